What follows belongs to an exercise in optimizing a design on an open flow for small area; a production flow would make more cautious choices.
Where RTL was checked, it was by simulation tests only, not by an equivalence proof against the original.
The runs stand in the order in which they began. Some may have run side by side, so a run need not build on the results above it, and the first need not be the original design.
Some runs may be left out. An edit can pass the tests and still lose a function that they never use.
For runs 2, 3, 7, 8, 11, 15 and 19, only the layout was checked, not whether the RTL still works.
Power figures rest on the tool's default switching activity, not on a simulated workload.

==> flow/design.v <==
module design_5 #(parameter width = 8, parameter cwidth =4)(
  input [width-1:0] OPA, OPB,
  input CLK, RST, CE, MODE, CIN,
  input [1:0] INP_VALID,
  input [cwidth-1:0] CMD,
  output reg [2*width:0] RES,
  output reg OFLOW,
  output reg COUT,
  output reg G,
  output reg L,
  output reg E,
  output reg ERR
);
reg [2*width:0] temp;
reg [2*width:0] next_RES;
reg next_COUT, next_OFLOW, next_G, next_L, next_E, next_ERR;
localparam CMD_ADD = 4'b0000;
localparam CMD_SUB = 4'b0001;
localparam CMD_ADD_CIN = 4'b0010;
localparam CMD_SUB_CIN = 4'b0011;
localparam CMD_EGL = 4'b1000;
localparam CMD_INC_MUL = 4'b1001;
localparam CMD_SHIFT_MUL = 4'b1010;
localparam CMD_SI_UNSI_ADD = 4'b1011;
localparam CMD_SI_UNSI_SUB = 4'b1100;
localparam CMD_INC_A = 4'b0100;
localparam CMD_DEC_A = 4'b0101;
localparam CMD_INC_B = 4'b0110;
localparam CMD_DEC_B = 4'b0111;
localparam CMD_AND = 4'b0000;
localparam CMD_NAND = 4'b0001;
localparam CMD_OR = 4'b0010;
localparam CMD_NOR = 4'b0011;
localparam CMD_XOR = 4'b0100;
localparam CMD_XNOR = 4'b0101;
localparam CMD_ROL_A_B = 4'b1100;
localparam CMD_ROR_A_B = 4'b1101;
localparam CMD_NOT_A = 4'b0110;
localparam CMD_SHR1_A = 4'b1000;
localparam CMD_SHLI_A = 4'b1001;
localparam CMD_NOT_B = 4'b0111;
localparam CMD_SHR1_B = 4'b1010;
localparam CMD_SHL1_B = 4'b1011;
wire [2:0] amount;
assign amount = OPB[2:0];
always@(posedge CLK or posedge RST)
begin
    if(RST)begin
        next_RES <= 'b0;
        next_COUT <= 1'b0;
        next_OFLOW <= 1'b0;
        next_G <= 1'b0;
        next_E <= 1'b0;
        next_L <= 1'b0;
        next_ERR <= 1'b0;
    end
    else if(CE)
    begin
        if(INP_VALID == 2'b00)
        begin
            next_RES <= 'b0;
            next_COUT <= 1'b0;
            next_OFLOW <= 1'b0;
            next_G <= 1'b0;
            next_E <= 1'b0;
            next_L <= 1'b0;
            next_ERR <= 1'b0;
        end
        else if(INP_VALID ==2'b11)
        begin
            next_RES <= 'b0;
            next_COUT <= 1'b0;
            next_OFLOW <= 1'b0;
            next_G <= 1'b0;
            next_E <= 1'b0;
            next_L <= 1'b0;
            next_ERR <= 1'b0;
            if(MODE)begin
                case(CMD)
                    CMD_ADD:
                    begin
                        temp = OPA + OPB;
                        next_RES <= temp;
                        next_COUT <= temp[width];
                    end
                    CMD_SUB:
                    begin
                        next_OFLOW <= (OPA<OPB)?1'b1:1'b0;
                        next_RES <= OPA-OPB;
                    end
                    CMD_ADD_CIN:
                    begin
                        temp = OPA + OPB + CIN;
                        next_RES <= temp;
                        next_COUT <= temp[width];
                    end
                    CMD_SUB_CIN:
                    begin
                        next_OFLOW <= (OPA<OPB)?1'b1:1'b0;
                        next_RES <= OPA-OPB-CIN;
                    end
                    CMD_EGL:
                    begin
                        next_RES <= 'b0;
                        if(OPA==OPB)
                        begin
                            next_E <= 1'b1;
                            next_G <= 1'b0;
                            next_L <= 1'b0;
                        end
                        else if(OPA>OPB)
                        begin
                            next_E <= 1'b0;
                            next_G <= 1'b1;
                            next_L <= 1'b0;
                        end
                        else
                        begin
                            next_E <= 1'b0;
                            next_G <= 1'b0;
                            next_L <= 1'b1;
                        end
                    end
                    CMD_INC_MUL:
                    begin
                        temp = (OPA+1) * (OPB+1);
                        next_RES <= temp;
                        next_COUT <= temp[2*width];
                    end
                    CMD_SHIFT_MUL:
                    begin
                        temp =(OPA<<1)*OPB;
                        next_RES <= temp;
                        next_COUT <= temp[2*width];
                    end
                    CMD_SI_UNSI_ADD:
                    begin
                        temp = $signed(OPA) + $signed(OPB);
                        next_RES <= temp;
                        next_COUT <= temp[width];
                        next_OFLOW <= ((OPA[width-1] == OPB[width-1]) && (temp[width-1] != OPA[width-1])) ? 1'b1 : 1'b0;
                        if($signed(OPA)==$signed(OPB))
                        begin
                            next_E <= 1'b1;
                            next_G <= 1'b0;
                            next_L <= 1'b0;
                        end
                        else if($signed(OPA)>$signed(OPB))
                        begin
                            next_E <= 1'b0;
                            next_G <= 1'b1;
                            next_L <= 1'b0;
                        end
                        else
                        begin
                            next_E <= 1'b0;
                            next_G <= 1'b0;
                            next_L <= 1'b1;
                        end
                    end
                    CMD_SI_UNSI_SUB:
                    begin
                        temp = $signed(OPA) - $signed(OPB);
                        next_RES<= temp;
                        next_COUT <= temp[width];
                       next_OFLOW <= ((OPA[width-1] != OPB[width-1]) && (temp[width-1] != OPA[width-1])) ? 1'b1 : 1'b0;
                        if($signed(OPA) == $signed(OPB))
                        begin
                            next_E <= 1'b1;
                            next_G <= 1'b0;
                            next_L <= 1'b0;
                        end
                        else if($signed(OPA) > $signed(OPB))
                        begin
                            next_E <= 1'b0;
                            next_G <= 1'b1;
                            next_L <= 1'b0;
                        end
                        else
                        begin
                            next_E <= 1'b0;
                            next_G <= 1'b0;
                            next_L <= 1'b1;
                        end
                    end
                    default:
                    begin
                        next_RES <= 'b0;
                        next_COUT <= 1'b0;
                        next_OFLOW <= 1'b0;
                        next_G <= 1'b0;
                        next_E <= 1'b0;
                        next_L <= 1'b0;
                        next_ERR <= 1'b0;
                    end
                endcase
            end
            else begin
                case(CMD)
                    CMD_AND:next_RES <= {{width*2-(width-1){1'b0}},OPA&OPB};
                    CMD_NAND:next_RES <= {{width*2-(width-1){1'b0}},~(OPA&OPB)};
                    CMD_OR:next_RES <= {{width*2-(width-1){1'b0}},OPA|OPB};
                    CMD_NOR:next_RES <= {{width*2-(width-1){1'b0}},~(OPA|OPB)};
                    CMD_XOR:next_RES <= {{width*2-(width-1){1'b0}},OPA^OPB};
                    CMD_XNOR:next_RES <= {{width*2-(width-1){1'b0}},~(OPA^OPB)};
                    CMD_ROL_A_B:
                    begin
                        if (amount == 0)
                            next_RES <= {{width*2-(width-1){1'b0}}, OPA};
                        else
                            next_RES <= {{width*2-(width){1'b0}}, (OPA << amount) | (OPA >> (width - amount))};
                        next_ERR <= (width > 3 && |OPB[width-1:3]) ? 1'b1 : 1'b0;
                    end
                    CMD_ROR_A_B:
                    begin
                        if (amount == 0)
                            next_RES <= {{width*2-(width-1){1'b0}}, OPA};
                        else
                            next_RES <= {{width*2-(width-1){1'b0}}, (OPA >> amount) | (OPA << (width - amount))};
                        next_ERR <= (width > 3 && |OPB[width-1:3]) ? 1'b1 : 1'b0;
                    end
                    default:
                    begin
                        next_RES <='b0;
                        next_COUT <= 1'b0;
                        next_OFLOW <= 1'b0;
                        next_G <= 1'b0;
                        next_E <= 1'b0;
                        next_L <= 1'b0;
                        next_ERR <= 1'b0;
                    end
                endcase
            end
        end
        else if(INP_VALID == 2'b01)
        begin
            next_RES <=  'b0;
            next_COUT <= 1'b0;
            next_OFLOW <= 1'b0;
            next_G <= 1'b0;
            next_E <= 1'b0;
            next_L <= 1'b0;
            next_ERR <= 1'b0;
            if(MODE)begin
                case(CMD)
                    CMD_INC_A:next_RES <= OPA+1;
                    CMD_DEC_A:next_RES <= OPA-1;
                    default:
                    begin
                        next_RES <= 'b0;
                        next_COUT <= 1'b0;
                        next_OFLOW <= 1'b0;
                        next_G <= 1'b0;
                        next_E <= 1'b0;
                        next_L <= 1'b0;
                        next_ERR <= 1'b0;
                    end
                endcase
            end
            else begin
                case(CMD)
                    CMD_NOT_A:next_RES <= {{width*2-(width-1){1'b0}},~OPA};
                    CMD_SHR1_A:next_RES <= {{width*2-(width-1){1'b0}},OPA>>1};
                    CMD_SHLI_A:next_RES <= {{width*2-(width-1){1'b0}},OPA<<1};
                    default:
                    begin
                        next_RES <= 'b0;
                        next_COUT <= 1'b0;
                        next_OFLOW <= 1'b0;
                        next_G <= 1'b0;
                        next_E <= 1'b0;
                        next_L <= 1'b0;
                        next_ERR <= 1'b0;
                    end
                endcase
            end
        end
        else if(INP_VALID == 2'b10)
            begin
                next_RES <= 'b0;
                next_COUT <= 1'b0;
                next_OFLOW <= 1'b0;
                next_G <= 1'b0;
                next_E <= 1'b0;
                next_L <= 1'b0;
                next_ERR <= 1'b0;
                if(MODE) begin
                    case(CMD)
                        CMD_INC_B: next_RES <= OPB + 1;
                        CMD_DEC_B: next_RES <= OPB - 1;
                        default:
                        begin
                            next_RES <= 'b0;
                            next_COUT <= 1'b0;
                            next_OFLOW <= 1'b0;
                            next_G <= 1'b0;
                            next_E <= 1'b0;
                            next_L <= 1'b0;
                            next_ERR <= 1'b0;
                        end
                    endcase
                end
                else begin
                    case(CMD)
                        CMD_NOT_B:next_RES <= {{width*2-(width-1){1'b0}},~OPB};
                        CMD_SHR1_B:next_RES <= {{width*2-(width-1){1'b0}},OPB>>1};
                        CMD_SHL1_B:next_RES <= {{width*2-(width-1){1'b0}},OPB<<1};
                        default:
                        begin
                            next_RES <= 'b0;
                            next_COUT <= 1'b0;
                            next_OFLOW <= 1'b0;
                            next_G <= 1'b0;
                            next_E <= 1'b0;
                            next_L <= 1'b0;
                            next_ERR <= 1'b0;
                        end
                    endcase
                end
        end
    end
end
always @(posedge CLK or posedge RST) begin
    if(RST) begin
        RES <= 'b0;
        COUT <= 1'b0;
        OFLOW <= 1'b0;
        G <= 1'b0;
        E <= 1'b0;
        L <= 1'b0;
        ERR <= 1'b0;
    end else if (CE) begin
        RES <= next_RES;
        COUT <= next_COUT;
        OFLOW <= next_OFLOW;
        G <= next_G;
        L <= next_L;
        E <= next_E;
        ERR <= next_ERR;
    end
end
endmodule
==> flow/run.sh <==
#!/bin/bash
# synth_recipe.tcl (not shown) runs the flow's synth.tcl, then flattens the netlist and writes it again
# the make line also repeats each setting of config.mk as NAME=value (left out here)
make -C /OpenROAD-flow-scripts/flow DESIGN_CONFIG=/design/flow/config.mk WORK_HOME=/design/flow/orfs CLKGATE_MAP_FILE= SYNTH_SCRIPT=/design/flow/synth_recipe.tcl finish
==> flow/config.mk <==
export PLATFORM = sky130hd
export DESIGN_NAME = design_5
export DESIGN_NICKNAME = design_5
export VERILOG_FILES = /design/flow/design.v
export SDC_FILE = /design/flow/constraint.sdc
export NUM_CORES = 4
export LEC_CHECK = 0
export CAP_MARGIN = 20
export CORE_MARGIN = 2
export CORE_UTILIZATION = 40
export SLEW_MARGIN = 20
==> flow/constraint.sdc <==
create_clock -name core_clock -period 8.0 [get_ports {CLK}]
set_input_delay 1.6000 -clock core_clock [delete_from_list [all_inputs] [get_ports {CLK}]]
set_output_delay 1.6000 -clock core_clock [all_outputs]
set_load 0.01 [all_outputs]
==> flow_summary_export.csv, run 1 <==
group,metric,value,unit
cells_and_area,drive_gt1_share,10.5,%
synth,yosysTopAreaCellShare,15.4,%
clocking,cts_buffers,5,
clocking,cts_tree,"yes",
cells_and_area,areaGrowthSynthToFinish,9.84,%
global_routing,grt-ovfl-total,0,
global_routing,use_met2,43.5,%
critical_path,timing.rr.end,"next_RES[0]$_DFFE_PP0P_",
clocking,cts_sinks,46,
global_routing,grt_pass1_vias,10400,
place,routabilityCongestion,0.984,
timing,hold_ws,487,ps
power,irDropWorstVdd,0.000117,V
worst_hold_path,hp-start,"next_OFLOW$_DFFE_PP0P_",
die,rows,61,
timing,hold_viol_final,0,
place,hpwl,32.5,mm
detailed_routing,post_drt_wl_per_cell,22.7,um
die,start_util,40.6,%
cells_and_area,fillers,2845,
global_routing,grt_first_pass_wirelength,62.8,mm
status,status,"finished clean",
timing,worst_slew_pin_slew,929,ps
clocking,clock_latency,280,ps
clocking,cts_hold_buf,0,
clocking,cts.htree.levels,2,
cells_and_area,nets,1658,
critical_path,max_stage_delay,730,ps
power,p_leak,5.66,nW
place,portBuffers,49,
critical_path,ff2ff_path_depth,4,
timing,rsz0062_at_grt,"false",
detailed_routing,drc_errors,0,
run,cap_violations,0,
synth,ys_seq_area_share,10.2,%
synth,netlist.top_cell.by_area,"fa_1",
detailed_routing,routed_via_density,6.05,
timing,skew,2.34,ps
die,pin_count,50,
clocking,cts-root-buf,"clkbuf_16",
critical_path,r2r_start,"next_RES[0]$_DFFE_PP0P_",
clocking,clockBufferDepth,2,
synth,synthArstFlopShare,100,%
critical_path,startpoint_type,"primary input",
critical_path,r2r_slack,6860,ps
detailed_routing,drt-initial-drc-count,1325,
critical_path,crit_required,8170,ps
die,die_x,172,um
synth,yosys-top-cells-area,"fa_1 15%, ha_1 12%, dfrtp_1 10%, inv_1 5.3%, nor2_1 4.9%",
detailed_routing,vias,11000,
critical_path,crit_chain,"clkdlybuf4s50_1 > ha_1 > nand4_1 > nor2_1 > xnor2_1 > nand2_1 > fa_1 > inv_1 > fa_1 > fa_1 > inv_1 > fa_1 > inv_1 > ha_1 > or2_2 > a21oi_1 > nor3_1 > nor3_1 > nor3_1 > xor2_1 > a221oi_2 > o21ai_2",
detailed_routing,postRouteAntennaNets,0,
global_routing,grt_max_degree,47,
synth,synth_cell_types,104,
worst_hold_path,hold_class,"register to register",
timing,setup_viol,0,
synth,postSynthAreaPerCell,8.06,um^2
synth,syn_inst,1401,
critical_path,crit_top_cell,"fa_1",
synth,yosys_register_bits,46,
critical_path,crit_arrival,7650,ps
synth,synth_edf_count,0,
clocking,cts_resized,0,
timing,fmax,134,MHz
synth,synth_fp_nets,1626,
synth,synth_ff_type,"dfrtp_1",
synth,synth_area,11300,um^2
critical_path,path_class,"primary input to register",
global_routing,grtUsageMet1,39.9,%
critical_path,cp-end-kind,"register",
timing,maxSlewViolCount,0,
clocking,path_clk_slew,60,ps
synth,synth_warnings,1,
critical_path,crit_fanout,7,
timing,tns,0,ps
die,core,27800,um^2
worst_hold_path,whs_endpoint,"next_OFLOW$_DFFE_PP0P_",
global_routing,grt_usage,27.9,%
power,power_density,168,nW/um^2
timing,slew_headroom,38.0,%
detailed_routing,firstDrtPassIters,8,
global_routing,use_met3,4.01,%
worst_hold_path,min_path_cells,1,
cells_and_area,diodes,0,
die,die-area,29600,um^2
critical_path,slowest_stage,"clkdlybuf4s50_1",
clocking,cts_setup_buffers,0,
global_routing,globalRoute.busiestLayer,"met2",
detailed_routing,routed_wl,41.2,mm
global_routing,antenna_found_initial,0,
die,die_height,172,um
timing,period_needed,7480,ps
timing,finalCritPeriodShare,93.5,%
==> final cells by class <==
class	count	area [um^2]	area share (%)
Timing Repair Buffer	105	906	7.31
Inverter	166	623	5.02
Clock inverter	1	30.0	0.242
Tap cell	378	473	3.81
Multi-Input combinational cell	1109	9080	73.3
Sequential cell	46	1150	9.28
Clock buffer	7	133	1.07
==> per-layer routing <==
metal / up-vias / routed length, um
met3: 96 / 3950
met2: 626 / 17600
met4: 0 / 1530
met5: - / 0
met1: 5279 / 18100
li1: 4955 / -
==> metrics by stage <==
step	setup slack (ps)	instance area (um^2)	power [W]	cells	utilization, %
2_1_floorplan	1010	11300	0.00136	1401	-
3_3_place_gp	455	12200	0.00182	1804	44.1
3_5_place_dp	323	12200	0.00183	1804	44.1
4_1_cts	626	12400	0.00207	1812	44.6
5_1_grt	267	12400	0.00226	1812	44.6
6_report	520	12400	0.00208	1812	44.6
==> sequential cells by signal (all words and copies together), names as in the netlist <==
name	cells
E	1
next_ERR	1
OFLOW	1
RES	17
next_RES	17
G	1
next_COUT	1
next_E	1
next_L	1
L	1
ERR	1
next_G	1
next_OFLOW	1
COUT	1
==> worst max-delay path, delay by kind of cell <==
kind                       cells  cell delay, ps
AOI/OAI and AO/OA              3             560
and+or+nand+nor                7            1490
xor gates and xnor gates       2             450
buffers and inverters          4             870
adders and majority gates      6            2670
==> cell usage after synthesis, drive strengths merged, types with 14 or more instances <==
library cell  count
ha              111
nor2b            14
xnor2            53
or2              22
a221oi           24
nand2b           19
mux2             26
mux2i            16
dfrtp            46
a21oi            69
buf              46
o21ai            73
o211ai           20
nor2            149
nand3            34
nand2           108
clkbuf           34
xor2             28
fa               87
a22oi            17
inv             161
nor3             29
==> logic make-up after synthesis <==
group                    after synthesis  share of synthesized area [%]
flip-flops                            46                           10.2
AO/OA/AOI/OAI                        334                           21.3
buffers and inverters                246                           9.33
adder cells (fa/ha/maj)              198                           27.7
XOR/XNOR                              81                           6.35
AND/OR/NAND/NOR                      447                           19.6
multiplexers                          49                           5.41
==> power by group <==
part / switching [W] / internal [W] / total [W]
Combinational: 0.000964 / 0.000629 / 0.00159
Sequential: 0.0000119 / 0.000254 / 0.000266
Clock: 0.0000780 / 0.000147 / 0.000225
Total: 0.00105 / 0.00103 / 0.00208
==> worst max path at each step <==
stage | from | end | slack (ps) | cells past startpoint
2_1_floorplan | OPB[0] | next_RES[15]$_DFFE_PP0P_ | 1010 | 24
3_3_place_gp | OPB[2] | next_RES[16]$_DFFE_PP0P_ | 460 | 21
3_5_place_dp | OPB[0] | next_RES[16]$_DFFE_PP0P_ | 320 | 21
4_1_cts | OPB[0] | next_RES[16]$_DFFE_PP0P_ | 630 | 21
5_1_grt | OPA[1] | next_RES[16]$_DFFE_PP0P_ | 270 | 21
6_report | OPA[1] | next_RES[15]$_DFFE_PP0P_ | 520 | 22
==> cells in the final DEF, fill, tap and decap left out, types with 19 or more instances in the layout <==
cell type	n
o21ai_0	56
xor2_1	28
nor3_1	25
nand2_1	108
a221oi_1	20
fa_1	87
clkdlybuf4s50_1	48
mux2_2	26
ha_1	111
inv_1	157
o211ai_1	19
buf_4	56
nor2_1	148
xnor2_1	52
dfrtp_1	46
a21oi_1	68
nand3_1	34
==> run 2: changes to the inputs <==
==> flow/design.v (replaced) <==
module design_5 #(parameter width = 8, parameter cwidth = 4)(
  input [width-1:0] OPA, OPB,
  input CLK, RST, CE, MODE, CIN,
  input [1:0] INP_VALID,
  input [cwidth-1:0] CMD,
  output [2*width:0] RES,
  output OFLOW,
  output COUT,
  output G,
  output L,
  output E,
  output ERR
);
  wire [7:0] A = OPA;
  wire [7:0] B = OPB;
  wire v11 = INP_VALID == 2'b11;
  wire v01 = INP_VALID == 2'b01;
  wire v10 = INP_VALID == 2'b10;
  wire op_add  =  MODE & v11 & (CMD == 4'b0000);
  wire op_sub  =  MODE & v11 & (CMD == 4'b0001);
  wire op_addc =  MODE & v11 & (CMD == 4'b0010);
  wire op_subc =  MODE & v11 & (CMD == 4'b0011);
  wire op_cmp  =  MODE & v11 & (CMD == 4'b1000);
  wire op_imul =  MODE & v11 & (CMD == 4'b1001);
  wire op_smul =  MODE & v11 & (CMD == 4'b1010);
  wire op_sadd =  MODE & v11 & (CMD == 4'b1011);
  wire op_ssub =  MODE & v11 & (CMD == 4'b1100);
  wire op_inca =  MODE & v01 & (CMD == 4'b0100);
  wire op_deca =  MODE & v01 & (CMD == 4'b0101);
  wire op_incb =  MODE & v10 & (CMD == 4'b0110);
  wire op_decb =  MODE & v10 & (CMD == 4'b0111);
  wire op_and  = ~MODE & v11 & (CMD == 4'b0000);
  wire op_nand = ~MODE & v11 & (CMD == 4'b0001);
  wire op_or   = ~MODE & v11 & (CMD == 4'b0010);
  wire op_nor  = ~MODE & v11 & (CMD == 4'b0011);
  wire op_xor  = ~MODE & v11 & (CMD == 4'b0100);
  wire op_xnor = ~MODE & v11 & (CMD == 4'b0101);
  wire op_rol  = ~MODE & v11 & (CMD == 4'b1100);
  wire op_ror  = ~MODE & v11 & (CMD == 4'b1101);
  wire op_nota = ~MODE & v01 & (CMD == 4'b0110);
  wire op_shra = ~MODE & v01 & (CMD == 4'b1000);
  wire op_shla = ~MODE & v01 & (CMD == 4'b1001);
  wire op_notb = ~MODE & v10 & (CMD == 4'b0111);
  wire op_shrb = ~MODE & v10 & (CMD == 4'b1010);
  wire op_shlb = ~MODE & v10 & (CMD == 4'b1011);
  wire sgn   = op_sadd | op_ssub;
  wire use_a = op_add | op_sub | op_addc | op_subc | op_sadd | op_ssub | op_inca | op_deca | op_imul;
  wire use_b = op_add | op_sub | op_addc | op_subc | op_sadd | op_ssub | op_incb | op_decb | op_imul;
  wire inv_b = op_sub | op_subc | op_ssub | op_deca;
  wire mul   = op_imul | op_smul;
  wire cin   = (op_addc & CIN) | op_sub | (op_subc & ~CIN) | op_ssub | op_inca | op_incb | op_imul;
  wire [8:0] U = ({sgn & A[7], A} & {9{use_a}}) | {9{op_decb}};
  wire [8:0] V = ({sgn & B[7], B} & {9{use_b}}) ^ {9{inv_b}};
  wire [7:0] X = A & {8{mul}};
  wire [16:0] R;
  wire pp0_0 = X[0] & B[0];
  wire pp0_1 = X[0] & B[1];
  wire pp0_2 = X[0] & B[2];
  wire pp0_3 = X[0] & B[3];
  wire pp0_4 = X[0] & B[4];
  wire pp0_5 = X[0] & B[5];
  wire pp0_6 = X[0] & B[6];
  wire pp0_7 = X[0] & B[7];
  wire pp1_0 = X[1] & B[0];
  wire pp1_1 = X[1] & B[1];
  wire pp1_2 = X[1] & B[2];
  wire pp1_3 = X[1] & B[3];
  wire pp1_4 = X[1] & B[4];
  wire pp1_5 = X[1] & B[5];
  wire pp1_6 = X[1] & B[6];
  wire pp1_7 = X[1] & B[7];
  wire pp2_0 = X[2] & B[0];
  wire pp2_1 = X[2] & B[1];
  wire pp2_2 = X[2] & B[2];
  wire pp2_3 = X[2] & B[3];
  wire pp2_4 = X[2] & B[4];
  wire pp2_5 = X[2] & B[5];
  wire pp2_6 = X[2] & B[6];
  wire pp2_7 = X[2] & B[7];
  wire pp3_0 = X[3] & B[0];
  wire pp3_1 = X[3] & B[1];
  wire pp3_2 = X[3] & B[2];
  wire pp3_3 = X[3] & B[3];
  wire pp3_4 = X[3] & B[4];
  wire pp3_5 = X[3] & B[5];
  wire pp3_6 = X[3] & B[6];
  wire pp3_7 = X[3] & B[7];
  wire pp4_0 = X[4] & B[0];
  wire pp4_1 = X[4] & B[1];
  wire pp4_2 = X[4] & B[2];
  wire pp4_3 = X[4] & B[3];
  wire pp4_4 = X[4] & B[4];
  wire pp4_5 = X[4] & B[5];
  wire pp4_6 = X[4] & B[6];
  wire pp4_7 = X[4] & B[7];
  wire pp5_0 = X[5] & B[0];
  wire pp5_1 = X[5] & B[1];
  wire pp5_2 = X[5] & B[2];
  wire pp5_3 = X[5] & B[3];
  wire pp5_4 = X[5] & B[4];
  wire pp5_5 = X[5] & B[5];
  wire pp5_6 = X[5] & B[6];
  wire pp5_7 = X[5] & B[7];
  wire pp6_0 = X[6] & B[0];
  wire pp6_1 = X[6] & B[1];
  wire pp6_2 = X[6] & B[2];
  wire pp6_3 = X[6] & B[3];
  wire pp6_4 = X[6] & B[4];
  wire pp6_5 = X[6] & B[5];
  wire pp6_6 = X[6] & B[6];
  wire pp6_7 = X[6] & B[7];
  wire pp7_0 = X[7] & B[0];
  wire pp7_1 = X[7] & B[1];
  wire pp7_2 = X[7] & B[2];
  wire pp7_3 = X[7] & B[3];
  wire pp7_4 = X[7] & B[4];
  wire pp7_5 = X[7] & B[5];
  wire pp7_6 = X[7] & B[6];
  wire pp7_7 = X[7] & B[7];
  wire hs0, hc0;
  assign hs0 = pp0_7 ^ pp1_6;
  assign hc0 = pp0_7 & pp1_6;
  wire hs1, hc1;
  assign hs1 = pp1_7 ^ pp2_6;
  assign hc1 = pp1_7 & pp2_6;
  wire hs2, hc2;
  assign hs2 = pp0_4 ^ pp1_3;
  assign hc2 = pp0_4 & pp1_3;
  wire fs3, fc3;
  assign fs3 = pp0_5 ^ pp1_4 ^ pp2_3;
  assign fc3 = (pp0_5 & pp1_4) | (pp2_3 & (pp0_5 ^ pp1_4));
  wire hs4, hc4;
  assign hs4 = pp3_2 ^ pp4_1;
  assign hc4 = pp3_2 & pp4_1;
  wire fs5, fc5;
  assign fs5 = pp0_6 ^ pp1_5 ^ pp2_4;
  assign fc5 = (pp0_6 & pp1_5) | (pp2_4 & (pp0_6 ^ pp1_5));
  wire fs6, fc6;
  assign fs6 = pp3_3 ^ pp4_2 ^ pp5_1;
  assign fc6 = (pp3_3 & pp4_2) | (pp5_1 & (pp3_3 ^ pp4_2));
  wire hs7, hc7;
  assign hs7 = pp6_0 ^ U[6];
  assign hc7 = pp6_0 & U[6];
  wire fs8, fc8;
  assign fs8 = hs0 ^ pp2_5 ^ pp3_4;
  assign fc8 = (hs0 & pp2_5) | (pp3_4 & (hs0 ^ pp2_5));
  wire fs9, fc9;
  assign fs9 = pp4_3 ^ pp5_2 ^ pp6_1;
  assign fc9 = (pp4_3 & pp5_2) | (pp6_1 & (pp4_3 ^ pp5_2));
  wire fs10, fc10;
  assign fs10 = pp7_0 ^ U[7] ^ V[7];
  assign fc10 = (pp7_0 & U[7]) | (V[7] & (pp7_0 ^ U[7]));
  wire fs11, fc11;
  assign fs11 = hs1 ^ pp3_5 ^ pp4_4;
  assign fc11 = (hs1 & pp3_5) | (pp4_4 & (hs1 ^ pp3_5));
  wire fs12, fc12;
  assign fs12 = pp5_3 ^ pp6_2 ^ pp7_1;
  assign fc12 = (pp5_3 & pp6_2) | (pp7_1 & (pp5_3 ^ pp6_2));
  wire fs13, fc13;
  assign fs13 = U[8] ^ V[8] ^ hc0;
  assign fc13 = (U[8] & V[8]) | (hc0 & (U[8] ^ V[8]));
  wire fs14, fc14;
  assign fs14 = pp2_7 ^ pp3_6 ^ pp4_5;
  assign fc14 = (pp2_7 & pp3_6) | (pp4_5 & (pp2_7 ^ pp3_6));
  wire fs15, fc15;
  assign fs15 = pp5_4 ^ pp6_3 ^ pp7_2;
  assign fc15 = (pp5_4 & pp6_3) | (pp7_2 & (pp5_4 ^ pp6_3));
  wire hs16, hc16;
  assign hs16 = pp3_7 ^ pp4_6;
  assign hc16 = pp3_7 & pp4_6;
  wire hs17, hc17;
  assign hs17 = pp0_2 ^ pp1_1;
  assign hc17 = pp0_2 & pp1_1;
  wire fs18, fc18;
  assign fs18 = pp0_3 ^ pp1_2 ^ pp2_1;
  assign fc18 = (pp0_3 & pp1_2) | (pp2_1 & (pp0_3 ^ pp1_2));
  wire hs19, hc19;
  assign hs19 = pp3_0 ^ U[3];
  assign hc19 = pp3_0 & U[3];
  wire fs20, fc20;
  assign fs20 = hs2 ^ pp2_2 ^ pp3_1;
  assign fc20 = (hs2 & pp2_2) | (pp3_1 & (hs2 ^ pp2_2));
  wire fs21, fc21;
  assign fs21 = pp4_0 ^ U[4] ^ V[4];
  assign fc21 = (pp4_0 & U[4]) | (V[4] & (pp4_0 ^ U[4]));
  wire fs22, fc22;
  assign fs22 = fs3 ^ hs4 ^ pp5_0;
  assign fc22 = (fs3 & hs4) | (pp5_0 & (fs3 ^ hs4));
  wire fs23, fc23;
  assign fs23 = U[5] ^ V[5] ^ hc2;
  assign fc23 = (U[5] & V[5]) | (hc2 & (U[5] ^ V[5]));
  wire fs24, fc24;
  assign fs24 = fs5 ^ fs6 ^ hs7;
  assign fc24 = (fs5 & fs6) | (hs7 & (fs5 ^ fs6));
  wire fs25, fc25;
  assign fs25 = V[6] ^ fc3 ^ hc4;
  assign fc25 = (V[6] & fc3) | (hc4 & (V[6] ^ fc3));
  wire fs26, fc26;
  assign fs26 = fs8 ^ fs9 ^ fs10;
  assign fc26 = (fs8 & fs9) | (fs10 & (fs8 ^ fs9));
  wire fs27, fc27;
  assign fs27 = fc5 ^ fc6 ^ hc7;
  assign fc27 = (fc5 & fc6) | (hc7 & (fc5 ^ fc6));
  wire fs28, fc28;
  assign fs28 = fs11 ^ fs12 ^ fs13;
  assign fc28 = (fs11 & fs12) | (fs13 & (fs11 ^ fs12));
  wire fs29, fc29;
  assign fs29 = fc8 ^ fc9 ^ fc10;
  assign fc29 = (fc8 & fc9) | (fc10 & (fc8 ^ fc9));
  wire fs30, fc30;
  assign fs30 = fs14 ^ fs15 ^ hc1;
  assign fc30 = (fs14 & fs15) | (hc1 & (fs14 ^ fs15));
  wire fs31, fc31;
  assign fs31 = fc11 ^ fc12 ^ fc13;
  assign fc31 = (fc11 & fc12) | (fc13 & (fc11 ^ fc12));
  wire fs32, fc32;
  assign fs32 = hs16 ^ pp5_5 ^ pp6_4;
  assign fc32 = (hs16 & pp5_5) | (pp6_4 & (hs16 ^ pp5_5));
  wire fs33, fc33;
  assign fs33 = pp7_3 ^ fc14 ^ fc15;
  assign fc33 = (pp7_3 & fc14) | (fc15 & (pp7_3 ^ fc14));
  wire fs34, fc34;
  assign fs34 = pp4_7 ^ pp5_6 ^ pp6_5;
  assign fc34 = (pp4_7 & pp5_6) | (pp6_5 & (pp4_7 ^ pp5_6));
  wire hs35, hc35;
  assign hs35 = pp7_4 ^ hc16;
  assign hc35 = pp7_4 & hc16;
  wire hs36, hc36;
  assign hs36 = pp5_7 ^ pp6_6;
  assign hc36 = pp5_7 & pp6_6;
  wire hs37, hc37;
  assign hs37 = pp0_0 ^ U[0];
  assign hc37 = pp0_0 & U[0];
  wire fs38, fc38;
  assign fs38 = pp0_1 ^ pp1_0 ^ U[1];
  assign fc38 = (pp0_1 & pp1_0) | (U[1] & (pp0_1 ^ pp1_0));
  wire fs39, fc39;
  assign fs39 = hs17 ^ pp2_0 ^ U[2];
  assign fc39 = (hs17 & pp2_0) | (U[2] & (hs17 ^ pp2_0));
  wire fs40, fc40;
  assign fs40 = fs18 ^ hs19 ^ V[3];
  assign fc40 = (fs18 & hs19) | (V[3] & (fs18 ^ hs19));
  wire fs41, fc41;
  assign fs41 = fs20 ^ fs21 ^ fc18;
  assign fc41 = (fs20 & fs21) | (fc18 & (fs20 ^ fs21));
  wire fs42, fc42;
  assign fs42 = fs22 ^ fs23 ^ fc20;
  assign fc42 = (fs22 & fs23) | (fc20 & (fs22 ^ fs23));
  wire fs43, fc43;
  assign fs43 = fs24 ^ fs25 ^ fc22;
  assign fc43 = (fs24 & fs25) | (fc22 & (fs24 ^ fs25));
  wire fs44, fc44;
  assign fs44 = fs26 ^ fs27 ^ fc24;
  assign fc44 = (fs26 & fs27) | (fc24 & (fs26 ^ fs27));
  wire fs45, fc45;
  assign fs45 = fs28 ^ fs29 ^ fc26;
  assign fc45 = (fs28 & fs29) | (fc26 & (fs28 ^ fs29));
  wire fs46, fc46;
  assign fs46 = fs30 ^ fs31 ^ fc28;
  assign fc46 = (fs30 & fs31) | (fc28 & (fs30 ^ fs31));
  wire fs47, fc47;
  assign fs47 = fs32 ^ fs33 ^ fc30;
  assign fc47 = (fs32 & fs33) | (fc30 & (fs32 ^ fs33));
  wire fs48, fc48;
  assign fs48 = fs34 ^ hs35 ^ fc32;
  assign fc48 = (fs34 & hs35) | (fc32 & (fs34 ^ hs35));
  wire fs49, fc49;
  assign fs49 = hs36 ^ pp7_5 ^ fc34;
  assign fc49 = (hs36 & pp7_5) | (fc34 & (hs36 ^ pp7_5));
  wire hs50, hc50;
  assign hs50 = pp6_7 ^ pp7_6;
  assign hc50 = pp6_7 & pp7_6;
  wire hs51, hc51;
  assign hs51 = hs37 ^ V[0];
  assign hc51 = hs37 & V[0];
  wire fs52, fc52;
  assign fs52 = fs38 ^ V[1] ^ hc37;
  assign fc52 = (fs38 & V[1]) | (hc37 & (fs38 ^ V[1]));
  wire fs53, fc53;
  assign fs53 = fs39 ^ V[2] ^ fc38;
  assign fc53 = (fs39 & V[2]) | (fc38 & (fs39 ^ V[2]));
  wire fs54, fc54;
  assign fs54 = fs40 ^ hc17 ^ fc39;
  assign fc54 = (fs40 & hc17) | (fc39 & (fs40 ^ hc17));
  wire fs55, fc55;
  assign fs55 = fs41 ^ hc19 ^ fc40;
  assign fc55 = (fs41 & hc19) | (fc40 & (fs41 ^ hc19));
  wire fs56, fc56;
  assign fs56 = fs42 ^ fc21 ^ fc41;
  assign fc56 = (fs42 & fc21) | (fc41 & (fs42 ^ fc21));
  wire fs57, fc57;
  assign fs57 = fs43 ^ fc23 ^ fc42;
  assign fc57 = (fs43 & fc23) | (fc42 & (fs43 ^ fc23));
  wire fs58, fc58;
  assign fs58 = fs44 ^ fc25 ^ fc43;
  assign fc58 = (fs44 & fc25) | (fc43 & (fs44 ^ fc25));
  wire fs59, fc59;
  assign fs59 = fs45 ^ fc27 ^ fc44;
  assign fc59 = (fs45 & fc27) | (fc44 & (fs45 ^ fc27));
  wire fs60, fc60;
  assign fs60 = fs46 ^ fc29 ^ fc45;
  assign fc60 = (fs46 & fc29) | (fc45 & (fs46 ^ fc29));
  wire fs61, fc61;
  assign fs61 = fs47 ^ fc31 ^ fc46;
  assign fc61 = (fs47 & fc31) | (fc46 & (fs47 ^ fc31));
  wire fs62, fc62;
  assign fs62 = fs48 ^ fc33 ^ fc47;
  assign fc62 = (fs48 & fc33) | (fc47 & (fs48 ^ fc33));
  wire fs63, fc63;
  assign fs63 = fs49 ^ hc35 ^ fc48;
  assign fc63 = (fs49 & hc35) | (fc48 & (fs49 ^ hc35));
  wire fs64, fc64;
  assign fs64 = hs50 ^ hc36 ^ fc49;
  assign fc64 = (hs50 & hc36) | (fc49 & (hs50 ^ hc36));
  wire hs65, hc65;
  assign hs65 = pp7_7 ^ hc50;
  assign hc65 = pp7_7 & hc50;
  wire hs66, hc66;
  assign hs66 = hs51 ^ cin;
  assign hc66 = hs51 & cin;
  assign R[0] = hs66;
  wire fs67, fc67;
  assign fs67 = fs52 ^ hc51 ^ hc66;
  assign fc67 = (fs52 & hc51) | (hc66 & (fs52 ^ hc51));
  assign R[1] = fs67;
  wire fs68, fc68;
  assign fs68 = fs53 ^ fc52 ^ fc67;
  assign fc68 = (fs53 & fc52) | (fc67 & (fs53 ^ fc52));
  assign R[2] = fs68;
  wire fs69, fc69;
  assign fs69 = fs54 ^ fc53 ^ fc68;
  assign fc69 = (fs54 & fc53) | (fc68 & (fs54 ^ fc53));
  assign R[3] = fs69;
  wire fs70, fc70;
  assign fs70 = fs55 ^ fc54 ^ fc69;
  assign fc70 = (fs55 & fc54) | (fc69 & (fs55 ^ fc54));
  assign R[4] = fs70;
  wire fs71, fc71;
  assign fs71 = fs56 ^ fc55 ^ fc70;
  assign fc71 = (fs56 & fc55) | (fc70 & (fs56 ^ fc55));
  assign R[5] = fs71;
  wire fs72, fc72;
  assign fs72 = fs57 ^ fc56 ^ fc71;
  assign fc72 = (fs57 & fc56) | (fc71 & (fs57 ^ fc56));
  assign R[6] = fs72;
  wire fs73, fc73;
  assign fs73 = fs58 ^ fc57 ^ fc72;
  assign fc73 = (fs58 & fc57) | (fc72 & (fs58 ^ fc57));
  assign R[7] = fs73;
  wire fs74, fc74;
  assign fs74 = fs59 ^ fc58 ^ fc73;
  assign fc74 = (fs59 & fc58) | (fc73 & (fs59 ^ fc58));
  assign R[8] = fs74;
  wire fs75, fc75;
  assign fs75 = fs60 ^ fc59 ^ fc74;
  assign fc75 = (fs60 & fc59) | (fc74 & (fs60 ^ fc59));
  assign R[9] = fs75;
  wire fs76, fc76;
  assign fs76 = fs61 ^ fc60 ^ fc75;
  assign fc76 = (fs61 & fc60) | (fc75 & (fs61 ^ fc60));
  assign R[10] = fs76;
  wire fs77, fc77;
  assign fs77 = fs62 ^ fc61 ^ fc76;
  assign fc77 = (fs62 & fc61) | (fc76 & (fs62 ^ fc61));
  assign R[11] = fs77;
  wire fs78, fc78;
  assign fs78 = fs63 ^ fc62 ^ fc77;
  assign fc78 = (fs63 & fc62) | (fc77 & (fs63 ^ fc62));
  assign R[12] = fs78;
  wire fs79, fc79;
  assign fs79 = fs64 ^ fc63 ^ fc78;
  assign fc79 = (fs64 & fc63) | (fc78 & (fs64 ^ fc63));
  assign R[13] = fs79;
  wire fs80, fc80;
  assign fs80 = hs65 ^ fc64 ^ fc79;
  assign fc80 = (hs65 & fc64) | (fc79 & (hs65 ^ fc64));
  assign R[14] = fs80;
  wire hs81, hc81;
  assign hs81 = hc65 ^ fc80;
  assign hc81 = hc65 & fc80;
  assign R[15] = hs81;
  assign R[16] = hc81;
  wire [7:0] ca = {A[7] ^ sgn, A[6:0]};
  wire [7:0] cb = {B[7] ^ sgn, B[6:0]};
  wire lt = ca < cb;
  wire eq = A == B;
  reg [3:0] tt;
  always @* begin
    tt = 4'b0000;
    if (op_and)  tt = 4'b1000;
    if (op_nand) tt = 4'b0111;
    if (op_or)   tt = 4'b1110;
    if (op_nor)  tt = 4'b0001;
    if (op_xor)  tt = 4'b0110;
    if (op_xnor) tt = 4'b1001;
    if (op_nota) tt = 4'b0011;
    if (op_notb) tt = 4'b0101;
  end
  reg [7:0] f2;
  integer i;
  always @* for (i = 0; i < 8; i = i + 1) f2[i] = tt[{A[i], B[i]}];
  wire [15:0] rl = {A, A} << B[2:0];
  wire [15:0] rr = {A, A} >> B[2:0];
  wire [7:0] lres = f2
    | ({8{op_shra}} & {1'b0, A[7:1]}) | ({8{op_shla}} & {A[6:0], 1'b0})
    | ({8{op_shrb}} & {1'b0, B[7:1]}) | ({8{op_shlb}} & {B[6:0], 1'b0})
    | ({8{op_rol}} & rl[15:8]) | ({8{op_ror}} & rr[7:0]);
  wire arith9 = op_add | op_sub | op_addc | op_subc | op_sadd | op_ssub | op_inca | op_deca | op_incb | op_decb;
  wire sx     = op_sub | op_subc | op_sadd | op_ssub | op_deca | op_decb;
  wire cf     = op_add | op_addc | op_sadd | op_ssub;
  wire [8:0] val = arith9 ? R[8:0] : {1'b0, lres};
  wire f_of = ((op_sub | op_subc) & lt)
            | (op_sadd & (A[7] == B[7]) & (R[7] != A[7]))
            | (op_ssub & (A[7] != B[7]) & (R[7] != A[7]));
  wire cmpop = op_cmp | sgn;
  wire f_e = cmpop & eq;
  wire f_l = cmpop & lt;
  wire f_g = cmpop & ~lt & ~eq;
  wire f_err = (op_rol | op_ror) & (|B[7:3]);
  wire [17:0] enc = mul ? {1'b1, op_imul ? R[16:0] : {R[15:0], 1'b0}}
                        : {1'b0, cf, 1'b0, f_err, f_e, f_l, f_g, f_of, sx, val};
  reg [17:0] s1, s2;
  always @(posedge CLK or posedge RST) begin
    if (RST) begin
      s1 <= 18'b0;
      s2 <= 18'b0;
    end else if (CE) begin
      s1 <= enc;
      s2 <= s1;
    end
  end
  wire m = s2[17];
  wire sext = s2[8] & s2[9];
  assign RES   = {m ? s2[16:9] : {8{sext}}, s2[8:0]};
  assign COUT  = s2[16] & (m | s2[8]);
  assign OFLOW = ~m & s2[10];
  assign G     = ~m & s2[11];
  assign L     = ~m & s2[12];
  assign E     = ~m & s2[13];
  assign ERR   = ~m & s2[14];
endmodule
--- a/flow/config.mk
+++ b/flow/config.mk
@@ -5,6 +5,7 @@
 export SDC_FILE = /design/flow/constraint.sdc
 export NUM_CORES = 4
 export LEC_CHECK = 0
+export ABC_AREA = 1
 export CAP_MARGIN = 20
 export CORE_MARGIN = 2
 export CORE_UTILIZATION = 40
==> flow_summary_export.csv, run 2 <==
group,metric,value,unit
detailed_routing,drt-initial-drc-count,475,
global_routing,grt_max_degree,48,
die,pin_count,50,
global_routing,grt_pass1_vias,6565,
timing,worst_slew_pin_slew,774,ps
power,power_density,82.1,nW/um^2
synth,synth_ff_type,"dfrtp_1",
timing,worst_slack,-422,ps
cells_and_area,diodes,0,
place,dpl_cell_area,7570,um^2
timing,fmax,119,MHz
detailed_routing,firstDrtPassIters,5,
power,comb_power_share,40.0,%
synth,synth_warnings,1,
clocking,cts_buffers,5,
critical_path,max_stage_delay,370,ps
synth,netlist.top_cell.by_area,"fa_1",
synth,synth_edf_count,0,
detailed_routing,vias,6413,
die,rows,44,
cells_and_area,nets,1177,
critical_path,r2r_slack,7110,ps
clocking,cts-root-buf,"clkbuf_16",
synth,synth_cell_types,40,
clocking,path_clk_slew,60,ps
detailed_routing,postRouteAntennaNets,0,
timing,skew,2.23,ps
timing,period_needed,8420,ps
power,pwr-share-clk,28.4,%
clocking,cts_sinks,36,
timing,maxSlewViolCount,0,
place,portBuffers,49,
detailed_routing,post_drt_wl_per_cell,16.4,um
synth,synth_fp_nets,1013,
power,p_seq_share,31.6,%
synth,syn_inst,895,
die,die_height,126,um
cells_and_area,final_common_cell,"nand2_1",
synth,synth.most_common_cell,"nand2_1",
synth,synthArstFlopShare,100,%
cells_and_area,fin_area,8050,um^2
global_routing,antenna_found_initial,0,
cells_and_area,layout_common_cells,"233 x nand2_1, 140 x buf_4, 110 x inv_1",
synth,yosys-top-cells-area,"fa_1 22%, nand2_1 15%, dfrtp_1 15%, inv_1 8.0%, nor2_1 7.2%",
critical_path,slowest_stage,"fa_2",
cells_and_area,seq_area,901,um^2
cells_and_area,fillers,1432,
timing,hold_ws,469,ps
clocking,clock_latency,270,ps
detailed_routing,routed_wl,20.5,mm
status,check-failures,"setup timing",
timing,hold_viol_final,0,
synth,yosysTopAreaCellShare,22.1,%
cells_and_area,multi_input_area,4600,um^2
power,irDropWorstVdd,0.0000727,V
critical_path,crit_arrival,8610,ps
clocking,cts_tree,"yes",
cells_and_area,top_regs,"s1: 18 flops, s2: 18 flops",
cells_and_area,drive_gt1_share,24.5,%
detailed_routing,drc_errors,0,
critical_path,startpoint_type,"primary input",
synth,postSynthAreaPerCell,6.67,um^2
synth,synth_commonest_cells,"241 x nand2_1, 128 x inv_1, 115 x nor2_1",
clocking,cts.htree.levels,2,
timing,finalCritPeriodShare,105,%
status,status,"complete, but fails checks",
power,p_leak,4.01,nW
run,cap_violations,0,
timing,setup_viol,4,
critical_path,crit_top_cell,"fa_2",
timing,slew_headroom,48.1,%
clocking,clockBufferDepth,2,
clocking,cts_hold_buf,0,
critical_path,crit_fanout,6,
power,internal_power,0.000429,W
critical_path,crit_required,8190,ps
die,core,14500,um^2
place,routabilityCongestion,0.929,
place,hpwl,16.7,mm
synth,yosys_register_bits,36,
power,p_sw_share,35.1,%
synth,ys_seq_area_share,15.1,%
critical_path,cp-end-kind,"register",
die,start_util,41.1,%
critical_path,path_class,"primary input to register",
die,die_x,126,um
die,die-area,15900,um^2
synth,synth_area,5970,um^2
worst_hold_path,hold_class,"register to register",
timing,tns,-1010,ps
global_routing,grt-ovfl-total,0,
global_routing,grt_first_pass_wirelength,33.6,mm
cells_and_area,areaGrowthSynthToFinish,34.8,%
timing,rsz0062_at_grt,"true",
detailed_routing,routed_via_density,5.16,
global_routing,grt_usage,26.5,%
power,switchingPower,0.000232,W
[run 2: timing repair]
item,CTS,global route
setup endpoints to repair,6,5
pin swaps,41,18
cloned,0,0
gates resized for setup,75,33
buffers inserted,10,7
[run 2: power by group through the flow]
| stage | sequential, W | combinational [W] | clock, W |
|---|---|---|---|
| finish | 0.000209 | 0.000264 | 0.000187 |
| floorplan | 0.000210 | 0.000140 | 0 |
| CTS | 0.000209 | 0.000255 | 0.000191 |
| detailed placement | 0.000212 | 0.000249 | 0 |
| global placement | 0.000212 | 0.000248 | 0 |
| global route | 0.000211 | 0.000292 | 0.000200 |
[run 2: worst paths after layout]
| check | from | to | cells after the start |
|---|---|---|---|
| max | INP_VALID[1] | s1[16]$_DFFE_PP0P_ | 41 |
| max in group asynchronous | RST | s2[8]$_DFFE_PP0P_ | 3 |
| min | s2[5]$_DFFE_PP0P_ | s2[5]$_DFFE_PP0P_ | 2 |
| min reg2reg | s2[5]$_DFFE_PP0P_ | s2[5]$_DFFE_PP0P_ | 2 |
| min in group asynchronous | RST | s2[12]$_DFFE_PP0P_ | 3 |
| max reg2reg | s2[17]$_DFFE_PP0P_ | s2[17]$_DFFE_PP0P_ | 2 |
[run 2: worst max-delay path: cells and delay by family]
family	cells	cell delay (ps)
adders and majority gates	18	4910
AOI/OAI and AO/OA	4	420
buffers and inverters	15	1010
and+or+nand+nor	4	660
[run 2: kinds of logic (layout without fill, tap and decap cells)]
kind of cell	count (synthesis)	in the layout	share of synthesized area [%]
and+or+nand+nor	482	482	34.7
AOI/OAI and AO/OA	97	97	9.09
DFF	36	36	15.1
xor gates and xnor gates	10	10	1.47
adders and majority gates	91	91	27.4
buffers and inverters	179	344	12.3
[run 2: per-layer routing]
| layer | vias up | routed length (um) | global-route usage (%) |
|---|---|---|---|
| met5 | - | 0 | 0 |
| met4 | 0 | 571 | 7.89 |
| met3 | 46 | 1480 | 4.55 |
| met2 | 283 | 9640 | 44.7 |
| met1 | 2967 | 8770 | 35.1 |
| li1 | 3117 | - | - |
[run 2: final cells by class]
class                           instances  area share (%)
Multi-Input combinational cell        680            57.2
Timing Repair Buffer                  195            20.1
Sequential cell                        36            11.2
Inverter                              141            6.89
Tap cell                              184            2.86
Clock buffer                            5            1.55
Clock inverter                          3           0.233
[run 2: metrics by stage]
step                      cells  setup WS, ps  utilization, %  total power, W
final                      1244          -422            55.4        0.000660
after global routing       1244          -694            55.4        0.000703
after global placement     1222         -1150            52.1        0.000460
after CTS                  1240          -515            54.4        0.000655
after detailed placement   1222         -1290            52.1        0.000461
after floorplan             895          -569               -        0.000350
==> run 3: changes to the inputs <==
==> flow/design.v (replaced) <==
module design_5 #(parameter width = 8, parameter cwidth = 4)(
  input [width-1:0] OPA, OPB,
  input CLK, RST, CE, MODE, CIN,
  input [1:0] INP_VALID,
  input [cwidth-1:0] CMD,
  output [2*width:0] RES,
  output OFLOW,
  output COUT,
  output G,
  output L,
  output E,
  output ERR
);
  localparam [4:0] C_ZERO = 5'b00000;
  localparam [4:0] C_AND  = 5'b01000, C_NAND = 5'b00111, C_OR   = 5'b01110, C_NOR = 5'b00001;
  localparam [4:0] C_XOR  = 5'b00110, C_XNOR = 5'b01001, C_NOTA = 5'b00011, C_NOTB = 5'b00101;
  localparam [4:0] C_ADD  = 5'b10000, C_ADD1 = 5'b10001, C_SUB1 = 5'b10010, C_SUB  = 5'b10011;
  localparam [4:0] C_SADD = 5'b10100, C_SSUB = 5'b10111, C_IDA  = 5'b10110, C_IDB  = 5'b10101;
  localparam [4:0] C_IMUL = 5'b11000, C_SMUL = 5'b11001, C_SHB  = 5'b11010, C_CMP  = 5'b11011;
  localparam [4:0] C_ROL  = 5'b11100, C_ROR  = 5'b11101, C_SHA  = 5'b11110;
  reg [4:0] code;
  always @* begin
    code = C_ZERO;
    case ({INP_VALID, MODE, CMD})
      7'b11_1_0000: code = C_ADD;
      7'b11_1_0001: code = C_SUB;
      7'b11_1_0010: code = CIN ? C_ADD1 : C_ADD;
      7'b11_1_0011: code = CIN ? C_SUB1 : C_SUB;
      7'b11_1_1000: code = C_CMP;
      7'b11_1_1001: code = C_IMUL;
      7'b11_1_1010: code = C_SMUL;
      7'b11_1_1011: code = C_SADD;
      7'b11_1_1100: code = C_SSUB;
      7'b01_1_0100: code = C_IDA;
      7'b01_1_0101: code = C_IDA;
      7'b10_1_0110: code = C_IDB;
      7'b10_1_0111: code = C_IDB;
      7'b11_0_0000: code = C_AND;
      7'b11_0_0001: code = C_NAND;
      7'b11_0_0010: code = C_OR;
      7'b11_0_0011: code = C_NOR;
      7'b11_0_0100: code = C_XOR;
      7'b11_0_0101: code = C_XNOR;
      7'b11_0_1100: code = C_ROL;
      7'b11_0_1101: code = C_ROR;
      7'b01_0_0110: code = C_NOTA;
      7'b01_0_1000: code = C_SHA;
      7'b01_0_1001: code = C_SHA;
      7'b10_0_0111: code = C_NOTB;
      7'b10_0_1010: code = C_SHB;
      7'b10_0_1011: code = C_SHB;
      default:      code = C_ZERO;
    endcase
  end
  wire [7:0] a_in = {OPA[7:1], INP_VALID == 2'b10 ? CMD[0] : OPA[0]};
  wire [7:0] b_in = {OPB[7:1], INP_VALID == 2'b01 ? CMD[0] : OPB[0]};
  reg [7:0] A, B;
  reg [4:0] op;
  reg [17:0] s2;
  wire [17:0] enc;
  always @(posedge CLK or posedge RST) begin
    if (RST) begin
      A  <= 8'b0;
      B  <= 8'b0;
      op <= 5'b0;
      s2 <= 18'b0;
    end else if (CE) begin
      A  <= a_in;
      B  <= b_in;
      op <= code;
      s2 <= enc;
    end
  end
  wire o_add  = op == C_ADD,  o_add1 = op == C_ADD1, o_sub  = op == C_SUB,  o_sub1 = op == C_SUB1;
  wire o_sadd = op == C_SADD, o_ssub = op == C_SSUB, o_ida  = op == C_IDA,  o_idb  = op == C_IDB;
  wire o_imul = op == C_IMUL, o_smul = op == C_SMUL, o_shb  = op == C_SHB,  o_cmp  = op == C_CMP;
  wire o_rol  = op == C_ROL,  o_ror  = op == C_ROR,  o_sha  = op == C_SHA;
  wire fgrp   = ~op[4];
  wire sgn   = o_sadd | o_ssub;
  wire use_a = o_add | o_add1 | o_sub | o_sub1 | sgn | o_ida | o_imul;
  wire use_b = o_add | o_add1 | o_sub | o_sub1 | sgn | o_idb | o_imul;
  wire inv_b = o_sub | o_sub1 | o_ssub | (o_ida & B[0]);
  wire ones_a = o_idb & A[0];
  wire mul   = o_imul | o_smul;
  wire cin   = o_add1 | o_sub | o_ssub | (o_ida & ~B[0]) | (o_idb & ~A[0]) | o_imul;
  wire rot   = o_rol | o_ror;
  wire sa    = o_sha | rot;             
  wire shl   = (o_sha & B[0]) | (o_shb & A[0]);
  wire shr   = (o_sha & ~B[0]) | (o_shb & ~A[0]);
  wire [2:0] k = o_ror ? 3'd0 - B[2:0] : B[2:0];
  wire [7:0] oh;
  genvar gj;
  generate for (gj = 0; gj < 8; gj = gj + 1) begin : g_oh
    if (gj == 1)      assign oh[gj] = (rot & (k == gj)) | shl;
    else if (gj == 7) assign oh[gj] = (rot & (k == gj)) | shr;
    else              assign oh[gj] = rot & (k == gj);
  end endgenerate
  wire [8:0] U = ({sgn & A[7], A} & {9{use_a}}) | {9{ones_a}};
  wire [8:0] V = ({sgn & B[7], B} & {9{use_b}}) ^ {9{inv_b}};
  wire [7:0] X = (A & {8{mul | sa}}) | (oh & {8{o_shb}});
  wire [7:0] Y = (B & {8{mul | o_shb}}) | (oh & {8{sa}});
  wire [16:0] R;
  wire pp0_0 = X[0] & Y[0];
  wire pp0_1 = X[0] & Y[1];
  wire pp0_2 = X[0] & Y[2];
  wire pp0_3 = X[0] & Y[3];
  wire pp0_4 = X[0] & Y[4];
  wire pp0_5 = X[0] & Y[5];
  wire pp0_6 = X[0] & Y[6];
  wire pp0_7 = X[0] & Y[7];
  wire pp1_0 = X[1] & Y[0];
  wire pp1_1 = X[1] & Y[1];
  wire pp1_2 = X[1] & Y[2];
  wire pp1_3 = X[1] & Y[3];
  wire pp1_4 = X[1] & Y[4];
  wire pp1_5 = X[1] & Y[5];
  wire pp1_6 = X[1] & Y[6];
  wire pp1_7 = X[1] & Y[7];
  wire pp2_0 = X[2] & Y[0];
  wire pp2_1 = X[2] & Y[1];
  wire pp2_2 = X[2] & Y[2];
  wire pp2_3 = X[2] & Y[3];
  wire pp2_4 = X[2] & Y[4];
  wire pp2_5 = X[2] & Y[5];
  wire pp2_6 = X[2] & Y[6];
  wire pp2_7 = X[2] & Y[7];
  wire pp3_0 = X[3] & Y[0];
  wire pp3_1 = X[3] & Y[1];
  wire pp3_2 = X[3] & Y[2];
  wire pp3_3 = X[3] & Y[3];
  wire pp3_4 = X[3] & Y[4];
  wire pp3_5 = X[3] & Y[5];
  wire pp3_6 = X[3] & Y[6];
  wire pp3_7 = X[3] & Y[7];
  wire pp4_0 = X[4] & Y[0];
  wire pp4_1 = X[4] & Y[1];
  wire pp4_2 = X[4] & Y[2];
  wire pp4_3 = X[4] & Y[3];
  wire pp4_4 = X[4] & Y[4];
  wire pp4_5 = X[4] & Y[5];
  wire pp4_6 = X[4] & Y[6];
  wire pp4_7 = X[4] & Y[7];
  wire pp5_0 = X[5] & Y[0];
  wire pp5_1 = X[5] & Y[1];
  wire pp5_2 = X[5] & Y[2];
  wire pp5_3 = X[5] & Y[3];
  wire pp5_4 = X[5] & Y[4];
  wire pp5_5 = X[5] & Y[5];
  wire pp5_6 = X[5] & Y[6];
  wire pp5_7 = X[5] & Y[7];
  wire pp6_0 = X[6] & Y[0];
  wire pp6_1 = X[6] & Y[1];
  wire pp6_2 = X[6] & Y[2];
  wire pp6_3 = X[6] & Y[3];
  wire pp6_4 = X[6] & Y[4];
  wire pp6_5 = X[6] & Y[5];
  wire pp6_6 = X[6] & Y[6];
  wire pp6_7 = X[6] & Y[7];
  wire pp7_0 = X[7] & Y[0];
  wire pp7_1 = X[7] & Y[1];
  wire pp7_2 = X[7] & Y[2];
  wire pp7_3 = X[7] & Y[3];
  wire pp7_4 = X[7] & Y[4];
  wire pp7_5 = X[7] & Y[5];
  wire pp7_6 = X[7] & Y[6];
  wire pp7_7 = X[7] & Y[7];
  wire hs0, hc0;
  ha_cell u_h0 (.a(pp0_7), .b(pp1_6), .s(hs0), .co(hc0));
  wire hs1, hc1;
  ha_cell u_h1 (.a(pp1_7), .b(pp2_6), .s(hs1), .co(hc1));
  wire hs2, hc2;
  ha_cell u_h2 (.a(pp0_4), .b(pp1_3), .s(hs2), .co(hc2));
  wire fs3, fc3;
  fa_cell u_f3 (.a(pp0_5), .b(pp1_4), .c(pp2_3), .s(fs3), .co(fc3));
  wire hs4, hc4;
  ha_cell u_h4 (.a(pp3_2), .b(pp4_1), .s(hs4), .co(hc4));
  wire fs5, fc5;
  fa_cell u_f5 (.a(pp0_6), .b(pp1_5), .c(pp2_4), .s(fs5), .co(fc5));
  wire fs6, fc6;
  fa_cell u_f6 (.a(pp3_3), .b(pp4_2), .c(pp5_1), .s(fs6), .co(fc6));
  wire hs7, hc7;
  ha_cell u_h7 (.a(pp6_0), .b(U[6]), .s(hs7), .co(hc7));
  wire fs8, fc8;
  fa_cell u_f8 (.a(hs0), .b(pp2_5), .c(pp3_4), .s(fs8), .co(fc8));
  wire fs9, fc9;
  fa_cell u_f9 (.a(pp4_3), .b(pp5_2), .c(pp6_1), .s(fs9), .co(fc9));
  wire fs10, fc10;
  fa_cell u_f10 (.a(pp7_0), .b(U[7]), .c(V[7]), .s(fs10), .co(fc10));
  wire fs11, fc11;
  fa_cell u_f11 (.a(hs1), .b(pp3_5), .c(pp4_4), .s(fs11), .co(fc11));
  wire fs12, fc12;
  fa_cell u_f12 (.a(pp5_3), .b(pp6_2), .c(pp7_1), .s(fs12), .co(fc12));
  wire fs13, fc13;
  fa_cell u_f13 (.a(U[8]), .b(V[8]), .c(hc0), .s(fs13), .co(fc13));
  wire fs14, fc14;
  fa_cell u_f14 (.a(pp2_7), .b(pp3_6), .c(pp4_5), .s(fs14), .co(fc14));
  wire fs15, fc15;
  fa_cell u_f15 (.a(pp5_4), .b(pp6_3), .c(pp7_2), .s(fs15), .co(fc15));
  wire hs16, hc16;
  ha_cell u_h16 (.a(pp3_7), .b(pp4_6), .s(hs16), .co(hc16));
  wire hs17, hc17;
  ha_cell u_h17 (.a(pp0_2), .b(pp1_1), .s(hs17), .co(hc17));
  wire fs18, fc18;
  fa_cell u_f18 (.a(pp0_3), .b(pp1_2), .c(pp2_1), .s(fs18), .co(fc18));
  wire hs19, hc19;
  ha_cell u_h19 (.a(pp3_0), .b(U[3]), .s(hs19), .co(hc19));
  wire fs20, fc20;
  fa_cell u_f20 (.a(hs2), .b(pp2_2), .c(pp3_1), .s(fs20), .co(fc20));
  wire fs21, fc21;
  fa_cell u_f21 (.a(pp4_0), .b(U[4]), .c(V[4]), .s(fs21), .co(fc21));
  wire fs22, fc22;
  fa_cell u_f22 (.a(fs3), .b(hs4), .c(pp5_0), .s(fs22), .co(fc22));
  wire fs23, fc23;
  fa_cell u_f23 (.a(U[5]), .b(V[5]), .c(hc2), .s(fs23), .co(fc23));
  wire fs24, fc24;
  fa_cell u_f24 (.a(fs5), .b(fs6), .c(hs7), .s(fs24), .co(fc24));
  wire fs25, fc25;
  fa_cell u_f25 (.a(V[6]), .b(fc3), .c(hc4), .s(fs25), .co(fc25));
  wire fs26, fc26;
  fa_cell u_f26 (.a(fs8), .b(fs9), .c(fs10), .s(fs26), .co(fc26));
  wire fs27, fc27;
  fa_cell u_f27 (.a(fc5), .b(fc6), .c(hc7), .s(fs27), .co(fc27));
  wire fs28, fc28;
  fa_cell u_f28 (.a(fs11), .b(fs12), .c(fs13), .s(fs28), .co(fc28));
  wire fs29, fc29;
  fa_cell u_f29 (.a(fc8), .b(fc9), .c(fc10), .s(fs29), .co(fc29));
  wire fs30, fc30;
  fa_cell u_f30 (.a(fs14), .b(fs15), .c(hc1), .s(fs30), .co(fc30));
  wire fs31, fc31;
  fa_cell u_f31 (.a(fc11), .b(fc12), .c(fc13), .s(fs31), .co(fc31));
  wire fs32, fc32;
  fa_cell u_f32 (.a(hs16), .b(pp5_5), .c(pp6_4), .s(fs32), .co(fc32));
  wire fs33, fc33;
  fa_cell u_f33 (.a(pp7_3), .b(fc14), .c(fc15), .s(fs33), .co(fc33));
  wire fs34, fc34;
  fa_cell u_f34 (.a(pp4_7), .b(pp5_6), .c(pp6_5), .s(fs34), .co(fc34));
  wire hs35, hc35;
  ha_cell u_h35 (.a(pp7_4), .b(hc16), .s(hs35), .co(hc35));
  wire hs36, hc36;
  ha_cell u_h36 (.a(pp5_7), .b(pp6_6), .s(hs36), .co(hc36));
  wire hs37, hc37;
  ha_cell u_h37 (.a(pp0_0), .b(U[0]), .s(hs37), .co(hc37));
  wire fs38, fc38;
  fa_cell u_f38 (.a(pp0_1), .b(pp1_0), .c(U[1]), .s(fs38), .co(fc38));
  wire fs39, fc39;
  fa_cell u_f39 (.a(hs17), .b(pp2_0), .c(U[2]), .s(fs39), .co(fc39));
  wire fs40, fc40;
  fa_cell u_f40 (.a(fs18), .b(hs19), .c(V[3]), .s(fs40), .co(fc40));
  wire fs41, fc41;
  fa_cell u_f41 (.a(fs20), .b(fs21), .c(fc18), .s(fs41), .co(fc41));
  wire fs42, fc42;
  fa_cell u_f42 (.a(fs22), .b(fs23), .c(fc20), .s(fs42), .co(fc42));
  wire fs43, fc43;
  fa_cell u_f43 (.a(fs24), .b(fs25), .c(fc22), .s(fs43), .co(fc43));
  wire fs44, fc44;
  fa_cell u_f44 (.a(fs26), .b(fs27), .c(fc24), .s(fs44), .co(fc44));
  wire fs45, fc45;
  fa_cell u_f45 (.a(fs28), .b(fs29), .c(fc26), .s(fs45), .co(fc45));
  wire fs46, fc46;
  fa_cell u_f46 (.a(fs30), .b(fs31), .c(fc28), .s(fs46), .co(fc46));
  wire fs47, fc47;
  fa_cell u_f47 (.a(fs32), .b(fs33), .c(fc30), .s(fs47), .co(fc47));
  wire fs48, fc48;
  fa_cell u_f48 (.a(fs34), .b(hs35), .c(fc32), .s(fs48), .co(fc48));
  wire fs49, fc49;
  fa_cell u_f49 (.a(hs36), .b(pp7_5), .c(fc34), .s(fs49), .co(fc49));
  wire hs50, hc50;
  ha_cell u_h50 (.a(pp6_7), .b(pp7_6), .s(hs50), .co(hc50));
  wire hs51, hc51;
  ha_cell u_h51 (.a(hs37), .b(V[0]), .s(hs51), .co(hc51));
  wire fs52, fc52;
  fa_cell u_f52 (.a(fs38), .b(V[1]), .c(hc37), .s(fs52), .co(fc52));
  wire fs53, fc53;
  fa_cell u_f53 (.a(fs39), .b(V[2]), .c(fc38), .s(fs53), .co(fc53));
  wire fs54, fc54;
  fa_cell u_f54 (.a(fs40), .b(hc17), .c(fc39), .s(fs54), .co(fc54));
  wire fs55, fc55;
  fa_cell u_f55 (.a(fs41), .b(hc19), .c(fc40), .s(fs55), .co(fc55));
  wire fs56, fc56;
  fa_cell u_f56 (.a(fs42), .b(fc21), .c(fc41), .s(fs56), .co(fc56));
  wire fs57, fc57;
  fa_cell u_f57 (.a(fs43), .b(fc23), .c(fc42), .s(fs57), .co(fc57));
  wire fs58, fc58;
  fa_cell u_f58 (.a(fs44), .b(fc25), .c(fc43), .s(fs58), .co(fc58));
  wire fs59, fc59;
  fa_cell u_f59 (.a(fs45), .b(fc27), .c(fc44), .s(fs59), .co(fc59));
  wire fs60, fc60;
  fa_cell u_f60 (.a(fs46), .b(fc29), .c(fc45), .s(fs60), .co(fc60));
  wire fs61, fc61;
  fa_cell u_f61 (.a(fs47), .b(fc31), .c(fc46), .s(fs61), .co(fc61));
  wire fs62, fc62;
  fa_cell u_f62 (.a(fs48), .b(fc33), .c(fc47), .s(fs62), .co(fc62));
  wire fs63, fc63;
  fa_cell u_f63 (.a(fs49), .b(hc35), .c(fc48), .s(fs63), .co(fc63));
  wire fs64, fc64;
  fa_cell u_f64 (.a(hs50), .b(hc36), .c(fc49), .s(fs64), .co(fc64));
  wire hs65, hc65;
  ha_cell u_h65 (.a(pp7_7), .b(hc50), .s(hs65), .co(hc65));
  wire hs66, hc66;
  ha_cell u_h66 (.a(hs51), .b(cin), .s(hs66), .co(hc66));
  assign R[0] = hs66;
  wire fs67, fc67;
  fa_cell u_f67 (.a(fs52), .b(hc51), .c(hc66), .s(fs67), .co(fc67));
  assign R[1] = fs67;
  wire fs68, fc68;
  fa_cell u_f68 (.a(fs53), .b(fc52), .c(fc67), .s(fs68), .co(fc68));
  assign R[2] = fs68;
  wire fs69, fc69;
  fa_cell u_f69 (.a(fs54), .b(fc53), .c(fc68), .s(fs69), .co(fc69));
  assign R[3] = fs69;
  wire fs70, fc70;
  fa_cell u_f70 (.a(fs55), .b(fc54), .c(fc69), .s(fs70), .co(fc70));
  assign R[4] = fs70;
  wire fs71, fc71;
  fa_cell u_f71 (.a(fs56), .b(fc55), .c(fc70), .s(fs71), .co(fc71));
  assign R[5] = fs71;
  wire fs72, fc72;
  fa_cell u_f72 (.a(fs57), .b(fc56), .c(fc71), .s(fs72), .co(fc72));
  assign R[6] = fs72;
  wire fs73, fc73;
  fa_cell u_f73 (.a(fs58), .b(fc57), .c(fc72), .s(fs73), .co(fc73));
  assign R[7] = fs73;
  wire fs74, fc74;
  fa_cell u_f74 (.a(fs59), .b(fc58), .c(fc73), .s(fs74), .co(fc74));
  assign R[8] = fs74;
  wire fs75, fc75;
  fa_cell u_f75 (.a(fs60), .b(fc59), .c(fc74), .s(fs75), .co(fc75));
  assign R[9] = fs75;
  wire fs76, fc76;
  fa_cell u_f76 (.a(fs61), .b(fc60), .c(fc75), .s(fs76), .co(fc76));
  assign R[10] = fs76;
  wire fs77, fc77;
  fa_cell u_f77 (.a(fs62), .b(fc61), .c(fc76), .s(fs77), .co(fc77));
  assign R[11] = fs77;
  wire fs78, fc78;
  fa_cell u_f78 (.a(fs63), .b(fc62), .c(fc77), .s(fs78), .co(fc78));
  assign R[12] = fs78;
  wire fs79, fc79;
  fa_cell u_f79 (.a(fs64), .b(fc63), .c(fc78), .s(fs79), .co(fc79));
  assign R[13] = fs79;
  wire fs80, fc80;
  fa_cell u_f80 (.a(hs65), .b(fc64), .c(fc79), .s(fs80), .co(fc80));
  assign R[14] = fs80;
  wire hs81, hc81;
  ha_cell u_h81 (.a(hc65), .b(fc80), .s(hs81), .co(hc81));
  assign R[15] = hs81;
  assign R[16] = hc81;
  wire [7:0] ca = {A[7] ^ sgn, A[6:0]};
  wire [7:0] cb = {B[7] ^ sgn, B[6:0]};
  reg gt;
  integer ci;
  always @* begin
    gt = 1'b0;
    for (ci = 0; ci < 8; ci = ci + 1)
      gt = (ca[ci] ^ cb[ci]) ? ca[ci] : gt;
  end
  wire eq = A == B;
  wire lt = ~gt & ~eq;
  reg [7:0] f2;
  integer i;
  always @* for (i = 0; i < 8; i = i + 1) f2[i] = fgrp & op[{A[i], B[i]}];
  wire arith9 = o_add | o_add1 | o_sub | o_sub1 | sgn | o_ida | o_idb;
  wire lo_en  = arith9 | rot | shl;
  wire hi_en  = rot | shr;
  wire sx     = o_sub | o_sub1 | sgn | (o_ida & B[0]) | (o_idb & A[0]);
  wire cf     = o_add | o_add1 | sgn;
  wire [8:0] val = ({R[8] & arith9, R[7:0] & {8{lo_en}}}) | {1'b0, R[15:8] & {8{hi_en}}} | {1'b0, f2};
  wire f_of = ((o_sub | o_sub1) & lt)
            | (o_sadd & (A[7] == B[7]) & (R[7] != A[7]))
            | (o_ssub & (A[7] != B[7]) & (R[7] != A[7]));
  wire cmpop = o_cmp | sgn;
  wire f_e = cmpop & eq;
  wire f_l = cmpop & lt;
  wire f_g = cmpop & gt;
  wire f_err = rot & (|B[7:3]);
  assign enc = mul ? {1'b1, o_imul ? R[16:0] : {R[15:0], 1'b0}}
                   : {1'b0, cf, 1'b0, f_err, f_e, f_l, f_g, f_of, sx, val};
  wire m = s2[17];
  wire sext = s2[8] & s2[9];
  assign RES   = {m ? s2[16:9] : {8{sext}}, s2[8:0]};
  assign COUT  = s2[16] & (m | s2[8]);
  assign OFLOW = ~m & s2[10];
  assign G     = ~m & s2[11];
  assign L     = ~m & s2[12];
  assign E     = ~m & s2[13];
  assign ERR   = ~m & s2[14];
endmodule
module fa_cell(input a, input b, input c, output s, output co);
  assign s = a ^ b ^ c;
  assign co = (a & b) | (c & (a ^ b));
endmodule
module ha_cell(input a, input b, output s, output co);
  assign s = a ^ b;
  assign co = a & b;
endmodule
--- a/flow/config.mk
+++ b/flow/config.mk
@@ -10,3 +10,5 @@
 export CORE_MARGIN = 2
 export CORE_UTILIZATION = 40
 export SLEW_MARGIN = 20
+export SYNTH_HIERARCHICAL = 1
+export SYNTH_MINIMUM_KEEP_SIZE = 0
==> flow_summary_export.csv, run 3 <==
group,metric,value,unit
timing,worst_slew_pin_slew,889,ps
power,pwr-share-clk,30.8,%
cells_and_area,multi_input_area,4020,um^2
die,rows,41,
synth,ys_seq_area_share,18.7,%
synth,synth_commonest_cells,"146 x nand2_1, 107 x nor2_1, 66 x fa_1",
clocking,cts_buffers,5,
die,start_util,41.2,%
synth,synth_area,5220,um^2
cells_and_area,final_cells,986,
die,pin_count,50,
status,check-failures,"setup timing",
cells_and_area,nets,927,
clocking,cts_tree,"yes",
cells_and_area,top_regs,"s2: 18 flops, A: 8 flops, B: 8 flops",
power,internal_power,0.000495,W
clocking,clock_latency,290,ps
clocking,cts-root-buf,"clkbuf_16",
timing,fmax,124,MHz
clocking,cts_sinks,39,
place,post-place-ws,-288,ps
synth,yosysTopAreaCellShare,25.3,%
run,cap_violations,0,
clocking,clockBufferDepth,2,
critical_path,max_stage_delay,470,ps
timing,maxSlewViolCount,0,
critical_path,path_class,"register to register",
synth,netlist.top_cell.by_area,"fa_1",
detailed_routing,firstDrtPassIters,5,
power,comb_power_share,37.6,%
detailed_routing,vias,5242,
critical_path,ff2ff_path_depth,28,
synth,postSynthAreaPerCell,7.46,um^2
worst_hold_path,min_path_cells,2,
place,dp.cells,972,
synth,yosys_register_bits,39,
synth,yosys-top-cells-area,"fa_1 25%, dfrtp_1 19%, nand2_1 11%, nor2_1 7.7%, o21ai_0 5.8%",
cells_and_area,diodes,0,
detailed_routing,post_drt_wl_per_cell,17.1,um
cells_and_area,regMostFlops,"s2",
die,die_height,118,um
die,core,12700,um^2
power,p_leak,3.29,nW
critical_path,crit_arrival,8240,ps
critical_path,crit_fanout,4,
synth,synth_warnings,7,
clocking,path_clk_slew,60,ps
power,p_seq_share,31.6,%
place,routabilityCongestion,0.933,
synth,synthArstFlopShare,100,%
cells_and_area,seq_area,976,um^2
cells_and_area,fillers,1231,
die,die_x,118,um
status,status,"complete, but fails checks",
timing,slew_headroom,40.7,%
worst_hold_path,whs_endpoint,"s2[4]$_DFFE_PP0P_",
critical_path,timing.rr.end,"s2[16]$_DFFE_PP0P_",
critical_path,r2r_start,"B[0]$_DFFE_PP0P_",
timing,skew,1.58,ps
critical_path,crit_top_cell,"fa_2",
timing,worst_slack,-68.4,ps
detailed_routing,routed_wl,16.9,mm
global_routing,grt_max_degree,58,
cells_and_area,drive_gt1_share,19.8,%
synth,synth.most_common_cell,"nand2_1",
detailed_routing,drt-initial-drc-count,409,
cells_and_area,largest_reg_flops,18,
timing,finalCritPeriodShare,101,%
timing,setup_viol,2,
critical_path,slowest_stage,"fa_1",
global_routing,grt_first_pass_wirelength,27.1,mm
detailed_routing,postRouteAntennaNets,0,
power,switchingPower,0.000261,W
cells_and_area,areaGrowthSynthToFinish,29.7,%
critical_path,crit_required,8170,ps
global_routing,grt_pass1_vias,5257,
power,power_density,112,nW/um^2
synth,synth_cell_types,41,
synth,synth_edf_count,0,
detailed_routing,drc_errors,0,
place,portBuffers,49,
global_routing,grt-ovfl-total,0,
cells_and_area,final_common_cell,"nand2_1",
worst_hold_path,hold_class,"register to register",
synth,synth_fp_nets,814,
synth,synth_ff_type,"dfrtp_1",
critical_path,r2r_slack,-70,ps
clocking,cts.htree.levels,2,
power,irDropWorstVdd,0.000104,V
global_routing,antenna_found_initial,0,
synth,syn_inst,700,
timing,rsz0062_at_grt,"true",
power,p_sw_share,34.5,%
worst_hold_path,hp-start,"s2[4]$_DFFE_PP0P_",
detailed_routing,routed_via_density,5.32,
timing,period_needed,8070,ps
critical_path,cp-end-kind,"register",
critical_path,startpoint_type,"register",
global_routing,grt_usage,24.3,%
place,hpwl,14.0,mm
die,die-area,14000,um^2
cells_and_area,layout_common_cells,"140 x nand2_1, 100 x nor2_1, 85 x buf_4",
timing,hold_viol_final,0,
-- run 3: cell count changes after synthesis, moves of 7 or more --
cell	change
nand3_1	-58
xor2_1	-7
o21ai_0	+10
nor2_1	-8
inv_1	-67
nand2_1	-95
a21oi_1	+37
xnor2_1	+8
-- run 3: cells by family (layout without fill, tap and decap cells) --
| kind of cell | Yosys count | after routing | synth area share (%) |
|---|---|---|---|
| AND/OR/NAND/NOR | 302 | 302 | 23.4 |
| AO/OA/AOI/OAI | 161 | 161 | 17.3 |
| buffers and inverters | 97 | 211 | 7.79 |
| adder cells (fa/ha/maj) | 87 | 87 | 30.4 |
| flip-flops | 39 | 39 | 18.7 |
| XOR/XNOR | 11 | 11 | 1.85 |
| multiplexers | 3 | 3 | 0.599 |
-- run 3: cell type report --
| class | instances | area share [%] |
|---|---|---|
| Clock buffer | 6 | 2.05 |
| Multi-Input combinational cell | 564 | 59.3 |
| Timing Repair Buffer | 134 | 16.6 |
| Tap cell | 172 | 3.18 |
| Clock inverter | 2 | 0.517 |
| Sequential cell | 39 | 14.4 |
| Inverter | 69 | 3.90 |
-- run 3: repair_timing --
item / CTS / global route
setup buffers: 4 / 2
hold buffers: 0 / 0
resized for setup: 10 / 18
setup endpoints to repair: 3 / 5
pin swaps: 5 / 8
-- run 3: worst max-delay path by stage --
stage                           start                 end  cells past startpoint
detailed placement  op[1]$_DFFE_PP0P_  s2[16]$_DFFE_PP0P_                     30
global placement    op[1]$_DFFE_PP0P_  s2[16]$_DFFE_PP0P_                     30
floorplan            B[0]$_DFFE_PP0P_  s2[16]$_DFFE_PP0P_                     31
CTS                  B[0]$_DFFE_PP0P_  s2[16]$_DFFE_PP0P_                     28
global route         B[0]$_DFFE_PP0P_  s2[16]$_DFFE_PP0P_                     28
finish               B[0]$_DFFE_PP0P_  s2[16]$_DFFE_PP0P_                     28
-- run 3: critical path: cells and delay by family, from the launching register on --
family	cells	cell delay, ps
AO/OA/AOI/OAI	5	800
adder cells (fa/ha/maj)	18	6410
buffers and inverters	2	110
flip-flops	1	410
AND/OR/NAND/NOR	3	240
-- run 3: metrics by stage --
step	cell area, um^2	power, W	TNS [ps]	util, %	hold slack (ps)
6_report	6770	0.000756	-118	53.4	476
5_1_grt	6770	0.000800	-983	53.4	495
4_1_cts	6690	0.000756	-107	52.8	481
3_5_place_dp	6430	0.000515	-636	50.8	465
3_3_place_gp	6430	0.000511	-427	50.8	461
2_1_floorplan	5300	0.000402	-129	-	450
-- run 3: power by group through the flow --
stage / Combinational, W / Clock (W) / Sequential, W
floorplan: 0.000165 / 0 / 0.000236
global placement: 0.000270 / 0 / 0.000242
detailed placement: 0.000273 / 0 / 0.000242
CTS: 0.000278 / 0.000240 / 0.000239
global route: 0.000311 / 0.000247 / 0.000242
finish: 0.000284 / 0.000233 / 0.000239
-- run 3: routing by layer --
metal	routed length (um)	global-route usage [%]	up-vias	share of wire, %
met5	0	0	-	0
met1	7630	33.7	2528	45
li1	-	-	2514	-
met2	7920	39.5	171	47
met3	998	4.05	29	5.9
met4	355	6.17	0	2.1
-- run 3: Yosys stat by module (local to each module, per instance) --
module    flip-flops and latches  cell area, um^2
design_5                      39             3700
fa_cell                        0             20.0
ha_cell                        0             12.5
==> run 4: changes to the inputs <==
--- a/flow/design.v
+++ b/flow/design.v
@@ -17,7 +17,7 @@
   localparam [4:0] C_ADD  = 5'b10000, C_ADD1 = 5'b10001, C_SUB1 = 5'b10010, C_SUB  = 5'b10011;
   localparam [4:0] C_SADD = 5'b10100, C_SSUB = 5'b10111, C_IDA  = 5'b10110, C_IDB  = 5'b10101;
   localparam [4:0] C_IMUL = 5'b11000, C_SMUL = 5'b11001, C_SHB  = 5'b11010, C_CMP  = 5'b11011;
-  localparam [4:0] C_ROL  = 5'b11100, C_ROR  = 5'b11101, C_SHA  = 5'b11110;
+  localparam [4:0] C_ROT  = 5'b11100, C_SHA  = 5'b11110;
   reg [4:0] code;
   always @* begin
     code = C_ZERO;
@@ -41,8 +41,8 @@
       7'b11_0_0011: code = C_NOR;
       7'b11_0_0100: code = C_XOR;
       7'b11_0_0101: code = C_XNOR;
-      7'b11_0_1100: code = C_ROL;
-      7'b11_0_1101: code = C_ROR;
+      7'b11_0_1100: code = C_ROT;
+      7'b11_0_1101: code = C_ROT;
       7'b01_0_0110: code = C_NOTA;
       7'b01_0_1000: code = C_SHA;
       7'b01_0_1001: code = C_SHA;
@@ -53,17 +53,19 @@
     endcase
   end
   wire [7:0] a_in = {OPA[7:1], INP_VALID == 2'b10 ? CMD[0] : OPA[0]};
-  wire [7:0] b_in = {OPB[7:1], INP_VALID == 2'b01 ? CMD[0] : OPB[0]};
+  wire ror_in = {INP_VALID, MODE, CMD} == 7'b11_0_1101;
+  wire [7:0] b_in = {OPB[7:3], OPB[2] ^ (ror_in & (OPB[1] | OPB[0])), OPB[1] ^ (ror_in & OPB[0]),
+                     INP_VALID == 2'b01 ? CMD[0] : OPB[0]};
   reg [7:0] A, B;
   reg [4:0] op;
-  reg [17:0] s2;
-  wire [17:0] enc;
+  reg [18:0] s2;
+  wire [18:0] enc;
   always @(posedge CLK or posedge RST) begin
     if (RST) begin
       A  <= 8'b0;
       B  <= 8'b0;
       op <= 5'b0;
-      s2 <= 18'b0;
+      s2 <= 19'b0;
     end else if (CE) begin
       A  <= a_in;
       B  <= b_in;
@@ -74,7 +76,7 @@
   wire o_add  = op == C_ADD,  o_add1 = op == C_ADD1, o_sub  = op == C_SUB,  o_sub1 = op == C_SUB1;
   wire o_sadd = op == C_SADD, o_ssub = op == C_SSUB, o_ida  = op == C_IDA,  o_idb  = op == C_IDB;
   wire o_imul = op == C_IMUL, o_smul = op == C_SMUL, o_shb  = op == C_SHB,  o_cmp  = op == C_CMP;
-  wire o_rol  = op == C_ROL,  o_ror  = op == C_ROR,  o_sha  = op == C_SHA;
+  wire o_rot  = op == C_ROT,  o_sha  = op == C_SHA;
   wire fgrp   = ~op[4];
   wire sgn   = o_sadd | o_ssub;
   wire use_a = o_add | o_add1 | o_sub | o_sub1 | sgn | o_ida | o_imul;
@@ -83,11 +85,11 @@
   wire ones_a = o_idb & A[0];
   wire mul   = o_imul | o_smul;
   wire cin   = o_add1 | o_sub | o_ssub | (o_ida & ~B[0]) | (o_idb & ~A[0]) | o_imul;
-  wire rot   = o_rol | o_ror;
+  wire rot   = o_rot;
   wire sa    = o_sha | rot;             
   wire shl   = (o_sha & B[0]) | (o_shb & A[0]);
   wire shr   = (o_sha & ~B[0]) | (o_shb & ~A[0]);
-  wire [2:0] k = o_ror ? 3'd0 - B[2:0] : B[2:0];
+  wire [2:0] k = B[2:0];
   wire [7:0] oh;
   genvar gj;
   generate for (gj = 0; gj < 8; gj = gj + 1) begin : g_oh
@@ -99,7 +101,9 @@
   wire [8:0] V = ({sgn & B[7], B} & {9{use_b}}) ^ {9{inv_b}};
   wire [7:0] X = (A & {8{mul | sa}}) | (oh & {8{o_shb}});
   wire [7:0] Y = (B & {8{mul | o_shb}}) | (oh & {8{sa}});
-  wire [16:0] R;
+  wire [16:0] R;      
+  wire c_split;
+  wire r8 = R[8] ^ c_split;
   wire pp0_0 = X[0] & Y[0];
   wire pp0_1 = X[0] & Y[1];
   wire pp0_2 = X[0] & Y[2];
@@ -320,11 +324,12 @@
   wire fs73, fc73;
   fa_cell u_f73 (.a(fs58), .b(fc57), .c(fc72), .s(fs73), .co(fc73));
   assign R[7] = fs73;
-  wire fs74, fc74;
-  fa_cell u_f74 (.a(fs59), .b(fc58), .c(fc73), .s(fs74), .co(fc74));
-  assign R[8] = fs74;
+  assign c_split = fc73;
+  wire hs74, hc74;
+  ha_cell u_h74 (.a(fs59), .b(fc58), .s(hs74), .co(hc74));
+  assign R[8] = hs74;
   wire fs75, fc75;
-  fa_cell u_f75 (.a(fs60), .b(fc59), .c(fc74), .s(fs75), .co(fc75));
+  fa_cell u_f75 (.a(fs60), .b(fc59), .c(hc74), .s(fs75), .co(fc75));
   assign R[9] = fs75;
   wire fs76, fc76;
   fa_cell u_f76 (.a(fs61), .b(fc60), .c(fc75), .s(fs76), .co(fc76));
@@ -364,7 +369,7 @@
   wire hi_en  = rot | shr;
   wire sx     = o_sub | o_sub1 | sgn | (o_ida & B[0]) | (o_idb & A[0]);
   wire cf     = o_add | o_add1 | sgn;
-  wire [8:0] val = ({R[8] & arith9, R[7:0] & {8{lo_en}}}) | {1'b0, R[15:8] & {8{hi_en}}} | {1'b0, f2};
+  wire [8:0] val = ({r8 & arith9, R[7:0] & {8{lo_en}}}) | {1'b0, R[15:8] & {8{hi_en}}} | {1'b0, f2};
   wire f_of = ((o_sub | o_sub1) & lt)
             | (o_sadd & (A[7] == B[7]) & (R[7] != A[7]))
             | (o_ssub & (A[7] != B[7]) & (R[7] != A[7]));
@@ -373,12 +378,14 @@
   wire f_l = cmpop & lt;
   wire f_g = cmpop & gt;
   wire f_err = rot & (|B[7:3]);
-  assign enc = mul ? {1'b1, o_imul ? R[16:0] : {R[15:0], 1'b0}}
-                   : {1'b0, cf, 1'b0, f_err, f_e, f_l, f_g, f_of, sx, val};
-  wire m = s2[17];
+  assign enc = mul ? (o_imul ? {1'b1, R[8] & c_split, R[16:9], r8, R[7:0]}
+                             : {1'b1, c_split, R[15:8], R[7:0], 1'b0})
+                   : {2'b00, cf, 1'b0, f_err, f_e, f_l, f_g, f_of, sx, val};
+  wire m = s2[18];
   wire sext = s2[8] & s2[9];
-  assign RES   = {m ? s2[16:9] : {8{sext}}, s2[8:0]};
-  assign COUT  = s2[16] & (m | s2[8]);
+  wire [7:0] hi = s2[16:9] + s2[17];
+  assign RES   = {m ? hi : {8{sext}}, s2[8:0]};
+  assign COUT  = m ? hi[7] : s2[16] & s2[8];
   assign OFLOW = ~m & s2[10];
   assign G     = ~m & s2[11];
   assign L     = ~m & s2[12];
==> flow_summary_export.csv, run 4 <==
group,metric,value,unit
status,status,"finished clean",
synth,synth_ff_type,"dfrtp_1",
detailed_routing,vias,5392,
run,cap_violations,0,
die,die-area,14800,um^2
detailed_routing,drt-initial-drc-count,401,
timing,skew,6.41,ps
cells_and_area,final_cells,981,
cells_and_area,utilization,47.3,%
synth,synth_cell_types,40,
clocking,cts-root-buf,"clkbuf_16",
die,die_x,121,um
critical_path,crit_arrival,7810,ps
cells_and_area,layout_common_cells,"184 x nand2_1, 115 x nor2_1, 72 x o21ai_0",
timing,tns,0,ps
synth,synthArstFlopShare,100,%
synth,netlist.top_cell.by_area,"fa_1",
timing,rsz0062_at_grt,"false",
synth,synth_edf_count,0,
die,core,13300,um^2
critical_path,crit_fanout,14,
cells_and_area,diodes,0,
cells_and_area,nets,918,
cells_and_area,areaGrowthSynthToFinish,14.4,%
power,power_density,111,nW/um^2
synth,syn_inst,770,
synth,postSynthAreaPerCell,7.17,um^2
die,die_height,121,um
clocking,cts.htree.levels,2,
cells_and_area,top_regs,"s2: 19 flops, A: 8 flops, B: 8 flops",
detailed_routing,firstDrtPassIters,5,
timing,worst_slew_pin_slew,874,ps
place,dp.cells,973,
power,p_sw_share,35.3,%
detailed_routing,route.met3.wl,976,um
timing,setup_viol,0,
synth,synth_area,5520,um^2
global_routing,antenna_found_initial,0,
global_routing,grt_pass1_vias,5258,
synth,ys_seq_area_share,18.1,%
clocking,clockBufferDepth,2,
die,rows,42,
cells_and_area,largest_reg_flops,19,
synth,yosysTopAreaCellShare,23.6,%
global_routing,grt_max_degree,46,
critical_path,path_class,"register to register",
detailed_routing,drt-met1-wl,7.67,mm
detailed_routing,postRouteAntennaNets,0,
clocking,cts_sinks,40,
global_routing,grt_first_pass_wirelength,27.6,mm
critical_path,startpoint_type,"register",
place,hpwl,14.0,mm
power,comb_power_share,31.1,%
clocking,cts_buffers,5,
worst_hold_path,hold_class,"register to register",
detailed_routing,drc_errors,0,
clocking,clock_latency,290,ps
cells_and_area,drive_gt1_share,5.22,%
synth,synth_commonest_cells,"184 x nand2_1, 116 x nor2_1, 72 x o21ai_0",
power,switchingPower,0.000246,W
power,p_leak,3.08,nW
place,post-place-ws,353,ps
critical_path,crit_required,8180,ps
synth,synth_fp_nets,884,
timing,fmax,131,MHz
power,pwr-share-clk,33.0,%
cells_and_area,regMostFlops,"s2",
detailed_routing,post_drt_wl_per_cell,17.2,um
clocking,cts_tree,"yes",
timing,maxSlewViolCount,0,
timing,slew_headroom,41.5,%
synth,synth.most_common_cell,"nand2_1",
global_routing,grt_usage,24.0,%
power,internal_power,0.000452,W
die,start_util,41.3,%
synth,yosys-top-cells-area,"fa_1 24%, dfrtp_1 18%, nand2_1 13%, nor2_1 7.9%, o21ai_0 6.5%",
timing,period_needed,7640,ps
place,routabilityCongestion,1.04,
cells_and_area,final_common_cell,"nand2_1",
power,irDropWorstVdd,0.0000837,V
power,p_seq_share,35.9,%
global_routing,grt-ovfl-total,0,
detailed_routing,routed_wl,16.9,mm
die,pin_count,50,
place,portBuffers,49,
synth,synth_warnings,7,
clocking,path_clk_slew,60,ps
timing,hold_viol_final,0,
detailed_routing,routed_via_density,5.50,
detailed_routing,routed.top_layer,"met4",
timing,worst_slack,365,ps
timing,finalCritPeriodShare,95.4,%
critical_path,cp-end-kind,"register",
synth,yosys_register_bits,40,
detailed_routing,wl_met2,7.84,mm
[run 4: area by class of cell]
class | instances | area, um^2
Tap cell | 176 | 220
Clock buffer | 5 | 125
Inverter | 73 | 274
Fill cell | 1380 | 7040
Clock inverter | 3 | 42.5
Timing Repair Buffer | 60 | 573
Sequential cell | 40 | 1000
Multi-Input combinational cell | 624 | 4080
[run 4: worst max-delay path: stages (launching register included)]
cell and delay (ps):
dfrtp_1 680, nor2_2 130, nand2_2 100, nor2_4 50, nor2_1 120, nand2_1 220
a21boi_2 450, a21oi_1 90, ha_1 350, fa_1 510, fa_1 520, fa_1 530
fa_1 500, ha_1 220, fa_1 370, fa_1 380, fa_1 390, fa_1 390
fa_1 450, fa_1 400, ha_1 320, a21oi_1 170, nand2_1 70, nand2_1 60
nand2_1 50
[run 4: kinds of logic (layout without fill, tap and decap cells)]
kind of cell / after synthesis / count (layout) / share of synthesized area (%)
and+or+nand+nor: 370 / 370 / 27.9
DFF: 40 / 40 / 18.1
xor gates and xnor gates: 11 / 11 / 1.75
AOI/OAI and AO/OA: 156 / 156 / 15.5
adders and majority gates: 87 / 87 / 28.6
buffers and inverters: 106 / 141 / 8.23
[run 4: layer usage]
| metal | up-vias | GRT usage (%) |
|---|---|---|
| met5 | - | 0 |
| met4 | 0 | 6.03 |
| met3 | 24 | 2.82 |
| met2 | 208 | 38.1 |
| met1 | 2590 | 35.1 |
| li1 | 2570 | - |
[run 4: worst paths after layout]
check | start | end | slack, ps | cells past startpoint
worst max-delay path | op[1]$_DFFE_PP0P_ | s2[7]$_DFFE_PP0P_ | 360 | 24
worst min register to register | s2[0]$_DFFE_PP0P_ | s2[0]$_DFFE_PP0P_ | 480 | 2
min in group asynchronous | RST | op[0]$_DFFE_PP0P_ | 1750 | 3
worst min-delay path | s2[0]$_DFFE_PP0P_ | s2[0]$_DFFE_PP0P_ | 480 | 2
worst max register to register | op[1]$_DFFE_PP0P_ | s2[7]$_DFFE_PP0P_ | 360 | 24
max in group asynchronous | RST | s2[8]$_DFFE_PP0P_ | 5900 | 3
[run 4: repair_timing]
| action | CTS | global route |
|---|---|---|
| gates resized for setup | 0 | 3 |
| setup buffers | 0 | 0 |
| endpoints found under the hold margin | 0 | 0 |
| hold buffers | 0 | 0 |
| setup endpoints to repair | 0 | 2 |
[run 4: through the flow]
stage | hold WS [ps] | total power (W) | area [um^2]
after CTS | 488 | 0.000701 | 6300
after floorplan | 450 | 0.000388 | 5520
final | 483 | 0.000699 | 6310
after detailed placement | 471 | 0.000468 | 6130
after global routing | 514 | 0.000741 | 6310
after global placement | 470 | 0.000466 | 6130
[run 4: power groups by stage]
stage	Combinational, W	Clock (W)	Sequential (W)
2_1_floorplan	0.000150	0	0.000238
3_3_place_gp	0.000213	0	0.000253
6_report	0.000217	0.000231	0.000251
4_1_cts	0.000216	0.000235	0.000250
3_5_place_dp	0.000215	0	0.000253
5_1_grt	0.000242	0.000245	0.000254
[run 4: modules after synthesis, one instance, submodules excluded]
module	times used	cell area, um^2	cells	flops+latches
design_5	1	4010	688	40
fa_cell	65	20.0	1	0
ha_cell	17	12.5	1	0
==> run 5: changes to the inputs <==
==> flow/design.v (replaced) <==
module design_5 #(parameter width = 8, parameter cwidth = 4)(
  input [width-1:0] OPA, OPB,
  input CLK, RST, CE, MODE, CIN,
  input [1:0] INP_VALID,
  input [cwidth-1:0] CMD,
  output [2*width:0] RES,
  output OFLOW,
  output COUT,
  output G,
  output L,
  output E,
  output ERR
);
  localparam [4:0] C_ZERO = 5'b00000;
  localparam [4:0] C_AND  = 5'b01000, C_NAND = 5'b00111, C_OR   = 5'b01110, C_NOR = 5'b00001;
  localparam [4:0] C_XOR  = 5'b00110, C_XNOR = 5'b01001, C_NOTA = 5'b00011, C_NOTB = 5'b00101;
  localparam [4:0] C_ADD  = 5'b10000, C_ADD1 = 5'b10001, C_SUB1 = 5'b10010, C_SUB  = 5'b10011;
  localparam [4:0] C_SADD = 5'b10100, C_SSUB = 5'b10111, C_IDA  = 5'b10110, C_IDB  = 5'b10101;
  localparam [4:0] C_IMUL = 5'b11000, C_SMUL = 5'b11001, C_SHB  = 5'b11010, C_CMP  = 5'b11011;
  localparam [4:0] C_ROT  = 5'b11100, C_SHA  = 5'b11110;
  reg [4:0] code;
  always @* begin
    code = C_ZERO;
    case ({INP_VALID, MODE, CMD})
      7'b11_1_0000: code = C_ADD;
      7'b11_1_0001: code = C_SUB;
      7'b11_1_0010: code = CIN ? C_ADD1 : C_ADD;
      7'b11_1_0011: code = CIN ? C_SUB1 : C_SUB;
      7'b11_1_1000: code = C_CMP;
      7'b11_1_1001: code = C_IMUL;
      7'b11_1_1010: code = C_SMUL;
      7'b11_1_1011: code = C_SADD;
      7'b11_1_1100: code = C_SSUB;
      7'b01_1_0100: code = C_IDA;
      7'b01_1_0101: code = C_IDA;
      7'b10_1_0110: code = C_IDB;
      7'b10_1_0111: code = C_IDB;
      7'b11_0_0000: code = C_AND;
      7'b11_0_0001: code = C_NAND;
      7'b11_0_0010: code = C_OR;
      7'b11_0_0011: code = C_NOR;
      7'b11_0_0100: code = C_XOR;
      7'b11_0_0101: code = C_XNOR;
      7'b11_0_1100: code = C_ROT;
      7'b11_0_1101: code = C_ROT;
      7'b01_0_0110: code = C_NOTA;
      7'b01_0_1000: code = C_SHA;
      7'b01_0_1001: code = C_SHA;
      7'b10_0_0111: code = C_NOTB;
      7'b10_0_1010: code = C_SHB;
      7'b10_0_1011: code = C_SHB;
      default:      code = C_ZERO;
    endcase
  end
  wire [7:0] a_in = {OPA[7:1], INP_VALID == 2'b10 ? CMD[0] : OPA[0]};
  wire ror_in = {INP_VALID, MODE, CMD} == 7'b11_0_1101;
  wire [7:0] b_in = {OPB[7:3], OPB[2] ^ (ror_in & (OPB[1] | OPB[0])), OPB[1] ^ (ror_in & OPB[0]),
                     INP_VALID == 2'b01 ? CMD[0] : OPB[0]};
  reg [7:0] A, B;
  reg [4:0] op;
  reg [18:0] s2;
  wire [18:0] enc;
  always @(posedge CLK) begin
    if (CE) begin
      A  <= a_in;
      B  <= b_in;
    end
  end
  always @(posedge CLK or posedge RST) begin
    if (RST) begin
      op <= 5'b0;
      s2 <= 19'b0;
    end else if (CE) begin
      op <= code;
      s2 <= enc;
    end
  end
  wire o_add  = op == C_ADD,  o_add1 = op == C_ADD1, o_sub  = op == C_SUB,  o_sub1 = op == C_SUB1;
  wire o_sadd = op == C_SADD, o_ssub = op == C_SSUB, o_ida  = op == C_IDA,  o_idb  = op == C_IDB;
  wire o_imul = op == C_IMUL, o_smul = op == C_SMUL, o_shb  = op == C_SHB,  o_cmp  = op == C_CMP;
  wire o_rot  = op == C_ROT,  o_sha  = op == C_SHA;
  wire fgrp   = ~op[4];
  wire sgn   = o_sadd | o_ssub;
  wire use_a = o_add | o_add1 | o_sub | o_sub1 | sgn | o_ida | o_imul;
  wire use_b = o_add | o_add1 | o_sub | o_sub1 | sgn | o_idb | o_imul;
  wire inv_b = o_sub | o_sub1 | o_ssub | (o_ida & B[0]);
  wire ones_a = o_idb & A[0];
  wire mul   = o_imul | o_smul;
  wire cin   = o_add1 | o_sub | o_ssub | (o_ida & ~B[0]) | (o_idb & ~A[0]) | o_imul;
  wire rot   = o_rot;
  wire sa    = o_sha | rot;             
  wire shl   = (o_sha & B[0]) | (o_shb & A[0]);
  wire shr   = (o_sha & ~B[0]) | (o_shb & ~A[0]);
  wire [2:0] k = B[2:0];
  wire [7:0] oh;
  genvar gj;
  generate for (gj = 0; gj < 8; gj = gj + 1) begin : g_oh
    if (gj == 1)      assign oh[gj] = (rot & (k == gj)) | shl;
    else if (gj == 7) assign oh[gj] = (rot & (k == gj)) | shr;
    else              assign oh[gj] = rot & (k == gj);
  end endgenerate
  wire [8:0] U = ({sgn & A[7], A} & {9{use_a}}) | {9{ones_a}};
  wire [8:0] V = ({sgn & B[7], B} & {9{use_b}}) ^ {9{inv_b}};
  wire [7:0] X = (A & {8{mul | sa}}) | (oh & {8{o_shb}});
  wire [7:0] Y = (B & {8{mul | o_shb}}) | (oh & {8{sa}});
  wire [16:0] R;      
  wire c_split;
  wire r8 = R[8] ^ c_split;
  wire pp0_0 = X[0] & Y[0];
  wire pp0_1 = X[0] & Y[1];
  wire pp0_2 = X[0] & Y[2];
  wire pp0_3 = X[0] & Y[3];
  wire pp0_4 = X[0] & Y[4];
  wire pp0_5 = X[0] & Y[5];
  wire pp0_6 = X[0] & Y[6];
  wire pp0_7 = X[0] & Y[7];
  wire pp1_0 = X[1] & Y[0];
  wire pp1_1 = X[1] & Y[1];
  wire pp1_2 = X[1] & Y[2];
  wire pp1_3 = X[1] & Y[3];
  wire pp1_4 = X[1] & Y[4];
  wire pp1_5 = X[1] & Y[5];
  wire pp1_6 = X[1] & Y[6];
  wire pp1_7 = X[1] & Y[7];
  wire pp2_0 = X[2] & Y[0];
  wire pp2_1 = X[2] & Y[1];
  wire pp2_2 = X[2] & Y[2];
  wire pp2_3 = X[2] & Y[3];
  wire pp2_4 = X[2] & Y[4];
  wire pp2_5 = X[2] & Y[5];
  wire pp2_6 = X[2] & Y[6];
  wire pp2_7 = X[2] & Y[7];
  wire pp3_0 = X[3] & Y[0];
  wire pp3_1 = X[3] & Y[1];
  wire pp3_2 = X[3] & Y[2];
  wire pp3_3 = X[3] & Y[3];
  wire pp3_4 = X[3] & Y[4];
  wire pp3_5 = X[3] & Y[5];
  wire pp3_6 = X[3] & Y[6];
  wire pp3_7 = X[3] & Y[7];
  wire pp4_0 = X[4] & Y[0];
  wire pp4_1 = X[4] & Y[1];
  wire pp4_2 = X[4] & Y[2];
  wire pp4_3 = X[4] & Y[3];
  wire pp4_4 = X[4] & Y[4];
  wire pp4_5 = X[4] & Y[5];
  wire pp4_6 = X[4] & Y[6];
  wire pp4_7 = X[4] & Y[7];
  wire pp5_0 = X[5] & Y[0];
  wire pp5_1 = X[5] & Y[1];
  wire pp5_2 = X[5] & Y[2];
  wire pp5_3 = X[5] & Y[3];
  wire pp5_4 = X[5] & Y[4];
  wire pp5_5 = X[5] & Y[5];
  wire pp5_6 = X[5] & Y[6];
  wire pp5_7 = X[5] & Y[7];
  wire pp6_0 = X[6] & Y[0];
  wire pp6_1 = X[6] & Y[1];
  wire pp6_2 = X[6] & Y[2];
  wire pp6_3 = X[6] & Y[3];
  wire pp6_4 = X[6] & Y[4];
  wire pp6_5 = X[6] & Y[5];
  wire pp6_6 = X[6] & Y[6];
  wire pp6_7 = X[6] & Y[7];
  wire pp7_0 = X[7] & Y[0];
  wire pp7_1 = X[7] & Y[1];
  wire pp7_2 = X[7] & Y[2];
  wire pp7_3 = X[7] & Y[3];
  wire pp7_4 = X[7] & Y[4];
  wire pp7_5 = X[7] & Y[5];
  wire pp7_6 = X[7] & Y[6];
  wire pp7_7 = X[7] & Y[7];
  wire fs0, fc0;
  fa_cell u_f0 (.a(U[0]), .b(cin), .c(V[0]), .s(fs0), .co(fc0));
  wire hs0, hc0;
  ha_cell u_h0 (.a(pp0_0), .b(fs0), .s(hs0), .co(hc0));
  assign R[0] = hs0;
  wire fs1, fc1;
  fa_cell u_f1 (.a(U[1]), .b(V[1]), .c(pp0_1), .s(fs1), .co(fc1));
  wire fs2, fc2;
  fa_cell u_f2 (.a(pp1_0), .b(fc0), .c(fs1), .s(fs2), .co(fc2));
  wire hs1, hc1;
  ha_cell u_h1 (.a(hc0), .b(fs2), .s(hs1), .co(hc1));
  assign R[1] = hs1;
  wire fs3, fc3;
  fa_cell u_f3 (.a(U[2]), .b(V[2]), .c(pp0_2), .s(fs3), .co(fc3));
  wire fs4, fc4;
  fa_cell u_f4 (.a(pp1_1), .b(pp2_0), .c(fc1), .s(fs4), .co(fc4));
  wire fs5, fc5;
  fa_cell u_f5 (.a(fs3), .b(fs4), .c(fc2), .s(fs5), .co(fc5));
  wire hs2, hc2;
  ha_cell u_h2 (.a(hc1), .b(fs5), .s(hs2), .co(hc2));
  assign R[2] = hs2;
  wire fs6, fc6;
  fa_cell u_f6 (.a(U[3]), .b(V[3]), .c(pp0_3), .s(fs6), .co(fc6));
  wire fs7, fc7;
  fa_cell u_f7 (.a(pp1_2), .b(pp2_1), .c(pp3_0), .s(fs7), .co(fc7));
  wire fs8, fc8;
  fa_cell u_f8 (.a(fc3), .b(fs6), .c(fs7), .s(fs8), .co(fc8));
  wire fs9, fc9;
  fa_cell u_f9 (.a(fc4), .b(fs8), .c(fc5), .s(fs9), .co(fc9));
  wire hs3, hc3;
  ha_cell u_h3 (.a(hc2), .b(fs9), .s(hs3), .co(hc3));
  assign R[3] = hs3;
  wire fs10, fc10;
  fa_cell u_f10 (.a(U[4]), .b(V[4]), .c(pp0_4), .s(fs10), .co(fc10));
  wire fs11, fc11;
  fa_cell u_f11 (.a(pp1_3), .b(pp2_2), .c(pp3_1), .s(fs11), .co(fc11));
  wire fs12, fc12;
  fa_cell u_f12 (.a(pp4_0), .b(fc6), .c(fc7), .s(fs12), .co(fc12));
  wire fs13, fc13;
  fa_cell u_f13 (.a(fs10), .b(fs11), .c(fs12), .s(fs13), .co(fc13));
  wire fs14, fc14;
  fa_cell u_f14 (.a(fc8), .b(fs13), .c(fc9), .s(fs14), .co(fc14));
  wire hs4, hc4;
  ha_cell u_h4 (.a(hc3), .b(fs14), .s(hs4), .co(hc4));
  assign R[4] = hs4;
  wire fs15, fc15;
  fa_cell u_f15 (.a(U[5]), .b(V[5]), .c(pp0_5), .s(fs15), .co(fc15));
  wire fs16, fc16;
  fa_cell u_f16 (.a(pp1_4), .b(pp2_3), .c(pp3_2), .s(fs16), .co(fc16));
  wire fs17, fc17;
  fa_cell u_f17 (.a(pp4_1), .b(pp5_0), .c(fc10), .s(fs17), .co(fc17));
  wire fs18, fc18;
  fa_cell u_f18 (.a(fc11), .b(fs15), .c(fs16), .s(fs18), .co(fc18));
  wire fs19, fc19;
  fa_cell u_f19 (.a(fc12), .b(fs17), .c(fs18), .s(fs19), .co(fc19));
  wire fs20, fc20;
  fa_cell u_f20 (.a(fc13), .b(fs19), .c(fc14), .s(fs20), .co(fc20));
  wire hs5, hc5;
  ha_cell u_h5 (.a(hc4), .b(fs20), .s(hs5), .co(hc5));
  assign R[5] = hs5;
  wire fs21, fc21;
  fa_cell u_f21 (.a(U[6]), .b(V[6]), .c(pp0_6), .s(fs21), .co(fc21));
  wire fs22, fc22;
  fa_cell u_f22 (.a(pp1_5), .b(pp2_4), .c(pp3_3), .s(fs22), .co(fc22));
  wire fs23, fc23;
  fa_cell u_f23 (.a(pp4_2), .b(pp5_1), .c(pp6_0), .s(fs23), .co(fc23));
  wire fs24, fc24;
  fa_cell u_f24 (.a(fc15), .b(fc16), .c(fs21), .s(fs24), .co(fc24));
  wire fs25, fc25;
  fa_cell u_f25 (.a(fs22), .b(fs23), .c(fc17), .s(fs25), .co(fc25));
  wire fs26, fc26;
  fa_cell u_f26 (.a(fc18), .b(fs24), .c(fs25), .s(fs26), .co(fc26));
  wire fs27, fc27;
  fa_cell u_f27 (.a(fc19), .b(fs26), .c(fc20), .s(fs27), .co(fc27));
  wire hs6, hc6;
  ha_cell u_h6 (.a(hc5), .b(fs27), .s(hs6), .co(hc6));
  assign R[6] = hs6;
  wire fs28, fc28;
  fa_cell u_f28 (.a(U[7]), .b(V[7]), .c(pp0_7), .s(fs28), .co(fc28));
  wire fs29, fc29;
  fa_cell u_f29 (.a(pp1_6), .b(pp2_5), .c(pp3_4), .s(fs29), .co(fc29));
  wire fs30, fc30;
  fa_cell u_f30 (.a(pp4_3), .b(pp5_2), .c(pp6_1), .s(fs30), .co(fc30));
  wire fs31, fc31;
  fa_cell u_f31 (.a(pp7_0), .b(fc21), .c(fc22), .s(fs31), .co(fc31));
  wire fs32, fc32;
  fa_cell u_f32 (.a(fc23), .b(fs28), .c(fs29), .s(fs32), .co(fc32));
  wire fs33, fc33;
  fa_cell u_f33 (.a(fs30), .b(fs31), .c(fc24), .s(fs33), .co(fc33));
  wire fs34, fc34;
  fa_cell u_f34 (.a(fs32), .b(fc25), .c(fs33), .s(fs34), .co(fc34));
  wire fs35, fc35;
  fa_cell u_f35 (.a(fc26), .b(fs34), .c(fc27), .s(fs35), .co(fc35));
  wire hs7, hc7;
  ha_cell u_h7 (.a(hc6), .b(fs35), .s(hs7), .co(hc7));
  assign R[7] = hs7;
  assign c_split = hc7;
  wire fs36, fc36;
  fa_cell u_f36 (.a(U[8]), .b(V[8]), .c(pp1_7), .s(fs36), .co(fc36));
  wire fs37, fc37;
  fa_cell u_f37 (.a(pp2_6), .b(pp3_5), .c(pp4_4), .s(fs37), .co(fc37));
  wire fs38, fc38;
  fa_cell u_f38 (.a(pp5_3), .b(pp6_2), .c(pp7_1), .s(fs38), .co(fc38));
  wire fs39, fc39;
  fa_cell u_f39 (.a(fc28), .b(fc29), .c(fc30), .s(fs39), .co(fc39));
  wire fs40, fc40;
  fa_cell u_f40 (.a(fs36), .b(fs37), .c(fs38), .s(fs40), .co(fc40));
  wire fs41, fc41;
  fa_cell u_f41 (.a(fc31), .b(fs39), .c(fc32), .s(fs41), .co(fc41));
  wire fs42, fc42;
  fa_cell u_f42 (.a(fs40), .b(fc33), .c(fs41), .s(fs42), .co(fc42));
  wire fs43, fc43;
  fa_cell u_f43 (.a(fc34), .b(fs42), .c(fc35), .s(fs43), .co(fc43));
  assign R[8] = fs43;
  wire fs44, fc44;
  fa_cell u_f44 (.a(pp2_7), .b(pp3_6), .c(pp4_5), .s(fs44), .co(fc44));
  wire fs45, fc45;
  fa_cell u_f45 (.a(pp5_4), .b(pp6_3), .c(pp7_2), .s(fs45), .co(fc45));
  wire fs46, fc46;
  fa_cell u_f46 (.a(fc36), .b(fc37), .c(fc38), .s(fs46), .co(fc46));
  wire fs47, fc47;
  fa_cell u_f47 (.a(fs44), .b(fs45), .c(fc39), .s(fs47), .co(fc47));
  wire fs48, fc48;
  fa_cell u_f48 (.a(fs46), .b(fc40), .c(fc41), .s(fs48), .co(fc48));
  wire fs49, fc49;
  fa_cell u_f49 (.a(fs47), .b(fc42), .c(fs48), .s(fs49), .co(fc49));
  wire hs8, hc8;
  ha_cell u_h8 (.a(fs49), .b(fc43), .s(hs8), .co(hc8));
  assign R[9] = hs8;
  wire fs50, fc50;
  fa_cell u_f50 (.a(pp3_7), .b(pp4_6), .c(pp5_5), .s(fs50), .co(fc50));
  wire fs51, fc51;
  fa_cell u_f51 (.a(pp6_4), .b(pp7_3), .c(fc44), .s(fs51), .co(fc51));
  wire fs52, fc52;
  fa_cell u_f52 (.a(fc45), .b(fs50), .c(fc46), .s(fs52), .co(fc52));
  wire fs53, fc53;
  fa_cell u_f53 (.a(fs51), .b(fc47), .c(fs52), .s(fs53), .co(fc53));
  wire fs54, fc54;
  fa_cell u_f54 (.a(fc48), .b(fs53), .c(fc49), .s(fs54), .co(fc54));
  wire hs9, hc9;
  ha_cell u_h9 (.a(fs54), .b(hc8), .s(hs9), .co(hc9));
  assign R[10] = hs9;
  wire fs55, fc55;
  fa_cell u_f55 (.a(pp4_7), .b(pp5_6), .c(pp6_5), .s(fs55), .co(fc55));
  wire fs56, fc56;
  fa_cell u_f56 (.a(pp7_4), .b(fc50), .c(fs55), .s(fs56), .co(fc56));
  wire fs57, fc57;
  fa_cell u_f57 (.a(fc51), .b(fs56), .c(fc52), .s(fs57), .co(fc57));
  wire fs58, fc58;
  fa_cell u_f58 (.a(fc53), .b(fs57), .c(fc54), .s(fs58), .co(fc58));
  wire hs10, hc10;
  ha_cell u_h10 (.a(fs58), .b(hc9), .s(hs10), .co(hc10));
  assign R[11] = hs10;
  wire fs59, fc59;
  fa_cell u_f59 (.a(pp5_7), .b(pp6_6), .c(pp7_5), .s(fs59), .co(fc59));
  wire fs60, fc60;
  fa_cell u_f60 (.a(fc55), .b(fs59), .c(fc56), .s(fs60), .co(fc60));
  wire fs61, fc61;
  fa_cell u_f61 (.a(fs60), .b(fc57), .c(fc58), .s(fs61), .co(fc61));
  wire hs11, hc11;
  ha_cell u_h11 (.a(fs61), .b(hc10), .s(hs11), .co(hc11));
  assign R[12] = hs11;
  wire fs62, fc62;
  fa_cell u_f62 (.a(pp6_7), .b(pp7_6), .c(fc59), .s(fs62), .co(fc62));
  wire fs63, fc63;
  fa_cell u_f63 (.a(fs62), .b(fc60), .c(fc61), .s(fs63), .co(fc63));
  wire hs12, hc12;
  ha_cell u_h12 (.a(fs63), .b(hc11), .s(hs12), .co(hc12));
  assign R[13] = hs12;
  wire fs64, fc64;
  fa_cell u_f64 (.a(pp7_7), .b(fc62), .c(fc63), .s(fs64), .co(fc64));
  wire hs13, hc13;
  ha_cell u_h13 (.a(fs64), .b(hc12), .s(hs13), .co(hc13));
  assign R[14] = hs13;
  wire hs14, hc14;
  ha_cell u_h14 (.a(fc64), .b(hc13), .s(hs14), .co(hc14));
  assign R[15] = hs14;
  assign R[16] = hc14;
  wire [7:0] ca = {A[7] ^ sgn, A[6:0]};
  wire [7:0] cb = {B[7] ^ sgn, B[6:0]};
  reg gt;
  integer ci;
  always @* begin
    gt = 1'b0;
    for (ci = 0; ci < 8; ci = ci + 1)
      gt = (ca[ci] ^ cb[ci]) ? ca[ci] : gt;
  end
  wire eq = A == B;
  wire lt = ~gt & ~eq;
  reg [7:0] f2;
  integer i;
  always @* for (i = 0; i < 8; i = i + 1)
    f2[i] = fgrp & ((op[3] & A[i] & B[i]) | (op[2] & A[i] & ~B[i]) | (op[1] & ~A[i] & B[i]) | (op[0] & ~A[i] & ~B[i]));
  wire arith9 = o_add | o_add1 | o_sub | o_sub1 | sgn | o_ida | o_idb;
  wire lo_en  = arith9 | rot | shl;
  wire hi_en  = rot | shr;
  wire sx     = o_sub | o_sub1 | sgn | (o_ida & B[0]) | (o_idb & A[0]);
  wire cf     = o_add | o_add1 | sgn;
  wire [8:0] val = ({r8 & arith9, R[7:0] & {8{lo_en}}}) | {1'b0, R[15:8] & {8{hi_en}}} | {1'b0, f2};
  wire f_of = ((o_sub | o_sub1) & lt)
            | (o_sadd & (A[7] == B[7]) & (R[7] != A[7]))
            | (o_ssub & (A[7] != B[7]) & (R[7] != A[7]));
  wire cmpop = o_cmp | sgn;
  wire f_e = cmpop & eq;
  wire f_l = cmpop & lt;
  wire f_g = cmpop & gt;
  wire f_err = rot & (|B[7:3]);
  assign enc = mul ? (o_imul ? {1'b1, R[8] & c_split, R[16:9], r8, R[7:0]}
                             : {1'b1, c_split, R[15:8], R[7:0], 1'b0})
                   : {2'b00, cf, 1'b0, f_err, f_e, f_l, f_g, f_of, sx, val};
  wire m = s2[18];
  wire sext = s2[8] & s2[9];
  wire [7:0] hi = s2[16:9] + s2[17];
  assign RES   = {m ? hi : {8{sext}}, s2[8:0]};
  assign COUT  = m ? hi[7] : s2[16] & s2[8];
  assign OFLOW = ~m & s2[10];
  assign G     = ~m & s2[11];
  assign L     = ~m & s2[12];
  assign E     = ~m & s2[13];
  assign ERR   = ~m & s2[14];
endmodule
module fa_cell(input a, input b, input c, output s, output co);
  assign s = a ^ b ^ c;
  assign co = (a & b) | (c & (a ^ b));
endmodule
module ha_cell(input a, input b, output s, output co);
  assign s = a ^ b;
  assign co = a & b;
endmodule
==> flow_summary_export.csv, run 5 <==
group,metric,value,unit
cells_and_area,final_common_cell,"nand2_1",
clocking,cts_resized,0,
place,hpwl,13.1,mm
global_routing,grt_pass1_vias,5071,
clocking,cts.htree.levels,2,
clocking,cts_tree,"yes",
place,portBuffers,49,
clocking,cts_setup_buffers,0,
synth,syn_inst,720,
synth,muxShareOfSynthArea,0,%
die,die-area,14400,um^2
die,die_height,120,um
critical_path,crit_arrival,7700,ps
critical_path,cp-end-kind,"register",
detailed_routing,drt-initial-drc-count,466,
global_routing,grt_first_pass_wirelength,26.6,mm
synth,synth_cell_types,44,
place,dpl_cell_area,6040,um^2
place,post-place-ws,490,ps
die,pin_count,50,
clocking,cts_sinks,40,
timing,skew,7.46,ps
timing,worst_slack,454,ps
die,start_util,40.9,%
run,cap_violations,0,
synth,synthArstFlopShare,60.0,%
cells_and_area,fillers,1320,
cells_and_area,diodes,0,
power,irDropWorstVdd,0.0000717,V
timing,maxSlewViolCount,0,
die,die_x,120,um
critical_path,path_class,"register to register",
synth,synth-xor-area-share,1.95,%
synth,synthSimpleGateAreaFrac,28.3,%
timing,hold_viol_final,0,
synth,synth_top_family_by_area,"adder cells",
synth,netlist.top_cell.by_area,"fa_1",
power,finalPower,0.000687,W
detailed_routing,vias,4916,
cells_and_area,areaGrowthSynthToFinish,15.4,%
synth,ys_seq_area_share,20.1,%
detailed_routing,drc_errors,0,
timing,period_needed,7550,ps
global_routing,grt_max_degree,36,
cells_and_area,drive_gt1_share,6.41,%
clocking,cts_hold_buf,0,
synth,synth_commonest_cells,"179 x nand2_1, 114 x nor2_1, 73 x inv_1",
synth,synth-compound-area-share,12.5,%
critical_path,crit_top_cell,"fa_1",
clocking,path_clk_slew,60,ps
timing,slew_headroom,68.3,%
timing,finalCritPeriodShare,94.3,%
critical_path,crit_buf_inv,1,
worst_hold_path,hold_class,"register to register",
global_routing,grt-ovfl-total,0,
place,routabilityCongestion,1.00,
detailed_routing,post_drt_wl_per_cell,17.0,um
critical_path,crit_required,8150,ps
die,rows,42,
synth,synth_edf_count,16,
detailed_routing,postRouteAntennaNets,0,
timing,rsz0062_at_grt,"false",
power,power_density,111,nW/um^2
cells_and_area,largest_reg_flops,19,
status,status,"finished clean",
timing,fmax,133,MHz
cells_and_area,layout_common_cells,"179 x nand2_1, 114 x nor2_1, 73 x inv_1",
synth,synth_fp_nets,832,
timing,setup_viol,0,
clocking,cts-root-buf,"clkbuf_16",
cells_and_area,top_regs,"s2: 19 flops, A: 8 flops, B: 8 flops",
synth,synth_warnings,7,
clocking,cts_buffers,5,
critical_path,crit_fanout,12,
detailed_routing,routed_wl,15.9,mm
power,p_leak,3.05,nW
synth,postSynthAreaPerCell,7.48,um^2
critical_path,startpoint_type,"register",
global_routing,antenna_found_initial,0,
clocking,clockBufferDepth,2,
critical_path,cp_top_family,"adder cells",
cells_and_area,multi_input_area,3850,um^2
global_routing,grt_usage,23.7,%
die,core,13200,um^2
synth,yosys_register_bits,40,
timing,tns,0,ps
clocking,clock_latency,290,ps
cells_and_area,seq_area,1080,um^2
cells_and_area,regMostFlops,"s2",
synth,yosys-top-cells-area,"fa_1 24%, nand2_1 12%, dfrtp_1 11%, edfxtp_1 8.9%, nor2_1 7.9%",
synth,synth.most_common_cell,"nand2_1",
synth,synth_fa_ha_area_share,28.8,%
timing,worst_slew_pin_slew,474,ps
synth,yosysTopAreaCellShare,24.1,%
synth,synth_ff_type,"dfrtp_1",
cells_and_area,nets,875,
critical_path,max_stage_delay,560,ps
synth,synth_area,5390,um^2
detailed_routing,routed_via_density,5.23,
cells_and_area,fin_area,6220,um^2
detailed_routing,firstDrtPassIters,7,
critical_path,slowest_stage,"dfrtp_1",
-- run 5: path summary, 6_finish.rpt --
| kind | startpoint | to | slack (ps) | cells after the start |
|---|---|---|---|---|
| max | op[3]$_DFFE_PP0P_ | s2[16]$_DFFE_PP0P_ | 450 | 27 |
| min | s2[7]$_DFFE_PP0P_ | s2[7]$_DFFE_PP0P_ | 480 | 2 |
| max reg2reg | op[3]$_DFFE_PP0P_ | s2[16]$_DFFE_PP0P_ | 450 | 27 |
| min reg2reg | s2[7]$_DFFE_PP0P_ | s2[7]$_DFFE_PP0P_ | 480 | 2 |
| max in group asynchronous | RST | op[2]$_DFFE_PP0P_ | 5950 | 3 |
| min in group asynchronous | RST | s2[0]$_DFFE_PP0P_ | 1600 | 2 |
-- run 5: cell type report --
cell class                 count  area share, %
tap                          176           3.54
timing repair buffer          63           9.70
multi-input combinational    575           62.0
inverter                      78           4.71
clock buffer                   5           2.01
sequential                    40           17.4
clock inverter                 3          0.684
-- run 5: worst register-to-register path: cells and delay by family, from the launching register on --
family | cells | cell delay [ps]
and+or+nand+nor | 8 | 1340
buffers and inverters | 1 | 150
DFF | 1 | 560
AOI/OAI and AO/OA | 2 | 280
adders and majority gates | 16 | 5060
-- run 5: kinds of logic after synthesis --
kind of cell	count (synthesis)
compound gates	115
flops	40
fa+ha+maj	85
buf+inv	105
simple gates	363
xor+xnor	12
-- run 5: through the flow --
step           hold WS [ps]  instances  utilization, %
6_report                476        940            47.2
5_1_grt                 491        940            47.2
4_1_cts                 482        939            47.0
3_5_place_dp            466        931            45.8
3_3_place_gp            462        931            45.8
2_1_floorplan           450        720               -
-- run 5: layer usage --
layer  wire, um  global-route usage [%]
met4        127                    3.97
met5          0                       0
met3        845                    3.85
met1       7330                    33.5
met2       7630                    38.8
-- run 5: report_power, final --
group	switching (W)	leakage (nW)	internal, W
registers	0.0000227	0.477	0.000233
logic	0.000122	2.50	0.0000788
clock network	0.0000839	0.0798	0.000147
total	0.000229	3.05	0.000459
-- run 5: modules after synthesis (local to each module, per instance) --
module    cells  copies in the design
fa_cell       1                    65
ha_cell       1                    15
design_5    640                     1
==> run 6: changes to the inputs <==
==> flow/flow/run.sh (new file) <==
#!/bin/bash
# Layout flow: the standard flow (standard.sh) with two changes:
#  - synthesis is the standard synthesis script (synth_recipe.tcl) with only
#    the ABC mapping script replaced by flow/area.abc (area-oriented mapping);
#  - the port buffers that placement inserts use sky130_fd_sc_hd__buf_1.
# Each tool's full output goes to a log file in this folder.
set -euo pipefail
W=$(pwd)
export MY_ABC_SCRIPT="$W/flow/area.abc"
{
  cat <<'TCL'
proc abc {args} {
  set i [lsearch -exact $args -script]
  if { $i >= 0 } { lset args [expr {$i + 1}] $::env(MY_ABC_SCRIPT) }
  yosys abc {*}$args
}
TCL
  cat "$W/synth_recipe.tcl"
} > "$W/own_synth.tcl"
bash "$W/standard.sh" finish "SYNTH_SCRIPT=$W/own_synth.tcl" \
  "BUFFER_PORTS_ARGS=-buffer_cell sky130_fd_sc_hd__buf_1" > "$W/flow_make.log" 2>&1
==> flow/flow/area.abc (new file) <==
&get -n
&st
&dc2
&dch -f
&nf -a
&put
topo
==> flow/standard.sh (new file) <==
#!/bin/bash
# synth_recipe.tcl (not shown) runs the flow's synth.tcl, then flattens the netlist and writes it again
# the make line also repeats each setting of config.mk as NAME=value (left out here)
make -C /OpenROAD-flow-scripts/flow DESIGN_CONFIG=/design/flow/config.mk WORK_HOME=/design/flow/orfs CLKGATE_MAP_FILE= SYNTH_SCRIPT=/design/flow/synth_recipe.tcl "${@:-finish}"
removed: flow/run.sh
==> flow_summary_export.csv, run 6 <==
group,metric,value,unit
critical_path,crit_buf_inv,0,
synth,synth_area,4960,um^2
place,post-place-ws,403,ps
global_routing,grt_usage,21.8,%
synth,synth_cell_types,53,
timing,rsz0062_at_grt,"false",
synth,yosys-top-cells-area,"fa_1 26%, dfrtp_1 12%, edfxtp_1 9.7%, nor2_1 7.0%, ha_1 5.0%",
timing,fmax,130,MHz
critical_path,crit_fanout,15,
synth,ys_seq_area_share,21.8,%
clocking,cts_tree,"yes",
global_routing,grt_first_pass_wirelength,22.4,mm
synth,synth-xor-area-share,2.30,%
clocking,clockBufferDepth,2,
synth,synth_top_family_by_area,"adder cells",
clocking,clock_latency,280,ps
timing,maxSlewViolCount,0,
cells_and_area,fin_area,5500,um^2
cells_and_area,areaGrowthSynthToFinish,10.9,%
cells_and_area,drive_gt1_share,4.76,%
power,irDropWorstVdd,0.0000758,V
die,start_util,41.1,%
clocking,cts_sinks,40,
timing,tns,0,ps
critical_path,slowest_stage,"dfrtp_1",
clocking,cts_buffers,5,
die,rows,40,
power,power_density,94.7,nW/um^2
clocking,cts.htree.levels,2,
synth,yosysTopAreaCellShare,26.2,%
place,portBuffers,49,
critical_path,crit_top_cell,"fa_1",
synth,synth_commonest_cells,"93 x nor2_1, 65 x fa_1, 49 x nand2_1",
detailed_routing,post_drt_wl_per_cell,19.0,um
synth,synth-compound-area-share,17.4,%
detailed_routing,vias,4545,
place,routabilityCongestion,0.943,
critical_path,startpoint_type,"register",
worst_hold_path,min_path_cells,2,
power,p_leak,2.37,nW
die,die-area,13300,um^2
synth,synth_warnings,7,
cells_and_area,diodes,0,
critical_path,cp_top_family,"adder cells",
die,die_height,115,um
critical_path,max_stage_delay,530,ps
timing,period_needed,7680,ps
detailed_routing,routed_wl,14.0,mm
critical_path,path_class,"register to register",
timing,hold_ws,504,ps
synth,netlist.top_cell.by_area,"fa_1",
clocking,path_clk_slew,60,ps
synth,synth_ff_type,"dfrtp_1",
synth,syn_inst,511,
global_routing,antenna_found_initial,0,
critical_path,crit_required,8150,ps
cells_and_area,nets,678,
die,core,12100,um^2
critical_path,crit_arrival,7830,ps
place,hpwl,10.9,mm
timing,setup_viol,0,
run,cap_violations,0,
global_routing,grt_pass1_vias,4315,
synth,synthArstFlopShare,60.0,%
timing,hold_viol_final,0,
detailed_routing,routed_via_density,6.18,
timing,skew,5.17,ps
synth,synth_fa_ha_area_share,31.3,%
global_routing,grt_max_degree,33,
clocking,cts-root-buf,"clkbuf_16",
timing,worst_slack,320,ps
place,dpl_cell_area,5350,um^2
detailed_routing,drt-initial-drc-count,674,
synth,synth_edf_count,16,
critical_path,cp-end-kind,"register",
timing,finalCritPeriodShare,96.0,%
detailed_routing,postRouteAntennaNets,0,
cells_and_area,regMostFlops,"s2",
cells_and_area,largest_reg_flops,19,
synth,synthSimpleGateAreaFrac,19.7,%
status,status,"finished clean",
critical_path,ff2ff_path_depth,25,
synth,synth.most_common_cell,"nor2_1",
timing,slew_headroom,31.7,%
synth,muxShareOfSynthArea,4.72,%
cells_and_area,final_common_cell,"nor2_1",
worst_hold_path,hold_class,"register to register",
cells_and_area,top_regs,"s2: 19 flops, A: 8 flops, B: 8 flops",
synth,postSynthAreaPerCell,9.71,um^2
synth,yosys_register_bits,40,
detailed_routing,firstDrtPassIters,9,
critical_path,critical_path_depth,25,
die,die_x,115,um
timing,worst_slew_pin_slew,1020,ps
die,pin_count,50,
synth,synth_fp_nets,623,
detailed_routing,drc_errors,0,
cells_and_area,layout_common_cells,"93 x nor2_1, 65 x fa_1, 49 x buf_1",
global_routing,grt-ovfl-total,0,
## run 6: changes by cell type after synthesis, moves of 9 or more
cell      change
o21ai_0      -36
xnor2_1      +11
nor2b_1      +16
clkinv_1     +19
nand3_1      -21
xor2_1       -10
a21oi_1       -9
nand2_1     -130
nor2_1       -21
inv_1        -73
## run 6: power by group
part | switching (W) | leakage, nW | internal, W
logic | 0.0000492 | 1.83 | 0.0000326
registers | 0.0000252 | 0.481 | 0.000227
clock network | 0.0000726 | 0.0655 | 0.000115
total | 0.000147 | 2.37 | 0.000374
## run 6: layout make-up
type                       count  area [um^2]
clock inverter                 1         3.75
multi-input combinational    443         3760
inverter                      19         71.3
sequential                    40         1080
fill                        1153         6560
tap                          168          210
clock buffer                   7          133
timing repair buffer          57          244
## run 6: metal layers
layer	GRT usage [%]	share of wire [%]	vias up
met4	4.58	1.7	0
met2	34.2	47	275
met1	32.0	43	2243
met3	3.53	8.4	32
li1	-	-	1995
met5	0	0	-
## run 6: path summary, 6_finish.rpt
kind	startpoint	endpoint	slack, ps
min reg2reg	s2[4]$_DFFE_PP0P_	s2[4]$_DFFE_PP0P_	500
min	s2[4]$_DFFE_PP0P_	s2[4]$_DFFE_PP0P_	500
max in group asynchronous	RST	op[2]$_DFFE_PP0P_	6190
min in group asynchronous	RST	s2[2]$_DFFE_PP0P_	1360
max reg2reg	op[3]$_DFFE_PP0P_	s2[7]$_DFFE_PP0P_	320
max	op[3]$_DFFE_PP0P_	s2[7]$_DFFE_PP0P_	320
## run 6: what timing repair did
item | 4_1_cts | 5_1_grt
endpoints found under the setup margin | 0 | 1
hold buffers | 0 | 0
buffers inserted | 0 | 0
gates resized for setup | 0 | 6
endpoints found under the hold margin | 0 | 0
## run 6: modules after synthesis, one instance, submodules excluded
module    copies in the design  area (um^2)
design_5                     1         3470
fa_cell                     65         20.0
ha_cell                     15         12.5
## run 6: worst reg2reg max path, stage by stage (launching register included)
cell and delay [ps]:
dfrtp_1 530, nor2b_1 340, nand4_1 230, nand2_1 260
nor2_1 100, nand3_1 230, nand2_1 120, xnor2_1 240
fa_1 480, fa_1 400, fa_1 390, fa_1 400
fa_1 390, fa_1 390, fa_1 380, fa_1 380
fa_1 370, ha_1 190, ha_1 180, ha_1 180
ha_1 190, ha_1 190, ha_1 190, ha_1 310
a222oi_1 360, o21ai_0 120
## run 6: cell families (layout without fill, tap and decap cells)
family / count (synthesis) / after routing
AOI/OAI and AO/OA: 118 / 118
xor gates and xnor gates: 13 / 13
adders and majority gates: 85 / 85
buffers and inverters: 28 / 84
DFF: 40 / 40
muxes: 13 / 13
and+or+nand+nor: 214 / 214
## run 6: through the flow
step / std cells / utilization (%) / power [W]
after CTS: 735 / 45.5 / 0.000524
after global routing: 735 / 45.6 / 0.000544
after detailed placement: 727 / 44.3 / 0.000336
final: 735 / 45.6 / 0.000521
after global placement: 727 / 44.3 / 0.000334
after floorplan: 511 / - / 0.000300
==> run 7: changes to the inputs <==
--- a/flow/design.v
+++ b/flow/design.v
@@ -3,7 +3,7 @@
   input CLK, RST, CE, MODE, CIN,
   input [1:0] INP_VALID,
   input [cwidth-1:0] CMD,
-  output [2*width:0] RES,
+  output reg [2*width:0] RES,
   output OFLOW,
   output COUT,
   output G,
@@ -58,7 +58,7 @@
                      INP_VALID == 2'b01 ? CMD[0] : OPB[0]};
   reg [7:0] A, B;
   reg [4:0] op;
-  reg [18:0] s2;
+  reg [18:9] s2;
   wire [18:0] enc;
   always @(posedge CLK) begin
     if (CE) begin
@@ -69,10 +69,12 @@
   always @(posedge CLK or posedge RST) begin
     if (RST) begin
       op <= 5'b0;
-      s2 <= 19'b0;
+      s2 <= 10'b0;
+      RES[8:0] <= 9'b0;
     end else if (CE) begin
       op <= code;
-      s2 <= enc;
+      s2 <= enc[18:9];
+      RES[8:0] <= enc[8:0];
     end
   end
   wire o_add  = op == C_ADD,  o_add1 = op == C_ADD1, o_sub  = op == C_SUB,  o_sub1 = op == C_SUB1;
@@ -379,12 +381,12 @@
   wire f_err = rot & (|B[7:3]);
   assign enc = mul ? (o_imul ? {1'b1, R[8] & c_split, R[16:9], r8, R[7:0]}
                              : {1'b1, c_split, R[15:8], R[7:0], 1'b0})
-                   : {2'b00, cf, 1'b0, f_err, f_e, f_l, f_g, f_of, sx, val};
+                   : {2'b00, cf & r8, 1'b0, f_err, f_e, f_l, f_g, f_of, sx & r8, val};
   wire m = s2[18];
-  wire sext = s2[8] & s2[9];
+  wire sext = s2[9];
   wire [7:0] hi = s2[16:9] + s2[17];
-  assign RES   = {m ? hi : {8{sext}}, s2[8:0]};
-  assign COUT  = m ? hi[7] : s2[16] & s2[8];
+  always @* RES[16:9] = m ? hi : {8{sext}};
+  assign COUT  = m ? hi[7] : s2[16];
   assign OFLOW = ~m & s2[10];
   assign G     = ~m & s2[11];
   assign L     = ~m & s2[12];
==> flow/flow/area.abc (replaced) <==
&get -n
&st
&dc2
&put
dch -f
amap
topo
==> flow_summary_export.csv, run 7 <==
group,metric,value,unit
critical_path,startpoint_type,"register",
cells_and_area,top_regs,"s2: 10 flops, RES: 9 flops",
critical_path,r2r_slack,520,ps
detailed_routing,postRouteAntennaNets,0,
critical_path,crit_required,8160,ps
detailed_routing,routed_via_density,5.82,
synth,synth_edf_count,16,
clocking,cts_buffers,5,
place,dp.cells,829,
die,die_height,115,um
timing,setup_viol,0,
critical_path,ff2ff_path_depth,25,
die,pin_count,50,
synth,synth_fp_nets,700,
die,rows,40,
timing,rsz0062_at_grt,"false",
critical_path,cp_top_family,"adder cells",
clocking,cts_resized,0,
critical_path,critical_path_depth,25,
power,power_density,101,nW/um^2
cells_and_area,nets,780,
detailed_routing,routed_wl,15.0,mm
place,routabilityCongestion,1.01,
detailed_routing,drc_errors,0,
critical_path,max_stage_delay,490,ps
clocking,clock_latency,290,ps
detailed_routing,vias,4869,
timing,period_needed,7480,ps
synth,synth_cell_types,40,
timing,fmax,134,MHz
die,start_util,41.0,%
critical_path,crit_top_cell,"fa_1",
cells_and_area,fillers,1214,
synth,synth.most_common_cell,"nor2_1",
cells_and_area,areaGrowthSynthToFinish,15.3,%
clocking,cts_hold_buf,0,
detailed_routing,firstDrtPassIters,5,
place,hpwl,12.0,mm
critical_path,crit_fanout,18,
place,portBuffers,49,
critical_path,crit_end,"RES[7]$_DFFE_PP0P_",
clocking,cts_sinks,40,
global_routing,antenna_found_initial,0,
critical_path,r2r_start,"op[0]$_DFFE_PP0P_",
critical_path,cp-end-kind,"register",
timing,maxSlewViolCount,0,
power,irDropWorstVdd,0.0000739,V
cells_and_area,multi_input_area,3640,um^2
cells_and_area,final_common_cell,"nor2_1",
worst_hold_path,hold_class,"register to register",
global_routing,grt_first_pass_wirelength,25.1,mm
timing,tns,0,ps
global_routing,grt_pass1_vias,4688,
synth,yosysTopAreaCellShare,26.3,%
timing,hold_viol_final,0,
synth,synth_warnings,7,
cells_and_area,layout_common_cells,"134 x nor2_1, 67 x o21ai_0, 65 x fa_1",
critical_path,path_class,"register to register",
cells_and_area,seq_area,1080,um^2
synth,synth_ff_type,"dfrtp_1",
synth,netlist.top_cell.by_area,"fa_1",
global_routing,grt-ovfl-total,0,
run,cap_violations,0,
timing,worst_slew_pin_slew,855,ps
synth,synth_commonest_cells,"135 x nor2_1, 67 x o21ai_0, 65 x clkinv_1, 65 x fa_1, 45 x nand2_1",
global_routing,grt_max_degree,46,
die,die_x,115,um
status,status,"finished clean",
critical_path,crit_buf_inv,2,
synth,synthArstFlopShare,60.0,%
synth,postSynthAreaPerCell,8.41,um^2
cells_and_area,final_cells,837,
critical_path,slowest_stage,"fa_1",
cells_and_area,largest_reg_flops,10,
timing,slew_headroom,42.6,%
global_routing,grt_usage,24.1,%
synth,synth_area,4940,um^2
clocking,clockBufferDepth,2,
detailed_routing,post_drt_wl_per_cell,18.0,um
clocking,cts_setup_buffers,0,
timing,skew,7.76,ps
cells_and_area,drive_gt1_share,6.13,%
critical_path,crit_arrival,7640,ps
clocking,cts.htree.levels,2,
synth,yosys-top-cells-area,"fa_1 26%, dfrtp_1 12%, nor2_1 10%, edfxtp_1 9.7%, o21ai_0 6.8%",
synth,ys_seq_area_share,21.9,%
synth,yosys_register_bits,40,
power,p_leak,2.35,nW
critical_path,critPathLaunch,"op[0]$_DFFE_PP0P_",
die,die-area,13300,um^2
clocking,cts_tree,"yes",
clocking,path_clk_slew,60,ps
timing,finalCritPeriodShare,93.5,%
detailed_routing,drt-initial-drc-count,562,
cells_and_area,diodes,0,
die,core,12100,um^2
cells_and_area,regMostFlops,"s2",
clocking,cts-root-buf,"clkbuf_16",
synth,syn_inst,588,
critical_path,timing.rr.end,"RES[7]$_DFFE_PP0P_",
## run 7: changes by cell type after synthesis, sizes merged, moves of 10 or more
| cell | before | now |
|---|---|---|
| o21ai | 21 | 67 |
| a221oi | 0 | 11 |
| xnor2 | 13 | 1 |
| clkinv | 19 | 65 |
| o22a | 1 | 11 |
| o22ai | 5 | 19 |
| a31oi | 3 | 15 |
| nor2b | 16 | 1 |
| nor2 | 93 | 135 |
## run 7: power by group
part | leakage (nW) | internal (W) | total [W] | switching [W]
registers | 0.470 | 0.000231 | 0.000249 | 0.0000183
logic | 1.81 | 0.0000412 | 0.000118 | 0.0000765
clock network | 0.0691 | 0.000124 | 0.000207 | 0.0000834
## run 7: cell type report
cell class	instances	area share, %
clock buffers	6	2.44
multi-input cells	483	63.9
well taps	168	3.69
repair buffers	73	6.41
clock inverters	2	0.263
flip-flops and latches	40	19.0
inverters	65	4.30
## run 7: kinds of logic after synthesis
family	Yosys count	share of synthesized area, %
AO/OA/AOI/OAI	174	23.0
XOR/XNOR	1	0.177
adder cells (fa/ha/maj)	85	31.4
buffers and inverters	65	4.93
flip-flops	40	21.9
AND/OR/NAND/NOR	223	18.6
## run 7: how the worst min path moves through the flow
stage	from	cells past startpoint	to	slack [ps]
detailed placement	RES[8]$_DFFE_PP0P_	1	RES[8]$_DFFE_PP0P_	510
global placement	RES[8]$_DFFE_PP0P_	1	RES[8]$_DFFE_PP0P_	490
floorplan	s2[9]$_DFFE_PP0P_	1	s2[9]$_DFFE_PP0P_	500
CTS	RES[8]$_DFFE_PP0P_	1	RES[8]$_DFFE_PP0P_	520
global route	RES[4]$_DFFE_PP0P_	2	RES[4]$_DFFE_PP0P_	550
finish	RES[8]$_DFFE_PP0P_	1	RES[8]$_DFFE_PP0P_	520
## run 7: Yosys stat by module, one instance, submodules excluded
module,cell area (um^2),times used,flops+latches,cells inside
design_5,3460,1,40,508
fa_cell,20.0,65,0,1
ha_cell,12.5,15,0,1
## run 7: metal layers
metal / GRT usage (%) / vias up / wire (um)
met3: 2.53 / 16 / 993
met5: 0 / - / 0
met2: 37.7 / 213 / 6910
met1: 36.5 / 2374 / 6970
li1: - / 2266 / -
met4: 4.42 / 0 / 174
## run 7: through the flow
| step | power [W] | utilization [%] | cell area, um^2 | hold WS, ps | worst slack, ps |
|---|---|---|---|---|---|
| 2_1_floorplan | 0.000320 | - | 4950 | 497 | 176 |
| 3_3_place_gp | 0.000366 | 45.8 | 5530 | 488 | 499 |
| 3_5_place_dp | 0.000368 | 45.8 | 5530 | 505 | 379 |
| 4_1_cts | 0.000575 | 47.1 | 5680 | 521 | 395 |
| 5_1_grt | 0.000604 | 47.3 | 5700 | 547 | 28.5 |
| 6_report | 0.000574 | 47.3 | 5700 | 517 | 521 |
==> run 8: changes to the inputs <==
--- a/flow/config.mk
+++ b/flow/config.mk
@@ -9,6 +9,7 @@
 export CAP_MARGIN = 20
 export CORE_MARGIN = 2
 export CORE_UTILIZATION = 40
+export GPL_TIMING_DRIVEN = 0
 export SLEW_MARGIN = 20
 export SYNTH_HIERARCHICAL = 1
 export SYNTH_MINIMUM_KEEP_SIZE = 0
==> flow_summary_export.csv, run 8 <==
group,metric,value,unit
status,status,"finished clean",
synth,yosys-top-cells-area,"fa_1 26%, dfrtp_1 12%, nor2_1 10%, edfxtp_1 9.7%, o21ai_0 6.8%",
timing,period_needed,7720,ps
power,power_density,97.3,nW/um^2
detailed_routing,postRouteAntennaNets,0,
detailed_routing,vias,4843,
global_routing,use_met3,3.16,%
die,pin_count,50,
cells_and_area,fin_area,5760,um^2
cells_and_area,nets,771,
power,irDropWorstVdd,0.0000777,V
place,portBuffers,49,
power,comb_power_share,21.3,%
synth,postSynthAreaPerCell,8.41,um^2
critical_path,crit_required,8160,ps
synth,yosys_register_bits,40,
power,internal_power,0.000389,W
die,die_x,115,um
synth,yosysTopAreaCellShare,26.3,%
power,pwr-share-clk,34.2,%
synth,synth.most_common_cell,"nor2_1",
detailed_routing,routed_wl,14.8,mm
global_routing,grt_pass1_vias,4696,
die,rows,40,
place,dpl_cell_area,5380,um^2
clocking,path_clk_slew,50,ps
critical_path,cp-end-kind,"register",
detailed_routing,drt-initial-drc-count,511,
detailed_routing,drc_errors,0,
cells_and_area,largest_reg_flops,10,
detailed_routing,routed_via_density,5.85,
timing,skew,5.04,ps
die,start_util,41.0,%
cells_and_area,fillers,1198,
power,p_sw_share,30.5,%
run,cap_violations,0,
cells_and_area,areaGrowthSynthToFinish,16.5,%
critical_path,path_class,"register to register",
cells_and_area,regMostFlops,"s2",
place,routabilityCongestion,0.962,
synth,synth_warnings,7,
global_routing,grt_first_pass_wirelength,24.1,mm
timing,hold_viol_final,0,
synth,syn_inst,588,
global_routing,antenna_found_initial,0,
die,die_height,115,um
cells_and_area,drive_gt1_share,6.97,%
critical_path,crit_top_cell,"fa_1",
critical_path,crit_arrival,7880,ps
timing,finalCritPeriodShare,96.5,%
clocking,cts_tree,"yes",
power,finalPower,0.000560,W
synth,ys_seq_area_share,21.9,%
power,p_seq_share,44.5,%
timing,worst_slew_pin_slew,995,ps
clocking,cts.htree.levels,2,
synth,synthArstFlopShare,60.0,%
place,post-place-ws,-1020,ps
power,switchingPower,0.000171,W
timing,setup_viol,0,
clocking,clock_latency,290,ps
detailed_routing,post_drt_wl_per_cell,17.9,um
clocking,cts-root-buf,"clkbuf_16",
global_routing,globalRoute.busiestLayer,"met2",
clocking,cts_buffers,5,
timing,maxSlewViolCount,0,
global_routing,grt-ovfl-total,0,
synth,synth_edf_count,16,
critical_path,max_stage_delay,550,ps
cells_and_area,final_common_cell,"nor2_1",
synth,synth_cell_types,40,
cells_and_area,diodes,0,
detailed_routing,firstDrtPassIters,7,
power,p_leak,2.37,nW
critical_path,startpoint_type,"register",
clocking,clockBufferDepth,2,
global_routing,grt_max_degree,31,
timing,slew_headroom,33.0,%
synth,synth_ff_type,"dfrtp_1",
synth,synth_fp_nets,700,
synth,synth_commonest_cells,"135 x nor2_1, 67 x o21ai_0, 65 x clkinv_1, 65 x fa_1, 45 x nand2_1",
critical_path,slowest_stage,"dfrtp_1",
global_routing,use_met2,39.0,%
synth,synth_area,4940,um^2
die,die-area,13300,um^2
global_routing,grt_usage,23.2,%
timing,tns,0,ps
worst_hold_path,hold_class,"register to register",
global_routing,grtUsageMet1,32.2,%
synth,netlist.top_cell.by_area,"fa_1",
place,hpwl,11.5,mm
critical_path,crit_fanout,21,
cells_and_area,top_regs,"s2: 10 flops, RES: 9 flops",
cells_and_area,layout_common_cells,"129 x nor2_1, 65 x fa_1, 62 x o21ai_0",
timing,worst_slack,280,ps
timing,fmax,130,MHz
clocking,cts_sinks,40,
die,core,12100,um^2
run 8: cell counts after synthesis:
No cell type changed its count.
run 8: final cells by class:
| cell class | count | area (um^2) | area share [%] |
|---|---|---|---|
| Multi-Input combinational cell | 483 | 3730 | 64.7 |
| Sequential cell | 40 | 1090 | 18.9 |
| Timing Repair Buffer | 64 | 318 | 5.51 |
| Inverter | 65 | 277 | 4.80 |
| Tap cell | 168 | 210 | 3.65 |
| Clock buffer | 7 | 133 | 2.30 |
| Clock inverter | 1 | 5.00 | 0.0868 |
run 8: layer usage:
layer | vias to the layer above | share of wire (%)
met3 | 28 | 6.6
met2 | 224 | 47
met4 | 0 | 1.8
met1 | 2343 | 45
met5 | - | 0
li1 | 2248 | -
run 8: power by group through the flow:
stage / Sequential, W / Clock [W] / Combinational (W)
floorplan: 0.000250 / 0 / 0.0000694
global placement: 0.000252 / 0 / 0.000109
detailed placement: 0.000252 / 0 / 0.000112
CTS: 0.000249 / 0.000195 / 0.000113
global route: 0.000251 / 0.000206 / 0.000134
finish: 0.000249 / 0.000192 / 0.000119
run 8: path summary, 6_finish.rpt:
check	startpoint	endpoint	slack, ps	cells past startpoint
min in group asynchronous	RST	s2[10]$_DFFE_PP0P_	1350	2
worst max-delay path	op[2]$_DFFE_PP0P_	RES[7]$_DFFE_PP0P_	280	26
worst min register to register	RES[1]$_DFFE_PP0P_	RES[1]$_DFFE_PP0P_	520	2
worst max register to register	op[2]$_DFFE_PP0P_	RES[7]$_DFFE_PP0P_	280	26
max in group asynchronous	RST	op[1]$_DFFE_PP0P_	6200	2
worst min-delay path	RES[1]$_DFFE_PP0P_	RES[1]$_DFFE_PP0P_	520	2
run 8: per-module statistics from Yosys (local to each module, per instance):
module / copies in the design / area, um^2
design_5: 1 / 3460
fa_cell: 65 / 20.0
ha_cell: 15 / 12.5
run 8: timing repair:
action,4_1_cts,5_1_grt
resized for setup,16,21
pin swaps,1,3
setup endpoints to repair,15,7
endpoints found under the hold margin,0,0
hold buffers,0,0
buffers inserted,1,13
run 8: through the flow:
step	std cells	hold slack [ps]	util, %
final	828	516	47.8
after global routing	828	532	47.8
after CTS	815	520	46.3
after detailed placement	806	510	44.6
after global placement	805	488	44.3
after floorplan	588	497	-
run 8: cells by family (layout without fill, tap and decap cells):
group / after synthesis / in the layout / share of synthesized area, %
and+or+nand+nor: 223 / 223 / 18.6
AOI/OAI and AO/OA: 174 / 174 / 23.0
adders and majority gates: 85 / 85 / 31.4
buffers and inverters: 65 / 137 / 4.93
DFF: 40 / 40 / 21.9
xor gates and xnor gates: 1 / 1 / 0.177
run 8: worst max-delay path: cells and delay by family, from the launching register on:
family / cells / cell delay (ps)
AO/OA/AOI/OAI: 2 / 470
adder cells (fa/ha/maj): 16 / 5200
buffers and inverters: 3 / 540
flip-flops: 1 / 550
AND/OR/NAND/NOR: 5 / 820
==> run 9: changes to the inputs <==
--- a/flow/design.v
+++ b/flow/design.v
@@ -91,20 +91,21 @@
   wire cin   = o_add1 | o_sub | o_ssub | (o_ida & ~B[0]) | (o_idb & ~A[0]) | o_imul;
   wire rot   = o_rot;
   wire sa    = o_sha | rot;             
-  wire shl   = (o_sha & B[0]) | (o_shb & A[0]);
-  wire shr   = (o_sha & ~B[0]) | (o_shb & ~A[0]);
-  wire [2:0] k = B[2:0];
+  wire shla  = o_sha & B[0], shra = o_sha & ~B[0];
+  wire shlb  = o_shb & A[0], shrb = o_shb & ~A[0];
+  wire shl   = shla | shlb;
+  wire shr   = shra | shrb;
   wire [7:0] oh;
   genvar gj;
   generate for (gj = 0; gj < 8; gj = gj + 1) begin : g_oh
-    if (gj == 1)      assign oh[gj] = (rot & (k == gj)) | shl;
-    else if (gj == 7) assign oh[gj] = (rot & (k == gj)) | shr;
-    else              assign oh[gj] = rot & (k == gj);
+    if (gj == 1)      assign oh[gj] = (rot & (B[2:0] == gj)) | shla;
+    else if (gj == 7) assign oh[gj] = (rot & (B[2:0] == gj)) | shra;
+    else              assign oh[gj] = rot & (B[2:0] == gj);
   end endgenerate
   wire [8:0] U = ({sgn & A[7], A} & {9{use_a}}) | {9{ones_a}};
   wire [8:0] V = ({sgn & B[7], B} & {9{use_b}}) ^ {9{inv_b}};
-  wire [7:0] X = (A & {8{mul | sa}}) | (oh & {8{o_shb}});
-  wire [7:0] Y = (B & {8{mul | o_shb}}) | (oh & {8{sa}});
+  wire [7:0] X = (A & {8{mul | sa}}) | {shrb, 5'b0, shlb, 1'b0};
+  wire [7:0] Y = (B & {8{mul | o_shb}}) | oh;
   wire [16:0] R;      
   wire c_split;
   wire r8 = R[8] ^ c_split;
@@ -366,11 +367,10 @@
   always @* for (i = 0; i < 8; i = i + 1)
     f2[i] = fgrp & ((op[3] & A[i] & B[i]) | (op[2] & A[i] & ~B[i]) | (op[1] & ~A[i] & B[i]) | (op[0] & ~A[i] & ~B[i]));
   wire arith9 = o_add | o_add1 | o_sub | o_sub1 | sgn | o_ida | o_idb;
-  wire lo_en  = arith9 | rot | shl;
   wire hi_en  = rot | shr;
   wire sx     = o_sub | o_sub1 | sgn | (o_ida & B[0]) | (o_idb & A[0]);
   wire cf     = o_add | o_add1 | sgn;
-  wire [8:0] val = ({r8 & arith9, R[7:0] & {8{lo_en}}}) | {1'b0, R[15:8] & {8{hi_en}}} | {1'b0, f2};
+  wire [8:0] val = {r8 & arith9, R[7] & ~shr, R[6:0]} | {1'b0, R[15:8] & {8{hi_en}}} | {1'b0, f2};
   wire f_of = ((o_sub | o_sub1) & lt)
             | (o_sadd & (A[7] == B[7]) & (R[7] != A[7]))
             | (o_ssub & (A[7] != B[7]) & (R[7] != A[7]));
@@ -379,9 +379,10 @@
   wire f_l = cmpop & lt;
   wire f_g = cmpop & gt;
   wire f_err = rot & (|B[7:3]);
-  assign enc = mul ? (o_imul ? {1'b1, R[8] & c_split, R[16:9], r8, R[7:0]}
-                             : {1'b1, c_split, R[15:8], R[7:0], 1'b0})
-                   : {2'b00, cf & r8, 1'b0, f_err, f_e, f_l, f_g, f_of, sx & r8, val};
+  assign enc[7:0]  = o_smul ? {R[6:0], 1'b0} : val[7:0];
+  assign enc[8]    = o_smul ? R[7] : r8 & (arith9 | o_imul);
+  assign enc[18:9] = mul ? (o_imul ? {1'b1, R[8] & c_split, R[16:9]} : {1'b1, c_split, R[15:8]})
+                         : {2'b00, cf & r8, 1'b0, f_err, f_e, f_l, f_g, f_of, sx & r8};
   wire m = s2[18];
   wire sext = s2[9];
   wire [7:0] hi = s2[16:9] + s2[17];
==> flow/flow/area.abc (replaced) <==
&get -n
&st
&dc2
&dch -f
&nf -a
&put
topo
--- a/flow/config.mk
+++ b/flow/config.mk
@@ -9,7 +9,6 @@
 export CAP_MARGIN = 20
 export CORE_MARGIN = 2
 export CORE_UTILIZATION = 40
-export GPL_TIMING_DRIVEN = 0
 export SLEW_MARGIN = 20
 export SYNTH_HIERARCHICAL = 1
 export SYNTH_MINIMUM_KEEP_SIZE = 0
==> flow_summary_export.csv, run 9 <==
group,metric,value,unit
detailed_routing,routed_via_density,5.97,
synth,syn_inst,505,
timing,finalCritPeriodShare,94.5,%
timing,maxSlewViolCount,0,
timing,skew,3.57,ps
clocking,cts.htree.levels,2,
cells_and_area,areaGrowthSynthToFinish,12.9,%
critical_path,crit_top_cell,"fa_1",
place,dp.cells,714,
synth,yosys-top-cells-area,"fa_1 27%, dfrtp_1 12%, edfxtp_1 9.9%, nor2_1 7.6%, ha_1 5.2%",
synth,muxShareOfSynthArea,4.20,%
critical_path,r2r_start,"op[3]$_DFFE_PP0P_",
clocking,clock_latency,280,ps
power,p_sw_share,28.8,%
clocking,cts_buffers,5,
critical_path,crit_required,8140,ps
power,p_seq_share,47.6,%
detailed_routing,post_drt_wl_per_cell,19.2,um
global_routing,antenna_found_initial,0,
power,irDropWorstVdd,0.000114,V
detailed_routing,routed_wl,13.9,mm
cells_and_area,drive_gt1_share,5.74,%
global_routing,grt_first_pass_wirelength,22.6,mm
critical_path,r2r_slack,440,ps
timing,fmax,132,MHz
synth,synth_ff_type,"dfrtp_1",
synth,synth_warnings,7,
global_routing,globalRoute.busiestLayer,"met2",
place,portBuffers,49,
clocking,path_clk_slew,60,ps
detailed_routing,drt-initial-drc-count,398,
synth,synthArstFlopShare,60.0,%
power,finalPower,0.000530,W
synth,synth_commonest_cells,"98 x nor2_1, 65 x fa_1, 47 x nand2_1",
critical_path,max_stage_delay,500,ps
place,hpwl,11.2,mm
critical_path,startpoint_type,"register",
synth,ys_seq_area_share,22.4,%
critical_path,path_class,"register to register",
global_routing,grt_pass1_vias,4328,
detailed_routing,vias,4310,
critical_path,ff2ff_path_depth,23,
synth,synth_fp_nets,617,
detailed_routing,firstDrtPassIters,5,
global_routing,grt_usage,22.4,%
detailed_routing,postRouteAntennaNets,0,
power,pwr-share-clk,35.5,%
critical_path,crit_buf_inv,0,
die,die_x,114,um
critical_path,crit_fanout,10,
worst_hold_path,whs_endpoint,"RES[0]$_DFFE_PP0P_",
clocking,cts_sinks,40,
cells_and_area,layout_common_cells,"98 x nor2_1, 65 x fa_1, 48 x buf_1",
clocking,cts-root-buf,"clkbuf_16",
global_routing,use_met3,3.51,%
timing,worst_slew_pin_slew,860,ps
critical_path,cp-end-kind,"register",
power,comb_power_share,16.8,%
clocking,cts_setup_buffers,0,
timing,setup_viol,0,
global_routing,grtUsageMet1,31.7,%
die,pin_count,50,
clocking,cts_hold_buf,0,
power,switchingPower,0.000153,W
synth,yosys_register_bits,40,
cells_and_area,final_cells,722,
cells_and_area,final_common_cell,"nor2_1",
cells_and_area,largest_reg_flops,10,
timing,rsz0062_at_grt,"false",
critical_path,timing.rr.end,"s2[16]$_DFFE_PP0P_",
die,die_height,114,um
clocking,cts_tree,"yes",
status,status,"finished clean",
synth,synth.most_common_cell,"nor2_1",
critical_path,crit_chain,"and3b_1 > a32o_1 > nor2_1 > nand3_1 > a21o_1 > fa_1 > fa_1 > fa_1 > fa_1 > fa_1 > fa_1 > fa_1 > fa_1 > fa_1 > ha_1 > ha_1 > ha_1 > ha_1 > ha_1 > ha_1 > ha_1 > a221oi_1 > a21oi_1",
timing,tns,0,ps
worst_hold_path,hp-start,"RES[0]$_DFFE_PP0P_",
critical_path,crit_arrival,7700,ps
cells_and_area,fillers,1183,
global_routing,grt_max_degree,59,
critical_path,cp_top_family,"adder cells",
cells_and_area,nets,686,
place,routabilityCongestion,0.910,
timing,hold_viol_final,0,
timing,period_needed,7560,ps
synth,postSynthAreaPerCell,9.57,um^2
synth,synth_edf_count,16,
cells_and_area,top_regs,"s2: 10 flops, RES: 9 flops",
worst_hold_path,hold_class,"register to register",
synth,netlist.top_cell.by_area,"fa_1",
clocking,clockBufferDepth,2,
power,p_leak,2.36,nW
synth,synth_area,4830,um^2
critical_path,slowest_stage,"dfrtp_1",
power,power_density,97.3,nW/um^2
synth,synthSimpleGateAreaFrac,20.9,%
global_routing,grt-ovfl-total,0,
synth,synth_top_family_by_area,"adder cells",
cells_and_area,regMostFlops,"s2",
timing,slew_headroom,42.7,%
die,rows,40,
synth,synth-xor-area-share,2.72,%
detailed_routing,drc_errors,0,
run,cap_violations,0,
die,die-area,13000,um^2
synth,synth_cell_types,51,
worst_hold_path,min_path_cells,2,
synth,synth_fa_ha_area_share,32.1,%
global_routing,use_met2,36.6,%
die,core,11900,um^2
synth,yosysTopAreaCellShare,26.9,%
cells_and_area,diodes,0,
die,start_util,40.6,%
synth,synth-compound-area-share,15.5,%
power,internal_power,0.000378,W
-- run 9: modules after synthesis (local to each module, per instance) --
| module | area (um^2) | flip-flops and latches | cells | copies in the design |
|---|---|---|---|---|
| design_5 | 3340 | 40 | 425 | 1 |
| fa_cell | 20.0 | 0 | 1 | 65 |
| ha_cell | 12.5 | 0 | 1 | 15 |
-- run 9: cells by family after synthesis --
logic type / Yosys count
xor gates and xnor gates: 15
muxes: 10
and+or+nand+nor: 219
DFF: 40
AOI/OAI and AO/OA: 108
buffers and inverters: 28
adders and majority gates: 85
-- run 9: final cells by class --
class / count / area [um^2] / area share, %
clock buffer: 5 / 125 / 2.29
inverter: 28 / 105 / 1.93
tap: 147 / 184 / 3.37
multi-input combinational: 437 / 3660 / 67.1
sequential: 40 / 1080 / 19.8
clock inverter: 3 / 13.8 / 0.252
timing repair buffer: 62 / 283 / 5.19
-- run 9: worst min-delay path: cells and delay by family (launching register included) --
family | cells | cell delay, ps
AOI/OAI and AO/OA | 1 | 60
buffers and inverters | 1 | 50
DFF | 1 | 370
-- run 9: worst max-delay path by stage --
stage                      startpoint                  to  slack [ps]  cells past startpoint
floorplan           op[0]$_DFFE_PP0P_  s2[16]$_DFFE_PP0P_         870                     22
global placement    op[4]$_DFFE_PP0P_  s2[16]$_DFFE_PP0P_         570                     24
detailed placement  op[4]$_DFFE_PP0P_  s2[16]$_DFFE_PP0P_         430                     23
CTS                 op[4]$_DFFE_PP0P_  s2[16]$_DFFE_PP0P_         430                     23
global route        op[3]$_DFFE_PP0P_  s2[16]$_DFFE_PP0P_          20                     23
finish              op[3]$_DFFE_PP0P_  s2[16]$_DFFE_PP0P_         440                     23
-- run 9: power by group through the flow --
stage               registers (W)  logic [W]  clock network (W)
floorplan                0.000249  0.0000543                  0
global placement         0.000256  0.0000877                  0
detailed placement       0.000256  0.0000890                  0
CTS                      0.000252  0.0000891           0.000192
global route             0.000255   0.000100           0.000201
finish                   0.000253  0.0000892           0.000188
-- run 9: timing repair --
item / CTS / global route
endpoints found under the setup margin: 0 / 2
endpoints found under the hold margin: 0 / 0
resized for setup: 0 / 4
-- run 9: routing by layer --
layer / vias to the layer above / wire [um]
li1: 1983 / -
met1: 2145 / 6180
met2: 160 / 6650
met3: 22 / 804
met4: 0 / 212
met5: - / 0
-- run 9: metrics by stage --
step	utilization, %	hold slack [ps]	setup WS [ps]	instance area, um^2
floorplan	-	500	873	4830
global placement	44.5	515	573	5300
detailed placement	44.5	516	432	5300
CTS	45.6	525	426	5440
global route	45.8	545	16.6	5450
finish	45.8	521	438	5450
==> run 10: changes to the inputs <==
--- a/flow/config.mk
+++ b/flow/config.mk
@@ -9,6 +9,9 @@
 export CAP_MARGIN = 20
 export CORE_MARGIN = 2
 export CORE_UTILIZATION = 40
+export CTS_BUF_LIST = sky130_fd_sc_hd__clkbuf_16
+export CTS_CLUSTER_DIAMETER = 500
+export CTS_CLUSTER_SIZE = 50
 export SLEW_MARGIN = 20
 export SYNTH_HIERARCHICAL = 1
 export SYNTH_MINIMUM_KEEP_SIZE = 0
==> flow_summary_export.csv, run 10 <==
group,metric,value,unit
detailed_routing,routed_wl,13.9,mm
run,cap_violations,0,
place,post-place-ws,432,ps
detailed_routing,postRouteAntennaNets,0,
cells_and_area,regMostFlops,"s2",
cells_and_area,diodes,0,
synth,synth_fp_nets,617,
synth,synth.most_common_cell,"nor2_1",
clocking,clockBufferDepth,2,
worst_hold_path,hold_class,"register to register",
global_routing,grt_pass1_vias,4328,
critical_path,crit_end,"s2[16]$_DFFE_PP0P_",
timing,maxSlewViolCount,0,
clocking,cts-root-buf,"clkbuf_16",
timing,fmax,132,MHz
synth,synth_fa_ha_area_share,32.1,%
global_routing,grt_first_pass_wirelength,22.6,mm
die,die-area,13000,um^2
synth,synth_cell_types,51,
die,pin_count,50,
die,die_height,114,um
synth,synth_edf_count,16,
synth,synth-compound-area-share,15.5,%
clocking,path_clk_slew,60,ps
clocking,cts_tree,"yes",
place,dpl_cell_area,5300,um^2
cells_and_area,top_regs,"s2: 10 flops, RES: 9 flops",
synth,synth-xor-area-share,2.72,%
detailed_routing,vias,4310,
synth,synthArstFlopShare,60.0,%
timing,worst_slew_pin_slew,860,ps
detailed_routing,drt-initial-drc-count,398,
cells_and_area,multi_input_area,3660,um^2
critical_path,crit_buf_inv,0,
cells_and_area,utilization,45.8,%
die,core,11900,um^2
cells_and_area,fin_area,5450,um^2
die,start_util,40.6,%
timing,setup_viol,0,
critical_path,startpoint_type,"register",
critical_path,timing.rr.end,"s2[16]$_DFFE_PP0P_",
synth,synthSimpleGateAreaFrac,20.9,%
timing,tns,0,ps
timing,slew_headroom,42.7,%
global_routing,grt_usage,22.4,%
clocking,cts_hold_buf,0,
status,status,"finished clean",
synth,synth_ff_type,"dfrtp_1",
cells_and_area,seq_area,1080,um^2
clocking,cts.htree.levels,2,
die,die_x,114,um
timing,skew,3.57,ps
die,rows,40,
detailed_routing,drc_errors,0,
synth,yosys-top-cells-area,"fa_1 27%, dfrtp_1 12%, edfxtp_1 9.9%, nor2_1 7.6%, ha_1 5.2%",
timing,hold_viol_final,0,
synth,yosysTopAreaCellShare,26.9,%
detailed_routing,firstDrtPassIters,5,
critical_path,r2r_start,"op[3]$_DFFE_PP0P_",
timing,rsz0062_at_grt,"false",
cells_and_area,areaGrowthSynthToFinish,12.9,%
cells_and_area,largest_reg_flops,10,
global_routing,antenna_found_initial,0,
clocking,clock_latency,280,ps
power,irDropWorstVdd,0.000114,V
critical_path,max_stage_delay,500,ps
cells_and_area,layout_common_cells,"98 x nor2_1, 65 x fa_1, 48 x buf_1",
synth,synth_warnings,7,
power,power_density,97.3,nW/um^2
place,routabilityCongestion,0.910,
critical_path,crit_top_cell,"fa_1",
synth,yosys_register_bits,40,
synth,postSynthAreaPerCell,9.57,um^2
global_routing,grt-ovfl-total,0,
critical_path,cp_top_family,"adder cells",
cells_and_area,fillers,1183,
critical_path,path_class,"register to register",
critical_path,crit_chain,"and3b_1 > a32o_1 > nor2_1 > nand3_1 > a21o_1 > fa_1 > fa_1 > fa_1 > fa_1 > fa_1 > fa_1 > fa_1 > fa_1 > fa_1 > ha_1 > ha_1 > ha_1 > ha_1 > ha_1 > ha_1 > ha_1 > a221oi_1 > a21oi_1",
detailed_routing,routed_via_density,5.97,
place,hpwl,11.2,mm
cells_and_area,drive_gt1_share,5.74,%
clocking,cts_buffers,5,
timing,period_needed,7560,ps
global_routing,grt_max_degree,59,
critical_path,critical_path_depth,23,
synth,muxShareOfSynthArea,4.20,%
critical_path,cp-end-kind,"register",
cells_and_area,nets,686,
critical_path,crit_arrival,7700,ps
clocking,cts_sinks,40,
critical_path,r2r_slack,440,ps
synth,synth_top_family_by_area,"adder cells",
synth,syn_inst,505,
critical_path,ff2ff_path_depth,23,
critical_path,crit_required,8140,ps
synth,synth_area,4830,um^2
critical_path,slowest_stage,"dfrtp_1",
timing,finalCritPeriodShare,94.5,%
power,p_leak,2.36,nW
detailed_routing,post_drt_wl_per_cell,19.2,um
timing,worst_slack,438,ps
critical_path,critPathLaunch,"op[3]$_DFFE_PP0P_",
synth,ys_seq_area_share,22.4,%
synth,netlist.top_cell.by_area,"fa_1",
critical_path,crit_fanout,10,
synth,synth_commonest_cells,"98 x nor2_1, 65 x fa_1, 47 x nand2_1",
cells_and_area,final_common_cell,"nor2_1",
place,portBuffers,49,
-- run 10: cell counts after synthesis --
Identical to the previous run, type by type.
-- run 10: logic make-up after synthesis --
family | count (synthesis)
simple gates | 219
compound gates | 108
fa+ha+maj | 85
flops | 40
buf+inv | 28
xor+xnor | 15
mux | 10
-- run 10: final cells by class --
cell class                 instances  area share, %
clock buffer                       5           2.29
multi-input combinational        437           67.1
clock inverter                     3          0.252
tap                              147           3.37
sequential                        40           19.8
inverter                          28           1.93
timing repair buffer              62           5.19
-- run 10: metrics by stage --
stage,hold slack (ps),std cells,power [W]
2_1_floorplan,500,505,0.000304
3_3_place_gp,515,714,0.000343
3_5_place_dp,516,714,0.000345
4_1_cts,525,722,0.000533
5_1_grt,545,722,0.000556
6_report,521,722,0.000530
-- run 10: power breakdown --
group	switching [W]	internal (W)	total (W)
combinational	0.0000534	0.0000357	0.0000892
clock	0.0000754	0.000113	0.000188
sequential	0.0000239	0.000229	0.000253
-- run 10: per-layer routing --
metal,wire length [um],share of wire (%),track usage (%)
met4,212,1.5,4.96
met1,6180,45,31.7
met3,804,5.8,3.51
met5,0,0,0
met2,6650,48,36.6
-- run 10: Yosys stat by module (local to each module, per instance) --
module | flops+latches | times used | cells inside
design_5 | 40 | 1 | 425
fa_cell | 0 | 65 | 1
ha_cell | 0 | 15 | 1
-- run 10: worst reg2reg max path: stages, from the launching register on --
cell      delay, ps
dfrtp_1         500
and3b_1         260
a32o_1          320
nor2_1          230
nand3_1         300
a21o_1          290
fa_1            460
fa_1            480
fa_1            420
fa_1            410
fa_1            390
fa_1            390
fa_1            380
fa_1            390
fa_1            380
ha_1            190
ha_1            180
ha_1            180
ha_1            180
ha_1            180
ha_1            190
ha_1            310
a221oi_1        290
a21oi_1         110
-- run 10: worst min path at each step --
stage,from,to,slack (ps),depth (start not counted)
floorplan,s2[17]$_DFFE_PP0P_,s2[17]$_DFFE_PP0P_,500,2
global placement,RES[2]$_DFFE_PP0P_,RES[2]$_DFFE_PP0P_,510,2
detailed placement,RES[0]$_DFFE_PP0P_,RES[0]$_DFFE_PP0P_,520,2
CTS,RES[0]$_DFFE_PP0P_,RES[0]$_DFFE_PP0P_,520,2
global route,RES[1]$_DFFE_PP0P_,RES[1]$_DFFE_PP0P_,550,2
finish,RES[0]$_DFFE_PP0P_,RES[0]$_DFFE_PP0P_,520,2
-- run 10: what timing repair did --
action / in CTS / in global routing
hold endpoints to repair: 0 / 0
resized for setup: 0 / 4
buffers inserted: 0 / 0
setup endpoints to repair: 0 / 2
==> run 11: changes to the inputs <==
--- a/flow/design.v
+++ b/flow/design.v
@@ -15,9 +15,9 @@
   localparam [4:0] C_AND  = 5'b01000, C_NAND = 5'b00111, C_OR   = 5'b01110, C_NOR = 5'b00001;
   localparam [4:0] C_XOR  = 5'b00110, C_XNOR = 5'b01001, C_NOTA = 5'b00011, C_NOTB = 5'b00101;
   localparam [4:0] C_ADD  = 5'b10000, C_ADD1 = 5'b10001, C_SUB1 = 5'b10010, C_SUB  = 5'b10011;
-  localparam [4:0] C_SADD = 5'b10100, C_SSUB = 5'b10111, C_IDA  = 5'b10110, C_IDB  = 5'b10101;
-  localparam [4:0] C_IMUL = 5'b11000, C_SMUL = 5'b11001, C_SHB  = 5'b11010, C_CMP  = 5'b11011;
-  localparam [4:0] C_ROT  = 5'b11100, C_SHA  = 5'b11110;
+  localparam [4:0] C_SADD = 5'b10100, C_IMUL = 5'b10101, C_IDA  = 5'b10110, C_SSUB = 5'b10111;
+  localparam [4:0] C_IDB  = 5'b11001, C_SHB  = 5'b11010, C_CMP  = 5'b11011;
+  localparam [4:0] C_SMUL = 5'b11100, C_ROT  = 5'b11101, C_SHA  = 5'b11110;
   reg [4:0] code;
   always @* begin
     code = C_ZERO;
@@ -82,15 +82,17 @@
   wire o_imul = op == C_IMUL, o_smul = op == C_SMUL, o_shb  = op == C_SHB,  o_cmp  = op == C_CMP;
   wire o_rot  = op == C_ROT,  o_sha  = op == C_SHA;
   wire fgrp   = ~op[4];
+  wire agrp  = op[4] & ~op[3];
   wire sgn   = o_sadd | o_ssub;
-  wire use_a = o_add | o_add1 | o_sub | o_sub1 | sgn | o_ida | o_imul;
-  wire use_b = o_add | o_add1 | o_sub | o_sub1 | sgn | o_idb | o_imul;
-  wire inv_b = o_sub | o_sub1 | o_ssub | (o_ida & B[0]);
+  wire use_a = agrp;
+  wire use_b = (agrp & ~o_ida) | o_idb;
+  wire inv_b = (agrp & op[1] & ~o_ida) | (o_ida & B[0]);
   wire ones_a = o_idb & A[0];
   wire mul   = o_imul | o_smul;
-  wire cin   = o_add1 | o_sub | o_ssub | (o_ida & ~B[0]) | (o_idb & ~A[0]) | o_imul;
+  wire cin   = (agrp & op[0]) | (o_ida & ~B[0]) | (o_idb & ~A[0]);
   wire rot   = o_rot;
   wire sa    = o_sha | rot;             
+  wire xa    = o_imul | (op[4] & op[3] & op[2]);
   wire shla  = o_sha & B[0], shra = o_sha & ~B[0];
   wire shlb  = o_shb & A[0], shrb = o_shb & ~A[0];
   wire shl   = shla | shlb;
@@ -104,7 +106,7 @@
   end endgenerate
   wire [8:0] U = ({sgn & A[7], A} & {9{use_a}}) | {9{ones_a}};
   wire [8:0] V = ({sgn & B[7], B} & {9{use_b}}) ^ {9{inv_b}};
-  wire [7:0] X = (A & {8{mul | sa}}) | {shrb, 5'b0, shlb, 1'b0};
+  wire [7:0] X = (A & {8{xa}}) | {shrb, 5'b0, shlb, 1'b0};
   wire [7:0] Y = (B & {8{mul | o_shb}}) | oh;
   wire [16:0] R;      
   wire c_split;
--- a/flow/config.mk
+++ b/flow/config.mk
@@ -9,9 +9,6 @@
 export CAP_MARGIN = 20
 export CORE_MARGIN = 2
 export CORE_UTILIZATION = 40
-export CTS_BUF_LIST = sky130_fd_sc_hd__clkbuf_16
-export CTS_CLUSTER_DIAMETER = 500
-export CTS_CLUSTER_SIZE = 50
 export SLEW_MARGIN = 20
 export SYNTH_HIERARCHICAL = 1
 export SYNTH_MINIMUM_KEEP_SIZE = 0
==> flow_summary_export.csv, run 11 <==
group,metric,value,unit
synth,synth_commonest_cells,"100 x nor2_1, 65 x fa_1, 51 x nand2_1",
clocking,clock_latency,280,ps
cells_and_area,seq_area,1080,um^2
cells_and_area,fillers,1126,
die,core,11900,um^2
critical_path,crit_fanout,11,
clocking,cts_resized,0,
power,p_leak,2.40,nW
worst_hold_path,hold_class,"register to register",
synth,yosys_register_bits,40,
clocking,cts_hold_buf,0,
synth,ys_seq_area_share,22.3,%
global_routing,grt_usage,20.6,%
die,pin_count,50,
timing,hold_viol_final,0,
synth,synth_fp_nets,623,
global_routing,grt_max_degree,43,
critical_path,cp-end-kind,"register",
critical_path,startpoint_type,"register",
global_routing,grt_pass1_vias,4178,
run,cap_violations,0,
synth,synthArstFlopShare,60.0,%
cells_and_area,nets,696,
synth,yosys-top-cells-area,"fa_1 27%, dfrtp_1 12%, edfxtp_1 9.9%, nor2_1 7.7%, ha_1 5.2%",
synth,synth_cell_types,50,
die,die-area,13000,um^2
clocking,cts_setup_buffers,0,
synth,syn_inst,511,
detailed_routing,post_drt_wl_per_cell,17.7,um
critical_path,crit_top_cell,"fa_1",
timing,worst_slew_pin_slew,830,ps
synth,synth_edf_count,16,
die,start_util,40.7,%
synth,yosysTopAreaCellShare,26.9,%
timing,setup_viol,0,
detailed_routing,firstDrtPassIters,5,
clocking,cts_tree,"yes",
critical_path,crit_arrival,7710,ps
global_routing,antenna_found_initial,0,
critical_path,crit_chain,"nand3b_1 > nor2_1 > buf_4 > nor2_1 > o21ai_1 > a221oi_1 > nor2_1 > fa_1 > fa_1 > fa_1 > fa_1 > fa_1 > fa_1 > fa_1 > fa_1 > fa_1 > ha_1 > ha_1 > ha_1 > ha_1 > ha_1 > ha_1 > a2111oi_0 > o22ai_1",
detailed_routing,drc_errors,0,
synth,postSynthAreaPerCell,9.48,um^2
cells_and_area,layout_common_cells,"99 x nor2_1, 65 x fa_1, 51 x nand2_1",
place,portBuffers,49,
clocking,path_clk_slew,50,ps
critical_path,max_stage_delay,500,ps
cells_and_area,diodes,0,
die,rows,40,
synth,synth_ff_type,"dfrtp_1",
timing,period_needed,7560,ps
clocking,cts-root-buf,"clkbuf_16",
detailed_routing,vias,4266,
place,routabilityCongestion,0.940,
timing,rsz0062_at_grt,"false",
synth,netlist.top_cell.by_area,"fa_1",
timing,skew,5.11,ps
place,hpwl,10.5,mm
clocking,cts_buffers,5,
power,finalPower,0.000560,W
power,irDropWorstVdd,0.0000804,V
clocking,cts.htree.levels,2,
synth,synth_area,4840,um^2
critical_path,path_class,"register to register",
cells_and_area,multi_input_area,3660,um^2
power,power_density,102,nW/um^2
clocking,cts_sinks,40,
die,die_x,114,um
cells_and_area,drive_gt1_share,5.81,%
cells_and_area,top_regs,"s2: 10 flops, RES: 9 flops",
cells_and_area,areaGrowthSynthToFinish,13.7,%
global_routing,grt-ovfl-total,0,
status,status,"finished clean",
timing,finalCritPeriodShare,94.5,%
critical_path,crit_buf_inv,1,
timing,maxSlewViolCount,0,
synth,synth_warnings,7,
timing,tns,0,ps
synth,synth.most_common_cell,"nor2_1",
cells_and_area,final_common_cell,"nor2_1",
global_routing,grt_first_pass_wirelength,21.2,mm
cells_and_area,largest_reg_flops,10,
die,die_height,114,um
timing,slew_headroom,44.3,%
critical_path,slowest_stage,"dfrtp_1",
critical_path,crit_required,8140,ps
detailed_routing,routed_wl,13.0,mm
detailed_routing,postRouteAntennaNets,0,
critical_path,cp_top_family,"adder cells",
cells_and_area,regMostFlops,"s2",
detailed_routing,routed_via_density,5.83,
detailed_routing,drt-initial-drc-count,434,
timing,fmax,132,MHz
clocking,clockBufferDepth,2,
==> run 11: cell count changes after synthesis, moves of 3 or more <==
| cell | previous run | this run |
|---|---|---|
| a21oi_1 | 14 | 11 |
| a22oi_1 | 4 | 7 |
| a32oi_1 | 4 | 1 |
| nand2_1 | 47 | 51 |
| nor3_1 | 7 | 11 |
| nor4b_1 | 4 | 0 |
| o221ai_1 | 5 | 0 |
| xnor2_1 | 14 | 6 |
| xor2_1 | 1 | 10 |
==> run 11: layout make-up <==
cell class                 instances  area share, %
sequential                        40           19.6
clock buffer                       6           2.34
tap                              147           3.34
clock inverter                     2          0.636
timing repair buffer              66           5.68
multi-input combinational        443           66.5
inverter                          28           1.91
==> run 11: tightest hold or removal path, cell delays in order (launching register included) <==
cell	delay, ps
dfrtp_1	370
clkinv_1	50
o22ai_1	60
==> run 11: kinds of logic after synthesis <==
kind of cell | Yosys count | share of synthesized area (%)
AOI/OAI and AO/OA | 106 | 15.1
xor gates and xnor gates | 16 | 2.89
adders and majority gates | 85 | 32.0
buffers and inverters | 28 | 2.17
DFF | 40 | 22.3
muxes | 10 | 4.16
and+or+nand+nor | 226 | 21.3
==> run 11: path summary, 6_finish.rpt <==
path                                    startpoint                  to  slack, ps  depth (start not counted)
worst min register to register  RES[0]$_DFFE_PP0P_  RES[0]$_DFFE_PP0P_        520                          2
worst min-delay path            RES[0]$_DFFE_PP0P_  RES[0]$_DFFE_PP0P_        520                          2
worst max register to register   op[4]$_DFFE_PP0P_  RES[6]$_DFFE_PP0P_        440                         24
min in group asynchronous                      RST  RES[1]$_DFFE_PP0P_       1350                          2
max in group asynchronous                      RST  s2[10]$_DFFE_PP0P_       6260                          2
worst max-delay path             op[4]$_DFFE_PP0P_  RES[6]$_DFFE_PP0P_        440                         24
==> run 11: routing by layer <==
metal / track usage, % / share of wire (%) / vias up
li1: - / - / 1989
met2: 33.0 / 46 / 185
met4: 6.02 / 2.5 / 0
met3: 3.19 / 6.2 / 26
met1: 29.2 / 46 / 2066
met5: 0 / 0 / -
==> run 11: Yosys stat by module (local to each module, per instance) <==
module	flip-flops and latches	area [um^2]	cells
fa_cell	0	20.0	1
design_5	40	3350	431
ha_cell	0	12.5	1
==> run 11: where the power goes <==
group	internal [W]	switching [W]	leakage [nW]
combinational	0.0000361	0.0000526	1.84
sequential	0.000229	0.0000217	0.478
clock	0.000146	0.0000738	0.0808
total	0.000411	0.000148	2.40
==> run 11: stage by stage <==
step	cells	instance area (um^2)	setup WS, ps	hold WS (ps)	util [%]
CTS	732	5500	289	525	46.2
finish	732	5510	437	522	46.2
floorplan	511	4840	254	507	-
global route	732	5510	123	542	46.2
detailed placement	724	5340	292	516	44.8
global placement	724	5340	437	511	44.8
==> run 12: changes to the inputs <==
--- a/flow/design.v
+++ b/flow/design.v
@@ -15,9 +15,9 @@
   localparam [4:0] C_AND  = 5'b01000, C_NAND = 5'b00111, C_OR   = 5'b01110, C_NOR = 5'b00001;
   localparam [4:0] C_XOR  = 5'b00110, C_XNOR = 5'b01001, C_NOTA = 5'b00011, C_NOTB = 5'b00101;
   localparam [4:0] C_ADD  = 5'b10000, C_ADD1 = 5'b10001, C_SUB1 = 5'b10010, C_SUB  = 5'b10011;
-  localparam [4:0] C_SADD = 5'b10100, C_IMUL = 5'b10101, C_IDA  = 5'b10110, C_SSUB = 5'b10111;
-  localparam [4:0] C_IDB  = 5'b11001, C_SHB  = 5'b11010, C_CMP  = 5'b11011;
-  localparam [4:0] C_SMUL = 5'b11100, C_ROT  = 5'b11101, C_SHA  = 5'b11110;
+  localparam [4:0] C_SADD = 5'b10100, C_SSUB = 5'b10111, C_IDA  = 5'b10110, C_IDB  = 5'b10101;
+  localparam [4:0] C_IMUL = 5'b11000, C_SMUL = 5'b11001, C_SHB  = 5'b11010, C_CMP  = 5'b11011;
+  localparam [4:0] C_ROT  = 5'b11100, C_SHA  = 5'b11110;
   reg [4:0] code;
   always @* begin
     code = C_ZERO;
@@ -82,17 +82,15 @@
   wire o_imul = op == C_IMUL, o_smul = op == C_SMUL, o_shb  = op == C_SHB,  o_cmp  = op == C_CMP;
   wire o_rot  = op == C_ROT,  o_sha  = op == C_SHA;
   wire fgrp   = ~op[4];
-  wire agrp  = op[4] & ~op[3];
   wire sgn   = o_sadd | o_ssub;
-  wire use_a = agrp;
-  wire use_b = (agrp & ~o_ida) | o_idb;
-  wire inv_b = (agrp & op[1] & ~o_ida) | (o_ida & B[0]);
+  wire use_a = o_add | o_add1 | o_sub | o_sub1 | sgn | o_ida | o_imul;
+  wire use_b = o_add | o_add1 | o_sub | o_sub1 | sgn | o_idb | o_imul;
+  wire inv_b = o_sub | o_sub1 | o_ssub | (o_ida & B[0]);
   wire ones_a = o_idb & A[0];
   wire mul   = o_imul | o_smul;
-  wire cin   = (agrp & op[0]) | (o_ida & ~B[0]) | (o_idb & ~A[0]);
+  wire cin   = o_add1 | o_sub | o_ssub | (o_ida & ~B[0]) | (o_idb & ~A[0]) | o_imul;
   wire rot   = o_rot;
   wire sa    = o_sha | rot;             
-  wire xa    = o_imul | (op[4] & op[3] & op[2]);
   wire shla  = o_sha & B[0], shra = o_sha & ~B[0];
   wire shlb  = o_shb & A[0], shrb = o_shb & ~A[0];
   wire shl   = shla | shlb;
@@ -106,7 +104,7 @@
   end endgenerate
   wire [8:0] U = ({sgn & A[7], A} & {9{use_a}}) | {9{ones_a}};
   wire [8:0] V = ({sgn & B[7], B} & {9{use_b}}) ^ {9{inv_b}};
-  wire [7:0] X = (A & {8{xa}}) | {shrb, 5'b0, shlb, 1'b0};
+  wire [7:0] X = (A & {8{mul | sa}}) | {shrb, 5'b0, shlb, 1'b0};
   wire [7:0] Y = (B & {8{mul | o_shb}}) | oh;
   wire [16:0] R;      
   wire c_split;
--- a/flow/config.mk
+++ b/flow/config.mk
@@ -9,6 +9,8 @@
 export CAP_MARGIN = 20
 export CORE_MARGIN = 2
 export CORE_UTILIZATION = 40
+export CTS_BUF_LIST = sky130_fd_sc_hd__clkbuf_8
+export GPL_TIMING_DRIVEN = 0
 export SLEW_MARGIN = 20
 export SYNTH_HIERARCHICAL = 1
 export SYNTH_MINIMUM_KEEP_SIZE = 0
==> flow_summary_export.csv, run 12 <==
group,metric,value,unit
cells_and_area,drive_gt1_share,5.32,%
place,routabilityCongestion,0.928,
critical_path,ff2ff_path_depth,23,
place,post-place-ws,104,ps
critical_path,crit_fanout,13,
critical_path,max_stage_delay,500,ps
synth,synth.most_common_cell,"nor2_1",
global_routing,grt_usage,20.9,%
clocking,clock_latency,300,ps
detailed_routing,routed.top_layer,"met4",
worst_hold_path,hp-start,"RES[3]$_DFFE_PP0P_",
timing,tns,0,ps
global_routing,grt_pass1_vias,4120,
timing,setup_viol,0,
critical_path,r2r_slack,270,ps
timing,maxSlewViolCount,0,
clocking,cts_hold_buf,0,
critical_path,crit_required,8160,ps
cells_and_area,largest_reg_flops,10,
global_routing,grt_max_degree,43,
global_routing,antenna_found_initial,0,
clocking,clockBufferDepth,2,
clocking,cts_tree,"yes",
cells_and_area,diodes,0,
synth,synth_edf_count,16,
worst_hold_path,min_path_cells,2,
timing,worst_slew_pin_slew,854,ps
timing,finalCritPeriodShare,96.6,%
place,dp.cells,702,
place,hpwl,10.3,mm
cells_and_area,regMostFlops,"s2",
timing,slew_headroom,42.7,%
die,pin_count,50,
detailed_routing,drt-initial-drc-count,433,
die,rows,40,
detailed_routing,routed_via_density,5.84,
synth,synthArstFlopShare,60.0,%
cells_and_area,layout_common_cells,"98 x nor2_1, 65 x fa_1, 48 x buf_1",
synth,synth_commonest_cells,"98 x nor2_1, 65 x fa_1, 47 x nand2_1",
synth,yosysTopAreaCellShare,26.9,%
synth,yosys-top-cells-area,"fa_1 27%, dfrtp_1 12%, edfxtp_1 9.9%, nor2_1 7.6%, ha_1 5.2%",
critical_path,timing.rr.end,"RES[6]$_DFFE_PP0P_",
detailed_routing,postRouteAntennaNets,0,
timing,worst_slack,273,ps
clocking,cts_buffers,5,
die,die-area,13000,um^2
worst_hold_path,hold_class,"register to register",
run,cap_violations,0,
detailed_routing,routed_wl,12.8,mm
cells_and_area,final_cells,711,
critical_path,cp-end-kind,"register",
critical_path,r2r_start,"op[4]$_DFFE_PP0P_",
clocking,cts_resized,0,
detailed_routing,post_drt_wl_per_cell,18.0,um
synth,syn_inst,505,
timing,fmax,129,MHz
cells_and_area,nets,675,
synth,synth_fp_nets,617,
detailed_routing,firstDrtPassIters,5,
detailed_routing,vias,4152,
clocking,cts.htree.levels,2,
critical_path,path_class,"register to register",
power,power_density,93.4,nW/um^2
detailed_routing,wl_met2,5.99,mm
critical_path,crit_chain,"and3b_1 > a32o_1 > nor2_1 > nand3_2 > nand2b_1 > and2_0 > fa_1 > fa_1 > fa_1 > fa_1 > fa_1 > fa_1 > fa_1 > fa_1 > fa_1 > ha_1 > ha_1 > ha_1 > ha_1 > ha_1 > ha_1 > a2111oi_1 > o22ai_1",
critical_path,startpoint_type,"register",
detailed_routing,drt-met1-wl,5.75,mm
synth,synth_area,4830,um^2
critical_path,crit_arrival,7890,ps
critical_path,crit_buf_inv,0,
global_routing,grt-ovfl-total,0,
status,status,"finished clean",
critical_path,cp_top_family,"adder cells",
cells_and_area,top_regs,"s2: 10 flops, RES: 9 flops",
cells_and_area,areaGrowthSynthToFinish,11.7,%
detailed_routing,drc_errors,0,
critical_path,slowest_stage,"dfrtp_2",
die,core,11900,um^2
cells_and_area,final_common_cell,"nor2_1",
power,finalPower,0.000504,W
critical_path,crit_top_cell,"fa_1",
die,die_x,114,um
synth,netlist.top_cell.by_area,"fa_1",
clocking,cts-root-buf,"clkbuf_8",
power,irDropWorstVdd,0.0000958,V
die,die_height,114,um
synth,ys_seq_area_share,22.4,%
synth,synth_warnings,7,
timing,skew,8.68,ps
clocking,path_clk_slew,80,ps
place,portBuffers,49,
global_routing,grt_first_pass_wirelength,21.3,mm
synth,synth_ff_type,"dfrtp_1",
timing,hold_viol_final,0,
clocking,cts_setup_buffers,0,
power,p_leak,2.32,nW
worst_hold_path,whs_endpoint,"RES[3]$_DFFE_PP0P_",
clocking,cts_sinks,40,
synth,yosys_register_bits,40,
detailed_routing,route.met3.wl,775,um
synth,postSynthAreaPerCell,9.57,um^2
timing,period_needed,7730,ps
synth,synth_cell_types,51,
die,start_util,40.6,%
==> run 12: cell count changes in the layout (fill, tap and decap cells not counted), sizes merged, moves of 5 or more <==
cell	previous run	this run
xor2	10	1
xnor2	6	14
buf	65	50
o221ai	0	5
==> run 12: cell families (layout without fill, tap and decap cells) <==
kind of cell    after synthesis  after routing  share of synthesized area (%)
compound gates              108            108                           15.5
xor+xnor                     15             15                           2.72
fa+ha+maj                    85             85                           32.1
buf+inv                      28             87                           2.18
flops                        40             40                           22.4
mux                          10             10                           4.20
simple gates                219            219                           20.9
==> run 12: layer usage <==
| metal | vias to the layer above | global-route usage (%) |
|---|---|---|
| met3 | 25 | 2.66 |
| li1 | 1954 | - |
| met1 | 2004 | 30.1 |
| met2 | 169 | 33.8 |
| met4 | 0 | 5.20 |
| met5 | - | 0 |
==> run 12: how the worst max path moves through the flow <==
stage                 startpoint            endpoint  slack, ps  cells after the start
6_report       op[4]$_DFFE_PP0P_  RES[6]$_DFFE_PP0P_        270                     23
5_1_grt        op[1]$_DFFE_PP0P_  RES[6]$_DFFE_PP0P_        -30                     23
4_1_cts        op[0]$_DFFE_PP0P_  RES[6]$_DFFE_PP0P_         60                     21
3_5_place_dp   op[1]$_DFFE_PP0P_  RES[6]$_DFFE_PP0P_        100                     18
3_3_place_gp   op[0]$_DFFE_PP0P_  RES[6]$_DFFE_PP0P_       -100                     22
2_1_floorplan  op[0]$_DFFE_PP0P_  s2[16]$_DFFE_PP0P_        870                     22
==> run 12: power by group <==
part           switching, W  internal, W  leakage (nW)
Clock             0.0000725    0.0000913        0.0593
Combinational     0.0000523    0.0000362          1.79
Sequential        0.0000235     0.000228         0.475
Total              0.000148     0.000356          2.32
==> run 12: cell type report <==
cell class,instances,area [um^2]
Clock buffer,5,68.8
Clock inverter,3,38.8
Fill cell,1178,6520
Inverter,28,113
Multi-Input combinational cell,437,3690
Sequential cell,40,1080
Tap cell,147,184
Timing Repair Buffer,51,213
==> run 12: modules after synthesis (local to each module, per instance) <==
module    flip-flops and latches  area (um^2)  times used
design_5                      40         3340           1
fa_cell                        0         20.0          65
ha_cell                        0         12.5          15
==> run 12: stage by stage <==
stage / hold slack [ps] / util, % / instance area (um^2)
2_1_floorplan: 500 / - / 4830
3_3_place_gp: 516 / 43.6 / 5200
3_5_place_dp: 520 / 43.9 / 5230
4_1_cts: 531 / 44.8 / 5330
5_1_grt: 553 / 45.3 / 5400
6_report: 526 / 45.3 / 5400
==> run 12: tightest hold or removal path: cells and delay by family, from the launching register on <==
kind                   cells  cell delay [ps]
buffers and inverters      1               50
flip-flops                 1              380
AO/OA/AOI/OAI              1               60
==> run 13: changes to the inputs <==
--- a/flow/config.mk
+++ b/flow/config.mk
@@ -9,7 +9,7 @@
 export CAP_MARGIN = 20
 export CORE_MARGIN = 2
 export CORE_UTILIZATION = 40
-export CTS_BUF_LIST = sky130_fd_sc_hd__clkbuf_8
+export CTS_BUF_LIST = sky130_fd_sc_hd__clkbuf_4 sky130_fd_sc_hd__clkbuf_8
 export GPL_TIMING_DRIVEN = 0
 export SLEW_MARGIN = 20
 export SYNTH_HIERARCHICAL = 1
==> flow_summary_export.csv, run 13 <==
group,metric,value,unit
detailed_routing,routed_via_density,5.84,
critical_path,crit_chain,"and3b_1 > a32o_1 > nor2_1 > nand3_2 > nand2b_1 > and2_0 > fa_1 > fa_1 > fa_1 > fa_1 > fa_1 > fa_1 > fa_1 > fa_1 > fa_1 > ha_1 > ha_1 > ha_1 > ha_1 > ha_1 > ha_1 > a2111oi_1 > o22ai_1",
cells_and_area,nets,675,
synth,syn_inst,505,
synth,synth_commonest_cells,"98 x nor2_1, 65 x fa_1, 47 x nand2_1",
synth,synth_edf_count,16,
synth,synth_fp_nets,617,
power,irDropWorstVdd,0.0000956,V
worst_hold_path,hold_class,"register to register",
synth,yosys-top-cells-area,"fa_1 27%, dfrtp_1 12%, edfxtp_1 9.9%, nor2_1 7.6%, ha_1 5.2%",
status,status,"finished clean",
synth,synthArstFlopShare,60.0,%
die,die_x,114,um
critical_path,crit_top_cell,"fa_1",
die,start_util,40.6,%
critical_path,crit_arrival,7890,ps
global_routing,grt_usage,20.9,%
place,post-place-ws,104,ps
cells_and_area,top_regs,"s2: 10 flops, RES: 9 flops",
synth,synth_fa_ha_area_share,32.1,%
critical_path,crit_fanout,13,
cells_and_area,final_common_cell,"nor2_1",
synth,ys_seq_area_share,22.4,%
die,pin_count,50,
clocking,clock_latency,300,ps
synth,synth-xor-area-share,2.72,%
detailed_routing,firstDrtPassIters,5,
detailed_routing,post_drt_wl_per_cell,18.0,um
clocking,cts_setup_buffers,0,
cells_and_area,largest_reg_flops,10,
global_routing,grt-ovfl-total,0,
detailed_routing,vias,4152,
detailed_routing,drt-initial-drc-count,433,
critical_path,max_stage_delay,500,ps
critical_path,crit_buf_inv,0,
place,routabilityCongestion,0.928,
critical_path,path_class,"register to register",
synth,yosysTopAreaCellShare,26.9,%
place,portBuffers,49,
critical_path,crit_required,8160,ps
die,core,11900,um^2
clocking,path_clk_slew,80,ps
timing,skew,8.93,ps
die,die_height,114,um
global_routing,grt_pass1_vias,4120,
timing,worst_slack,269,ps
synth,synthSimpleGateAreaFrac,20.9,%
cells_and_area,layout_common_cells,"98 x nor2_1, 65 x fa_1, 48 x buf_1",
detailed_routing,drc_errors,0,
clocking,cts_sinks,40,
synth,muxShareOfSynthArea,4.20,%
cells_and_area,final_cells,711,
timing,hold_ws,526,ps
synth,synth_area,4830,um^2
synth,synth_warnings,7,
power,power_density,94.2,nW/um^2
critical_path,cp_top_family,"adder cells",
synth,netlist.top_cell.by_area,"fa_1",
timing,finalCritPeriodShare,96.6,%
timing,setup_viol,0,
power,p_leak,2.32,nW
clocking,cts.htree.levels,2,
place,dp.cells,702,
critical_path,slowest_stage,"dfrtp_2",
global_routing,grt_max_degree,43,
timing,hold_viol_final,0,
global_routing,grt_first_pass_wirelength,21.3,mm
cells_and_area,regMostFlops,"s2",
timing,slew_headroom,42.7,%
timing,worst_slew_pin_slew,854,ps
global_routing,antenna_found_initial,0,
critical_path,cp-end-kind,"register",
synth,yosys_register_bits,40,
cells_and_area,drive_gt1_share,5.50,%
die,rows,40,
timing,fmax,129,MHz
synth,synth-compound-area-share,15.5,%
synth,synth.most_common_cell,"nor2_1",
clocking,cts_buffers,5,
detailed_routing,routed_wl,12.8,mm
timing,period_needed,7730,ps
cells_and_area,areaGrowthSynthToFinish,11.8,%
synth,synth_top_family_by_area,"adder cells",
synth,synth_ff_type,"dfrtp_1",
synth,postSynthAreaPerCell,9.57,um^2
die,die-area,13000,um^2
clocking,cts_tree,"yes",
place,hpwl,10.3,mm
timing,maxSlewViolCount,0,
critical_path,startpoint_type,"register",
run,cap_violations,0,
synth,synth_cell_types,51,
detailed_routing,postRouteAntennaNets,0,
clocking,cts-root-buf,"clkbuf_8",
clocking,clockBufferDepth,2,
cells_and_area,diodes,0,
run 13: cell types whose count changed in the layout (fill, tap and decap cells not counted):
cell and change:
clkbuf_4 +1, inv_1 -1
run 13: per-stage QoR:
| step | utilization (%) | TNS [ps] | area (um^2) | power, W |
|---|---|---|---|---|
| floorplan | - | 0 | 4830 | 0.000304 |
| global placement | 43.6 | -187 | 5200 | 0.000340 |
| detailed placement | 43.9 | 0 | 5230 | 0.000343 |
| CTS | 44.8 | 0 | 5340 | 0.000509 |
| global route | 45.3 | -35.7 | 5400 | 0.000536 |
| finish | 45.3 | 0 | 5400 | 0.000509 |
run 13: layout make-up:
class	instances	area (um^2)
Inverter	28	113
Sequential cell	40	1080
Tap cell	147	184
Timing Repair Buffer	51	213
Fill cell	1176	6510
Clock inverter	2	35.0
Multi-Input combinational cell	437	3690
Clock buffer	6	76.3
run 13: report_power, final:
group          switching (W)  internal, W  leakage, nW
clock network      0.0000722    0.0000960       0.0586
logic              0.0000523    0.0000362         1.79
registers          0.0000235     0.000228        0.475
run 13: final timing paths:
check,slack [ps],cells after the start,start,to
max in group asynchronous,6230,2,RST,op[3]$_DFFE_PP0P_
max reg2reg,270,23,op[4]$_DFFE_PP0P_,RES[6]$_DFFE_PP0P_
max,270,23,op[4]$_DFFE_PP0P_,RES[6]$_DFFE_PP0P_
min,530,2,RES[3]$_DFFE_PP0P_,RES[3]$_DFFE_PP0P_
min in group asynchronous,1330,2,RST,s2[12]$_DFFE_PP0P_
min reg2reg,530,2,RES[3]$_DFFE_PP0P_,RES[3]$_DFFE_PP0P_
run 13: modules after synthesis (local to each module, per instance):
module    flops+latches  cell area [um^2]
fa_cell               0              20.0
design_5             40              3340
ha_cell               0              12.5
run 13: logic make-up (layout without fill, tap and decap cells):
kind of cell             Yosys count  count (layout)
buffers and inverters             28              87
AND/OR/NAND/NOR                  219             219
AO/OA/AOI/OAI                    108             108
XOR/XNOR                          15              15
multiplexers                      10              10
adder cells (fa/ha/maj)           85              85
flip-flops                        40              40
run 13: what timing repair did:
item / in CTS / in global routing
resized for setup: 0 / 13
hold buffers: 0 / 0
endpoints found under the setup margin: 0 / 5
run 13: routing by layer:
| metal | track usage (%) | wire [um] | share of wire (%) | up-vias |
|---|---|---|---|---|
| met3 | 2.66 | 815 | 6.4 | 23 |
| met2 | 33.8 | 6000 | 47 | 176 |
| met4 | 5.20 | 250 | 2.0 | 0 |
| li1 | - | - | - | 1953 |
| met5 | 0 | 0 | 0 | - |
| met1 | 30.1 | 5730 | 45 | 2000 |
run 13: worst reg2reg max path, stage by stage (launching register included):
cell and delay (ps):
dfrtp_2 500, and3b_1 260, a32o_1 330, nor2_1 280, nand3_2 230, nand2b_1 230, and2_0 180, fa_1 450
fa_1 450, fa_1 410, fa_1 410, fa_1 400, fa_1 390, fa_1 390, fa_1 400, fa_1 380
ha_1 190, ha_1 180, ha_1 200, ha_1 190, ha_1 190, ha_1 350, a2111oi_1 440, o22ai_1 160
==> run 14: changes to the inputs <==
--- a/flow/config.mk
+++ b/flow/config.mk
@@ -9,8 +9,9 @@
 export CAP_MARGIN = 20
 export CORE_MARGIN = 2
 export CORE_UTILIZATION = 40
-export CTS_BUF_LIST = sky130_fd_sc_hd__clkbuf_4 sky130_fd_sc_hd__clkbuf_8
-export GPL_TIMING_DRIVEN = 0
+export CTS_BUF_LIST = sky130_fd_sc_hd__clkbuf_8
+export CTS_CLUSTER_DIAMETER = 500
+export CTS_CLUSTER_SIZE = 50
 export SLEW_MARGIN = 20
 export SYNTH_HIERARCHICAL = 1
 export SYNTH_MINIMUM_KEEP_SIZE = 0
==> flow_summary_export.csv, run 14 <==
group,metric,value,unit
timing,setup_viol,0,
cells_and_area,seq_area,1080,um^2
critical_path,cp-end-kind,"register",
worst_hold_path,hold_class,"register to register",
detailed_routing,routed_via_density,5.97,
synth,yosys_register_bits,40,
clocking,path_clk_slew,80,ps
power,irDropWorstVdd,0.0000931,V
detailed_routing,firstDrtPassIters,7,
synth,postSynthAreaPerCell,9.57,um^2
detailed_routing,vias,4307,
worst_hold_path,min_path_cells,2,
synth,synth.most_common_cell,"nor2_1",
die,die_height,114,um
synth,yosys-top-cells-area,"fa_1 27%, dfrtp_1 12%, edfxtp_1 9.9%, nor2_1 7.6%, ha_1 5.2%",
critical_path,crit_required,8160,ps
synth,synth_fp_nets,617,
global_routing,antenna_found_initial,0,
cells_and_area,top_regs,"s2: 10 flops, RES: 9 flops",
power,p_leak,2.34,nW
detailed_routing,drc_errors,0,
power,switchingPower,0.000147,W
critical_path,startpoint_type,"register",
global_routing,grt_max_degree,59,
clocking,cts_sinks,40,
synth,synth_warnings,7,
power,p_sw_share,31.3,%
detailed_routing,drt-initial-drc-count,431,
cells_and_area,layout_common_cells,"98 x nor2_1, 65 x fa_1, 48 x buf_1",
cells_and_area,fillers,1186,
power,internal_power,0.000323,W
global_routing,grt_usage,22.3,%
critical_path,crit_arrival,7710,ps
run,cap_violations,0,
global_routing,grt-ovfl-total,0,
synth,yosysTopAreaCellShare,26.9,%
die,rows,40,
timing,worst_slack,447,ps
global_routing,grt_first_pass_wirelength,22.5,mm
die,die-area,13000,um^2
power,p_seq_share,53.6,%
clocking,cts.htree.levels,2,
timing,period_needed,7550,ps
die,start_util,40.6,%
timing,hold_viol_final,0,
synth,synthArstFlopShare,60.0,%
timing,fmax,132,MHz
timing,skew,4.58,ps
cells_and_area,drive_gt1_share,5.74,%
synth,syn_inst,505,
timing,slew_headroom,43.5,%
synth,synth_cell_types,51,
critical_path,ff2ff_path_depth,23,
power,pwr-share-clk,27.5,%
synth,ys_seq_area_share,22.4,%
clocking,clockBufferDepth,2,
timing,finalCritPeriodShare,94.4,%
place,hpwl,11.2,mm
synth,synth_area,4830,um^2
cells_and_area,utilization,45.3,%
synth,synth_commonest_cells,"98 x nor2_1, 65 x fa_1, 47 x nand2_1",
cells_and_area,nets,686,
die,die_x,114,um
timing,worst_slew_pin_slew,842,ps
clocking,cts_buffers,5,
clocking,clock_latency,300,ps
place,portBuffers,49,
detailed_routing,post_drt_wl_per_cell,19.1,um
place,post-place-ws,432,ps
clocking,cts_hold_buf,0,
clocking,cts-root-buf,"clkbuf_8",
power,comb_power_share,18.9,%
detailed_routing,routed_wl,13.8,mm
timing,tns,0,ps
synth,netlist.top_cell.by_area,"fa_1",
cells_and_area,regMostFlops,"s2",
synth,synth_ff_type,"dfrtp_1",
critical_path,crit_fanout,10,
cells_and_area,areaGrowthSynthToFinish,11.7,%
power,power_density,87.1,nW/um^2
die,core,11900,um^2
die,pin_count,50,
cells_and_area,diodes,0,
timing,rsz0062_at_grt,"false",
place,routabilityCongestion,0.910,
cells_and_area,final_common_cell,"nor2_1",
clocking,cts_tree,"yes",
detailed_routing,postRouteAntennaNets,0,
timing,maxSlewViolCount,0,
synth,synth_edf_count,16,
cells_and_area,multi_input_area,3660,um^2
global_routing,grt_pass1_vias,4278,
cells_and_area,largest_reg_flops,10,
critical_path,path_class,"register to register",
status,status,"finished clean",
[run 14: power by group through the flow]
| stage | Combinational [W] | Sequential [W] | Clock (W) |
|---|---|---|---|
| after global routing | 0.0000999 | 0.000255 | 0.000142 |
| after global placement | 0.0000877 | 0.000256 | 0 |
| final | 0.0000888 | 0.000252 | 0.000129 |
| after CTS | 0.0000891 | 0.000252 | 0.000132 |
| after detailed placement | 0.0000890 | 0.000256 | 0 |
| after floorplan | 0.0000543 | 0.000249 | 0 |
[run 14: path summary, 6_finish.rpt]
| path | start | slack, ps | to |
|---|---|---|---|
| min in group asynchronous | RST | 1330 | op[0]$_DFFE_PP0P_ |
| hold reg to reg | RES[0]$_DFFE_PP0P_ | 520 | RES[0]$_DFFE_PP0P_ |
| setup reg to reg | op[3]$_DFFE_PP0P_ | 450 | s2[16]$_DFFE_PP0P_ |
| hold / removal | RES[0]$_DFFE_PP0P_ | 520 | RES[0]$_DFFE_PP0P_ |
| max in group asynchronous | RST | 6240 | op[4]$_DFFE_PP0P_ |
| setup / recovery | op[3]$_DFFE_PP0P_ | 450 | s2[16]$_DFFE_PP0P_ |
[run 14: logic make-up after synthesis]
| group | count (synthesis) | share of synthesized area, % |
|---|---|---|
| muxes | 10 | 4.20 |
| adders and majority gates | 85 | 32.1 |
| and+or+nand+nor | 219 | 20.9 |
| xor gates and xnor gates | 15 | 2.72 |
| buffers and inverters | 28 | 2.18 |
| AOI/OAI and AO/OA | 108 | 15.5 |
| DFF | 40 | 22.4 |
[run 14: stage by stage]
stage          power, W  instances  instance area (um^2)  hold slack, ps
6_report       0.000470        722                  5400             523
5_1_grt        0.000496        722                  5400             548
4_1_cts        0.000473        722                  5380             527
3_5_place_dp   0.000345        714                  5300             516
3_3_place_gp   0.000343        714                  5300             515
2_1_floorplan  0.000304        505                  4830             500
[run 14: layout make-up]
cell class              count  area share, %
flip-flops and latches     40           20.1
inverters                  28           1.95
well taps                 147           3.41
clock inverters             3          0.255
repair buffers             62           5.24
clock buffers               5           1.28
multi-input cells         437           67.8
[run 14: worst max-delay path, cell delays in order, from the launching register on]
cell and delay, ps:
dfrtp_1 500, and3b_1 250, a32o_1 320, nor2_1 240
nand3_1 290, a21o_1 280, fa_1 460, fa_1 480
fa_1 420, fa_1 410, fa_1 390, fa_1 390
fa_1 380, fa_1 390, fa_1 380, ha_1 190
ha_1 180, ha_1 180, ha_1 180, ha_1 180
ha_1 180, ha_1 320, a221oi_1 290, a21oi_1 100
[run 14: per-module statistics from Yosys (local to each module, per instance)]
module | times used | area, um^2
design_5 | 1 | 3340
fa_cell | 65 | 20.0
ha_cell | 15 | 12.5
[run 14: what timing repair did]
item / in CTS / in global routing
hold endpoints to repair: 0 / 0
endpoints found under the setup margin: 0 / 2
resized for setup: 0 / 4
buffers inserted: 0 / 0
[run 14: layer usage]
layer  GRT usage, %  wire, um
met1           31.7      6150
met2           36.5      6510
met3           3.19       897
met4           4.88       201
met5              0         0
==> run 15: changes to the inputs <==
--- a/flow/design.v
+++ b/flow/design.v
@@ -108,7 +108,7 @@
   wire [7:0] Y = (B & {8{mul | o_shb}}) | oh;
   wire [16:0] R;      
   wire c_split;
-  wire r8 = R[8] ^ c_split;
+  wire r8 = R[8] ^ U[8] ^ V[8] ^ c_split;
   wire pp0_0 = X[0] & Y[0];
   wire pp0_1 = X[0] & Y[1];
   wire pp0_2 = X[0] & Y[2];
@@ -271,86 +271,70 @@
   assign R[7] = hs7;
   assign c_split = hc7;
   wire fs36, fc36;
-  fa_cell u_f36 (.a(U[8]), .b(V[8]), .c(pp1_7), .s(fs36), .co(fc36));
+  fa_cell u_f36 (.a(pp1_7), .b(pp2_6), .c(pp3_5), .s(fs36), .co(fc36));
   wire fs37, fc37;
-  fa_cell u_f37 (.a(pp2_6), .b(pp3_5), .c(pp4_4), .s(fs37), .co(fc37));
+  fa_cell u_f37 (.a(pp4_4), .b(pp5_3), .c(pp6_2), .s(fs37), .co(fc37));
   wire fs38, fc38;
-  fa_cell u_f38 (.a(pp5_3), .b(pp6_2), .c(pp7_1), .s(fs38), .co(fc38));
+  fa_cell u_f38 (.a(pp7_1), .b(fc28), .c(fc29), .s(fs38), .co(fc38));
   wire fs39, fc39;
-  fa_cell u_f39 (.a(fc28), .b(fc29), .c(fc30), .s(fs39), .co(fc39));
+  fa_cell u_f39 (.a(fc30), .b(fs36), .c(fs37), .s(fs39), .co(fc39));
   wire fs40, fc40;
-  fa_cell u_f40 (.a(fs36), .b(fs37), .c(fs38), .s(fs40), .co(fc40));
+  fa_cell u_f40 (.a(fc31), .b(fs38), .c(fc32), .s(fs40), .co(fc40));
   wire fs41, fc41;
-  fa_cell u_f41 (.a(fc31), .b(fs39), .c(fc32), .s(fs41), .co(fc41));
+  fa_cell u_f41 (.a(fs39), .b(fc33), .c(fs40), .s(fs41), .co(fc41));
   wire fs42, fc42;
-  fa_cell u_f42 (.a(fs40), .b(fc33), .c(fs41), .s(fs42), .co(fc42));
+  fa_cell u_f42 (.a(fc34), .b(fs41), .c(fc35), .s(fs42), .co(fc42));
+  assign R[8] = fs42;
   wire fs43, fc43;
-  fa_cell u_f43 (.a(fc34), .b(fs42), .c(fc35), .s(fs43), .co(fc43));
-  assign R[8] = fs43;
+  fa_cell u_f43 (.a(pp2_7), .b(pp3_6), .c(pp4_5), .s(fs43), .co(fc43));
   wire fs44, fc44;
-  fa_cell u_f44 (.a(pp2_7), .b(pp3_6), .c(pp4_5), .s(fs44), .co(fc44));
+  fa_cell u_f44 (.a(pp5_4), .b(pp6_3), .c(pp7_2), .s(fs44), .co(fc44));
   wire fs45, fc45;
-  fa_cell u_f45 (.a(pp5_4), .b(pp6_3), .c(pp7_2), .s(fs45), .co(fc45));
+  fa_cell u_f45 (.a(fc36), .b(fc37), .c(fs43), .s(fs45), .co(fc45));
   wire fs46, fc46;
-  fa_cell u_f46 (.a(fc36), .b(fc37), .c(fc38), .s(fs46), .co(fc46));
+  fa_cell u_f46 (.a(fs44), .b(fc38), .c(fc39), .s(fs46), .co(fc46));
   wire fs47, fc47;
-  fa_cell u_f47 (.a(fs44), .b(fs45), .c(fc39), .s(fs47), .co(fc47));
+  fa_cell u_f47 (.a(fs45), .b(fc40), .c(fs46), .s(fs47), .co(fc47));
   wire fs48, fc48;
-  fa_cell u_f48 (.a(fs46), .b(fc40), .c(fc41), .s(fs48), .co(fc48));
+  fa_cell u_f48 (.a(fc41), .b(fs47), .c(fc42), .s(fs48), .co(fc48));
+  assign R[9] = fs48;
   wire fs49, fc49;
-  fa_cell u_f49 (.a(fs47), .b(fc42), .c(fs48), .s(fs49), .co(fc49));
-  wire hs8, hc8;
-  ha_cell u_h8 (.a(fs49), .b(fc43), .s(hs8), .co(hc8));
-  assign R[9] = hs8;
+  fa_cell u_f49 (.a(pp3_7), .b(pp4_6), .c(pp5_5), .s(fs49), .co(fc49));
   wire fs50, fc50;
-  fa_cell u_f50 (.a(pp3_7), .b(pp4_6), .c(pp5_5), .s(fs50), .co(fc50));
+  fa_cell u_f50 (.a(pp6_4), .b(pp7_3), .c(fc43), .s(fs50), .co(fc50));
   wire fs51, fc51;
-  fa_cell u_f51 (.a(pp6_4), .b(pp7_3), .c(fc44), .s(fs51), .co(fc51));
+  fa_cell u_f51 (.a(fc44), .b(fs49), .c(fs50), .s(fs51), .co(fc51));
   wire fs52, fc52;
-  fa_cell u_f52 (.a(fc45), .b(fs50), .c(fc46), .s(fs52), .co(fc52));
+  fa_cell u_f52 (.a(fc45), .b(fc46), .c(fs51), .s(fs52), .co(fc52));
   wire fs53, fc53;
-  fa_cell u_f53 (.a(fs51), .b(fc47), .c(fs52), .s(fs53), .co(fc53));
+  fa_cell u_f53 (.a(fc47), .b(fs52), .c(fc48), .s(fs53), .co(fc53));
+  assign R[10] = fs53;
   wire fs54, fc54;
-  fa_cell u_f54 (.a(fc48), .b(fs53), .c(fc49), .s(fs54), .co(fc54));
-  wire hs9, hc9;
-  ha_cell u_h9 (.a(fs54), .b(hc8), .s(hs9), .co(hc9));
-  assign R[10] = hs9;
+  fa_cell u_f54 (.a(pp4_7), .b(pp5_6), .c(pp6_5), .s(fs54), .co(fc54));
   wire fs55, fc55;
-  fa_cell u_f55 (.a(pp4_7), .b(pp5_6), .c(pp6_5), .s(fs55), .co(fc55));
+  fa_cell u_f55 (.a(pp7_4), .b(fc49), .c(fs54), .s(fs55), .co(fc55));
   wire fs56, fc56;
-  fa_cell u_f56 (.a(pp7_4), .b(fc50), .c(fs55), .s(fs56), .co(fc56));
+  fa_cell u_f56 (.a(fc50), .b(fs55), .c(fc51), .s(fs56), .co(fc56));
   wire fs57, fc57;
-  fa_cell u_f57 (.a(fc51), .b(fs56), .c(fc52), .s(fs57), .co(fc57));
+  fa_cell u_f57 (.a(fc52), .b(fs56), .c(fc53), .s(fs57), .co(fc57));
+  assign R[11] = fs57;
   wire fs58, fc58;
-  fa_cell u_f58 (.a(fc53), .b(fs57), .c(fc54), .s(fs58), .co(fc58));
-  wire hs10, hc10;
-  ha_cell u_h10 (.a(fs58), .b(hc9), .s(hs10), .co(hc10));
-  assign R[11] = hs10;
+  fa_cell u_f58 (.a(pp5_7), .b(pp6_6), .c(pp7_5), .s(fs58), .co(fc58));
   wire fs59, fc59;
-  fa_cell u_f59 (.a(pp5_7), .b(pp6_6), .c(pp7_5), .s(fs59), .co(fc59));
+  fa_cell u_f59 (.a(fc54), .b(fs58), .c(fc55), .s(fs59), .co(fc59));
   wire fs60, fc60;
-  fa_cell u_f60 (.a(fc55), .b(fs59), .c(fc56), .s(fs60), .co(fc60));
+  fa_cell u_f60 (.a(fs59), .b(fc56), .c(fc57), .s(fs60), .co(fc60));
+  assign R[12] = fs60;
   wire fs61, fc61;
-  fa_cell u_f61 (.a(fs60), .b(fc57), .c(fc58), .s(fs61), .co(fc61));
-  wire hs11, hc11;
-  ha_cell u_h11 (.a(fs61), .b(hc10), .s(hs11), .co(hc11));
-  assign R[12] = hs11;
+  fa_cell u_f61 (.a(pp6_7), .b(pp7_6), .c(fc58), .s(fs61), .co(fc61));
   wire fs62, fc62;
-  fa_cell u_f62 (.a(pp6_7), .b(pp7_6), .c(fc59), .s(fs62), .co(fc62));
+  fa_cell u_f62 (.a(fs61), .b(fc59), .c(fc60), .s(fs62), .co(fc62));
+  assign R[13] = fs62;
   wire fs63, fc63;
-  fa_cell u_f63 (.a(fs62), .b(fc60), .c(fc61), .s(fs63), .co(fc63));
-  wire hs12, hc12;
-  ha_cell u_h12 (.a(fs63), .b(hc11), .s(hs12), .co(hc12));
-  assign R[13] = hs12;
-  wire fs64, fc64;
-  fa_cell u_f64 (.a(pp7_7), .b(fc62), .c(fc63), .s(fs64), .co(fc64));
-  wire hs13, hc13;
-  ha_cell u_h13 (.a(fs64), .b(hc12), .s(hs13), .co(hc13));
-  assign R[14] = hs13;
-  wire hs14, hc14;
-  ha_cell u_h14 (.a(fc64), .b(hc13), .s(hs14), .co(hc14));
-  assign R[15] = hs14;
-  assign R[16] = hc14;
+  fa_cell u_f63 (.a(pp7_7), .b(fc61), .c(fc62), .s(fs63), .co(fc63));
+  assign R[14] = fs63;
+  assign R[15] = fc63;
+  assign R[16] = 1'b0;
   wire [7:0] ca = {A[7] ^ sgn, A[6:0]};
   wire [7:0] cb = {B[7] ^ sgn, B[6:0]};
   reg gt;
==> flow/flow/area.abc (replaced) <==
strash
dc2
dch -f
amap
topo
==> flow_summary_export.csv, run 15 <==
group,metric,value,unit
global_routing,antenna_found_initial,0,
synth,postSynthAreaPerCell,8.11,um^2
critical_path,max_stage_delay,520,ps
power,pwr-share-clk,31.6,%
global_routing,grtUsageMet1,35.9,%
synth,synth_edf_count,16,
power,switchingPower,0.000158,W
global_routing,use_met3,3.80,%
timing,finalCritPeriodShare,97.0,%
detailed_routing,drc_errors,0,
timing,maxSlewViolCount,0,
critical_path,crit_top_cell,"fa_2",
timing,hold_ws,490,ps
timing,fmax,129,MHz
timing,slew_headroom,42.1,%
critical_path,slowest_stage,"fa_1",
power,comb_power_share,21.9,%
synth,synth_commonest_cells,"152 x nor2_1, 67 x clkinv_1, 64 x fa_1",
critical_path,path_class,"register to register",
synth,synth-compound-area-share,19.8,%
detailed_routing,routed_via_density,5.72,
global_routing,grt_first_pass_wirelength,24.5,mm
synth,synth-xor-area-share,0,%
timing,hold_viol_final,0,
detailed_routing,firstDrtPassIters,5,
cells_and_area,areaGrowthSynthToFinish,24.8,%
synth,synth_fp_nets,686,
synth,synthSimpleGateAreaFrac,21.8,%
detailed_routing,routed_wl,14.9,mm
cells_and_area,layout_common_cells,"142 x nor2_1, 67 x buf_4, 61 x clkinv_1",
synth,muxShareOfSynthArea,0,%
clocking,path_clk_slew,80,ps
power,p_sw_share,30.5,%
global_routing,grt_pass1_vias,4766,
clocking,clockBufferDepth,2,
timing,skew,9.06,ps
die,die_height,113,um
critical_path,crit_required,8170,ps
cells_and_area,diodes,0,
die,rows,39,
die,core,11500,um^2
die,start_util,41.2,%
detailed_routing,drt-initial-drc-count,414,
detailed_routing,vias,4862,
timing,period_needed,7760,ps
synth,netlist.top_cell.by_area,"fa_1",
synth,synth_cell_types,38,
power,internal_power,0.000362,W
synth,yosysTopAreaCellShare,27.1,%
synth,synth.most_common_cell,"nor2_1",
status,status,"finished clean",
clocking,cts_tree,"yes",
synth,synth_top_family_by_area,"adder cells",
synth,ys_seq_area_share,22.9,%
cells_and_area,utilization,51.5,%
synth,yosys-top-cells-area,"fa_1 27%, dfrtp_1 13%, nor2_1 12%, edfxtp_1 10%, o21ai_0 6.0%",
power,irDropWorstVdd,0.0000994,V
detailed_routing,post_drt_wl_per_cell,17.6,um
cells_and_area,top_regs,"s2: 10 flops, RES: 9 flops",
timing,worst_slew_pin_slew,863,ps
synth,synth_fa_ha_area_share,30.3,%
run,cap_violations,0,
clocking,cts_hold_buf,0,
die,die-area,12700,um^2
detailed_routing,postRouteAntennaNets,0,
worst_hold_path,hold_class,"register to register",
synth,synth_warnings,7,
place,hpwl,12.3,mm
critical_path,crit_arrival,7930,ps
place,dp.cells,835,
clocking,cts_buffers,5,
power,p_leak,2.48,nW
synth,syn_inst,583,
cells_and_area,final_common_cell,"nor2_1",
clocking,cts-root-buf,"clkbuf_8",
global_routing,use_met2,37.8,%
critical_path,startpoint_type,"register",
critical_path,cp-end-kind,"register",
power,p_seq_share,46.5,%
cells_and_area,final_cells,850,
cells_and_area,drive_gt1_share,17.5,%
die,pin_count,50,
cells_and_area,nets,809,
place,portBuffers,49,
global_routing,grt-ovfl-total,0,
clocking,cts.htree.levels,2,
global_routing,globalRoute.busiestLayer,"met2",
place,routabilityCongestion,0.942,
cells_and_area,largest_reg_flops,10,
critical_path,crit_fanout,8,
die,die_x,113,um
timing,setup_viol,0,
global_routing,grt_usage,24.2,%
clocking,cts_sinks,40,
power,finalPower,0.000520,W
synth,synthArstFlopShare,60.0,%
synth,synth_area,4730,um^2
synth,yosys_register_bits,40,
power,power_density,88.1,nW/um^2
clocking,clock_latency,300,ps
synth,synth_ff_type,"dfrtp_1",
global_routing,grt_max_degree,35,
cells_and_area,regMostFlops,"s2",
run 15: cell types whose count changed after synthesis, moves of 5 or more:
| cell | previous run | this run |
|---|---|---|
| clkinv_1 | 28 | 67 |
| nor2_1 | 98 | 152 |
| and3_1 | 5 | 0 |
| o21ai_0 | 17 | 57 |
| nor3_1 | 7 | 24 |
| a22oi_1 | 4 | 10 |
| a21o_1 | 8 | 1 |
| xnor2_1 | 14 | 0 |
| nand2_1 | 47 | 53 |
| ha_1 | 20 | 12 |
| nor2b_1 | 11 | 2 |
| o22ai_1 | 15 | 22 |
| mux4_2 | 8 | 0 |
| nand2b_1 | 5 | 0 |
run 15: per-module statistics from Yosys, one instance, submodules excluded:
module,cell area (um^2),flops+latches
design_5,3350,40
fa_cell,20.0,0
ha_cell,12.5,0
run 15: layout make-up:
cell class,instances,area [um^2]
Timing Repair Buffer,116,688
Clock buffer,5,68.8
Clock inverter,3,38.8
Inverter,67,265
Tap cell,143,179
Sequential cell,40,1090
Multi-Input combinational cell,476,3580
Fill cell,1072,5560
run 15: metal layers:
layer / wire, um / vias up
met5: 0 / -
met4: 156 / 0
met3: 1210 / 16
met2: 6860 / 235
met1: 6710 / 2316
li1: - / 2295
run 15: path summary, 6_finish.rpt:
| path | startpoint | endpoint | slack, ps | depth (start not counted) |
|---|---|---|---|---|
| worst max-delay path | op[2]$_DFFE_PP0P_ | RES[6]$_DFFE_PP0P_ | 240 | 25 |
| worst min-delay path | RES[1]$_DFFE_PP0P_ | RES[1]$_DFFE_PP0P_ | 490 | 2 |
| worst max register to register | op[2]$_DFFE_PP0P_ | RES[6]$_DFFE_PP0P_ | 240 | 25 |
| worst min register to register | RES[1]$_DFFE_PP0P_ | RES[1]$_DFFE_PP0P_ | 490 | 2 |
| max in group asynchronous | RST | op[2]$_DFFE_PP0P_ | 6230 | 2 |
| min in group asynchronous | RST | s2[16]$_DFFE_PP0P_ | 1330 | 2 |
run 15: cell families after synthesis:
family / after synthesis
DFF: 40
adders and majority gates: 76
AOI/OAI and AO/OA: 147
buffers and inverters: 67
and+or+nand+nor: 253
run 15: timing repair:
item	in CTS	in global routing
pin swaps	2	6
setup endpoints to repair	2	5
buffers inserted	5	2
gates resized for setup	11	21
hold endpoints to repair	0	0
run 15: power by group through the flow:
stage / registers (W) / clock network [W] / logic, W
detailed placement: 0.000246 / 0 / 0.000109
global route: 0.000244 / 0.000177 / 0.000126
CTS: 0.000242 / 0.000168 / 0.000112
floorplan: 0.000246 / 0 / 0.0000605
global placement: 0.000245 / 0 / 0.000109
finish: 0.000242 / 0.000164 / 0.000114
run 15: critical path, delay by kind of cell (launching register included):
kind                     cells  cell delay [ps]
AO/OA/AOI/OAI                4              890
adder cells (fa/ha/maj)     14             5410
buffers and inverters        4              640
flip-flops                   1              460
AND/OR/NAND/NOR              3              230
run 15: metrics by stage:
step	area [um^2]	TNS, ps	worst slack, ps
finish	5900	0	242
global route	5900	-1.77	-1.77
CTS	5820	0	0.520
detailed placement	5640	-99.9	-51.2
global placement	5640	0	66.8
floorplan	4820	0	28.2
==> run 16: changes to the inputs <==
--- a/flow/design.v
+++ b/flow/design.v
@@ -180,19 +180,19 @@
   assign R[0] = hs0;
   wire fs1, fc1;
   fa_cell u_f1 (.a(U[1]), .b(V[1]), .c(pp0_1), .s(fs1), .co(fc1));
-  wire fs2, fc2;
-  fa_cell u_f2 (.a(pp1_0), .b(fc0), .c(fs1), .s(fs2), .co(fc2));
   wire hs1, hc1;
-  ha_cell u_h1 (.a(hc0), .b(fs2), .s(hs1), .co(hc1));
-  assign R[1] = hs1;
+  ha_cell u_h1 (.a(pp1_0), .b(fc0), .s(hs1), .co(hc1));
+  wire fs2, fc2;
+  fa_cell u_f2 (.a(hc0), .b(fs1), .c(hs1), .s(fs2), .co(fc2));
+  assign R[1] = fs2;
   wire fs3, fc3;
   fa_cell u_f3 (.a(U[2]), .b(V[2]), .c(pp0_2), .s(fs3), .co(fc3));
   wire fs4, fc4;
-  fa_cell u_f4 (.a(pp1_1), .b(pp2_0), .c(fc1), .s(fs4), .co(fc4));
+  fa_cell u_f4 (.a(pp1_1), .b(pp2_0), .c(hc1), .s(fs4), .co(fc4));
   wire fs5, fc5;
-  fa_cell u_f5 (.a(fs3), .b(fs4), .c(fc2), .s(fs5), .co(fc5));
+  fa_cell u_f5 (.a(fc1), .b(fs3), .c(fs4), .s(fs5), .co(fc5));
   wire hs2, hc2;
-  ha_cell u_h2 (.a(hc1), .b(fs5), .s(hs2), .co(hc2));
+  ha_cell u_h2 (.a(fc2), .b(fs5), .s(hs2), .co(hc2));
   assign R[2] = hs2;
   wire fs6, fc6;
   fa_cell u_f6 (.a(U[3]), .b(V[3]), .c(pp0_3), .s(fs6), .co(fc6));
@@ -212,43 +212,43 @@
   wire fs12, fc12;
   fa_cell u_f12 (.a(pp4_0), .b(fc6), .c(fc7), .s(fs12), .co(fc12));
   wire fs13, fc13;
-  fa_cell u_f13 (.a(fs10), .b(fs11), .c(fs12), .s(fs13), .co(fc13));
+  fa_cell u_f13 (.a(fs10), .b(fs11), .c(fc8), .s(fs13), .co(fc13));
   wire fs14, fc14;
-  fa_cell u_f14 (.a(fc8), .b(fs13), .c(fc9), .s(fs14), .co(fc14));
+  fa_cell u_f14 (.a(fs12), .b(fs13), .c(fc9), .s(fs14), .co(fc14));
   wire hs4, hc4;
   ha_cell u_h4 (.a(hc3), .b(fs14), .s(hs4), .co(hc4));
   assign R[4] = hs4;
+  wire hs5, hc5;
+  ha_cell u_h5 (.a(U[5]), .b(V[5]), .s(hs5), .co(hc5));
   wire fs15, fc15;
-  fa_cell u_f15 (.a(U[5]), .b(V[5]), .c(pp0_5), .s(fs15), .co(fc15));
+  fa_cell u_f15 (.a(pp0_5), .b(pp1_4), .c(pp2_3), .s(fs15), .co(fc15));
   wire fs16, fc16;
-  fa_cell u_f16 (.a(pp1_4), .b(pp2_3), .c(pp3_2), .s(fs16), .co(fc16));
+  fa_cell u_f16 (.a(pp3_2), .b(pp4_1), .c(pp5_0), .s(fs16), .co(fc16));
   wire fs17, fc17;
-  fa_cell u_f17 (.a(pp4_1), .b(pp5_0), .c(fc10), .s(fs17), .co(fc17));
+  fa_cell u_f17 (.a(hs5), .b(fc10), .c(fc11), .s(fs17), .co(fc17));
   wire fs18, fc18;
-  fa_cell u_f18 (.a(fc11), .b(fs15), .c(fs16), .s(fs18), .co(fc18));
+  fa_cell u_f18 (.a(fs15), .b(fs16), .c(fc12), .s(fs18), .co(fc18));
   wire fs19, fc19;
-  fa_cell u_f19 (.a(fc12), .b(fs17), .c(fs18), .s(fs19), .co(fc19));
+  fa_cell u_f19 (.a(fs17), .b(fc13), .c(fs18), .s(fs19), .co(fc19));
   wire fs20, fc20;
-  fa_cell u_f20 (.a(fc13), .b(fs19), .c(fc14), .s(fs20), .co(fc20));
-  wire hs5, hc5;
-  ha_cell u_h5 (.a(hc4), .b(fs20), .s(hs5), .co(hc5));
-  assign R[5] = hs5;
+  fa_cell u_f20 (.a(fs19), .b(fc14), .c(hc4), .s(fs20), .co(fc20));
+  assign R[5] = fs20;
   wire fs21, fc21;
-  fa_cell u_f21 (.a(U[6]), .b(V[6]), .c(pp0_6), .s(fs21), .co(fc21));
+  fa_cell u_f21 (.a(U[6]), .b(V[6]), .c(hc5), .s(fs21), .co(fc21));
   wire fs22, fc22;
-  fa_cell u_f22 (.a(pp1_5), .b(pp2_4), .c(pp3_3), .s(fs22), .co(fc22));
+  fa_cell u_f22 (.a(pp0_6), .b(pp1_5), .c(pp2_4), .s(fs22), .co(fc22));
   wire fs23, fc23;
-  fa_cell u_f23 (.a(pp4_2), .b(pp5_1), .c(pp6_0), .s(fs23), .co(fc23));
+  fa_cell u_f23 (.a(pp3_3), .b(pp4_2), .c(pp5_1), .s(fs23), .co(fc23));
   wire fs24, fc24;
-  fa_cell u_f24 (.a(fc15), .b(fc16), .c(fs21), .s(fs24), .co(fc24));
+  fa_cell u_f24 (.a(pp6_0), .b(fc15), .c(fc16), .s(fs24), .co(fc24));
   wire fs25, fc25;
-  fa_cell u_f25 (.a(fs22), .b(fs23), .c(fc17), .s(fs25), .co(fc25));
+  fa_cell u_f25 (.a(fs21), .b(fs22), .c(fs23), .s(fs25), .co(fc25));
   wire fs26, fc26;
-  fa_cell u_f26 (.a(fc18), .b(fs24), .c(fs25), .s(fs26), .co(fc26));
+  fa_cell u_f26 (.a(fc17), .b(fs24), .c(fs25), .s(fs26), .co(fc26));
   wire fs27, fc27;
-  fa_cell u_f27 (.a(fc19), .b(fs26), .c(fc20), .s(fs27), .co(fc27));
+  fa_cell u_f27 (.a(fc18), .b(fs26), .c(fc19), .s(fs27), .co(fc27));
   wire hs6, hc6;
-  ha_cell u_h6 (.a(hc5), .b(fs27), .s(hs6), .co(hc6));
+  ha_cell u_h6 (.a(fs27), .b(fc20), .s(hs6), .co(hc6));
   assign R[6] = hs6;
   wire fs28, fc28;
   fa_cell u_f28 (.a(U[7]), .b(V[7]), .c(pp0_7), .s(fs28), .co(fc28));
@@ -258,18 +258,18 @@
   fa_cell u_f30 (.a(pp4_3), .b(pp5_2), .c(pp6_1), .s(fs30), .co(fc30));
   wire fs31, fc31;
   fa_cell u_f31 (.a(pp7_0), .b(fc21), .c(fc22), .s(fs31), .co(fc31));
+  wire hs7, hc7;
+  ha_cell u_h7 (.a(fc23), .b(fs28), .s(hs7), .co(hc7));
   wire fs32, fc32;
-  fa_cell u_f32 (.a(fc23), .b(fs28), .c(fs29), .s(fs32), .co(fc32));
+  fa_cell u_f32 (.a(fs29), .b(fs30), .c(hs7), .s(fs32), .co(fc32));
   wire fs33, fc33;
-  fa_cell u_f33 (.a(fs30), .b(fs31), .c(fc24), .s(fs33), .co(fc33));
+  fa_cell u_f33 (.a(fc24), .b(fc25), .c(fs31), .s(fs33), .co(fc33));
   wire fs34, fc34;
-  fa_cell u_f34 (.a(fs32), .b(fc25), .c(fs33), .s(fs34), .co(fc34));
+  fa_cell u_f34 (.a(fs32), .b(fc26), .c(fs33), .s(fs34), .co(fc34));
   wire fs35, fc35;
-  fa_cell u_f35 (.a(fc26), .b(fs34), .c(fc27), .s(fs35), .co(fc35));
-  wire hs7, hc7;
-  ha_cell u_h7 (.a(hc6), .b(fs35), .s(hs7), .co(hc7));
-  assign R[7] = hs7;
-  assign c_split = hc7;
+  fa_cell u_f35 (.a(fs34), .b(fc27), .c(hc6), .s(fs35), .co(fc35));
+  assign R[7] = fs35;
+  assign c_split = fc35;
   wire fs36, fc36;
   fa_cell u_f36 (.a(pp1_7), .b(pp2_6), .c(pp3_5), .s(fs36), .co(fc36));
   wire fs37, fc37;
@@ -279,11 +279,11 @@
   wire fs39, fc39;
   fa_cell u_f39 (.a(fc30), .b(fs36), .c(fs37), .s(fs39), .co(fc39));
   wire fs40, fc40;
-  fa_cell u_f40 (.a(fc31), .b(fs38), .c(fc32), .s(fs40), .co(fc40));
+  fa_cell u_f40 (.a(hc7), .b(fc31), .c(fs38), .s(fs40), .co(fc40));
   wire fs41, fc41;
-  fa_cell u_f41 (.a(fs39), .b(fc33), .c(fs40), .s(fs41), .co(fc41));
+  fa_cell u_f41 (.a(fs39), .b(fc32), .c(fc33), .s(fs41), .co(fc41));
   wire fs42, fc42;
-  fa_cell u_f42 (.a(fc34), .b(fs41), .c(fc35), .s(fs42), .co(fc42));
+  fa_cell u_f42 (.a(fs40), .b(fc34), .c(fs41), .s(fs42), .co(fc42));
   assign R[8] = fs42;
   wire fs43, fc43;
   fa_cell u_f43 (.a(pp2_7), .b(pp3_6), .c(pp4_5), .s(fs43), .co(fc43));
@@ -303,9 +303,9 @@
   wire fs50, fc50;
   fa_cell u_f50 (.a(pp6_4), .b(pp7_3), .c(fc43), .s(fs50), .co(fc50));
   wire fs51, fc51;
-  fa_cell u_f51 (.a(fc44), .b(fs49), .c(fs50), .s(fs51), .co(fc51));
+  fa_cell u_f51 (.a(fc44), .b(fs49), .c(fc45), .s(fs51), .co(fc51));
   wire fs52, fc52;
-  fa_cell u_f52 (.a(fc45), .b(fc46), .c(fs51), .s(fs52), .co(fc52));
+  fa_cell u_f52 (.a(fs50), .b(fc46), .c(fs51), .s(fs52), .co(fc52));
   wire fs53, fc53;
   fa_cell u_f53 (.a(fc47), .b(fs52), .c(fc48), .s(fs53), .co(fc53));
   assign R[10] = fs53;
==> flow_summary_export.csv, run 16 <==
group,metric,value,unit
global_routing,antenna_found_initial,0,
timing,period_needed,7610,ps
global_routing,grt_first_pass_wirelength,25.2,mm
timing,worst_slew_pin_slew,924,ps
synth,synth_ff_type,"dfrtp_1",
place,dpl_cell_area,5270,um^2
synth,yosys-top-cells-area,"fa_1 27%, dfrtp_1 13%, nor2_1 12%, edfxtp_1 10%, o21ai_0 6.0%",
synth,synth.most_common_cell,"nor2_1",
detailed_routing,firstDrtPassIters,5,
timing,fmax,131,MHz
cells_and_area,largest_reg_flops,10,
critical_path,max_stage_delay,530,ps
die,die-area,12700,um^2
global_routing,use_met2,38.5,%
critical_path,slowest_stage,"a2111oi_0",
power,power_density,89.4,nW/um^2
cells_and_area,diodes,0,
cells_and_area,fin_area,5370,um^2
clocking,cts_sinks,40,
worst_hold_path,hold_class,"register to register",
synth,synth_cell_types,38,
detailed_routing,routed_via_density,5.75,
die,die_x,113,um
global_routing,grt-ovfl-total,0,
die,core,11500,um^2
cells_and_area,top_regs,"s2: 10 flops, RES: 9 flops",
clocking,cts_hold_buf,0,
clocking,cts_tree,"yes",
global_routing,grt_max_degree,35,
synth,synth_warnings,7,
synth,synth_fp_nets,686,
timing,skew,6.64,ps
run,cap_violations,0,
detailed_routing,drt-initial-drc-count,412,
global_routing,grtUsageMet1,36.1,%
synth,synthArstFlopShare,60.0,%
synth,yosys_register_bits,40,
place,hpwl,12.4,mm
synth,synth_commonest_cells,"152 x nor2_1, 67 x clkinv_1, 64 x fa_1",
critical_path,path_class,"register to register",
cells_and_area,regMostFlops,"s2",
detailed_routing,routed_wl,15.0,mm
cells_and_area,layout_common_cells,"149 x nor2_1, 67 x clkinv_1, 64 x fa_1",
cells_and_area,drive_gt1_share,6.03,%
power,irDropWorstVdd,0.0000902,V
clocking,cts_buffers,5,
synth,yosysTopAreaCellShare,27.1,%
die,rows,39,
detailed_routing,drc_errors,0,
global_routing,use_met3,4.61,%
critical_path,crit_fanout,9,
die,start_util,41.2,%
global_routing,grt_usage,25.0,%
critical_path,crit_buf_inv,3,
critical_path,cp-end-kind,"register",
critical_path,cp_top_family,"adder cells",
critical_path,crit_arrival,7770,ps
clocking,clockBufferDepth,2,
timing,setup_viol,0,
power,p_leak,2.25,nW
place,portBuffers,49,
synth,postSynthAreaPerCell,8.11,um^2
cells_and_area,fillers,1174,
timing,finalCritPeriodShare,95.1,%
synth,ys_seq_area_share,22.9,%
global_routing,globalRoute.busiestLayer,"met2",
power,finalPower,0.000480,W
die,pin_count,50,
detailed_routing,vias,4637,
timing,slew_headroom,37.6,%
synth,syn_inst,583,
synth,synth_edf_count,16,
cells_and_area,nets,765,
clocking,cts-root-buf,"clkbuf_8",
cells_and_area,final_common_cell,"nor2_1",
timing,maxSlewViolCount,0,
timing,hold_viol_final,0,
clocking,path_clk_slew,80,ps
clocking,clock_latency,310,ps
synth,synth_area,4730,um^2
cells_and_area,areaGrowthSynthToFinish,13.6,%
status,status,"finished clean",
detailed_routing,postRouteAntennaNets,0,
critical_path,crit_required,8160,ps
global_routing,grt_pass1_vias,4748,
clocking,cts.htree.levels,2,
synth,netlist.top_cell.by_area,"fa_1",
place,routabilityCongestion,0.984,
detailed_routing,post_drt_wl_per_cell,18.5,um
critical_path,crit_top_cell,"fa_1",
die,die_height,113,um
critical_path,startpoint_type,"register",
run 16: cells by family (layout without fill, tap and decap cells):
family / Yosys count / after routing / synth area share (%)
compound gates: 147 / 147 / 19.8
flops: 40 / 40 / 22.9
simple gates: 253 / 253 / 21.8
fa+ha+maj: 76 / 76 / 30.3
buf+inv: 67 / 147 / 5.32
run 16: path summary, 6_finish.rpt:
kind / to / slack [ps] / from / depth (start not counted)
min in group asynchronous: op[4]$_DFFE_PP0P_ / 1340 / RST / 2
max in group asynchronous: op[2]$_DFFE_PP0P_ / 6230 / RST / 2
worst max register to register: RES[7]$_DFFE_PP0P_ / 390 / op[0]$_DFFE_PP0P_ / 25
worst min-delay path: RES[4]$_DFFE_PP0P_ / 490 / RES[4]$_DFFE_PP0P_ / 2
worst min register to register: RES[4]$_DFFE_PP0P_ / 490 / RES[4]$_DFFE_PP0P_ / 2
worst max-delay path: RES[7]$_DFFE_PP0P_ / 390 / op[0]$_DFFE_PP0P_ / 25
run 16: power by group:
group | leakage, nW | internal, W | switching [W]
sequential | 0.473 | 0.000229 | 0.0000160
combinational | 1.73 | 0.0000342 | 0.0000677
clock | 0.0453 | 0.0000593 | 0.0000745
run 16: Yosys stat by module (local to each module, per instance):
module,times used,cell area [um^2],cells inside,flops+latches
design_5,1,3350,511,40
fa_cell,64,20.0,1,0
ha_cell,8,12.5,1,0
run 16: timing repair:
item	in CTS	in global routing
resized for setup	0	9
setup buffers	0	0
endpoints found under the setup margin	0	5
run 16: cell type report:
class	instances	area (um^2)	share of cell area [%]
well taps	143	179	3.33
inverters	67	255	4.75
flip-flops and latches	40	1080	20.2
multi-input cells	476	3410	63.5
repair buffers	72	358	6.66
clock buffers	5	68.8	1.28
clock inverters	3	13.8	0.256
run 16: routing by layer:
metal / part of all wire (%) / vias to the layer above
met5: 0 / -
li1: - / 2194
met4: 2.7 / 0
met1: 47 / 2240
met3: 6.3 / 33
met2: 44 / 170
run 16: worst register-to-register path, stage by stage (launching register included):
cell        delay (ps)
dfrtp_2            460
clkinvlp_4         210
nor2_1             180
clkinv_1           110
nor2_2             200
nor2_1             120
nand2_1            140
nor3_1              80
buf_4              180
nor2_1             120
nand2_1             60
o21ai_0            100
ha_1               190
fa_1               440
fa_1               470
fa_1               490
fa_1               400
fa_1               420
fa_1               390
fa_1               390
fa_1               380
fa_1               390
fa_1               430
fa_1               460
a2111oi_0          530
o32ai_1            140
run 16: stage by stage:
stage | setup WS (ps) | utilization, % | hold WS, ps | setup TNS (ps) | instances
after global placement | 333 | 45.9 | 465 | 0 | 798
after global routing | -50.5 | 46.9 | 518 | -50.5 | 806
after floorplan | 691 | - | 458 | 0 | 583
after CTS | 204 | 46.6 | 489 | 0 | 806
final | 392 | 46.9 | 485 | 0 | 806
after detailed placement | 230 | 45.9 | 471 | 0 | 798
==> run 17: changes to the inputs <==
--- a/flow/config.mk
+++ b/flow/config.mk
@@ -12,6 +12,7 @@
 export CTS_BUF_LIST = sky130_fd_sc_hd__clkbuf_8
 export CTS_CLUSTER_DIAMETER = 500
 export CTS_CLUSTER_SIZE = 50
+export GPL_TIMING_DRIVEN = 0
 export SLEW_MARGIN = 20
 export SYNTH_HIERARCHICAL = 1
 export SYNTH_MINIMUM_KEEP_SIZE = 0
==> flow_summary_export.csv, run 17 <==
group,metric,value,unit
cells_and_area,final_common_cell,"nor2_1",
critical_path,r2r_start,"op[1]$_DFFE_PP0P_",
cells_and_area,diodes,0,
timing,fmax,130,MHz
global_routing,grt_first_pass_wirelength,22.7,mm
cells_and_area,fillers,1163,
timing,worst_slew_pin_slew,1070,ps
place,post-place-ws,-333,ps
power,pwr-share-clk,27.3,%
power,p_seq_share,51.7,%
detailed_routing,drc_errors,0,
global_routing,grt_pass1_vias,4369,
critical_path,path_class,"register to register",
cells_and_area,areaGrowthSynthToFinish,13.8,%
timing,maxSlewViolCount,0,
power,p_leak,2.23,nW
timing,hold_viol_final,0,
synth,yosys-top-cells-area,"fa_1 27%, dfrtp_1 13%, nor2_1 12%, edfxtp_1 10%, o21ai_0 6.0%",
timing,worst_slack,313,ps
timing,slew_headroom,27.8,%
cells_and_area,top_regs,"s2: 10 flops, RES: 9 flops",
detailed_routing,postRouteAntennaNets,0,
synth,netlist.top_cell.by_area,"fa_1",
cells_and_area,regMostFlops,"s2",
detailed_routing,vias,4606,
die,start_util,41.2,%
synth,synth_area,4730,um^2
cells_and_area,seq_area,1080,um^2
synth,synth_edf_count,16,
power,switchingPower,0.000153,W
timing,finalCritPeriodShare,96.1,%
global_routing,grt_usage,22.5,%
detailed_routing,drt-initial-drc-count,394,
die,die_x,113,um
synth,synth_ff_type,"dfrtp_1",
cells_and_area,multi_input_area,3480,um^2
critical_path,slowest_stage,"fa_1",
synth,synth_fp_nets,686,
critical_path,ff2ff_path_depth,25,
power,internal_power,0.000321,W
synth,ys_seq_area_share,22.9,%
clocking,cts.htree.levels,2,
synth,synth_warnings,7,
synth,yosys_register_bits,40,
status,status,"finished clean",
critical_path,r2r_slack,310,ps
clocking,cts-root-buf,"clkbuf_8",
synth,yosysTopAreaCellShare,27.1,%
global_routing,grt-ovfl-total,0,
synth,synth.most_common_cell,"nor2_1",
timing,setup_viol,0,
timing,period_needed,7690,ps
detailed_routing,post_drt_wl_per_cell,17.8,um
die,die-area,12700,um^2
critical_path,startpoint_type,"register",
power,power_density,88.2,nW/um^2
critical_path,crit_fanout,10,
power,irDropWorstVdd,0.0000676,V
cells_and_area,drive_gt1_share,5.81,%
worst_hold_path,hp-start,"RES[1]$_DFFE_PP0P_",
clocking,cts_hold_buf,0,
power,p_sw_share,32.3,%
synth,syn_inst,583,
power,comb_power_share,21.0,%
worst_hold_path,whs_endpoint,"RES[1]$_DFFE_PP0P_",
power,finalPower,0.000475,W
detailed_routing,firstDrtPassIters,7,
detailed_routing,routed_wl,14.2,mm
synth,synthArstFlopShare,60.0,%
synth,postSynthAreaPerCell,8.11,um^2
cells_and_area,largest_reg_flops,10,
clocking,clockBufferDepth,2,
critical_path,max_stage_delay,570,ps
die,core,11500,um^2
global_routing,grt_max_degree,35,
timing,hold_ws,489,ps
global_routing,antenna_found_initial,0,
clocking,cts_buffers,5,
synth,synth_cell_types,38,
detailed_routing,routed_via_density,5.78,
clocking,path_clk_slew,70,ps
place,routabilityCongestion,0.965,
place,portBuffers,49,
cells_and_area,layout_common_cells,"147 x nor2_1, 64 x clkinv_1, 64 x fa_1",
worst_hold_path,min_path_cells,2,
cells_and_area,nets,756,
clocking,cts_tree,"yes",
synth,synth_commonest_cells,"152 x nor2_1, 67 x clkinv_1, 64 x fa_1",
die,rows,39,
place,hpwl,11.4,mm
critical_path,cp-end-kind,"register",
critical_path,crit_top_cell,"fa_1",
die,die_height,113,um
critical_path,crit_arrival,7850,ps
worst_hold_path,hold_class,"register to register",
clocking,cts_sinks,40,
critical_path,timing.rr.end,"RES[6]$_DFFE_PP0P_",
timing,skew,11.8,ps
critical_path,crit_required,8160,ps
run,cap_violations,0,
clocking,clock_latency,300,ps
die,pin_count,50,
## run 17: cell counts after synthesis
Identical to the previous run, type by type.
## run 17: metrics by stage
stage | utilization (%) | TNS (ps) | cells | area [um^2]
detailed placement | 44.5 | -909 | 776 | 5100
floorplan | - | 0 | 583 | 4730
CTS | 45.4 | 0 | 786 | 5210
global placement | 44.4 | -870 | 775 | 5090
finish | 46.9 | 0 | 797 | 5380
global route | 46.9 | -4.20 | 797 | 5380
## run 17: worst max path at each step
stage,from,endpoint,cells after the start
3_5_place_dp,op[2]$_DFFE_PP0P_,RES[6]$_DFFE_PP0P_,24
2_1_floorplan,op[3]$_DFFE_PP0P_,RES[6]$_DFFE_PP0P_,24
4_1_cts,op[3]$_DFFE_PP0P_,RES[6]$_DFFE_PP0P_,22
5_1_grt,op[1]$_DFFE_PP0P_,RES[6]$_DFFE_PP0P_,25
3_3_place_gp,op[0]$_DFFE_PP0P_,RES[7]$_DFFE_PP0P_,18
6_report,op[1]$_DFFE_PP0P_,RES[6]$_DFFE_PP0P_,25
## run 17: cells by family (layout without fill, tap and decap cells)
group | after synthesis | in the layout | synth area share [%]
buffers and inverters | 67 | 137 | 5.32
AO/OA/AOI/OAI | 147 | 147 | 19.8
flip-flops | 40 | 40 | 22.9
AND/OR/NAND/NOR | 253 | 254 | 21.8
adder cells (fa/ha/maj) | 76 | 76 | 30.3
## run 17: power by group through the flow
stage,combinational [W],sequential (W),clock [W]
2_1_floorplan,0.0000596,0.000246,0
3_3_place_gp,0.0000951,0.000248,0
3_5_place_dp,0.0000952,0.000248,0
4_1_cts,0.0000957,0.000244,0.000134
5_1_grt,0.000111,0.000247,0.000145
6_report,0.0000999,0.000245,0.000130
## run 17: timing repair
action	4_1_cts	5_1_grt
endpoints found under the setup margin	5	6
pin swaps	1	2
setup buffers	2	10
gates cloned	0	1
resized for setup	4	20
## run 17: cell type report
cell class	count	share of cell area, %
well taps	143	3.33
flip-flops and latches	40	20.2
clock inverters	3	0.233
repair buffers	62	5.44
multi-input cells	477	64.7
inverters	67	4.88
clock buffers	5	1.28
## run 17: critical path: cells and delay by family (launching register included)
kind / cells / cell delay (ps)
adders and majority gates: 12 / 4920
AOI/OAI and AO/OA: 4 / 730
and+or+nand+nor: 7 / 1010
DFF: 1 / 530
buffers and inverters: 2 / 340
## run 17: modules after synthesis, one instance, submodules excluded
module / copies in the design / cells / flip-flops and latches / area (um^2)
ha_cell: 8 / 1 / 0 / 12.5
fa_cell: 64 / 1 / 0 / 20.0
design_5: 1 / 511 / 40 / 3350
## run 17: routing by layer
metal	track usage, %	vias up	wire length [um]	part of all wire [%]
met5	0	-	0	0
met4	4.80	0	179	1.3
met3	3.70	13	1030	7.2
met2	36.0	197	6590	46
met1	32.5	2215	6420	45
li1	-	2181	-	-
==> run 18: changes to the inputs <==
==> flow/flow/area.abc (replaced) <==
&get -n
&st
&dc2
&dch -f
&nf -a
&put
topo
==> flow_summary_export.csv, run 18 <==
group,metric,value,unit
status,status,"finished clean",
detailed_routing,postRouteAntennaNets,0,
clocking,clock_latency,300,ps
cells_and_area,areaGrowthSynthToFinish,12.3,%
cells_and_area,nets,667,
critical_path,timing.rr.end,"RES[6]$_DFFE_PP0P_",
synth,synth_commonest_cells,"99 x nor2_1, 64 x fa_1, 48 x nand2_1",
critical_path,crit_end,"RES[6]$_DFFE_PP0P_",
synth,synth_edf_count,16,
place,dp.cells,697,
power,p_leak,2.26,nW
critical_path,ff2ff_path_depth,20,
power,irDropWorstVdd,0.000108,V
power,p_sw_share,29.2,%
critical_path,cp-end-kind,"register",
synth,postSynthAreaPerCell,9.47,um^2
worst_hold_path,hold_class,"register to register",
synth,synth.most_common_cell,"nor2_1",
power,internal_power,0.000357,W
detailed_routing,firstDrtPassIters,23,
critical_path,crit_buf_inv,1,
synth,netlist.top_cell.by_area,"fa_1",
cells_and_area,diodes,0,
clocking,cts-root-buf,"clkbuf_8",
synth,syn_inst,502,
die,die_x,113,um
detailed_routing,drt-initial-drc-count,346,
run,cap_violations,0,
cells_and_area,layout_common_cells,"97 x nor2_1, 64 x fa_1, 48 x nand2_1, 48 x buf_1, 27 x clkinv_1",
power,switchingPower,0.000147,W
global_routing,grt-ovfl-total,0,
cells_and_area,drive_gt1_share,6.02,%
die,rows,39,
timing,period_needed,7610,ps
power,pwr-share-clk,32.1,%
synth,synthArstFlopShare,60.0,%
timing,skew,5.56,ps
synth,synth_warnings,7,
critical_path,cp_top_family,"adder cells",
critical_path,critical_path_depth,20,
critical_path,critPathLaunch,"op[0]$_DFFE_PP0P_",
clocking,cts_sinks,40,
timing,fmax,131,MHz
timing,setup_viol,0,
place,portBuffers,49,
cells_and_area,top_regs,"s2: 10 flops, RES: 9 flops",
clocking,cts_tree,"yes",
critical_path,crit_fanout,18,
cells_and_area,utilization,46.4,%
power,comb_power_share,17.8,%
critical_path,r2r_slack,390,ps
detailed_routing,post_drt_wl_per_cell,18.2,um
critical_path,startpoint_type,"register",
timing,slew_headroom,40.7,%
critical_path,crit_top_cell,"fa_1",
global_routing,grt_pass1_vias,4269,
clocking,clockBufferDepth,2,
power,power_density,94.5,nW/um^2
cells_and_area,final_common_cell,"nor2_1",
die,die_height,113,um
die,core,11500,um^2
synth,yosys_register_bits,40,
critical_path,max_stage_delay,590,ps
timing,hold_viol_final,0,
global_routing,grt_first_pass_wirelength,21.7,mm
synth,synth_fp_nets,605,
critical_path,slowest_stage,"or4_4",
critical_path,path_class,"register to register",
cells_and_area,regMostFlops,"s2",
die,die-area,12800,um^2
place,hpwl,10.4,mm
timing,worst_slew_pin_slew,889,ps
detailed_routing,drc_errors,0,
synth,ys_seq_area_share,22.7,%
global_routing,use_met2,34.7,%
synth,yosys-top-cells-area,"fa_1 27%, dfrtp_1 13%, edfxtp_1 10%, nor2_1 7.8%, mux4_2 3.8%",
timing,finalCritPeriodShare,95.1,%
timing,rsz0062_at_grt,"false",
global_routing,globalRoute.busiestLayer,"met2",
die,pin_count,50,
place,routabilityCongestion,0.969,
clocking,path_clk_slew,80,ps
critical_path,crit_arrival,7780,ps
clocking,cts.htree.levels,2,
critical_path,crit_chain,"and2_0 > o21ai_2 > clkinv_1 > or4_4 > nand2_1 > xor2_1 > ha_1 > fa_1 > fa_1 > fa_1 > fa_1 > fa_1 > fa_1 > fa_1 > fa_1 > fa_1 > fa_1 > fa_1 > a2111oi_2 > o22ai_1",
global_routing,grt_max_degree,42,
global_routing,use_met3,4.34,%
detailed_routing,vias,4211,
die,start_util,41.3,%
timing,maxSlewViolCount,0,
synth,yosysTopAreaCellShare,26.9,%
critical_path,crit_required,8180,ps
cells_and_area,final_cells,708,
synth,synth_cell_types,49,
power,p_seq_share,50.1,%
global_routing,grtUsageMet1,29.5,%
detailed_routing,routed_wl,12.9,mm
cells_and_area,largest_reg_flops,10,
global_routing,grt_usage,21.3,%
detailed_routing,routed_via_density,5.95,
clocking,cts_buffers,5,
synth,synth_ff_type,"dfrtp_1",
global_routing,antenna_found_initial,0,
synth,synth_area,4760,um^2
critical_path,r2r_start,"op[0]$_DFFE_PP0P_",
## run 18: cell types whose count changed in the layout (fill, tap and decap cells not counted), sizes merged, moves of 10 or more
cell / previous run / this run
nor2: 152 / 99
o21ai: 57 / 20
clkinv: 65 / 29
nor3: 25 / 10
nor2b: 2 / 14
nand2b: 0 / 10
## run 18: worst min-delay path, cell delays in order (launching register included)
cell	delay, ps
dfrtp_1	380
clkinv_1	40
o22ai_1	60
## run 18: how the worst min path moves through the flow
stage,startpoint,endpoint,slack (ps),cells past startpoint
finish,RES[0]$_DFFE_PP0P_,RES[0]$_DFFE_PP0P_,520,2
CTS,RES[0]$_DFFE_PP0P_,RES[0]$_DFFE_PP0P_,530,2
floorplan,s2[9]$_DFFE_PP0P_,s2[9]$_DFFE_PP0P_,490,2
global route,RES[5]$_DFFE_PP0P_,RES[5]$_DFFE_PP0P_,540,2
global placement,RES[0]$_DFFE_PP0P_,RES[0]$_DFFE_PP0P_,510,2
detailed placement,RES[0]$_DFFE_PP0P_,RES[0]$_DFFE_PP0P_,510,2
## run 18: logic make-up (layout without fill, tap and decap cells)
kind of cell / count (synthesis) / count (layout) / synth area share (%)
AND/OR/NAND/NOR: 222 / 222 / 21.3
AO/OA/AOI/OAI: 107 / 107 / 15.5
adder cells (fa/ha/maj): 76 / 76 / 30.1
flip-flops: 40 / 40 / 22.7
buffers and inverters: 28 / 91 / 2.21
XOR/XNOR: 17 / 17 / 3.42
multiplexers: 12 / 12 / 4.68
## run 18: Yosys stat by module (local to each module, per instance)
module    cells inside  flops+latches  times used  area, um^2
design_5           430             40           1        3370
fa_cell              1              0          64        20.0
ha_cell              1              0           8        12.5
## run 18: per-layer routing
metal	vias up	wire length, um
li1	1948	-
met5	-	0
met2	183	5920
met1	2054	5720
met4	0	232
met3	26	1020
## run 18: timing repair
item | in CTS | in global routing
pin swaps | 0 | 1
endpoints found under the setup margin | 2 | 4
resized for setup | 3 | 10
buffers inserted | 0 | 2
hold buffers | 0 | 0
## run 18: area by class of cell
class	count	area, um^2
fillers	1137	6180
multi-input cells	434	3620
flip-flops and latches	40	1080
repair buffers	55	243
well taps	143	179
inverters	28	106
clock buffers	5	68.8
clock inverters	3	38.8
## run 18: stage by stage
step                      TNS (ps)  setup slack (ps)  power (W)  hold WS, ps  instance area [um^2]
after CTS                        0              20.5   0.000507          527                  5280
after floorplan                  0               243   0.000305          495                  4760
after detailed placement      -228              -228   0.000345          514                  5160
final                            0               391   0.000504          523                  5340
after global routing             0              22.5   0.000532          544                  5340
after global placement       -3720              -868   0.000343          512                  5120
## run 18: power groups by stage
| stage | logic [W] | clock network, W | registers, W |
|---|---|---|---|
| CTS | 0.0000891 | 0.000166 | 0.000252 |
| floorplan | 0.0000555 | 0 | 0.000250 |
| global route | 0.000101 | 0.000175 | 0.000255 |
| global placement | 0.0000865 | 0 | 0.000256 |
| finish | 0.0000898 | 0.000162 | 0.000253 |
| detailed placement | 0.0000889 | 0 | 0.000256 |
==> run 19: changes to the inputs <==
--- a/flow/design.v
+++ b/flow/design.v
@@ -15,9 +15,9 @@
   localparam [4:0] C_AND  = 5'b01000, C_NAND = 5'b00111, C_OR   = 5'b01110, C_NOR = 5'b00001;
   localparam [4:0] C_XOR  = 5'b00110, C_XNOR = 5'b01001, C_NOTA = 5'b00011, C_NOTB = 5'b00101;
   localparam [4:0] C_ADD  = 5'b10000, C_ADD1 = 5'b10001, C_SUB1 = 5'b10010, C_SUB  = 5'b10011;
-  localparam [4:0] C_SADD = 5'b10100, C_SSUB = 5'b10111, C_IDA  = 5'b10110, C_IDB  = 5'b10101;
-  localparam [4:0] C_IMUL = 5'b11000, C_SMUL = 5'b11001, C_SHB  = 5'b11010, C_CMP  = 5'b11011;
-  localparam [4:0] C_ROT  = 5'b11100, C_SHA  = 5'b11110;
+  localparam [4:0] C_SADD = 5'b10100, C_IMUL = 5'b10101, C_IDA  = 5'b10110, C_SSUB = 5'b10111;
+  localparam [4:0] C_IDB  = 5'b11001, C_SHB  = 5'b11010, C_CMP  = 5'b11011;
+  localparam [4:0] C_SMUL = 5'b11100, C_ROT  = 5'b11101, C_SHA  = 5'b11110;
   reg [4:0] code;
   always @* begin
     code = C_ZERO;
@@ -82,15 +82,17 @@
   wire o_imul = op == C_IMUL, o_smul = op == C_SMUL, o_shb  = op == C_SHB,  o_cmp  = op == C_CMP;
   wire o_rot  = op == C_ROT,  o_sha  = op == C_SHA;
   wire fgrp   = ~op[4];
+  wire agrp  = op[4] & ~op[3];
   wire sgn   = o_sadd | o_ssub;
-  wire use_a = o_add | o_add1 | o_sub | o_sub1 | sgn | o_ida | o_imul;
-  wire use_b = o_add | o_add1 | o_sub | o_sub1 | sgn | o_idb | o_imul;
-  wire inv_b = o_sub | o_sub1 | o_ssub | (o_ida & B[0]);
+  wire use_a = agrp;
+  wire use_b = (agrp & ~o_ida) | o_idb;
+  wire inv_b = (agrp & op[1] & ~o_ida) | (o_ida & B[0]);
   wire ones_a = o_idb & A[0];
   wire mul   = o_imul | o_smul;
-  wire cin   = o_add1 | o_sub | o_ssub | (o_ida & ~B[0]) | (o_idb & ~A[0]) | o_imul;
+  wire cin   = (agrp & op[0]) | (o_ida & ~B[0]) | (o_idb & ~A[0]);
   wire rot   = o_rot;
   wire sa    = o_sha | rot;             
+  wire xa    = o_imul | (op[4] & op[3] & op[2]);
   wire shla  = o_sha & B[0], shra = o_sha & ~B[0];
   wire shlb  = o_shb & A[0], shrb = o_shb & ~A[0];
   wire shl   = shla | shlb;
@@ -104,7 +106,7 @@
   end endgenerate
   wire [8:0] U = ({sgn & A[7], A} & {9{use_a}}) | {9{ones_a}};
   wire [8:0] V = ({sgn & B[7], B} & {9{use_b}}) ^ {9{inv_b}};
-  wire [7:0] X = (A & {8{mul | sa}}) | {shrb, 5'b0, shlb, 1'b0};
+  wire [7:0] X = (A & {8{xa}}) | {shrb, 5'b0, shlb, 1'b0};
   wire [7:0] Y = (B & {8{mul | o_shb}}) | oh;
   wire [16:0] R;      
   wire c_split;
==> flow/flow/area.abc (replaced) <==
&get -n
&st
&dc2
&put
dch -f
amap
topo
--- a/flow/config.mk
+++ b/flow/config.mk
@@ -12,7 +12,6 @@
 export CTS_BUF_LIST = sky130_fd_sc_hd__clkbuf_8
 export CTS_CLUSTER_DIAMETER = 500
 export CTS_CLUSTER_SIZE = 50
-export GPL_TIMING_DRIVEN = 0
 export SLEW_MARGIN = 20
 export SYNTH_HIERARCHICAL = 1
 export SYNTH_MINIMUM_KEEP_SIZE = 0
==> flow_summary_export.csv, run 19 <==
group,metric,value,unit
power,irDropWorstVdd,0.0000820,V
clocking,cts_hold_buf,0,
synth,synthArstFlopShare,60.0,%
status,status,"finished clean",
synth,yosys_register_bits,40,
clocking,clockBufferDepth,2,
detailed_routing,postRouteAntennaNets,0,
clocking,cts_setup_buffers,0,
die,die_height,113,um
critical_path,path_class,"register to register",
clocking,cts_resized,0,
timing,hold_ws,493,ps
detailed_routing,wl_met2,6.53,mm
cells_and_area,nets,755,
clocking,cts-root-buf,"clkbuf_8",
detailed_routing,routed_wl,14.9,mm
clocking,cts_tree,"yes",
timing,fmax,132,MHz
die,rows,39,
clocking,path_clk_slew,90,ps
synth,synth.most_common_cell,"nor2_1",
synth,synth_ff_type,"dfrtp_1",
timing,slew_headroom,39.3,%
synth,synth_warnings,7,
synth,synth_cell_types,39,
die,start_util,41.1,%
clocking,cts_sinks,40,
synth,synth_commonest_cells,"128 x nor2_1, 64 x fa_1, 63 x o21ai_0",
cells_and_area,areaGrowthSynthToFinish,14.3,%
run,cap_violations,0,
power,power_density,100,nW/um^2
timing,skew,7.63,ps
clocking,cts_buffers,5,
cells_and_area,drive_gt1_share,5.36,%
detailed_routing,drt-initial-drc-count,522,
synth,synth_fp_nets,673,
critical_path,cp-end-kind,"register",
place,routabilityCongestion,1.02,
detailed_routing,vias,4743,
timing,worst_slew_pin_slew,905,ps
critical_path,startpoint_type,"register",
timing,period_needed,7600,ps
cells_and_area,top_regs,"s2: 10 flops, RES: 9 flops",
global_routing,grt_max_degree,34,
die,die_x,113,um
place,portBuffers,49,
synth,synth_area,4710,um^2
timing,maxSlewViolCount,0,
die,die-area,12700,um^2
global_routing,grt-ovfl-total,0,
cells_and_area,diodes,0,
detailed_routing,firstDrtPassIters,5,
cells_and_area,largest_reg_flops,10,
global_routing,grt_first_pass_wirelength,24.2,mm
timing,tns,0,ps
cells_and_area,layout_common_cells,"127 x nor2_1, 64 x fa_1, 63 x o21ai_0",
timing,hold_viol_final,0,
timing,finalCritPeriodShare,95.0,%
detailed_routing,post_drt_wl_per_cell,18.7,um
detailed_routing,drc_errors,0,
timing,setup_viol,0,
die,pin_count,50,
global_routing,grt_pass1_vias,4604,
power,p_leak,2.17,nW
place,hpwl,12.1,mm
clocking,cts.htree.levels,2,
critical_path,crit_arrival,7780,ps
synth,yosysTopAreaCellShare,27.2,%
critical_path,crit_required,8180,ps
cells_and_area,final_common_cell,"nor2_1",
synth,yosys-top-cells-area,"fa_1 27%, dfrtp_1 13%, edfxtp_1 10%, nor2_1 10%, o21ai_0 6.7%",
die,core,11500,um^2
critical_path,crit_fanout,8,
synth,postSynthAreaPerCell,8.26,um^2
detailed_routing,drt-met1-wl,6.68,mm
detailed_routing,routed.top_layer,"met4",
detailed_routing,routed_via_density,5.96,
worst_hold_path,hold_class,"register to register",
cells_and_area,regMostFlops,"s2",
detailed_routing,route.met3.wl,1.29,mm
synth,syn_inst,570,
timing,rsz0062_at_grt,"false",
synth,netlist.top_cell.by_area,"fa_1",
synth,ys_seq_area_share,23.0,%
synth,synth_edf_count,16,
clocking,clock_latency,310,ps
global_routing,grt_usage,24.1,%
global_routing,antenna_found_initial,0,
## run 19: changes by cell type after synthesis, moves of 8 or more
cell,previous run,this run
o21ai_0,20,63
a21oi_1,11,28
nor2b_1,14,1
nand2b_1,10,0
nor2_1,99,128
clkinv_1,28,59
mux4_2,8,0
xor2_1,9,0
nor3_1,10,25
## run 19: report_power, final
group / internal, W / total [W] / leakage [nW] / switching (W)
logic: 0.0000406 / 0.000116 / 1.65 / 0.0000754
registers: 0.000231 / 0.000252 / 0.472 / 0.0000204
clock network: 0.0000923 / 0.000170 / 0.0541 / 0.0000779
## run 19: area by class of cell
type                       instances  area (um^2)
clock inverter                     3         42.5
sequential                        40         1080
inverter                          59          221
fill                            1147         6090
timing repair buffer              75          379
clock buffer                       5         68.8
multi-input combinational        471         3410
tap                              143          179
## run 19: path summary, 6_finish.rpt
check | slack (ps) | to | start | cells after the start
worst max-delay path | 400 | RES[6]$_DFFE_PP0P_ | op[3]$_DFFE_PP0P_ | 21
worst max register to register | 400 | RES[6]$_DFFE_PP0P_ | op[3]$_DFFE_PP0P_ | 21
worst min-delay path | 490 | RES[2]$_DFFE_PP0P_ | RES[2]$_DFFE_PP0P_ | 2
min in group asynchronous | 1340 | s2[10]$_DFFE_PP0P_ | RST | 2
max in group asynchronous | 6230 | op[2]$_DFFE_PP0P_ | RST | 2
worst min register to register | 490 | RES[2]$_DFFE_PP0P_ | RES[2]$_DFFE_PP0P_ | 2
## run 19: kinds of logic (layout without fill, tap and decap cells)
| logic type | count (synthesis) | after routing | share of synthesized area [%] |
|---|---|---|---|
| buf+inv | 59 | 142 | 4.70 |
| fa+ha+maj | 76 | 76 | 30.4 |
| flops | 40 | 40 | 23.0 |
| compound gates | 167 | 167 | 21.9 |
| simple gates | 228 | 228 | 20.0 |
## run 19: modules after synthesis (local to each module, per instance)
module | flops+latches | area, um^2 | copies in the design
fa_cell | 0 | 20.0 | 64
design_5 | 40 | 3330 | 1
ha_cell | 0 | 12.5 | 8
## run 19: metrics by stage
step                instance area (um^2)  utilization [%]  worst slack [ps]  total power [W]  std cells
finish                              5380             46.9               397         0.000538        796
global route                        5380             46.9              13.7         0.000564        796
CTS                                 5380             46.9               261         0.000540        796
detailed placement                  5270             45.9               327         0.000369        788
global placement                    5270             45.9               339         0.000368        788
floorplan                           4710                -              83.8         0.000318        570
## run 19: worst max-delay path, cell delays in order, from the launching register on
cell and delay, ps:
dfrtp_1 480, clkinv_1 240, nor3_1 330, clkinv_1 170, o21ai_0 720, a21oi_1 230, nor2_1 190, fa_1 470
fa_1 430, fa_1 490, fa_1 420, fa_1 420, fa_1 390, fa_1 390, fa_1 390, fa_1 380
fa_1 400, fa_1 480, o21ai_0 90, nand3b_1 90, a22oi_1 180, o21ai_0 90
## run 19: per-layer routing
layer	GRT usage [%]	up-vias
met1	34.6	2272
met4	6.75	0
met2	36.8	248
li1	-	2181
met5	0	-
met3	5.56	42
==> run 20: changes to the inputs <==
--- a/flow/design.v
+++ b/flow/design.v
@@ -15,9 +15,9 @@
   localparam [4:0] C_AND  = 5'b01000, C_NAND = 5'b00111, C_OR   = 5'b01110, C_NOR = 5'b00001;
   localparam [4:0] C_XOR  = 5'b00110, C_XNOR = 5'b01001, C_NOTA = 5'b00011, C_NOTB = 5'b00101;
   localparam [4:0] C_ADD  = 5'b10000, C_ADD1 = 5'b10001, C_SUB1 = 5'b10010, C_SUB  = 5'b10011;
-  localparam [4:0] C_SADD = 5'b10100, C_IMUL = 5'b10101, C_IDA  = 5'b10110, C_SSUB = 5'b10111;
-  localparam [4:0] C_IDB  = 5'b11001, C_SHB  = 5'b11010, C_CMP  = 5'b11011;
-  localparam [4:0] C_SMUL = 5'b11100, C_ROT  = 5'b11101, C_SHA  = 5'b11110;
+  localparam [4:0] C_SADD = 5'b10100, C_SSUB = 5'b10111, C_IDA  = 5'b10110, C_IDB  = 5'b10101;
+  localparam [4:0] C_IMUL = 5'b11000, C_SMUL = 5'b11001, C_SHB  = 5'b11010, C_CMP  = 5'b11011;
+  localparam [4:0] C_ROT  = 5'b11100, C_SHA  = 5'b11110;
   reg [4:0] code;
   always @* begin
     code = C_ZERO;
@@ -82,17 +82,15 @@
   wire o_imul = op == C_IMUL, o_smul = op == C_SMUL, o_shb  = op == C_SHB,  o_cmp  = op == C_CMP;
   wire o_rot  = op == C_ROT,  o_sha  = op == C_SHA;
   wire fgrp   = ~op[4];
-  wire agrp  = op[4] & ~op[3];
   wire sgn   = o_sadd | o_ssub;
-  wire use_a = agrp;
-  wire use_b = (agrp & ~o_ida) | o_idb;
-  wire inv_b = (agrp & op[1] & ~o_ida) | (o_ida & B[0]);
+  wire use_a = o_add | o_add1 | o_sub | o_sub1 | sgn | o_ida | o_imul;
+  wire use_b = o_add | o_add1 | o_sub | o_sub1 | sgn | o_idb | o_imul;
+  wire inv_b = o_sub | o_sub1 | o_ssub | (o_ida & B[0]);
   wire ones_a = o_idb & A[0];
   wire mul   = o_imul | o_smul;
-  wire cin   = (agrp & op[0]) | (o_ida & ~B[0]) | (o_idb & ~A[0]);
+  wire cin   = o_add1 | o_sub | o_ssub | (o_ida & ~B[0]) | (o_idb & ~A[0]) | o_imul;
   wire rot   = o_rot;
   wire sa    = o_sha | rot;             
-  wire xa    = o_imul | (op[4] & op[3] & op[2]);
   wire shla  = o_sha & B[0], shra = o_sha & ~B[0];
   wire shlb  = o_shb & A[0], shrb = o_shb & ~A[0];
   wire shl   = shla | shlb;
@@ -106,7 +104,7 @@
   end endgenerate
   wire [8:0] U = ({sgn & A[7], A} & {9{use_a}}) | {9{ones_a}};
   wire [8:0] V = ({sgn & B[7], B} & {9{use_b}}) ^ {9{inv_b}};
-  wire [7:0] X = (A & {8{xa}}) | {shrb, 5'b0, shlb, 1'b0};
+  wire [7:0] X = (A & {8{mul | sa}}) | {shrb, 5'b0, shlb, 1'b0};
   wire [7:0] Y = (B & {8{mul | o_shb}}) | oh;
   wire [16:0] R;      
   wire c_split;
==> flow/flow/run.sh (replaced) <==
#!/bin/bash
set -euo pipefail
W=$(pwd)
export MY_ABC_SCRIPT="$W/flow/area.abc"
{
  cat <<'TCL'
proc abc {args} {
  set i [lsearch -exact $args -script]
  if { $i >= 0 } { lset args [expr {$i + 1}] $::env(MY_ABC_SCRIPT) }
  yosys abc {*}$args
}
TCL
  cat "$W/synth_recipe.tcl"
} > "$W/own_synth.tcl"
bash "$W/standard.sh" finish "SYNTH_SCRIPT=$W/own_synth.tcl" \
  "BUFFER_PORTS_ARGS=-buffer_cell sky130_fd_sc_hd__buf_1" \
  "CTS_ARGS=-sink_clustering_enable -repair_clock_nets -sink_clustering_size 50 -sink_clustering_max_diameter 500 -buf_list sky130_fd_sc_hd__clkbuf_8 -dont_use_dummy_load" \
  > "$W/flow_make.log" 2>&1
==> flow/flow/area.abc (replaced) <==
&get -n
&st
&dc2
&dch -f
&nf -a
&put
topo
--- a/flow/config.mk
+++ b/flow/config.mk
@@ -12,6 +12,7 @@
 export CTS_BUF_LIST = sky130_fd_sc_hd__clkbuf_8
 export CTS_CLUSTER_DIAMETER = 500
 export CTS_CLUSTER_SIZE = 50
+export GPL_TIMING_DRIVEN = 0
 export SLEW_MARGIN = 20
 export SYNTH_HIERARCHICAL = 1
 export SYNTH_MINIMUM_KEEP_SIZE = 0
==> flow_summary_export.csv, run 20 <==
group,metric,value,unit
status,status,"finished clean",
clocking,cts_tree,"yes",
timing,finalCritPeriodShare,96.1,%
synth,synth_commonest_cells,"99 x nor2_1, 64 x fa_1, 48 x nand2_1",
worst_hold_path,hold_class,"register to register",
place,dpl_cell_area,5160,um^2
clocking,clock_latency,300,ps
clocking,cts.htree.levels,2,
timing,hold_viol_final,0,
synth,synthArstFlopShare,60.0,%
critical_path,startpoint_type,"register",
synth,yosysTopAreaCellShare,26.9,%
cells_and_area,final_common_cell,"nor2_1",
synth,synth_warnings,7,
synth,synth_ff_type,"dfrtp_1",
synth,postSynthAreaPerCell,9.47,um^2
place,routabilityCongestion,0.969,
place,dp.cells,697,
detailed_routing,drc_errors,0,
detailed_routing,vias,4188,
synth,synth.most_common_cell,"nor2_1",
critical_path,crit_fanout,18,
timing,period_needed,7690,ps
global_routing,grt_usage,21.2,%
cells_and_area,layout_common_cells,"97 x nor2_1, 64 x fa_1, 48 x nand2_1, 48 x buf_1, 27 x clkinv_1",
synth,yosys-top-cells-area,"fa_1 27%, dfrtp_1 13%, edfxtp_1 10%, nor2_1 7.8%, mux4_2 3.8%",
critical_path,max_stage_delay,770,ps
cells_and_area,largest_reg_flops,10,
clocking,cts_buffers,5,
cells_and_area,fin_area,5300,um^2
clocking,cts_sinks,40,
global_routing,grt_pass1_vias,4263,
critical_path,path_class,"register to register",
cells_and_area,diodes,0,
place,post-place-ws,-228,ps
critical_path,slowest_stage,"a221oi_1",
clocking,cts-root-buf,"clkbuf_8",
cells_and_area,regMostFlops,"s2",
power,power_density,87.2,nW/um^2
timing,slew_headroom,40.5,%
synth,synth_edf_count,16,
critical_path,crit_chain,"and2_0 > nor2_1 > a221oi_1 > clkdlybuf4s18_2 > nor2_1 > fa_1 > fa_1 > fa_1 > fa_1 > fa_1 > fa_1 > fa_1 > fa_1 > fa_1 > fa_1 > fa_1 > a2111oi_2 > o22ai_1",
run,cap_violations,0,
timing,setup_viol,0,
die,start_util,41.3,%
die,die_height,113,um
cells_and_area,areaGrowthSynthToFinish,11.3,%
synth,syn_inst,502,
timing,skew,11.7,ps
timing,worst_slack,311,ps
critical_path,cp-end-kind,"register",
timing,rsz0062_at_grt,"false",
synth,synth_area,4760,um^2
clocking,clockBufferDepth,2,
synth,yosys_register_bits,40,
detailed_routing,routed_via_density,5.94,
die,core,11500,um^2
global_routing,grt-ovfl-total,0,
cells_and_area,drive_gt1_share,5.52,%
clocking,path_clk_slew,70,ps
cells_and_area,final_cells,705,
die,die_x,113,um
synth,netlist.top_cell.by_area,"fa_1",
detailed_routing,firstDrtPassIters,21,
power,irDropWorstVdd,0.0000987,V
timing,maxSlewViolCount,0,
die,pin_count,50,
global_routing,antenna_found_initial,0,
cells_and_area,utilization,46.0,%
detailed_routing,drt-initial-drc-count,383,
cells_and_area,nets,667,
detailed_routing,routed_wl,12.8,mm
die,rows,39,
detailed_routing,postRouteAntennaNets,0,
critical_path,crit_required,8170,ps
place,portBuffers,49,
global_routing,grt_max_degree,42,
cells_and_area,top_regs,"s2: 10 flops, RES: 9 flops",
timing,fmax,130,MHz
die,die-area,12800,um^2
power,p_leak,2.24,nW
synth,synth_fp_nets,605,
timing,worst_slew_pin_slew,892,ps
synth,ys_seq_area_share,22.7,%
detailed_routing,post_drt_wl_per_cell,18.2,um
synth,synth_cell_types,49,
place,hpwl,10.4,mm
critical_path,crit_arrival,7860,ps
global_routing,grt_first_pass_wirelength,21.7,mm
critical_path,crit_top_cell,"fa_1",
[run 20: changes by cell type in the layout (fill, tap and decap cells not counted), sizes merged, moves of 8 or more]
cell	delta
buf	-22
xor2	+9
nor2b	+13
clkinv	-32
mux4	+8
o21ai	-43
nand2b	+10
nor2	-29
a21oi	-17
nor3	-15
[run 20: cell families (layout without fill, tap and decap cells)]
| group | Yosys count | after routing | share of synthesized area (%) |
|---|---|---|---|
| simple gates | 222 | 222 | 21.3 |
| compound gates | 107 | 107 | 15.5 |
| fa+ha+maj | 76 | 76 | 30.1 |
| flops | 40 | 40 | 22.7 |
| buf+inv | 28 | 88 | 2.21 |
| xor+xnor | 17 | 17 | 3.42 |
| mux | 12 | 12 | 4.68 |
[run 20: cell type report]
| cell class | count | area (um^2) |
|---|---|---|
| Sequential cell | 40 | 1080 |
| Tap cell | 143 | 179 |
| Inverter | 28 | 106 |
| Timing Repair Buffer | 55 | 243 |
| Fill cell | 1142 | 6220 |
| Multi-Input combinational cell | 434 | 3620 |
| Clock buffer | 5 | 68.8 |
[run 20: where the power goes]
| group | internal [W] | switching (W) | leakage (nW) | total (W) |
|---|---|---|---|---|
| clock network | 0.0000561 | 0.0000635 | 0.0359 | 0.000120 |
| registers | 0.000229 | 0.0000236 | 0.476 | 0.000252 |
| logic | 0.0000370 | 0.0000525 | 1.72 | 0.0000895 |
| total | 0.000322 | 0.000140 | 2.24 | 0.000462 |
[run 20: Yosys stat by module, one instance, submodules excluded]
| module | flops+latches | times used | cells | cell area [um^2] |
|---|---|---|---|---|
| ha_cell | 0 | 8 | 1 | 12.5 |
| design_5 | 40 | 1 | 430 | 3370 |
| fa_cell | 0 | 64 | 1 | 20.0 |
[run 20: final timing paths]
check,slack [ps],endpoint,depth (start not counted),start
min in group asynchronous,1340,RES[7]$_DFFE_PP0P_,2,RST
worst max register to register,310,RES[6]$_DFFE_PP0P_,18,op[0]$_DFFE_PP0P_
max in group asynchronous,6230,op[0]$_DFFE_PP0P_,2,RST
worst min-delay path,520,RES[0]$_DFFE_PP0P_,2,RES[0]$_DFFE_PP0P_
worst min register to register,520,RES[0]$_DFFE_PP0P_,2,RES[0]$_DFFE_PP0P_
worst max-delay path,310,RES[6]$_DFFE_PP0P_,18,op[0]$_DFFE_PP0P_
[run 20: layer usage]
| layer | wire length [um] | track usage [%] | up-vias |
|---|---|---|---|
| met5 | 0 | 0 | - |
| met4 | 247 | 4.72 | 0 |
| met3 | 1270 | 4.34 | 25 |
| met2 | 5880 | 34.6 | 212 |
| met1 | 5400 | 29.5 | 2006 |
| li1 | - | - | 1945 |
[run 20: stage by stage]
step,setup TNS [ps],hold slack [ps],total power (W)
2_1_floorplan,0,495,0.000305
3_3_place_gp,-3720,512,0.000343
3_5_place_dp,-228,514,0.000345
4_1_cts,0,526,0.000465
5_1_grt,0,543,0.000489
6_report,0,522,0.000462
[run 20: worst max-delay path, delay by kind of cell, from the launching register on]
kind,cells,cell delay [ps]
fa+ha+maj,11,4740
compound gates,3,1250
simple gates,3,600
flops,1,580
buf+inv,1,370
[run 20: timing repair]
action,in CTS,in global routing
setup buffers,0,2
hold buffers,0,0
setup endpoints to repair,2,4
gates resized for setup,3,9
hold endpoints to repair,0,0
pin swaps,0,1
==> run 21: changes to the inputs <==
--- a/flow/config.mk
+++ b/flow/config.mk
@@ -6,13 +6,13 @@
 export NUM_CORES = 4
 export LEC_CHECK = 0
 export ABC_AREA = 1
-export CAP_MARGIN = 20
+export CAP_MARGIN = 0
 export CORE_MARGIN = 2
 export CORE_UTILIZATION = 40
 export CTS_BUF_LIST = sky130_fd_sc_hd__clkbuf_8
 export CTS_CLUSTER_DIAMETER = 500
 export CTS_CLUSTER_SIZE = 50
 export GPL_TIMING_DRIVEN = 0
-export SLEW_MARGIN = 20
+export SLEW_MARGIN = 0
 export SYNTH_HIERARCHICAL = 1
 export SYNTH_MINIMUM_KEEP_SIZE = 0
==> flow_summary_export.csv, run 21 <==
group,metric,value,unit
status,status,"finished clean",
synth,synth_cell_types,49,
die,die_height,113,um
cells_and_area,layout_common_cells,"97 x nor2_1, 64 x fa_1, 48 x nand2_1, 48 x buf_1, 27 x clkinv_1",
critical_path,crit_fanout,12,
die,rows,39,
place,routabilityCongestion,0.969,
clocking,cts.htree.levels,2,
timing,fmax,130,MHz
worst_hold_path,hp-start,"RES[0]$_DFFE_PP0P_",
global_routing,grt_usage,21.4,%
power,power_density,88.0,nW/um^2
timing,hold_viol_final,0,
critical_path,critPathLaunch,"op[4]$_DFFE_PP0P_",
cells_and_area,seq_area,1080,um^2
cells_and_area,fillers,1113,
power,finalPower,0.000463,W
power,internal_power,0.000322,W
synth,synth_ff_type,"dfrtp_1",
detailed_routing,postRouteAntennaNets,0,
critical_path,crit_required,8170,ps
clocking,cts_buffers,5,
cells_and_area,top_regs,"s2: 10 flops, RES: 9 flops",
timing,setup_viol,0,
cells_and_area,regMostFlops,"s2",
synth,synth_fp_nets,605,
cells_and_area,largest_reg_flops,10,
power,comb_power_share,19.5,%
die,die_x,113,um
power,p_sw_share,30.4,%
place,post-place-ws,-276,ps
timing,worst_slew_pin_slew,1110,ps
power,p_seq_share,54.6,%
synth,ys_seq_area_share,22.7,%
synth,yosysTopAreaCellShare,26.9,%
global_routing,grt_first_pass_wirelength,21.9,mm
cells_and_area,nets,662,
clocking,cts_hold_buf,0,
cells_and_area,final_common_cell,"nor2_1",
detailed_routing,vias,4197,
global_routing,grt_max_degree,58,
die,die-area,12800,um^2
synth,synth_commonest_cells,"99 x nor2_1, 64 x fa_1, 48 x nand2_1",
global_routing,grt_pass1_vias,4219,
clocking,clock_latency,300,ps
synth,synth_edf_count,16,
detailed_routing,routed_via_density,6.00,
synth,synthArstFlopShare,60.0,%
cells_and_area,areaGrowthSynthToFinish,10.5,%
place,portBuffers,49,
timing,maxSlewViolCount,0,
cells_and_area,drive_gt1_share,4.67,%
synth,yosys_register_bits,40,
synth,postSynthAreaPerCell,9.47,um^2
synth,synth.most_common_cell,"nor2_1",
power,p_leak,2.21,nW
timing,worst_slack,288,ps
clocking,cts_tree,"yes",
clocking,cts_setup_buffers,0,
synth,synth_warnings,7,
synth,syn_inst,502,
clocking,clockBufferDepth,2,
die,start_util,41.3,%
timing,skew,14.1,ps
critical_path,r2r_start,"op[4]$_DFFE_PP0P_",
synth,yosys-top-cells-area,"fa_1 27%, dfrtp_1 13%, edfxtp_1 10%, nor2_1 7.8%, mux4_2 3.8%",
global_routing,antenna_found_initial,0,
run,cap_violations,0,
cells_and_area,diodes,0,
critical_path,crit_arrival,7880,ps
synth,synth_area,4760,um^2
power,irDropWorstVdd,0.0000994,V
critical_path,path_class,"register to register",
critical_path,r2r_slack,290,ps
timing,slew_headroom,26.0,%
worst_hold_path,hold_class,"register to register",
die,core,11500,um^2
detailed_routing,firstDrtPassIters,16,
detailed_routing,routed_wl,13.0,mm
power,pwr-share-clk,25.9,%
power,switchingPower,0.000141,W
detailed_routing,post_drt_wl_per_cell,18.5,um
timing,rsz0062_at_grt,"false",
clocking,path_clk_slew,70,ps
timing,period_needed,7710,ps
detailed_routing,drc_errors,0,
critical_path,cp-end-kind,"register",
die,pin_count,50,
synth,netlist.top_cell.by_area,"fa_1",
critical_path,startpoint_type,"register",
cells_and_area,multi_input_area,3620,um^2
place,hpwl,10.4,mm
cells_and_area,utilization,45.7,%
detailed_routing,drt-initial-drc-count,415,
timing,finalCritPeriodShare,96.4,%
clocking,cts-root-buf,"clkbuf_8",
global_routing,grt-ovfl-total,0,
clocking,cts_sinks,40,
run 21: cells by family after synthesis:
| logic type | synth area share [%] |
|---|---|
| adders and majority gates | 30.1 |
| xor gates and xnor gates | 3.42 |
| muxes | 4.68 |
| AOI/OAI and AO/OA | 15.5 |
| buffers and inverters | 2.21 |
| and+or+nand+nor | 21.3 |
| DFF | 22.7 |
run 21: stage by stage:
step / setup TNS, ps / std cells / hold slack (ps) / cell area, um^2
finish: 0 / 700 / 522 / 5260
global route: 0 / 700 / 541 / 5260
CTS: 0 / 700 / 528 / 5220
detailed placement: -312 / 695 / 516 / 5150
global placement: -3720 / 694 / 512 / 5120
floorplan: 0 / 502 / 495 / 4760
run 21: power by group through the flow:
stage	logic, W	clock network, W	registers, W
after floorplan	0.0000555	0	0.000250
after global placement	0.0000865	0	0.000256
after detailed placement	0.0000893	0	0.000256
after CTS	0.0000896	0.000124	0.000252
after global routing	0.000102	0.000133	0.000256
final	0.0000902	0.000120	0.000253
run 21: worst paths after layout:
path | to | depth (start not counted)
setup / recovery | RES[6]$_DFFE_PP0P_ | 18
hold / removal | RES[0]$_DFFE_PP0P_ | 2
min in group asynchronous | s2[14]$_DFFE_PP0P_ | 2
setup reg to reg | RES[6]$_DFFE_PP0P_ | 18
max in group asynchronous | op[0]$_DFFE_PP0P_ | 2
hold reg to reg | RES[0]$_DFFE_PP0P_ | 2
run 21: cell type report:
type | instances | share of cell area [%]
repair buffers | 50 | 3.90
inverters | 28 | 2.02
flip-flops and latches | 40 | 20.6
clock buffers | 5 | 1.31
well taps | 143 | 3.40
multi-input cells | 434 | 68.8
run 21: layer usage:
metal | wire [um] | global-route usage (%) | vias up
li1 | - | - | 1930
met3 | 1120 | 4.66 | 18
met5 | 0 | 0 | -
met4 | 160 | 3.82 | 0
met2 | 5990 | 34.3 | 186
met1 | 5680 | 30.3 | 2063
run 21: what timing repair did:
item / CTS / global route
gates resized for setup: 4 / 8
cloned: 0 / 0
setup endpoints to repair: 3 / 3
run 21: critical path: stages, from the launching register on:
cell and delay (ps):
dfrtp_1 590, nand3b_1 290, nand2b_1 340, o2111ai_1 730, a21o_1 230, ha_1 160, fa_1 450, fa_1 510
fa_1 410, fa_1 430, fa_1 420, fa_1 420, fa_1 390, fa_1 390, fa_1 380, fa_1 390
fa_1 580, a2111oi_2 350, o22ai_1 130
run 21: modules after synthesis (local to each module, per instance):
module	area (um^2)	copies in the design
design_5	3370	1
fa_cell	20.0	64
ha_cell	12.5	8
==> run 22: changes to the inputs <==
--- a/flow/config.mk
+++ b/flow/config.mk
@@ -6,13 +6,13 @@
 export NUM_CORES = 4
 export LEC_CHECK = 0
 export ABC_AREA = 1
-export CAP_MARGIN = 0
+export CAP_MARGIN = 20
 export CORE_MARGIN = 2
 export CORE_UTILIZATION = 40
 export CTS_BUF_LIST = sky130_fd_sc_hd__clkbuf_8
 export CTS_CLUSTER_DIAMETER = 500
 export CTS_CLUSTER_SIZE = 50
 export GPL_TIMING_DRIVEN = 0
-export SLEW_MARGIN = 0
+export SLEW_MARGIN = 20
 export SYNTH_HIERARCHICAL = 1
 export SYNTH_MINIMUM_KEEP_SIZE = 0
==> flow_summary_export.csv, run 22 <==
group,metric,value,unit
status,status,"finished clean",
place,post-place-ws,-228,ps
timing,tns,0,ps
critical_path,max_stage_delay,770,ps
critical_path,crit_top_cell,"fa_1",
detailed_routing,postRouteAntennaNets,0,
run,cap_violations,0,
cells_and_area,regMostFlops,"s2",
clocking,clockBufferDepth,2,
clocking,clock_latency,300,ps
die,die_height,113,um
synth,synth_fp_nets,605,
synth,synth_cell_types,49,
timing,setup_viol,0,
cells_and_area,areaGrowthSynthToFinish,11.3,%
detailed_routing,route.met3.wl,1.27,mm
detailed_routing,drt-met1-wl,5.40,mm
timing,maxSlewViolCount,0,
timing,slew_headroom,40.5,%
die,pin_count,50,
synth,synth.most_common_cell,"nor2_1",
global_routing,grt_first_pass_wirelength,21.7,mm
detailed_routing,drt-initial-drc-count,383,
synth,synth-xor-area-share,3.42,%
detailed_routing,routed.top_layer,"met4",
clocking,cts.htree.levels,2,
place,routabilityCongestion,0.969,
detailed_routing,routed_via_density,5.94,
synth,synth_top_family_by_area,"adder cells",
critical_path,crit_chain,"and2_0 > nor2_1 > a221oi_1 > clkdlybuf4s18_2 > nor2_1 > fa_1 > fa_1 > fa_1 > fa_1 > fa_1 > fa_1 > fa_1 > fa_1 > fa_1 > fa_1 > fa_1 > a2111oi_2 > o22ai_1",
die,start_util,41.3,%
timing,period_needed,7690,ps
synth,yosys-top-cells-area,"fa_1 27%, dfrtp_1 13%, edfxtp_1 10%, nor2_1 7.8%, mux4_2 3.8%",
critical_path,slowest_stage,"a221oi_1",
critical_path,cp-end-kind,"register",
cells_and_area,layout_common_cells,"97 x nor2_1, 64 x fa_1, 48 x nand2_1, 48 x buf_1, 27 x clkinv_1",
timing,hold_viol_final,0,
worst_hold_path,hold_class,"register to register",
global_routing,antenna_found_initial,0,
synth,synth_edf_count,16,
critical_path,path_class,"register to register",
die,rows,39,
synth,netlist.top_cell.by_area,"fa_1",
critical_path,startpoint_type,"register",
timing,skew,11.7,ps
clocking,cts-root-buf,"clkbuf_8",
cells_and_area,fillers,1142,
timing,worst_slew_pin_slew,892,ps
detailed_routing,vias,4188,
clocking,cts_tree,"yes",
timing,fmax,130,MHz
synth,synth_fa_ha_area_share,30.1,%
critical_path,crit_fanout,18,
critical_path,cp_top_family,"adder cells",
synth,synth_area,4760,um^2
clocking,path_clk_slew,70,ps
synth,yosysTopAreaCellShare,26.9,%
cells_and_area,largest_reg_flops,10,
synth,synth_warnings,7,
critical_path,critPathLaunch,"op[0]$_DFFE_PP0P_",
detailed_routing,drc_errors,0,
worst_hold_path,hp-start,"RES[0]$_DFFE_PP0P_",
power,irDropWorstVdd,0.0000987,V
global_routing,grt_pass1_vias,4263,
global_routing,grt_max_degree,42,
detailed_routing,firstDrtPassIters,21,
cells_and_area,nets,667,
global_routing,grt_usage,21.2,%
die,die-area,12800,um^2
detailed_routing,post_drt_wl_per_cell,18.2,um
die,core,11500,um^2
clocking,cts_sinks,40,
timing,finalCritPeriodShare,96.1,%
cells_and_area,diodes,0,
synth,yosys_register_bits,40,
critical_path,crit_arrival,7860,ps
detailed_routing,wl_met2,5.88,mm
critical_path,crit_buf_inv,1,
synth,postSynthAreaPerCell,9.47,um^2
power,power_density,87.2,nW/um^2
cells_and_area,seq_area,1080,um^2
synth,ys_seq_area_share,22.7,%
cells_and_area,top_regs,"s2: 10 flops, RES: 9 flops",
synth,muxShareOfSynthArea,4.68,%
synth,syn_inst,502,
power,p_leak,2.24,nW
synth,synthArstFlopShare,60.0,%
cells_and_area,multi_input_area,3620,um^2
synth,synth_commonest_cells,"99 x nor2_1, 64 x fa_1, 48 x nand2_1",
place,hpwl,10.4,mm
clocking,cts_hold_buf,0,
cells_and_area,drive_gt1_share,5.52,%
synth,synth-compound-area-share,15.5,%
detailed_routing,routed_wl,12.8,mm
synth,synth_ff_type,"dfrtp_1",
global_routing,grt-ovfl-total,0,
timing,rsz0062_at_grt,"false",
synth,synthSimpleGateAreaFrac,21.3,%
timing,worst_slack,311,ps
cells_and_area,final_common_cell,"nor2_1",
place,portBuffers,49,
critical_path,r2r_start,"op[0]$_DFFE_PP0P_",
die,die_x,113,um
critical_path,crit_required,8170,ps
cells_and_area,utilization,46.0,%
clocking,cts_buffers,5,
[run 22: layout make-up]
class	instances	share of cell area, %
Tap cell	143	3.38
Inverter	28	2.01
Sequential cell	40	20.4
Multi-Input combinational cell	434	68.3
Timing Repair Buffer	55	4.58
Clock buffer	5	1.30
[run 22: cell families (layout without fill, tap and decap cells)]
family                     after synthesis  count (layout)
DFF                                     40              40
muxes                                   12              12
xor gates and xnor gates                17              17
AOI/OAI and AO/OA                      107             107
buffers and inverters                   28              88
adders and majority gates               76              76
and+or+nand+nor                        222             222
[run 22: worst paths after layout]
| path | end | cells after the start | slack [ps] |
|---|---|---|---|
| worst max-delay path | RES[6]$_DFFE_PP0P_ | 18 | 310 |
| worst min-delay path | RES[0]$_DFFE_PP0P_ | 2 | 520 |
| worst max register to register | RES[6]$_DFFE_PP0P_ | 18 | 310 |
| worst min register to register | RES[0]$_DFFE_PP0P_ | 2 | 520 |
| max in group asynchronous | op[0]$_DFFE_PP0P_ | 2 | 6230 |
| min in group asynchronous | RES[7]$_DFFE_PP0P_ | 2 | 1340 |
[run 22: what timing repair did]
| item | in CTS | in global routing |
|---|---|---|
| setup endpoints to repair | 2 | 4 |
| buffers inserted | 0 | 2 |
| gates resized for setup | 3 | 9 |
| pin swaps | 0 | 1 |
[run 22: metal layers]
| layer | up-vias | GRT usage (%) |
|---|---|---|
| li1 | 1945 | - |
| met1 | 2006 | 29.5 |
| met2 | 212 | 34.6 |
| met3 | 25 | 4.34 |
| met4 | 0 | 4.72 |
| met5 | - | 0 |
[run 22: where the power goes]
| group | internal, W | leakage (nW) | switching [W] |
|---|---|---|---|
| combinational | 0.0000370 | 1.72 | 0.0000525 |
| clock | 0.0000561 | 0.0359 | 0.0000635 |
| sequential | 0.000229 | 0.476 | 0.0000236 |
| total | 0.000322 | 2.24 | 0.000140 |
[run 22: modules after synthesis, one instance, submodules excluded]
module / times used / cell area (um^2) / flip-flops and latches
fa_cell: 64 / 20.0 / 0
design_5: 1 / 3370 / 40
ha_cell: 8 / 12.5 / 0
[run 22: metrics by stage]
step | cell area (um^2) | instances | total power, W | hold WS, ps
floorplan | 4760 | 502 | 0.000305 | 495
global placement | 5120 | 694 | 0.000343 | 512
detailed placement | 5160 | 697 | 0.000345 | 514
CTS | 5240 | 702 | 0.000465 | 526
global route | 5300 | 705 | 0.000489 | 543
finish | 5300 | 705 | 0.000462 | 522
[run 22: worst register-to-register path, cell delays in order, from the launching register on]
cell and delay [ps]:
dfrtp_2 580, and2_0 350, nor2_1 190, a221oi_1 770, clkdlybuf4s18_2 380, nor2_1 70, fa_1 520, fa_1 430
fa_1 400, fa_1 430, fa_1 420, fa_1 410, fa_1 390, fa_1 390, fa_1 380, fa_1 390
fa_1 580, a2111oi_2 350, o22ai_1 130

-- separate check: timing with driven ports --
How much do the figures lean on ideal ports? The routed layouts below were timed once more, with nothing changed but the port constraints.
Step 1, drivers: a clkbuf_16 drives CLK and a buf_2 each remaining input, both assumed.
Step 2 adds t to the input delays and takes it off the output delays; t is the mean of the earliest and latest rising clock arrival at the registers after step 1. Input paths then give back, and output paths get back, about the clock's delay inside the block.
a / b / c = ideal ports / drivers / drivers and shift; a / b = the first two.
run	t (ns)	setup WS [ns]	hold WS [ns]	latest minus earliest clock arrival (ns)
run 1	0.311	0.520 / 0.530 / 0.219	0.487 / 0.487 / 0.487	0.004 / 0.004
run 2	0.304	-0.422 / -0.434 / -0.738	0.469 / 0.469 / 0.469	0.004 / 0.004
run 3	0.322	-0.068 / -0.068 / -0.068	0.476 / 0.476 / 0.476	0.001 / 0.001
run 4	0.326	0.365 / 0.365 / 0.365	0.483 / 0.483 / 0.483	0.006 / 0.007
run 5	0.325	0.454 / 0.454 / 0.454	0.476 / 0.476 / 0.476	0.007 / 0.007
run 6	0.311	0.320 / 0.320 / 0.320	0.504 / 0.504 / 0.504	0.007 / 0.007
run 7	0.322	0.521 / 0.521 / 0.521	0.517 / 0.517 / 0.517	0.007 / 0.007
run 8	0.320	0.280 / 0.280 / 0.280	0.516 / 0.516 / 0.516	0.006 / 0.005
run 9	0.319	0.438 / 0.438 / 0.438	0.521 / 0.521 / 0.521	0.003 / 0.004
run 10	0.319	0.438 / 0.438 / 0.438	0.521 / 0.521 / 0.521	0.003 / 0.004
run 11	0.315	0.437 / 0.437 / 0.437	0.522 / 0.522 / 0.522	0.005 / 0.005
run 12	0.333	0.273 / 0.273 / 0.273	0.526 / 0.526 / 0.526	0.008 / 0.009
run 13	0.332	0.269 / 0.269 / 0.269	0.526 / 0.526 / 0.526	0.009 / 0.009
run 14	0.333	0.447 / 0.447 / 0.447	0.523 / 0.523 / 0.523	0.006 / 0.005
run 15	0.334	0.242 / 0.242 / 0.242	0.490 / 0.490 / 0.490	0.009 / 0.009
run 16	0.334	0.392 / 0.392 / 0.392	0.485 / 0.485 / 0.485	0.007 / 0.007
run 17	0.326	0.313 / 0.313 / 0.313	0.489 / 0.489 / 0.489	0.013 / 0.013
run 18	0.331	0.391 / 0.391 / 0.391	0.523 / 0.523 / 0.523	0.006 / 0.005
run 19	0.334	0.397 / 0.397 / 0.397	0.493 / 0.493 / 0.493	0.008 / 0.007
run 20	0.321	0.311 / 0.311 / 0.311	0.522 / 0.522 / 0.522	0.012 / 0.012
run 21	0.322	0.288 / 0.288 / 0.288	0.522 / 0.522 / 0.522	0.014 / 0.014
run 22	0.321	0.311 / 0.311 / 0.311	0.522 / 0.522 / 0.522	0.012 / 0.012
The setup slack of run 2, which loses most, moves by -0.012 ns with the drivers and by -0.316 ns with both steps.
